What follows belongs to an exercise in optimizing a design on an open flow for small area, a short achievable clock period and few clock cycles; a production flow would make more cautious choices.
RTL that was checked went through simulation tests only; none was proved equivalent to the original.
The runs stand in the order in which they began. Some may have run side by side, so a run need not build on the results above it, and the first need not be the original design.
Not every run is shown, and edits may drop behaviour that the tests do not exercise.
The RTL of runs 4 to 9, 11 to 14, 17, 18, 26, 27 and 35 was laid out without a check of its function.

==> design/flow/design.v <==
`timescale 1 ns / 1 ps
module freqcalccore_v1_0_S00_AXI #
	(
		parameter integer FHT_B = 7,
		parameter integer FHT_N = 2 ** FHT_B,
		parameter IDLE = 3'b000,
		parameter PRELOAD = 3'b001,
		parameter PREMULT_1 = 3'b010,
		parameter PREMULT_2 = 3'b011,
		parameter ACCUMULATION = 3'b100,
		parameter SQUARING = 3'b101,
		parameter CONVERSION = 3'b110,
		parameter FIND_MAX = 3'b111,
		parameter integer PDM_DIV = 2,
		parameter integer SAMPLE_DIV = 256,
		parameter integer C_S_AXI_DATA_WIDTH	= 32,
		parameter integer C_S_AXI_ADDR_WIDTH	= 4
	)
	(
		input wire pdm_data,
		output wire pdm_clk,
		output wire pdm_lrsel,
		output wire led0,
		output wire led1,
		input wire  S_AXI_ACLK,
		input wire  S_AXI_ARESETN,
		input wire [C_S_AXI_ADDR_WIDTH-1 : 0] S_AXI_AWADDR,
		input wire [2 : 0] S_AXI_AWPROT,
		input wire  S_AXI_AWVALID,
		output wire  S_AXI_AWREADY,
		input wire [C_S_AXI_DATA_WIDTH-1 : 0] S_AXI_WDATA,
		input wire [(C_S_AXI_DATA_WIDTH/8)-1 : 0] S_AXI_WSTRB,
		input wire  S_AXI_WVALID,
		output wire  S_AXI_WREADY,
		output wire [1 : 0] S_AXI_BRESP,
		output wire  S_AXI_BVALID,
		input wire  S_AXI_BREADY,
		input wire [C_S_AXI_ADDR_WIDTH-1 : 0] S_AXI_ARADDR,
		input wire [2 : 0] S_AXI_ARPROT,
		input wire  S_AXI_ARVALID,
		output wire  S_AXI_ARREADY,
		output wire [C_S_AXI_DATA_WIDTH-1 : 0] S_AXI_RDATA,
		output wire [1 : 0] S_AXI_RRESP,
		output wire  S_AXI_RVALID,
		input wire  S_AXI_RREADY
	);
    localparam [767:0] CLS_TBL = 768'hb6db6cb2cb2caebaebaaaaaaa68a279a59659248e28a181f79e79e79d75d75c71c6da69a6596186175d65955144d245040f3cf3cf38e38e34d34c30c2cb28a2492081c61440c2040000000000000000000000000000000000000000000000000;
    localparam [1151:0] THR_TBL = 1152'h31ffcd8ff3a7fcfaff42dfd4fff63ffdcfff7fffe9ffffffffffffffffffffffffffffffffffffffffffffffffffffe9fff7fffdcfff63ffd4fff42dfcfaff3a7fcd8ff31ffcb7bf29dfc96ed21ab0766b198a855e81169835650949024e30528814a10518414600518014600518014600518414a10528824e30949035651169855e8198a8766b21ab096ed29dfcb7bf;
    function ge6;
        input [5:0] a;
        input [5:0] b;
        integer n;
        reg r;
        begin
            r = 1'b1;
            for (n = 0; n < 6; n = n + 1)
                r = (a[n] & ~b[n]) | (~(a[n] ^ b[n]) & r);
            ge6 = r;
        end
    endfunction
    wire clk = S_AXI_ACLK;
    wire rstn = S_AXI_ARESETN;
    reg bvalid, rvalid;
    reg [1:0] raddr;
    reg [5:0] out_k;         
    reg [17:0] out_amp;      
    reg [5:0] cache_k;       
    reg [17:0] cache_amp;
    wire wr_hs = S_AXI_AWVALID & S_AXI_WVALID & ~bvalid;
    wire rd_hs = S_AXI_ARVALID & ~rvalid;
    wire wr_nz = (S_AXI_WSTRB[0] & (|S_AXI_WDATA[7:0])) | (S_AXI_WSTRB[1] & (|S_AXI_WDATA[15:8])) |
                 (S_AXI_WSTRB[2] & (|S_AXI_WDATA[23:16])) | (S_AXI_WSTRB[3] & (|S_AXI_WDATA[31:24]));
    wire start = wr_hs & (S_AXI_AWADDR[3:2] == 2'd3) & wr_nz;
    assign S_AXI_AWREADY = ~bvalid;
    assign S_AXI_WREADY  = ~bvalid;
    assign S_AXI_BVALID  = bvalid;
    assign S_AXI_BRESP   = 2'b00;
    assign S_AXI_ARREADY = ~rvalid;
    assign S_AXI_RVALID  = rvalid;
    assign S_AXI_RRESP   = 2'b00;
    assign S_AXI_RDATA   = (raddr == 2'd1) ? {23'd0, out_k, 3'd0} :
                           (raddr == 2'd2) ? {14'd0, out_amp} : 32'd0;
    always @(posedge clk) begin
        if (!rstn) begin
            bvalid <= 1'b0;
            rvalid <= 1'b0;
            out_k <= 6'd0;
            out_amp <= 18'd0;
        end else begin
            if (wr_hs) bvalid <= 1'b1;
            else if (S_AXI_BREADY) bvalid <= 1'b0;
            if (rd_hs) rvalid <= 1'b1;
            else if (S_AXI_RREADY) rvalid <= 1'b0;
            if (start) begin
                out_k <= cache_k;
                out_amp <= cache_amp;
            end
        end
    end
    always @(posedge clk) if (rd_hs) raddr <= S_AXI_ARADDR[3:2];
    reg [7:0] cnt;           
    reg [6:0] acc;           
    wire bnd = (cnt == 8'd255);
    assign pdm_clk = ~cnt[0];
    assign led0 = ~cnt[0];
    assign led1 = pdm_data;
    assign pdm_lrsel = 1'b0;
    always @(posedge clk) begin
        if (!rstn) cnt <= 8'd0;
        else cnt <= cnt + 8'd1;
        if (cnt[0]) acc <= bnd ? 7'd0 : acc + {6'd0, pdm_data};
    end
    reg [767:0] ring;
    reg [5:0] hold;
    reg pending, clr;
    reg [6:0] ptr;
    wire ins = pending & (ptr[3:0] == 4'd15);
    wire [6:0] ptr1 = ptr + 7'd1;
    wire [2:0] wsel = ins ? ptr1[6:4] : ptr[6:4];
    always @(posedge clk) begin
        if (!rstn) begin
            pending <= 1'b0;
            clr <= 1'b0;
            ptr <= 7'd0;
        end else begin
            clr <= ins;
            if (bnd) pending <= 1'b1;
            else if (ins) pending <= 1'b0;
            if (!clr) ptr <= ptr1;
        end
        if (bnd) hold <= CLS_TBL[6*acc +: 6];
    end
    genvar gq;
    generate
        for (gq = 0; gq < 128; gq = gq + 1) begin : g_ring
            if ((gq % 16) == 0) begin : g_ins
                wire here = (ins | clr) & (wsel == (gq / 16));
                always @(posedge clk)
                    ring[6*gq +: 6] <= here ? (ins ? hold : 6'd0) : ring[6*((gq + 127) % 128) +: 6];
            end else begin : g_sh
                always @(posedge clk)
                    ring[6*gq +: 6] <= ring[6*((gq + 127) % 128) +: 6];
            end
        end
    endgenerate
    reg run_i;
    reg [3:0] ph_i;
    reg [4:0] lk_i;
    wire go = ~run_i & (cnt[7:2] == 6'd5) & (ptr1[1:0] == 2'd0);
    wire last_i = (ph_i == 4'd11) & (lk_i == 5'd16);
    always @(posedge clk) begin
        if (!rstn) begin
            run_i <= 1'b0;
            ph_i <= 4'd0;
            lk_i <= 5'd0;
        end else if (go) begin
            run_i <= 1'b1;
            ph_i <= 4'd1;
            lk_i <= 5'd0;
        end else if (run_i) begin
            if (last_i) run_i <= 1'b0;
            if (ph_i == 4'd11) begin
                ph_i <= 4'd0;
                lk_i <= lk_i + 5'd1;
            end else begin
                ph_i <= ph_i + 4'd1;
            end
        end
    end
    wire [3:0] ph_n = go ? 4'd0 : ph_i;
    wire [6:0] lk7 = go ? 7'd0 : {2'd0, lk_i};
    wire [6:0] xb = (ph_n[3:2] == 2'd0) ? lk7 :
                    (ph_n[0] ? (7'd0 - lk7) : (7'd1 - lk7));
    reg [111:0] m_r;
    reg xodd_r;
    wire [6:0] Jn = ptr1;
    wire [6:0] Mx = Jn * xb;
    genvar gu;
    generate
        for (gu = 0; gu < 16; gu = gu + 1) begin : g_m
            wire [4:0] ux = gu * xb[4:0];
            always @(posedge clk) m_r[7*gu +: 7] <= Mx - {ux, 2'b00};
        end
    endgenerate
    always @(posedge clk) xodd_r <= xb[0];
    reg [95:0] t_r;
    generate
        for (gu = 0; gu < 16; gu = gu + 1) begin : g_t
            wire [6:0] mu = m_r[7*gu +: 7];
            wire [17:0] th = THR_TBL[18*mu[5:0] +: 18];
            wire ng = (mu >= 7'd49) && (mu <= 7'd111);
            wire [5:0] xa = ring[6*(4*gu) +: 6];
            wire [5:0] xc = ring[6*(4*gu+64) +: 6];
            wire [1:0] fa = {1'b0, ge6(xa, th[17:12])} + {1'b0, ge6(xa, th[11:6])} + {1'b0, ge6(xa, th[5:0])};
            wire [1:0] fc = {1'b0, ge6(xc, th[17:12])} + {1'b0, ge6(xc, th[11:6])} + {1'b0, ge6(xc, th[5:0])};
            wire nc = ng ^ xodd_r;
            always @(posedge clk) begin
                t_r[3*gu +: 3]      <= ng ? (3'd0 - {1'b0, fa}) : {1'b0, fa};
                t_r[3*(gu+16) +: 3] <= nc ? (3'd0 - {1'b0, fc}) : {1'b0, fc};
            end
        end
    endgenerate
    reg run_e1, run_e2;
    reg [3:0] ph_e1, ph_e2;
    reg [4:0] lk_e1, lk_e2;
    always @(posedge clk) begin
        if (!rstn) begin
            run_e1 <= 1'b0;
            run_e2 <= 1'b0;
        end else begin
            run_e1 <= run_i | go;
            run_e2 <= run_e1;
        end
        ph_e1 <= ph_n;
        lk_e1 <= lk7[4:0];
        ph_e2 <= ph_e1;
        lk_e2 <= lk_e1;
    end
    integer i;
    reg signed [7:0] vsum;
    always @(*) begin
        vsum = 8'sd0;
        for (i = 0; i < 32; i = i + 1)
            vsum = vsum + {{5{t_r[3*i+2]}}, t_r[3*i +: 3]};
    end
    reg signed [7:0] vb0, vb1, vb2, vb3, vn0, vm1, vn2, vm3;
    reg signed [8:0] c1, c2;      
    wire item_e2 = run_e2 & ~ph_e2[3];
    always @(posedge clk) begin
        if (item_e2) begin
            case (ph_e2[2:0])
                3'd0: vb0 <= vsum;
                3'd1: vb1 <= vsum;
                3'd2: vb2 <= vsum;
                3'd3: vb3 <= vsum;
                3'd4: vn0 <= vsum;
                3'd5: vm1 <= vsum;
                3'd6: vn2 <= vsum;
                default: vm3 <= vsum;
            endcase
        end
        if (run_e2 && ph_e2 == 4'd10) c1 <= vm1 + vm3;
        if (run_e2 && ph_e2 == 4'd11) c2 <= vb1 - vb3;
    end
    wire gap_e2 = run_e2 & ph_e2[3];
    wire [1:0] g = ph_e2[1:0];
    wire signed [8:0] e_hi = g[1] ? (vb0 - vb2) : (vb0 + vb2);
    wire signed [8:0] o_hi = g[1] ? (vm1 - vm3) : (vb1 + vb3);
    wire signed [9:0] bin1 = g[0] ? (e_hi - o_hi) : (e_hi + o_hi);
    wire signed [8:0] e_lo = g[1] ? (vn0 - vn2) : (vn0 + vn2);
    wire signed [8:0] cc = g[1] ? c2 : c1;
    wire signed [9:0] bin2 = (g == 2'd0 || g == 2'd3) ? (e_lo + cc) : (e_lo - cc);
    wire [5:0] lk6 = {1'b0, lk_e2};
    reg [5:0] k_p;
    reg v_p;
    always @(*) begin
        case (g)
            2'd0: begin k_p = lk6 - 6'd1;  v_p = (lk_e2 >= 5'd9); end
            2'd1: begin k_p = 6'd0 - lk6;  v_p = (lk_e2 >= 5'd2); end   
            2'd2: begin k_p = lk6 + 6'd31; v_p = (lk_e2 >= 5'd1); end
            default: begin k_p = 6'd32 - lk6; v_p = (lk_e2 >= 5'd1); end
        endcase
    end
    reg signed [9:0] b1_r, b2_r;
    reg [5:0] k1_r;
    reg v1_r;
    always @(posedge clk) begin
        if (!rstn) v1_r <= 1'b0;
        else v1_r <= gap_e2 & v_p;
        b1_r <= bin1;
        b2_r <= bin2;
        k1_r <= k_p;
    end
    wire [8:0] a1 = b1_r[9] ? (9'd0 - b1_r[8:0]) : b1_r[8:0];
    wire [8:0] a2 = b2_r[9] ? (9'd0 - b2_r[8:0]) : b2_r[8:0];
    reg [16:0] sq1_r, sq2_r;
    reg signed [10:0] s_r;
    reg [5:0] k2_r;
    reg v2_r;
    always @(posedge clk) begin
        if (!rstn) v2_r <= 1'b0;
        else v2_r <= v1_r;
        sq1_r <= a1 * a1;
        sq2_r <= a2 * a2;
        s_r <= b1_r + b2_r;
        k2_r <= k1_r;
    end
    wire [17:0] p0 = sq1_r + sq2_r;
    wire [53:0] pd;
    assign pd[17:0] = p0;
    assign pd[35:18] = p0 + {{6{s_r[10]}}, s_r, 1'b0} + 18'd2;
    assign pd[53:36] = p0 + {{5{s_r[10]}}, s_r, 2'b00} + 18'd8;
    reg [53:0] mx;
    reg [17:0] mk;
    wire clr_cand = go;
    genvar gd;
    generate
        for (gd = 0; gd < 3; gd = gd + 1) begin : g_c
            wire [17:0] pv = pd[18*gd +: 18];
            wire [17:0] mv = mx[18*gd +: 18];
            wire [5:0] kv = mk[6*gd +: 6];
            wire better = (pv > mv) | ((pv == mv) & (k2_r < kv));
            always @(posedge clk) begin
                if (clr_cand) begin
                    mx[18*gd +: 18] <= 18'd0;
                    mk[6*gd +: 6] <= 6'd0;
                end else if (v2_r & better) begin
                    mx[18*gd +: 18] <= pv;
                    mk[6*gd +: 6] <= k2_r;
                end
            end
        end
    endgenerate
    wire [1:0] dsel = (acc >= 7'd91) ? 2'd2 : (acc >= 7'd46) ? 2'd1 : 2'd0;
    always @(posedge clk) begin
        if (bnd) begin
            cache_k <= mk[6*dsel +: 6];
            cache_amp <= mx[18*dsel +: 18];
        end
    end
endmodule
==> design/flow/run.sh <==
#!/bin/bash
# synth_recipe.tcl (not shown) runs the flow's synth.tcl, then flattens the netlist and writes it again
# the make line also repeats each setting of config.mk as NAME=value (left out here)
make -C /OpenROAD-flow-scripts/flow DESIGN_CONFIG=/design/flow/config.mk WORK_HOME=/design/flow/orfs CLKGATE_MAP_FILE= SYNTH_SCRIPT=/design/flow/synth_recipe.tcl finish
==> design/flow/config.mk <==
export PLATFORM = sky130hd
export DESIGN_NAME = freqcalccore_v1_0_S00_AXI
export DESIGN_NICKNAME = freqcalccore_v1_0_S00_AXI
export VERILOG_FILES = /design/flow/design.v
export SDC_FILE = /design/flow/constraint.sdc
export NUM_CORES = 8
export LEC_CHECK = 0
export CAP_MARGIN = 20
export CORE_MARGIN = 2
export CORE_UTILIZATION = 30
export PLACE_DENSITY = 0.45
export SLEW_MARGIN = 20
==> design/flow/constraint.sdc <==
create_clock -name core_clock -period 12.0 [get_ports {S_AXI_ACLK}]
set_input_delay 2.4000 -clock core_clock [delete_from_list [all_inputs] [get_ports {S_AXI_ACLK}]]
set_output_delay 2.4000 -clock core_clock [all_outputs]
set_load 0.01 [all_outputs]
==> results of run 1 <==
state kept, by name, summed over array words and instances, names as in the netlist, 11 cells and up:
name and count:
ring 768, t_r 96, mx 54, m_r 48, cache_amp 18, mk 18
out_amp 18, sq1_r 16, sq2_r 16, s_r 11
synthesized netlist by cell type (52+ instances only):
cell      number
xnor2_1      216
nor2b_1       89
nand3_1       59
nor3_1        52
mux2i_1      224
nor2_1       604
nand2b_1      81
dfxtp_1     1135
a21o_1        97
fa_1         241
a21oi_1      415
and2_1        93
nand2_1      364
xor2_1        95
clkbuf_1     161
inv_1        629
edfxtp_1     121
ha_1         880
o21a_1       162
o21ai_0      420
per-layer routing:
layer,vias to the layer above,share of wire (%),global-route usage [%]
li1,22870,-,-
met1,21920,46,24.53
met2,1001,44,28.94
met3,304,4.6,3.011
met4,0,4.6,8.106
met5,-,0,0
critical path, stage by stage (launching register included):
cell and delay (ns):
dfxtp_1 0.66, ha_1 0.27, nand4_1 0.62, nand2_1 0.38, ha_1 0.24, and2_1 0.14, o21ai_0 0.12, a21oi_2 0.59
nand2_1 0.16, fa_1 0.54, inv_1 0.04, ha_1 0.26, inv_1 0.05, fa_1 0.50, fa_1 0.55, inv_1 0.05
ha_1 0.31, a21oi_1 0.17, xnor2_1 0.17, xnor2_1 0.10, xnor3_1 0.91, xor2_4 0.35, xnor2_1 0.14
worst min-delay path by stage:
stage	from	endpoint	slack [ns]
after floorplan	k1_r[0]	k2_r[0]	0.31
after detailed placement	ring[152]	ring[158]	0.31
after global placement	ring[351]	ring[357]	0.31
after CTS	ring[404]	ring[410]	0.29
final	ring[404]	ring[410]	0.30
after global routing	ring[280]	ring[286]	0.31
kinds of logic after synthesis:
group / Yosys count / synth area share [%]
adder cells (fa/ha/maj): 1125 / 23.92
AND/OR/NAND/NOR: 1464 / 10.07
buffers and inverters: 872 / 5.104
flip-flops: 1256 / 39.72
AO/OA/AOI/OAI: 1410 / 12.92
XOR/XNOR: 313 / 4.180
multiplexers: 265 / 4.075
other: 1 / 0.005651
metrics by stage:
stage / setup slack (ns) / hold WS (ns) / util (%)
floorplan: 5.801 / 0.3096 / -
detailed placement: 4.452 / 0.3121 / 32.01
global route: 3.915 / 0.3052 / 34.29
CTS: 4.381 / 0.2894 / 34.28
global placement: 4.548 / 0.3096 / 32.00
finish: 4.520 / 0.2988 / 34.30
layout make-up:
type	count	area share [%]
Sequential cell	1256	34.98
Clock inverter	59	1.199
Multi-Input combinational cell	4596	48.75
Clock buffer	197	5.435
Inverter	651	3.242
Antenna cell	15	0.04980
Tap cell	2958	4.910
Timing Repair Buffer	121	1.441
==> flow_summary_export.csv, run 1 <==
group,metric,value,unit
logic_synthesis,synthTopCellsByArea,"dfxtp_1, ha_1, fa_1",
clock_tree,cts_tree,"yes",
sta,final_hold_viol_count,0,
setup_path,cp-startpoint,"ptr[0]",
setup_path,worstSetupEndpoint,"m_r[13]",
clock_tree,numCtsBuffers,140,
layout,area.sequential,0.02636,sq mm
sta,fin_setup_tns,0,ns
grt,grt_pass1_vias,46160,
place,place_inst,9582,
place,gp_congestion,0.9514,
die,initial_core_util,30.20,%
setup_path,crit_fanout,16,
routing,vias,46100,
routing,detail_route.vias_per_cell,4.679,
sta,fin_skew,0.04904,ns
sta,max_freq,0.1337,GHz
setup_path,reg2reg_setup_slack,4.52,ns
layout,instances_no_fill,9853,
logic_synthesis,synthArstFlopShare,0,%
grt,grt_pass1_wl,303800,um
clock_tree,cts.sinks,1256,
setup_path,critPathKind,"reg -> reg",
place,dp_hpwl,164800,um
sta,worstMarginPinSlew,1.147,ns
layout,fillers,22180,
layout,multi_input_area,0.03674,sq mm
die,num_io_pins,103,
routing,firstDrtPassIters,5,
clock_tree,clk_latency,0.81,ns
die,rows,172,
layout,nNetsFinal,7945,
setup_path,cp.required,12.66,ns
sta,grt_setup_unrepaired,"false",
place,io_buffers,73,
clock_tree,cts_resized,0,
logic_synthesis,synth_edf_count,121,
die,die_area,0.2250,sq mm
setup_path,critical_path_arrival,8.14,ns
grt,overflow,0,
logic_synthesis,ys_types,81,
logic_synthesis,synth_flop_cell,"dfxtp_1",
logic_synthesis,synth_top_area_share,34.24,%
setup_path,end_kind,"flip-flop",
die,die_w,474.3,um
min_path,hold_class,"reg -> reg",
run_status,status,"failed layout checks",
setup_path,r2r-start,"ptr[0]",
routing,wl,206200,um
setup_path,cp-start-kind,"flip-flop",
setup_path,ff2ff_path_depth,22,
layout,layout-drive-gt1-share,5.669,%
layout,syn2layout_area_growth,13.59,%
run_status,check.faults,"antenna violations",
logic_synthesis,netlist_instances,6706,
clock_tree,path_clk_slew,0.07,ns
run,maxCapViolCount,0,
logic_synthesis,ys_ff_latch,1256,
grt,grt_max_degree,75,
routing,drc,0,
routing,first_iter_violations,2795,
logic_synthesis,syn_area,0.06635,sq mm
clock_tree,cts_setup_buffers,0,
setup_path,timing.rr.end,"m_r[13]",
sta,drv_slew,0,
sta,finalSetupViolCount,0,
grt,antenna_found_initial,11,
logic_synthesis,synth_warnings,1,
logic_synthesis,syn_area_per_cell,9.895,sq um
grt,grt_use_total,18.33,%
clock_tree,root_buffer,"clkbuf_16",
routing,wl_per_cell,20.93,um
logic_synthesis,synth_top_cell_by_area,"dfxtp_1",
die,core_region_area,0.2197,sq mm
clock_tree,ctsHoldBuffers,0,
clock_tree,cts_max_path_buffers,3,
place,placed_cell_area,0.07033,sq mm
sta,period_needed,7.481,ns
layout,final_cell_mix,"dfxtp_1, ha_1, inv_1, nor2_1, o21ai_0",
die,die_h,474.3,um
logic_synthesis,ys_seq_area_share,39.72,%
min_path,hold_depth,0,
routing,ant_nets,1,
sta,max-slew-margin-rel,23.27,%
clock_tree,h-tree-depth,4,
sta,fin_crit_sh,62.34,%
layout,final_area,0.07537,sq mm
layout,mostFrequentLayoutCell,"dfxtp_1",
Testbench counts, summed over its fixed seeds: cycles 180.
Power of run 1 is not shown: the default activity estimate is doubtful for this run.
==> inputs of run 2 (changes only) <==
--- a/design/flow/design.v
+++ b/design/flow/design.v
@@ -46,6 +46,20 @@
 	);
     localparam [767:0] CLS_TBL = 768'hb6db6cb2cb2caebaebaaaaaaa68a279a59659248e28a181f79e79e79d75d75c71c6da69a6596186175d65955144d245040f3cf3cf38e38e34d34c30c2cb28a2492081c61440c2040000000000000000000000000000000000000000000000000;
     localparam [1151:0] THR_TBL = 1152'h31ffcd8ff3a7fcfaff42dfd4fff63ffdcfff7fffe9ffffffffffffffffffffffffffffffffffffffffffffffffffffe9fff7fffdcfff63ffd4fff42dfcfaff3a7fcd8ff31ffcb7bf29dfc96ed21ab0766b198a855e81169835650949024e30528814a10518414600518014600518014600518414a10528824e30949035651169855e8198a8766b21ab096ed29dfcb7bf;
+    function [16:0] sq9;
+        input [8:0] a;
+        begin
+            sq9 = 17'({(a[0] & a[8]), (a[0] & a[7]), (a[0] & a[6]), (a[0] & a[5]), (a[0] & a[4]), (a[0] & a[3]), (a[0] & a[2]), (a[0] & a[1]), 1'b0, a[0]})
+                + 17'({(a[1] & a[8]), (a[1] & a[7]), (a[1] & a[6]), (a[1] & a[5]), (a[1] & a[4]), (a[1] & a[3]), (a[1] & a[2]), 1'b0, a[1], 1'b0, 1'b0})
+                + 17'({(a[2] & a[8]), (a[2] & a[7]), (a[2] & a[6]), (a[2] & a[5]), (a[2] & a[4]), (a[2] & a[3]), 1'b0, a[2], 1'b0, 1'b0, 1'b0, 1'b0})
+                + 17'({(a[3] & a[8]), (a[3] & a[7]), (a[3] & a[6]), (a[3] & a[5]), (a[3] & a[4]), 1'b0, a[3], 1'b0, 1'b0, 1'b0, 1'b0, 1'b0, 1'b0})
+                + 17'({(a[4] & a[8]), (a[4] & a[7]), (a[4] & a[6]), (a[4] & a[5]), 1'b0, a[4], 1'b0, 1'b0, 1'b0, 1'b0, 1'b0, 1'b0, 1'b0, 1'b0})
+                + 17'({(a[5] & a[8]), (a[5] & a[7]), (a[5] & a[6]), 1'b0, a[5], 1'b0, 1'b0, 1'b0, 1'b0, 1'b0, 1'b0, 1'b0, 1'b0, 1'b0, 1'b0})
+                + 17'({(a[6] & a[8]), (a[6] & a[7]), 1'b0, a[6], 1'b0, 1'b0, 1'b0, 1'b0, 1'b0, 1'b0, 1'b0, 1'b0, 1'b0, 1'b0, 1'b0, 1'b0})
+                + 17'({(a[7] & a[8]), 1'b0, a[7], 1'b0, 1'b0, 1'b0, 1'b0, 1'b0, 1'b0, 1'b0, 1'b0, 1'b0, 1'b0, 1'b0, 1'b0, 1'b0, 1'b0})
+                + 17'({a[8], 1'b0, 1'b0, 1'b0, 1'b0, 1'b0, 1'b0, 1'b0, 1'b0, 1'b0, 1'b0, 1'b0, 1'b0, 1'b0, 1'b0, 1'b0, 1'b0});
+        end
+    endfunction
     function ge6;
         input [5:0] a;
         input [5:0] b;
@@ -146,7 +160,8 @@
     reg run_i;
     reg [3:0] ph_i;
     reg [4:0] lk_i;
-    wire go = ~run_i & (cnt[7:2] == 6'd5) & (ptr1[1:0] == 2'd0);
+    wire [6:0] ptr2 = ptr + 7'd2;
+    wire go = ~run_i & (cnt[7:2] == 6'd5) & (ptr2[1:0] == 2'd0);
     wire last_i = (ph_i == 4'd11) & (lk_i == 5'd16);
     always @(posedge clk) begin
         if (!rstn) begin
@@ -171,18 +186,21 @@
     wire [6:0] lk7 = go ? 7'd0 : {2'd0, lk_i};
     wire [6:0] xb = (ph_n[3:2] == 2'd0) ? lk7 :
                     (ph_n[0] ? (7'd0 - lk7) : (7'd1 - lk7));
+    reg [6:0] jx_r, x_r;
+    always @(posedge clk) begin
+        jx_r <= ptr2 * xb;
+        x_r <= xb;
+    end
     reg [111:0] m_r;
     reg xodd_r;
-    wire [6:0] Jn = ptr1;
-    wire [6:0] Mx = Jn * xb;
     genvar gu;
     generate
         for (gu = 0; gu < 16; gu = gu + 1) begin : g_m
-            wire [4:0] ux = gu * xb[4:0];
-            always @(posedge clk) m_r[7*gu +: 7] <= Mx - {ux, 2'b00};
+            wire [4:0] ux = gu * x_r[4:0];
+            always @(posedge clk) m_r[7*gu +: 7] <= jx_r - {ux, 2'b00};
         end
     endgenerate
-    always @(posedge clk) xodd_r <= xb[0];
+    always @(posedge clk) xodd_r <= x_r[0];
     reg [95:0] t_r;
     generate
         for (gu = 0; gu < 16; gu = gu + 1) begin : g_t
@@ -191,8 +209,10 @@
             wire ng = (mu >= 7'd49) && (mu <= 7'd111);
             wire [5:0] xa = ring[6*(4*gu) +: 6];
             wire [5:0] xc = ring[6*(4*gu+64) +: 6];
-            wire [1:0] fa = {1'b0, ge6(xa, th[17:12])} + {1'b0, ge6(xa, th[11:6])} + {1'b0, ge6(xa, th[5:0])};
-            wire [1:0] fc = {1'b0, ge6(xc, th[17:12])} + {1'b0, ge6(xc, th[11:6])} + {1'b0, ge6(xc, th[5:0])};
+            wire a2 = ge6(xa, th[11:6]);
+            wire c2 = ge6(xc, th[11:6]);
+            wire [1:0] fa = {a2, ge6(xa, a2 ? th[5:0] : th[17:12])};
+            wire [1:0] fc = {c2, ge6(xc, c2 ? th[5:0] : th[17:12])};
             wire nc = ng ^ xodd_r;
             always @(posedge clk) begin
                 t_r[3*gu +: 3]      <= ng ? (3'd0 - {1'b0, fa}) : {1'b0, fa};
@@ -200,19 +220,23 @@
             end
         end
     endgenerate
-    reg run_e1, run_e2;
-    reg [3:0] ph_e1, ph_e2;
-    reg [4:0] lk_e1, lk_e2;
+    reg run_s1, run_e1, run_e2;
+    reg [3:0] ph_s1, ph_e1, ph_e2;
+    reg [4:0] lk_s1, lk_e1, lk_e2;
     always @(posedge clk) begin
         if (!rstn) begin
+            run_s1 <= 1'b0;
             run_e1 <= 1'b0;
             run_e2 <= 1'b0;
         end else begin
-            run_e1 <= run_i | go;
+            run_s1 <= run_i | go;
+            run_e1 <= run_s1;
             run_e2 <= run_e1;
         end
-        ph_e1 <= ph_n;
-        lk_e1 <= lk7[4:0];
+        ph_s1 <= ph_n;
+        lk_s1 <= lk7[4:0];
+        ph_e1 <= ph_s1;
+        lk_e1 <= lk_s1;
         ph_e2 <= ph_e1;
         lk_e2 <= lk_e1;
     end
@@ -223,56 +247,67 @@
         for (i = 0; i < 32; i = i + 1)
             vsum = vsum + {{5{t_r[3*i+2]}}, t_r[3*i +: 3]};
     end
+    reg signed [7:0] vsum_r;
+    reg run_e3;
+    reg [3:0] ph_e3;
+    reg [4:0] lk_e3;
+    always @(posedge clk) begin
+        if (!rstn) run_e3 <= 1'b0;
+        else run_e3 <= run_e2;
+        ph_e3 <= ph_e2;
+        lk_e3 <= lk_e2;
+        vsum_r <= vsum;
+    end
     reg signed [7:0] vb0, vb1, vb2, vb3, vn0, vm1, vn2, vm3;
     reg signed [8:0] c1, c2;      
-    wire item_e2 = run_e2 & ~ph_e2[3];
+    wire item_e3 = run_e3 & ~ph_e3[3];
     always @(posedge clk) begin
-        if (item_e2) begin
-            case (ph_e2[2:0])
-                3'd0: vb0 <= vsum;
-                3'd1: vb1 <= vsum;
-                3'd2: vb2 <= vsum;
-                3'd3: vb3 <= vsum;
-                3'd4: vn0 <= vsum;
-                3'd5: vm1 <= vsum;
-                3'd6: vn2 <= vsum;
-                default: vm3 <= vsum;
+        if (item_e3) begin
+            case (ph_e3[2:0])
+                3'd0: vb0 <= vsum_r;
+                3'd1: vb1 <= vsum_r;
+                3'd2: vb2 <= vsum_r;
+                3'd3: vb3 <= vsum_r;
+                3'd4: vn0 <= vsum_r;
+                3'd5: vm1 <= vsum_r;
+                3'd6: vn2 <= vsum_r;
+                default: vm3 <= vsum_r;
             endcase
         end
-        if (run_e2 && ph_e2 == 4'd10) c1 <= vm1 + vm3;
-        if (run_e2 && ph_e2 == 4'd11) c2 <= vb1 - vb3;
+        if (run_e3 && ph_e3 == 4'd10) c1 <= vm1 + vm3;
+        if (run_e3 && ph_e3 == 4'd11) c2 <= vb1 - vb3;
     end
-    wire gap_e2 = run_e2 & ph_e2[3];
-    wire [1:0] g = ph_e2[1:0];
+    wire gap_e3 = run_e3 & ph_e3[3];
+    wire [1:0] g = ph_e3[1:0];
     wire signed [8:0] e_hi = g[1] ? (vb0 - vb2) : (vb0 + vb2);
     wire signed [8:0] o_hi = g[1] ? (vm1 - vm3) : (vb1 + vb3);
     wire signed [9:0] bin1 = g[0] ? (e_hi - o_hi) : (e_hi + o_hi);
     wire signed [8:0] e_lo = g[1] ? (vn0 - vn2) : (vn0 + vn2);
     wire signed [8:0] cc = g[1] ? c2 : c1;
     wire signed [9:0] bin2 = (g == 2'd0 || g == 2'd3) ? (e_lo + cc) : (e_lo - cc);
-    wire [5:0] lk6 = {1'b0, lk_e2};
+    wire [5:0] lk6 = {1'b0, lk_e3};
     reg [5:0] k_p;
     reg v_p;
     always @(*) begin
         case (g)
-            2'd0: begin k_p = lk6 - 6'd1;  v_p = (lk_e2 >= 5'd9); end
-            2'd1: begin k_p = 6'd0 - lk6;  v_p = (lk_e2 >= 5'd2); end   
-            2'd2: begin k_p = lk6 + 6'd31; v_p = (lk_e2 >= 5'd1); end
-            default: begin k_p = 6'd32 - lk6; v_p = (lk_e2 >= 5'd1); end
+            2'd0: begin k_p = lk6 - 6'd1;  v_p = (lk_e3 >= 5'd9); end
+            2'd1: begin k_p = 6'd0 - lk6;  v_p = (lk_e3 >= 5'd2); end   
+            2'd2: begin k_p = lk6 + 6'd31; v_p = (lk_e3 >= 5'd1); end
+            default: begin k_p = 6'd32 - lk6; v_p = (lk_e3 >= 5'd1); end
         endcase
     end
-    reg signed [9:0] b1_r, b2_r;
+    reg [8:0] a1_r, a2_r;
+    reg signed [10:0] s1_r;
     reg [5:0] k1_r;
     reg v1_r;
     always @(posedge clk) begin
         if (!rstn) v1_r <= 1'b0;
-        else v1_r <= gap_e2 & v_p;
-        b1_r <= bin1;
-        b2_r <= bin2;
+        else v1_r <= gap_e3 & v_p;
+        a1_r <= bin1[9] ? (9'd0 - bin1[8:0]) : bin1[8:0];
+        a2_r <= bin2[9] ? (9'd0 - bin2[8:0]) : bin2[8:0];
+        s1_r <= bin1 + bin2;
         k1_r <= k_p;
     end
-    wire [8:0] a1 = b1_r[9] ? (9'd0 - b1_r[8:0]) : b1_r[8:0];
-    wire [8:0] a2 = b2_r[9] ? (9'd0 - b2_r[8:0]) : b2_r[8:0];
     reg [16:0] sq1_r, sq2_r;
     reg signed [10:0] s_r;
     reg [5:0] k2_r;
@@ -280,26 +315,27 @@
     always @(posedge clk) begin
         if (!rstn) v2_r <= 1'b0;
         else v2_r <= v1_r;
-        sq1_r <= a1 * a1;
-        sq2_r <= a2 * a2;
-        s_r <= b1_r + b2_r;
+        sq1_r <= sq9(a1_r);
+        sq2_r <= sq9(a2_r);
+        s_r <= s1_r;
         k2_r <= k1_r;
     end
-    wire [17:0] p0 = sq1_r + sq2_r;
-    wire [53:0] pd;
-    assign pd[17:0] = p0;
-    assign pd[35:18] = p0 + {{6{s_r[10]}}, s_r, 1'b0} + 18'd2;
-    assign pd[53:36] = p0 + {{5{s_r[10]}}, s_r, 2'b00} + 18'd8;
+    wire [17:0] dl0 = 18'd0;
+    wire [17:0] dl1 = {{6{s_r[10]}}, s_r, 1'b0} + 18'd2;
+    wire [17:0] dl2 = {{5{s_r[10]}}, s_r, 2'b00} + 18'd8;
+    wire [53:0] dl = {dl2, dl1, dl0};
     reg [53:0] mx;
     reg [17:0] mk;
     wire clr_cand = go;
     genvar gd;
     generate
         for (gd = 0; gd < 3; gd = gd + 1) begin : g_c
-            wire [17:0] pv = pd[18*gd +: 18];
+            wire [17:0] dv = dl[18*gd +: 18];
             wire [17:0] mv = mx[18*gd +: 18];
             wire [5:0] kv = mk[6*gd +: 6];
-            wire better = (pv > mv) | ((pv == mv) & (k2_r < kv));
+            wire [17:0] pv = sq1_r + sq2_r + dv;
+            wire [18:0] df = {2'b00, sq1_r} + {2'b00, sq2_r} + {dv[17], dv} - {1'b0, mv};
+            wire better = ~df[18] & ((df != 19'd0) | (k2_r < kv));    
             always @(posedge clk) begin
                 if (clr_cand) begin
                     mx[18*gd +: 18] <= 18'd0;
--- a/design/flow/config.mk
+++ b/design/flow/config.mk
@@ -5,8 +5,10 @@
 export SDC_FILE = /design/flow/constraint.sdc
 export NUM_CORES = 8
 export LEC_CHECK = 0
+export ABC_CLOCK_PERIOD_IN_PS = 5000
 export CAP_MARGIN = 20
 export CORE_MARGIN = 2
-export CORE_UTILIZATION = 30
-export PLACE_DENSITY = 0.45
+export CORE_UTILIZATION = 40
+export PLACE_DENSITY = 0.6
+export SETUP_SLACK_MARGIN = 5
 export SLEW_MARGIN = 20
==> run 2 against run 1 <==
Net effect: the run now finishes clean; sequential share of layout area grew 1.3 points; maximum frequency grew 13%; register-to-register slack gained 0.88 ns; hold slack gained 0.0082 ns; synthesized cell count grew 1.6%; non-clock buffer count grew 31; design area is essentially flat; first-iteration DRC count grew 63%; routed wire length shrank 2.8%; sequential cell count grew 49; clock skew shrank 0.014 ns; critical path type unchanged; critical endpoint is now t_r[55]; highest routed layer is now met5.
==> flow_summary_export.csv, run 2 <==
group,metric,value,unit
layout,regMostFlops,"ring",
logic_synthesis,ys_ff_latch,1305,
logic_synthesis,synthArstFlopShare,0,%
setup_path,end_kind,"flip-flop",
grt,grt_use_total,22.68,%
routing,met3WireLength,17690,um
sta,grt_setup_unrepaired,"false",
clock_tree,h-tree-depth,4,
sta,period_needed,6.604,ns
routing,wl_met2,83690,um
run,maxCapViolCount,0,
logic_synthesis,ys_seq_area_share,40.50,%
logic_synthesis,synth_flop_cell,"dfxtp_1",
grt,grt_pass1_wl,293600,um
routing,vias,49750,
routing,wl,200400,um
die,num_io_pins,103,
routing,wl_met1,90070,um
layout,reg_top3,"ring x768, t_r x96, mx x54",
logic_synthesis,syn_area_per_cell,9.905,sq um
clock_tree,cts.sinks,1305,
logic_synthesis,synth_top_area_share,35.12,%
sta,final_hold_viol_count,0,
clock_tree,ctsHoldBuffers,0,
clock_tree,cts_resized,0,
setup_path,critical_path_arrival,7.23,ns
die,die_area,0.1720,sq mm
place,gp_congestion,1.007,
grt,antenna_found_initial,14,
die,rows,150,
sta,fin_skew,0.03511,ns
clock_tree,root_buffer,"clkbuf_16",
routing,firstDrtPassIters,7,
logic_synthesis,synthTopCellsByCount,"dfxtp_1, ha_1, nor2_1",
routing,ant_nets,0,
grt,grt_max_degree,70,
setup_path,cp-start-kind,"flip-flop",
clock_tree,cts_max_path_buffers,3,
logic_synthesis,synth_top_cell_by_area,"dfxtp_1",
logic_synthesis,synth_warnings,1,
clock_tree,path_clk_slew,0.06,ns
die,die_h,414.8,um
place,dp_hpwl,157200,um
clock_tree,cts_tree,"yes",
die,initial_core_util,40.32,%
clock_tree,clk_latency,0.80,ns
routing,detail_route.vias_per_cell,5.414,
logic_synthesis,synth_edf_count,121,
sta,fin_setup_tns,0,ns
logic_synthesis,netlist_instances,6814,
min_path,hold_class,"reg -> reg",
setup_path,critPathKind,"reg -> reg",
sta,fin_crit_sh,55.03,%
sta,drv_slew,0,
routing,wl_per_cell,21.81,um
logic_synthesis,synthTopCellsByArea,"dfxtp_1, ha_1, fa_1",
clock_tree,numCtsBuffers,138,
grt,overflow,0,
setup_path,crit_fanout,69,
sta,worstMarginPinSlew,1.365,ns
layout,syn2layout_area_growth,11.57,%
logic_synthesis,ys_types,102,
die,core_region_area,0.1674,sq mm
die,die_w,414.8,um
layout,layout-drive-gt1-share,6.852,%
routing,top_layer_used,"met5",
setup_path,cp.required,12.62,ns
sta,finalSetupViolCount,0,
run_status,status,"timing/DRC/antenna clean",
layout,largest_reg_flops,768,
sta,max_freq,0.1514,GHz
sta,max-slew-margin-rel,8.325,%
routing,first_iter_violations,4569,
grt,grt_pass1_vias,46870,
logic_synthesis,yosysMostFrequentCell,"dfxtp_1",
clock_tree,cts_setup_buffers,0,
layout,nNetsFinal,7858,
routing,drc,0,
logic_synthesis,syn_area,0.06749,sq mm
layout,final_cell_mix,"dfxtp_1, ha_1, nor2_1, inv_1, nand2_1",
place,io_buffers,73,
layout,mostFrequentLayoutCell,"dfxtp_1",
run 2: cell types whose count changed after synthesis, sizes merged, moves of 32 or more:
cell	previous run	this run
ha	880	726
inv	645	506
o21ai	420	319
nand2	364	454
o21a	162	73
nor2	607	552
nand3	59	112
dfxtp	1135	1184
nor2b	89	130
mux2	41	79
nor3	52	88
or3	16	50
fa	241	209
run 2: worst max-delay path, cell delays in order, from the launching register on:
cell      delay [ns]
dfxtp_2         0.31
buf_4           0.57
inv_1           0.63
ha_1            0.83
o21ai_0         0.17
o21ai_0         0.53
nor2_1          0.08
a21oi_1         0.26
ha_1            0.30
and3_1          0.15
a21oi_1         0.10
o21ai_1         0.08
o41a_1          0.47
mux2_2          0.33
ha_1            0.27
o311a_1         0.16
o211ai_1        0.10
a31o_1          0.25
ha_1            0.28
nor2_1          0.04
a21oi_1         0.46
run 2: metal layers:
metal  GRT usage [%]  up-vias
met5               0        -
met4           9.978       10
met3           5.921      418
met2           33.31     1772
met1           31.20    23740
li1                -    23810
run 2: kinds of logic (layout without fill, tap and decap cells):
logic type | Yosys count | in the layout | share of synthesized area, %
AO/OA/AOI/OAI | 1427 | 1427 | 13.95
other | 1 | 27 | 0.005556
AND/OR/NAND/NOR | 1730 | 1730 | 12.09
adder cells (fa/ha/maj) | 935 | 935 | 19.66
flip-flops | 1305 | 1305 | 40.50
XOR/XNOR | 329 | 329 | 4.269
multiplexers | 320 | 320 | 5.028
buffers and inverters | 767 | 911 | 4.497
run 2: worst paths after layout:
path / slack [ns] / from / endpoint / cells after the start
max: 5.40 / m_r[2] / t_r[55] / 20
min: 0.31 / ring[261] / ring[267] / 0
max reg2reg: 5.40 / m_r[2] / t_r[55] / 20
min reg2reg: 0.31 / ring[261] / ring[267] / 0
run 2: cell type report:
type	count	area, sq um
multi-input cells	4760	37250
flip-flops and latches	1305	27340
repair buffers	152	1329
inverters	508	1907
fillers	15740	92110
clock inverters	68	775.7
diodes	8	20.02
well taps	2204	2758
clock buffers	183	3919
run 2: stage by stage:
stage	hold WS, ns	instance area [sq um]	utilization, %	worst slack (ns)	std cells
final	0.3069	75300	44.98	5.396	9188
after global routing	0.3131	75280	44.97	5.006	9180
after CTS	0.3042	75250	44.95	5.410	9178
after detailed placement	0.3121	70560	42.15	5.472	8927
after global placement	0.3099	70550	42.14	5.501	8927
after floorplan	0.3096	67560	-	6.110	6832
Testbench counts for the RTL of run 2, summed over its fixed seeds: cycles 180.
Power of run 2 is not shown: the default activity estimate is doubtful for this run.
==> inputs of run 3 (changes only) <==
--- a/design/flow/config.mk
+++ b/design/flow/config.mk
@@ -5,10 +5,8 @@
 export SDC_FILE = /design/flow/constraint.sdc
 export NUM_CORES = 8
 export LEC_CHECK = 0
-export ABC_CLOCK_PERIOD_IN_PS = 5000
 export CAP_MARGIN = 20
 export CORE_MARGIN = 2
 export CORE_UTILIZATION = 40
 export PLACE_DENSITY = 0.6
-export SETUP_SLACK_MARGIN = 5
 export SLEW_MARGIN = 20
==> run 3 against run 2 <==
Net effect: non-clock buffer count unchanged; routed wire length unchanged; utilization unchanged; via count unchanged; largest cell class unchanged; highest routed layer unchanged.
==> flow_summary_export.csv, run 3 <==
group,metric,value,unit
run_status,status,"timing/DRC/antenna clean",
logic_synthesis,yosysMostFrequentCell,"dfxtp_1",
sta,max_freq,0.1514,GHz
min_path,hold_class,"reg -> reg",
die,initial_core_util,40.32,%
logic_synthesis,ys_ff_latch,1305,
die,die_h,414.8,um
clock_tree,clk_latency,0.80,ns
routing,wl,200400,um
sta,worstMarginPinSlew,1.365,ns
place,dp_hpwl,157200,um
layout,largest_reg_flops,768,
routing,firstDrtPassIters,7,
clock_tree,cts_resized,0,
clock_tree,h-tree-depth,4,
setup_path,cp-start-kind,"flip-flop",
setup_path,crit_fanout,69,
sta,fin_crit_sh,55.03,%
logic_synthesis,ys_types,102,
logic_synthesis,synthTopCellsByArea,"dfxtp_1, ha_1, fa_1",
grt,antenna_found_initial,14,
die,rows,150,
sta,finalSetupViolCount,0,
layout,mostFrequentLayoutCell,"dfxtp_1",
die,die_w,414.8,um
layout,instances_no_fill,9188,
place,gp_congestion,1.007,
sta,drv_slew,0,
layout,final_cell_mix,"dfxtp_1, ha_1, nor2_1, inv_1, nand2_1",
layout,syn2layout_area_growth,11.57,%
sta,grt_setup_unrepaired,"false",
logic_synthesis,synth_flop_cell,"dfxtp_1",
routing,detail_route.vias_per_cell,5.414,
layout,fillers,15740,
clock_tree,cts_max_path_buffers,3,
setup_path,critPathKind,"reg -> reg",
setup_path,end_kind,"flip-flop",
clock_tree,root_buffer,"clkbuf_16",
sta,fin_setup_tns,0,ns
sta,period_needed,6.604,ns
routing,first_iter_violations,4569,
layout,regMostFlops,"ring",
clock_tree,numCtsBuffers,138,
layout,layout-drive-gt1-share,6.852,%
sta,fin_skew,0.03511,ns
logic_synthesis,syn_area,0.06749,sq mm
clock_tree,ctsHoldBuffers,0,
sta,max-slew-margin-rel,8.325,%
clock_tree,cts_tree,"yes",
grt,grt_pass1_wl,293600,um
routing,drc,0,
min_path,hold_depth,0,
routing,ant_nets,0,
setup_path,cp.required,12.62,ns
run,maxCapViolCount,0,
layout,nNetsFinal,7858,
clock_tree,cts.sinks,1305,
place,place_inst,8927,
logic_synthesis,syn_area_per_cell,9.905,sq um
routing,wl_per_cell,21.81,um
layout,reg_top3,"ring x768, t_r x96, mx x54",
grt,grt_pass1_vias,46870,
setup_path,cpMaxStageDelayCell,"ha_1",
place,io_buffers,73,
grt,grt_max_degree,70,
logic_synthesis,synthTopCellsByCount,"dfxtp_1, ha_1, nor2_1",
setup_path,critical_path_arrival,7.23,ns
logic_synthesis,synthArstFlopShare,0,%
grt,overflow,0,
clock_tree,cts_setup_buffers,0,
setup_path,crit_chain,"buf_4, inv_1, ha_1, o21ai_0, o21ai_0, nor2_1, a21oi_1, ha_1, and3_1, a21oi_1, o21ai_1, o41a_1, mux2_2, ha_1, o311a_1, o211ai_1, a31o_1, ha_1, nor2_1, a21oi_1",
routing,vias,49750,
grt,grt_use_total,22.68,%
die,core_region_area,0.1674,sq mm
die,num_io_pins,103,
die,die_area,0.1720,sq mm
setup_path,cp_common_cell,"ha_1",
logic_synthesis,synth_top_cell_by_area,"dfxtp_1",
logic_synthesis,netlist_instances,6814,
setup_path,cpPeakStageDelay,0.83,ns
logic_synthesis,synth_top_area_share,35.12,%
clock_tree,path_clk_slew,0.06,ns
setup_path,ff2ff_path_depth,20,
logic_synthesis,synth_edf_count,121,
sta,final_hold_viol_count,0,
logic_synthesis,ys_seq_area_share,40.50,%
logic_synthesis,synth_warnings,1,
## run 3: cell counts after synthesis
Identical to the previous run, type by type.
## run 3: path summary, 6_finish.rpt
check                           slack (ns)   endpoint       from
worst max-delay path                  5.40    t_r[55]     m_r[2]
worst min-delay path                  0.31  ring[267]  ring[261]
worst max register to register        5.40    t_r[55]     m_r[2]
worst min register to register        0.31  ring[267]  ring[261]
## run 3: metal layers
metal | GRT usage (%) | part of all wire (%) | vias to the layer above
li1 | - | - | 23810
met1 | 31.20 | 45 | 23740
met2 | 33.31 | 42 | 1772
met3 | 5.921 | 8.8 | 418
met4 | 9.978 | 4.4 | 10
met5 | 0 | 0.030 | -
## run 3: per-stage QoR
| step | hold slack [ns] | area, sq um | worst slack (ns) | utilization (%) |
|---|---|---|---|---|
| after global placement | 0.3099 | 70550 | 5.501 | 42.14 |
| after CTS | 0.3042 | 75250 | 5.410 | 44.95 |
| after global routing | 0.3131 | 75280 | 5.006 | 44.97 |
| final | 0.3069 | 75300 | 5.396 | 44.98 |
| after detailed placement | 0.3121 | 70560 | 5.472 | 42.15 |
| after floorplan | 0.3096 | 67560 | 6.110 | - |
## run 3: worst max-delay path: cells and delay by family, from the launching register on
family | cells | cell delay (ns)
buffers and inverters | 2 | 1.20
AND/OR/NAND/NOR | 3 | 0.27
flip-flops | 1 | 0.31
multiplexers | 1 | 0.33
AO/OA/AOI/OAI | 10 | 2.58
adder cells (fa/ha/maj) | 4 | 1.68
## run 3: final cells by class
class                      count  area, sq um  share of cell area, %
timing repair buffer         152         1329                  1.765
clock inverter                68        775.7                  1.030
multi-input combinational   4760        37250                  49.47
sequential                  1305        27340                  36.31
clock buffer                 183         3919                  5.204
tap                         2204         2758                  3.662
antenna                        8        20.02                0.02659
inverter                     508         1907                  2.532
## run 3: cells by family after synthesis
kind of cell / after synthesis / share of synthesized area [%]
flip-flops: 1305 / 40.50
XOR/XNOR: 329 / 4.269
AND/OR/NAND/NOR: 1730 / 12.09
multiplexers: 320 / 5.028
other: 1 / 0.005556
adder cells (fa/ha/maj): 935 / 19.66
buffers and inverters: 767 / 4.497
AO/OA/AOI/OAI: 1427 / 13.95
Power of run 3 is not shown: the default activity estimate is doubtful for this run.
==> inputs of run 4 (changes only) <==
--- a/design/flow/design.v
+++ b/design/flow/design.v
@@ -157,152 +157,200 @@
             end
         end
     endgenerate
+    localparam [167:0] TPL = 168'hddafd77cd8e97fbcf2d576bcc8805b2cc888c9214f;
+    localparam [23:0] FIRST = 24'h041c35;    
     reg run_i;
-    reg [3:0] ph_i;
-    reg [4:0] lk_i;
+    reg [4:0] s_i;
+    reg [3:0] d_i;
     wire [6:0] ptr2 = ptr + 7'd2;
-    wire go = ~run_i & (cnt[7:2] == 6'd5) & (ptr2[1:0] == 2'd0);
-    wire last_i = (ph_i == 4'd11) & (lk_i == 5'd16);
+    wire go = ~run_i & (cnt[7:3] == 5'd2) & (ptr2[2:0] == 3'd0);
+    wire wrap_i = (s_i == 5'd23);
+    wire last_i = (d_i == 4'd9) & (s_i == 5'd5);
     always @(posedge clk) begin
         if (!rstn) begin
             run_i <= 1'b0;
-            ph_i <= 4'd0;
-            lk_i <= 5'd0;
+            s_i <= 5'd0;
+            d_i <= 4'd0;
         end else if (go) begin
             run_i <= 1'b1;
-            ph_i <= 4'd1;
-            lk_i <= 5'd0;
+            s_i <= 5'd1;
+            d_i <= 4'd0;
         end else if (run_i) begin
             if (last_i) run_i <= 1'b0;
-            if (ph_i == 4'd11) begin
-                ph_i <= 4'd0;
-                lk_i <= lk_i + 5'd1;
-            end else begin
-                ph_i <= ph_i + 4'd1;
-            end
+            s_i <= wrap_i ? 5'd0 : s_i + 5'd1;
+            if (wrap_i) d_i <= d_i + 4'd1;
         end
     end
-    wire [3:0] ph_n = go ? 4'd0 : ph_i;
-    wire [6:0] lk7 = go ? 7'd0 : {2'd0, lk_i};
-    wire [6:0] xb = (ph_n[3:2] == 2'd0) ? lk7 :
-                    (ph_n[0] ? (7'd0 - lk7) : (7'd1 - lk7));
+    wire [4:0] s_n = go ? 5'd0 : s_i;
+    wire [3:0] d_n = go ? 4'd0 : d_i;
+    wire [6:0] tpl = TPL[7*s_n +: 7];
+    wire [2:0] ty_n = tpl[6:4];
+    wire lag_n = tpl[0];
+    wire [6:0] b7 = {3'd0, d_n};
+    reg [6:0] xb;
+    always @(*) begin
+        case (ty_n)
+            3'd0, 3'd2, 3'd4: xb = b7;                   
+            3'd1:    xb = 7'd1 - b7;                      
+            3'd3:    xb = 7'd16 + b7;                     
+            3'd5:    xb = 7'd0 - b7;                      
+            3'd6:    xb = 7'd16 - b7;                     
+            default: xb = 7'd48 + b7;                     
+        endcase
+    end
+    wire item_n = (run_i | go) & (d_n != 4'd9);
     reg [6:0] jx_r, x_r;
+    reg lag_r;
     always @(posedge clk) begin
-        jx_r <= ptr2 * xb;
+        jx_r <= (ptr2 - {6'd0, lag_n}) * xb;
         x_r <= xb;
+        lag_r <= lag_n;
     end
-    reg [111:0] m_r;
-    reg xodd_r;
+    reg [55:0] m_r;
+    reg xodd_r, lag_s;
     genvar gu;
     generate
-        for (gu = 0; gu < 16; gu = gu + 1) begin : g_m
-            wire [4:0] ux = gu * x_r[4:0];
-            always @(posedge clk) m_r[7*gu +: 7] <= jx_r - {ux, 2'b00};
+        for (gu = 0; gu < 8; gu = gu + 1) begin : g_m
+            wire [3:0] ux = gu * x_r[3:0];
+            always @(posedge clk) m_r[7*gu +: 7] <= jx_r - {ux, 3'b000};
         end
     endgenerate
-    always @(posedge clk) xodd_r <= x_r[0];
-    reg [95:0] t_r;
+    always @(posedge clk) begin
+        xodd_r <= x_r[0];
+        lag_s <= lag_r;
+    end
+    reg [47:0] t_r;
     generate
-        for (gu = 0; gu < 16; gu = gu + 1) begin : g_t
+        for (gu = 0; gu < 8; gu = gu + 1) begin : g_t
             wire [6:0] mu = m_r[7*gu +: 7];
             wire [17:0] th = THR_TBL[18*mu[5:0] +: 18];
             wire ng = (mu >= 7'd49) && (mu <= 7'd111);
-            wire [5:0] xa = ring[6*(4*gu) +: 6];
-            wire [5:0] xc = ring[6*(4*gu+64) +: 6];
+            wire [5:0] xa = lag_s ? ring[6*(8*gu+1) +: 6] : ring[6*(8*gu) +: 6];
+            wire [5:0] xc = lag_s ? ring[6*(8*gu+65) +: 6] : ring[6*(8*gu+64) +: 6];
             wire a2 = ge6(xa, th[11:6]);
             wire c2 = ge6(xc, th[11:6]);
             wire [1:0] fa = {a2, ge6(xa, a2 ? th[5:0] : th[17:12])};
             wire [1:0] fc = {c2, ge6(xc, c2 ? th[5:0] : th[17:12])};
             wire nc = ng ^ xodd_r;
             always @(posedge clk) begin
-                t_r[3*gu +: 3]      <= ng ? (3'd0 - {1'b0, fa}) : {1'b0, fa};
-                t_r[3*(gu+16) +: 3] <= nc ? (3'd0 - {1'b0, fc}) : {1'b0, fc};
+                t_r[3*gu +: 3]     <= ng ? (3'd0 - {1'b0, fa}) : {1'b0, fa};
+                t_r[3*(gu+8) +: 3] <= nc ? (3'd0 - {1'b0, fc}) : {1'b0, fc};
             end
         end
     endgenerate
-    reg run_s1, run_e1, run_e2;
-    reg [3:0] ph_s1, ph_e1, ph_e2;
-    reg [4:0] lk_s1, lk_e1, lk_e2;
+    reg it_s1, it_e1, it_e2, it_e3;
+    reg run_s1, run_e1;
+    reg [4:0] s_s1, s_e1, s_e2, s_e3;
+    reg [3:0] d_s1, d_e1;
     always @(posedge clk) begin
         if (!rstn) begin
-            run_s1 <= 1'b0;
-            run_e1 <= 1'b0;
-            run_e2 <= 1'b0;
+            it_s1 <= 1'b0; it_e1 <= 1'b0; it_e2 <= 1'b0; it_e3 <= 1'b0;
+            run_s1 <= 1'b0; run_e1 <= 1'b0;
         end else begin
-            run_s1 <= run_i | go;
-            run_e1 <= run_s1;
-            run_e2 <= run_e1;
-        end
-        ph_s1 <= ph_n;
-        lk_s1 <= lk7[4:0];
-        ph_e1 <= ph_s1;
-        lk_e1 <= lk_s1;
-        ph_e2 <= ph_e1;
-        lk_e2 <= lk_e1;
+            it_s1 <= item_n; it_e1 <= it_s1; it_e2 <= it_e1; it_e3 <= it_e2;
+            run_s1 <= run_i | go; run_e1 <= run_s1;
+        end
+        s_s1 <= s_n; s_e1 <= s_s1; s_e2 <= s_e1; s_e3 <= s_e2;
+        d_s1 <= d_n; d_e1 <= d_s1;
     end
     integer i;
-    reg signed [7:0] vsum;
+    reg signed [6:0] vsum;
     always @(*) begin
-        vsum = 8'sd0;
-        for (i = 0; i < 32; i = i + 1)
-            vsum = vsum + {{5{t_r[3*i+2]}}, t_r[3*i +: 3]};
-    end
-    reg signed [7:0] vsum_r;
-    reg run_e3;
-    reg [3:0] ph_e3;
-    reg [4:0] lk_e3;
-    always @(posedge clk) begin
-        if (!rstn) run_e3 <= 1'b0;
-        else run_e3 <= run_e2;
-        ph_e3 <= ph_e2;
-        lk_e3 <= lk_e2;
-        vsum_r <= vsum;
-    end
-    reg signed [7:0] vb0, vb1, vb2, vb3, vn0, vm1, vn2, vm3;
-    reg signed [8:0] c1, c2;      
-    wire item_e3 = run_e3 & ~ph_e3[3];
-    always @(posedge clk) begin
-        if (item_e3) begin
-            case (ph_e3[2:0])
-                3'd0: vb0 <= vsum_r;
-                3'd1: vb1 <= vsum_r;
-                3'd2: vb2 <= vsum_r;
-                3'd3: vb3 <= vsum_r;
-                3'd4: vn0 <= vsum_r;
-                3'd5: vm1 <= vsum_r;
-                3'd6: vn2 <= vsum_r;
-                default: vm3 <= vsum_r;
-            endcase
-        end
-        if (run_e3 && ph_e3 == 4'd10) c1 <= vm1 + vm3;
-        if (run_e3 && ph_e3 == 4'd11) c2 <= vb1 - vb3;
-    end
-    wire gap_e3 = run_e3 & ph_e3[3];
-    wire [1:0] g = ph_e3[1:0];
-    wire signed [8:0] e_hi = g[1] ? (vb0 - vb2) : (vb0 + vb2);
-    wire signed [8:0] o_hi = g[1] ? (vm1 - vm3) : (vb1 + vb3);
-    wire signed [9:0] bin1 = g[0] ? (e_hi - o_hi) : (e_hi + o_hi);
-    wire signed [8:0] e_lo = g[1] ? (vn0 - vn2) : (vn0 + vn2);
-    wire signed [8:0] cc = g[1] ? c2 : c1;
-    wire signed [9:0] bin2 = (g == 2'd0 || g == 2'd3) ? (e_lo + cc) : (e_lo - cc);
-    wire [5:0] lk6 = {1'b0, lk_e3};
+        vsum = 7'sd0;
+        for (i = 0; i < 16; i = i + 1)
+            vsum = vsum + {{4{t_r[3*i+2]}}, t_r[3*i +: 3]};
+    end
+    reg signed [6:0] vsum_r;
+    always @(posedge clk) vsum_r <= vsum;
+    wire [6:0] tpl3 = TPL[7*s_e3 +: 7];
+    wire [2:0] ty3 = tpl3[6:4];
+    wire [2:0] r3 = tpl3[3:1];
+    wire neg3 = (r3 == 3'd3) | (r3 == 3'd4) | (r3 == 3'd6) | (r3 == 3'd7);
+    wire first3 = FIRST[s_e3];
+    reg [143:0] ac;      
+    wire signed [8:0] vx = {{2{vsum_r[6]}}, vsum_r};
+    genvar ga;
+    generate
+        for (ga = 0; ga < 8; ga = ga + 1) begin : g_acc
+            wire signed [8:0] so = ac[18*ga +: 9];
+            wire signed [8:0] dn = ac[18*ga+9 +: 9];
+            wire signed [8:0] sa = first3 ? 9'sd0 : so;
+            wire signed [8:0] da = first3 ? 9'sd0 : dn;
+            always @(posedge clk) begin
+                if (it_e3 && ty3 == ga) begin
+                    ac[18*ga +: 9] <= sa + vx;
+                    ac[18*ga+9 +: 9] <= neg3 ? (da - vx) : (da + vx);
+                end
+            end
+        end
+    endgenerate
+    wire signed [8:0] uS = ac[0 +: 9],   uD = ac[9 +: 9];
+    wire signed [8:0] wS = ac[18 +: 9],  wD = ac[27 +: 9];
+    wire signed [8:0] tbS = ac[36 +: 9], tbD = ac[45 +: 9];
+    wire signed [8:0] tcS = ac[54 +: 9], tcD = ac[63 +: 9];
+    wire signed [8:0] obS = ac[72 +: 9], obD = ac[81 +: 9];
+    wire signed [8:0] omS = ac[90 +: 9], omD = ac[99 +: 9];
+    wire signed [8:0] ocS = ac[108 +: 9], ocD = ac[117 +: 9];
+    wire signed [8:0] odS = ac[126 +: 9], odD = ac[135 +: 9];
+    reg signed [8:0] c_o1, c_o33, c_t2c, c_o17, c_t2b, c_o113;
+    always @(posedge clk) begin
+        if (run_e1) begin
+            if (s_e1 == 5'd20) c_o1 <= omS;
+            if (s_e1 == 5'd21) begin c_o33 <= obD; c_t2c <= tcD; end
+            if (s_e1 == 5'd2) c_o17 <= ocS;
+            if (s_e1 == 5'd3) begin c_t2b <= tbD; c_o113 <= odD; end
+        end
+    end
+    reg [2:0] pp;      
+    always @(*) begin
+        case (s_e1)
+            5'd12: pp = 3'd1;
+            5'd20: pp = 3'd2;
+            5'd21: pp = 3'd3;
+            5'd0:  pp = 3'd4;
+            5'd1:  pp = 3'd5;
+            5'd2:  pp = 3'd6;
+            5'd3:  pp = 3'd7;
+            default: pp = 3'd0;
+        endcase
+    end
+    wire [3:0] own = pp[2] ? (d_e1 - 4'd1) : d_e1;    
+    wire [5:0] b6 = {2'd0, own};
+    wire bp = pp[2];
+    wire signed [8:0] op_u = bp ? uD : uS;
+    wire signed [8:0] op_t = bp ? tcS : tbS;
+    wire signed [8:0] op_w = bp ? wD : wS;
+    wire signed [8:0] op_t2 = bp ? c_t2b : c_t2c;
+    reg signed [8:0] op_o, op_c;
+    reg ng_t, ng_o, ng_t2, ng_c;
     reg [5:0] k_p;
     reg v_p;
     always @(*) begin
-        case (g)
-            2'd0: begin k_p = lk6 - 6'd1;  v_p = (lk_e3 >= 5'd9); end
-            2'd1: begin k_p = 6'd0 - lk6;  v_p = (lk_e3 >= 5'd2); end   
-            2'd2: begin k_p = lk6 + 6'd31; v_p = (lk_e3 >= 5'd1); end
-            default: begin k_p = 6'd32 - lk6; v_p = (lk_e3 >= 5'd1); end
+        case (pp)
+            3'd1: begin op_o = obS; op_c = c_o1;   ng_t = 1'b0; ng_o = 1'b1; ng_t2 = 1'b0; ng_c = 1'b1; k_p = 6'd0 - b6;  v_p = (own >= 4'd2); end
+            3'd2: begin op_o = omD; op_c = c_o33;  ng_t = 1'b1; ng_o = 1'b0; ng_t2 = 1'b1; ng_c = 1'b1; k_p = b6 + 6'd31; v_p = (own >= 4'd1); end
+            3'd3: begin op_o = omD; op_c = c_o33;  ng_t = 1'b1; ng_o = 1'b1; ng_t2 = 1'b1; ng_c = 1'b0; k_p = 6'd32 - b6; v_p = (own >= 4'd1); end
+            3'd4: begin op_o = odS; op_c = c_o17;  ng_t = 1'b1; ng_o = 1'b0; ng_t2 = 1'b0; ng_c = 1'b1; k_p = b6 + 6'd47; v_p = (own >= 4'd1); end
+            3'd5: begin op_o = odS; op_c = c_o17;  ng_t = 1'b1; ng_o = 1'b1; ng_t2 = 1'b0; ng_c = 1'b0; k_p = 6'd16 - b6; v_p = (own >= 4'd1); end
+            3'd6: begin op_o = ocD; op_c = c_o113; ng_t = 1'b0; ng_o = 1'b0; ng_t2 = 1'b1; ng_c = 1'b0; k_p = b6 + 6'd15; v_p = (own >= 4'd1); end
+            3'd7: begin op_o = ocD; op_c = c_o113; ng_t = 1'b0; ng_o = 1'b1; ng_t2 = 1'b1; ng_c = 1'b1; k_p = 6'd48 - b6; v_p = (own >= 4'd1); end
+            default: begin op_o = obS; op_c = c_o1; ng_t = 1'b0; ng_o = 1'b0; ng_t2 = 1'b0; ng_c = 1'b0; k_p = 6'd0; v_p = 1'b0; end
         endcase
     end
+    wire [9:0] xt = {op_t[8], op_t} ^ {10{ng_t}};
+    wire [9:0] xo = {op_o[8], op_o} ^ {10{ng_o}};
+    wire [9:0] xt2 = {op_t2[8], op_t2} ^ {10{ng_t2}};
+    wire [9:0] xc = {op_c[8], op_c} ^ {10{ng_c}};
+    wire signed [9:0] bin1 = {op_u[8], op_u} + xt + xo + {8'd0, ng_t & ng_o, ng_t ^ ng_o};
+    wire signed [9:0] bin2 = {op_w[8], op_w} + xt2 + xc + {8'd0, ng_t2 & ng_c, ng_t2 ^ ng_c};
+    wire pair_e1 = run_e1 & (pp != 3'd0) & v_p & (own <= 4'd8);
     reg [8:0] a1_r, a2_r;
     reg signed [10:0] s1_r;
     reg [5:0] k1_r;
     reg v1_r;
     always @(posedge clk) begin
         if (!rstn) v1_r <= 1'b0;
-        else v1_r <= gap_e3 & v_p;
+        else v1_r <= pair_e1;
         a1_r <= bin1[9] ? (9'd0 - bin1[8:0]) : bin1[8:0];
         a2_r <= bin2[9] ? (9'd0 - bin2[8:0]) : bin2[8:0];
         s1_r <= bin1 + bin2;
==> run 4 against run 3 <==
Net effect: worst setup slack lost 0.26 ns; design area shrank 2.5%; area after synthesis shrank 3.1%; routed wire length shrank 20%; sequential share of layout area grew 3.6 points; still clean; register-to-register slack lost 0.26 ns; hold slack lost 0.0090 ns; critical path depth grew 4; non-clock buffer count shrank 19; count of clock-buffer cells in the layout grew 14; final cell count shrank 6.1%; sequential cell count grew 39.
==> flow_summary_export.csv, run 4 <==
group,metric,value,unit
run_status,status,"timing/DRC/antenna clean",
routing,vias,44530,
logic_synthesis,synthTopCellsByCount,"dfxtp_1, ha_1, inv_1",
logic_synthesis,yosysMostFrequentCell,"dfxtp_1",
sta,finalSetupViolCount,0,
clock_tree,path_clk_slew,0.08,ns
layout,regMostFlops,"ring",
logic_synthesis,netlist_instances,6281,
sta,drv_slew,0,
min_path,hold_class,"reg -> reg",
layout,final_cell_mix,"dfxtp_1, ha_1, inv_1, a21oi_1, nand2_1",
die,rows,148,
grt,overflow,0,
logic_synthesis,synth_warnings,1,
routing,detail_route.vias_per_cell,5.163,
routing,first_iter_violations,3298,
place,gp_congestion,0.9061,
routing,wl,160900,um
clock_tree,root_buffer,"clkbuf_16",
run,maxCapViolCount,0,
sta,worstMarginPinSlew,1.270,ns
place,io_buffers,73,
sta,grt_setup_unrepaired,"false",
grt,grt_use_met1,27.60,%
clock_tree,cts_resized,0,
layout,nNetsFinal,7175,
clock_tree,ctsHoldBuffers,0,
layout,instances_no_fill,8626,
setup_path,cp-start-kind,"flip-flop",
setup_path,timing.rr.end,"s1_r[10]",
setup_path,critical_path_arrival,7.53,ns
setup_path,crit_fanout,44,
setup_path,critPathKind,"reg -> reg",
logic_synthesis,syn_area_per_cell,10.41,sq um
sta,period_needed,6.868,ns
routing,drc,0,
min_path,worstHoldEndpoint,"ring[180]",
clock_tree,h-tree-depth,4,
logic_synthesis,synthArstFlopShare,0,%
layout,fillers,15250,
layout,area.sequential,0.02928,sq mm
layout,largest_reg_flops,768,
layout,layout-drive-gt1-share,7.258,%
layout,multi_input_area,0.03358,sq mm
place,dp_hpwl,120400,um
layout,mostFrequentLayoutCell,"dfxtp_1",
logic_synthesis,synth_top_cell_by_area,"dfxtp_1",
sta,fin_skew,0.07710,ns
die,core_region_area,0.1626,sq mm
logic_synthesis,syn_area,0.06538,sq mm
grt,antenna_found_initial,2,
die,initial_core_util,40.21,%
die,die_h,408.3,um
setup_path,cp.required,12.67,ns
logic_synthesis,synth_edf_count,237,
grt,grt_pass1_vias,43160,
layout,syn2layout_area_growth,12.24,%
clock_tree,cts_tree,"yes",
clock_tree,cts_setup_buffers,0,
logic_synthesis,ys_types,90,
min_path,hold_start,"ring[174]",
die,num_io_pins,103,
routing,wl_per_cell,18.65,um
logic_synthesis,ys_seq_area_share,44.78,%
grt,met2_usage,29.55,%
die,die_area,0.1667,sq mm
sta,max-slew-margin-rel,14.42,%
sta,final_hold_viol_count,0,
logic_synthesis,synth_flop_cell,"dfxtp_1",
logic_synthesis,ys_ff_latch,1344,
sta,max_freq,0.1456,GHz
setup_path,r2r-start,"s_e1[3]",
routing,firstDrtPassIters,6,
min_path,hold_depth,0,
grt,gr-usage-met3,2.828,%
grt,top_usage_layer,"met2",
clock_tree,cts.sinks,1344,
die,die_w,408.3,um
sta,fin_crit_sh,57.23,%
sta,fin_setup_tns,0,ns
grt,grt_max_degree,68,
logic_synthesis,synthTopCellsByArea,"dfxtp_1, ha_1, edfxtp_1",
layout,reg_top3,"ring x768, ac x144, mx x54",
setup_path,end_kind,"flip-flop",
place,place_inst,8366,
logic_synthesis,synth_top_area_share,33.90,%
grt,grt_pass1_wl,250400,um
routing,ant_nets,0,
clock_tree,clk_latency,0.82,ns
clock_tree,numCtsBuffers,141,
setup_path,ff2ff_path_depth,24,
clock_tree,cts_max_path_buffers,3,
grt,grt_use_total,19.15,%
setup_path,reg2reg_setup_slack,5.13,ns
## run 4: changes by cell type in the layout (fill, tap and decap cells not counted), moves of 39 or more
cell / change
dfxtp_1: -74
nand2_1: -41
nor2_1: -202
and2_1: +106
ha_1: -116
nor2b_1: -54
mux2_2: +41
xnor2_1: +44
edfxtp_1: +116
inv_1: -64
o21bai_1: +39
## run 4: layer usage
layer,vias up,wire length (um),share of wire [%]
met5,-,0,0
met4,0,4378,2.7
met3,230,8334,5.2
met2,1103,70460,44
met1,21310,77700,48
li1,21890,-,-
## run 4: area by class of cell
type	count	area share [%]
Timing Repair Buffer	133	1.603
Clock buffer	197	5.478
Clock inverter	60	1.248
Inverter	448	2.292
Multi-Input combinational cell	4266	45.76
Antenna cell	3	0.01023
Sequential cell	1344	39.91
Tap cell	2175	3.708
## run 4: cell families after synthesis
| logic type | share of synthesized area [%] |
|---|---|
| adders and majority gates | 16.99 |
| xor gates and xnor gates | 5.366 |
| muxes | 5.471 |
| and+or+nand+nor | 10.71 |
| other | 0.005736 |
| buffers and inverters | 4.116 |
| AOI/OAI and AO/OA | 12.56 |
| DFF | 44.78 |
## run 4: worst max-delay path by stage
stage	startpoint	end	depth (start not counted)
2_1_floorplan	s_e1[2]	s1_r[10]	25
3_3_place_gp	s_e1[4]	s1_r[10]	24
3_5_place_dp	s_e1[4]	s1_r[10]	24
4_1_cts	s_e1[3]	s1_r[10]	24
5_1_grt	s_e1[3]	s1_r[10]	24
6_report	s_e1[3]	s1_r[10]	24
## run 4: metrics by stage
step / hold slack (ns) / setup slack (ns) / instance area, sq um / utilization (%)
CTS: 0.2978 / 5.091 / 73370 / 45.13
finish: 0.2979 / 5.132 / 73380 / 45.14
floorplan: 0.3096 / 5.957 / 65450 / -
detailed placement: 0.3118 / 5.101 / 68440 / 42.09
global route: 0.3066 / 4.575 / 73380 / 45.13
global placement: 0.3096 / 5.180 / 68440 / 42.09
## run 4: critical path, cell delays in order, from the launching register on
cell	delay, ns
dfxtp_1	0.39
or3_1	0.13
buf_4	0.46
inv_2	0.27
a21oi_1	0.64
inv_1	0.24
ha_1	0.24
nor2_1	0.23
inv_2	0.18
xnor2_1	0.24
fa_1	0.47
fa_1	0.50
ha_1	0.23
fa_1	0.40
a21o_1	0.19
a21oi_1	0.22
o21bai_1	0.09
a21oi_1	0.23
o21bai_1	0.09
a21oi_1	0.17
xnor2_1	0.37
inv_1	0.11
ha_1	0.37
nor2b_1	0.06
a31o_2	0.21
Power of run 4 is not shown: the default activity estimate is doubtful for this run.
==> inputs of run 5 (changes only) <==
--- a/design/flow/design.v
+++ b/design/flow/design.v
@@ -157,15 +157,16 @@
             end
         end
     endgenerate
-    localparam [167:0] TPL = 168'hddafd77cd8e97fbcf2d576bcc8805b2cc888c9214f;
-    localparam [23:0] FIRST = 24'h041c35;    
+    localparam [167:0] TPL = 168'hddafd77cdcf17fbcf2d576a908805b2c4988d4e14f;
+    localparam [95:0] REG = 96'hdcefdecfb7ab642058139a89;
+    localparam [23:0] FIRSTR = 24'h0f1007;
     reg run_i;
     reg [4:0] s_i;
     reg [3:0] d_i;
     wire [6:0] ptr2 = ptr + 7'd2;
     wire go = ~run_i & (cnt[7:3] == 5'd2) & (ptr2[2:0] == 3'd0);
     wire wrap_i = (s_i == 5'd23);
-    wire last_i = (d_i == 4'd9) & (s_i == 5'd5);
+    wire last_i = (d_i == 4'd9) & (s_i == 5'd8);
     always @(posedge clk) begin
         if (!rstn) begin
             run_i <= 1'b0;
@@ -262,128 +263,156 @@
     end
     reg signed [6:0] vsum_r;
     always @(posedge clk) vsum_r <= vsum;
-    wire [6:0] tpl3 = TPL[7*s_e3 +: 7];
-    wire [2:0] ty3 = tpl3[6:4];
-    wire [2:0] r3 = tpl3[3:1];
-    wire neg3 = (r3 == 3'd3) | (r3 == 3'd4) | (r3 == 3'd6) | (r3 == 3'd7);
-    wire first3 = FIRST[s_e3];
-    reg [143:0] ac;      
-    wire signed [8:0] vx = {{2{vsum_r[6]}}, vsum_r};
-    genvar ga;
-    generate
-        for (ga = 0; ga < 8; ga = ga + 1) begin : g_acc
-            wire signed [8:0] so = ac[18*ga +: 9];
-            wire signed [8:0] dn = ac[18*ga+9 +: 9];
-            wire signed [8:0] sa = first3 ? 9'sd0 : so;
-            wire signed [8:0] da = first3 ? 9'sd0 : dn;
-            always @(posedge clk) begin
-                if (it_e3 && ty3 == ga) begin
-                    ac[18*ga +: 9] <= sa + vx;
-                    ac[18*ga+9 +: 9] <= neg3 ? (da - vx) : (da + vx);
-                end
-            end
+    wire [3:0] rg3 = REG[4*s_e3 +: 4];
+    wire first3 = FIRSTR[s_e3];
+    wire signed [7:0] vx = {vsum_r[6], vsum_r};
+    reg signed [6:0] iu0, iu4, iw0, iw4, itb2, itb6, itc2, itc6;
+    reg signed [7:0] pb, qb, pm, qm, pc, qc, pd, qd;
+    reg signed [7:0] acc_in;
+    always @(*) begin
+        case (rg3[2:0])
+            3'd0: acc_in = pb;
+            3'd1: acc_in = qb;
+            3'd2: acc_in = pm;
+            3'd3: acc_in = qm;
+            3'd4: acc_in = pc;
+            3'd5: acc_in = qc;
+            3'd6: acc_in = pd;
+            default: acc_in = qd;
+        endcase
+    end
+    wire signed [7:0] acc_out = (first3 ? 8'sd0 : acc_in) + vx;
+    always @(posedge clk) begin
+        if (it_e3) begin
+            case (rg3)
+                4'd0: iu0 <= vsum_r;
+                4'd1: iu4 <= vsum_r;
+                4'd2: iw0 <= vsum_r;
+                4'd3: iw4 <= vsum_r;
+                4'd4: itb2 <= vsum_r;
+                4'd5: itb6 <= vsum_r;
+                4'd6: itc2 <= vsum_r;
+                4'd7: itc6 <= vsum_r;
+                4'd8: pb <= acc_out;
+                4'd9: qb <= acc_out;
+                4'd10: pm <= acc_out;
+                4'd11: qm <= acc_out;
+                4'd12: pc <= acc_out;
+                4'd13: qc <= acc_out;
+                4'd14: pd <= acc_out;
+                default: qd <= acc_out;
+            endcase
         end
-    endgenerate
-    wire signed [8:0] uS = ac[0 +: 9],   uD = ac[9 +: 9];
-    wire signed [8:0] wS = ac[18 +: 9],  wD = ac[27 +: 9];
-    wire signed [8:0] tbS = ac[36 +: 9], tbD = ac[45 +: 9];
-    wire signed [8:0] tcS = ac[54 +: 9], tcD = ac[63 +: 9];
-    wire signed [8:0] obS = ac[72 +: 9], obD = ac[81 +: 9];
-    wire signed [8:0] omS = ac[90 +: 9], omD = ac[99 +: 9];
-    wire signed [8:0] ocS = ac[108 +: 9], ocD = ac[117 +: 9];
-    wire signed [8:0] odS = ac[126 +: 9], odD = ac[135 +: 9];
+    end
     reg signed [8:0] c_o1, c_o33, c_t2c, c_o17, c_t2b, c_o113;
     always @(posedge clk) begin
         if (run_e1) begin
-            if (s_e1 == 5'd20) c_o1 <= omS;
-            if (s_e1 == 5'd21) begin c_o33 <= obD; c_t2c <= tcD; end
-            if (s_e1 == 5'd2) c_o17 <= ocS;
-            if (s_e1 == 5'd3) begin c_t2b <= tbD; c_o113 <= odD; end
+            if (s_e1 == 5'd18) c_o1 <= pm + qm;
+            if (s_e1 == 5'd20) c_o33 <= pb - qb;
+            if (s_e1 == 5'd20) c_t2c <= itc2 - itc6;
+            if (s_e1 == 5'd2) c_o17 <= pc + qc;
+            if (s_e1 == 5'd6) c_t2b <= itb2 - itb6;
+            if (s_e1 == 5'd6) c_o113 <= pd - qd;
         end
     end
     reg [2:0] pp;      
     always @(*) begin
         case (s_e1)
-            5'd12: pp = 3'd1;
-            5'd20: pp = 3'd2;
-            5'd21: pp = 3'd3;
-            5'd0:  pp = 3'd4;
-            5'd1:  pp = 3'd5;
-            5'd2:  pp = 3'd6;
-            5'd3:  pp = 3'd7;
+            5'd13: pp = 3'd1;
+            5'd18: pp = 3'd2;
+            5'd20: pp = 3'd3;
+            5'd0: pp = 3'd4;
+            5'd2: pp = 3'd5;
+            5'd4: pp = 3'd6;
+            5'd6: pp = 3'd7;
             default: pp = 3'd0;
         endcase
     end
     wire [3:0] own = pp[2] ? (d_e1 - 4'd1) : d_e1;    
     wire [5:0] b6 = {2'd0, own};
     wire bp = pp[2];
-    wire signed [8:0] op_u = bp ? uD : uS;
-    wire signed [8:0] op_t = bp ? tcS : tbS;
-    wire signed [8:0] op_w = bp ? wD : wS;
-    wire signed [8:0] op_t2 = bp ? c_t2b : c_t2c;
-    reg signed [8:0] op_o, op_c;
-    reg ng_t, ng_o, ng_t2, ng_c;
+    wire [6:0] op_t2 = bp ? itc2 : itb2;
+    wire [6:0] op_t6 = bp ? itc6 : itb6;
+    wire [8:0] op_tt = bp ? c_t2b : c_t2c;
+    reg [7:0] op_p, op_q;
+    reg [8:0] op_c;
+    reg nu, nt, np, nq, nt2, nc;
     reg [5:0] k_p;
     reg v_p;
     always @(*) begin
+        nu = bp;
         case (pp)
-            3'd1: begin op_o = obS; op_c = c_o1;   ng_t = 1'b0; ng_o = 1'b1; ng_t2 = 1'b0; ng_c = 1'b1; k_p = 6'd0 - b6;  v_p = (own >= 4'd2); end
-            3'd2: begin op_o = omD; op_c = c_o33;  ng_t = 1'b1; ng_o = 1'b0; ng_t2 = 1'b1; ng_c = 1'b1; k_p = b6 + 6'd31; v_p = (own >= 4'd1); end
-            3'd3: begin op_o = omD; op_c = c_o33;  ng_t = 1'b1; ng_o = 1'b1; ng_t2 = 1'b1; ng_c = 1'b0; k_p = 6'd32 - b6; v_p = (own >= 4'd1); end
-            3'd4: begin op_o = odS; op_c = c_o17;  ng_t = 1'b1; ng_o = 1'b0; ng_t2 = 1'b0; ng_c = 1'b1; k_p = b6 + 6'd47; v_p = (own >= 4'd1); end
-            3'd5: begin op_o = odS; op_c = c_o17;  ng_t = 1'b1; ng_o = 1'b1; ng_t2 = 1'b0; ng_c = 1'b0; k_p = 6'd16 - b6; v_p = (own >= 4'd1); end
-            3'd6: begin op_o = ocD; op_c = c_o113; ng_t = 1'b0; ng_o = 1'b0; ng_t2 = 1'b1; ng_c = 1'b0; k_p = b6 + 6'd15; v_p = (own >= 4'd1); end
-            3'd7: begin op_o = ocD; op_c = c_o113; ng_t = 1'b0; ng_o = 1'b1; ng_t2 = 1'b1; ng_c = 1'b1; k_p = 6'd48 - b6; v_p = (own >= 4'd1); end
-            default: begin op_o = obS; op_c = c_o1; ng_t = 1'b0; ng_o = 1'b0; ng_t2 = 1'b0; ng_c = 1'b0; k_p = 6'd0; v_p = 1'b0; end
+            3'd1: begin op_p = pb; op_q = qb; op_c = c_o1;   nt = 1'b0; np = 1'b1; nq = 1'b1; nt2 = 1'b0; nc = 1'b1; k_p = 6'd0 - b6;  v_p = (own >= 4'd2); end
+            3'd2: begin op_p = pm; op_q = qm; op_c = c_o33;  nt = 1'b1; np = 1'b0; nq = 1'b1; nt2 = 1'b1; nc = 1'b1; k_p = b6 + 6'd31; v_p = (own >= 4'd1); end
+            3'd3: begin op_p = pm; op_q = qm; op_c = c_o33;  nt = 1'b1; np = 1'b1; nq = 1'b0; nt2 = 1'b1; nc = 1'b0; k_p = 6'd32 - b6; v_p = (own >= 4'd1); end
+            3'd4: begin op_p = pd; op_q = qd; op_c = c_o17;  nt = 1'b1; np = 1'b0; nq = 1'b0; nt2 = 1'b0; nc = 1'b1; k_p = b6 + 6'd47; v_p = (own >= 4'd1); end
+            3'd5: begin op_p = pd; op_q = qd; op_c = c_o17;  nt = 1'b1; np = 1'b1; nq = 1'b1; nt2 = 1'b0; nc = 1'b0; k_p = 6'd16 - b6; v_p = (own >= 4'd1); end
+            3'd6: begin op_p = pc; op_q = qc; op_c = c_o113; nt = 1'b0; np = 1'b0; nq = 1'b1; nt2 = 1'b1; nc = 1'b0; k_p = b6 + 6'd15; v_p = (own >= 4'd1); end
+            3'd7: begin op_p = pc; op_q = qc; op_c = c_o113; nt = 1'b0; np = 1'b1; nq = 1'b0; nt2 = 1'b1; nc = 1'b1; k_p = 6'd48 - b6; v_p = (own >= 4'd1); end
+            default: begin op_p = pb; op_q = qb; op_c = c_o1; nt = 1'b0; np = 1'b0; nq = 1'b0; nt2 = 1'b0; nc = 1'b0; k_p = 6'd0; v_p = 1'b0; end
         endcase
     end
-    wire [9:0] xt = {op_t[8], op_t} ^ {10{ng_t}};
-    wire [9:0] xo = {op_o[8], op_o} ^ {10{ng_o}};
-    wire [9:0] xt2 = {op_t2[8], op_t2} ^ {10{ng_t2}};
-    wire [9:0] xc = {op_c[8], op_c} ^ {10{ng_c}};
-    wire signed [9:0] bin1 = {op_u[8], op_u} + xt + xo + {8'd0, ng_t & ng_o, ng_t ^ ng_o};
-    wire signed [9:0] bin2 = {op_w[8], op_w} + xt2 + xc + {8'd0, ng_t2 & ng_c, ng_t2 ^ ng_c};
+    wire [9:0] e_u0 = {{3{iu0[6]}}, iu0};
+    wire [9:0] e_u4 = {{3{iu4[6]}}, iu4} ^ {10{nu}};
+    wire [9:0] e_t2 = {{3{op_t2[6]}}, op_t2} ^ {10{nt}};
+    wire [9:0] e_t6 = {{3{op_t6[6]}}, op_t6} ^ {10{nt}};
+    wire [9:0] e_p = {{2{op_p[7]}}, op_p} ^ {10{np}};
+    wire [9:0] e_q = {{2{op_q[7]}}, op_q} ^ {10{nq}};
+    wire [9:0] e_w0 = {{3{iw0[6]}}, iw0};
+    wire [9:0] e_w4 = {{3{iw4[6]}}, iw4} ^ {10{nu}};
+    wire [9:0] e_tt = {op_tt[8], op_tt} ^ {10{nt2}};
+    wire [9:0] e_c = {op_c[8], op_c} ^ {10{nc}};
+    wire [2:0] one1 = {2'd0, nu} + {1'b0, nt, 1'b0} + {2'd0, np} + {2'd0, nq};
+    wire [1:0] one2 = {1'b0, nu} + {1'b0, nt2} + {1'b0, nc};
+    wire signed [9:0] bin1 = e_u0 + e_u4 + e_t2 + e_t6 + e_p + e_q + {7'd0, one1};
+    wire signed [9:0] bin2 = e_w0 + e_w4 + e_tt + e_c + {8'd0, one2};
     wire pair_e1 = run_e1 & (pp != 3'd0) & v_p & (own <= 4'd8);
     reg [8:0] a1_r, a2_r;
     reg signed [10:0] s1_r;
     reg [5:0] k1_r;
-    reg v1_r;
+    reg v1_r, va_r;
     always @(posedge clk) begin
-        if (!rstn) v1_r <= 1'b0;
-        else v1_r <= pair_e1;
-        a1_r <= bin1[9] ? (9'd0 - bin1[8:0]) : bin1[8:0];
-        a2_r <= bin2[9] ? (9'd0 - bin2[8:0]) : bin2[8:0];
-        s1_r <= bin1 + bin2;
-        k1_r <= k_p;
+        if (!rstn) begin
+            v1_r <= 1'b0;
+            va_r <= 1'b0;
+        end else begin
+            v1_r <= pair_e1;
+            va_r <= v1_r;
+        end
+        if (pair_e1) begin
+            a1_r <= bin1[9] ? (9'd0 - bin1[8:0]) : bin1[8:0];
+            a2_r <= bin2[9] ? (9'd0 - bin2[8:0]) : bin2[8:0];
+            s1_r <= bin1 + bin2;
+            k1_r <= k_p;
+        end
     end
-    reg [16:0] sq1_r, sq2_r;
+    wire [16:0] sq = sq9(va_r ? a2_r : a1_r);
+    reg [16:0] sqa_r;
+    reg [17:0] p0_r;
     reg signed [10:0] s_r;
     reg [5:0] k2_r;
     reg v2_r;
     always @(posedge clk) begin
         if (!rstn) v2_r <= 1'b0;
-        else v2_r <= v1_r;
-        sq1_r <= sq9(a1_r);
-        sq2_r <= sq9(a2_r);
+        else v2_r <= va_r;
+        if (v1_r) sqa_r <= sq;
+        p0_r <= sqa_r + sq;
         s_r <= s1_r;
         k2_r <= k1_r;
     end
-    wire [17:0] dl0 = 18'd0;
     wire [17:0] dl1 = {{6{s_r[10]}}, s_r, 1'b0} + 18'd2;
     wire [17:0] dl2 = {{5{s_r[10]}}, s_r, 2'b00} + 18'd8;
-    wire [53:0] dl = {dl2, dl1, dl0};
+    wire [53:0] pd3 = {p0_r + dl2, p0_r + dl1, p0_r};
     reg [53:0] mx;
     reg [17:0] mk;
     wire clr_cand = go;
     genvar gd;
     generate
         for (gd = 0; gd < 3; gd = gd + 1) begin : g_c
-            wire [17:0] dv = dl[18*gd +: 18];
+            wire [17:0] pv = pd3[18*gd +: 18];
             wire [17:0] mv = mx[18*gd +: 18];
             wire [5:0] kv = mk[6*gd +: 6];
-            wire [17:0] pv = sq1_r + sq2_r + dv;
-            wire [18:0] df = {2'b00, sq1_r} + {2'b00, sq2_r} + {dv[17], dv} - {1'b0, mv};
-            wire better = ~df[18] & ((df != 19'd0) | (k2_r < kv));    
+            wire better = {pv, ~k2_r} > {mv, ~kv};    
             always @(posedge clk) begin
                 if (clr_cand) begin
                     mx[18*gd +: 18] <= 18'd0;
--- a/design/flow/config.mk
+++ b/design/flow/config.mk
@@ -8,5 +8,6 @@
 export CAP_MARGIN = 20
 export CORE_MARGIN = 2
 export CORE_UTILIZATION = 40
+export CTS_BUF_LIST = sky130_fd_sc_hd__clkbuf_4 sky130_fd_sc_hd__clkbuf_8
 export PLACE_DENSITY = 0.6
 export SLEW_MARGIN = 20
==> run 5 against run 4 <==
Net effect: largest cell class is now sequential cells; highest routed layer is now met5; still clean; critical endpoint is now s1_r[9]; clock skew is 0.019 ns lower; final cell count is 10% lower; non-clock buffer count is 14 lower.
==> flow_summary_export.csv, run 5 <==
group,metric,value,unit
die,die_w,389.1,um
setup_path,cpMaxStageDelayCell,"a21oi_2",
place,io_buffers,73,
layout,layout-drive-gt1-share,10.31,%
die,rows,141,
logic_synthesis,synth_flop_cell,"dfxtp_1",
sta,fin_skew,0.05771,ns
run_status,status,"timing/DRC/antenna clean",
sta,finalWorstSetupSlack,4.117,ns
layout,nNetsFinal,6305,
setup_path,critPathKind,"reg -> reg",
sta,worstMarginPinSlew,1.259,ns
setup_path,crit_fanout,49,
setup_path,crit_family,"adder cells",
clock_tree,numCtsBuffers,201,
logic_synthesis,synth_top_cell_by_area,"dfxtp_1",
logic_synthesis,synthTopCellsByCount,"dfxtp_1, ha_1, inv_1",
grt,overflow,0,
routing,first_iter_violations,2922,
setup_path,cpPeakStageDelay,0.60,ns
routing,detail_route.vias_per_cell,5.085,
setup_path,cp_common_cell,"fa_1",
routing,drc,0,
logic_synthesis,syn_area,0.05931,sq mm
logic_synthesis,ys_types,96,
clock_tree,path_clk_slew,0.06,ns
setup_path,critical_path_arrival,8.56,ns
die,die_area,0.1514,sq mm
grt,grt_pass1_vias,38290,
die,die_h,389.1,um
place,gp_congestion,0.9410,
setup_path,cp.required,12.68,ns
min_path,hold_class,"reg -> reg",
grt,grt_pass1_wl,218000,um
logic_synthesis,netlist_instances,5495,
logic_synthesis,yosysMostFrequentCell,"dfxtp_1",
clock_tree,cts_setup_buffers,0,
sta,final_hold_viol_count,0,
logic_synthesis,synth_top_area_share,35.74,%
logic_synthesis,ys_ff_latch,1321,
grt,antenna_found_initial,5,
clock_tree,cts_max_path_buffers,3,
sta,max_freq,0.1269,GHz
routing,wl_per_cell,18.19,um
sta,grt_setup_unrepaired,"false",
setup_path,worst-path-buf-inv,6,
logic_synthesis,syn_area_per_cell,10.79,sq um
grt,grt_max_degree,73,
layout,reg_top3,"ring x768, mx x54, t_r x48",
clock_tree,h-tree-depth,4,
sta,max-slew-margin-rel,15.15,%
die,initial_core_util,40.21,%
layout,largest_reg_flops,768,
layout,final_cell_mix,"dfxtp_1, ha_1, inv_1, nor2_1, a21oi_1",
clock_tree,cts.sinks,1321,
clock_tree,cts_resized,0,
layout,mostFrequentLayoutCell,"dfxtp_1",
clock_tree,cts_tree,"yes",
logic_synthesis,ys_seq_area_share,49.01,%
sta,drv_slew,0,
clock_tree,ctsHoldBuffers,0,
routing,vias,39280,
logic_synthesis,synth_edf_count,262,
place,dp_hpwl,105800,um
routing,ant_nets,0,
clock_tree,root_buffer,"clkbuf_8",
logic_synthesis,synthTopCellsByArea,"dfxtp_1, edfxtp_1, ha_1",
sta,fin_setup_tns,0,ns
die,core_region_area,0.1475,sq mm
routing,firstDrtPassIters,6,
die,num_io_pins,103,
routing,wl,140500,um
clock_tree,clk_latency,0.93,ns
sta,finalSetupViolCount,0,
grt,grt_use_total,18.44,%
setup_path,cp-start-kind,"flip-flop",
logic_synthesis,synth_warnings,1,
run,maxCapViolCount,0,
place,place_ws,4.114,ns
setup_path,end_kind,"flip-flop",
sta,fin_crit_sh,65.69,%
logic_synthesis,synthArstFlopShare,0,%
layout,syn2layout_area_growth,12.67,%
sta,period_needed,7.883,ns
layout,regMostFlops,"ring",
[run 5: layout make-up]
| cell class | count | area [sq um] |
|---|---|---|
| Sequential cell | 1321 | 29070 |
| Timing Repair Buffer | 119 | 1131 |
| Tap cell | 1930 | 2415 |
| Antenna cell | 4 | 10.01 |
| Clock inverter | 77 | 967.2 |
| Fill cell | 13660 | 80660 |
| Inverter | 434 | 1629 |
| Multi-Input combinational cell | 3541 | 27820 |
| Clock buffer | 298 | 3782 |
[run 5: worst paths after layout]
check / start / slack, ns / end / cells past startpoint
max: s_e1[2] / 4.12 / s1_r[9] / 28
min: ring[505] / 0.30 / ring[511] / 0
max reg2reg: s_e1[2] / 4.12 / s1_r[9] / 28
min reg2reg: ring[505] / 0.30 / ring[511] / 0
[run 5: cells by family after synthesis]
kind of cell    Yosys count  synth area share [%]
xor+xnor                298                 4.413
buf+inv                 651                 4.339
other cells               1              0.006323
mux                     346                 6.217
fa+ha+maj               630                 15.10
compound gates         1032                 11.20
flops                  1321                 49.01
simple gates           1216                 9.719
[run 5: metal layers]
metal | vias up | track usage, % | share of wire, %
met5 | - | 0 | 0.011
met2 | 1000 | 28.25 | 44
met1 | 18740 | 26.14 | 48
met3 | 227 | 3.241 | 5.5
met4 | 2 | 6.448 | 2.8
li1 | 19310 | - | -
[run 5: metrics by stage]
stage                     cells  cell area, sq um  hold WS, ns  utilization (%)
after detailed placement   7342             61990       0.3121            42.03
after floorplan            5513             59380       0.3096                -
after CTS                  7717             66740       0.2851            45.25
final                      7724             66830       0.2950            45.31
after global placement     7342             61990       0.3098            42.03
after global routing       7721             66820       0.2938            45.31
Power of run 5 is not shown: the default activity estimate is doubtful for this run.
==> inputs of run 6 (changes only) <==
--- a/design/flow/design.v
+++ b/design/flow/design.v
@@ -45,7 +45,7 @@
 		input wire  S_AXI_RREADY
 	);
     localparam [767:0] CLS_TBL = 768'hb6db6cb2cb2caebaebaaaaaaa68a279a59659248e28a181f79e79e79d75d75c71c6da69a6596186175d65955144d245040f3cf3cf38e38e34d34c30c2cb28a2492081c61440c2040000000000000000000000000000000000000000000000000;
-    localparam [1151:0] THR_TBL = 1152'h31ffcd8ff3a7fcfaff42dfd4fff63ffdcfff7fffe9ffffffffffffffffffffffffffffffffffffffffffffffffffffe9fff7fffdcfff63ffd4fff42dfcfaff3a7fcd8ff31ffcb7bf29dfc96ed21ab0766b198a855e81169835650949024e30528814a10518414600518014600518014600518414a10528824e30949035651169855e8198a8766b21ab096ed29dfcb7bf;
+    localparam [575:0] THR_TBL = 576'hffffffffffffffffffffffe9fff7fffdcfff63ffd4fff42dfcfaff3a7fcd8ff31ffcb7bf29dfc96ed21ab0766b198a855e81169835650949024e30528814a1051841460051801460;
     function [16:0] sq9;
         input [8:0] a;
         begin
@@ -163,10 +163,10 @@
     reg run_i;
     reg [4:0] s_i;
     reg [3:0] d_i;
-    wire [6:0] ptr2 = ptr + 7'd2;
-    wire go = ~run_i & (cnt[7:3] == 5'd2) & (ptr2[2:0] == 3'd0);
+    wire [6:0] ptr3 = ptr + 7'd3;
+    wire go = ~run_i & ~pending & ~clr & (cnt >= 8'd14) & (cnt <= 8'd40) & (ptr3[2:0] == 3'd0);
     wire wrap_i = (s_i == 5'd23);
-    wire last_i = (d_i == 4'd9) & (s_i == 5'd8);
+    wire last_i = (d_i == 4'd9) & (s_i == 5'd9);
     always @(posedge clk) begin
         if (!rstn) begin
             run_i <= 1'b0;
@@ -186,7 +186,6 @@
     wire [3:0] d_n = go ? 4'd0 : d_i;
     wire [6:0] tpl = TPL[7*s_n +: 7];
     wire [2:0] ty_n = tpl[6:4];
-    wire lag_n = tpl[0];
     wire [6:0] b7 = {3'd0, d_n};
     reg [6:0] xb;
     always @(*) begin
@@ -200,20 +199,31 @@
         endcase
     end
     wire item_n = (run_i | go) & (d_n != 4'd9);
+    reg [6:0] xb_x;
+    reg lag_x;
+    always @(posedge clk) begin
+        xb_x <= xb;
+        lag_x <= tpl[0];
+    end
     reg [6:0] jx_r, x_r;
     reg lag_r;
+    wire [6:0] ptr2 = ptr + 7'd2;
     always @(posedge clk) begin
-        jx_r <= (ptr2 - {6'd0, lag_n}) * xb;
-        x_r <= xb;
-        lag_r <= lag_n;
+        jx_r <= (ptr2 - {6'd0, lag_x}) * xb_x;
+        x_r <= xb_x;
+        lag_r <= lag_x;
     end
-    reg [55:0] m_r;
+    reg [47:0] dg_r;      
     reg xodd_r, lag_s;
     genvar gu;
     generate
         for (gu = 0; gu < 8; gu = gu + 1) begin : g_m
             wire [3:0] ux = gu * x_r[3:0];
-            always @(posedge clk) m_r[7*gu +: 7] <= jx_r - {ux, 3'b000};
+            wire [6:0] mu = jx_r - {ux, 3'b000};
+            wire [5:0] uu = mu[5:0] - 6'd16;
+            wire [4:0] dd = (uu == 6'd32) ? 5'd31 : (uu[5] ? (5'd0 - uu[4:0]) : uu[4:0]);
+            wire ng = (mu >= 7'd49) && (mu <= 7'd111);
+            always @(posedge clk) dg_r[6*gu +: 6] <= {ng, dd};
         end
     endgenerate
     always @(posedge clk) begin
@@ -223,15 +233,15 @@
     reg [47:0] t_r;
     generate
         for (gu = 0; gu < 8; gu = gu + 1) begin : g_t
-            wire [6:0] mu = m_r[7*gu +: 7];
-            wire [17:0] th = THR_TBL[18*mu[5:0] +: 18];
-            wire ng = (mu >= 7'd49) && (mu <= 7'd111);
+            wire [4:0] dd = dg_r[6*gu +: 5];
+            wire ng = dg_r[6*gu+5];
+            wire [17:0] th = THR_TBL[18*dd +: 18];
             wire [5:0] xa = lag_s ? ring[6*(8*gu+1) +: 6] : ring[6*(8*gu) +: 6];
             wire [5:0] xc = lag_s ? ring[6*(8*gu+65) +: 6] : ring[6*(8*gu+64) +: 6];
-            wire a2 = ge6(xa, th[11:6]);
-            wire c2 = ge6(xc, th[11:6]);
-            wire [1:0] fa = {a2, ge6(xa, a2 ? th[5:0] : th[17:12])};
-            wire [1:0] fc = {c2, ge6(xc, c2 ? th[5:0] : th[17:12])};
+            wire a1 = ge6(xa, th[17:12]), a2 = ge6(xa, th[11:6]), a3 = ge6(xa, th[5:0]);
+            wire c1 = ge6(xc, th[17:12]), c2 = ge6(xc, th[11:6]), c3 = ge6(xc, th[5:0]);
+            wire [1:0] fa = {a2, (a1 & ~a2) | a3};
+            wire [1:0] fc = {c2, (c1 & ~c2) | c3};
             wire nc = ng ^ xodd_r;
             always @(posedge clk) begin
                 t_r[3*gu +: 3]     <= ng ? (3'd0 - {1'b0, fa}) : {1'b0, fa};
@@ -239,20 +249,20 @@
             end
         end
     endgenerate
-    reg it_s1, it_e1, it_e2, it_e3;
-    reg run_s1, run_e1;
-    reg [4:0] s_s1, s_e1, s_e2, s_e3;
-    reg [3:0] d_s1, d_e1;
+    reg it_s0, it_s1, it_e1, it_e2, it_e3;
+    reg run_s0, run_s1, run_e1;
+    reg [4:0] s_s0, s_s1, s_e1, s_e2, s_e3;
+    reg [3:0] d_s0, d_s1, d_e1;
     always @(posedge clk) begin
         if (!rstn) begin
-            it_s1 <= 1'b0; it_e1 <= 1'b0; it_e2 <= 1'b0; it_e3 <= 1'b0;
-            run_s1 <= 1'b0; run_e1 <= 1'b0;
+            it_s0 <= 1'b0; it_s1 <= 1'b0; it_e1 <= 1'b0; it_e2 <= 1'b0; it_e3 <= 1'b0;
+            run_s0 <= 1'b0; run_s1 <= 1'b0; run_e1 <= 1'b0;
         end else begin
-            it_s1 <= item_n; it_e1 <= it_s1; it_e2 <= it_e1; it_e3 <= it_e2;
-            run_s1 <= run_i | go; run_e1 <= run_s1;
+            it_s0 <= item_n; it_s1 <= it_s0; it_e1 <= it_s1; it_e2 <= it_e1; it_e3 <= it_e2;
+            run_s0 <= run_i | go; run_s1 <= run_s0; run_e1 <= run_s1;
         end
-        s_s1 <= s_n; s_e1 <= s_s1; s_e2 <= s_e1; s_e3 <= s_e2;
-        d_s1 <= d_n; d_e1 <= d_s1;
+        s_s0 <= s_n; s_s1 <= s_s0; s_e1 <= s_s1; s_e2 <= s_e1; s_e3 <= s_e2;
+        d_s0 <= d_n; d_s1 <= d_s0; d_e1 <= d_s1;
     end
     integer i;
     reg signed [6:0] vsum;
@@ -364,41 +374,45 @@
     wire [9:0] e_c = {op_c[8], op_c} ^ {10{nc}};
     wire [2:0] one1 = {2'd0, nu} + {1'b0, nt, 1'b0} + {2'd0, np} + {2'd0, nq};
     wire [1:0] one2 = {1'b0, nu} + {1'b0, nt2} + {1'b0, nc};
-    wire signed [9:0] bin1 = e_u0 + e_u4 + e_t2 + e_t6 + e_p + e_q + {7'd0, one1};
-    wire signed [9:0] bin2 = e_w0 + e_w4 + e_tt + e_c + {8'd0, one2};
+    wire [2:0] one1a = {2'd0, nu} + {1'b0, nt, 1'b0};
+    wire [1:0] one1b = {1'b0, np} + {1'b0, nq};
+    wire [9:0] x1 = e_u0 + e_u4 + e_t2 + e_t6 + {7'd0, one1a};
+    wire [9:0] x2 = e_p + e_q + {8'd0, one1b};
+    wire [9:0] y2 = e_w0 + e_w4 + e_tt + e_c + {8'd0, one2};
     wire pair_e1 = run_e1 & (pp != 3'd0) & v_p & (own <= 4'd8);
-    reg [8:0] a1_r, a2_r;
-    reg signed [10:0] s1_r;
-    reg [5:0] k1_r;
-    reg v1_r, va_r;
+    reg [9:0] x1_r, x2_r, y2_r, b1_r, b2_r;
+    reg [5:0] k1_r, kb_r;
+    reg v1_r, vb_r;
     always @(posedge clk) begin
         if (!rstn) begin
             v1_r <= 1'b0;
-            va_r <= 1'b0;
+            vb_r <= 1'b0;
         end else begin
             v1_r <= pair_e1;
-            va_r <= v1_r;
+            vb_r <= v1_r;
         end
-        if (pair_e1) begin
-            a1_r <= bin1[9] ? (9'd0 - bin1[8:0]) : bin1[8:0];
-            a2_r <= bin2[9] ? (9'd0 - bin2[8:0]) : bin2[8:0];
-            s1_r <= bin1 + bin2;
-            k1_r <= k_p;
-        end
-    end
-    wire [16:0] sq = sq9(va_r ? a2_r : a1_r);
-    reg [16:0] sqa_r;
+        x1_r <= x1;
+        x2_r <= x2;
+        y2_r <= y2;
+        k1_r <= k_p;
+        b1_r <= x1_r + x2_r;
+        b2_r <= y2_r;
+        kb_r <= k1_r;
+    end
+    wire [8:0] c1m = b1_r[8:0] ^ {9{b1_r[9]}};
+    wire [8:0] c2m = b2_r[8:0] ^ {9{b2_r[9]}};
+    wire [17:0] p0 = sq9(c1m) + sq9(c2m) + (b1_r[9] ? {8'd0, c1m, 1'b1} : 18'd0)
+                                         + (b2_r[9] ? {8'd0, c2m, 1'b1} : 18'd0);
     reg [17:0] p0_r;
     reg signed [10:0] s_r;
     reg [5:0] k2_r;
     reg v2_r;
     always @(posedge clk) begin
         if (!rstn) v2_r <= 1'b0;
-        else v2_r <= va_r;
-        if (v1_r) sqa_r <= sq;
-        p0_r <= sqa_r + sq;
-        s_r <= s1_r;
-        k2_r <= k1_r;
+        else v2_r <= vb_r;
+        p0_r <= p0;
+        s_r <= $signed(b1_r) + $signed(b2_r);
+        k2_r <= kb_r;
     end
     wire [17:0] dl1 = {{6{s_r[10]}}, s_r, 1'b0} + 18'd2;
     wire [17:0] dl2 = {{5{s_r[10]}}, s_r, 2'b00} + 18'd8;
==> run 6 against run 5 <==
Net effect: critical path depth fell by 6; register-to-register slack gained 1.5 ns; critical endpoint is now p0_r[14]; routed wire length shrank 0.42%; sequential share of layout area fell by 2.5 points; non-clock buffer count is 20 lower; design area up 8.2%; utilization decreased by 0.23 points; global-route usage fell by 1.5 points; hold slack improved by 0.0015 ns; die area rose by 8.7%; sequential cell count increased by 53.
==> flow_summary_export.csv, run 6 <==
group,metric,value,unit
run_status,status,"timing/DRC/antenna clean",
setup_path,critPathKind,"reg -> reg",
clock_tree,cts_max_path_buffers,3,
clock_tree,clk_latency,0.96,ns
die,die_h,405.7,um
logic_synthesis,syn_area,0.06455,sq mm
die,die_area,0.1646,sq mm
clock_tree,cts.sinks,1374,
sta,period_needed,6.426,ns
routing,wl,139900,um
clock_tree,root_buffer,"clkbuf_8",
routing,firstDrtPassIters,5,
sta,fin_skew,0.05240,ns
routing,wl_per_cell,16.48,um
grt,antenna_found_initial,8,
clock_tree,numCtsBuffers,215,
layout,largest_reg_flops,768,
setup_path,cp-startpoint,"b1_r[9]",
die,num_io_pins,103,
sta,worstMarginPinSlew,1.165,ns
clock_tree,h-tree-depth,4,
routing,first_iter_violations,2525,
die,core_region_area,0.1604,sq mm
min_path,hold_class,"reg -> reg",
setup_path,cpPeakStageDelay,0.62,ns
grt,overflow,0,
clock_tree,cts_resized,0,
place,dp_hpwl,103100,um
min_path,hold_start,"ring[463]",
grt,grt_max_degree,64,
logic_synthesis,synthTopCellsByArea,"dfxtp_1, ha_1, edfxtp_1",
logic_synthesis,ys_seq_area_share,45.89,%
logic_synthesis,synth_top_cell_by_area,"dfxtp_1",
run,maxCapViolCount,0,
layout,reg_top3,"ring x768, mx x54",
layout,fillers,14980,
sta,max-slew-margin-rel,22.02,%
setup_path,end_kind,"flip-flop",
sta,max_freq,0.1556,GHz
layout,final_cell_mix,"dfxtp_1, ha_1, inv_1, nor2_1, a21oi_1",
layout,mostFrequentLayoutCell,"dfxtp_1",
logic_synthesis,yosysMostFrequentCell,"dfxtp_1",
logic_synthesis,syn_area_per_cell,10.71,sq um
min_path,hold_depth,0,
logic_synthesis,synth_edf_count,211,
die,initial_core_util,40.24,%
logic_synthesis,synth_top_area_share,36.07,%
sta,fin_crit_sh,53.55,%
grt,grt_pass1_vias,41380,
clock_tree,cts_tree,"yes",
routing,ant_nets,0,
sta,final_hold_viol_count,0,
setup_path,crit_chain,"ha_1, or2_2, fa_1, fa_1, inv_1, ha_1, ha_1, a21o_1, a21oi_1, xnor2_1, fa_1, inv_1, fa_1, inv_1, ha_1, and2_1, a31o_2, a31oi_1, a21oi_1, a21o_1, a21oi_1, xnor2_1",
layout,regMostFlops,"ring",
logic_synthesis,synthTopCellsByCount,"dfxtp_1, ha_1, inv_1",
setup_path,cp.required,12.83,ns
clock_tree,path_clk_slew,0.06,ns
logic_synthesis,synth_warnings,1,
logic_synthesis,synthArstFlopShare,0,%
place,io_buffers,73,
die,rows,147,
setup_path,cp-start-kind,"flip-flop",
grt,grt_pass1_wl,222000,um
grt,grt_use_total,16.98,%
layout,layout-drive-gt1-share,10.43,%
layout,nNetsFinal,7094,
sta,grt_setup_unrepaired,"false",
routing,vias,41930,
logic_synthesis,ys_ff_latch,1374,
clock_tree,ctsHoldBuffers,0,
sta,finalSetupViolCount,0,
die,die_w,405.7,um
logic_synthesis,ys_types,99,
routing,drc,0,
routing,detail_route.vias_per_cell,4.938,
setup_path,r2r-start,"b1_r[9]",
setup_path,crit_fanout,11,
setup_path,ff2ff_path_depth,22,
logic_synthesis,netlist_instances,6027,
place,gp_congestion,0.8689,
logic_synthesis,synth_flop_cell,"dfxtp_1",
setup_path,critical_path_arrival,7.26,ns
clock_tree,cts_setup_buffers,0,
setup_path,cpMaxStageDelayCell,"dfxtp_1",
layout,syn2layout_area_growth,12.01,%
sta,drv_slew,0,
sta,fin_setup_tns,0,ns
## run 6: kinds of logic (layout without fill, tap and decap cells)
kind of cell,count (synthesis),count (layout),share of synthesized area (%)
compound gates,1115,1115,11.12
xor+xnor,325,325,4.422
other cells,1,23,0.005810
simple gates,1240,1240,9.091
flops,1374,1374,45.89
fa+ha+maj,897,897,19.25
mux,328,328,5.534
buf+inv,747,1029,4.695
## run 6: stage by stage
stage,hold slack [ns],instance area [sq um],setup slack [ns],cells,util [%]
global placement,0.3099,67200,5.631,8081,41.90
global route,0.3088,72290,5.195,8488,45.07
detailed placement,0.3121,67200,5.560,8081,41.90
CTS,0.2963,72260,5.540,8486,45.06
finish,0.2965,72300,5.574,8491,45.08
floorplan,0.3096,64610,6.136,6045,-
## run 6: final timing paths
path,slack [ns],to
worst min register to register,0.30,ring[469]
worst max-delay path,5.57,p0_r[14]
worst min-delay path,0.30,ring[469]
worst max register to register,5.57,p0_r[14]
## run 6: area by class of cell
type | instances | area, sq um | share of cell area, %
Sequential cell | 1374 | 29620 | 40.97
Inverter | 525 | 1971 | 2.726
Clock buffer | 324 | 4115 | 5.692
Tap cell | 2160 | 2703 | 3.738
Timing Repair Buffer | 99 | 933.4 | 1.291
Antenna cell | 4 | 10.01 | 0.01385
Multi-Input combinational cell | 3924 | 31990 | 44.25
Clock inverter | 81 | 948.4 | 1.312
## run 6: critical path, delay by kind of cell, from the launching register on
| kind | cells | cell delay (ns) |
|---|---|---|
| buf+inv | 3 | 0.14 |
| xor+xnor | 2 | 0.26 |
| flops | 1 | 0.62 |
| simple gates | 2 | 0.56 |
| compound gates | 7 | 1.35 |
| fa+ha+maj | 8 | 3.40 |
## run 6: metal layers
metal / track usage (%) / routed length, um / vias to the layer above
met3: 2.741 / 5715 / 199
met5: 0 / 13 / -
li1: - / - / 20960
met4: 5.491 / 3118 / 2
met1: 23.72 / 68370 / 20010
met2: 26.73 / 62670 / 763
Power of run 6 is not shown: the default activity estimate is doubtful for this run.
==> inputs of run 7 (changes only) <==
==> design/flow/flow/run.sh (new file) <==
#!/bin/bash
# Own layout flow: the standard flow (standard.sh, unchanged synthesis), with repair_timing
# aiming at a tighter setup margin so that the layout's reg-to-reg and port paths come out
# shorter.  The clock period and the constraints are the design's (constraint.sdc).
set -euo pipefail
MARGIN=$(cat flow/margin.txt 2>/dev/null || echo 6)
bash standard.sh SETUP_SLACK_MARGIN=$MARGIN TNS_END_PERCENT=100 finish > standard_make.log 2>&1
==> design/flow/flow/margin.txt (new file) <==
6.5
==> design/flow/standard.sh (new file) <==
#!/bin/bash
# synth_recipe.tcl (not shown) runs the flow's synth.tcl, then flattens the netlist and writes it again
# the make line also repeats each setting of config.mk as NAME=value (left out here)
make -C /OpenROAD-flow-scripts/flow DESIGN_CONFIG=/design/flow/config.mk WORK_HOME=/design/flow/orfs CLKGATE_MAP_FILE= SYNTH_SCRIPT=/design/flow/synth_recipe.tcl "${@:-finish}"
removed: design/flow/run.sh
==> run 7 against run 6 <==
Net effect: die area unchanged; routed wire length increased by 0.70%; still clean; global-route usage increased by 0.13 points; area after synthesis unchanged; highest routed layer is now met4; critical path type unchanged; critical path depth increased by 1; non-clock buffer count increased by 26; design area increased by 0.90%; clock skew increased by 0.00060 ns; maximum frequency increased by 16%; hold slack improved by 0.013 ns; worst setup slack improved by 0.87 ns; via count increased by 0.43%.
==> flow_summary_export.csv, run 7 <==
group,metric,value,unit
sta,max-slew-margin-rel,27.35,%
logic_synthesis,synthTopCellsByArea,"dfxtp_1, ha_1, edfxtp_1",
layout,instances_no_fill,8517,
run,maxCapViolCount,0,
setup_path,critical_path_arrival,6.37,ns
place,dp_hpwl,103400,um
clock_tree,root_buffer,"clkbuf_8",
logic_synthesis,synth_adder_area_share,19.25,%
logic_synthesis,synth_top_family_by_area,"adder cells",
grt,antenna_found_initial,9,
setup_path,critPathKind,"reg -> reg",
setup_path,timing.rr.end,"p0_r[15]",
sta,period_needed,5.554,ns
setup_path,r2r-start,"b1_r[9]",
layout,mostFrequentLayoutCell,"dfxtp_1",
place,gp_congestion,0.8663,
run_status,status,"timing/DRC/antenna clean",
die,die_h,405.7,um
grt,overflow,0,
layout,largest_reg_flops,768,
sta,max_freq,0.1800,GHz
logic_synthesis,synthXorXnorAreaFrac,4.422,%
routing,drc,0,
min_path,hold_class,"reg -> reg",
routing,detail_route.vias_per_cell,4.944,
min_path,hold_start,"ring[275]",
die,initial_core_util,40.24,%
sta,drv_slew,0,
routing,wl_per_cell,16.54,um
logic_synthesis,synth_top_area_share,36.07,%
logic_synthesis,synth_top_cell_by_area,"dfxtp_1",
grt,grt_use_total,17.10,%
logic_synthesis,syn_area,0.06455,sq mm
sta,final_hold_viol_count,0,
logic_synthesis,synth-compound-area-share,11.12,%
sta,worstMarginPinSlew,1.090,ns
layout,final_cell_mix,"dfxtp_1, ha_1, inv_1, nor2_1, a21oi_1",
die,die_area,0.1646,sq mm
routing,ant_nets,0,
place,io_buffers,73,
setup_path,cp_common_cell,"fa_1",
setup_path,end_kind,"flip-flop",
clock_tree,path_clk_slew,0.07,ns
logic_synthesis,ys_types,99,
logic_synthesis,synth_warnings,1,
clock_tree,cts.sinks,1374,
grt,grt_pass1_wl,223700,um
logic_synthesis,synth_flop_cell,"dfxtp_1",
min_path,hold_depth,0,
routing,firstDrtPassIters,6,
die,num_io_pins,103,
setup_path,crit_chain,"buf_12, ha_4, nor2_4, fa_1, inv_2, fa_1, inv_2, fa_1, ha_4, a21oi_4, xnor2_2, fa_1, inv_2, fa_1, inv_2, ha_4, and2_4, o21a_1, a31oi_2, a211o_1, o21bai_1, a21oi_2, xnor2_1",
layout,nNetsFinal,7123,
logic_synthesis,ys_ff_latch,1374,
layout,reg_top3,"ring x768, mx x54",
die,rows,147,
clock_tree,h-tree-depth,4,
routing,wl,140900,um
logic_synthesis,synthTopCellsByCount,"dfxtp_1, ha_1, inv_1",
logic_synthesis,synthMuxAreaShare,5.534,%
clock_tree,cts_max_path_buffers,3,
logic_synthesis,synth_edf_count,211,
layout,syn2layout_area_growth,13.01,%
sta,grt_setup_unrepaired,"true",
sta,finalSetupViolCount,0,
clock_tree,ctsHoldBuffers,0,
logic_synthesis,syn_area_per_cell,10.71,sq um
setup_path,cp-start-kind,"flip-flop",
setup_path,crit_fanout,6,
clock_tree,cts_tree,"yes",
die,core_region_area,0.1604,sq mm
sta,fin_skew,0.05300,ns
sta,fin_setup_tns,0,ns
setup_path,cpMaxStageDelayCell,"fa_1",
clock_tree,numCtsBuffers,218,
logic_synthesis,synthArstFlopShare,0,%
setup_path,reg2reg_setup_slack,6.45,ns
min_path,worstHoldEndpoint,"ring[281]",
place,place_inst,8081,
logic_synthesis,yosysMostFrequentCell,"dfxtp_1",
grt,grt_pass1_vias,41420,
sta,fin_crit_sh,46.28,%
routing,vias,42110,
setup_path,cpPeakStageDelay,0.58,ns
grt,grt_max_degree,64,
layout,layout-drive-gt1-share,11.90,%
clock_tree,clk_latency,0.95,ns
logic_synthesis,synth_simple_gate_area_share,9.091,%
setup_path,cp.required,12.82,ns
logic_synthesis,ys_seq_area_share,45.89,%
layout,regMostFlops,"ring",
setup_path,ff2ff_path_depth,23,
die,die_w,405.7,um
routing,first_iter_violations,2604,
logic_synthesis,netlist_instances,6027,
[run 7: per-stage QoR]
step | setup WS (ns) | cell area [sq um] | utilization, % | hold WS, ns
2_1_floorplan | 6.490 | 64690 | - | 0.3095
3_3_place_gp | 5.986 | 67260 | 41.94 | 0.3105
3_5_place_dp | 6.017 | 67260 | 41.94 | 0.3121
4_1_cts | 6.434 | 72710 | 45.34 | 0.3061
5_1_grt | 6.260 | 72940 | 45.48 | 0.3113
6_report | 6.446 | 72950 | 45.48 | 0.3093
[run 7: critical path: cells and delay by family (launching register included)]
kind	cells	cell delay, ns
compound gates	6	0.97
xor+xnor	2	0.20
buf+inv	5	0.32
fa+ha+maj	8	3.42
simple gates	2	0.19
flops	1	0.37
[run 7: layer usage]
metal  GRT usage, %  part of all wire, %  wire length [um]  vias to the layer above
li1               -                    -                 -                    21040
met1          24.07                   49             68690                    20000
met2          26.62                   44             62480                      853
met3          2.729                  4.4              6175                      220
met4          5.804                  2.5              3529                        0
met5              0                    0                 0                        -
[run 7: timing repair]
item,4_1_cts,5_1_grt
pin swaps,32,28
gates resized for setup,63,33
setup buffers,19,8
endpoints found under the hold margin,0,0
endpoints found under the setup margin,32,46
[run 7: area by class of cell]
type | count | area [sq um]
diodes | 3 | 7.507
clock buffers | 320 | 4035
clock inverters | 86 | 982.2
fillers | 14950 | 87440
inverters | 525 | 1973
multi-input cells | 3924 | 32460
flip-flops and latches | 1374 | 29630
well taps | 2160 | 2703
repair buffers | 125 | 1150
[run 7: cell families after synthesis]
family | after synthesis
flip-flops | 1374
AND/OR/NAND/NOR | 1240
AO/OA/AOI/OAI | 1115
adder cells (fa/ha/maj) | 897
buffers and inverters | 747
multiplexers | 328
XOR/XNOR | 325
other | 1
[run 7: worst max path at each step]
stage / from / to / slack [ns] / depth (start not counted)
2_1_floorplan: b1_r[1] / p0_r[14] / 6.49 / 24
3_3_place_gp: b1_r[9] / p0_r[17] / 5.99 / 23
3_5_place_dp: b1_r[0] / p0_r[17] / 6.02 / 23
4_1_cts: b1_r[9] / p0_r[15] / 6.43 / 23
5_1_grt: b1_r[1] / p0_r[15] / 6.26 / 23
6_report: b1_r[9] / p0_r[15] / 6.45 / 23
Power of run 7 is not shown: the default activity estimate is doubtful for this run.
==> inputs of run 8 (changes only) <==
--- a/design/flow/design.v
+++ b/design/flow/design.v
@@ -380,9 +380,12 @@
     wire [9:0] x2 = e_p + e_q + {8'd0, one1b};
     wire [9:0] y2 = e_w0 + e_w4 + e_tt + e_c + {8'd0, one2};
     wire pair_e1 = run_e1 & (pp != 3'd0) & v_p & (own <= 4'd8);
-    reg [9:0] x1_r, x2_r, y2_r, b1_r, b2_r;
+    reg [9:0] x1_r, x2_r, y2_r;
+    reg [8:0] a1_r, a2_r;
+    reg signed [10:0] s1_r;
     reg [5:0] k1_r, kb_r;
     reg v1_r, vb_r;
+    wire [9:0] b1 = x1_r + x2_r;
     always @(posedge clk) begin
         if (!rstn) begin
             v1_r <= 1'b0;
@@ -395,14 +398,11 @@
         x2_r <= x2;
         y2_r <= y2;
         k1_r <= k_p;
-        b1_r <= x1_r + x2_r;
-        b2_r <= y2_r;
+        a1_r <= b1[9] ? (9'd0 - b1[8:0]) : b1[8:0];
+        a2_r <= y2_r[9] ? (9'd0 - y2_r[8:0]) : y2_r[8:0];
+        s1_r <= $signed({x1_r[9], x1_r}) + $signed({x2_r[9], x2_r}) + $signed({y2_r[9], y2_r});
         kb_r <= k1_r;
     end
-    wire [8:0] c1m = b1_r[8:0] ^ {9{b1_r[9]}};
-    wire [8:0] c2m = b2_r[8:0] ^ {9{b2_r[9]}};
-    wire [17:0] p0 = sq9(c1m) + sq9(c2m) + (b1_r[9] ? {8'd0, c1m, 1'b1} : 18'd0)
-                                         + (b2_r[9] ? {8'd0, c2m, 1'b1} : 18'd0);
     reg [17:0] p0_r;
     reg signed [10:0] s_r;
     reg [5:0] k2_r;
@@ -410,8 +410,8 @@
     always @(posedge clk) begin
         if (!rstn) v2_r <= 1'b0;
         else v2_r <= vb_r;
-        p0_r <= p0;
-        s_r <= $signed(b1_r) + $signed(b2_r);
+        p0_r <= sq9(a1_r) + sq9(a2_r);
+        s_r <= s1_r;
         k2_r <= kb_r;
     end
     wire [17:0] dl1 = {{6{s_r[10]}}, s_r, 1'b0} + 18'd2;
==> design/flow/flow/margin.txt (replaced) <==
6.8
==> run 8 against run 7 <==
Net effect: count of clock-buffer cells in the layout is 14 lower; final cell count up 0.39%; sequential cell count is 9 higher; maximum frequency increased by 8.8%; largest cell class unchanged; clock skew grew 0.011 ns; worst setup slack better by 0.45 ns; critical path depth fell by 21; global-route usage is essentially flat; hold slack worse by 0.021 ns.
==> flow_summary_export.csv, run 8 <==
group,metric,value,unit
run_status,status,"timing/DRC/antenna clean",
die,die_area,0.1643,sq mm
routing,ant_nets,0,
layout,fillers,14830,
setup_path,reg2reg_setup_slack,7.02,ns
logic_synthesis,ys_ff_latch,1383,
routing,wl_met2,64410,um
routing,firstDrtPassIters,7,
routing,top_layer_used,"met4",
grt,grt_pass1_wl,224300,um
routing,wl_per_cell,16.59,um
clock_tree,cts_tree,"yes",
logic_synthesis,synth_edf_count,211,
sta,final_hold_viol_count,0,
routing,met3WireLength,6710,um
layout,syn2layout_area_growth,12.28,%
die,die_h,405.4,um
setup_path,crit_family,"buffers and inverters",
logic_synthesis,synthXorXnorAreaFrac,4.351,%
logic_synthesis,synth-compound-area-share,12.57,%
layout,regMostFlops,"ring",
die,die_w,405.4,um
routing,detail_route.vias_per_cell,4.991,
setup_path,r2r-start,"t_r[11]",
layout,mostFrequentLayoutCell,"dfxtp_1",
min_path,worstHoldEndpoint,"ring[275]",
layout,largest_reg_flops,768,
grt,antenna_found_initial,7,
clock_tree,clk_latency,0.97,ns
routing,drc,0,
routing,wl_met1,67760,um
run,maxCapViolCount,0,
logic_synthesis,yosysMostFrequentCell,"dfxtp_1",
clock_tree,path_clk_slew,0.07,ns
sta,grt_setup_unrepaired,"true",
logic_synthesis,synth_top_cell_by_area,"dfxtp_1",
die,core_region_area,0.1602,sq mm
logic_synthesis,ys_seq_area_share,46.24,%
sta,period_needed,5.103,ns
die,initial_core_util,40.23,%
logic_synthesis,synth_flop_cell,"dfxtp_1",
min_path,hold_start,"ring[269]",
routing,wl,141900,um
sta,max_freq,0.1960,GHz
place,dp_hpwl,105400,um
sta,max-slew-margin-rel,26.70,%
layout,nNetsFinal,7124,
grt,overflow,0,
grt,grt_pass1_vias,41850,
sta,fin_skew,0.06392,ns
setup_path,end_kind,"output port",
logic_synthesis,netlist_instances,6084,
setup_path,critPathKind,"in -> out",
min_path,hold_class,"reg -> reg",
layout,final_cell_mix,"dfxtp_1, ha_1, inv_1, a21oi_1, nor2_1",
sta,fin_setup_tns,0,ns
sta,finalSetupViolCount,0,
setup_path,timing.rr.end,"vsum_r[6]",
clock_tree,h-tree-depth,4,
logic_synthesis,synth_top_area_share,36.41,%
logic_synthesis,synthMuxAreaShare,4.436,%
layout,layout-drive-gt1-share,10.04,%
clock_tree,cts_max_path_buffers,3,
logic_synthesis,syn_area_per_cell,10.59,sq um
logic_synthesis,synth_adder_area_share,18.34,%
setup_path,critical_path_arrival,2.70,ns
layout,reg_top3,"ring x768, mx x54",
setup_path,crit_chain,"dlymetal6s2s_1, clkbuf_2",
logic_synthesis,synthTopCellsByArea,"dfxtp_1, ha_1, edfxtp_1",
setup_path,cpPeakStageDelay,0.16,ns
setup_path,cp.required,9.60,ns
grt,grt_use_total,17.13,%
routing,vias,42680,
clock_tree,cts.sinks,1383,
logic_synthesis,syn_area,0.06445,sq mm
setup_path,crit_fanout,2,
sta,fin_crit_sh,42.52,%
sta,worstMarginPinSlew,1.100,ns
setup_path,cpMaxStageDelayCell,"clkbuf_2",
setup_path,cp-start-kind,"input port",
clock_tree,numCtsBuffers,210,
logic_synthesis,synthTopCellsByCount,"dfxtp_1, ha_1, inv_1",
min_path,hold_depth,0,
logic_synthesis,synthArstFlopShare,0,%
logic_synthesis,synth_simple_gate_area_share,9.839,%
routing,first_iter_violations,2678,
die,num_io_pins,103,
die,rows,147,
clock_tree,root_buffer,"clkbuf_8",
sta,drv_slew,0,
logic_synthesis,synth_top_family_by_area,"adder cells",
setup_path,ff2ff_path_depth,15,
grt,grt_max_degree,80,
place,io_buffers,73,
logic_synthesis,ys_types,90,
logic_synthesis,synth_warnings,1,
place,gp_congestion,0.8897,
setup_path,worst-path-buf-inv,2,
[run 8: worst max-delay path by stage]
stage / from / to / slack, ns / cells after the start
2_1_floorplan: pdm_data / led1 / 7.08 / 1
3_3_place_gp: pdm_data / led1 / 6.11 / 2
3_5_place_dp: pdm_data / led1 / 6.10 / 2
4_1_cts: pdm_data / led1 / 6.37 / 2
5_1_grt: s_e1[4] / x1_r[9] / 6.77 / 17
6_report: pdm_data / led1 / 6.90 / 2
[run 8: what timing repair did]
item / 4_1_cts / 5_1_grt
resized for setup: 8 / 30
pin swaps: 3 / 2
gates cloned: 0 / 1
hold buffers: 0 / 0
buffers inserted: 3 / 6
endpoints found under the setup margin: 73 / 63
[run 8: kinds of logic (layout without fill, tap and decap cells)]
family / after synthesis / in the layout
compound gates: 1271 / 1271
mux: 255 / 255
flops: 1383 / 1383
other cells: 1 / 24
simple gates: 1320 / 1320
buf+inv: 683 / 966
xor+xnor: 318 / 318
fa+ha+maj: 853 / 853
[run 8: metrics by stage]
step	hold WS [ns]	cell area [sq um]	instances	utilization [%]	setup WS (ns)
6_report	0.2882	72360	8550	45.17	6.897
3_3_place_gp	0.3105	67290	8150	42.00	6.108
3_5_place_dp	0.3121	67290	8150	42.00	6.098
5_1_grt	0.2760	72350	8547	45.16	6.766
2_1_floorplan	0.3096	64510	6102	-	7.081
4_1_cts	0.2767	72180	8537	45.06	6.374
[run 8: layout make-up]
type	instances	area, sq um	share of cell area (%)
multi-input combinational	4036	32140	44.42
sequential	1383	29810	41.20
clock buffer	306	3836	5.302
tap	2160	2703	3.735
inverter	465	1749	2.417
timing repair buffer	117	1090	1.506
clock inverter	78	1012	1.399
antenna	5	12.51	0.01729
[run 8: metal layers]
metal | track usage (%) | vias to the layer above
li1 | - | 21420
met1 | 23.44 | 20260
met2 | 27.43 | 785
met3 | 3.100 | 214
met4 | 5.217 | 0
met5 | 0 | -
Power of run 8 is not shown: the default activity estimate is doubtful for this run.
==> inputs of run 9 (changes only) <==
--- a/design/flow/config.mk
+++ b/design/flow/config.mk
@@ -8,6 +8,6 @@
 export CAP_MARGIN = 20
 export CORE_MARGIN = 2
 export CORE_UTILIZATION = 40
-export CTS_BUF_LIST = sky130_fd_sc_hd__clkbuf_4 sky130_fd_sc_hd__clkbuf_8
+export CTS_BUF_LIST = sky130_fd_sc_hd__clkbuf_4
 export PLACE_DENSITY = 0.6
 export SLEW_MARGIN = 20
==> run 9 against run 8 <==
Net effect: die area stayed put; hold slack worse by 0.035 ns; maximum frequency hardly changed; via count is 2.1% higher; utilization is 0.27 points lower; sequential cell count stayed put; non-clock buffer count is 5 higher; first-iteration DRC count is 3.4% higher; routed wire length is 0.85% higher; sequential share of layout area is 0.25 points higher; global-route usage is 0.19 points higher; register-to-register slack worse by 0.04 ns; critical endpoint unchanged; highest routed layer unchanged.
==> flow_summary_export.csv, run 9 <==
group,metric,value,unit
routing,ant_nets,0,
sta,max_freq,0.1960,GHz
routing,firstDrtPassIters,5,
clock_tree,cts.sinks,1383,
setup_path,critPathKind,"in -> out",
setup_path,cpPeakStageDelay,0.16,ns
layout,reg_top3,"ring x768, mx x54",
layout,largest_reg_flops,768,
sta,final_hold_viol_count,0,
routing,vias,43560,
grt,antenna_found_initial,12,
die,core_region_area,0.1602,sq mm
clock_tree,numCtsBuffers,357,
layout,final_cell_mix,"dfxtp_1, ha_1, clkbuf_4, inv_1, a21oi_1",
setup_path,crit_chain,"dlymetal6s2s_1, clkbuf_2",
layout,layout-drive-gt1-share,12.41,%
grt,grt_use_total,17.32,%
run_status,status,"timing/DRC/antenna clean",
sta,worstMarginPinSlew,1.136,ns
place,dp_hpwl,105400,um
die,initial_core_util,40.23,%
setup_path,end_kind,"output port",
logic_synthesis,synth_edf_count,211,
logic_synthesis,synthArstFlopShare,0,%
grt,grt_pass1_wl,227300,um
sta,fin_crit_sh,42.52,%
clock_tree,clk_latency,1.30,ns
layout,syn2layout_area_growth,11.60,%
setup_path,crit_fanout,2,
die,die_w,405.4,um
logic_synthesis,synthTopCellsByArea,"dfxtp_1, ha_1, edfxtp_1",
sta,max-slew-margin-rel,24.30,%
clock_tree,cts_max_path_buffers,4,
logic_synthesis,syn_area_per_cell,10.59,sq um
sta,finalSetupViolCount,0,
setup_path,cpMaxStageDelayCell,"clkbuf_2",
routing,first_iter_violations,2768,
logic_synthesis,synth_flop_cell,"dfxtp_1",
grt,grt_pass1_vias,43210,
clock_tree,cts_tree,"yes",
logic_synthesis,synthTopCellsByCount,"dfxtp_1, ha_1, inv_1",
setup_path,reg2reg_setup_slack,6.98,ns
die,rows,147,
sta,holdWs,0.2531,ns
sta,grt_setup_unrepaired,"false",
clock_tree,path_clk_slew,0.07,ns
sta,fin_setup_tns,0,ns
layout,regMostFlops,"ring",
logic_synthesis,synth_warnings,1,
layout,mostFrequentLayoutCell,"dfxtp_1",
logic_synthesis,ys_types,90,
die,die_area,0.1643,sq mm
die,num_io_pins,103,
min_path,hold_class,"reg -> reg",
sta,fin_skew,0.1030,ns
sta,period_needed,5.103,ns
layout,fillers,15060,
grt,overflow,0,
layout,nNetsFinal,7277,
place,io_buffers,73,
sta,drv_slew,0,
logic_synthesis,synth_top_cell_by_area,"dfxtp_1",
logic_synthesis,ys_seq_area_share,46.24,%
clock_tree,h-tree-depth,5,
logic_synthesis,ys_ff_latch,1383,
setup_path,cp-start-kind,"input port",
logic_synthesis,synth_top_area_share,36.41,%
place,gp_congestion,0.8897,
routing,wl,143100,um
logic_synthesis,netlist_instances,6084,
setup_path,cp.required,9.60,ns
routing,drc,0,
setup_path,critical_path_arrival,2.70,ns
run,maxCapViolCount,0,
routing,wl_per_cell,16.29,um
setup_path,worst-path-buf-inv,2,
grt,grt_max_degree,80,
logic_synthesis,yosysMostFrequentCell,"dfxtp_1",
routing,detail_route.vias_per_cell,4.958,
layout,final_core_util,44.89,%
die,die_h,405.4,um
clock_tree,root_buffer,"clkbuf_4",
logic_synthesis,syn_area,0.06445,sq mm
setup_path,crit_family,"buffers and inverters",
## run 9: what timing repair did
| action | 4_1_cts | 5_1_grt |
|---|---|---|
| setup buffers | 4 | 10 |
| gates cloned | 0 | 2 |
| pin swaps | 3 | 4 |
| hold buffers | 0 | 0 |
| endpoints found under the setup margin | 72 | 73 |
| hold endpoints to repair | 0 | 0 |
| resized for setup | 19 | 37 |
## run 9: cell families after synthesis
family | count (synthesis) | synth area share, %
flops | 1383 | 46.24
compound gates | 1271 | 12.57
simple gates | 1320 | 9.839
xor+xnor | 318 | 4.351
mux | 255 | 4.436
fa+ha+maj | 853 | 18.34
buf+inv | 683 | 4.221
other cells | 1 | 0.005819
## run 9: metrics by stage
stage	worst slack (ns)	area (sq um)	cells
5_1_grt	6.785	71910	8781
3_3_place_gp	6.108	67290	8150
3_5_place_dp	6.098	67290	8150
2_1_floorplan	7.081	64510	6102
4_1_cts	6.374	71670	8761
6_report	6.897	71920	8785
## run 9: layer usage
layer / track usage [%] / part of all wire [%]
met1: 23.21 / 47
met2: 27.58 / 46
met3: 3.891 / 5.2
met4: 5.636 / 2.1
met5: 0 / 0
## run 9: path summary, 6_finish.rpt
kind,from,to,depth (start not counted)
worst max-delay path,pdm_data,led1,2
worst min register to register,ring[280],ring[286],0
worst max register to register,t_r[11],vsum_r[6],15
worst min-delay path,ring[280],ring[286],0
## run 9: layout make-up
cell class                      instances  area [sq um]  area share, %
Clock buffer                          507          3806          5.292
Inverter                              465          1749          2.432
Tap cell                             2160          2703          3.758
Clock inverter                        100         503.0         0.6994
Sequential cell                      1383         29810          41.45
Antenna cell                           11         27.53        0.03827
Multi-Input combinational cell       4037         32170          44.74
Timing Repair Buffer                  122          1144          1.590
Power of run 9 is not shown: the default activity estimate is doubtful for this run.
==> inputs of run 10 (changes only) <==
--- a/design/flow/design.v
+++ b/design/flow/design.v
@@ -45,7 +45,7 @@
 		input wire  S_AXI_RREADY
 	);
     localparam [767:0] CLS_TBL = 768'hb6db6cb2cb2caebaebaaaaaaa68a279a59659248e28a181f79e79e79d75d75c71c6da69a6596186175d65955144d245040f3cf3cf38e38e34d34c30c2cb28a2492081c61440c2040000000000000000000000000000000000000000000000000;
-    localparam [575:0] THR_TBL = 576'hffffffffffffffffffffffe9fff7fffdcfff63ffd4fff42dfcfaff3a7fcd8ff31ffcb7bf29dfc96ed21ab0766b198a855e81169835650949024e30528814a1051841460051801460;
+    localparam [1151:0] THR_TBL = 1152'h31ffcd8ff3a7fcfaff42dfd4fff63ffdcfff7fffe9ffffffffffffffffffffffffffffffffffffffffffffffffffffe9fff7fffdcfff63ffd4fff42dfcfaff3a7fcd8ff31ffcb7bf29dfc96ed21ab0766b198a855e81169835650949024e30528814a10518414600518014600518014600518414a10528824e30949035651169855e8198a8766b21ab096ed29dfcb7bf;
     function [16:0] sq9;
         input [8:0] a;
         begin
@@ -213,17 +213,13 @@
         x_r <= xb_x;
         lag_r <= lag_x;
     end
-    reg [47:0] dg_r;      
+    reg [55:0] m_r;
     reg xodd_r, lag_s;
     genvar gu;
     generate
         for (gu = 0; gu < 8; gu = gu + 1) begin : g_m
             wire [3:0] ux = gu * x_r[3:0];
-            wire [6:0] mu = jx_r - {ux, 3'b000};
-            wire [5:0] uu = mu[5:0] - 6'd16;
-            wire [4:0] dd = (uu == 6'd32) ? 5'd31 : (uu[5] ? (5'd0 - uu[4:0]) : uu[4:0]);
-            wire ng = (mu >= 7'd49) && (mu <= 7'd111);
-            always @(posedge clk) dg_r[6*gu +: 6] <= {ng, dd};
+            always @(posedge clk) m_r[7*gu +: 7] <= jx_r - {ux, 3'b000};
         end
     endgenerate
     always @(posedge clk) begin
@@ -233,9 +229,9 @@
     reg [47:0] t_r;
     generate
         for (gu = 0; gu < 8; gu = gu + 1) begin : g_t
-            wire [4:0] dd = dg_r[6*gu +: 5];
-            wire ng = dg_r[6*gu+5];
-            wire [17:0] th = THR_TBL[18*dd +: 18];
+            wire [6:0] mu = m_r[7*gu +: 7];
+            wire [17:0] th = THR_TBL[18*mu[5:0] +: 18];
+            wire ng = (mu >= 7'd49) && (mu <= 7'd111);
             wire [5:0] xa = lag_s ? ring[6*(8*gu+1) +: 6] : ring[6*(8*gu) +: 6];
             wire [5:0] xc = lag_s ? ring[6*(8*gu+65) +: 6] : ring[6*(8*gu+64) +: 6];
             wire a1 = ge6(xa, th[17:12]), a2 = ge6(xa, th[11:6]), a3 = ge6(xa, th[5:0]);
@@ -374,46 +370,47 @@
     wire [9:0] e_c = {op_c[8], op_c} ^ {10{nc}};
     wire [2:0] one1 = {2'd0, nu} + {1'b0, nt, 1'b0} + {2'd0, np} + {2'd0, nq};
     wire [1:0] one2 = {1'b0, nu} + {1'b0, nt2} + {1'b0, nc};
-    wire [2:0] one1a = {2'd0, nu} + {1'b0, nt, 1'b0};
-    wire [1:0] one1b = {1'b0, np} + {1'b0, nq};
-    wire [9:0] x1 = e_u0 + e_u4 + e_t2 + e_t6 + {7'd0, one1a};
-    wire [9:0] x2 = e_p + e_q + {8'd0, one1b};
-    wire [9:0] y2 = e_w0 + e_w4 + e_tt + e_c + {8'd0, one2};
+    wire [9:0] bin1 = e_u0 + e_u4 + e_t2 + e_t6 + e_p + e_q + {7'd0, one1};
+    wire [9:0] bin2 = e_w0 + e_w4 + e_tt + e_c + {8'd0, one2};
     wire pair_e1 = run_e1 & (pp != 3'd0) & v_p & (own <= 4'd8);
-    reg [9:0] x1_r, x2_r, y2_r;
-    reg [8:0] a1_r, a2_r;
-    reg signed [10:0] s1_r;
-    reg [5:0] k1_r, kb_r;
-    reg v1_r, vb_r;
-    wire [9:0] b1 = x1_r + x2_r;
+    reg [9:0] b1_r, b2_r;
+    reg [5:0] k1_r;
+    reg v1_r;
+    always @(posedge clk) begin
+        if (!rstn) v1_r <= 1'b0;
+        else v1_r <= pair_e1;
+        if (pair_e1) begin
+            b1_r <= bin1;
+            b2_r <= bin2;
+            k1_r <= k_p;
+        end
+    end
+    reg va_r, vq_r;
     always @(posedge clk) begin
         if (!rstn) begin
-            v1_r <= 1'b0;
-            vb_r <= 1'b0;
+            va_r <= 1'b0;
+            vq_r <= 1'b0;
         end else begin
-            v1_r <= pair_e1;
-            vb_r <= v1_r;
+            va_r <= v1_r;
+            vq_r <= va_r;
         end
-        x1_r <= x1;
-        x2_r <= x2;
-        y2_r <= y2;
-        k1_r <= k_p;
-        a1_r <= b1[9] ? (9'd0 - b1[8:0]) : b1[8:0];
-        a2_r <= y2_r[9] ? (9'd0 - y2_r[8:0]) : y2_r[8:0];
-        s1_r <= $signed({x1_r[9], x1_r}) + $signed({x2_r[9], x2_r}) + $signed({y2_r[9], y2_r});
-        kb_r <= k1_r;
     end
-    reg [17:0] p0_r;
+    wire [9:0] bq = va_r ? b2_r : b1_r;
+    wire [8:0] cq = bq[8:0] ^ {9{bq[9]}};
+    wire [16:0] sq = sq9(cq) + (bq[9] ? {7'd0, cq, 1'b1} : 17'd0);
+    reg [16:0] sqa_r, sqb_r;
     reg signed [10:0] s_r;
     reg [5:0] k2_r;
-    reg v2_r;
     always @(posedge clk) begin
-        if (!rstn) v2_r <= 1'b0;
-        else v2_r <= vb_r;
-        p0_r <= sq9(a1_r) + sq9(a2_r);
-        s_r <= s1_r;
-        k2_r <= kb_r;
+        if (v1_r) begin
+            sqa_r <= sq;
+            s_r <= {b1_r[9], b1_r} + {b2_r[9], b2_r};
+            k2_r <= k1_r;
+        end
+        if (va_r) sqb_r <= sq;
     end
+    wire v2_r = vq_r;
+    wire [17:0] p0_r = {1'b0, sqa_r} + {1'b0, sqb_r};
     wire [17:0] dl1 = {{6{s_r[10]}}, s_r, 1'b0} + 18'd2;
     wire [17:0] dl2 = {{5{s_r[10]}}, s_r, 2'b00} + 18'd8;
     wire [53:0] pd3 = {p0_r + dl2, p0_r + dl1, p0_r};
==> run 10 against run 9 <==
Net effect: critical endpoint is now mx[53]; sequential cell count fell by 54; clock skew rose by 0.088 ns; critical path type is now reg -> reg; via count fell by 6.4%; area after synthesis shrank 6.1%; hold slack got worse by 0.012 ns; first-iteration DRC count fell by 10%; utilization is 1.3 points higher.
==> flow_summary_export.csv, run 10 <==
group,metric,value,unit
grt,grt_pass1_vias,40260,
logic_synthesis,synthTopCellsByCount,"dfxtp_1, ha_1, inv_1",
die,die_area,0.1545,sq mm
logic_synthesis,synth_flop_cell,"dfxtp_1",
routing,first_iter_violations,2484,
setup_path,cp.required,13.09,ns
setup_path,critical_path_arrival,6.64,ns
clock_tree,clk_latency,1.34,ns
run,maxCapViolCount,0,
layout,nNetsFinal,6712,
grt,grt_pass1_wl,221400,um
logic_synthesis,ys_ff_latch,1329,
routing,drc,0,
clock_tree,root_buffer,"clkbuf_4",
logic_synthesis,ys_seq_area_share,48.67,%
grt,grt_max_degree,68,
sta,fin_crit_sh,46.31,%
sta,fin_skew,0.1913,ns
sta,finalSetupViolCount,0,
routing,vias,40770,
grt,overflow,0,
logic_synthesis,synth_edf_count,286,
logic_synthesis,synth_top_area_share,34.49,%
layout,instances_no_fill,8171,
layout,layout-drive-gt1-share,16.02,%
clock_tree,cts.sinks,1329,
sta,period_needed,5.557,ns
sta,fin_setup_tns,0,ns
clock_tree,h-tree-depth,5,
place,gp_congestion,0.9355,
layout,reg_top3,"ring x768, mx x54, t_r x48",
die,die_w,393.0,um
sta,drv_slew,0,
routing,detail_route.vias_per_cell,4.990,
place,place_inst,7511,
die,num_io_pins,103,
logic_synthesis,synthTopCellsByArea,"dfxtp_1, edfxtp_1, ha_1",
grt,grt_use_total,18.53,%
setup_path,critPathKind,"reg -> reg",
sta,final_hold_viol_count,0,
logic_synthesis,ys_types,97,
die,core_region_area,0.1501,sq mm
layout,regMostFlops,"ring",
layout,fillers,14040,
clock_tree,cts_max_path_buffers,4,
place,io_buffers,73,
sta,max-slew-margin-rel,23.28,%
die,rows,142,
sta,worstMarginPinSlew,1.147,ns
routing,wl,145000,um
setup_path,cpPeakStageDelay,0.42,ns
routing,ant_nets,0,
setup_path,end_kind,"flip-flop",
logic_synthesis,synth_warnings,1,
setup_path,cp-start-kind,"flip-flop",
place,dp_hpwl,105600,um
clock_tree,numCtsBuffers,342,
logic_synthesis,synthArstFlopShare,0,%
setup_path,cp_common_cell,"buf_4",
layout,mostFrequentLayoutCell,"dfxtp_1",
setup_path,cpMaxStageDelayCell,"edfxtp_1",
clock_tree,cts_tree,"yes",
run_status,status,"timing/DRC/antenna clean",
logic_synthesis,netlist_instances,5574,
layout,largest_reg_flops,768,
layout,syn2layout_area_growth,14.55,%
logic_synthesis,syn_area,0.06054,sq mm
logic_synthesis,syn_area_per_cell,10.86,sq um
sta,max_freq,0.1800,GHz
routing,wl_per_cell,17.75,um
clock_tree,path_clk_slew,0.07,ns
grt,antenna_found_initial,6,
layout,final_cell_mix,"dfxtp_1, ha_1, clkbuf_4, inv_1, nor2_1",
die,die_h,393.0,um
sta,grt_setup_unrepaired,"true",
die,initial_core_util,40.33,%
min_path,hold_class,"reg -> reg",
routing,firstDrtPassIters,7,
logic_synthesis,synth_top_cell_by_area,"dfxtp_1",
setup_path,crit_fanout,8,
logic_synthesis,yosysMostFrequentCell,"dfxtp_1",
-- run 10: area by class of cell --
cell class / instances / area [sq um] / area share (%)
Multi-Input combinational cell: 3595 / 29470 / 42.49
Antenna cell: 5 / 12.51 / 0.01804
Clock inverter: 95 / 515.5 / 0.7433
Timing Repair inverter: 1 / 8.758 / 0.01263
Sequential cell: 1329 / 29490 / 42.52
Inverter: 457 / 1730 / 2.495
Clock buffer: 472 / 3543 / 5.109
Tap cell: 2016 / 2522 / 3.637
Timing Repair Buffer: 201 / 2066 / 2.979
-- run 10: stage by stage --
step | hold slack [ns] | setup WS, ns | area (sq um) | utilization, %
after floorplan | 0.3096 | 6.774 | 60620 | -
after global placement | 0.3096 | 5.318 | 63270 | 42.14
after detailed placement | 0.3118 | 5.505 | 63300 | 42.16
after CTS | 0.2351 | 6.423 | 68520 | 45.64
after global routing | 0.2386 | 6.193 | 69350 | 46.19
final | 0.2410 | 6.443 | 69350 | 46.19
-- run 10: kinds of logic (layout without fill, tap and decap cells) --
group | Yosys count | count (layout) | synth area share [%]
adder cells (fa/ha/maj) | 727 | 727 | 16.83
buffers and inverters | 669 | 1226 | 4.460
flip-flops | 1329 | 1329 | 48.67
XOR/XNOR | 282 | 282 | 4.123
AND/OR/NAND/NOR | 1204 | 1204 | 9.263
AO/OA/AOI/OAI | 1023 | 1024 | 10.74
other | 1 | 24 | 0.006194
multiplexers | 339 | 339 | 5.904
-- run 10: critical path: cells and delay by family, from the launching register on --
family                   cells  cell delay, ns
adder cells (fa/ha/maj)      3            0.76
AND/OR/NAND/NOR              7            0.82
AO/OA/AOI/OAI               11            2.22
XOR/XNOR                     1            0.15
buffers and inverters        6            1.02
flip-flops                   1            0.42
-- run 10: layer usage --
metal | track usage (%) | part of all wire, %
met3 | 4.154 | 6.3
met2 | 29.43 | 45
met4 | 5.441 | 2.0
met5 | 0 | 0
met1 | 25.19 | 47
-- run 10: timing repair --
item	in CTS	in global routing
resized for setup	128	118
pin swaps	40	52
hold buffers	0	0
setup buffers	53	25
setup endpoints to repair	87	68
gates cloned	6	4
-- run 10: final timing paths --
check	startpoint	endpoint	slack, ns	depth (start not counted)
setup / recovery	sqa_r[3]	mx[53]	6.44	28
hold / removal	ring[384]	ring[390]	0.24	0
setup reg to reg	sqa_r[3]	mx[53]	6.44	28
hold reg to reg	ring[384]	ring[390]	0.24	0
Testbench counts for the RTL of run 10, summed over its fixed seeds: cycles 180.
Power of run 10 is not shown: the default activity estimate is doubtful for this run.
==> inputs of run 11 (changes only) <==
--- a/design/flow/design.v
+++ b/design/flow/design.v
@@ -213,35 +213,38 @@
         x_r <= xb_x;
         lag_r <= lag_x;
     end
-    reg [55:0] m_r;
-    reg xodd_r, lag_s;
-    genvar gu;
+    reg [27:0] m_r;
+    reg [1:0] x2_s;
+    reg lag_s;
+    genvar gu, gk;
     generate
-        for (gu = 0; gu < 8; gu = gu + 1) begin : g_m
+        for (gu = 0; gu < 4; gu = gu + 1) begin : g_m
             wire [3:0] ux = gu * x_r[3:0];
             always @(posedge clk) m_r[7*gu +: 7] <= jx_r - {ux, 3'b000};
         end
     endgenerate
     always @(posedge clk) begin
-        xodd_r <= x_r[0];
+        x2_s <= x_r[1:0];
         lag_s <= lag_r;
     end
     reg [47:0] t_r;
     generate
-        for (gu = 0; gu < 8; gu = gu + 1) begin : g_t
-            wire [6:0] mu = m_r[7*gu +: 7];
-            wire [17:0] th = THR_TBL[18*mu[5:0] +: 18];
-            wire ng = (mu >= 7'd49) && (mu <= 7'd111);
-            wire [5:0] xa = lag_s ? ring[6*(8*gu+1) +: 6] : ring[6*(8*gu) +: 6];
-            wire [5:0] xc = lag_s ? ring[6*(8*gu+65) +: 6] : ring[6*(8*gu+64) +: 6];
-            wire a1 = ge6(xa, th[17:12]), a2 = ge6(xa, th[11:6]), a3 = ge6(xa, th[5:0]);
-            wire c1 = ge6(xc, th[17:12]), c2 = ge6(xc, th[11:6]), c3 = ge6(xc, th[5:0]);
-            wire [1:0] fa = {a2, (a1 & ~a2) | a3};
-            wire [1:0] fc = {c2, (c1 & ~c2) | c3};
-            wire nc = ng ^ xodd_r;
-            always @(posedge clk) begin
-                t_r[3*gu +: 3]     <= ng ? (3'd0 - {1'b0, fa}) : {1'b0, fa};
-                t_r[3*(gu+8) +: 3] <= nc ? (3'd0 - {1'b0, fc}) : {1'b0, fc};
+        for (gu = 0; gu < 4; gu = gu + 1) begin : g_t
+            wire [6:0] m0 = m_r[7*gu +: 7];
+            wire [5:0] m32 = m0[5:0] + 6'd32;
+            wire [17:0] th0 = THR_TBL[18*m0[5:0] +: 18];
+            wire [17:0] th1 = THR_TBL[18*m32 +: 18];
+            wire [17:0] tho = x2_s[0] ? th1 : th0;
+            for (gk = 0; gk < 4; gk = gk + 1) begin : g_k
+                wire [1:0] kx = gk * x2_s;
+                wire [6:0] mk = m0 - {kx, 5'b00000};
+                wire ng = (mk >= 7'd49) && (mk <= 7'd111);
+                wire [17:0] th = (gk % 2 == 1) ? tho : th0;
+                wire [5:0] xa = lag_s ? ring[6*(8*gu+32*gk+1) +: 6] : ring[6*(8*gu+32*gk) +: 6];
+                wire a1 = ge6(xa, th[17:12]), a2 = ge6(xa, th[11:6]), a3 = ge6(xa, th[5:0]);
+                wire [1:0] fa = {a2, (a1 & ~a2) | a3};
+                always @(posedge clk)
+                    t_r[3*(gu+4*gk) +: 3] <= ng ? (3'd0 - {1'b0, fa}) : {1'b0, fa};
             end
         end
     endgenerate
--- a/design/flow/config.mk
+++ b/design/flow/config.mk
@@ -8,6 +8,7 @@
 export CAP_MARGIN = 20
 export CORE_MARGIN = 2
 export CORE_UTILIZATION = 40
-export CTS_BUF_LIST = sky130_fd_sc_hd__clkbuf_4
+export CTS_BUF_LIST = sky130_fd_sc_hd__clkbuf_8
+export CTS_CLUSTER_SIZE = 20
 export PLACE_DENSITY = 0.6
 export SLEW_MARGIN = 20
==> run 11 against run 10 <==
Net effect: final cell count decreased by 1.8%; register-to-register slack improved by 0.06 ns; routed wire length rose by 3.7%; count of clock-buffer cells in the layout fell by 231; still clean; sequential cell count down 7; critical endpoint is now mx[36]; synthesized cell count grew 1.1%.
==> flow_summary_export.csv, run 11 <==
group,metric,value,unit
sta,holdWs,0.2833,ns
logic_synthesis,syn_area_per_cell,10.78,sq um
run,maxCapViolCount,0,
routing,ant_nets,0,
min_path,hold_class,"reg -> reg",
sta,finalSetupViolCount,0,
logic_synthesis,synthArstFlopShare,0,%
layout,mostFrequentLayoutCell,"dfxtp_1",
sta,final_hold_viol_count,0,
routing,first_iter_violations,2887,
grt,grt_use_total,19.13,%
sta,fin_skew,0.06922,ns
min_path,hold_start,"jx_r[1]",
clock_tree,cts.sinks,1322,
layout,layout-drive-gt1-share,11.54,%
layout,final_cell_mix,"dfxtp_1, ha_1, inv_1, nor2_1, a21oi_1",
layout,area.sequential,0.02935,sq mm
sta,grt_setup_unrepaired,"true",
routing,vias,40540,
die,die_h,393.7,um
grt,grt_max_degree,80,
layout,nNetsFinal,6601,
die,initial_core_util,40.13,%
logic_synthesis,synth_warnings,1,
clock_tree,path_clk_slew,0.07,ns
logic_synthesis,synth_top_cell_by_area,"dfxtp_1",
layout,syn2layout_area_growth,14.44,%
logic_synthesis,yosysMostFrequentCell,"dfxtp_1",
routing,detail_route.vias_per_cell,5.055,
place,dp_hpwl,110900,um
logic_synthesis,ys_seq_area_share,48.28,%
setup_path,cp.required,12.77,ns
sta,fin_setup_tns,0,ns
setup_path,end_kind,"flip-flop",
setup_path,crit_fanout,7,
grt,overflow,0,
die,core_region_area,0.1514,sq mm
sta,period_needed,5.500,ns
sta,fin_crit_sh,45.83,%
setup_path,r2r-start,"sqa_r[3]",
logic_synthesis,syn_area,0.06075,sq mm
grt,antenna_found_initial,11,
logic_synthesis,synth_top_area_share,34.14,%
layout,fillers,13940,
layout,final_core_util,45.93,%
clock_tree,cts_tree,"yes",
routing,wl_per_cell,18.75,um
die,num_io_pins,103,
clock_tree,h-tree-depth,4,
layout,reg_top3,"ring x768, mx x54, t_r x48",
clock_tree,clk_latency,0.97,ns
logic_synthesis,synth_edf_count,286,
layout,multi_input_area,0.02954,sq mm
sta,worstMarginPinSlew,1.081,ns
routing,drc,0,
logic_synthesis,synth_flop_cell,"dfxtp_1",
run_status,status,"timing/DRC/antenna clean",
clock_tree,ctsHoldBuffers,0,
die,die_w,393.7,um
grt,grt_pass1_wl,229900,um
grt,grt_pass1_vias,39450,
setup_path,cp-start-kind,"flip-flop",
routing,wl,150400,um
setup_path,critical_path_arrival,6.27,ns
logic_synthesis,ys_types,96,
logic_synthesis,ys_ff_latch,1322,
place,gp_congestion,0.9315,
setup_path,critPathKind,"reg -> reg",
die,die_area,0.1550,sq mm
die,rows,143,
sta,max-slew-margin-rel,27.95,%
setup_path,cp-startpoint,"sqa_r[3]",
clock_tree,numCtsBuffers,204,
routing,firstDrtPassIters,8,
layout,largest_reg_flops,768,
layout,regMostFlops,"ring",
logic_synthesis,synthTopCellsByArea,"dfxtp_1, edfxtp_1, ha_1",
sta,max_freq,0.1818,GHz
clock_tree,cts_max_path_buffers,3,
logic_synthesis,synthTopCellsByCount,"dfxtp_1, ha_1, inv_1",
logic_synthesis,netlist_instances,5633,
clock_tree,root_buffer,"clkbuf_8",
place,io_buffers,73,
sta,drv_slew,0,
==> run 11: area by class of cell <==
class	count	area share, %
well taps	2030	3.653
diodes	4	0.01440
inverters	450	2.455
repair buffers	187	2.869
clock inverters	130	1.505
multi-input cells	3654	42.49
flip-flops and latches	1322	42.22
clock buffers	241	4.771
repair inverters	2	0.02520
==> run 11: worst max-delay path: stages (launching register included) <==
cell	delay (ns)
edfxtp_1	0.41
ha_4	0.30
a211oi_4	0.06
o21a_1	0.22
o31a_1	0.31
o21bai_4	0.18
a21oi_4	0.08
buf_4	0.16
xnor2_4	0.27
ha_4	0.27
or2_2	0.30
a21oi_1	0.18
a31oi_1	0.11
a31oi_1	0.22
xnor2_1	0.15
ha_1	0.31
nand4_1	0.13
or3_4	0.43
nor4_4	0.13
buf_4	0.18
o21ai_4	0.06
a221oi_4	0.33
buf_4	0.20
buf_16	0.13
mux2i_1	0.18
nor2_1	0.05
==> run 11: worst paths after layout <==
path	end	slack [ns]	cells after the start
worst max-delay path	mx[36]	6.50	25
worst min-delay path	m_r[1]	0.28	0
worst max register to register	mx[36]	6.50	25
worst min register to register	m_r[1]	0.28	0
==> run 11: timing repair <==
action / CTS / global route
buffers inserted: 37 / 25
gates resized for setup: 105 / 57
cloned: 10 / 3
endpoints found under the setup margin: 92 / 86
pin swaps: 28 / 41
==> run 11: logic make-up after synthesis <==
logic type      Yosys count  synth area share (%)
compound gates         1083                 11.34
xor+xnor                287                 4.185
fa+ha+maj               722                 16.65
buf+inv                 675                 4.389
flops                  1322                 48.28
mux                     324                 5.635
other cells               1              0.006173
simple gates           1219                 9.519
==> run 11: metal layers <==
layer / routed length, um / GRT usage (%) / up-vias
met3: 8318 / 3.055 / 245
met5: 15 / 0 / -
met4: 4120 / 6.288 / 2
met1: 70800 / 26.98 / 19410
li1: - / - / 19890
met2: 67090 / 29.89 / 1007
==> run 11: metrics by stage <==
step	instance area (sq um)	setup WS [ns]	cells
2_1_floorplan	60840	6.810	5651
3_3_place_gp	63500	5.618	7569
3_5_place_dp	63530	5.591	7570
4_1_cts	68940	6.443	7988
5_1_grt	69520	6.189	8017
6_report	69520	6.500	8020
Power of run 11 is not shown: the default activity estimate is doubtful for this run.
==> inputs of run 12 (changes only) <==
--- a/design/flow/design.v
+++ b/design/flow/design.v
@@ -158,8 +158,8 @@
         end
     endgenerate
     localparam [167:0] TPL = 168'hddafd77cdcf17fbcf2d576a908805b2c4988d4e14f;
-    localparam [95:0] REG = 96'hdcefdecfb7ab642058139a89;
-    localparam [23:0] FIRSTR = 24'h0f1007;
+    localparam [95:0] REG2 = 96'hefdecfb7ab642058139a89dc;
+    localparam [23:0] FIRSTR2 = 24'h3c401c;
     reg run_i;
     reg [4:0] s_i;
     reg [3:0] d_i;
@@ -250,18 +250,28 @@
     endgenerate
     reg it_s0, it_s1, it_e1, it_e2, it_e3;
     reg run_s0, run_s1, run_e1;
-    reg [4:0] s_s0, s_s1, s_e1, s_e2, s_e3;
-    reg [3:0] d_s0, d_s1, d_e1;
+    reg go_s0, go_s1;
+    reg [4:0] s_e1;
+    reg [3:0] d_e1;
     always @(posedge clk) begin
         if (!rstn) begin
             it_s0 <= 1'b0; it_s1 <= 1'b0; it_e1 <= 1'b0; it_e2 <= 1'b0; it_e3 <= 1'b0;
             run_s0 <= 1'b0; run_s1 <= 1'b0; run_e1 <= 1'b0;
+            go_s0 <= 1'b0; go_s1 <= 1'b0;
         end else begin
             it_s0 <= item_n; it_s1 <= it_s0; it_e1 <= it_s1; it_e2 <= it_e1; it_e3 <= it_e2;
             run_s0 <= run_i | go; run_s1 <= run_s0; run_e1 <= run_s1;
+            go_s0 <= go; go_s1 <= go_s0;
+        end
+        if (go_s1) begin
+            s_e1 <= 5'd0;
+            d_e1 <= 4'd0;
+        end else if (s_e1 == 5'd23) begin
+            s_e1 <= 5'd0;
+            d_e1 <= d_e1 + 4'd1;
+        end else begin
+            s_e1 <= s_e1 + 5'd1;
         end
-        s_s0 <= s_n; s_s1 <= s_s0; s_e1 <= s_s1; s_e2 <= s_e1; s_e3 <= s_e2;
-        d_s0 <= d_n; d_s1 <= d_s0; d_e1 <= d_s1;
     end
     integer i;
     reg signed [6:0] vsum;
@@ -272,8 +282,8 @@
     end
     reg signed [6:0] vsum_r;
     always @(posedge clk) vsum_r <= vsum;
-    wire [3:0] rg3 = REG[4*s_e3 +: 4];
-    wire first3 = FIRSTR[s_e3];
+    wire [3:0] rg3 = REG2[4*s_e1 +: 4];
+    wire first3 = FIRSTR2[s_e1];
     wire signed [7:0] vx = {vsum_r[6], vsum_r};
     reg signed [6:0] iu0, iu4, iw0, iw4, itb2, itb6, itc2, itc6;
     reg signed [7:0] pb, qb, pm, qm, pc, qc, pd, qd;
@@ -413,10 +423,11 @@
         if (va_r) sqb_r <= sq;
     end
     wire v2_r = vq_r;
-    wire [17:0] p0_r = {1'b0, sqa_r} + {1'b0, sqb_r};
-    wire [17:0] dl1 = {{6{s_r[10]}}, s_r, 1'b0} + 18'd2;
-    wire [17:0] dl2 = {{5{s_r[10]}}, s_r, 2'b00} + 18'd8;
-    wire [53:0] pd3 = {p0_r + dl2, p0_r + dl1, p0_r};
+    wire [17:0] s2 = {{6{s_r[10]}}, s_r, 1'b0};
+    wire [17:0] s4 = {{5{s_r[10]}}, s_r, 2'b00};
+    wire [53:0] pd3 = {{1'b0, sqa_r} + {1'b0, sqb_r} + s4 + 18'd8,
+                       {1'b0, sqa_r} + {1'b0, sqb_r} + s2 + 18'd2,
+                       {1'b0, sqa_r} + {1'b0, sqb_r}};
     reg [53:0] mx;
     reg [17:0] mk;
     wire clr_cand = go;
--- a/design/flow/config.mk
+++ b/design/flow/config.mk
@@ -9,6 +9,5 @@
 export CORE_MARGIN = 2
 export CORE_UTILIZATION = 40
 export CTS_BUF_LIST = sky130_fd_sc_hd__clkbuf_8
-export CTS_CLUSTER_SIZE = 20
 export PLACE_DENSITY = 0.6
 export SLEW_MARGIN = 20
==> run 12 against run 11 <==
Net effect: still clean; area after synthesis decreased by 1.4%; sequential share of layout area decreased by 0.49 points; clock skew decreased by 0.011 ns; worst setup slack improved by 0.11 ns; maximum frequency rose by 2.1%; largest cell class unchanged.
==> flow_summary_export.csv, run 12 <==
group,metric,value,unit
routing,vias,39680,
grt,top_usage_layer,"met2",
layout,layout-drive-gt1-share,13.79,%
die,initial_core_util,40.41,%
clock_tree,root_buffer,"clkbuf_8",
grt,met2_usage,28.81,%
logic_synthesis,synthTopCellsByCount,"dfxtp_1, ha_1, inv_1",
setup_path,critPathKind,"reg -> reg",
grt,grt_pass1_vias,38400,
routing,detail_route.vias_per_cell,5.092,
layout,nNetsFinal,6492,
logic_synthesis,synth_edf_count,286,
grt,grt_use_met1,25.80,%
sta,fin_setup_tns,0,ns
setup_path,cp-start-kind,"flip-flop",
sta,fin_skew,0.05787,ns
setup_path,critical_path_arrival,6.20,ns
clock_tree,numCtsBuffers,203,
logic_synthesis,ys_seq_area_share,48.10,%
sta,max-slew-margin-rel,23.09,%
logic_synthesis,synth_warnings,1,
clock_tree,path_clk_slew,0.06,ns
grt,grt_pass1_wl,218400,um
logic_synthesis,synth_top_cell_by_area,"dfxtp_1",
clock_tree,clk_latency,0.95,ns
place,dp_hpwl,105100,um
clock_tree,cts.sinks,1296,
sta,worstMarginPinSlew,1.150,ns
routing,first_iter_violations,2437,
layout,regMostFlops,"ring",
sta,final_hold_viol_count,0,
layout,mostFrequentLayoutCell,"dfxtp_1",
logic_synthesis,synthArstFlopShare,0,%
setup_path,crit_fanout,4,
grt,overflow,0,
die,rows,141,
place,io_buffers,73,
setup_path,cpPeakStageDelay,0.42,ns
logic_synthesis,yosysMostFrequentCell,"dfxtp_1",
logic_synthesis,ys_ff_latch,1296,
grt,antenna_found_initial,5,
die,core_region_area,0.1482,sq mm
sta,period_needed,5.386,ns
grt,grt_max_degree,73,
min_path,hold_class,"reg -> reg",
place,gp_congestion,0.9252,
setup_path,cp_common_cell,"ha_4",
run,maxCapViolCount,0,
logic_synthesis,synthTopCellsByArea,"dfxtp_1, edfxtp_1, ha_1",
die,die_w,390.9,um
clock_tree,cts_tree,"yes",
sta,fin_crit_sh,44.89,%
logic_synthesis,synth_flop_cell,"dfxtp_1",
die,die_area,0.1528,sq mm
logic_synthesis,syn_area_per_cell,10.92,sq um
routing,drc,0,
logic_synthesis,synth_top_area_share,33.76,%
setup_path,cp.required,12.82,ns
layout,final_core_util,46.63,%
routing,firstDrtPassIters,5,
logic_synthesis,netlist_instances,5484,
sta,drv_slew,0,
clock_tree,h-tree-depth,4,
routing,wl,143600,um
layout,final_cell_mix,"dfxtp_1, ha_1, inv_1, nor2_1, a21oi_1",
layout,reg_top3,"ring x768, mx x54, t_r x48",
clock_tree,cts_max_path_buffers,3,
run_status,status,"timing/DRC/antenna clean",
logic_synthesis,ys_types,90,
grt,grt_use_total,18.44,%
die,num_io_pins,103,
layout,syn2layout_area_growth,15.37,%
layout,fillers,13490,
routing,ant_nets,0,
sta,finalSetupViolCount,0,
grt,gr-usage-met3,3.256,%
sta,grt_setup_unrepaired,"true",
logic_synthesis,syn_area,0.05989,sq mm
setup_path,crit_chain,"ha_4, a211oi_4, o21ai_2, and3_4, o21a_1, nor2_2, xnor2_2, ha_4, ha_4, and3_4, a21boi_4, nand3b_1, a41oi_2, xnor2_1, ha_1, nand4_1, nor3_2, nand4_1, o31a_1, o41ai_4, bufinv_8, and4_1, a311o_1",
die,die_h,390.9,um
setup_path,end_kind,"flip-flop",
layout,largest_reg_flops,768,
sta,max_freq,0.1857,GHz
setup_path,cpMaxStageDelayCell,"edfxtp_1",
routing,wl_per_cell,18.43,um
clock_tree,ctsHoldBuffers,0,
==> run 12: metal layers <==
metal	part of all wire (%)	routed length [um]
met1	48	68260
met3	5.2	7404
met5	0	0
met4	2.6	3798
met2	45	64130
==> run 12: logic make-up after synthesis <==
kind of cell               synth area share [%]
AOI/OAI and AO/OA                         11.13
muxes                                     6.324
xor gates and xnor gates                  3.974
buffers and inverters                     4.324
and+or+nand+nor                           8.877
other                                  0.006261
adders and majority gates                 17.26
DFF                                       48.10
==> run 12: critical path: cells and delay by family, from the launching register on <==
family          cells  cell delay, ns
fa+ha+maj           4            1.08
compound gates      8            1.75
simple gates        8            1.49
flops               1            0.42
buf+inv             1            0.28
xor+xnor            2            0.29
==> run 12: repair_timing <==
| action | 4_1_cts | 5_1_grt |
|---|---|---|
| pin swaps | 44 | 68 |
| resized for setup | 124 | 142 |
| buffers inserted | 30 | 51 |
| gates cloned | 9 | 2 |
| endpoints found under the setup margin | 105 | 82 |
==> run 12: stage by stage <==
stage / instance area [sq um] / setup WS [ns] / std cells / hold slack [ns]
2_1_floorplan: 60010 / 6.772 / 5502 / 0.3096
3_3_place_gp: 62520 / 4.615 / 7325 / 0.3096
3_5_place_dp: 62520 / 4.539 / 7325 / 0.3121
4_1_cts: 67850 / 6.670 / 7736 / 0.2801
5_1_grt: 69100 / 6.422 / 7792 / 0.2923
6_report: 69100 / 6.614 / 7793 / 0.2952
==> run 12: cell type report <==
class | count | area [sq um] | share of cell area [%]
multi-input combinational | 3555 | 29740 | 43.05
sequential | 1296 | 28830 | 41.73
clock buffer | 243 | 3344 | 4.840
tap | 1930 | 2415 | 3.495
timing repair buffer | 201 | 2093 | 3.029
inverter | 436 | 1690 | 2.446
clock inverter | 129 | 955.9 | 1.383
timing repair inverter | 1 | 16.27 | 0.02354
antenna | 2 | 5.005 | 0.007243
==> run 12: final timing paths <==
| check | cells past startpoint | slack [ns] | end | startpoint |
|---|---|---|---|---|
| worst max register to register | 23 | 6.61 | mx[34] | sqa_r[3] |
| worst min register to register | 0 | 0.30 | ring[356] | ring[350] |
| worst min-delay path | 0 | 0.30 | ring[356] | ring[350] |
| worst max-delay path | 23 | 6.61 | mx[34] | sqa_r[3] |
Power of run 12 is not shown: the default activity estimate is doubtful for this run.
==> inputs of run 13 (changes only) <==
==> design/flow/flow/margin.txt (replaced) <==
7.2
==> run 13 against run 12 <==
Net effect: still clean on timing, DRC and antenna; count of clock-buffer cells in the layout decreased by 5; first-iteration DRC count rose by 4.4%; routed wire length increased by 2.0%; via count up 1.2%; design area increased by 1.3%; sequential share of layout area decreased by 0.54 points; maximum frequency is 1.1% lower; worst setup slack got worse by 0.059 ns; die area is the same; critical path type unchanged; critical endpoint unchanged; largest cell class unchanged; highest routed layer unchanged.
==> flow_summary_export.csv, run 13 <==
group,metric,value,unit
grt,grt_max_degree,80,
logic_synthesis,synthTopCellsByCount,"dfxtp_1, ha_1, inv_1",
min_path,worstHoldEndpoint,"ring[319]",
layout,syn2layout_area_growth,16.92,%
grt,overflow,0,
die,initial_core_util,40.41,%
sta,period_needed,5.446,ns
setup_path,timing.rr.end,"mx[34]",
place,placed_cell_area,0.06278,sq mm
min_path,hold_start,"ring[313]",
sta,fin_skew,0.05674,ns
routing,detail_route.vias_per_cell,5.112,
layout,nNetsFinal,6553,
grt,antenna_found_initial,4,
setup_path,cp-startpoint,"sqa_r[3]",
grt,grt_pass1_vias,39740,
logic_synthesis,ys_ff_latch,1296,
setup_path,critical_path_arrival,6.24,ns
logic_synthesis,netlist_instances,5484,
clock_tree,ctsHoldBuffers,0,
setup_path,crit_fanout,5,
place,gp_congestion,0.9557,
sta,fin_crit_sh,45.38,%
setup_path,cp-start-kind,"flip-flop",
min_path,hold_class,"reg -> reg",
clock_tree,cts_max_path_buffers,3,
routing,wl,146500,um
logic_synthesis,synthArstFlopShare,0,%
logic_synthesis,ys_types,90,
place,dp_hpwl,105700,um
clock_tree,numCtsBuffers,203,
sta,drv_slew,0,
setup_path,end_kind,"flip-flop",
logic_synthesis,syn_area,0.05989,sq mm
layout,final_area,0.07003,sq mm
logic_synthesis,ys_seq_area_share,48.10,%
logic_synthesis,synth_edf_count,286,
die,rows,141,
die,die_h,390.9,um
logic_synthesis,synth_top_cell_by_area,"dfxtp_1",
sta,finalSetupViolCount,0,
setup_path,cp.required,12.80,ns
setup_path,r2r-start,"sqa_r[3]",
layout,largest_reg_flops,768,
die,num_io_pins,103,
setup_path,cpMaxStageDelayCell,"edfxtp_1",
clock_tree,cts.sinks,1296,
sta,holdWs,0.2935,ns
layout,final_cell_mix,"dfxtp_1, ha_1, inv_1, nor2_1, a21oi_1",
logic_synthesis,synth_flop_cell,"dfxtp_1",
routing,vias,40140,
setup_path,cpPeakStageDelay,0.42,ns
clock_tree,path_clk_slew,0.07,ns
setup_path,crit_family,"compound AO/OA/AOI/OAI gates",
grt,grt_pass1_wl,225600,um
clock_tree,root_buffer,"clkbuf_8",
layout,regMostFlops,"ring",
setup_path,ff2ff_path_depth,24,
layout,reg_top3,"ring x768, mx x54, t_r x48",
clock_tree,h-tree-depth,4,
die,die_w,390.9,um
layout,final_core_util,47.25,%
setup_path,reg2reg_setup_slack,6.55,ns
routing,first_iter_violations,2545,
logic_synthesis,synth_top_area_share,33.76,%
run_status,status,"timing/DRC/antenna clean",
sta,worstMarginPinSlew,1.039,ns
sta,final_hold_viol_count,0,
clock_tree,clk_latency,0.95,ns
layout,mostFrequentLayoutCell,"dfxtp_1",
place,io_buffers,73,
routing,wl_per_cell,18.65,um
routing,firstDrtPassIters,8,
sta,fin_setup_tns,0,ns
routing,ant_nets,0,
clock_tree,cts_tree,"yes",
sta,max_freq,0.1836,GHz
logic_synthesis,synth_warnings,1,
sta,max-slew-margin-rel,30.70,%
logic_synthesis,synthTopCellsByArea,"dfxtp_1, edfxtp_1, ha_1",
sta,grt_setup_unrepaired,"true",
setup_path,worst-path-buf-inv,2,
layout,layout-drive-gt1-share,16.40,%
setup_path,crit_chain,"ha_4, a211oi_4, o21ai_2, and3_4, o21a_1, nor2_2, xnor2_2, ha_1, ha_4, and3_4, a21boi_4, nand3b_1, a41oi_2, xnor2_1, ha_1, nand4_1, nor3_2, nand4_1, o31a_1, o41ai_4, buf_4, buf_12, nor4_1, a311o_1",
logic_synthesis,syn_area_per_cell,10.92,sq um
run,maxCapViolCount,0,
grt,grt_use_total,19.05,%
min_path,hold_depth,0,
logic_synthesis,yosysMostFrequentCell,"dfxtp_1",
die,die_area,0.1528,sq mm
setup_path,critPathKind,"reg -> reg",
die,core_region_area,0.1482,sq mm
routing,drc,0,
run 13: cell types whose count changed in the layout (fill, tap and decap cells not counted), moves of 14 or more:
cell	delta
ha_4	+14
inv_1	-24
dlygate4sd2_1	+18
ha_1	-18
buf_4	+48
clkdlybuf4s50_1	-18
run 13: worst register-to-register path, cell delays in order, from the launching register on:
cell      delay, ns
edfxtp_1       0.42
ha_4           0.28
a211oi_4       0.26
o21ai_2        0.12
and3_4         0.18
o21a_1         0.17
nor2_2         0.12
xnor2_2        0.11
ha_1           0.34
ha_4           0.29
and3_4         0.20
a21boi_4       0.19
nand3b_1       0.19
a41oi_2        0.15
xnor2_1        0.16
ha_1           0.29
nand4_1        0.17
nor3_2         0.25
nand4_1        0.23
o31a_1         0.39
o41ai_4        0.07
buf_4          0.19
buf_12         0.12
nor4_1         0.05
a311o_1        0.35
run 13: cells by family after synthesis:
| logic type | synth area share [%] |
|---|---|
| flip-flops | 48.10 |
| AND/OR/NAND/NOR | 8.877 |
| AO/OA/AOI/OAI | 11.13 |
| adder cells (fa/ha/maj) | 17.26 |
| buffers and inverters | 4.324 |
| multiplexers | 6.324 |
| XOR/XNOR | 3.974 |
| other | 0.006261 |
run 13: metal layers:
layer / track usage [%] / part of all wire, %
met5: 0 / 0
met4: 7.006 / 3.1
met3: 3.302 / 5.5
met2: 30.01 / 45
met1: 26.17 / 47
run 13: per-stage QoR:
| step | worst slack [ns] | cells |
|---|---|---|
| after global placement | 4.851 | 7329 |
| after floorplan | 7.047 | 5502 |
| after global routing | 6.342 | 7850 |
| after CTS | 6.560 | 7801 |
| final | 6.554 | 7852 |
| after detailed placement | 4.755 | 7329 |
run 13: how the worst max path moves through the flow:
stage                          to  slack [ns]  cells after the start
final                      mx[34]        6.55                     24
after global routing       mx[24]        6.34                     24
after CTS                  mx[34]        6.56                     23
after detailed placement  b1_r[9]        4.75                     23
after global placement    b1_r[9]        4.85                     23
after floorplan           b1_r[8]        7.05                     26
run 13: what timing repair did:
| action | 4_1_cts | 5_1_grt |
|---|---|---|
| endpoints found under the setup margin | 155 | 128 |
| setup buffers | 91 | 45 |
| endpoints found under the hold margin | 0 | 0 |
| cloned | 12 | 2 |
| gates resized for setup | 202 | 175 |
| pin swaps | 92 | 93 |
run 13: layout make-up:
class / count / area (sq um)
Tap cell: 1930 / 2415
Clock buffer: 238 / 3276
Inverter: 436 / 1697
Multi-Input combinational cell: 3557 / 30230
Antenna cell: 3 / 7.507
Sequential cell: 1296 / 28850
Timing Repair inverter: 2 / 22.52
Fill cell: 13500 / 78170
Timing Repair Buffer: 259 / 2537
Clock inverter: 131 / 991.0
Power of run 13 is not shown: the default activity estimate is doubtful for this run.
==> inputs of run 14 (changes only) <==
--- a/design/flow/design.v
+++ b/design/flow/design.v
@@ -425,19 +425,19 @@
     wire v2_r = vq_r;
     wire [17:0] s2 = {{6{s_r[10]}}, s_r, 1'b0};
     wire [17:0] s4 = {{5{s_r[10]}}, s_r, 2'b00};
-    wire [53:0] pd3 = {{1'b0, sqa_r} + {1'b0, sqb_r} + s4 + 18'd8,
-                       {1'b0, sqa_r} + {1'b0, sqb_r} + s2 + 18'd2,
-                       {1'b0, sqa_r} + {1'b0, sqb_r}};
+    wire [53:0] dl = {s4 + 18'd8, s2 + 18'd2, 18'd0};
     reg [53:0] mx;
     reg [17:0] mk;
     wire clr_cand = go;
     genvar gd;
     generate
         for (gd = 0; gd < 3; gd = gd + 1) begin : g_c
-            wire [17:0] pv = pd3[18*gd +: 18];
+            wire [17:0] dv = dl[18*gd +: 18];
             wire [17:0] mv = mx[18*gd +: 18];
             wire [5:0] kv = mk[6*gd +: 6];
-            wire better = {pv, ~k2_r} > {mv, ~kv};    
+            wire [17:0] pv = {1'b0, sqa_r} + {1'b0, sqb_r} + dv;
+            wire [18:0] df = {2'b00, sqa_r} + {2'b00, sqb_r} + {dv[17], dv} - {1'b0, mv};
+            wire better = ~df[18] & ((df != 19'd0) | (k2_r < kv));    
             always @(posedge clk) begin
                 if (clr_cand) begin
                     mx[18*gd +: 18] <= 18'd0;
==> design/flow/flow/margin.txt (replaced) <==
6.8
==> run 14 against run 13 <==
Net effect: clock skew increased by 0.055 ns; worst setup slack improved by 0.021 ns; critical endpoint is now mk[14]; via count increased by 4.5%; count of clock-buffer cells in the layout increased by 2; largest cell class unchanged; utilization decreased by 0.86 points; critical path depth decreased by 2.
==> flow_summary_export.csv, run 14 <==
group,metric,value,unit
run_status,status,"timing/DRC/antenna clean",
sta,grt_setup_unrepaired,"true",
routing,detail_route.vias_per_cell,5.121,
sta,fin_crit_sh,45.21,%
die,rows,144,
sta,final_hold_viol_count,0,
layout,reg_top3,"ring x768, mx x54, t_r x48",
setup_path,cpMaxStageDelayCell,"or4_4",
run,maxCapViolCount,0,
setup_path,critical_path_arrival,6.14,ns
logic_synthesis,synth_warnings,1,
logic_synthesis,synth_flop_cell,"dfxtp_1",
routing,top_layer_used,"met4",
place,dp_hpwl,112000,um
setup_path,end_kind,"flip-flop",
place,placed_cell_area,0.06483,sq mm
die,die_h,397.6,um
routing,first_iter_violations,2920,
setup_path,cp_common_cell,"ha_4",
logic_synthesis,syn_area,0.06198,sq mm
place,gp_congestion,0.9423,
logic_synthesis,ys_seq_area_share,46.48,%
grt,grt_pass1_wl,235600,um
clock_tree,numCtsBuffers,201,
routing,wl_per_cell,18.72,um
logic_synthesis,synthArstFlopShare,0,%
setup_path,cp-start-kind,"flip-flop",
sta,fin_setup_tns,0,ns
logic_synthesis,ys_ff_latch,1296,
layout,final_area,0.07147,sq mm
logic_synthesis,syn_area_per_cell,10.76,sq um
logic_synthesis,yosysMostFrequentCell,"dfxtp_1",
layout,instances_no_fill,8192,
clock_tree,path_clk_slew,0.06,ns
layout,mostFrequentLayoutCell,"dfxtp_1",
routing,wl_met2,69050,um
layout,largest_reg_flops,768,
logic_synthesis,netlist_instances,5759,
logic_synthesis,ys_types,102,
sta,max_freq,0.1843,GHz
die,die_w,397.6,um
sta,fin_skew,0.1118,ns
layout,layout-drive-gt1-share,13.29,%
sta,worstMarginPinSlew,1.026,ns
logic_synthesis,synth_top_area_share,32.62,%
setup_path,critPathKind,"reg -> reg",
layout,nNetsFinal,6792,
clock_tree,clk_latency,0.96,ns
clock_tree,cts.sinks,1296,
logic_synthesis,synth_edf_count,286,
routing,drc,0,
grt,grt_use_total,19.19,%
sta,finalSetupViolCount,0,
grt,antenna_found_initial,4,
clock_tree,cts_max_path_buffers,3,
setup_path,crit_fanout,8,
setup_path,cp.required,12.71,ns
routing,wl,153300,um
die,num_io_pins,103,
sta,drv_slew,0,
grt,grt_pass1_vias,41130,
routing,vias,41950,
routing,met3WireLength,8124,um
die,initial_core_util,40.23,%
layout,fillers,14110,
grt,grt_max_degree,67,
sta,max-slew-margin-rel,31.11,%
place,place_inst,7721,
setup_path,cpPeakStageDelay,0.57,ns
routing,firstDrtPassIters,6,
logic_synthesis,synthTopCellsByArea,"dfxtp_1, edfxtp_1, ha_1",
logic_synthesis,synth_top_cell_by_area,"dfxtp_1",
clock_tree,root_buffer,"clkbuf_8",
routing,wl_met1,71870,um
layout,regMostFlops,"ring",
sta,period_needed,5.425,ns
setup_path,crit_chain,"ha_4, a21o_1, nand2_1, nor4b_4, or3b_4, a31oi_4, a21oi_4, buf_6, xnor2_4, fa_1, ha_4, o21ai_4, nor2_4, o21a_1, or4b_4, mux2i_2, o22ai_1, or4_4, nand3_4, buf_12, mux2i_1, nor2_1",
routing,ant_nets,0,
die,core_region_area,0.1540,sq mm
grt,overflow,0,
sta,holdWs,0.2771,ns
clock_tree,h-tree-depth,4,
logic_synthesis,synthTopCellsByCount,"dfxtp_1, ha_1, inv_1",
layout,final_cell_mix,"dfxtp_1, ha_1, inv_1, nor2_1, a21oi_1",
place,io_buffers,73,
clock_tree,cts_tree,"yes",
layout,syn2layout_area_growth,15.31,%
die,die_area,0.1581,sq mm
min_path,hold_class,"reg -> reg",
## run 14: changes by cell type in the layout (fill, tap and decap cells not counted), sizes merged, moves of 17 or more
cell	change
inv	+43
fa	+36
dlygate4sd2	-17
buf	-46
o21ai	+70
o21a	+19
nand3	+22
a21o	+43
xnor2	+26
nand2b	+25
a211oi	-17
clkdlybuf4s50	+18
## run 14: final timing paths
kind	slack [ns]	from	depth (start not counted)	to
setup / recovery	6.57	sqa_r[5]	22	mk[14]
setup reg to reg	6.57	sqa_r[5]	22	mk[14]
hold / removal	0.28	ring[425]	0	ring[431]
hold reg to reg	0.28	ring[425]	0	ring[431]
## run 14: critical path, delay by kind of cell, from the launching register on
kind	cells	cell delay, ns
AO/OA/AOI/OAI	6	0.91
XOR/XNOR	1	0.23
adder cells (fa/ha/maj)	3	1.11
buffers and inverters	2	0.30
flip-flops	1	0.41
multiplexers	2	0.35
AND/OR/NAND/NOR	8	1.88
## run 14: through the flow
step	utilization [%]	setup WS, ns
2_1_floorplan	-	6.749
3_3_place_gp	42.09	5.633
5_1_grt	46.39	6.406
6_report	46.39	6.575
4_1_cts	45.91	6.498
3_5_place_dp	42.09	5.575
## run 14: logic make-up (layout without fill, tap and decap cells)
group	Yosys count	count (layout)	share of synthesized area [%]
flip-flops	1296	1296	46.48
AO/OA/AOI/OAI	1178	1178	11.94
AND/OR/NAND/NOR	1148	1149	8.925
adder cells (fa/ha/maj)	760	760	17.52
buffers and inverters	710	1078	4.524
multiplexers	355	355	6.172
XOR/XNOR	311	311	4.429
other	1	21	0.006051
## run 14: area by class of cell
class	count	area, sq um	area share [%]
Multi-Input combinational cell	3772	31340	43.85
Sequential cell	1296	28830	40.34
Clock buffer	240	3303	4.622
Tap cell	2044	2557	3.579
Timing Repair Buffer	211	2250	3.148
Inverter	492	1876	2.624
Clock inverter	135	1301	1.821
Antenna cell	2	5.005	0.007003
## run 14: routing by layer
metal  global-route usage (%)  up-vias
li1                         -    20410
met1                    26.74    20200
met2                    30.26     1087
met3                    3.175      257
met4                    6.311        0
met5                        0        -
## run 14: what timing repair did
action                     4_1_cts  5_1_grt
gates resized for setup        128       84
setup endpoints to repair      174      106
pin swaps                       38       52
hold buffers                     0        0
buffers inserted                51       33
gates cloned                     8        1
hold endpoints to repair         0        0
Power of run 14 is not shown: the default activity estimate is doubtful for this run.
==> inputs of run 15 (changes only) <==
--- a/design/flow/design.v
+++ b/design/flow/design.v
@@ -44,8 +44,8 @@
 		output wire  S_AXI_RVALID,
 		input wire  S_AXI_RREADY
 	);
-    localparam [767:0] CLS_TBL = 768'hb6db6cb2cb2caebaebaaaaaaa68a279a59659248e28a181f79e79e79d75d75c71c6da69a6596186175d65955144d245040f3cf3cf38e38e34d34c30c2cb28a2492081c61440c2040000000000000000000000000000000000000000000000000;
-    localparam [1151:0] THR_TBL = 1152'h31ffcd8ff3a7fcfaff42dfd4fff63ffdcfff7fffe9ffffffffffffffffffffffffffffffffffffffffffffffffffffe9fff7fffdcfff63ffd4fff42dfcfaff3a7fcd8ff31ffcb7bf29dfc96ed21ab0766b198a855e81169835650949024e30528814a10518414600518014600518014600518414a10528824e30949035651169855e8198a8766b21ab096ed29dfcb7bf;
+    localparam [767:0] CLS_TBL = 768'hf7df7cf3cf3cefbefbebaebae78e37db5d75d34cf2cb1c2eb6db6db6cb2cb2baebaa9a69a289e79e69a59648e38a181f7de79e79e75d75d71c71b6db69a6596185d7595513491400000000000000000000000000000000000000000000000000;
+    localparam [1151:0] THR_TBL = 1152'h6eefdccff777fdeeff7fdfe3fff9fffebfffbbfff9fffffffffffffffffffffffffffffffffffffffffffffffffffff9fffbbffebfff9fffe3fff7fdfdeeff777fdccff6eefdab7f66cfd8abd5e9f16a3b567e949b84e5d92935463d118b3421c90871420c50830420c10830420c10830420c50871421c918b3463d129354e5d949b8567e96a3b5e9f18abd66cfdab7f;
     function [16:0] sq9;
         input [8:0] a;
         begin
@@ -398,46 +398,48 @@
             k1_r <= k_p;
         end
     end
-    reg va_r, vq_r;
+    reg va_r, vq_r, vp_r;
     always @(posedge clk) begin
         if (!rstn) begin
             va_r <= 1'b0;
             vq_r <= 1'b0;
+            vp_r <= 1'b0;
         end else begin
             va_r <= v1_r;
             vq_r <= va_r;
+            vp_r <= vq_r;
         end
     end
     wire [9:0] bq = va_r ? b2_r : b1_r;
     wire [8:0] cq = bq[8:0] ^ {9{bq[9]}};
     wire [16:0] sq = sq9(cq) + (bq[9] ? {7'd0, cq, 1'b1} : 17'd0);
     reg [16:0] sqa_r, sqb_r;
+    reg [17:0] p0_r;
     reg signed [10:0] s_r;
     reg [5:0] k2_r;
     always @(posedge clk) begin
-        if (v1_r) begin
-            sqa_r <= sq;
+        if (v1_r) sqa_r <= sq;
+        if (va_r) begin
+            sqb_r <= sq;
             s_r <= {b1_r[9], b1_r} + {b2_r[9], b2_r};
             k2_r <= k1_r;
         end
-        if (va_r) sqb_r <= sq;
+        if (vq_r) p0_r <= {1'b0, sqa_r} + {1'b0, sqb_r};
     end
-    wire v2_r = vq_r;
+    wire v2_r = vp_r;
     wire [17:0] s2 = {{6{s_r[10]}}, s_r, 1'b0};
     wire [17:0] s4 = {{5{s_r[10]}}, s_r, 2'b00};
-    wire [53:0] dl = {s4 + 18'd8, s2 + 18'd2, 18'd0};
+    wire [53:0] pd3 = {p0_r + s4 + 18'd8, p0_r + s2 + 18'd2, p0_r};
     reg [53:0] mx;
     reg [17:0] mk;
     wire clr_cand = go;
     genvar gd;
     generate
         for (gd = 0; gd < 3; gd = gd + 1) begin : g_c
-            wire [17:0] dv = dl[18*gd +: 18];
+            wire [17:0] pv = pd3[18*gd +: 18];
             wire [17:0] mv = mx[18*gd +: 18];
             wire [5:0] kv = mk[6*gd +: 6];
-            wire [17:0] pv = {1'b0, sqa_r} + {1'b0, sqb_r} + dv;
-            wire [18:0] df = {2'b00, sqa_r} + {2'b00, sqb_r} + {dv[17], dv} - {1'b0, mv};
-            wire better = ~df[18] & ((df != 19'd0) | (k2_r < kv));    
+            wire better = {pv, ~k2_r} > {mv, ~kv};    
             always @(posedge clk) begin
                 if (clr_cand) begin
                     mx[18*gd +: 18] <= 18'd0;
==> run 15 against run 14 <==
Net effect: final cell count is 6.2% lower; first-iteration DRC count is 11% lower; routed wire length is 4.8% lower; non-clock buffer count is 53 lower; highest routed layer is now met5; still clean; critical path depth is 20 lower; largest cell class is now sequential cells; count of clock-buffer cells in the layout is 7 higher; via count is 6.3% lower; sequential cell count is 19 higher; maximum frequency is 5.7% higher; worst setup slack better by 0.29 ns.
==> flow_summary_export.csv, run 15 <==
group,metric,value,unit
sta,drv_slew,0,
sta,max-slew-margin-rel,29.42,%
sta,max_freq,0.1948,GHz
place,dp_hpwl,107300,um
place,gp_congestion,0.9223,
die,rows,141,
routing,first_iter_violations,2599,
logic_synthesis,synth_warnings,1,
run,maxCapViolCount,0,
clock_tree,cts.sinks,1315,
die,num_io_pins,103,
setup_path,crit_family,"buffers and inverters",
grt,gr-usage-met3,3.518,%
layout,nNetsFinal,6349,
routing,detail_route.vias_per_cell,5.113,
die,die_area,0.1527,sq mm
sta,fin_crit_sh,42.78,%
grt,antenna_found_initial,5,
setup_path,critPathKind,"in -> out",
logic_synthesis,synth_top_cell_by_area,"dfxtp_1",
sta,fin_skew,0.09081,ns
sta,worstMarginPinSlew,1.059,ns
setup_path,crit_fanout,2,
sta,finalSetupViolCount,0,
clock_tree,h-tree-depth,4,
clock_tree,numCtsBuffers,207,
routing,firstDrtPassIters,6,
logic_synthesis,synthArstFlopShare,0,%
setup_path,crit_chain,"clkdlybuf4s15_1, buf_2",
setup_path,worst-path-buf-inv,2,
die,initial_core_util,40.38,%
layout,reg_top3,"ring x768, mx x54, t_r x48",
clock_tree,cts_max_path_buffers,3,
routing,vias,39300,
min_path,hold_class,"reg -> reg",
setup_path,critical_path_arrival,2.73,ns
logic_synthesis,syn_area_per_cell,11.06,sq um
logic_synthesis,netlist_instances,5411,
layout,regMostFlops,"ring",
layout,syn2layout_area_growth,13.63,%
grt,grt_use_total,18.93,%
sta,final_hold_viol_count,0,
grt,grt_use_met1,26.45,%
setup_path,reg2reg_setup_slack,6.90,ns
layout,final_cell_mix,"dfxtp_1, ha_1, inv_1, nor2_1, a21oi_1",
logic_synthesis,synth_top_area_share,33.83,%
logic_synthesis,ys_seq_area_share,49.08,%
grt,top_usage_layer,"met2",
run_status,status,"timing/DRC/antenna clean",
clock_tree,root_buffer,"clkbuf_8",
logic_synthesis,syn_area,0.05983,sq mm
sta,fin_setup_tns,0,ns
logic_synthesis,synth_edf_count,304,
setup_path,end_kind,"output port",
logic_synthesis,synthTopCellsByCount,"dfxtp_1, ha_1, inv_1",
die,die_h,390.8,um
layout,layout-drive-gt1-share,12.32,%
layout,largest_reg_flops,768,
logic_synthesis,yosysMostFrequentCell,"dfxtp_1",
die,die_w,390.8,um
logic_synthesis,ys_ff_latch,1315,
clock_tree,cts_tree,"yes",
setup_path,cp.required,9.60,ns
setup_path,cpMaxStageDelayCell,"clkdlybuf4s15_1",
die,core_region_area,0.1482,sq mm
layout,fillers,13610,
setup_path,cp-start-kind,"input port",
logic_synthesis,synthTopCellsByArea,"dfxtp_1, edfxtp_1, ha_1",
grt,overflow,0,
grt,grt_max_degree,77,
place,io_buffers,73,
logic_synthesis,ys_types,89,
layout,mostFrequentLayoutCell,"dfxtp_1",
grt,grt_pass1_vias,38820,
grt,met2_usage,29.85,%
routing,wl,145900,um
setup_path,cpPeakStageDelay,0.18,ns
routing,drc,0,
grt,grt_pass1_wl,222700,um
sta,period_needed,5.133,ns
sta,grt_setup_unrepaired,"true",
clock_tree,path_clk_slew,0.06,ns
clock_tree,ctsHoldBuffers,0,
routing,ant_nets,0,
clock_tree,clk_latency,0.97,ns
logic_synthesis,synth_flop_cell,"dfxtp_1",
routing,wl_per_cell,18.99,um
-- run 15: changes by cell type after synthesis, moves of 35 or more --
cell	change
a21o_1	-36
nor2_1	-54
nand2b_1	-35
fa_1	-36
inv_1	-74
buf_2	+35
-- run 15: cells by family after synthesis --
kind of cell	count (synthesis)	share of synthesized area, %
AOI/OAI and AO/OA	1067	11.15
xor gates and xnor gates	273	4.009
DFF	1315	49.08
adders and majority gates	710	16.65
buffers and inverters	632	4.222
and+or+nand+nor	1069	8.532
muxes	344	6.340
other	1	0.006267
-- run 15: final cells by class --
| type | count | area, sq um | share of cell area (%) |
|---|---|---|---|
| flip-flops and latches | 1315 | 29390 | 43.23 |
| clock buffers | 247 | 3400 | 5.000 |
| clock inverters | 134 | 1245 | 1.831 |
| inverters | 416 | 1568 | 2.306 |
| well taps | 1930 | 2415 | 3.552 |
| diodes | 2 | 5.005 | 0.007361 |
| multi-input cells | 3483 | 28370 | 41.72 |
| repair buffers | 158 | 1594 | 2.345 |
-- run 15: per-layer routing --
layer / wire (um) / share of wire [%]
met1: 69060 / 47
met2: 65460 / 45
met5: 12 / 0.0082
met4: 3019 / 2.1
met3: 8369 / 5.7
-- run 15: through the flow --
step | std cells | setup slack (ns) | hold WS [ns] | util, % | area (sq um)
finish | 7685 | 6.867 | 0.2621 | 45.88 | 67990
global route | 7684 | 6.692 | 0.2891 | 45.88 | 67980
CTS | 7666 | 6.705 | 0.2658 | 45.56 | 67510
detailed placement | 7264 | 5.744 | 0.3121 | 42.19 | 62520
global placement | 7264 | 5.795 | 0.3095 | 42.19 | 62520
floorplan | 5429 | 6.820 | 0.3096 | - | 59940
-- run 15: what timing repair did --
item                       4_1_cts  5_1_grt
buffers inserted                19       13
gates cloned                     2        4
setup endpoints to repair       74       68
gates resized for setup         41       64
pin swaps                        6       25
-- run 15: worst paths after layout --
kind | start | depth (start not counted) | to
worst min-delay path | ring[742] | 0 | ring[748]
worst min register to register | ring[742] | 0 | ring[748]
worst max-delay path | pdm_data | 2 | led1
worst max register to register | s_e1[1] | 25 | b1_r[8]
Testbench counts for the RTL of run 15, summed over its fixed seeds: cycles 180.
Power of run 15 is not shown: the default activity estimate is doubtful for this run.
==> inputs of run 16 (changes only) <==
--- a/design/flow/config.mk
+++ b/design/flow/config.mk
@@ -7,7 +7,7 @@
 export LEC_CHECK = 0
 export CAP_MARGIN = 20
 export CORE_MARGIN = 2
-export CORE_UTILIZATION = 40
+export CORE_UTILIZATION = 50
 export CTS_BUF_LIST = sky130_fd_sc_hd__clkbuf_8
-export PLACE_DENSITY = 0.6
+export PLACE_DENSITY = 0.75
 export SLEW_MARGIN = 20
==> run 16 against run 15 <==
Net effect: critical path depth stayed put; count of clock-buffer cells in the layout is 12 lower; synthesized cell count stayed put; design area is 1.3% lower; critical endpoint unchanged; sequential cell count stayed put; first-iteration DRC count is 18% higher; via count is 1.1% higher; sequential share of layout area is 0.58 points higher; hold slack worse by 0.024 ns; die area is 20% lower; routed wire length is 3.6% lower.
==> flow_summary_export.csv, run 16 <==
group,metric,value,unit
layout,regMostFlops,"ring",
logic_synthesis,synth_top_area_share,33.83,%
clock_tree,cts_tree,"yes",
setup_path,cpPeakStageDelay,0.19,ns
min_path,hold_depth,0,
die,die_h,349.9,um
routing,first_iter_violations,3079,
layout,multi_input_area,0.02827,sq mm
logic_synthesis,ys_types,89,
logic_synthesis,synth_warnings,1,
setup_path,cpMaxStageDelayCell,"clkdlybuf4s15_1",
die,die_w,349.9,um
setup_path,timing.rr.end,"b1_r[8]",
routing,firstDrtPassIters,6,
die,rows,126,
grt,grt_use_total,22.82,%
logic_synthesis,ys_seq_area_share,49.08,%
logic_synthesis,synthTopCellsByArea,"dfxtp_1, edfxtp_1, ha_1",
clock_tree,h-tree-depth,4,
setup_path,critPathKind,"in -> out",
logic_synthesis,yosysMostFrequentCell,"dfxtp_1",
sta,fin_skew,0.1116,ns
clock_tree,ctsHoldBuffers,0,
clock_tree,cts_max_path_buffers,3,
logic_synthesis,ys_ff_latch,1315,
setup_path,cp.required,9.60,ns
sta,period_needed,5.140,ns
layout,fillers,9639,
clock_tree,clk_latency,0.97,ns
routing,wl_per_cell,19.18,um
die,die_area,0.1225,sq mm
layout,largest_reg_flops,768,
die,num_io_pins,103,
min_path,hold_start,"ring[421]",
logic_synthesis,syn_area,0.05983,sq mm
setup_path,worst-path-buf-inv,2,
logic_synthesis,netlist_instances,5411,
setup_path,crit_family,"buffers and inverters",
run_status,status,"timing/DRC/antenna clean",
sta,max-slew-margin-rel,24.81,%
place,io_buffers,73,
sta,fin_crit_sh,42.83,%
setup_path,ff2ff_path_depth,25,
min_path,hold_class,"reg -> reg",
setup_path,crit_chain,"clkdlybuf4s15_1, buf_2",
sta,final_hold_viol_count,0,
layout,mostFrequentLayoutCell,"dfxtp_1",
grt,grt_pass1_wl,216400,um
routing,ant_nets,0,
sta,holdWs,0.2382,ns
layout,layout-drive-gt1-share,11.22,%
setup_path,critical_path_arrival,2.74,ns
die,initial_core_util,50.54,%
setup_path,reg2reg_setup_slack,6.91,ns
layout,reg_top3,"ring x768, mx x54, t_r x48",
die,core_region_area,0.1184,sq mm
logic_synthesis,syn_area_per_cell,11.06,sq um
layout,syn2layout_area_growth,12.11,%
sta,drv_slew,0,
logic_synthesis,synth_top_cell_by_area,"dfxtp_1",
sta,grt_setup_unrepaired,"true",
setup_path,cp-start-kind,"input port",
routing,vias,39720,
routing,drc,0,
grt,overflow,0,
routing,detail_route.vias_per_cell,5.417,
setup_path,end_kind,"output port",
min_path,worstHoldEndpoint,"ring[427]",
clock_tree,path_clk_slew,0.06,ns
sta,finalSetupViolCount,0,
place,gp_congestion,0.9633,
clock_tree,root_buffer,"clkbuf_8",
logic_synthesis,synthTopCellsByCount,"dfxtp_1, ha_1, inv_1",
grt,grt_max_degree,82,
sta,max_freq,0.1946,GHz
sta,fin_setup_tns,0,ns
routing,wl,140700,um
setup_path,r2r-start,"s_e1[0]",
logic_synthesis,synthArstFlopShare,0,%
setup_path,crit_fanout,2,
place,dp_hpwl,102900,um
grt,grt_pass1_vias,38940,
run,maxCapViolCount,0,
clock_tree,cts.sinks,1315,
layout,area.sequential,0.02939,sq mm
logic_synthesis,synth_edf_count,304,
logic_synthesis,synth_flop_cell,"dfxtp_1",
clock_tree,numCtsBuffers,198,
grt,antenna_found_initial,4,
layout,final_cell_mix,"dfxtp_1, ha_1, inv_1, nor2_1, a21oi_1",
sta,worstMarginPinSlew,1.114,ns
layout,nNetsFinal,6332,
## run 16: changes by cell type in the layout (fill, tap and decap cells not counted), sizes merged, moves of 2 or more
cell / before / now
inv: 463 / 491
clkinv: 67 / 41
diode: 2 / 4
clkbuf: 251 / 237
bufinv: 14 / 10
clkinvlp: 6 / 4
buf: 82 / 76
## run 16: worst max path at each step
stage	endpoint	cells past startpoint	startpoint
2_1_floorplan	b1_r[8]	27	s_e1[1]
3_3_place_gp	b1_r[8]	26	s_e1[1]
3_5_place_dp	b1_r[8]	26	s_e1[1]
4_1_cts	b1_r[8]	24	s_e1[0]
5_1_grt	b1_r[8]	25	s_e1[0]
6_report	led1	2	pdm_data
## run 16: logic make-up after synthesis
logic type                 after synthesis  synth area share, %
muxes                                  344                6.340
DFF                                   1315                49.08
adders and majority gates              710                16.65
buffers and inverters                  632                4.222
AOI/OAI and AO/OA                     1067                11.15
other                                    1             0.006267
and+or+nand+nor                       1069                8.532
xor gates and xnor gates               273                4.009
## run 16: timing repair
action,CTS,global route
pin swaps,16,13
resized for setup,54,36
endpoints found under the setup margin,98,79
setup buffers,17,13
cloned,2,2
## run 16: through the flow
| stage | setup slack [ns] | utilization (%) | instances | area (sq um) |
|---|---|---|---|---|
| after floorplan | 6.820 | - | 5429 | 59940 |
| after global placement | 5.407 | 52.43 | 6930 | 62070 |
| after detailed placement | 5.287 | 52.43 | 6930 | 62070 |
| after CTS | 6.797 | 56.41 | 7314 | 66780 |
| after global routing | 6.723 | 56.65 | 7332 | 67080 |
| final | 6.860 | 56.66 | 7333 | 67080 |
## run 16: cell type report
cell class | count | share of cell area [%]
Timing Repair Buffer | 151 | 2.240
Sequential cell | 1315 | 43.81
Multi-Input combinational cell | 3482 | 42.15
Antenna cell | 4 | 0.01492
Inverter | 416 | 2.339
Tap cell | 1600 | 2.984
Clock buffer | 235 | 4.822
Clock inverter | 130 | 1.640
## run 16: per-layer routing
layer / track usage [%] / vias to the layer above / wire length [um]
met5: 0 / - / 0
met2: 36.06 / 1153 / 63420
li1: - / 19130 / -
met3: 3.779 / 233 / 8537
met4: 7.398 / 0 / 3666
met1: 31.90 / 19210 / 65040
Power of run 16 is not shown: the default activity estimate is doubtful for this run.
==> inputs of run 17 (changes only) <==
--- a/design/flow/design.v
+++ b/design/flow/design.v
@@ -398,35 +398,31 @@
             k1_r <= k_p;
         end
     end
-    reg va_r, vq_r, vp_r;
+    reg va_r, vq_r;
     always @(posedge clk) begin
         if (!rstn) begin
             va_r <= 1'b0;
             vq_r <= 1'b0;
-            vp_r <= 1'b0;
         end else begin
             va_r <= v1_r;
             vq_r <= va_r;
-            vp_r <= vq_r;
         end
     end
     wire [9:0] bq = va_r ? b2_r : b1_r;
     wire [8:0] cq = bq[8:0] ^ {9{bq[9]}};
-    wire [16:0] sq = sq9(cq) + (bq[9] ? {7'd0, cq, 1'b1} : 17'd0);
-    reg [16:0] sqa_r, sqb_r;
     reg [17:0] p0_r;
     reg signed [10:0] s_r;
     reg [5:0] k2_r;
+    wire [17:0] pin = va_r ? p0_r : 18'd0;
     always @(posedge clk) begin
-        if (v1_r) sqa_r <= sq;
+        if (v1_r | va_r)
+            p0_r <= {1'b0, sq9(cq)} + (bq[9] ? {8'd0, cq, 1'b1} : 18'd0) + pin;
         if (va_r) begin
-            sqb_r <= sq;
             s_r <= {b1_r[9], b1_r} + {b2_r[9], b2_r};
             k2_r <= k1_r;
         end
-        if (vq_r) p0_r <= {1'b0, sqa_r} + {1'b0, sqb_r};
     end
-    wire v2_r = vp_r;
+    wire v2_r = vq_r;
     wire [17:0] s2 = {{6{s_r[10]}}, s_r, 1'b0};
     wire [17:0] s4 = {{5{s_r[10]}}, s_r, 2'b00};
     wire [53:0] pd3 = {p0_r + s4 + 18'd8, p0_r + s2 + 18'd2, p0_r};
==> run 17 against run 16 <==
Net effect: sequential cell count decreased by 33; area after synthesis decreased by 0.25%; critical path depth increased by 17; synthesized cell count increased by 1.4%; sequential share of layout area decreased by 1.8 points; non-clock buffer count increased by 49; utilization increased by 0.57 points; maximum frequency decreased by 8.0%; count of clock-buffer cells in the layout decreased by 2; critical endpoint is now p0_r[17]; highest routed layer is now met5.
==> flow_summary_export.csv, run 17 <==
group,metric,value,unit
run_status,status,"timing/DRC/antenna clean",
logic_synthesis,ys_ff_latch,1282,
sta,final_hold_viol_count,0,
min_path,hold_class,"reg -> reg",
grt,grt_pass1_wl,222300,um
sta,max-slew-margin-rel,31.00,%
clock_tree,ctsHoldBuffers,0,
setup_path,cp-start-kind,"flip-flop",
routing,detail_route.vias_per_cell,5.505,
clock_tree,cts.sinks,1282,
grt,grt_use_total,23.39,%
setup_path,critPathKind,"reg -> reg",
grt,overflow,0,
sta,fin_setup_tns,0,ns
grt,grt_max_degree,84,
clock_tree,clk_latency,0.92,ns
setup_path,crit_fanout,7,
sta,drv_slew,0,
grt,grt_pass1_vias,39810,
clock_tree,cts_tree,"yes",
sta,grt_setup_unrepaired,"true",
layout,fillers,9620,
logic_synthesis,synth_top_cell_by_area,"dfxtp_1",
sta,finalSetupViolCount,0,
routing,wl,144500,um
routing,firstDrtPassIters,6,
clock_tree,h-tree-depth,4,
logic_synthesis,ys_types,89,
layout,regMostFlops,"ring",
die,die_h,349.5,um
logic_synthesis,yosysMostFrequentCell,"dfxtp_1",
clock_tree,cts_max_path_buffers,3,
logic_synthesis,synth_top_area_share,33.88,%
sta,period_needed,5.584,ns
clock_tree,root_buffer,"clkbuf_8",
die,die_area,0.1222,sq mm
logic_synthesis,netlist_instances,5486,
sta,fin_skew,0.04803,ns
die,initial_core_util,50.48,%
layout,instances_no_fill,7381,
logic_synthesis,syn_area_per_cell,10.88,sq um
clock_tree,path_clk_slew,0.06,ns
layout,nNetsFinal,6451,
layout,syn2layout_area_growth,13.37,%
logic_synthesis,synth_warnings,1,
place,place_inst,6943,
place,dp_hpwl,105900,um
logic_synthesis,syn_area,0.05969,sq mm
layout,mostFrequentLayoutCell,"dfxtp_1",
setup_path,critical_path_arrival,6.26,ns
layout,reg_top3,"ring x768, mx x54, t_r x48",
routing,first_iter_violations,3175,
logic_synthesis,synthTopCellsByCount,"dfxtp_1, ha_1, inv_1",
setup_path,cp.required,12.67,ns
sta,holdWs,0.2806,ns
logic_synthesis,synthArstFlopShare,0,%
logic_synthesis,synthTopCellsByArea,"dfxtp_1, edfxtp_1, ha_1",
sta,worstMarginPinSlew,1.031,ns
grt,antenna_found_initial,6,
die,core_region_area,0.1182,sq mm
logic_synthesis,synth_flop_cell,"dfxtp_1",
setup_path,end_kind,"flip-flop",
layout,layout-drive-gt1-share,13.08,%
routing,wl_per_cell,19.57,um
routing,drc,0,
sta,fin_crit_sh,46.53,%
layout,final_cell_mix,"dfxtp_1, ha_1, inv_1, nor2_1, nand2_1",
die,num_io_pins,103,
die,die_w,349.5,um
place,gp_congestion,0.9762,
routing,ant_nets,0,
clock_tree,numCtsBuffers,195,
layout,largest_reg_flops,768,
logic_synthesis,synth_edf_count,272,
die,rows,126,
logic_synthesis,ys_seq_area_share,47.56,%
sta,max_freq,0.1791,GHz
run,maxCapViolCount,0,
place,io_buffers,73,
routing,vias,40630,
-- run 17: changes by cell type in the layout (fill, tap and decap cells not counted), sizes merged, moves of 20 or more --
cell	delta
nand2	+48
a21oi	-76
nor2	-25
buf	+49
a22oi	+21
edfxtp	-32
o21a	+20
o22ai	+33
nor3	+30
nand3	-22
-- run 17: logic make-up after synthesis --
kind of cell / share of synthesized area [%]
AO/OA/AOI/OAI: 11.78
XOR/XNOR: 3.874
adder cells (fa/ha/maj): 16.80
buffers and inverters: 4.453
flip-flops: 47.56
multiplexers: 6.440
other: 0.006283
AND/OR/NAND/NOR: 9.087
-- run 17: what timing repair did --
action                                  CTS  global route
endpoints found under the setup margin   91            83
pin swaps                                15            21
buffers inserted                         26            41
hold endpoints to repair                  0             0
gates resized for setup                  80            70
gates cloned                              2             5
-- run 17: metrics by stage --
| step | setup WS (ns) | instance area, sq um | utilization (%) |
|---|---|---|---|
| floorplan | 6.567 | 60150 | - |
| global placement | 5.030 | 62120 | 52.53 |
| detailed placement | 5.695 | 62130 | 52.55 |
| CTS | 6.452 | 66930 | 56.60 |
| global route | 6.206 | 67660 | 57.22 |
| finish | 6.416 | 67660 | 57.23 |
-- run 17: final timing paths --
| path | startpoint | endpoint | slack (ns) | cells past startpoint |
|---|---|---|---|---|
| setup / recovery | va_r | p0_r[17] | 6.42 | 19 |
| hold reg to reg | ring[413] | ring[419] | 0.28 | 0 |
| setup reg to reg | va_r | p0_r[17] | 6.42 | 19 |
| hold / removal | ring[413] | ring[419] | 0.28 | 0 |
-- run 17: layout make-up --
| cell class | instances | area (sq um) | area share (%) |
|---|---|---|---|
| repair buffers | 200 | 1877 | 2.774 |
| well taps | 1536 | 1922 | 2.840 |
| clock buffers | 233 | 3207 | 4.739 |
| diodes | 2 | 5.005 | 0.007397 |
| clock inverters | 127 | 1010 | 1.492 |
| flip-flops and latches | 1282 | 28420 | 42.00 |
| multi-input cells | 3570 | 29580 | 43.72 |
| inverters | 431 | 1645 | 2.432 |
-- run 17: worst max-delay path, stage by stage (launching register included) --
cell,delay [ns]
dfxtp_4,0.44
buf_8,0.17
mux2i_4,0.29
ha_4,0.26
or2_4,0.23
fa_1,0.47
fa_1,0.52
inv_2,0.05
ha_4,0.25
ha_1,0.22
xor2_1,0.19
fa_1,0.44
ha_1,0.26
nor3_1,0.31
o21ai_0,0.25
a41oi_2,0.29
a21oi_2,0.11
a311o_1,0.38
a21oi_2,0.14
xnor2_1,0.08
-- run 17: per-layer routing --
metal	global-route usage, %	vias up	wire (um)
met5	0	-	13
met3	5.071	263	9732
li1	-	19590	-
met4	8.330	2	4313
met2	36.63	1245	64770
met1	31.95	19530	65630
Power of run 17 is not shown: the default activity estimate is doubtful for this run.
==> inputs of run 18 (changes only) <==
--- a/design/flow/config.mk
+++ b/design/flow/config.mk
@@ -5,6 +5,7 @@
 export SDC_FILE = /design/flow/constraint.sdc
 export NUM_CORES = 8
 export LEC_CHECK = 0
+export ABC_AREA = 1
 export CAP_MARGIN = 20
 export CORE_MARGIN = 2
 export CORE_UTILIZATION = 50
==> run 18 against run 17 <==
Net effect: critical path type unchanged; final cell count rose by 11%; synthesized cell count rose by 14%; register-to-register slack improved by 0.08 ns; design area fell by 0.95%; global-route usage rose by 0.10 points; highest routed layer is now met4; worst setup slack improved by 0.076 ns; first-iteration DRC count rose by 2.0%; non-clock buffer count fell by 13; still clean; utilization rose by 0.37 points; clock skew rose by 0.012 ns.
==> flow_summary_export.csv, run 18 <==
group,metric,value,unit
run_status,status,"timing/DRC/antenna clean",
logic_synthesis,netlist_instances,6242,
logic_synthesis,synth_top_area_share,34.39,%
logic_synthesis,syn_area_per_cell,9.420,sq um
setup_path,crit_family,"adder cells",
sta,fin_skew,0.05975,ns
clock_tree,h-tree-depth,4,
logic_synthesis,ys_types,63,
routing,vias,42190,
setup_path,cpPeakStageDelay,0.50,ns
die,num_io_pins,103,
sta,fin_setup_tns,0,ns
logic_synthesis,yosysMostFrequentCell,"nand2_1",
sta,max_freq,0.1816,GHz
routing,first_iter_violations,3240,
run,maxCapViolCount,0,
routing,firstDrtPassIters,6,
layout,largest_reg_flops,768,
logic_synthesis,syn_area,0.05880,sq mm
grt,grt_use_total,23.50,%
setup_path,ff2ff_path_depth,28,
clock_tree,path_clk_slew,0.06,ns
sta,period_needed,5.507,ns
setup_path,cp.required,12.65,ns
logic_synthesis,synthTopCellsByCount,"nand2_1, dfxtp_1, inv_1",
min_path,worstHoldEndpoint,"ring[24]",
logic_synthesis,ys_ff_latch,1282,
routing,wl_per_cell,17.69,um
sta,worstMarginPinSlew,1.105,ns
setup_path,cpMaxStageDelayCell,"fa_1",
layout,final_cell_mix,"nand2_1, dfxtp_1, inv_1, ha_1, o21ai_0",
layout,mostFrequentLayoutCell,"nand2_1",
sta,fin_crit_sh,45.89,%
logic_synthesis,synthArstFlopShare,0,%
setup_path,cp-start-kind,"flip-flop",
setup_path,critPathKind,"reg -> reg",
die,rows,125,
layout,fillers,9660,
grt,antenna_found_initial,5,
place,dp_hpwl,107500,um
sta,holdWs,0.2904,ns
grt,grt_pass1_wl,221300,um
sta,final_hold_viol_count,0,
routing,drc,0,
layout,nNetsFinal,7251,
routing,detail_route.vias_per_cell,5.162,
die,initial_core_util,50.53,%
logic_synthesis,synth_warnings,1,
setup_path,timing.rr.end,"p0_r[16]",
die,core_region_area,0.1164,sq mm
clock_tree,cts.sinks,1282,
layout,regMostFlops,"ring",
setup_path,r2r-start,"va_r",
logic_synthesis,synthTopCellsByArea,"dfxtp_1, edfxtp_1, ha_1",
min_path,hold_depth,0,
clock_tree,numCtsBuffers,197,
grt,grt_max_degree,76,
die,die_w,346.9,um
setup_path,cp_common_cell,"nor2_4",
clock_tree,root_buffer,"clkbuf_8",
logic_synthesis,ys_seq_area_share,48.28,%
layout,syn2layout_area_growth,13.98,%
sta,drv_slew,0,
sta,max-slew-margin-rel,25.55,%
sta,finalSetupViolCount,0,
clock_tree,cts_tree,"yes",
layout,reg_top3,"ring x768, mx x54, t_r x48",
grt,overflow,0,
sta,grt_setup_unrepaired,"true",
routing,ant_nets,0,
clock_tree,clk_latency,0.93,ns
die,die_area,0.1204,sq mm
grt,grt_pass1_vias,40970,
min_path,hold_class,"reg -> reg",
setup_path,crit_fanout,7,
logic_synthesis,synth_edf_count,272,
clock_tree,cts_max_path_buffers,3,
setup_path,critical_path_arrival,6.16,ns
place,io_buffers,73,
setup_path,end_kind,"flip-flop",
routing,wl,144600,um
min_path,hold_start,"ring[18]",
setup_path,worst-path-buf-inv,4,
layout,layout-drive-gt1-share,10.31,%
logic_synthesis,synth_flop_cell,"dfxtp_1",
setup_path,reg2reg_setup_slack,6.49,ns
logic_synthesis,synth_top_cell_by_area,"dfxtp_1",
die,die_h,346.9,um
place,gp_congestion,0.9645,
## run 18: cells by family (layout without fill, tap and decap cells)
group	Yosys count	in the layout	synth area share, %
fa+ha+maj	713	713	17.05
simple gates	1898	1898	13.03
compound gates	946	946	8.744
xor+xnor	251	251	3.841
other cells	1	23	0.006378
buf+inv	1033	1418	6.867
mux	118	118	2.179
flops	1282	1282	48.28
## run 18: worst max-delay path by stage
stage,cells past startpoint,endpoint,from
2_1_floorplan,28,p0_r[17],va_r
3_3_place_gp,30,b1_r[9],s_e1[1]
3_5_place_dp,30,b1_r[9],s_e1[1]
4_1_cts,28,p0_r[16],va_r
5_1_grt,29,p0_r[17],va_r
6_report,28,p0_r[16],va_r
## run 18: repair_timing
item	in CTS	in global routing
pin swaps	40	59
hold buffers	0	0
endpoints found under the setup margin	59	45
gates cloned	3	1
setup buffers	39	49
resized for setup	105	105
## run 18: per-layer routing
metal / global-route usage [%] / up-vias / part of all wire [%]
met4: 7.063 / 0 / 2.2
met1: 32.82 / 19940 / 46
met2: 37.29 / 1284 / 45
met5: 0 / - / 0
li1: - / 20750 / -
met3: 4.098 / 220 / 6.5
## run 18: layout make-up
cell class / instances / area, sq um / share of cell area (%)
timing repair buffer: 187 / 1795 / 2.679
tap: 1524 / 1907 / 2.845
antenna: 4 / 10.01 / 0.01494
multi-input combinational: 3945 / 27410 / 40.90
clock inverter: 129 / 939.7 / 1.402
timing repair inverter: 1 / 7.507 / 0.01120
inverter: 866 / 3304 / 4.931
sequential: 1282 / 28410 / 42.39
clock buffer: 235 / 3234 / 4.826
## run 18: worst register-to-register path: cells and delay by family (launching register included)
kind / cells / cell delay, ns
xor gates and xnor gates: 2 / 0.25
adders and majority gates: 7 / 2.74
buffers and inverters: 4 / 0.38
AOI/OAI and AO/OA: 5 / 0.59
DFF: 1 / 0.39
and+or+nand+nor: 10 / 0.88
## run 18: per-stage QoR
step / instance area (sq um) / instances / worst slack [ns] / utilization (%)
global route: 67010 / 8171 / 6.250 / 57.59
global placement: 61180 / 7713 / 5.595 / 52.58
floorplan: 59180 / 6260 / 6.626 / -
finish: 67020 / 8173 / 6.493 / 57.59
CTS: 66150 / 8119 / 6.563 / 56.85
detailed placement: 61180 / 7713 / 5.527 / 52.58
Power of run 18 is not shown: the default activity estimate is doubtful for this run.
==> inputs of run 19 (changes only) <==
--- a/design/flow/design.v
+++ b/design/flow/design.v
@@ -398,31 +398,35 @@
             k1_r <= k_p;
         end
     end
-    reg va_r, vq_r;
+    reg va_r, vq_r, vp_r;
     always @(posedge clk) begin
         if (!rstn) begin
             va_r <= 1'b0;
             vq_r <= 1'b0;
+            vp_r <= 1'b0;
         end else begin
             va_r <= v1_r;
             vq_r <= va_r;
+            vp_r <= vq_r;
         end
     end
     wire [9:0] bq = va_r ? b2_r : b1_r;
     wire [8:0] cq = bq[8:0] ^ {9{bq[9]}};
+    wire [16:0] sq = sq9(cq) + (bq[9] ? {7'd0, cq, 1'b1} : 17'd0);
+    reg [16:0] sqa_r, sqb_r;
     reg [17:0] p0_r;
     reg signed [10:0] s_r;
     reg [5:0] k2_r;
-    wire [17:0] pin = va_r ? p0_r : 18'd0;
     always @(posedge clk) begin
-        if (v1_r | va_r)
-            p0_r <= {1'b0, sq9(cq)} + (bq[9] ? {8'd0, cq, 1'b1} : 18'd0) + pin;
+        if (v1_r) sqa_r <= sq;
         if (va_r) begin
+            sqb_r <= sq;
             s_r <= {b1_r[9], b1_r} + {b2_r[9], b2_r};
             k2_r <= k1_r;
         end
+        if (vq_r) p0_r <= {1'b0, sqa_r} + {1'b0, sqb_r};
     end
-    wire v2_r = vq_r;
+    wire v2_r = vp_r;
     wire [17:0] s2 = {{6{s_r[10]}}, s_r, 1'b0};
     wire [17:0] s4 = {{5{s_r[10]}}, s_r, 2'b00};
     wire [53:0] pd3 = {p0_r + s4 + 18'd8, p0_r + s2 + 18'd2, p0_r};
==> run 19 against run 18 <==
Net effect: hold slack got worse by 0.0030 ns; critical path depth is 26 lower; non-clock buffer count shrank 56; worst setup slack improved by 0.33 ns; still clean on timing, DRC and antenna; count of clock-buffer cells in the layout is 5 lower.
==> flow_summary_export.csv, run 19 <==
group,metric,value,unit
layout,multi_input_area,0.02666,sq mm
logic_synthesis,synth_edf_count,304,
routing,detail_route.vias_per_cell,5.195,
setup_path,crit_chain,"dlygate4sd2_1, buf_2",
layout,largest_reg_flops,768,
logic_synthesis,synthArstFlopShare,0,%
logic_synthesis,ys_seq_area_share,49.36,%
logic_synthesis,synthTopCellsByCount,"nand2_1, dfxtp_1, inv_1",
logic_synthesis,synthTopCellsByArea,"dfxtp_1, edfxtp_1, ha_1",
grt,grt_max_degree,75,
die,die_w,348.9,um
clock_tree,ctsHoldBuffers,0,
sta,fin_setup_tns,0,ns
clock_tree,numCtsBuffers,198,
logic_synthesis,synth_flop_cell,"dfxtp_1",
setup_path,end_kind,"output port",
run_status,status,"timing/DRC/antenna clean",
sta,final_hold_viol_count,0,
setup_path,critical_path_arrival,2.78,ns
logic_synthesis,syn_area,0.05949,sq mm
layout,fillers,9954,
clock_tree,root_buffer,"clkbuf_8",
routing,vias,41900,
setup_path,critPathKind,"in -> out",
setup_path,worst-path-buf-inv,2,
sta,max_freq,0.1930,GHz
setup_path,crit_family,"buffers and inverters",
die,num_io_pins,103,
grt,grt_pass1_vias,40630,
place,io_buffers,73,
min_path,hold_class,"reg -> reg",
setup_path,cp.required,9.60,ns
sta,finalSetupViolCount,0,
clock_tree,clk_latency,0.95,ns
grt,grt_pass1_wl,224900,um
grt,overflow,0,
sta,fin_skew,0.06744,ns
clock_tree,cts_max_path_buffers,3,
layout,area.sequential,0.02939,sq mm
clock_tree,cts.sinks,1315,
layout,layout-drive-gt1-share,8.397,%
die,initial_core_util,50.38,%
logic_synthesis,ys_ff_latch,1315,
logic_synthesis,netlist_instances,6181,
layout,reg_top3,"ring x768, mx x54, t_r x48",
sta,grt_setup_unrepaired,"true",
layout,final_cell_mix,"nand2_1, dfxtp_1, inv_1, ha_1, o21ai_0",
logic_synthesis,yosysMostFrequentCell,"nand2_1",
setup_path,cp-start-kind,"input port",
place,dp_hpwl,110600,um
layout,regMostFlops,"ring",
clock_tree,h-tree-depth,4,
layout,mostFrequentLayoutCell,"nand2_1",
logic_synthesis,synth_warnings,1,
setup_path,crit_fanout,2,
place,gp_congestion,0.9719,
logic_synthesis,syn_area_per_cell,9.625,sq um
die,rows,126,
run,maxCapViolCount,0,
grt,antenna_found_initial,7,
logic_synthesis,ys_types,70,
die,core_region_area,0.1181,sq mm
setup_path,cpPeakStageDelay,0.24,ns
sta,max-slew-margin-rel,18.28,%
routing,first_iter_violations,3236,
layout,nNetsFinal,7137,
grt,grt_use_total,23.97,%
setup_path,cpMaxStageDelayCell,"dlygate4sd2_1",
routing,wl,147000,um
logic_synthesis,synth_top_area_share,34.02,%
die,die_h,348.9,um
routing,wl_per_cell,18.23,um
sta,fin_crit_sh,43.17,%
sta,period_needed,5.180,ns
routing,ant_nets,0,
routing,drc,0,
clock_tree,path_clk_slew,0.06,ns
sta,drv_slew,0,
sta,worstMarginPinSlew,1.213,ns
clock_tree,cts_tree,"yes",
die,die_area,0.1218,sq mm
routing,firstDrtPassIters,6,
layout,syn2layout_area_growth,12.04,%
logic_synthesis,synth_top_cell_by_area,"dfxtp_1",
==> run 19: changes by cell type in the layout (fill, tap and decap cells not counted), sizes merged, moves of 8 or more <==
cell    before   now
buf        113    59
xor2       189   197
o21bai      12    21
a21oi      300   330
inv        942   898
clkinv      35    57
edfxtp     272   304
o21ai      488   454
nand2     1237  1144
o22ai       26    46
==> run 19: path summary, 6_finish.rpt <==
| check | startpoint | to | slack (ns) | depth (start not counted) |
|---|---|---|---|---|
| worst min register to register | ring[354] | ring[360] | 0.29 | 0 |
| worst min-delay path | ring[354] | ring[360] | 0.29 | 0 |
| worst max register to register | s_e1[1] | b1_r[9] | 6.96 | 28 |
| worst max-delay path | pdm_data | led1 | 6.82 | 2 |
==> run 19: kinds of logic (layout without fill, tap and decap cells) <==
family	Yosys count	count (layout)	synth area share [%]
and+or+nand+nor	1801	1804	12.31
DFF	1315	1315	49.36
AOI/OAI and AO/OA	967	967	8.955
adders and majority gates	710	710	16.75
muxes	119	119	2.170
other	1	22	0.006303
buffers and inverters	1011	1335	6.627
xor gates and xnor gates	257	257	3.821
==> run 19: stage by stage <==
stage | instance area, sq um | hold slack (ns) | worst slack (ns) | std cells | util (%)
6_report | 66650 | 0.2874 | 6.820 | 8065 | 56.45
2_1_floorplan | 59560 | 0.3096 | 6.839 | 6199 | -
3_3_place_gp | 61660 | 0.3095 | 5.154 | 7667 | 52.22
5_1_grt | 66650 | 0.2973 | 6.690 | 8064 | 56.45
3_5_place_dp | 61660 | 0.3121 | 5.085 | 7667 | 52.22
4_1_cts | 66220 | 0.2787 | 6.718 | 8041 | 56.08
==> run 19: layer usage <==
layer / share of wire (%) / global-route usage (%) / vias to the layer above
met4: 2.5 / 7.108 / 2
met1: 45 / 32.82 / 19860
met2: 45 / 38.10 / 1218
li1: - / - / 20560
met3: 6.9 / 5.216 / 256
met5: 0.013 / 0 / -
==> run 19: area by class of cell <==
type	count	share of cell area (%)
inverters	846	4.817
diodes	3	0.01126
flip-flops and latches	1315	44.09
multi-input cells	3876	40.00
clock buffers	230	4.749
repair buffers	131	1.868
clock inverters	127	1.575
repair inverters	1	0.01126
well taps	1536	2.883
==> run 19: what timing repair did <==
| action | in CTS | in global routing |
|---|---|---|
| gates resized for setup | 53 | 59 |
| pin swaps | 8 | 30 |
| gates cloned | 4 | 1 |
| setup buffers | 13 | 19 |
| endpoints found under the setup margin | 51 | 54 |
Testbench counts for the RTL of run 19, summed over its fixed seeds: cycles 180.
Power of run 19 is not shown: the default activity estimate is doubtful for this run.
==> inputs of run 20 (changes only) <==
--- a/design/flow/config.mk
+++ b/design/flow/config.mk
@@ -5,10 +5,9 @@
 export SDC_FILE = /design/flow/constraint.sdc
 export NUM_CORES = 8
 export LEC_CHECK = 0
-export ABC_AREA = 1
 export CAP_MARGIN = 20
 export CORE_MARGIN = 2
-export CORE_UTILIZATION = 50
+export CORE_UTILIZATION = 60
 export CTS_BUF_LIST = sky130_fd_sc_hd__clkbuf_8
-export PLACE_DENSITY = 0.75
+export PLACE_DENSITY = 0.82
 export SLEW_MARGIN = 20
==> run 20 against run 19 <==
Net effect: non-clock buffer count grew 38; first-iteration DRC count rose by 22%; hold slack worse by 0.039 ns; worst setup slack improved by 0.050 ns; synthesized cell count fell by 12%; global-route usage is 3.8 points higher; largest cell class unchanged; via count decreased by 3.0%.
==> flow_summary_export.csv, run 20 <==
group,metric,value,unit
logic_synthesis,ys_types,89,
routing,wl,145000,um
routing,firstDrtPassIters,14,
layout,regMostFlops,"ring",
sta,period_needed,5.130,ns
layout,syn2layout_area_growth,12.04,%
setup_path,critical_path_arrival,2.73,ns
clock_tree,cts_max_path_buffers,3,
setup_path,cpPeakStageDelay,0.18,ns
setup_path,crit_fanout,2,
routing,wl_met2,67060,um
sta,drv_slew,0,
logic_synthesis,yosysMostFrequentCell,"dfxtp_1",
layout,layout-drive-gt1-share,12.16,%
routing,wl_per_cell,20.61,um
logic_synthesis,ys_ff_latch,1315,
sta,fin_crit_sh,42.75,%
die,die_h,319.8,um
grt,grt_max_degree,82,
routing,met3WireLength,11700,um
grt,antenna_found_initial,5,
setup_path,crit_chain,"clkdlybuf4s15_1, buf_2",
clock_tree,cts.sinks,1315,
layout,reg_top3,"ring x768, mx x54, t_r x48",
sta,max-slew-margin-rel,27.06,%
sta,worstMarginPinSlew,1.093,ns
die,rows,115,
logic_synthesis,synth_flop_cell,"dfxtp_1",
logic_synthesis,syn_area,0.05983,sq mm
setup_path,crit_family,"buffers and inverters",
place,gp_congestion,0.9970,
die,num_io_pins,103,
die,core_region_area,0.09856,sq mm
sta,holdWs,0.2488,ns
setup_path,cp-start-kind,"input port",
die,initial_core_util,60.71,%
logic_synthesis,synthTopCellsByArea,"dfxtp_1, edfxtp_1, ha_1",
layout,nNetsFinal,6346,
setup_path,critPathKind,"in -> out",
logic_synthesis,synth_warnings,1,
routing,ant_nets,0,
logic_synthesis,netlist_instances,5411,
routing,first_iter_violations,3937,
logic_synthesis,synthArstFlopShare,0,%
logic_synthesis,synth_top_area_share,33.83,%
setup_path,cpMaxStageDelayCell,"clkdlybuf4s15_1",
min_path,hold_class,"reg -> reg",
sta,fin_setup_tns,0,ns
routing,detail_route.vias_per_cell,5.774,
logic_synthesis,synthTopCellsByCount,"dfxtp_1, ha_1, inv_1",
logic_synthesis,synth_top_cell_by_area,"dfxtp_1",
clock_tree,numCtsBuffers,194,
routing,vias,40640,
clock_tree,root_buffer,"clkbuf_8",
place,io_buffers,73,
clock_tree,h-tree-depth,4,
routing,drc,0,
run,maxCapViolCount,0,
sta,finalSetupViolCount,0,
logic_synthesis,ys_seq_area_share,49.08,%
sta,fin_skew,0.1203,ns
logic_synthesis,synth_edf_count,304,
layout,mostFrequentLayoutCell,"dfxtp_1",
clock_tree,cts_tree,"yes",
clock_tree,clk_latency,0.93,ns
layout,final_core_util,68.01,%
layout,final_cell_mix,"dfxtp_1, ha_1, inv_1, nor2_1, a21oi_1",
grt,grt_pass1_vias,40630,
logic_synthesis,syn_area_per_cell,11.06,sq um
setup_path,end_kind,"output port",
grt,overflow,0,
clock_tree,path_clk_slew,0.07,ns
die,die_area,0.1023,sq mm
sta,finalWorstSetupSlack,6.870,ns
sta,final_hold_viol_count,0,
run_status,status,"timing/DRC/antenna clean",
die,die_w,319.8,um
routing,top_layer_used,"met4",
setup_path,worst-path-buf-inv,2,
place,place_ws,5.640,ns
place,dp_hpwl,101500,um
grt,grt_use_total,27.81,%
grt,grt_pass1_wl,222100,um
sta,max_freq,0.1949,GHz
layout,largest_reg_flops,768,
sta,grt_setup_unrepaired,"true",
routing,wl_met1,60800,um
setup_path,cp.required,9.60,ns
## run 20: cell count changes in the layout (fill, tap and decap cells not counted), sizes merged, moves of 68 or more
cell	delta
and2	+75
nand2	-898
mux2i	+136
nor2b	+98
xnor2	+140
o21ai	-189
inv	-429
a21o	+68
xor2	-124
nand3	-122
mux2	+77
## run 20: metrics by stage
stage                     instances  instance area, sq um
after global placement         6615                 61670
final                          7038                 67040
after CTS                      6994                 66400
after floorplan                5429                 59940
after detailed placement       6615                 61670
after global routing           7038                 67040
## run 20: cell type report
| cell class | count | area (sq um) |
|---|---|---|
| multi-input combinational | 3482 | 28350 |
| tap | 1287 | 1610 |
| fill | 6719 | 31530 |
| clock inverter | 117 | 935.9 |
| timing repair buffer | 169 | 1724 |
| sequential | 1315 | 29390 |
| inverter | 416 | 1579 |
| antenna | 2 | 5.005 |
| clock buffer | 250 | 3441 |
## run 20: logic make-up (layout without fill, tap and decap cells)
group                      count (synthesis)  after routing  share of synthesized area [%]
muxes                                    344            344                          6.340
buffers and inverters                    632            952                          4.222
and+or+nand+nor                         1069           1069                          8.532
adders and majority gates                710            710                          16.65
AOI/OAI and AO/OA                       1067           1067                          11.15
DFF                                     1315           1315                          49.08
xor gates and xnor gates                 273            273                          4.009
other                                      1             21                       0.006267
## run 20: repair_timing
action | CTS | global route
gates resized for setup | 51 | 60
endpoints found under the hold margin | 0 | 0
cloned | 3 | 4
setup buffers | 9 | 38
setup endpoints to repair | 80 | 69
pin swaps | 4 | 29
hold buffers | 0 | 0
## run 20: path summary, 6_finish.rpt
path                            startpoint         to  slack [ns]  cells after the start
worst max-delay path              pdm_data       led1        6.87                      2
worst min-delay path             ring[446]  ring[452]        0.25                      0
worst max register to register     b1_r[9]  sqa_r[16]        6.88                     15
worst min register to register   ring[446]  ring[452]        0.25                      0
## run 20: routing by layer
layer	vias to the layer above	global-route usage (%)
met5	-	0
li1	19150	-
met4	0	11.46
met3	362	5.826
met2	1620	44.85
met1	19500	36.55
Power of run 20 is not shown: the default activity estimate is doubtful for this run.
==> inputs of run 21 (changes only) <==
==> design/flow/flow/run.sh (replaced) <==
#!/bin/bash
# Own layout flow: the standard flow (standard.sh, unchanged synthesis), with repair_timing
# aiming at a tighter setup margin so that the layout's reg-to-reg and port paths come out
# shorter, and clock tree synthesis without dummy balancing loads.  The clock period and the
# constraints are the design's (constraint.sdc).
set -euo pipefail
MARGIN=$(cat flow/margin.txt 2>/dev/null || echo 6)
CTS="-sink_clustering_enable -repair_clock_nets -dont_use_dummy_load -buf_list sky130_fd_sc_hd__clkbuf_8"
bash standard.sh SETUP_SLACK_MARGIN=$MARGIN TNS_END_PERCENT=100 "CTS_ARGS=$CTS" finish > standard_make.log 2>&1
--- a/design/flow/config.mk
+++ b/design/flow/config.mk
@@ -5,9 +5,10 @@
 export SDC_FILE = /design/flow/constraint.sdc
 export NUM_CORES = 8
 export LEC_CHECK = 0
+export ABC_AREA = 1
 export CAP_MARGIN = 20
 export CORE_MARGIN = 2
-export CORE_UTILIZATION = 60
+export CORE_UTILIZATION = 50
 export CTS_BUF_LIST = sky130_fd_sc_hd__clkbuf_8
-export PLACE_DENSITY = 0.82
+export PLACE_DENSITY = 0.75
 export SLEW_MARGIN = 20
==> run 21 against run 20 <==
Net effect: critical path depth is the same; routed wire length grew 0.47%; register-to-register slack gained 0.04 ns; highest routed layer unchanged; final cell count grew 12%; maximum frequency shrank 0.96%; clock skew grew 0.028 ns; first-iteration DRC count shrank 17%.
==> flow_summary_export.csv, run 21 <==
group,metric,value,unit
grt,grt_pass1_wl,223100,um
min_path,worstHoldEndpoint,"ring[95]",
logic_synthesis,synthTopCellsByCount,"nand2_1, dfxtp_1, inv_1",
clock_tree,cts_tree,"yes",
clock_tree,numCtsBuffers,198,
logic_synthesis,synth_edf_count,304,
setup_path,crit_fanout,2,
sta,fin_crit_sh,43.17,%
routing,wl,145700,um
setup_path,reg2reg_setup_slack,6.92,ns
logic_synthesis,synth_top_cell_by_area,"dfxtp_1",
sta,max_freq,0.1930,GHz
routing,vias,41550,
logic_synthesis,netlist_instances,6181,
grt,antenna_found_initial,6,
layout,regMostFlops,"ring",
sta,period_needed,5.180,ns
place,io_buffers,73,
setup_path,crit_chain,"dlygate4sd2_1, buf_2",
logic_synthesis,synthTopCellsByArea,"dfxtp_1, edfxtp_1, ha_1",
routing,firstDrtPassIters,6,
min_path,hold_class,"reg -> reg",
clock_tree,h-tree-depth,4,
sta,final_hold_viol_count,0,
die,core_region_area,0.1181,sq mm
setup_path,r2r-start,"s_e1[1]",
place,gp_congestion,0.9719,
sta,finalSetupViolCount,0,
sta,drv_slew,0,
clock_tree,clk_latency,0.96,ns
setup_path,end_kind,"output port",
die,die_area,0.1218,sq mm
layout,mostFrequentLayoutCell,"nand2_1",
layout,largest_reg_flops,768,
logic_synthesis,synth_top_area_share,34.02,%
layout,instances_no_fill,7904,
logic_synthesis,ys_types,70,
sta,fin_setup_tns,0,ns
place,place_inst,7667,
routing,wl_per_cell,18.43,um
routing,drc,0,
layout,layout-drive-gt1-share,7.056,%
setup_path,cp.required,9.60,ns
sta,worstMarginPinSlew,1.285,ns
logic_synthesis,syn_area_per_cell,9.625,sq um
die,num_io_pins,103,
clock_tree,cts.sinks,1315,
grt,grt_use_total,23.78,%
clock_tree,root_buffer,"clkbuf_8",
die,initial_core_util,50.38,%
die,die_w,348.9,um
setup_path,cp-start-kind,"input port",
min_path,hold_depth,0,
clock_tree,cts_max_path_buffers,3,
setup_path,cpPeakStageDelay,0.24,ns
sta,max-slew-margin-rel,13.40,%
layout,final_area,0.06508,sq mm
grt,grt_max_degree,75,
setup_path,timing.rr.end,"b1_r[9]",
layout,syn2layout_area_growth,9.399,%
logic_synthesis,synth_warnings,1,
run_status,status,"timing/DRC/antenna clean",
clock_tree,path_clk_slew,0.06,ns
routing,first_iter_violations,3257,
place,dp_hpwl,110600,um
place,placed_cell_area,0.06166,sq mm
routing,ant_nets,0,
setup_path,crit_family,"buffers and inverters",
logic_synthesis,ys_ff_latch,1315,
logic_synthesis,syn_area,0.05949,sq mm
logic_synthesis,ys_seq_area_share,49.36,%
min_path,hold_start,"ring[89]",
clock_tree,ctsHoldBuffers,0,
layout,reg_top3,"ring x768, mx x54, t_r x48",
logic_synthesis,synthArstFlopShare,0,%
logic_synthesis,yosysMostFrequentCell,"nand2_1",
setup_path,cpMaxStageDelayCell,"dlygate4sd2_1",
routing,detail_route.vias_per_cell,5.257,
grt,overflow,0,
setup_path,ff2ff_path_depth,28,
layout,nNetsFinal,7133,
die,rows,126,
logic_synthesis,synth_flop_cell,"dfxtp_1",
sta,grt_setup_unrepaired,"true",
run,maxCapViolCount,0,
setup_path,worst-path-buf-inv,2,
setup_path,critical_path_arrival,2.78,ns
setup_path,critPathKind,"in -> out",
sta,fin_skew,0.1488,ns
grt,grt_pass1_vias,40370,
layout,final_cell_mix,"nand2_1, dfxtp_1, inv_1, ha_1, o21ai_0",
die,die_h,348.9,um
run 21: per-stage QoR:
step | util [%] | hold slack (ns) | worst slack, ns
2_1_floorplan | - | 0.3096 | 6.839
3_3_place_gp | 52.22 | 0.3095 | 5.154
3_5_place_dp | 52.22 | 0.3121 | 5.085
4_1_cts | 54.81 | 0.2437 | 6.638
5_1_grt | 55.12 | 0.2587 | 6.680
6_report | 55.12 | 0.2471 | 6.820
run 21: worst max path at each step:
stage | from | end | slack (ns) | cells past startpoint
2_1_floorplan | s_e1[1] | b1_r[9] | 6.84 | 26
3_3_place_gp | s_e1[1] | b1_r[9] | 5.15 | 26
3_5_place_dp | s_e1[1] | b1_r[9] | 5.08 | 26
4_1_cts | s_e1[1] | b1_r[9] | 6.64 | 27
5_1_grt | s_e1[1] | b1_r[9] | 6.68 | 26
6_report | pdm_data | led1 | 6.82 | 2
run 21: area by class of cell:
cell class	count	area (sq um)
repair buffers	128	1207
repair inverters	1	7.507
inverters	846	3206
diodes	5	12.51
multi-input cells	3875	26610
clock buffers	198	2725
well taps	1536	1922
flip-flops and latches	1315	29390
fillers	10150	53000
run 21: cell families (layout without fill, tap and decap cells):
family	Yosys count	count (layout)	share of synthesized area [%]
compound gates	967	967	8.955
xor+xnor	257	257	3.821
fa+ha+maj	710	710	16.75
buf+inv	1011	1173	6.627
flops	1315	1315	49.36
mux	119	119	2.170
other cells	1	24	0.006303
simple gates	1801	1803	12.31
run 21: per-layer routing:
metal	wire [um]	track usage, %
met1	66710	32.68
met2	65310	37.71
met3	9930	5.019
met4	3750	7.187
met5	0	0
run 21: timing repair:
action,4_1_cts,5_1_grt
pin swaps,6,22
gates cloned,3,1
resized for setup,58,49
setup buffers,15,14
endpoints found under the setup margin,50,45
Power of run 21 is not shown: the default activity estimate is doubtful for this run.
==> inputs of run 22 (changes only) <==
--- a/design/flow/flow/run.sh
+++ b/design/flow/flow/run.sh
@@ -5,5 +5,5 @@
 # constraints are the design's (constraint.sdc).
 set -euo pipefail
 MARGIN=$(cat flow/margin.txt 2>/dev/null || echo 6)
-CTS="-sink_clustering_enable -repair_clock_nets -dont_use_dummy_load -buf_list sky130_fd_sc_hd__clkbuf_8"
+CTS="-sink_clustering_enable -repair_clock_nets -dont_use_dummy_load -sink_clustering_size 15 -sink_clustering_max_diameter 80 -buf_list sky130_fd_sc_hd__clkbuf_8"
 bash standard.sh SETUP_SLACK_MARGIN=$MARGIN TNS_END_PERCENT=100 "CTS_ARGS=$CTS" finish > standard_make.log 2>&1
==> run 22 against run 21 <==
Net effect: synthesized cell count unchanged; clock skew decreased by 0.065 ns; design area decreased by 1.9%; critical path depth unchanged; utilization decreased by 1.1 points; sequential share of layout area increased by 0.89 points; maximum frequency unchanged; worst setup slack unchanged; area after synthesis unchanged; non-clock buffer count increased by 4; via count decreased by 1.5%; die area unchanged; critical endpoint unchanged; largest cell class unchanged; highest routed layer unchanged.
==> flow_summary_export.csv, run 22 <==
group,metric,value,unit
run_status,status,"timing/DRC/antenna clean",
clock_tree,cts.sinks,1315,
routing,firstDrtPassIters,7,
die,rows,126,
routing,wl,144000,um
place,dp_hpwl,110600,um
setup_path,timing.rr.end,"b1_r[9]",
sta,fin_setup_tns,0,ns
layout,mostFrequentLayoutCell,"nand2_1",
layout,largest_reg_flops,768,
grt,overflow,0,
layout,regMostFlops,"ring",
die,die_area,0.1218,sq mm
logic_synthesis,synthTopCellsByCount,"nand2_1, dfxtp_1, inv_1",
clock_tree,h-tree-depth,3,
clock_tree,path_clk_slew,0.08,ns
setup_path,critical_path_arrival,2.78,ns
min_path,hold_start,"ring[506]",
routing,drc,0,
setup_path,critPathKind,"in -> out",
die,die_h,348.9,um
logic_synthesis,synth_flop_cell,"dfxtp_1",
sta,finalSetupViolCount,0,
setup_path,reg2reg_setup_slack,6.88,ns
routing,first_iter_violations,3153,
setup_path,ff2ff_path_depth,26,
min_path,hold_class,"reg -> reg",
place,gp_congestion,0.9719,
layout,layout-drive-gt1-share,5.883,%
sta,period_needed,5.180,ns
run,maxCapViolCount,0,
routing,detail_route.vias_per_cell,5.242,
setup_path,cp-start-kind,"input port",
setup_path,crit_family,"buffers and inverters",
logic_synthesis,yosysMostFrequentCell,"nand2_1",
min_path,worstHoldEndpoint,"ring[512]",
setup_path,worst-path-buf-inv,2,
setup_path,r2r-start,"s_e1[1]",
sta,fin_crit_sh,43.17,%
place,io_buffers,73,
logic_synthesis,syn_area_per_cell,9.625,sq um
routing,wl_per_cell,18.43,um
sta,worstMarginPinSlew,1.383,ns
logic_synthesis,synthArstFlopShare,0,%
sta,fin_skew,0.08365,ns
setup_path,crit_fanout,2,
logic_synthesis,ys_types,70,
grt,grt_pass1_wl,219800,um
sta,final_hold_viol_count,0,
sta,grt_setup_unrepaired,"true",
sta,max-slew-margin-rel,6.840,%
layout,reg_top3,"ring x768, mx x54, t_r x48",
clock_tree,clk_latency,0.83,ns
sta,max_freq,0.1930,GHz
logic_synthesis,synth_top_area_share,34.02,%
logic_synthesis,synthTopCellsByArea,"dfxtp_1, edfxtp_1, ha_1",
logic_synthesis,ys_seq_area_share,49.36,%
setup_path,crit_chain,"dlygate4sd2_1, buf_2",
grt,antenna_found_initial,3,
min_path,hold_depth,0,
grt,grt_max_degree,75,
clock_tree,root_buffer,"clkbuf_8",
grt,grt_pass1_vias,39320,
logic_synthesis,ys_ff_latch,1315,
setup_path,cpMaxStageDelayCell,"dlygate4sd2_1",
routing,ant_nets,0,
layout,syn2layout_area_growth,7.294,%
clock_tree,cts_max_path_buffers,3,
layout,final_cell_mix,"nand2_1, dfxtp_1, inv_1, ha_1, o21ai_0",
sta,drv_slew,0,
die,die_w,348.9,um
setup_path,cp.required,9.60,ns
routing,vias,40940,
layout,nNetsFinal,7042,
logic_synthesis,netlist_instances,6181,
clock_tree,numCtsBuffers,102,
setup_path,cpPeakStageDelay,0.24,ns
logic_synthesis,synth_top_cell_by_area,"dfxtp_1",
setup_path,end_kind,"output port",
die,core_region_area,0.1181,sq mm
grt,grt_use_total,23.40,%
logic_synthesis,synth_warnings,1,
clock_tree,cts_tree,"yes",
die,initial_core_util,50.38,%
logic_synthesis,synth_edf_count,304,
logic_synthesis,syn_area,0.05949,sq mm
die,num_io_pins,103,
## run 22: cell counts after synthesis
No cell type changed its count.
## run 22: metrics by stage
| step | util [%] | hold slack, ns | instance area (sq um) | instances | setup WS, ns |
|---|---|---|---|---|---|
| finish | 54.06 | 0.2642 | 63830 | 7810 | 6.820 |
| global route | 54.06 | 0.2685 | 63830 | 7810 | 6.649 |
| CTS | 53.74 | 0.2622 | 63450 | 7791 | 6.692 |
| detailed placement | 52.22 | 0.3121 | 61660 | 7667 | 5.085 |
| global placement | 52.22 | 0.3095 | 61660 | 7667 | 5.154 |
| floorplan | - | 0.3096 | 59560 | 6199 | 6.839 |
## run 22: cell families after synthesis
group / after synthesis / share of synthesized area, %
AO/OA/AOI/OAI: 967 / 8.955
XOR/XNOR: 257 / 3.821
adder cells (fa/ha/maj): 710 / 16.75
buffers and inverters: 1011 / 6.627
flip-flops: 1315 / 49.36
multiplexers: 119 / 2.170
other: 1 / 0.006303
AND/OR/NAND/NOR: 1801 / 12.31
## run 22: worst max path at each step
stage               startpoint  depth (start not counted)      end
detailed placement     s_e1[1]                         26  b1_r[9]
finish                pdm_data                          2     led1
floorplan              s_e1[1]                         26  b1_r[9]
global placement       s_e1[1]                         26  b1_r[9]
global route           s_e1[1]                         27  b1_r[9]
CTS                    s_e1[1]                         26  b1_r[9]
## run 22: cell type report
| cell class | instances | area, sq um |
|---|---|---|
| clock buffers | 102 | 1404 |
| repair buffers | 132 | 1236 |
| inverters | 846 | 3211 |
| diodes | 2 | 5.005 |
| well taps | 1536 | 1922 |
| flip-flops and latches | 1315 | 29390 |
| fillers | 10250 | 54250 |
| repair inverters | 1 | 7.507 |
| multi-input cells | 3876 | 26650 |
## run 22: worst register-to-register path: cells and delay by family (launching register included)
kind	cells	cell delay, ns
AO/OA/AOI/OAI	8	1.04
XOR/XNOR	2	0.40
adder cells (fa/ha/maj)	5	2.03
buffers and inverters	4	0.33
flip-flops	1	0.41
AND/OR/NAND/NOR	7	0.71
## run 22: layer usage
layer	vias up	global-route usage [%]	share of wire [%]
met5	-	0	0
li1	20190	-	-
met4	0	6.615	2.4
met3	229	3.838	6.6
met2	1109	37.30	45
met1	19410	32.87	46
## run 22: repair_timing
action                                  in CTS  in global routing
endpoints found under the setup margin      53                 55
pin swaps                                   10                 30
buffers inserted                            18                 15
hold buffers                                 0                  0
resized for setup                           52                 66
gates cloned                                 4                  1
hold endpoints to repair                     0                  0
Power of run 22 is not shown: the default activity estimate is doubtful for this run.
==> inputs of run 23 (changes only) <==
==> design/flow/flow/run.sh (replaced) <==
#!/bin/bash
# Own layout flow: the standard flow (standard.sh, unchanged synthesis), with repair_timing
# aiming at a tighter setup margin so that the layout's reg-to-reg and port paths come out
# shorter; clock tree synthesis with larger sink clusters and without dummy balancing loads;
# and the port buffers (every port still gets one) made of buf_2 cells.  The clock period and
# the constraints are the design's (constraint.sdc).
set -euo pipefail
MARGIN=$(cat flow/margin.txt 2>/dev/null || echo 6)
CTS="-sink_clustering_enable -repair_clock_nets -dont_use_dummy_load -sink_clustering_size 20 -sink_clustering_max_diameter 65 -buf_list sky130_fd_sc_hd__clkbuf_8"
bash standard.sh SETUP_SLACK_MARGIN=$MARGIN TNS_END_PERCENT=100 "CTS_ARGS=$CTS" "BUFFER_PORTS_ARGS=-buffer_cell sky130_fd_sc_hd__buf_2" finish > standard_make.log 2>&1
==> run 23 against run 22 <==
Net effect: worst setup slack improved by 0.013 ns; maximum frequency increased by 0.26%; via count about the same; critical path depth rose by 25; utilization shrank 0.26 points; die area unchanged; final cell count up 0.10%; clock skew rose by 0.027 ns; non-clock buffer count increased by 8; critical path type is now reg -> reg; highest routed layer unchanged.
==> flow_summary_export.csv, run 23 <==
group,metric,value,unit
run_status,status,"timing/DRC/antenna clean",
place,place_ws,5.096,ns
setup_path,critical_path_arrival,5.67,ns
setup_path,worst-path-stages,27,
logic_synthesis,synthMuxAreaShare,2.170,%
logic_synthesis,yosysMostFrequentCell,"nand2_1",
die,die_w,348.9,um
sta,fin_setup_tns,0,ns
place,gp_congestion,0.9772,
routing,drc,0,
clock_tree,numCtsBuffers,99,
sta,grt_setup_unrepaired,"true",
logic_synthesis,synth_flop_cell,"dfxtp_1",
layout,area.sequential,0.02939,sq mm
grt,grt_pass1_wl,216000,um
routing,wl,141200,um
setup_path,cpPeakStageDelay,0.55,ns
min_path,hold_class,"reg -> reg",
logic_synthesis,synth_top_area_share,34.02,%
sta,max_freq,0.1935,GHz
grt,grt_pass1_vias,39100,
grt,grt_use_met1,31.89,%
grt,top_usage_layer,"met2",
layout,reg_top3,"ring x768, mx x54, t_r x48",
routing,first_iter_violations,3530,
setup_path,reg2reg_setup_slack,6.83,ns
setup_path,end_kind,"flip-flop",
die,initial_core_util,50.38,%
die,rows,126,
setup_path,crit_family,"adder cells",
setup_path,cp.required,12.50,ns
logic_synthesis,syn_area_per_cell,9.625,sq um
sta,worstMarginPinSlew,1.351,ns
die,core_region_area,0.1181,sq mm
logic_synthesis,syn_area,0.05949,sq mm
layout,fillers,10170,
routing,detail_route.vias_per_cell,5.233,
logic_synthesis,netlist_instances,6181,
routing,ant_nets,0,
sta,finalWorstSetupSlack,6.833,ns
clock_tree,h-tree-depth,3,
layout,multi_input_area,0.02665,sq mm
logic_synthesis,synth_warnings,1,
clock_tree,cts_tree,"yes",
logic_synthesis,synth-compound-area-share,8.955,%
clock_tree,clk_latency,0.83,ns
layout,final_cell_mix,"nand2_1, dfxtp_1, inv_1, ha_1, o21ai_0",
setup_path,crit_fanout,7,
layout,layout-drive-gt1-share,7.026,%
place,io_buffers,73,
logic_synthesis,synth_top_family_by_area,"adder cells",
layout,final_core_util,53.80,%
logic_synthesis,synth_edf_count,304,
logic_synthesis,synthTopCellsByCount,"nand2_1, dfxtp_1, inv_1",
place,dp_hpwl,107500,um
sta,fin_skew,0.1105,ns
logic_synthesis,synthTopCellsByArea,"dfxtp_1, edfxtp_1, ha_1",
sta,final_hold_viol_count,0,
routing,wl_per_cell,18.06,um
grt,antenna_found_initial,7,
layout,nNetsFinal,7047,
setup_path,cpMaxStageDelayCell,"fa_1",
clock_tree,path_clk_slew,0.11,ns
die,die_area,0.1218,sq mm
logic_synthesis,ys_seq_area_share,49.36,%
run,maxCapViolCount,0,
logic_synthesis,synth_simple_gate_area_share,12.31,%
routing,firstDrtPassIters,6,
die,num_io_pins,103,
layout,regMostFlops,"ring",
layout,mostFrequentLayoutCell,"nand2_1",
layout,syn2layout_area_growth,6.776,%
sta,fin_crit_sh,43.06,%
clock_tree,root_buffer,"clkbuf_8",
logic_synthesis,synthXorXnorAreaFrac,3.821,%
grt,gr-usage-met3,3.901,%
die,die_h,348.9,um
grt,grt_use_total,22.84,%
grt,grt_max_degree,75,
clock_tree,cts_max_path_buffers,3,
setup_path,cp-start-kind,"flip-flop",
setup_path,critPathKind,"reg -> reg",
grt,overflow,0,
logic_synthesis,synthArstFlopShare,0,%
sta,period_needed,5.167,ns
logic_synthesis,ys_types,70,
sta,max-slew-margin-rel,9.002,%
sta,drv_slew,0,
setup_path,ff2ff_path_depth,27,
logic_synthesis,synth_adder_area_share,16.75,%
grt,met2_usage,36.77,%
layout,largest_reg_flops,768,
logic_synthesis,ys_ff_latch,1315,
clock_tree,cts.sinks,1315,
sta,finalSetupViolCount,0,
setup_path,worst-path-buf-inv,6,
min_path,hold_depth,0,
logic_synthesis,synth_top_cell_by_area,"dfxtp_1",
routing,vias,40910,
## run 23: cell count changes in the layout (fill, tap and decap cells not counted), sizes merged, moves of 3 or more
| cell | previous run | this run |
|---|---|---|
| clkbuf | 102 | 99 |
| clkdlybuf4s50 | 70 | 0 |
| diode | 2 | 5 |
| buf | 60 | 139 |
## run 23: cells by family (layout without fill, tap and decap cells)
logic type | Yosys count | in the layout
multiplexers | 119 | 119
XOR/XNOR | 257 | 257
adder cells (fa/ha/maj) | 710 | 710
flip-flops | 1315 | 1315
other | 1 | 24
AND/OR/NAND/NOR | 1801 | 1804
buffers and inverters | 1011 | 1086
AO/OA/AOI/OAI | 967 | 967
## run 23: worst paths after layout
path             start   endpoint
max            s_e1[1]    b1_r[9]
min          ring[407]  ring[413]
max reg2reg    s_e1[1]    b1_r[9]
min reg2reg  ring[407]  ring[413]
## run 23: timing repair
| item | CTS | global route |
|---|---|---|
| pin swaps | 8 | 32 |
| gates resized for setup | 50 | 58 |
| hold endpoints to repair | 0 | 0 |
| endpoints found under the setup margin | 59 | 54 |
| cloned | 4 | 1 |
| buffers inserted | 19 | 23 |
| hold buffers | 0 | 0 |
## run 23: layout make-up
cell class	instances	share of cell area, %
diodes	5	0.01970
multi-input cells	3876	41.95
flip-flops and latches	1315	46.26
clock buffers	99	2.145
repair buffers	140	1.528
repair inverters	1	0.01182
well taps	1536	3.025
inverters	846	5.060
## run 23: routing by layer
metal / part of all wire (%) / wire length [um] / up-vias
met5: 0 / 0 / -
met2: 45 / 63940 / 1172
met3: 6.7 / 9405 / 206
met1: 46 / 64440 / 19320
li1: - / - / 20220
met4: 2.4 / 3437 / 0
## run 23: metrics by stage
step / instance area [sq um] / std cells / hold slack, ns
2_1_floorplan: 59560 / 6199 / 0.3096
3_3_place_gp: 61280 / 7666 / 0.3095
3_5_place_dp: 61280 / 7666 / 0.3121
4_1_cts: 63040 / 7788 / 0.2205
5_1_grt: 63520 / 7818 / 0.2219
6_report: 63520 / 7818 / 0.2312
Power of run 23 is not shown: the default activity estimate is doubtful for this run.
==> inputs of run 24 (changes only) <==
--- a/design/flow/flow/run.sh
+++ b/design/flow/flow/run.sh
@@ -6,5 +6,5 @@
 # the constraints are the design's (constraint.sdc).
 set -euo pipefail
 MARGIN=$(cat flow/margin.txt 2>/dev/null || echo 6)
-CTS="-sink_clustering_enable -repair_clock_nets -dont_use_dummy_load -sink_clustering_size 20 -sink_clustering_max_diameter 65 -buf_list sky130_fd_sc_hd__clkbuf_8"
+CTS="-sink_clustering_enable -repair_clock_nets -dont_use_dummy_load -sink_clustering_size 18 -sink_clustering_max_diameter 60 -buf_list sky130_fd_sc_hd__clkbuf_8"
 bash standard.sh SETUP_SLACK_MARGIN=$MARGIN TNS_END_PERCENT=100 "CTS_ARGS=$CTS" "BUFFER_PORTS_ARGS=-buffer_cell sky130_fd_sc_hd__buf_2" finish > standard_make.log 2>&1
==> run 24 against run 23 <==
Net effect: still clean; area after synthesis stayed put; count of clock-buffer cells in the layout is 7 higher; non-clock buffer count stayed put; utilization is 0.064 points higher; maximum frequency is 1.3% higher; sequential cell count stayed put; register-to-register slack better by 0.07 ns; die area stayed put; clock skew is 0.023 ns higher; hold slack better by 0.045 ns; design area is 0.12% higher; sequential share of layout area is 0.053 points lower.
==> flow_summary_export.csv, run 24 <==
group,metric,value,unit
logic_synthesis,synthTopCellsByCount,"nand2_1, dfxtp_1, inv_1",
sta,grt_setup_unrepaired,"true",
logic_synthesis,synth_edf_count,304,
layout,syn2layout_area_growth,6.903,%
layout,layout-drive-gt1-share,7.161,%
die,die_w,348.9,um
die,initial_core_util,50.38,%
place,io_buffers,73,
logic_synthesis,synth_top_area_share,34.02,%
logic_synthesis,netlist_instances,6181,
sta,max_freq,0.1961,GHz
die,core_region_area,0.1181,sq mm
layout,regMostFlops,"ring",
grt,grt_pass1_wl,215600,um
layout,reg_top3,"ring x768, mx x54, t_r x48",
min_path,hold_start,"ring[169]",
place,gp_congestion,0.9772,
setup_path,critical_path_arrival,5.62,ns
setup_path,cp-start-kind,"flip-flop",
sta,period_needed,5.098,ns
grt,antenna_found_initial,5,
clock_tree,cts_max_path_buffers,3,
sta,final_hold_viol_count,0,
logic_synthesis,syn_area_per_cell,9.625,sq um
setup_path,cp-startpoint,"s_e1[1]",
logic_synthesis,ys_seq_area_share,49.36,%
logic_synthesis,synth_warnings,1,
grt,grt_use_total,22.81,%
run,maxCapViolCount,0,
place,dp_hpwl,107500,um
routing,detail_route.vias_per_cell,5.239,
grt,grt_max_degree,75,
grt,grt_pass1_vias,39080,
clock_tree,cts.sinks,1315,
die,rows,126,
routing,ant_nets,0,
layout,multi_input_area,0.02662,sq mm
sta,fin_skew,0.1331,ns
routing,wl_per_cell,18.00,um
logic_synthesis,syn_area,0.05949,sq mm
logic_synthesis,synth_flop_cell,"dfxtp_1",
layout,final_core_util,53.86,%
run_status,status,"timing/DRC/antenna clean",
sta,max-slew-margin-rel,12.12,%
logic_synthesis,synth_simple_gate_area_share,12.31,%
layout,fillers,10190,
place,place_inst,7666,
sta,drv_slew,0,
min_path,hold_class,"reg -> reg",
setup_path,crit_fanout,10,
grt,overflow,0,
routing,firstDrtPassIters,6,
logic_synthesis,synthArstFlopShare,0,%
logic_synthesis,synth-compound-area-share,8.955,%
clock_tree,cts_tree,"yes",
die,die_area,0.1218,sq mm
logic_synthesis,yosysMostFrequentCell,"nand2_1",
sta,finalSetupViolCount,0,
die,num_io_pins,103,
grt,grt_use_met1,31.96,%
layout,final_cell_mix,"nand2_1, dfxtp_1, inv_1, ha_1, o21ai_0",
logic_synthesis,synth_top_family_by_area,"adder cells",
clock_tree,numCtsBuffers,106,
die,die_h,348.9,um
grt,top_usage_layer,"met2",
routing,wl,140800,um
setup_path,critPathKind,"reg -> reg",
layout,nNetsFinal,7054,
clock_tree,path_clk_slew,0.10,ns
sta,fin_setup_tns,0,ns
clock_tree,root_buffer,"clkbuf_8",
sta,fin_crit_sh,42.49,%
setup_path,end_kind,"flip-flop",
routing,drc,0,
logic_synthesis,synth_adder_area_share,16.75,%
routing,first_iter_violations,3598,
layout,mostFrequentLayoutCell,"nand2_1",
logic_synthesis,synthXorXnorAreaFrac,3.821,%
layout,area.sequential,0.02939,sq mm
layout,instances_no_fill,7824,
logic_synthesis,ys_ff_latch,1315,
grt,gr-usage-met3,3.513,%
routing,vias,40990,
clock_tree,h-tree-depth,3,
logic_synthesis,ys_types,70,
clock_tree,clk_latency,0.83,ns
layout,largest_reg_flops,768,
logic_synthesis,synth_top_cell_by_area,"dfxtp_1",
setup_path,cp.required,12.52,ns
logic_synthesis,synthTopCellsByArea,"dfxtp_1, edfxtp_1, ha_1",
sta,worstMarginPinSlew,1.304,ns
grt,met2_usage,36.60,%
logic_synthesis,synthMuxAreaShare,2.170,%
setup_path,r2r-start,"s_e1[1]",
## run 24: metal layers
metal,routed length [um],share of wire (%)
met5,0,0
met4,3850,2.7
met3,9717,6.9
met2,63150,45
met1,64080,46
## run 24: worst max-delay path, cell delays in order, from the launching register on
cell and delay (ns):
dfxtp_4 0.37, inv_2 0.11, ha_4 0.19, nand3_4 0.12, nor2_4 0.14, inv_1 0.08, nand2_2 0.11, buf_12 0.16
clkinvlp_4 0.19, buf_4 0.20, o221ai_2 0.20, nor2_1 0.09, xor2_1 0.16, fa_1 0.49, inv_1 0.05, fa_1 0.46
fa_1 0.55, inv_1 0.05, ha_1 0.35, inv_1 0.09, o21bai_2 0.06, nand2_1 0.07, nand2_1 0.06, a21oi_2 0.17
o21ai_1 0.08, a21oi_1 0.19, xor2_1 0.09
## run 24: kinds of logic (layout without fill, tap and decap cells)
group           after synthesis  count (layout)
compound gates              967             967
xor+xnor                    257             257
fa+ha+maj                   710             710
buf+inv                    1011            1093
flops                      1315            1315
mux                         119             119
other cells                   1              23
simple gates               1801            1804
## run 24: path summary, 6_finish.rpt
check,end,slack [ns],cells past startpoint
max,b1_r[9],6.90,26
min,ring[175],0.28,0
max reg2reg,b1_r[9],6.90,26
min reg2reg,ring[175],0.28,0
## run 24: timing repair
action	CTS	global route
hold buffers	0	0
pin swaps	5	35
setup endpoints to repair	58	53
gates resized for setup	49	57
buffers inserted	17	25
gates cloned	4	1
## run 24: final cells by class
class	instances	area share [%]
multi-input cells	3876	41.86
diodes	4	0.01574
well taps	1536	3.022
flip-flops and latches	1315	46.21
inverters	846	5.056
repair inverters	1	0.01180
clock buffers	106	2.294
repair buffers	140	1.535
## run 24: metrics by stage
stage / hold slack (ns) / cell area (sq um) / setup WS, ns
after CTS: 0.2605 / 63140 / 6.717
after detailed placement: 0.3121 / 61280 / 5.096
final: 0.2766 / 63600 / 6.902
after global routing: 0.2740 / 63600 / 6.675
after global placement: 0.3095 / 61280 / 5.276
after floorplan: 0.3096 / 59560 / 6.839
Power of run 24 is not shown: the default activity estimate is doubtful for this run.
==> inputs of run 25 (changes only) <==
==> design/flow/flow/run.sh (replaced) <==
#!/bin/bash
# Own layout flow: the standard flow (standard.sh, unchanged synthesis), with repair_timing
# aiming at a tighter setup margin so that the layout's reg-to-reg and port paths come out
# shorter, and clock tree synthesis without dummy balancing loads.  The clock period and the
# constraints are the design's (constraint.sdc).
set -euo pipefail
MARGIN=$(cat flow/margin.txt 2>/dev/null || echo 6)
CTS="-sink_clustering_enable -repair_clock_nets -dont_use_dummy_load -sink_clustering_size 18 -sink_clustering_max_diameter 60 -buf_list sky130_fd_sc_hd__clkbuf_8"
bash standard.sh SETUP_SLACK_MARGIN=$MARGIN TNS_END_PERCENT=100 "CTS_ARGS=$CTS" finish > standard_make.log 2>&1
==> run 25 against run 24 <==
Net effect: still clean on timing, DRC and antenna; area after synthesis unchanged; sequential cell count is the same; design area up 0.37%; utilization up 0.20 points; count of clock-buffer cells in the layout down 1; critical path depth fell by 24; first-iteration DRC count is 14% lower; sequential share of layout area decreased by 0.16 points; worst setup slack lost 0.082 ns; maximum frequency decreased by 1.6%; register-to-register slack gained 0.02 ns; critical path type is now in -> out; largest cell class unchanged.
==> flow_summary_export.csv, run 25 <==
group,metric,value,unit
logic_synthesis,netlist_instances,6181,
clock_tree,cts.sinks,1315,
die,core_region_area,0.1181,sq mm
grt,grt_pass1_vias,39360,
routing,firstDrtPassIters,6,
clock_tree,path_clk_slew,0.10,ns
clock_tree,root_buffer,"clkbuf_8",
die,initial_core_util,50.38,%
logic_synthesis,syn_area,0.05949,sq mm
setup_path,r2r-start,"s_e1[1]",
setup_path,cp-startpoint,"pdm_data",
clock_tree,cts_max_path_buffers,3,
logic_synthesis,synth_flop_cell,"dfxtp_1",
min_path,hold_class,"reg -> reg",
layout,area.sequential,0.02939,sq mm
routing,ant_nets,0,
logic_synthesis,synthTopCellsByArea,"dfxtp_1, edfxtp_1, ha_1",
layout,mostFrequentLayoutCell,"nand2_1",
logic_synthesis,synth_warnings,1,
logic_synthesis,ys_seq_area_share,49.36,%
setup_path,worst-path-buf-inv,2,
setup_path,reg2reg_setup_slack,6.92,ns
place,dp_hpwl,110600,um
die,rows,126,
layout,fillers,10280,
setup_path,cpMaxStageDelayCell,"dlygate4sd2_1",
setup_path,worst-path-stages,2,
routing,detail_route.vias_per_cell,5.244,
routing,wl,144000,um
die,die_h,348.9,um
setup_path,cpPeakStageDelay,0.24,ns
logic_synthesis,synthArstFlopShare,0,%
setup_path,cp.required,9.60,ns
layout,syn2layout_area_growth,7.296,%
logic_synthesis,synthTopCellsByCount,"nand2_1, dfxtp_1, inv_1",
sta,grt_setup_unrepaired,"true",
routing,wl_per_cell,18.44,um
routing,drc,0,
setup_path,end_kind,"output port",
setup_path,ff2ff_path_depth,25,
layout,reg_top3,"ring x768, mx x54, t_r x48",
die,num_io_pins,103,
place,io_buffers,73,
setup_path,crit_fanout,2,
logic_synthesis,syn_area_per_cell,9.625,sq um
setup_path,crit_family,"buffers and inverters",
layout,nNetsFinal,7040,
sta,finalSetupViolCount,0,
setup_path,cp-start-kind,"input port",
layout,final_cell_mix,"nand2_1, dfxtp_1, inv_1, ha_1, o21ai_0",
sta,final_hold_viol_count,0,
grt,antenna_found_initial,4,
logic_synthesis,synth_top_area_share,34.02,%
run,maxCapViolCount,0,
clock_tree,cts_tree,"yes",
setup_path,timing.rr.end,"b1_r[9]",
layout,layout-drive-gt1-share,5.710,%
setup_path,critPathKind,"in -> out",
sta,worstMarginPinSlew,1.414,ns
sta,drv_slew,0,
sta,fin_skew,0.1124,ns
logic_synthesis,yosysMostFrequentCell,"nand2_1",
setup_path,critical_path_arrival,2.78,ns
grt,grt_use_total,23.43,%
grt,grt_max_degree,75,
setup_path,crit_chain,"dlygate4sd2_1, buf_2",
logic_synthesis,synth_top_cell_by_area,"dfxtp_1",
sta,max_freq,0.1930,GHz
layout,largest_reg_flops,768,
clock_tree,clk_latency,0.86,ns
clock_tree,numCtsBuffers,105,
grt,overflow,0,
sta,fin_setup_tns,0,ns
sta,period_needed,5.180,ns
clock_tree,h-tree-depth,3,
routing,first_iter_violations,3099,
layout,multi_input_area,0.02664,sq mm
grt,grt_pass1_wl,219900,um
die,die_area,0.1218,sq mm
run_status,status,"timing/DRC/antenna clean",
place,gp_congestion,0.9719,
clock_tree,ctsHoldBuffers,0,
setup_path,worstSetupEndpoint,"led1",
logic_synthesis,ys_types,70,
die,die_w,348.9,um
layout,regMostFlops,"ring",
logic_synthesis,ys_ff_latch,1315,
routing,vias,40950,
logic_synthesis,synth_edf_count,304,
sta,fin_crit_sh,43.17,%
sta,max-slew-margin-rel,4.716,%
[run 25: cell types whose count changed in the layout (fill, tap and decap cells not counted), moves of 4 or more]
cell | before | now
o21ai_0 | 426 | 431
xor2_1 | 192 | 188
inv_2 | 14 | 10
xor2_2 | 5 | 9
buf_2 | 73 | 2
o21ai_1 | 23 | 16
inv_1 | 813 | 817
clkdlybuf4s50_1 | 0 | 70
buf_4 | 60 | 49
[run 25: worst min-delay path by stage]
| stage | from | endpoint | slack, ns | cells past startpoint |
|---|---|---|---|---|
| 2_1_floorplan | lag_r | lag_s | 0.31 | 0 |
| 3_3_place_gp | ring[750] | ring[756] | 0.31 | 0 |
| 3_5_place_dp | ring[112] | ring[118] | 0.31 | 0 |
| 4_1_cts | ring[506] | ring[512] | 0.25 | 0 |
| 5_1_grt | ring[413] | ring[419] | 0.26 | 0 |
| 6_report | ring[373] | ring[379] | 0.25 | 0 |
[run 25: logic make-up after synthesis]
family          Yosys count  synth area share [%]
simple gates           1801                 12.31
flops                  1315                 49.36
buf+inv                1011                 6.627
compound gates          967                 8.955
fa+ha+maj               710                 16.75
xor+xnor                257                 3.821
mux                     119                 2.170
other cells               1              0.006303
[run 25: through the flow]
| step | setup slack (ns) | instances | instance area (sq um) | utilization (%) | hold slack, ns |
|---|---|---|---|---|---|
| global placement | 5.154 | 7667 | 61660 | 52.22 | 0.3095 |
| floorplan | 6.839 | 6199 | 59560 | - | 0.3096 |
| detailed placement | 5.085 | 7667 | 61660 | 52.22 | 0.3121 |
| global route | 6.672 | 7808 | 63830 | 54.06 | 0.2605 |
| finish | 6.820 | 7809 | 63830 | 54.06 | 0.2513 |
| CTS | 6.708 | 7794 | 63490 | 53.76 | 0.2521 |
[run 25: final cells by class]
| cell class | count | area share (%) |
|---|---|---|
| Timing Repair inverter | 1 | 0.01176 |
| Multi-Input combinational cell | 3875 | 41.73 |
| Inverter | 846 | 5.026 |
| Sequential cell | 1315 | 46.05 |
| Clock buffer | 105 | 2.264 |
| Antenna cell | 3 | 0.01176 |
| Timing Repair Buffer | 128 | 1.903 |
| Tap cell | 1536 | 3.011 |
[run 25: repair_timing]
action                     in CTS  in global routing
gates resized for setup        52                 50
buffers inserted               18                 11
setup endpoints to repair      50                 50
cloned                          4                  0
pin swaps                      10                 21
[run 25: layer usage]
layer	wire (um)	GRT usage [%]	vias up
met5	8	0	-
met4	3622	6.844	2
met3	9582	3.912	240
met2	64600	37.48	1124
met1	66170	32.68	19370
li1	-	-	20210
Power of run 25 is not shown: the default activity estimate is doubtful for this run.
==> inputs of run 26 (changes only) <==
--- a/design/flow/design.v
+++ b/design/flow/design.v
@@ -244,7 +244,7 @@
                 wire a1 = ge6(xa, th[17:12]), a2 = ge6(xa, th[11:6]), a3 = ge6(xa, th[5:0]);
                 wire [1:0] fa = {a2, (a1 & ~a2) | a3};
                 always @(posedge clk)
-                    t_r[3*(gu+4*gk) +: 3] <= ng ? (3'd0 - {1'b0, fa}) : {1'b0, fa};
+                    t_r[3*(gu+4*gk) +: 3] <= {1'b0, fa} ^ {3{ng}};    
             end
         end
     endgenerate
@@ -278,7 +278,7 @@
     always @(*) begin
         vsum = 7'sd0;
         for (i = 0; i < 16; i = i + 1)
-            vsum = vsum + {{4{t_r[3*i+2]}}, t_r[3*i +: 3]};
+            vsum = vsum + {{4{t_r[3*i+2]}}, t_r[3*i +: 3]} + {6'd0, t_r[3*i+2]};
     end
     reg signed [6:0] vsum_r;
     always @(posedge clk) vsum_r <= vsum;
@@ -334,21 +334,48 @@
             if (s_e1 == 5'd6) c_o113 <= pd - qd;
         end
     end
-    reg [2:0] pp;      
+    reg [2:0] pp_n;
     always @(*) begin
         case (s_e1)
-            5'd13: pp = 3'd1;
-            5'd18: pp = 3'd2;
-            5'd20: pp = 3'd3;
-            5'd0: pp = 3'd4;
-            5'd2: pp = 3'd5;
-            5'd4: pp = 3'd6;
-            5'd6: pp = 3'd7;
-            default: pp = 3'd0;
+            5'd12: pp_n = 3'd1;
+            5'd17: pp_n = 3'd2;
+            5'd19: pp_n = 3'd3;
+            5'd23: pp_n = 3'd4;
+            5'd1: pp_n = 3'd5;
+            5'd3: pp_n = 3'd6;
+            5'd5: pp_n = 3'd7;
+            default: pp_n = 3'd0;
         endcase
     end
-    wire [3:0] own = pp[2] ? (d_e1 - 4'd1) : d_e1;    
+    wire [3:0] d_nx = (s_e1 == 5'd23) ? d_e1 + 4'd1 : d_e1;
+    wire [3:0] own = pp_n[2] ? (d_nx - 4'd1) : d_nx;    
     wire [5:0] b6 = {2'd0, own};
+    reg [5:0] k_n;
+    always @(*) begin
+        case (pp_n)
+            3'd1: k_n = 6'd0 - b6;
+            3'd2: k_n = b6 + 6'd31;
+            3'd3: k_n = 6'd32 - b6;
+            3'd4: k_n = b6 + 6'd47;
+            3'd5: k_n = 6'd16 - b6;
+            3'd6: k_n = b6 + 6'd15;
+            default: k_n = 6'd48 - b6;
+        endcase
+    end
+    wire v_n = run_s1 & ~go_s1 & (pp_n != 3'd0) & (own >= ((pp_n == 3'd1) ? 4'd2 : 4'd1)) & (own <= 4'd8);
+    reg [2:0] pp;
+    reg pair_e1;
+    reg [5:0] k_p;
+    always @(posedge clk) begin
+        if (!rstn) begin
+            pp <= 3'd0;
+            pair_e1 <= 1'b0;
+        end else begin
+            pp <= pp_n;
+            pair_e1 <= v_n;
+        end
+        k_p <= k_n;
+    end
     wire bp = pp[2];
     wire [6:0] op_t2 = bp ? itc2 : itb2;
     wire [6:0] op_t6 = bp ? itc6 : itb6;
@@ -356,19 +383,17 @@
     reg [7:0] op_p, op_q;
     reg [8:0] op_c;
     reg nu, nt, np, nq, nt2, nc;
-    reg [5:0] k_p;
-    reg v_p;
     always @(*) begin
         nu = bp;
         case (pp)
-            3'd1: begin op_p = pb; op_q = qb; op_c = c_o1;   nt = 1'b0; np = 1'b1; nq = 1'b1; nt2 = 1'b0; nc = 1'b1; k_p = 6'd0 - b6;  v_p = (own >= 4'd2); end
-            3'd2: begin op_p = pm; op_q = qm; op_c = c_o33;  nt = 1'b1; np = 1'b0; nq = 1'b1; nt2 = 1'b1; nc = 1'b1; k_p = b6 + 6'd31; v_p = (own >= 4'd1); end
-            3'd3: begin op_p = pm; op_q = qm; op_c = c_o33;  nt = 1'b1; np = 1'b1; nq = 1'b0; nt2 = 1'b1; nc = 1'b0; k_p = 6'd32 - b6; v_p = (own >= 4'd1); end
-            3'd4: begin op_p = pd; op_q = qd; op_c = c_o17;  nt = 1'b1; np = 1'b0; nq = 1'b0; nt2 = 1'b0; nc = 1'b1; k_p = b6 + 6'd47; v_p = (own >= 4'd1); end
-            3'd5: begin op_p = pd; op_q = qd; op_c = c_o17;  nt = 1'b1; np = 1'b1; nq = 1'b1; nt2 = 1'b0; nc = 1'b0; k_p = 6'd16 - b6; v_p = (own >= 4'd1); end
-            3'd6: begin op_p = pc; op_q = qc; op_c = c_o113; nt = 1'b0; np = 1'b0; nq = 1'b1; nt2 = 1'b1; nc = 1'b0; k_p = b6 + 6'd15; v_p = (own >= 4'd1); end
-            3'd7: begin op_p = pc; op_q = qc; op_c = c_o113; nt = 1'b0; np = 1'b1; nq = 1'b0; nt2 = 1'b1; nc = 1'b1; k_p = 6'd48 - b6; v_p = (own >= 4'd1); end
-            default: begin op_p = pb; op_q = qb; op_c = c_o1; nt = 1'b0; np = 1'b0; nq = 1'b0; nt2 = 1'b0; nc = 1'b0; k_p = 6'd0; v_p = 1'b0; end
+            3'd1: begin op_p = pb; op_q = qb; op_c = c_o1;   nt = 1'b0; np = 1'b1; nq = 1'b1; nt2 = 1'b0; nc = 1'b1; end
+            3'd2: begin op_p = pm; op_q = qm; op_c = c_o33;  nt = 1'b1; np = 1'b0; nq = 1'b1; nt2 = 1'b1; nc = 1'b1; end
+            3'd3: begin op_p = pm; op_q = qm; op_c = c_o33;  nt = 1'b1; np = 1'b1; nq = 1'b0; nt2 = 1'b1; nc = 1'b0; end
+            3'd4: begin op_p = pd; op_q = qd; op_c = c_o17;  nt = 1'b1; np = 1'b0; nq = 1'b0; nt2 = 1'b0; nc = 1'b1; end
+            3'd5: begin op_p = pd; op_q = qd; op_c = c_o17;  nt = 1'b1; np = 1'b1; nq = 1'b1; nt2 = 1'b0; nc = 1'b0; end
+            3'd6: begin op_p = pc; op_q = qc; op_c = c_o113; nt = 1'b0; np = 1'b0; nq = 1'b1; nt2 = 1'b1; nc = 1'b0; end
+            3'd7: begin op_p = pc; op_q = qc; op_c = c_o113; nt = 1'b0; np = 1'b1; nq = 1'b0; nt2 = 1'b1; nc = 1'b1; end
+            default: begin op_p = pb; op_q = qb; op_c = c_o1; nt = 1'b0; np = 1'b0; nq = 1'b0; nt2 = 1'b0; nc = 1'b0; end
         endcase
     end
     wire [9:0] e_u0 = {{3{iu0[6]}}, iu0};
@@ -385,7 +410,6 @@
     wire [1:0] one2 = {1'b0, nu} + {1'b0, nt2} + {1'b0, nc};
     wire [9:0] bin1 = e_u0 + e_u4 + e_t2 + e_t6 + e_p + e_q + {7'd0, one1};
     wire [9:0] bin2 = e_w0 + e_w4 + e_tt + e_c + {8'd0, one2};
-    wire pair_e1 = run_e1 & (pp != 3'd0) & v_p & (own <= 4'd8);
     reg [9:0] b1_r, b2_r;
     reg [5:0] k1_r;
     reg v1_r;
==> design/flow/flow/run.sh (replaced) <==
#!/bin/bash
# Own layout flow: the standard flow (standard.sh, unchanged synthesis), with repair_timing
# aiming at a tighter setup margin so that the layout's reg-to-reg and port paths come out
# shorter; clock tree synthesis with larger sink clusters and without dummy balancing loads;
# and the port buffers (every port still gets one) made of buf_2 cells.  The clock period and
# the constraints are the design's (constraint.sdc).
set -euo pipefail
MARGIN=$(cat flow/margin.txt 2>/dev/null || echo 6)
CTS="-sink_clustering_enable -repair_clock_nets -dont_use_dummy_load -sink_clustering_size 18 -sink_clustering_max_diameter 60 -buf_list sky130_fd_sc_hd__clkbuf_8"
bash standard.sh SETUP_SLACK_MARGIN=$MARGIN TNS_END_PERCENT=100 "CTS_ARGS=$CTS" "BUFFER_PORTS_ARGS=-buffer_cell sky130_fd_sc_hd__buf_2" finish > standard_make.log 2>&1
==> run 26 against run 25 <==
Net effect: still clean on timing, DRC and antenna; utilization is 0.15 points lower; critical path depth stayed put; final cell count is 1.3% higher; first-iteration DRC count is 16% higher; design area hardly changed; maximum frequency is 2.6% higher; register-to-register slack better by 0.05 ns; non-clock buffer count stayed put; global-route usage is 1.0 points lower; routed wire length is 4.2% lower.
==> flow_summary_export.csv, run 26 <==
group,metric,value,unit
run_status,status,"timing/DRC/antenna clean",
sta,period_needed,5.048,ns
clock_tree,cts_tree,"yes",
die,num_io_pins,103,
routing,vias,40680,
logic_synthesis,ys_types,68,
logic_synthesis,synth_top_family_by_area,"adder cells",
layout,reg_top3,"ring x768, mx x54, t_r x48",
grt,grt_max_degree,75,
place,dp_hpwl,106600,um
clock_tree,path_clk_slew,0.10,ns
place,gp_congestion,0.9754,
layout,largest_reg_flops,768,
clock_tree,clk_latency,0.81,ns
clock_tree,h-tree-depth,3,
logic_synthesis,synthXorXnorAreaFrac,4.201,%
logic_synthesis,synth_adder_area_share,16.70,%
layout,area.sequential,0.02959,sq mm
grt,grt_pass1_wl,214300,um
layout,nNetsFinal,7068,
setup_path,end_kind,"output port",
sta,finalSetupViolCount,0,
die,initial_core_util,50.56,%
grt,antenna_found_initial,3,
setup_path,crit_chain,"buf_2, buf_2",
sta,max_freq,0.1981,GHz
layout,syn2layout_area_growth,6.621,%
clock_tree,ctsHoldBuffers,0,
logic_synthesis,syn_area_per_cell,9.640,sq um
logic_synthesis,synthTopCellsByCount,"nand2_1, dfxtp_1, inv_1",
grt,grt_use_total,22.41,%
logic_synthesis,yosysMostFrequentCell,"nand2_1",
logic_synthesis,synth_edf_count,304,
setup_path,crit_family,"buffers and inverters",
sta,holdWs,0.2633,ns
logic_synthesis,synth_top_area_share,34.14,%
clock_tree,numCtsBuffers,100,
layout,multi_input_area,0.02642,sq mm
sta,fin_crit_sh,42.07,%
routing,firstDrtPassIters,7,
die,die_area,0.1225,sq mm
clock_tree,cts.sinks,1325,
clock_tree,root_buffer,"clkbuf_8",
die,rows,126,
run,maxCapViolCount,0,
sta,drv_slew,0,
routing,ant_nets,0,
logic_synthesis,synthMuxAreaShare,1.877,%
die,core_region_area,0.1184,sq mm
routing,wl_per_cell,17.45,um
sta,grt_setup_unrepaired,"true",
sta,fin_setup_tns,0,ns
logic_synthesis,synth_flop_cell,"dfxtp_1",
grt,grt_pass1_vias,39290,
setup_path,cpPeakStageDelay,0.14,ns
place,io_buffers,73,
logic_synthesis,synth_top_cell_by_area,"dfxtp_1",
logic_synthesis,ys_seq_area_share,49.39,%
logic_synthesis,synth_simple_gate_area_share,11.92,%
routing,detail_route.vias_per_cell,5.145,
layout,final_cell_mix,"nand2_1, dfxtp_1, inv_1, ha_1, o21ai_0",
die,die_w,350.0,um
min_path,hold_class,"reg -> reg",
sta,final_hold_viol_count,0,
grt,overflow,0,
layout,layout-drive-gt1-share,6.648,%
logic_synthesis,syn_area,0.05986,sq mm
routing,wl,138000,um
logic_synthesis,netlist_instances,6210,
setup_path,cp-start-kind,"input port",
logic_synthesis,synth_warnings,1,
setup_path,cpMaxStageDelayCell,"buf_2",
layout,fillers,10390,
sta,worstMarginPinSlew,1.233,ns
logic_synthesis,synthArstFlopShare,0,%
layout,final_area,0.06383,sq mm
layout,mostFrequentLayoutCell,"nand2_1",
routing,drc,0,
setup_path,critPathKind,"in -> out",
clock_tree,cts_max_path_buffers,3,
logic_synthesis,synth-compound-area-share,8.904,%
setup_path,cp_common_cell,"buf_2",
sta,max-slew-margin-rel,17.80,%
routing,first_iter_violations,3603,
sta,fin_skew,0.09499,ns
setup_path,worst-path-buf-inv,2,
logic_synthesis,ys_ff_latch,1325,
die,die_h,350.0,um
logic_synthesis,synthTopCellsByArea,"dfxtp_1, edfxtp_1, ha_1",
setup_path,cp.required,9.60,ns
setup_path,crit_fanout,2,
setup_path,critical_path_arrival,2.65,ns
place,placed_cell_area,0.06187,sq mm
layout,regMostFlops,"ring",
==> run 26: changes by cell type after synthesis, moves of 11 or more <==
cell	before	now
inv_1	826	898
nor2_1	369	302
a21oi_1	329	277
nand2_1	1135	1175
xnor2_1	60	86
mux2i_1	39	20
ha_1	566	548
fa_1	144	157
a31oi_1	6	17
==> run 26: cell type report <==
type	instances	area share, %
Inverter	922	5.471
Antenna cell	5	0.01960
Timing Repair Buffer	128	1.457
Multi-Input combinational cell	3827	41.40
Sequential cell	1325	46.36
Timing Repair inverter	1	0.007841
Tap cell	1600	3.137
Clock buffer	100	2.156
==> run 26: per-stage QoR <==
| stage | utilization, % | cells | setup slack (ns) |
|---|---|---|---|
| 2_1_floorplan | - | 6228 | 6.928 |
| 3_3_place_gp | 52.26 | 7781 | 5.908 |
| 5_1_grt | 53.90 | 7905 | 6.778 |
| 4_1_cts | 53.62 | 7892 | 6.743 |
| 3_5_place_dp | 52.26 | 7781 | 5.834 |
| 6_report | 53.91 | 7908 | 6.952 |
==> run 26: path summary, 6_finish.rpt <==
path | slack, ns | cells past startpoint | end | startpoint
worst max register to register | 6.97 | 25 | b1_r[9] | pp[2]
worst min-delay path | 0.26 | 0 | ring[599] | ring[593]
worst max-delay path | 6.95 | 2 | led1 | pdm_data
worst min register to register | 0.26 | 0 | ring[599] | ring[593]
==> run 26: metal layers <==
layer | vias to the layer above | global-route usage, % | share of wire, %
met5 | - | 0 | 0
met4 | 0 | 7.336 | 3.0
met3 | 219 | 3.139 | 6.0
met2 | 1156 | 36.06 | 45
met1 | 19110 | 31.15 | 46
li1 | 20200 | - | -
==> run 26: cells by family after synthesis <==
family / after synthesis
AOI/OAI and AO/OA: 954
xor gates and xnor gates: 282
adders and majority gates: 705
buffers and inverters: 1077
DFF: 1325
muxes: 101
other: 1
and+or+nand+nor: 1765
==> run 26: repair_timing <==
action / 4_1_cts / 5_1_grt
gates cloned: 3 / 4
resized for setup: 23 / 52
setup buffers: 8 / 7
pin swaps: 1 / 10
endpoints found under the setup margin: 45 / 23
Power of run 26 is not shown: the default activity estimate is doubtful for this run.
==> inputs of run 27 (changes only) <==
==> design/flow/flow/margin.txt (replaced) <==
6.95
==> run 27 against run 26 <==
Net effect: still clean; synthesized cell count is the same; design area grew 0.59%; critical path depth is the same; area after synthesis is the same; first-iteration DRC count shrank 8.1%; clock skew grew 0.0086 ns; routed wire length grew 1.3%; critical endpoint unchanged.
==> flow_summary_export.csv, run 27 <==
group,metric,value,unit
sta,finalSetupViolCount,0,
die,initial_core_util,50.56,%
routing,drc,0,
place,place_ws,5.710,ns
logic_synthesis,syn_area,0.05986,sq mm
logic_synthesis,synthTopCellsByCount,"nand2_1, dfxtp_1, inv_1",
clock_tree,root_buffer,"clkbuf_8",
layout,regMostFlops,"ring",
grt,overflow,0,
min_path,hold_depth,0,
clock_tree,path_clk_slew,0.10,ns
grt,grt_pass1_wl,215100,um
grt,grt_pass1_vias,39510,
layout,final_cell_mix,"nand2_1, dfxtp_1, inv_1, ha_1, o21ai_0",
clock_tree,ctsHoldBuffers,0,
sta,grt_setup_unrepaired,"true",
layout,syn2layout_area_growth,7.253,%
layout,nNetsFinal,7097,
setup_path,cp_common_cell,"buf_2",
layout,layout-drive-gt1-share,7.359,%
setup_path,r2r-start,"t_r[11]",
clock_tree,cts.sinks,1325,
layout,instances_no_fill,7933,
setup_path,crit_fanout,2,
min_path,hold_class,"reg -> reg",
sta,fin_skew,0.1036,ns
die,num_io_pins,103,
routing,wl,139700,um
sta,period_needed,5.037,ns
logic_synthesis,synth_warnings,1,
die,die_area,0.1225,sq mm
layout,largest_reg_flops,768,
setup_path,cp.required,9.60,ns
logic_synthesis,synthTopCellsByArea,"dfxtp_1, edfxtp_1, ha_1",
clock_tree,cts_max_path_buffers,3,
logic_synthesis,ys_types,68,
logic_synthesis,ys_seq_area_share,49.39,%
layout,fillers,10270,
die,die_h,350.0,um
routing,detail_route.vias_per_cell,5.135,
setup_path,crit_family,"buffers and inverters",
setup_path,timing.rr.end,"vsum_r[5]",
routing,wl_per_cell,17.61,um
routing,vias,40740,
setup_path,crit_chain,"buf_2, buf_2",
grt,antenna_found_initial,3,
clock_tree,h-tree-depth,3,
sta,max_freq,0.1985,GHz
setup_path,critical_path_arrival,2.64,ns
logic_synthesis,synth_flop_cell,"dfxtp_1",
setup_path,worst-path-buf-inv,2,
logic_synthesis,netlist_instances,6210,
place,placed_cell_area,0.06189,sq mm
sta,fin_crit_sh,41.98,%
logic_synthesis,synthArstFlopShare,0,%
place,gp_congestion,0.9908,
setup_path,end_kind,"output port",
clock_tree,numCtsBuffers,103,
logic_synthesis,synth_edf_count,304,
sta,finalWorstSetupSlack,6.963,ns
min_path,worstHoldEndpoint,"ring[43]",
routing,first_iter_violations,3312,
sta,max-slew-margin-rel,27.33,%
grt,grt_use_total,22.60,%
setup_path,cpMaxStageDelayCell,"buf_2",
setup_path,cp-start-kind,"input port",
layout,final_area,0.06420,sq mm
logic_synthesis,yosysMostFrequentCell,"nand2_1",
clock_tree,clk_latency,0.83,ns
place,place_inst,7782,
logic_synthesis,synth_top_cell_by_area,"dfxtp_1",
die,die_w,350.0,um
layout,mostFrequentLayoutCell,"nand2_1",
die,core_region_area,0.1184,sq mm
logic_synthesis,synth_top_area_share,34.14,%
run_status,status,"timing/DRC/antenna clean",
place,io_buffers,73,
sta,final_hold_viol_count,0,
setup_path,critPathKind,"in -> out",
logic_synthesis,syn_area_per_cell,9.640,sq um
sta,drv_slew,0,
setup_path,ff2ff_path_depth,16,
run,maxCapViolCount,0,
routing,ant_nets,0,
sta,worstMarginPinSlew,1.090,ns
setup_path,reg2reg_setup_slack,7.13,ns
clock_tree,cts_tree,"yes",
grt,grt_max_degree,75,
logic_synthesis,ys_ff_latch,1325,
die,rows,126,
min_path,hold_start,"ring[37]",
place,dp_hpwl,106900,um
sta,fin_setup_tns,0,ns
setup_path,cpPeakStageDelay,0.13,ns
routing,firstDrtPassIters,6,
layout,reg_top3,"ring x768, mx x54, t_r x48",
-- run 27: changes by cell type in the layout (fill, tap and decap cells not counted), moves of 3 or more --
| cell | delta |
|---|---|
| buf_4 | +25 |
| a21oi_1 | -5 |
| ha_4 | +5 |
| a21oi_2 | +4 |
| diode_2 | -4 |
| ha_1 | -4 |
| buf_6 | +3 |
| clkbuf_8 | +3 |
-- run 27: timing repair --
| action | CTS | global route |
|---|---|---|
| gates cloned | 3 | 1 |
| resized for setup | 31 | 70 |
| pin swaps | 3 | 21 |
| setup buffers | 6 | 37 |
| setup endpoints to repair | 25 | 77 |
-- run 27: worst max path at each step --
stage | from | endpoint | slack [ns] | depth (start not counted)
after floorplan | va_r | sqa_r[16] | 7.08 | 22
after global placement | pp[2] | b1_r[8] | 5.81 | 26
after CTS | pp[2] | b1_r[8] | 6.94 | 24
after global routing | va_r | sqa_r[15] | 6.89 | 23
final | pdm_data | led1 | 6.96 | 2
after detailed placement | pp[2] | b1_r[8] | 5.71 | 26
-- run 27: kinds of logic after synthesis --
kind of cell	synth area share, %
DFF	49.39
adders and majority gates	16.70
xor gates and xnor gates	4.201
and+or+nand+nor	11.92
muxes	1.877
buffers and inverters	6.996
AOI/OAI and AO/OA	8.904
other	0.006264
-- run 27: layer usage --
| layer | vias up | wire, um | GRT usage [%] | share of wire [%] |
|---|---|---|---|---|
| met5 | - | 0 | 0 | 0 |
| met4 | 0 | 5250 | 8.603 | 3.8 |
| met3 | 235 | 9237 | 4.003 | 6.6 |
| met2 | 1115 | 61950 | 35.74 | 44 |
| met1 | 19130 | 63280 | 30.96 | 45 |
| li1 | 20260 | - | - | - |
-- run 27: stage by stage --
step | utilization (%) | hold WS [ns]
2_1_floorplan | - | 0.3096
3_3_place_gp | 52.27 | 0.3095
3_5_place_dp | 52.27 | 0.3121
4_1_cts | 53.67 | 0.2566
5_1_grt | 54.23 | 0.2549
6_report | 54.23 | 0.2595
-- run 27: final cells by class --
cell class / instances / area (sq um) / share of cell area [%]
clock buffer: 103 / 1418 / 2.208
multi-input combinational: 3826 / 26550 / 41.35
timing repair buffer: 156 / 1146 / 1.785
inverter: 922 / 3497 / 5.447
tap: 1600 / 2002 / 3.118
antenna: 1 / 2.502 / 0.003898
sequential: 1325 / 29590 / 46.08
Power of run 27 is not shown: the default activity estimate is doubtful for this run.
==> inputs of run 28 (changes only) <==
--- a/design/flow/design.v
+++ b/design/flow/design.v
@@ -158,8 +158,8 @@
         end
     endgenerate
     localparam [167:0] TPL = 168'hddafd77cdcf17fbcf2d576a908805b2c4988d4e14f;
-    localparam [95:0] REG2 = 96'hefdecfb7ab642058139a89dc;
-    localparam [23:0] FIRSTR2 = 24'h3c401c;
+    localparam [95:0] REG3 = 96'hecfb7ab642058139a89dcefd;
+    localparam [23:0] FIRSTR3 = 24'he200e1;
     reg run_i;
     reg [4:0] s_i;
     reg [3:0] d_i;
@@ -250,27 +250,13 @@
     endgenerate
     reg it_s0, it_s1, it_e1, it_e2, it_e3;
     reg run_s0, run_s1, run_e1;
-    reg go_s0, go_s1;
-    reg [4:0] s_e1;
-    reg [3:0] d_e1;
     always @(posedge clk) begin
         if (!rstn) begin
             it_s0 <= 1'b0; it_s1 <= 1'b0; it_e1 <= 1'b0; it_e2 <= 1'b0; it_e3 <= 1'b0;
             run_s0 <= 1'b0; run_s1 <= 1'b0; run_e1 <= 1'b0;
-            go_s0 <= 1'b0; go_s1 <= 1'b0;
         end else begin
             it_s0 <= item_n; it_s1 <= it_s0; it_e1 <= it_s1; it_e2 <= it_e1; it_e3 <= it_e2;
             run_s0 <= run_i | go; run_s1 <= run_s0; run_e1 <= run_s1;
-            go_s0 <= go; go_s1 <= go_s0;
-        end
-        if (go_s1) begin
-            s_e1 <= 5'd0;
-            d_e1 <= 4'd0;
-        end else if (s_e1 == 5'd23) begin
-            s_e1 <= 5'd0;
-            d_e1 <= d_e1 + 4'd1;
-        end else begin
-            s_e1 <= s_e1 + 5'd1;
         end
     end
     integer i;
@@ -282,8 +268,8 @@
     end
     reg signed [6:0] vsum_r;
     always @(posedge clk) vsum_r <= vsum;
-    wire [3:0] rg3 = REG2[4*s_e1 +: 4];
-    wire first3 = FIRSTR2[s_e1];
+    wire [3:0] rg3 = REG3[4*s_i +: 4];
+    wire first3 = FIRSTR3[s_i];
     wire signed [7:0] vx = {vsum_r[6], vsum_r};
     reg signed [6:0] iu0, iu4, iw0, iw4, itb2, itb6, itc2, itc6;
     reg signed [7:0] pb, qb, pm, qm, pc, qc, pd, qd;
@@ -326,29 +312,28 @@
     reg signed [8:0] c_o1, c_o33, c_t2c, c_o17, c_t2b, c_o113;
     always @(posedge clk) begin
         if (run_e1) begin
-            if (s_e1 == 5'd18) c_o1 <= pm + qm;
-            if (s_e1 == 5'd20) c_o33 <= pb - qb;
-            if (s_e1 == 5'd20) c_t2c <= itc2 - itc6;
-            if (s_e1 == 5'd2) c_o17 <= pc + qc;
-            if (s_e1 == 5'd6) c_t2b <= itb2 - itb6;
-            if (s_e1 == 5'd6) c_o113 <= pd - qd;
+            if (s_i == 5'd21) c_o1 <= pm + qm;
+            if (s_i == 5'd23) c_o33 <= pb - qb;
+            if (s_i == 5'd23) c_t2c <= itc2 - itc6;
+            if (s_i == 5'd5) c_o17 <= pc + qc;
+            if (s_i == 5'd9) c_t2b <= itb2 - itb6;
+            if (s_i == 5'd9) c_o113 <= pd - qd;
         end
     end
     reg [2:0] pp_n;
     always @(*) begin
-        case (s_e1)
-            5'd12: pp_n = 3'd1;
-            5'd17: pp_n = 3'd2;
-            5'd19: pp_n = 3'd3;
-            5'd23: pp_n = 3'd4;
-            5'd1: pp_n = 3'd5;
-            5'd3: pp_n = 3'd6;
-            5'd5: pp_n = 3'd7;
+        case (s_i)
+            5'd15: pp_n = 3'd1;
+            5'd20: pp_n = 3'd2;
+            5'd22: pp_n = 3'd3;
+            5'd2: pp_n = 3'd4;
+            5'd4: pp_n = 3'd5;
+            5'd6: pp_n = 3'd6;
+            5'd8: pp_n = 3'd7;
             default: pp_n = 3'd0;
         endcase
     end
-    wire [3:0] d_nx = (s_e1 == 5'd23) ? d_e1 + 4'd1 : d_e1;
-    wire [3:0] own = pp_n[2] ? (d_nx - 4'd1) : d_nx;    
+    wire [3:0] own = pp_n[2] ? (d_i - 4'd1) : d_i;    
     wire [5:0] b6 = {2'd0, own};
     reg [5:0] k_n;
     always @(*) begin
@@ -362,7 +347,7 @@
             default: k_n = 6'd48 - b6;
         endcase
     end
-    wire v_n = run_s1 & ~go_s1 & (pp_n != 3'd0) & (own >= ((pp_n == 3'd1) ? 4'd2 : 4'd1)) & (own <= 4'd8);
+    wire v_n = run_s1 & (pp_n != 3'd0) & (own >= ((pp_n == 3'd1) ? 4'd2 : 4'd1)) & (own <= 4'd8);
     reg [2:0] pp;
     reg pair_e1;
     reg [5:0] k_p;
==> design/flow/flow/margin.txt (replaced) <==
6.8
==> run 28 against run 27 <==
Net effect: design area down 1.4%; die area fell by 0.44%; critical endpoint unchanged; largest cell class unchanged; critical path depth is the same; critical path type unchanged; first-iteration DRC count decreased by 14%; clock skew is 0.026 ns higher.
==> flow_summary_export.csv, run 28 <==
group,metric,value,unit
routing,ant_nets,0,
place,gp_congestion,0.9559,
clock_tree,ctsHoldBuffers,0,
grt,overflow,0,
setup_path,critPathKind,"in -> out",
layout,reg_top3,"ring x768, mx x54, t_r x48",
logic_synthesis,ys_seq_area_share,49.24,%
die,core_region_area,0.1181,sq mm
die,die_area,0.1220,sq mm
setup_path,cpPeakStageDelay,0.18,ns
sta,worstMarginPinSlew,1.126,ns
logic_synthesis,synth_top_cell_by_area,"dfxtp_1",
die,num_io_pins,103,
setup_path,critical_path_arrival,2.75,ns
grt,grt_pass1_wl,215600,um
sta,max_freq,0.1943,GHz
routing,firstDrtPassIters,6,
die,die_w,349.2,um
sta,fin_crit_sh,42.88,%
layout,layout-drive-gt1-share,6.772,%
logic_synthesis,ys_types,76,
run,maxCapViolCount,0,
logic_synthesis,syn_area_per_cell,9.647,sq um
grt,grt_use_total,22.71,%
sta,holdWs,0.2295,ns
sta,grt_setup_unrepaired,"false",
sta,period_needed,5.146,ns
logic_synthesis,synth_top_area_share,33.93,%
logic_synthesis,synthArstFlopShare,0,%
layout,nNetsFinal,7021,
logic_synthesis,synth_flop_cell,"dfxtp_1",
grt,antenna_found_initial,6,
routing,wl,139700,um
layout,largest_reg_flops,768,
setup_path,cp.required,9.60,ns
grt,grt_max_degree,65,
grt,grt_pass1_vias,39990,
setup_path,crit_fanout,2,
run_status,status,"timing/DRC/antenna clean",
routing,detail_route.vias_per_cell,5.191,
die,die_h,349.2,um
clock_tree,root_buffer,"clkbuf_8",
sta,final_hold_viol_count,0,
clock_tree,h-tree-depth,3,
die,initial_core_util,50.47,%
logic_synthesis,synth_edf_count,304,
sta,fin_setup_tns,0,ns
sta,drv_slew,0,
setup_path,worst-path-buf-inv,2,
clock_tree,path_clk_slew,0.10,ns
setup_path,crit_family,"buffers and inverters",
min_path,hold_class,"reg -> reg",
clock_tree,cts_max_path_buffers,3,
sta,max-slew-margin-rel,24.16,%
grt,top_usage_layer,"met2",
place,dp_hpwl,107300,um
logic_synthesis,synthTopCellsByCount,"nand2_1, dfxtp_1, inv_1",
logic_synthesis,yosysMostFrequentCell,"nand2_1",
grt,grt_use_met1,28.98,%
clock_tree,clk_latency,0.81,ns
layout,mostFrequentLayoutCell,"nand2_1",
setup_path,cp-start-kind,"input port",
setup_path,crit_chain,"buf_2, buf_2",
routing,wl_per_cell,17.90,um
clock_tree,cts_tree,"yes",
logic_synthesis,syn_area,0.05960,sq mm
place,io_buffers,73,
grt,met2_usage,39.74,%
logic_synthesis,synth_warnings,1,
layout,regMostFlops,"ring",
grt,gr-usage-met3,2.693,%
sta,fin_skew,0.1298,ns
logic_synthesis,ys_ff_latch,1314,
routing,vias,40500,
die,rows,126,
logic_synthesis,netlist_instances,6178,
logic_synthesis,synthTopCellsByArea,"dfxtp_1, edfxtp_1, ha_1",
routing,drc,0,
clock_tree,numCtsBuffers,102,
clock_tree,cts.sinks,1314,
layout,syn2layout_area_growth,6.250,%
layout,final_cell_mix,"nand2_1, dfxtp_1, inv_1, ha_1, o21ai_0",
setup_path,cp_common_cell,"buf_2",
setup_path,end_kind,"output port",
routing,first_iter_violations,2857,
sta,finalSetupViolCount,0,
setup_path,cpMaxStageDelayCell,"buf_2",
[run 28: worst paths after layout]
check / to / slack, ns / cells after the start / from
setup reg to reg: b1_r[9] / 7.03 / 20 / pp[1]
setup / recovery: led1 / 6.85 / 2 / pdm_data
hold reg to reg: ring[88] / 0.23 / 0 / ring[82]
hold / removal: ring[88] / 0.23 / 0 / ring[82]
[run 28: stage by stage]
| stage | std cells | util, % | area, sq um | setup slack (ns) |
|---|---|---|---|---|
| floorplan | 6196 | - | 59670 | 6.926 |
| global placement | 7676 | 52.07 | 61490 | 5.916 |
| detailed placement | 7676 | 52.07 | 61490 | 5.865 |
| CTS | 7784 | 53.35 | 62990 | 6.781 |
| global route | 7798 | 53.62 | 63310 | 6.724 |
| finish | 7801 | 53.63 | 63320 | 6.854 |
[run 28: area by class of cell]
| class | count | area, sq um |
|---|---|---|
| Antenna cell | 4 | 10.01 |
| Multi-Input combinational cell | 3810 | 26370 |
| Clock buffer | 102 | 1404 |
| Sequential cell | 1314 | 29370 |
| Inverter | 907 | 3422 |
| Timing Repair Buffer | 128 | 830.8 |
| Fill cell | 10250 | 54760 |
| Tap cell | 1536 | 1922 |
[run 28: what timing repair did]
item,in CTS,in global routing
gates cloned,0,3
pin swaps,0,11
endpoints found under the hold margin,0,0
endpoints found under the setup margin,43,70
setup buffers,6,10
resized for setup,15,48
[run 28: kinds of logic (layout without fill, tap and decap cells)]
kind of cell	after synthesis	in the layout	share of synthesized area, %
flip-flops	1314	1314	49.24
multiplexers	110	110	2.036
other	1	23	0.006292
adder cells (fa/ha/maj)	700	700	16.67
buffers and inverters	1072	1137	6.993
XOR/XNOR	278	278	4.205
AND/OR/NAND/NOR	1768	1768	12.08
AO/OA/AOI/OAI	935	935	8.765
[run 28: routing by layer]
| metal | wire length [um] | vias to the layer above | share of wire, % |
|---|---|---|---|
| met2 | 68140 | 1034 | 49 |
| met5 | 0 | - | 0 |
| li1 | - | 20100 | - |
| met3 | 7198 | 243 | 5.2 |
| met1 | 59420 | 19120 | 43 |
| met4 | 4900 | 0 | 3.5 |
Testbench counts for the RTL of run 28, summed over its fixed seeds: cycles 180.
Power of run 28 is not shown: the default activity estimate is doubtful for this run.
==> inputs of run 29 (changes only) <==
--- a/design/flow/flow/run.sh
+++ b/design/flow/flow/run.sh
@@ -6,5 +6,5 @@
 # the constraints are the design's (constraint.sdc).
 set -euo pipefail
 MARGIN=$(cat flow/margin.txt 2>/dev/null || echo 6)
-CTS="-sink_clustering_enable -repair_clock_nets -dont_use_dummy_load -sink_clustering_size 18 -sink_clustering_max_diameter 60 -buf_list sky130_fd_sc_hd__clkbuf_8"
+CTS="-sink_clustering_enable -repair_clock_nets -dont_use_dummy_load -sink_clustering_size 30 -sink_clustering_max_diameter 80 -sink_clustering_buffer sky130_fd_sc_hd__clkbuf_16 -buf_list sky130_fd_sc_hd__clkbuf_8"
 bash standard.sh SETUP_SLACK_MARGIN=$MARGIN TNS_END_PERCENT=100 "CTS_ARGS=$CTS" "BUFFER_PORTS_ARGS=-buffer_cell sky130_fd_sc_hd__buf_2" finish > standard_make.log 2>&1
==> design/flow/flow/margin.txt (replaced) <==
6.95
==> run 29 against run 28 <==
Net effect: routed wire length up 1.5%; worst setup slack better by 0.11 ns; synthesized cell count unchanged; area after synthesis unchanged.
==> flow_summary_export.csv, run 29 <==
group,metric,value,unit
die,die_area,0.1220,sq mm
sta,fin_crit_sh,42.00,%
clock_tree,cts_max_path_buffers,3,
layout,nNetsFinal,7004,
setup_path,cp-startpoint,"pdm_data",
setup_path,end_kind,"output port",
logic_synthesis,ys_seq_area_share,49.24,%
die,num_io_pins,103,
grt,grt_max_degree,65,
place,io_buffers,73,
grt,grt_use_total,23.00,%
die,initial_core_util,50.47,%
setup_path,worst-path-buf-inv,2,
layout,regMostFlops,"ring",
sta,max_freq,0.1984,GHz
clock_tree,clk_latency,0.89,ns
logic_synthesis,ys_types,76,
grt,antenna_found_initial,3,
routing,vias,40790,
logic_synthesis,synthTopCellsByCount,"nand2_1, dfxtp_1, inv_1",
setup_path,cp_common_cell,"buf_6",
setup_path,ff2ff_path_depth,24,
sta,fin_setup_tns,0,ns
logic_synthesis,synth_top_cell_by_area,"dfxtp_1",
die,core_region_area,0.1181,sq mm
clock_tree,cts.sinks,1314,
grt,grt_pass1_wl,218200,um
setup_path,crit_family,"buffers and inverters",
sta,worstMarginPinSlew,1.111,ns
min_path,hold_start,"ring[447]",
routing,ant_nets,0,
layout,mostFrequentLayoutCell,"nand2_1",
logic_synthesis,synth_flop_cell,"dfxtp_1",
routing,drc,0,
routing,wl,141700,um
layout,layout-drive-gt1-share,7.207,%
clock_tree,ctsHoldBuffers,0,
setup_path,r2r-start,"pp[2]",
logic_synthesis,synth_edf_count,304,
min_path,hold_class,"reg -> reg",
logic_synthesis,synthArstFlopShare,0,%
layout,syn2layout_area_growth,7.012,%
logic_synthesis,synth_warnings,1,
setup_path,critPathKind,"in -> out",
setup_path,worst-path-stages,2,
logic_synthesis,yosysMostFrequentCell,"nand2_1",
layout,final_cell_mix,"nand2_1, dfxtp_1, inv_1, ha_1, o21ai_0",
routing,wl_per_cell,18.21,um
sta,final_hold_viol_count,0,
die,die_h,349.2,um
clock_tree,root_buffer,"clkbuf_8",
logic_synthesis,netlist_instances,6178,
setup_path,critical_path_arrival,2.64,ns
clock_tree,path_clk_slew,0.11,ns
clock_tree,numCtsBuffers,60,
setup_path,cp-start-kind,"input port",
min_path,hold_depth,0,
clock_tree,cts_tree,"yes",
sta,period_needed,5.040,ns
routing,detail_route.vias_per_cell,5.241,
grt,overflow,0,
sta,grt_setup_unrepaired,"false",
sta,drv_slew,0,
logic_synthesis,ys_ff_latch,1314,
die,rows,126,
layout,reg_top3,"ring x768, mx x54, t_r x48",
sta,finalSetupViolCount,0,
die,die_w,349.2,um
routing,firstDrtPassIters,7,
clock_tree,h-tree-depth,2,
place,dp_hpwl,106800,um
setup_path,cp.required,9.60,ns
logic_synthesis,synth_top_area_share,33.93,%
run,maxCapViolCount,0,
layout,largest_reg_flops,768,
logic_synthesis,syn_area,0.05960,sq mm
place,gp_congestion,0.9703,
sta,max-slew-margin-rel,25.14,%
logic_synthesis,syn_area_per_cell,9.647,sq um
routing,first_iter_violations,3125,
grt,grt_pass1_vias,39780,
logic_synthesis,synthTopCellsByArea,"dfxtp_1, edfxtp_1, ha_1",
setup_path,crit_chain,"buf_6, buf_6",
setup_path,crit_fanout,2,
run_status,status,"timing/DRC/antenna clean",
setup_path,cpMaxStageDelayCell,"buf_6",
sta,fin_skew,0.1066,ns
setup_path,cpPeakStageDelay,0.12,ns
[run 29: kinds of logic (layout without fill, tap and decap cells)]
group | after synthesis | in the layout | share of synthesized area, %
adders and majority gates | 700 | 700 | 16.67
other | 1 | 22 | 0.006292
muxes | 110 | 110 | 2.036
buffers and inverters | 1072 | 1120 | 6.993
AOI/OAI and AO/OA | 935 | 935 | 8.765
DFF | 1314 | 1314 | 49.24
and+or+nand+nor | 1768 | 1768 | 12.08
xor gates and xnor gates | 278 | 278 | 4.205
[run 29: worst paths after layout]
check / to / slack [ns]
worst min-delay path: ring[453] / 0.22
worst max-delay path: led1 / 6.96
worst max register to register: b1_r[9] / 7.03
worst min register to register: ring[453] / 0.22
[run 29: per-layer routing]
metal | wire length, um | vias up | global-route usage (%)
met5 | 15 | - | 0
met4 | 4903 | 2 | 7.987
met3 | 7440 | 249 | 2.629
met2 | 68630 | 1032 | 39.79
met1 | 60750 | 19450 | 29.77
li1 | - | 20060 | -
[run 29: repair_timing]
action / in CTS / in global routing
cloned: 2 / 2
setup endpoints to repair: 44 / 61
buffers inserted: 7 / 29
hold endpoints to repair: 0 / 0
pin swaps: 9 / 58
resized for setup: 39 / 82
[run 29: cell type report]
type	instances	area, sq um
repair buffers	153	1129
diodes	3	7.507
flip-flops and latches	1314	29390
clock buffers	60	1445
multi-input cells	3810	26470
inverters	907	3416
fillers	10210	54300
well taps	1536	1922
[run 29: stage by stage]
stage	hold WS, ns	instance area [sq um]	utilization, %	std cells	worst slack (ns)
after floorplan	0.3096	59670	-	6196	7.033
after global placement	0.3098	61520	52.10	7680	6.451
after detailed placement	0.3121	61520	52.10	7680	6.356
after CTS	0.2208	63200	53.52	7749	6.954
after global routing	0.2181	63770	54.01	7781	6.852
final	0.2229	63780	54.01	7783	6.960
Power of run 29 is not shown: the default activity estimate is doubtful for this run.
==> inputs of run 30 (changes only) <==
--- a/design/flow/flow/run.sh
+++ b/design/flow/flow/run.sh
@@ -6,5 +6,5 @@
 # the constraints are the design's (constraint.sdc).
 set -euo pipefail
 MARGIN=$(cat flow/margin.txt 2>/dev/null || echo 6)
-CTS="-sink_clustering_enable -repair_clock_nets -dont_use_dummy_load -sink_clustering_size 30 -sink_clustering_max_diameter 80 -sink_clustering_buffer sky130_fd_sc_hd__clkbuf_16 -buf_list sky130_fd_sc_hd__clkbuf_8"
+CTS="-sink_clustering_enable -repair_clock_nets -dont_use_dummy_load -sink_clustering_size 18 -sink_clustering_max_diameter 60 -buf_list sky130_fd_sc_hd__clkbuf_8"
 bash standard.sh SETUP_SLACK_MARGIN=$MARGIN TNS_END_PERCENT=100 "CTS_ARGS=$CTS" "BUFFER_PORTS_ARGS=-buffer_cell sky130_fd_sc_hd__buf_2" finish > standard_make.log 2>&1
==> run 30 against run 29 <==
Net effect: still clean on timing, DRC and antenna; register-to-register slack improved by 0.02 ns; worst setup slack improved by 0.0022 ns; final cell count grew 0.44%; count of clock-buffer cells in the layout is 47 higher; clock skew is 0.059 ns higher; hold slack improved by 0.0042 ns; first-iteration DRC count rose by 3.0%; utilization decreased by 0.058 points; area after synthesis did not move; critical endpoint unchanged; highest routed layer is now met4.
==> flow_summary_export.csv, run 30 <==
group,metric,value,unit
sta,fin_crit_sh,41.98,%
routing,first_iter_violations,3218,
run_status,status,"timing/DRC/antenna clean",
clock_tree,h-tree-depth,3,
clock_tree,root_buffer,"clkbuf_8",
layout,mostFrequentLayoutCell,"nand2_1",
layout,final_area,0.06371,sq mm
die,die_h,349.2,um
setup_path,worst-path-buf-inv,2,
clock_tree,cts_max_path_buffers,3,
sta,finalWorstSetupSlack,6.963,ns
clock_tree,path_clk_slew,0.10,ns
routing,detail_route.vias_per_cell,5.230,
grt,grt_pass1_vias,40190,
logic_synthesis,synthTopCellsByArea,"dfxtp_1, edfxtp_1, ha_1",
die,initial_core_util,50.47,%
place,dp_hpwl,106800,um
die,num_io_pins,103,
logic_synthesis,synthXorXnorAreaFrac,4.205,%
die,rows,126,
sta,fin_skew,0.1660,ns
setup_path,timing.rr.end,"b1_r[9]",
logic_synthesis,synth_top_family_by_area,"adder cells",
setup_path,cpMaxStageDelayCell,"buf_6",
sta,fin_setup_tns,0,ns
die,die_w,349.2,um
logic_synthesis,synth_top_area_share,33.93,%
sta,finalSetupViolCount,0,
place,gp_congestion,0.9703,
routing,firstDrtPassIters,6,
setup_path,r2r-start,"pp[1]",
setup_path,cpPeakStageDelay,0.12,ns
setup_path,reg2reg_setup_slack,7.05,ns
die,core_region_area,0.1181,sq mm
setup_path,ff2ff_path_depth,23,
setup_path,critPathKind,"in -> out",
place,place_ws,6.356,ns
min_path,hold_start,"ring[653]",
routing,met3WireLength,7542,um
logic_synthesis,synthArstFlopShare,0,%
setup_path,crit_family,"buffers and inverters",
layout,multi_input_area,0.02651,sq mm
logic_synthesis,ys_ff_latch,1314,
clock_tree,numCtsBuffers,107,
logic_synthesis,yosysMostFrequentCell,"nand2_1",
logic_synthesis,netlist_instances,6178,
logic_synthesis,synth_flop_cell,"dfxtp_1",
layout,layout-drive-gt1-share,7.662,%
clock_tree,clk_latency,0.83,ns
routing,ant_nets,0,
die,die_area,0.1220,sq mm
logic_synthesis,synthTopCellsByCount,"nand2_1, dfxtp_1, inv_1",
setup_path,end_kind,"output port",
sta,period_needed,5.037,ns
logic_synthesis,synth_top_cell_by_area,"dfxtp_1",
grt,grt_pass1_wl,218500,um
grt,overflow,0,
layout,area.sequential,0.02938,sq mm
setup_path,cp.required,9.60,ns
run,maxCapViolCount,0,
layout,syn2layout_area_growth,6.897,%
logic_synthesis,synthMuxAreaShare,2.036,%
sta,final_hold_viol_count,0,
logic_synthesis,synth_adder_area_share,16.67,%
logic_synthesis,synth_warnings,1,
logic_synthesis,ys_seq_area_share,49.24,%
sta,max_freq,0.1985,GHz
logic_synthesis,synth-compound-area-share,8.765,%
routing,top_layer_used,"met4",
grt,grt_use_total,23.03,%
layout,regMostFlops,"ring",
logic_synthesis,synth_simple_gate_area_share,12.08,%
routing,drc,0,
clock_tree,cts.sinks,1314,
place,io_buffers,73,
setup_path,crit_chain,"buf_6, buf_6",
min_path,hold_depth,0,
routing,wl_met1,60660,um
logic_synthesis,syn_area,0.05960,sq mm
layout,largest_reg_flops,768,
layout,nNetsFinal,7038,
setup_path,critical_path_arrival,2.64,ns
logic_synthesis,syn_area_per_cell,9.647,sq um
setup_path,cp_common_cell,"buf_6",
routing,wl_per_cell,18.13,um
setup_path,cp-start-kind,"input port",
place,placed_cell_area,0.06152,sq mm
min_path,hold_class,"reg -> reg",
sta,worstMarginPinSlew,1.124,ns
routing,wl_met2,68420,um
clock_tree,cts_tree,"yes",
logic_synthesis,ys_types,76,
routing,wl,141700,um
grt,grt_max_degree,65,
layout,final_cell_mix,"nand2_1, dfxtp_1, inv_1, ha_1, o21ai_0",
setup_path,crit_fanout,2,
sta,drv_slew,0,
sta,grt_setup_unrepaired,"false",
sta,max-slew-margin-rel,24.27,%
layout,fillers,10220,
routing,vias,40880,
grt,antenna_found_initial,2,
logic_synthesis,synth_edf_count,304,
min_path,worstHoldEndpoint,"ring[659]",
layout,reg_top3,"ring x768, mx x54, t_r x48",
## run 30: repair_timing
item                                    in CTS  in global routing
gates cloned                                 1                  3
endpoints found under the setup margin      46                 61
hold buffers                                 0                  0
resized for setup                           37                 81
pin swaps                                    9                 37
buffers inserted                             8                 15
## run 30: cell families (layout without fill, tap and decap cells)
group | count (synthesis) | count (layout)
and+or+nand+nor | 1768 | 1768
DFF | 1314 | 1314
buffers and inverters | 1072 | 1154
AOI/OAI and AO/OA | 935 | 935
adders and majority gates | 700 | 700
xor gates and xnor gates | 278 | 278
muxes | 110 | 110
other | 1 | 22
## run 30: cell type report
type	instances	area share (%)
Antenna cell	3	0.01178
Clock buffer	107	2.312
Inverter	907	5.362
Multi-Input combinational cell	3810	41.61
Sequential cell	1314	46.11
Tap cell	1536	3.017
Timing Repair Buffer	140	1.575
## run 30: how the worst max path moves through the flow
stage             start        end  slack [ns]  cells after the start
5_1_grt         t_r[38]  vsum_r[5]        6.90                     18
2_1_floorplan      va_r  sqa_r[15]        7.03                     22
6_report       pdm_data       led1        6.96                      2
3_3_place_gp      pp[1]    b1_r[9]        6.45                     25
4_1_cts          s_i[0]      qc[7]        6.95                     23
3_5_place_dp     s_r[1]     mx[47]        6.36                     23
## run 30: per-stage QoR
step	utilization [%]	cells	hold slack [ns]
after floorplan	-	6196	0.3096
after global placement	52.10	7680	0.3098
after detailed placement	52.10	7680	0.3121
after CTS	53.53	7796	0.2250
after global routing	53.95	7815	0.2081
final	53.95	7817	0.2270
## run 30: per-layer routing
layer  up-vias  GRT usage (%)
met5         -              0
met4         0          8.242
met3       287          3.119
met2      1113          39.65
met1     19390          29.57
li1      20100              -
Power of run 30 is not shown: the default activity estimate is doubtful for this run.
==> inputs of run 31 (changes only) <==
==> design/flow/flow/run.sh (replaced) <==
#!/bin/bash
# Own layout flow: the standard flow (standard.sh, unchanged synthesis), with repair_timing
# aiming at a tighter setup margin so that the layout's reg-to-reg and port paths come out
# shorter; clock tree synthesis with larger sink clusters and without dummy balancing loads;
# and the port buffers (every port still gets one) made of buf_4 cells.  The clock period and
# the constraints are the design's (constraint.sdc).
set -euo pipefail
MARGIN=$(cat flow/margin.txt 2>/dev/null || echo 6)
CTS="-sink_clustering_enable -repair_clock_nets -dont_use_dummy_load -sink_clustering_size 18 -sink_clustering_max_diameter 60 -buf_list sky130_fd_sc_hd__clkbuf_8"
bash standard.sh SETUP_SLACK_MARGIN=$MARGIN TNS_END_PERCENT=100 "CTS_ARGS=$CTS" "BUFFER_PORTS_ARGS=-buffer_cell sky130_fd_sc_hd__buf_4" finish > standard_make.log 2>&1
==> design/flow/flow/margin.txt (replaced) <==
7.05
==> run 31 against run 30 <==
Net effect: critical endpoint unchanged; critical path type unchanged; first-iteration DRC count increased by 7.8%; routed wire length increased by 2.4%; global-route usage increased by 0.50 points; non-clock buffer count increased by 23; design area increased by 0.80%; count of clock-buffer cells in the layout increased by 4; synthesized cell count unchanged; worst setup slack improved by 0.028 ns; maximum frequency increased by 0.55%.
==> flow_summary_export.csv, run 31 <==
group,metric,value,unit
run_status,status,"timing/DRC/antenna clean",
die,num_io_pins,103,
setup_path,critical_path_arrival,2.61,ns
clock_tree,root_buffer,"clkbuf_8",
setup_path,cpMaxStageDelayCell,"buf_6",
setup_path,r2r-start,"pp[1]",
setup_path,crit_family,"buffers and inverters",
setup_path,end_kind,"output port",
min_path,hold_depth,0,
routing,detail_route.vias_per_cell,5.248,
grt,overflow,0,
logic_synthesis,netlist_instances,6178,
clock_tree,path_clk_slew,0.10,ns
die,die_w,349.2,um
logic_synthesis,ys_seq_area_share,49.24,%
grt,grt_max_degree,64,
routing,firstDrtPassIters,6,
min_path,worstHoldEndpoint,"ring[172]",
die,core_region_area,0.1181,sq mm
place,dp_hpwl,108700,um
layout,mostFrequentLayoutCell,"nand2_1",
layout,reg_top3,"ring x768, mx x54, t_r x48",
routing,first_iter_violations,3470,
logic_synthesis,synthArstFlopShare,0,%
setup_path,worst-path-buf-inv,2,
die,die_h,349.2,um
clock_tree,cts_tree,"yes",
die,die_area,0.1220,sq mm
sta,worstMarginPinSlew,1.203,ns
die,initial_core_util,50.47,%
logic_synthesis,synthTopCellsByArea,"dfxtp_1, edfxtp_1, ha_1",
clock_tree,cts.sinks,1314,
routing,drc,0,
setup_path,crit_fanout,2,
logic_synthesis,syn_area,0.05960,sq mm
layout,layout-drive-gt1-share,8.358,%
layout,nNetsFinal,7065,
setup_path,timing.rr.end,"b1_r[9]",
sta,drv_slew,0,
logic_synthesis,ys_types,76,
layout,largest_reg_flops,768,
place,gp_congestion,0.9468,
grt,top_usage_layer,"met2",
sta,period_needed,5.010,ns
setup_path,cp-start-kind,"input port",
logic_synthesis,syn_area_per_cell,9.647,sq um
sta,grt_setup_unrepaired,"true",
routing,vias,41180,
routing,wl_per_cell,18.49,um
grt,grt_pass1_wl,222200,um
grt,met2_usage,39.78,%
sta,fin_crit_sh,41.75,%
grt,grt_use_met1,31.50,%
place,io_buffers,73,
sta,max-slew-margin-rel,18.98,%
setup_path,reg2reg_setup_slack,7.05,ns
layout,syn2layout_area_growth,7.751,%
logic_synthesis,synth_edf_count,304,
logic_synthesis,ys_ff_latch,1314,
sta,final_hold_viol_count,0,
routing,ant_nets,0,
grt,grt_use_total,23.53,%
layout,regMostFlops,"ring",
grt,antenna_found_initial,5,
routing,wl,145100,um
clock_tree,h-tree-depth,3,
sta,max_freq,0.1996,GHz
run,maxCapViolCount,0,
clock_tree,cts_max_path_buffers,3,
logic_synthesis,synth_warnings,1,
layout,final_cell_mix,"nand2_1, dfxtp_1, inv_1, ha_1, o21ai_0",
logic_synthesis,synth_flop_cell,"dfxtp_1",
logic_synthesis,synth_top_cell_by_area,"dfxtp_1",
setup_path,crit_chain,"buf_12, buf_6",
min_path,hold_start,"ring[166]",
logic_synthesis,synthTopCellsByCount,"nand2_1, dfxtp_1, inv_1",
grt,gr-usage-met3,3.130,%
setup_path,cp.required,9.60,ns
sta,finalSetupViolCount,0,
setup_path,critPathKind,"in -> out",
die,rows,126,
setup_path,cpPeakStageDelay,0.11,ns
clock_tree,clk_latency,0.83,ns
setup_path,ff2ff_path_depth,25,
layout,fillers,10190,
logic_synthesis,synth_top_area_share,33.93,%
sta,fin_setup_tns,0,ns
logic_synthesis,yosysMostFrequentCell,"nand2_1",
clock_tree,numCtsBuffers,111,
sta,fin_skew,0.1060,ns
min_path,hold_class,"reg -> reg",
grt,grt_pass1_vias,40330,
[run 31: cell types whose count changed in the layout (fill, tap and decap cells not counted), moves of 4 or more]
cell / change
buf_2: -71
buf_4: +88
clkbuf_8: +4
dfxtp_1: -7
dfxtp_2: +7
nor2_1: -4
[run 31: kinds of logic after synthesis]
logic type	after synthesis	synth area share (%)
AOI/OAI and AO/OA	935	8.765
xor gates and xnor gates	278	4.205
adders and majority gates	700	16.67
muxes	110	2.036
buffers and inverters	1072	6.993
and+or+nand+nor	1768	12.08
DFF	1314	49.24
other	1	0.006292
[run 31: worst max-delay path by stage]
| stage | from | to | slack, ns | cells past startpoint |
|---|---|---|---|---|
| after global placement | va_r | sqa_r[15] | 6.45 | 20 |
| after CTS | pdm_data | led1 | 7.00 | 2 |
| after floorplan | pdm_data | led1 | 7.08 | 1 |
| after global routing | pp[1] | b1_r[9] | 6.86 | 25 |
| after detailed placement | va_r | sqa_r[15] | 6.37 | 20 |
| final | pdm_data | led1 | 6.99 | 2 |
[run 31: metrics by stage]
| step | instance area, sq um | utilization (%) | std cells | worst slack [ns] | hold WS, ns |
|---|---|---|---|---|---|
| 4_1_cts | 63530 | 53.81 | 7804 | 6.996 | 0.1958 |
| 5_1_grt | 64210 | 54.38 | 7844 | 6.864 | 0.2043 |
| 2_1_floorplan | 59670 | - | 6196 | 7.081 | 0.3096 |
| 3_3_place_gp | 61690 | 52.24 | 7678 | 6.451 | 0.3098 |
| 6_report | 64220 | 54.38 | 7847 | 6.990 | 0.2118 |
| 3_5_place_dp | 61690 | 52.25 | 7678 | 6.368 | 0.3121 |
[run 31: per-layer routing]
layer | vias to the layer above | share of wire, %
li1 | 20150 | -
met1 | 19610 | 44
met2 | 1174 | 47
met3 | 248 | 5.8
met4 | 0 | 3.1
met5 | - | 0
[run 31: cell type report]
class                      count  area (sq um)  share of cell area, %
tap                         1536          1922                  2.993
clock buffer                 111          1528                  2.379
antenna                        6         15.01                0.02338
multi-input combinational   3810         26540                  41.33
timing repair buffer         163          1405                  2.188
inverter                     907          3418                  5.323
sequential                  1314         29390                  45.76
[run 31: what timing repair did]
| item | in CTS | in global routing |
|---|---|---|
| cloned | 2 | 2 |
| pin swaps | 9 | 50 |
| setup buffers | 13 | 35 |
| hold buffers | 0 | 0 |
| resized for setup | 43 | 95 |
| endpoints found under the setup margin | 31 | 82 |
Power of run 31 is not shown: the default activity estimate is doubtful for this run.
==> inputs of run 32 (changes only) <==
--- a/design/flow/design.v
+++ b/design/flow/design.v
@@ -310,14 +310,27 @@
         end
     end
     reg signed [8:0] c_o1, c_o33, c_t2c, c_o17, c_t2b, c_o113;
+    reg signed [7:0] ca, cb;
+    reg csub;
+    always @(*) begin
+        case (s_i)
+            5'd21:  begin ca = pm; cb = qm; csub = 1'b0; end
+            5'd3: begin ca = pb; cb = qb; csub = 1'b1; end
+            5'd23: begin ca = {itc2[6], itc2}; cb = {itc6[6], itc6}; csub = 1'b1; end
+            5'd5: begin ca = pc; cb = qc; csub = 1'b0; end
+            5'd9: begin ca = {itb2[6], itb2}; cb = {itb6[6], itb6}; csub = 1'b1; end
+            default:   begin ca = pd; cb = qd; csub = 1'b1; end
+        endcase
+    end
+    wire [8:0] cv = {ca[7], ca} + ({cb[7], cb} ^ {9{csub}}) + {8'd0, csub};
     always @(posedge clk) begin
         if (run_e1) begin
-            if (s_i == 5'd21) c_o1 <= pm + qm;
-            if (s_i == 5'd23) c_o33 <= pb - qb;
-            if (s_i == 5'd23) c_t2c <= itc2 - itc6;
-            if (s_i == 5'd5) c_o17 <= pc + qc;
-            if (s_i == 5'd9) c_t2b <= itb2 - itb6;
-            if (s_i == 5'd9) c_o113 <= pd - qd;
+            if (s_i == 5'd21) c_o1 <= cv;
+            if (s_i == 5'd3) c_o33 <= cv;
+            if (s_i == 5'd23) c_t2c <= cv;
+            if (s_i == 5'd5) c_o17 <= cv;
+            if (s_i == 5'd9) c_t2b <= cv;
+            if (s_i == 5'd10) c_o113 <= cv;
         end
     end
     reg [2:0] pp_n;
==> design/flow/flow/run.sh (replaced) <==
#!/bin/bash
# Own layout flow: the standard flow (standard.sh, unchanged synthesis), with repair_timing
# aiming at a tighter setup margin so that the layout's reg-to-reg and port paths come out
# shorter; clock tree synthesis with larger sink clusters and without dummy balancing loads;
# and the port buffers (every port still gets one) made of buf_2 cells.  The clock period and
# the constraints are the design's (constraint.sdc).
set -euo pipefail
MARGIN=$(cat flow/margin.txt 2>/dev/null || echo 6)
CTS="-sink_clustering_enable -repair_clock_nets -dont_use_dummy_load -sink_clustering_size 18 -sink_clustering_max_diameter 60 -buf_list sky130_fd_sc_hd__clkbuf_8"
bash standard.sh SETUP_SLACK_MARGIN=$MARGIN TNS_END_PERCENT=100 "CTS_ARGS=$CTS" "BUFFER_PORTS_ARGS=-buffer_cell sky130_fd_sc_hd__buf_2" finish > standard_make.log 2>&1
==> design/flow/flow/margin.txt (replaced) <==
6.95
==> run 32 against run 31 <==
Net effect: still clean; final cell count decreased by 1.7%; die area fell by 1.2%; critical path depth is the same; design area is 2.3% lower; critical path type unchanged; critical endpoint unchanged; highest routed layer unchanged.
==> flow_summary_export.csv, run 32 <==
group,metric,value,unit
setup_path,worst-path-stages,2,
setup_path,cpMaxStageDelayCell,"buf_6",
clock_tree,cts_max_path_buffers,3,
routing,wl_per_cell,18.34,um
grt,grt_pass1_vias,39420,
die,die_h,347.2,um
routing,vias,40460,
die,die_w,347.2,um
clock_tree,root_buffer,"clkbuf_8",
logic_synthesis,netlist_instances,6108,
sta,finalSetupViolCount,0,
layout,syn2layout_area_growth,6.527,%
grt,grt_pass1_wl,218000,um
grt,overflow,0,
layout,mostFrequentLayoutCell,"nand2_1",
routing,drc,0,
min_path,hold_depth,0,
routing,wl_met2,62890,um
setup_path,crit_family,"buffers and inverters",
setup_path,reg2reg_setup_slack,7.10,ns
routing,top_layer_used,"met4",
grt,grt_max_degree,72,
sta,worstMarginPinSlew,1.113,ns
min_path,hold_start,"ring[499]",
logic_synthesis,synthArstFlopShare,0,%
clock_tree,ctsHoldBuffers,0,
layout,reg_top3,"ring x768, mx x54, t_r x48",
clock_tree,numCtsBuffers,100,
logic_synthesis,yosysMostFrequentCell,"nand2_1",
setup_path,r2r-start,"t_r[16]",
place,gp_congestion,0.9884,
layout,fillers,10210,
logic_synthesis,synthTopCellsByArea,"dfxtp_1, edfxtp_1, ha_1",
setup_path,cpPeakStageDelay,0.11,ns
die,rows,125,
logic_synthesis,synth_top_cell_by_area,"dfxtp_1",
sta,drv_slew,0,
logic_synthesis,synthTopCellsByCount,"nand2_1, dfxtp_1, inv_1",
clock_tree,cts_tree,"yes",
setup_path,worst-path-buf-inv,2,
min_path,hold_class,"reg -> reg",
routing,first_iter_violations,3432,
logic_synthesis,synth_top_area_share,34.33,%
run_status,status,"timing/DRC/antenna clean",
die,die_area,0.1205,sq mm
place,io_buffers,73,
routing,wl_met1,64900,um
setup_path,critPathKind,"in -> out",
logic_synthesis,syn_area_per_cell,9.641,sq um
sta,grt_setup_unrepaired,"false",
layout,largest_reg_flops,768,
routing,firstDrtPassIters,6,
clock_tree,path_clk_slew,0.11,ns
clock_tree,cts.sinks,1316,
setup_path,timing.rr.end,"vsum_r[5]",
logic_synthesis,synth_flop_cell,"dfxtp_1",
layout,multi_input_area,0.02583,sq mm
logic_synthesis,ys_ff_latch,1316,
setup_path,cp_common_cell,"buf_6",
min_path,worstHoldEndpoint,"ring[505]",
setup_path,end_kind,"output port",
clock_tree,h-tree-depth,3,
setup_path,crit_fanout,2,
sta,fin_crit_sh,41.82,%
setup_path,cp-start-kind,"input port",
logic_synthesis,synth_warnings,1,
setup_path,cp.required,9.60,ns
logic_synthesis,synth_edf_count,306,
setup_path,critical_path_arrival,2.62,ns
logic_synthesis,syn_area,0.05889,sq mm
layout,final_cell_mix,"nand2_1, dfxtp_1, inv_1, ha_1, o21ai_0",
routing,wl,141500,um
routing,detail_route.vias_per_cell,5.245,
routing,met3WireLength,7965,um
routing,ant_nets,0,
logic_synthesis,ys_seq_area_share,49.94,%
layout,area.sequential,0.02944,sq mm
sta,fin_skew,0.1383,ns
setup_path,ff2ff_path_depth,18,
grt,antenna_found_initial,4,
sta,period_needed,5.019,ns
grt,grt_use_total,23.20,%
sta,final_hold_viol_count,0,
layout,regMostFlops,"ring",
logic_synthesis,ys_types,72,
die,num_io_pins,103,
sta,fin_setup_tns,0,ns
place,dp_hpwl,107400,um
setup_path,crit_chain,"buf_6, buf_6",
sta,max-slew-margin-rel,25.52,%
die,core_region_area,0.1165,sq mm
layout,nNetsFinal,6903,
sta,max_freq,0.1992,GHz
die,initial_core_util,50.54,%
clock_tree,clk_latency,0.89,ns
layout,layout-drive-gt1-share,7.292,%
setup_path,cp-startpoint,"pdm_data",
run,maxCapViolCount,0,
run 32: area by class of cell:
cell class / count / share of cell area [%]
well taps: 1524 / 3.040
clock buffers: 100 / 2.194
multi-input cells: 3774 / 41.17
inverters: 866 / 5.217
repair buffers: 128 / 1.420
flip-flops and latches: 1316 / 46.93
repair inverters: 1 / 0.007978
diodes: 5 / 0.01994
run 32: how the worst max path moves through the flow:
| stage | end | slack (ns) |
|---|---|---|
| 4_1_cts | b1_r[9] | 6.89 |
| 5_1_grt | vsum_r[6] | 6.94 |
| 3_3_place_gp | b1_r[9] | 5.12 |
| 3_5_place_dp | b1_r[9] | 5.11 |
| 2_1_floorplan | sqa_r[15] | 7.05 |
| 6_report | led1 | 6.98 |
run 32: repair_timing:
item	4_1_cts	5_1_grt
resized for setup	31	82
cloned	3	2
setup buffers	6	14
endpoints found under the setup margin	75	88
pin swaps	5	35
run 32: layer usage:
layer  up-vias  track usage, %
li1      19910               -
met1     19130           32.24
met2      1141           36.89
met3       279           2.968
met4         0           9.033
met5         -               0
run 32: per-stage QoR:
stage / instance area [sq um] / hold WS, ns / setup slack [ns] / utilization (%) / instances
final: 62730 / 0.2640 / 6.981 / 53.84 / 7714
after global routing: 62730 / 0.2655 / 6.942 / 53.83 / 7711
after CTS: 62300 / 0.2674 / 6.889 / 53.47 / 7693
after detailed placement: 60720 / 0.3121 / 5.109 / 52.11 / 7584
after global placement: 60710 / 0.3098 / 5.125 / 52.11 / 7584
after floorplan: 58960 / 0.3096 / 7.052 / - / 6126
run 32: cells by family after synthesis:
family | after synthesis | share of synthesized area, %
flip-flops | 1316 | 49.94
multiplexers | 101 | 1.887
XOR/XNOR | 259 | 3.916
buffers and inverters | 1037 | 6.848
other | 1 | 0.006368
AO/OA/AOI/OAI | 950 | 9.157
adder cells (fa/ha/maj) | 658 | 15.93
AND/OR/NAND/NOR | 1786 | 12.32
Testbench counts for the RTL of run 32, summed over its fixed seeds: cycles 180.
Power of run 32 is not shown: the default activity estimate is doubtful for this run.
==> inputs of run 33 (changes only) <==
--- a/design/flow/config.mk
+++ b/design/flow/config.mk
@@ -10,5 +10,6 @@
 export CORE_MARGIN = 2
 export CORE_UTILIZATION = 50
 export CTS_BUF_LIST = sky130_fd_sc_hd__clkbuf_8
+export GPL_TIMING_DRIVEN = 0
 export PLACE_DENSITY = 0.75
 export SLEW_MARGIN = 20
==> run 33 against run 32 <==
Net effect: hold slack improved by 0.014 ns; critical path depth rose by 1; utilization increased by 0.48 points; count of clock-buffer cells in the layout did not move; worst setup slack lost 0.092 ns; clock skew increased by 0.0069 ns; final cell count rose by 1.8%; global-route usage increased by 1.6 points; maximum frequency is 1.8% lower; sequential share of layout area shrank 0.44 points; register-to-register slack is essentially flat; synthesized cell count unchanged.
==> flow_summary_export.csv, run 33 <==
group,metric,value,unit
run,maxCapViolCount,0,
sta,final_hold_viol_count,0,
min_path,hold_class,"reg -> reg",
logic_synthesis,synthTopCellsByCount,"nand2_1, dfxtp_1, inv_1",
logic_synthesis,syn_area,0.05889,sq mm
routing,first_iter_violations,3655,
clock_tree,path_clk_slew,0.10,ns
logic_synthesis,ys_seq_area_share,49.94,%
routing,wl_per_cell,19.35,um
sta,fin_crit_sh,42.59,%
grt,grt_pass1_vias,40040,
logic_synthesis,syn_area_per_cell,9.641,sq um
layout,layout-drive-gt1-share,7.527,%
routing,drc,0,
logic_synthesis,yosysMostFrequentCell,"nand2_1",
setup_path,crit_fanout,2,
die,num_io_pins,103,
clock_tree,h-tree-depth,3,
run_status,status,"timing/DRC/antenna clean",
logic_synthesis,synth_warnings,1,
routing,detail_route.vias_per_cell,5.255,
clock_tree,root_buffer,"clkbuf_8",
routing,top_layer_used,"met4",
clock_tree,cts_tree,"yes",
die,die_h,347.2,um
layout,reg_top3,"ring x768, mx x54, t_r x48",
routing,wl_met2,71500,um
grt,overflow,0,
die,die_w,347.2,um
sta,grt_setup_unrepaired,"true",
clock_tree,cts_max_path_buffers,3,
setup_path,timing.rr.end,"b1_r[8]",
routing,wl,151900,um
routing,ant_nets,0,
layout,syn2layout_area_growth,7.477,%
setup_path,end_kind,"output port",
clock_tree,clk_latency,0.81,ns
logic_synthesis,synth_flop_cell,"dfxtp_1",
setup_path,ff2ff_path_depth,24,
grt,grt_max_degree,28,
layout,instances_no_fill,7853,
die,initial_core_util,50.54,%
layout,fillers,10200,
setup_path,reg2reg_setup_slack,7.09,ns
grt,antenna_found_initial,9,
logic_synthesis,netlist_instances,6108,
sta,fin_setup_tns,0,ns
logic_synthesis,synth_edf_count,306,
layout,final_cell_mix,"nand2_1, dfxtp_1, inv_1, ha_1, o21ai_0",
routing,vias,41270,
routing,firstDrtPassIters,7,
sta,fin_skew,0.1452,ns
routing,wl_met1,65200,um
routing,met3WireLength,8272,um
clock_tree,cts.sinks,1316,
setup_path,cp.required,9.60,ns
grt,grt_use_total,24.79,%
logic_synthesis,synth_top_area_share,34.33,%
setup_path,cp-start-kind,"input port",
clock_tree,numCtsBuffers,100,
logic_synthesis,synthTopCellsByArea,"dfxtp_1, edfxtp_1, ha_1",
grt,grt_pass1_wl,229000,um
layout,regMostFlops,"ring",
setup_path,r2r-start,"pp[2]",
setup_path,critPathKind,"in -> out",
min_path,hold_start,"ring[336]",
sta,max-slew-margin-rel,14.41,%
sta,period_needed,5.111,ns
die,die_area,0.1205,sq mm
place,gp_congestion,0.9669,
place,dp_hpwl,120500,um
layout,nNetsFinal,7042,
place,place_inst,7726,
sta,drv_slew,0,
place,io_buffers,73,
setup_path,critical_path_arrival,2.71,ns
die,rows,125,
min_path,worstHoldEndpoint,"ring[342]",
logic_synthesis,ys_types,72,
die,core_region_area,0.1165,sq mm
sta,worstMarginPinSlew,1.270,ns
min_path,hold_depth,0,
logic_synthesis,synthArstFlopShare,0,%
sta,finalSetupViolCount,0,
layout,largest_reg_flops,768,
logic_synthesis,ys_ff_latch,1316,
sta,max_freq,0.1957,GHz
layout,mostFrequentLayoutCell,"nand2_1",
logic_synthesis,synth_top_cell_by_area,"dfxtp_1",
-- run 33: cell counts after synthesis --
No cell type changed its count.
-- run 33: cell type report --
class / count / area [sq um] / share of cell area [%]
plain buffers: 171 / 853.3 / 1.348
diodes: 5 / 12.51 / 0.01977
multi-input cells: 3773 / 25830 / 40.81
inverters: 866 / 3269 / 5.165
clock buffers: 100 / 1376 / 2.175
well taps: 1524 / 1907 / 3.013
flip-flops and latches: 1316 / 29430 / 46.50
repair buffers: 98 / 614.3 / 0.9706
-- run 33: cells by family after synthesis --
kind of cell	count (synthesis)	synth area share, %
AND/OR/NAND/NOR	1786	12.32
flip-flops	1316	49.94
buffers and inverters	1037	6.848
AO/OA/AOI/OAI	950	9.157
adder cells (fa/ha/maj)	658	15.93
XOR/XNOR	259	3.916
multiplexers	101	1.887
other	1	0.006368
-- run 33: repair_timing --
action	CTS	global route
buffers inserted	5	16
hold endpoints to repair	0	0
hold buffers	0	0
pin swaps	1	31
cloned	0	0
setup endpoints to repair	52	86
gates resized for setup	41	93
-- run 33: metrics by stage --
stage / area [sq um] / setup WS (ns) / hold slack (ns) / util (%)
floorplan: 58960 / 7.052 / 0.3096 / -
global placement: 61230 / 5.700 / 0.3096 / 52.55
detailed placement: 61280 / 5.603 / 0.3121 / 52.59
CTS: 62800 / 6.892 / 0.2736 / 53.90
global route: 63290 / 6.877 / 0.2717 / 54.31
finish: 63290 / 6.889 / 0.2784 / 54.32
-- run 33: worst max-delay path: stages --
cell,delay [ns]
buf_12,0.10
buf_6,0.10
buf_6,0.11
-- run 33: worst max path at each step --
stage | end | from | slack [ns]
after floorplan | sqa_r[15] | va_r | 7.05
after global placement | b1_r[9] | pp[2] | 5.70
after detailed placement | b1_r[9] | pp[2] | 5.60
after CTS | b1_r[9] | pp[2] | 6.89
after global routing | b1_r[8] | pp[2] | 6.88
final | led1 | pdm_data | 6.89
-- run 33: layer usage --
metal,vias up,global-route usage [%]
met5,-,0
met4,0,10.74
met3,299,2.588
met2,1261,41.86
met1,19500,32.31
li1,20210,-
Power of run 33 is not shown: the default activity estimate is doubtful for this run.
==> inputs of run 34 (changes only) <==
--- a/design/flow/flow/run.sh
+++ b/design/flow/flow/run.sh
@@ -6,5 +6,5 @@
 # the constraints are the design's (constraint.sdc).
 set -euo pipefail
 MARGIN=$(cat flow/margin.txt 2>/dev/null || echo 6)
-CTS="-sink_clustering_enable -repair_clock_nets -dont_use_dummy_load -sink_clustering_size 18 -sink_clustering_max_diameter 60 -buf_list sky130_fd_sc_hd__clkbuf_8"
+CTS="-sink_clustering_enable -repair_clock_nets -dont_use_dummy_load -sink_clustering_size 22 -sink_clustering_max_diameter 50 -buf_list sky130_fd_sc_hd__clkbuf_8"
 bash standard.sh SETUP_SLACK_MARGIN=$MARGIN TNS_END_PERCENT=100 "CTS_ARGS=$CTS" "BUFFER_PORTS_ARGS=-buffer_cell sky130_fd_sc_hd__buf_2" finish > standard_make.log 2>&1
--- a/design/flow/config.mk
+++ b/design/flow/config.mk
@@ -10,6 +10,5 @@
 export CORE_MARGIN = 2
 export CORE_UTILIZATION = 50
 export CTS_BUF_LIST = sky130_fd_sc_hd__clkbuf_8
-export GPL_TIMING_DRIVEN = 0
 export PLACE_DENSITY = 0.75
 export SLEW_MARGIN = 20
==> run 34 against run 33 <==
Net effect: still clean; design area down 0.80%; first-iteration DRC count up 0.38%; register-to-register slack about the same; critical path type unchanged; highest routed layer unchanged.
==> flow_summary_export.csv, run 34 <==
group,metric,value,unit
grt,grt_use_total,23.22,%
logic_synthesis,synth_top_area_share,34.33,%
layout,syn2layout_area_growth,6.614,%
setup_path,worst-path-buf-inv,2,
logic_synthesis,ys_types,72,
sta,fin_skew,0.1562,ns
setup_path,end_kind,"output port",
min_path,hold_start,"ring[29]",
routing,detail_route.vias_per_cell,5.259,
clock_tree,numCtsBuffers,105,
setup_path,cp-start-kind,"input port",
logic_synthesis,netlist_instances,6108,
routing,wl_per_cell,18.36,um
routing,wl,141600,um
die,die_w,347.2,um
sta,drv_slew,0,
run_status,status,"timing/DRC/antenna clean",
sta,fin_crit_sh,41.82,%
sta,max_freq,0.1993,GHz
die,initial_core_util,50.54,%
die,die_h,347.2,um
sta,period_needed,5.018,ns
die,core_region_area,0.1165,sq mm
logic_synthesis,ys_seq_area_share,49.94,%
clock_tree,clk_latency,0.87,ns
logic_synthesis,synth_flop_cell,"dfxtp_1",
logic_synthesis,ys_ff_latch,1316,
clock_tree,cts_max_path_buffers,3,
die,die_area,0.1205,sq mm
grt,antenna_found_initial,5,
clock_tree,root_buffer,"clkbuf_8",
layout,mostFrequentLayoutCell,"nand2_1",
layout,fillers,10220,
logic_synthesis,syn_area_per_cell,9.641,sq um
clock_tree,cts_tree,"yes",
setup_path,reg2reg_setup_slack,7.09,ns
layout,largest_reg_flops,768,
layout,reg_top3,"ring x768, mx x54, t_r x48",
logic_synthesis,synthTopCellsByArea,"dfxtp_1, edfxtp_1, ha_1",
logic_synthesis,syn_area,0.05889,sq mm
min_path,hold_class,"reg -> reg",
layout,final_cell_mix,"nand2_1, dfxtp_1, inv_1, ha_1, o21ai_0",
routing,firstDrtPassIters,6,
setup_path,critical_path_arrival,2.62,ns
setup_path,ff2ff_path_depth,18,
grt,grt_pass1_vias,39520,
clock_tree,ctsHoldBuffers,0,
clock_tree,path_clk_slew,0.12,ns
routing,drc,0,
setup_path,cpPeakStageDelay,0.11,ns
setup_path,cp.required,9.60,ns
sta,finalSetupViolCount,0,
place,gp_congestion,0.9884,
clock_tree,cts.sinks,1316,
min_path,worstHoldEndpoint,"ring[35]",
logic_synthesis,synthArstFlopShare,0,%
routing,vias,40570,
sta,max-slew-margin-rel,19.42,%
grt,grt_max_degree,72,
logic_synthesis,yosysMostFrequentCell,"nand2_1",
setup_path,r2r-start,"t_r[16]",
setup_path,cp_common_cell,"buf_6",
sta,fin_setup_tns,0,ns
sta,final_hold_viol_count,0,
setup_path,critPathKind,"in -> out",
sta,grt_setup_unrepaired,"true",
grt,overflow,0,
setup_path,crit_fanout,2,
logic_synthesis,synth_top_cell_by_area,"dfxtp_1",
routing,ant_nets,0,
sta,worstMarginPinSlew,1.204,ns
logic_synthesis,synth_edf_count,306,
layout,regMostFlops,"ring",
layout,final_area,0.06279,sq mm
layout,nNetsFinal,6906,
setup_path,cpMaxStageDelayCell,"buf_6",
grt,grt_pass1_wl,218500,um
place,dp_hpwl,107400,um
setup_path,crit_family,"buffers and inverters",
die,num_io_pins,103,
routing,first_iter_violations,3669,
layout,layout-drive-gt1-share,7.256,%
logic_synthesis,synth_warnings,1,
place,io_buffers,73,
clock_tree,h-tree-depth,3,
min_path,hold_depth,0,
setup_path,crit_chain,"buf_6, buf_6",
logic_synthesis,synthTopCellsByCount,"nand2_1, dfxtp_1, inv_1",
setup_path,timing.rr.end,"vsum_r[5]",
die,rows,125,
place,placed_cell_area,0.06072,sq mm
run,maxCapViolCount,0,
## run 34: cell count changes in the layout (fill, tap and decap cells not counted), sizes merged
cell	change
buf	-37
bufbuf	+1
clkbuf	-102
clkinv	-1
clkinvlp	+2
diode	-2
nor2	+1
## run 34: cell type report
| class | count | area, sq um | area share [%] |
|---|---|---|---|
| Sequential cell | 1316 | 29440 | 46.89 |
| Timing Repair Buffer | 126 | 875.8 | 1.395 |
| Inverter | 866 | 3273 | 5.213 |
| Multi-Input combinational cell | 3774 | 25830 | 41.15 |
| Antenna cell | 3 | 7.507 | 0.01196 |
| Tap cell | 1524 | 1907 | 3.037 |
| Timing Repair inverter | 1 | 5.005 | 0.007971 |
| Clock buffer | 105 | 1445 | 2.302 |
## run 34: per-layer routing
layer | track usage, % | share of wire [%]
met5 | 0 | 0
met4 | 8.953 | 4.0
met3 | 2.963 | 5.7
met2 | 36.98 | 45
met1 | 32.27 | 46
## run 34: per-stage QoR
stage | instances | util (%) | hold WS [ns] | worst slack (ns)
global route | 7714 | 53.88 | 0.2113 | 6.842
floorplan | 6126 | - | 0.3096 | 7.052
global placement | 7584 | 52.11 | 0.3098 | 5.125
CTS | 7699 | 53.54 | 0.2058 | 6.881
finish | 7715 | 53.88 | 0.2012 | 6.982
detailed placement | 7584 | 52.11 | 0.3121 | 5.109
## run 34: worst reg2reg max path, cell delays in order (launching register included)
cell and delay, ns:
dfxtp_2 0.34, inv_2 0.04, fa_1 0.54, inv_2 0.04, fa_1 0.56, fa_1 0.45, fa_1 0.54, fa_1 0.51
inv_1 0.05, fa_2 0.54, inv_1 0.05, ha_1 0.26, nand2_1 0.07, nor2_1 0.05, a211oi_2 0.24, nor2_1 0.08
o21ai_1 0.14, nand2_1 0.07, xor2_1 0.14
## run 34: cell families after synthesis
kind of cell,count (synthesis),synth area share (%)
AOI/OAI and AO/OA,950,9.157
xor gates and xnor gates,259,3.916
adders and majority gates,658,15.93
buffers and inverters,1037,6.848
DFF,1316,49.94
muxes,101,1.887
other,1,0.006368
and+or+nand+nor,1786,12.32
## run 34: worst max-delay path by stage
stage                endpoint  slack, ns      from  cells past startpoint
floorplan           sqa_r[15]       7.05      va_r                     22
CTS                   b1_r[9]       6.88     pp[2]                     23
detailed placement    b1_r[9]       5.11     pp[2]                     25
global route          b1_r[9]       6.84     pp[2]                     25
finish                   led1       6.98  pdm_data                      2
global placement      b1_r[9]       5.12     pp[2]                     25
## run 34: what timing repair did
item,in CTS,in global routing
buffers inserted,7,11
endpoints found under the hold margin,0,0
gates cloned,3,2
resized for setup,31,75
pin swaps,6,32
endpoints found under the setup margin,65,86
Power of run 34 is not shown: the default activity estimate is doubtful for this run.
==> inputs of run 35 (changes only) <==
--- a/design/flow/design.v
+++ b/design/flow/design.v
@@ -166,7 +166,7 @@
     wire [6:0] ptr3 = ptr + 7'd3;
     wire go = ~run_i & ~pending & ~clr & (cnt >= 8'd14) & (cnt <= 8'd40) & (ptr3[2:0] == 3'd0);
     wire wrap_i = (s_i == 5'd23);
-    wire last_i = (d_i == 4'd9) & (s_i == 5'd9);
+    wire last_i = (d_i == 4'd9) & (s_i == 5'd13);
     always @(posedge clk) begin
         if (!rstn) begin
             run_i <= 1'b0;
@@ -347,23 +347,9 @@
         endcase
     end
     wire [3:0] own = pp_n[2] ? (d_i - 4'd1) : d_i;    
-    wire [5:0] b6 = {2'd0, own};
-    reg [5:0] k_n;
-    always @(*) begin
-        case (pp_n)
-            3'd1: k_n = 6'd0 - b6;
-            3'd2: k_n = b6 + 6'd31;
-            3'd3: k_n = 6'd32 - b6;
-            3'd4: k_n = b6 + 6'd47;
-            3'd5: k_n = 6'd16 - b6;
-            3'd6: k_n = b6 + 6'd15;
-            default: k_n = 6'd48 - b6;
-        endcase
-    end
     wire v_n = run_s1 & (pp_n != 3'd0) & (own >= ((pp_n == 3'd1) ? 4'd2 : 4'd1)) & (own <= 4'd8);
     reg [2:0] pp;
     reg pair_e1;
-    reg [5:0] k_p;
     always @(posedge clk) begin
         if (!rstn) begin
             pp <= 3'd0;
@@ -372,7 +358,6 @@
             pp <= pp_n;
             pair_e1 <= v_n;
         end
-        k_p <= k_n;
     end
     wire bp = pp[2];
     wire [6:0] op_t2 = bp ? itc2 : itb2;
@@ -409,7 +394,6 @@
     wire [9:0] bin1 = e_u0 + e_u4 + e_t2 + e_t6 + e_p + e_q + {7'd0, one1};
     wire [9:0] bin2 = e_w0 + e_w4 + e_tt + e_c + {8'd0, one2};
     reg [9:0] b1_r, b2_r;
-    reg [5:0] k1_r;
     reg v1_r;
     always @(posedge clk) begin
         if (!rstn) v1_r <= 1'b0;
@@ -417,7 +401,6 @@
         if (pair_e1) begin
             b1_r <= bin1;
             b2_r <= bin2;
-            k1_r <= k_p;
         end
     end
     reg va_r, vq_r, vp_r;
@@ -438,17 +421,41 @@
     reg [16:0] sqa_r, sqb_r;
     reg [17:0] p0_r;
     reg signed [10:0] s_r;
-    reg [5:0] k2_r;
     always @(posedge clk) begin
         if (v1_r) sqa_r <= sq;
         if (va_r) begin
             sqb_r <= sq;
             s_r <= {b1_r[9], b1_r} + {b2_r[9], b2_r};
-            k2_r <= k1_r;
         end
         if (vq_r) p0_r <= {1'b0, sqa_r} + {1'b0, sqb_r};
     end
     wire v2_r = vp_r;
+    reg [2:0] pp3;
+    reg wr3;
+    always @(*) begin
+        case (s_i)
+            5'd20: begin pp3 = 3'd1; wr3 = 1'b0; end
+            5'd1: begin pp3 = 3'd2; wr3 = 1'b1; end
+            5'd3: begin pp3 = 3'd3; wr3 = 1'b1; end
+            5'd7: begin pp3 = 3'd4; wr3 = 1'b0; end
+            5'd9: begin pp3 = 3'd5; wr3 = 1'b0; end
+            5'd11: begin pp3 = 3'd6; wr3 = 1'b0; end
+            default:   begin pp3 = 3'd7; wr3 = 1'b0; end
+        endcase
+    end
+    wire [5:0] b6 = {2'd0, d_i - {3'd0, wr3} - {3'd0, pp3[2]}};    
+    reg [5:0] k2_r;
+    always @(*) begin
+        case (pp3)
+            3'd1: k2_r = 6'd0 - b6;
+            3'd2: k2_r = b6 + 6'd31;
+            3'd3: k2_r = 6'd32 - b6;
+            3'd4: k2_r = b6 + 6'd47;
+            3'd5: k2_r = 6'd16 - b6;
+            3'd6: k2_r = b6 + 6'd15;
+            default: k2_r = 6'd48 - b6;
+        endcase
+    end
     wire [17:0] s2 = {{6{s_r[10]}}, s_r, 1'b0};
     wire [17:0] s4 = {{5{s_r[10]}}, s_r, 2'b00};
     wire [53:0] pd3 = {p0_r + s4 + 18'd8, p0_r + s2 + 18'd2, p0_r};
--- a/design/flow/flow/run.sh
+++ b/design/flow/flow/run.sh
@@ -6,5 +6,5 @@
 # the constraints are the design's (constraint.sdc).
 set -euo pipefail
 MARGIN=$(cat flow/margin.txt 2>/dev/null || echo 6)
-CTS="-sink_clustering_enable -repair_clock_nets -dont_use_dummy_load -sink_clustering_size 22 -sink_clustering_max_diameter 50 -buf_list sky130_fd_sc_hd__clkbuf_8"
+CTS="-sink_clustering_enable -repair_clock_nets -dont_use_dummy_load -sink_clustering_size 18 -sink_clustering_max_diameter 60 -buf_list sky130_fd_sc_hd__clkbuf_8"
 bash standard.sh SETUP_SLACK_MARGIN=$MARGIN TNS_END_PERCENT=100 "CTS_ARGS=$CTS" "BUFFER_PORTS_ARGS=-buffer_cell sky130_fd_sc_hd__buf_2" finish > standard_make.log 2>&1
==> run 35 against run 34 <==
Net effect: worst setup slack lost 0.048 ns; utilization up 0.34 points; register-to-register slack got worse by 0.16 ns; critical endpoint is now b1_r[8]; largest cell class unchanged; highest routed layer unchanged.
==> flow_summary_export.csv, run 35 <==
group,metric,value,unit
run_status,status,"timing/DRC/antenna clean",
setup_path,cp-start-kind,"flip-flop",
clock_tree,numCtsBuffers,101,
clock_tree,clk_latency,0.88,ns
routing,vias,40990,
routing,ant_nets,0,
grt,grt_pass1_wl,216400,um
sta,fin_crit_sh,42.22,%
layout,mostFrequentLayoutCell,"nand2_1",
sta,period_needed,5.066,ns
layout,final_cell_mix,"nand2_1, dfxtp_1, inv_1, ha_1, o21ai_0",
logic_synthesis,synthTopCellsByCount,"nand2_1, dfxtp_1, inv_1",
logic_synthesis,synth_top_area_share,34.20,%
layout,nNetsFinal,6985,
logic_synthesis,syn_area_per_cell,9.541,sq um
place,dp_hpwl,104900,um
layout,layout-drive-gt1-share,8.235,%
grt,grt_max_degree,59,
clock_tree,cts_max_path_buffers,3,
place,gp_congestion,0.9661,
sta,final_hold_viol_count,0,
sta,fin_setup_tns,0,ns
logic_synthesis,synthTopCellsByArea,"dfxtp_1, edfxtp_1, ha_1",
layout,final_core_util,54.22,%
layout,final_area,0.06309,sq mm
setup_path,end_kind,"flip-flop",
grt,antenna_found_initial,3,
layout,instances_no_fill,7795,
logic_synthesis,ys_ff_latch,1298,
layout,regMostFlops,"ring",
die,die_w,346.9,um
logic_synthesis,ys_seq_area_share,49.22,%
clock_tree,path_clk_slew,0.10,ns
logic_synthesis,yosysMostFrequentCell,"nand2_1",
sta,fin_skew,0.09941,ns
clock_tree,cts.sinks,1298,
sta,max-slew-margin-rel,32.13,%
die,die_area,0.1203,sq mm
setup_path,critical_path_arrival,5.61,ns
logic_synthesis,synth_flop_cell,"dfxtp_1",
sta,max_freq,0.1974,GHz
grt,grt_use_total,22.93,%
sta,worstMarginPinSlew,1.014,ns
sta,finalSetupViolCount,0,
logic_synthesis,synth_edf_count,294,
grt,overflow,0,
setup_path,crit_fanout,3,
clock_tree,h-tree-depth,3,
place,placed_cell_area,0.06046,sq mm
routing,firstDrtPassIters,6,
routing,wl_per_cell,18.05,um
die,rows,125,
sta,grt_setup_unrepaired,"true",
clock_tree,root_buffer,"clkbuf_8",
layout,syn2layout_area_growth,7.353,%
place,place_inst,7626,
clock_tree,ctsHoldBuffers,0,
die,die_h,346.9,um
die,num_io_pins,103,
sta,drv_slew,0,
logic_synthesis,ys_types,76,
routing,wl,140700,um
clock_tree,cts_tree,"yes",
logic_synthesis,netlist_instances,6160,
routing,first_iter_violations,3554,
min_path,hold_class,"reg -> reg",
die,core_region_area,0.1164,sq mm
logic_synthesis,syn_area,0.05877,sq mm
layout,largest_reg_flops,768,
run,maxCapViolCount,0,
routing,drc,0,
setup_path,critPathKind,"reg -> reg",
logic_synthesis,synth_top_cell_by_area,"dfxtp_1",
die,initial_core_util,50.51,%
logic_synthesis,synth_warnings,1,
logic_synthesis,synthArstFlopShare,0,%
layout,reg_top3,"ring x768, mx x54, t_r x48",
layout,fillers,10210,
grt,grt_pass1_vias,39490,
place,io_buffers,73,
routing,detail_route.vias_per_cell,5.259,
setup_path,cp.required,12.54,ns
-- run 35: metrics by stage --
step | hold slack (ns) | setup slack, ns
floorplan | 0.3096 | 7.006
global placement | 0.3093 | 5.631
detailed placement | 0.3121 | 5.562
CTS | 0.2591 | 6.866
global route | 0.2576 | 6.770
finish | 0.2635 | 6.934
-- run 35: critical path: stages (launching register included) --
cell and delay, ns:
dfxtp_4 0.37, buf_12 0.12, clkinvlp_4 0.10, buf_12 0.14, nor2_4 0.21, clkinv_4 0.12, o22ai_2 0.10, a21oi_1 0.06
nand2_1 0.11, xor2_1 0.15, inv_1 0.07, fa_1 0.50, inv_2 0.04, fa_1 0.49, inv_2 0.04, fa_1 0.52
fa_2 0.40, fa_2 0.39, nand3_2 0.09, nand2_2 0.07, a21oi_2 0.14, o21ai_2 0.08, and2_4 0.14, o21ai_2 0.10
nand2_1 0.07, xor2_1 0.14
-- run 35: timing repair --
item / in CTS / in global routing
gates cloned: 5 / 5
pin swaps: 12 / 36
setup endpoints to repair: 108 / 95
buffers inserted: 22 / 31
resized for setup: 54 / 131
-- run 35: per-layer routing --
layer / vias to the layer above / GRT usage [%] / part of all wire, %
li1: 20050 / - / -
met1: 19310 / 31.12 / 44
met2: 1321 / 36.47 / 45
met3: 307 / 3.273 / 6.3
met4: 0 / 10.23 / 4.6
met5: - / 0 / 0
-- run 35: cell type report --
class                           count  area, sq um  area share (%)
Antenna cell                        5        12.51         0.01983
Clock buffer                      101         1390           2.203
Inverter                          895         3398           5.386
Multi-Input combinational cell   3817        26260           41.62
Sequential cell                  1298        28960           45.91
Tap cell                         1524         1907           3.022
Timing Repair Buffer              152         1139           1.805
Timing Repair inverter              3        22.52         0.03570
-- run 35: worst paths after layout --
path / slack, ns / start / cells after the start / endpoint
setup / recovery: 6.93 / pp[2] / 25 / b1_r[8]
hold / removal: 0.26 / ring[268] / 0 / ring[274]
setup reg to reg: 6.93 / pp[2] / 25 / b1_r[8]
hold reg to reg: 0.26 / ring[268] / 0 / ring[274]
-- run 35: cell families (layout without fill, tap and decap cells) --
group | Yosys count | count (layout) | share of synthesized area [%]
xor gates and xnor gates | 260 | 260 | 3.958
and+or+nand+nor | 1848 | 1850 | 12.75
DFF | 1298 | 1298 | 49.22
AOI/OAI and AO/OA | 931 | 931 | 9.110
other | 1 | 24 | 0.006381
adders and majority gates | 659 | 659 | 16.02
muxes | 98 | 98 | 1.822
buffers and inverters | 1065 | 1151 | 7.117
Power of run 35 is not shown: the default activity estimate is doubtful for this run.
==> inputs of run 36 (changes only) <==
==> design/flow/design.v: back to that of run 32 <==
--- a/design/flow/config.mk
+++ b/design/flow/config.mk
@@ -8,7 +8,7 @@
 export ABC_AREA = 1
 export CAP_MARGIN = 20
 export CORE_MARGIN = 2
-export CORE_UTILIZATION = 50
+export CORE_UTILIZATION = 45
 export CTS_BUF_LIST = sky130_fd_sc_hd__clkbuf_8
-export PLACE_DENSITY = 0.75
+export PLACE_DENSITY = 0.7
 export SLEW_MARGIN = 20
==> run 36 against run 35 <==
Net effect: design area is 0.36% higher; area after synthesis is 0.20% higher; non-clock buffer count is 4 lower; routed wire length is 1.3% higher; maximum frequency is 0.52% higher; critical endpoint is now led1; final cell count is 1.9% higher; die area is 11% higher; critical path depth is 23 lower.
==> flow_summary_export.csv, run 36 <==
group,metric,value,unit
die,die_w,365.8,um
logic_synthesis,synth_warnings,1,
grt,grt_use_met1,29.26,%
layout,largest_reg_flops,768,
min_path,worstHoldEndpoint,"ring[312]",
place,dp_hpwl,106800,um
sta,fin_skew,0.1688,ns
grt,met2_usage,33.18,%
grt,gr-usage-met3,2.931,%
die,core_region_area,0.1296,sq mm
clock_tree,h-tree-depth,3,
setup_path,reg2reg_setup_slack,7.12,ns
logic_synthesis,synth_top_area_share,34.33,%
setup_path,worst-path-buf-inv,2,
grt,top_usage_layer,"met2",
setup_path,critPathKind,"in -> out",
routing,detail_route.vias_per_cell,5.100,
grt,grt_use_total,20.89,%
setup_path,ff2ff_path_depth,27,
clock_tree,root_buffer,"clkbuf_8",
routing,wl,142600,um
clock_tree,cts.sinks,1316,
setup_path,crit_family,"buffers and inverters",
sta,fin_setup_tns,0,ns
grt,grt_pass1_vias,38760,
logic_synthesis,yosysMostFrequentCell,"nand2_1",
logic_synthesis,synth-compound-area-share,9.157,%
routing,vias,40530,
grt,overflow,0,
sta,grt_setup_unrepaired,"true",
logic_synthesis,syn_area_per_cell,9.641,sq um
logic_synthesis,ys_ff_latch,1316,
setup_path,timing.rr.end,"b1_r[9]",
logic_synthesis,synth_edf_count,306,
setup_path,cp.required,9.60,ns
sta,drv_slew,0,
routing,firstDrtPassIters,6,
routing,ant_nets,0,
layout,syn2layout_area_growth,7.523,%
grt,grt_pass1_wl,219100,um
min_path,hold_class,"reg -> reg",
logic_synthesis,synthMuxAreaShare,1.887,%
logic_synthesis,ys_seq_area_share,49.94,%
logic_synthesis,synthTopCellsByCount,"nand2_1, dfxtp_1, inv_1",
sta,period_needed,5.040,ns
sta,max_freq,0.1984,GHz
die,num_io_pins,103,
setup_path,crit_chain,"buf_4, buf_6",
setup_path,worst-path-stages,2,
sta,fin_crit_sh,42.00,%
die,die_area,0.1338,sq mm
layout,mostFrequentLayoutCell,"nand2_1",
logic_synthesis,synth_adder_area_share,15.93,%
die,die_h,365.8,um
logic_synthesis,synthArstFlopShare,0,%
setup_path,critical_path_arrival,2.64,ns
clock_tree,cts_tree,"yes",
layout,regMostFlops,"ring",
setup_path,cpMaxStageDelayCell,"buf_4",
routing,wl_per_cell,17.94,um
min_path,hold_start,"ring[306]",
die,initial_core_util,45.42,%
place,io_buffers,73,
clock_tree,clk_latency,0.87,ns
logic_synthesis,syn_area,0.05889,sq mm
setup_path,cp-start-kind,"input port",
logic_synthesis,synth_top_family_by_area,"adder cells",
layout,final_cell_mix,"nand2_1, dfxtp_1, inv_1, ha_1, o21ai_0",
clock_tree,numCtsBuffers,100,
setup_path,r2r-start,"pp[2]",
run_status,status,"timing/DRC/antenna clean",
logic_synthesis,synthXorXnorAreaFrac,3.916,%
min_path,hold_depth,0,
setup_path,crit_fanout,2,
grt,grt_max_degree,66,
layout,layout-drive-gt1-share,7.899,%
clock_tree,ctsHoldBuffers,0,
sta,max-slew-margin-rel,22.14,%
sta,final_hold_viol_count,0,
logic_synthesis,synthTopCellsByArea,"dfxtp_1, edfxtp_1, ha_1",
layout,reg_top3,"ring x768, mx x54, t_r x48",
logic_synthesis,synth_simple_gate_area_share,12.32,%
clock_tree,path_clk_slew,0.10,ns
place,gp_congestion,0.9601,
logic_synthesis,netlist_instances,6108,
logic_synthesis,synth_top_cell_by_area,"dfxtp_1",
die,rows,132,
setup_path,end_kind,"output port",
logic_synthesis,synth_flop_cell,"dfxtp_1",
clock_tree,cts_max_path_buffers,3,
sta,finalSetupViolCount,0,
run,maxCapViolCount,0,
logic_synthesis,ys_types,72,
grt,antenna_found_initial,5,
routing,first_iter_violations,3497,
setup_path,cpPeakStageDelay,0.13,ns
routing,drc,0,
sta,worstMarginPinSlew,1.164,ns
layout,nNetsFinal,6921,
-- run 36: layout make-up --
| type | instances | area (sq um) |
|---|---|---|
| Sequential cell | 1316 | 29450 |
| Fill cell | 11820 | 66330 |
| Timing Repair Buffer | 148 | 1072 |
| Inverter | 866 | 3279 |
| Multi-Input combinational cell | 3773 | 25960 |
| Tap cell | 1742 | 2180 |
| Clock buffer | 100 | 1376 |
| Antenna cell | 2 | 5.005 |
-- run 36: how the worst max path moves through the flow --
stage,startpoint,endpoint,slack (ns)
CTS,pp[2],b1_r[9],6.91
floorplan,va_r,sqa_r[15],7.05
global placement,pp[2],b1_r[9],6.00
global route,pp[2],b1_r[9],6.88
detailed placement,pp[2],b1_r[9],5.99
finish,pdm_data,led1,6.96
-- run 36: layer usage --
metal	wire length, um	up-vias
met5	13	-
met4	4559	2
met3	8786	237
met2	64080	1157
met1	65160	19190
li1	-	19940
-- run 36: cells by family after synthesis --
kind of cell,after synthesis
buffers and inverters,1037
XOR/XNOR,259
AND/OR/NAND/NOR,1786
other,1
multiplexers,101
AO/OA/AOI/OAI,950
flip-flops,1316
adder cells (fa/ha/maj),658
-- run 36: timing repair --
item	in CTS	in global routing
gates resized for setup	36	107
pin swaps	7	59
buffers inserted	6	30
cloned	2	3
endpoints found under the setup margin	71	77
-- run 36: per-stage QoR --
step	setup WS, ns	util (%)	instances	cell area, sq um	hold WS [ns]
after floorplan	7.052	-	6126	58960	0.3096
after global placement	5.995	47.05	7804	61000	0.3096
after detailed placement	5.991	47.05	7804	61000	0.3121
after CTS	6.908	48.29	7912	62610	0.2559
after global routing	6.885	48.84	7947	63320	0.2567
final	6.960	48.84	7947	63320	0.2643
Testbench counts for the RTL of run 36, summed over its fixed seeds: cycles 180.
Power of run 36 is not shown: the default activity estimate is doubtful for this run.
==> inputs of run 37 (changes only) <==
--- a/design/flow/config.mk
+++ b/design/flow/config.mk
@@ -8,7 +8,7 @@
 export ABC_AREA = 1
 export CAP_MARGIN = 20
 export CORE_MARGIN = 2
-export CORE_UTILIZATION = 45
+export CORE_UTILIZATION = 55
 export CTS_BUF_LIST = sky130_fd_sc_hd__clkbuf_8
-export PLACE_DENSITY = 0.7
+export PLACE_DENSITY = 0.8
 export SLEW_MARGIN = 20
==> run 37 against run 36 <==
Net effect: largest cell class unchanged; maximum frequency about the same; critical path type unchanged; design area is 1.4% lower; utilization is 9.7 points higher.
==> flow_summary_export.csv, run 37 <==
group,metric,value,unit
run_status,status,"timing/DRC/antenna clean",
die,die_area,0.1097,sq mm
clock_tree,clk_latency,0.83,ns
clock_tree,path_clk_slew,0.10,ns
die,die_h,331.2,um
grt,grt_max_degree,66,
logic_synthesis,netlist_instances,6108,
logic_synthesis,syn_area,0.05889,sq mm
grt,gr-usage-met3,3.759,%
grt,met2_usage,42.45,%
logic_synthesis,ys_types,72,
routing,firstDrtPassIters,6,
setup_path,end_kind,"output port",
clock_tree,cts.sinks,1316,
logic_synthesis,synthMuxAreaShare,1.887,%
die,initial_core_util,55.24,%
layout,mostFrequentLayoutCell,"nand2_1",
grt,overflow,0,
routing,ant_nets,0,
min_path,hold_depth,0,
sta,max_freq,0.1983,GHz
grt,grt_use_total,25.05,%
logic_synthesis,synth_flop_cell,"dfxtp_1",
setup_path,critical_path_arrival,2.64,ns
grt,grt_pass1_wl,215200,um
logic_synthesis,synth_top_area_share,34.33,%
setup_path,worst-path-buf-inv,2,
sta,final_hold_viol_count,0,
sta,grt_setup_unrepaired,"true",
layout,layout-drive-gt1-share,6.929,%
clock_tree,cts_max_path_buffers,3,
run,maxCapViolCount,0,
layout,largest_reg_flops,768,
logic_synthesis,synthTopCellsByArea,"dfxtp_1, edfxtp_1, ha_1",
setup_path,critPathKind,"in -> out",
routing,wl_per_cell,18.54,um
setup_path,crit_fanout,2,
logic_synthesis,ys_ff_latch,1316,
logic_synthesis,synth_top_cell_by_area,"dfxtp_1",
setup_path,worst-path-stages,2,
die,rows,120,
sta,worstMarginPinSlew,1.142,ns
sta,finalSetupViolCount,0,
layout,reg_top3,"ring x768, mx x54, t_r x48",
layout,syn2layout_area_growth,5.989,%
layout,regMostFlops,"ring",
place,dp_hpwl,106500,um
place,io_buffers,73,
clock_tree,cts_tree,"yes",
clock_tree,root_buffer,"clkbuf_8",
place,gp_congestion,0.9662,
layout,nNetsFinal,6895,
logic_synthesis,synthArstFlopShare,0,%
setup_path,cp.required,9.60,ns
sta,fin_setup_tns,0,ns
setup_path,cpPeakStageDelay,0.12,ns
routing,vias,40900,
sta,max-slew-margin-rel,23.56,%
grt,antenna_found_initial,6,
logic_synthesis,synth_adder_area_share,15.93,%
logic_synthesis,synthTopCellsByCount,"nand2_1, dfxtp_1, inv_1",
clock_tree,ctsHoldBuffers,0,
logic_synthesis,synth_top_family_by_area,"adder cells",
clock_tree,h-tree-depth,3,
clock_tree,numCtsBuffers,95,
setup_path,ff2ff_path_depth,22,
grt,top_usage_layer,"met2",
setup_path,crit_family,"buffers and inverters",
logic_synthesis,synth_warnings,1,
setup_path,cp_common_cell,"buf_6",
logic_synthesis,synthXorXnorAreaFrac,3.916,%
logic_synthesis,synth_edf_count,306,
routing,first_iter_violations,3294,
logic_synthesis,synth-compound-area-share,9.157,%
setup_path,crit_chain,"buf_6, buf_6",
setup_path,cpMaxStageDelayCell,"buf_6",
setup_path,cp-start-kind,"input port",
routing,wl,140600,um
grt,grt_use_met1,32.33,%
die,die_w,331.2,um
routing,drc,0,
logic_synthesis,synth_simple_gate_area_share,12.32,%
sta,fin_skew,0.1063,ns
sta,fin_crit_sh,42.03,%
grt,grt_pass1_vias,39810,
logic_synthesis,ys_seq_area_share,49.94,%
sta,drv_slew,0,
logic_synthesis,yosysMostFrequentCell,"nand2_1",
routing,detail_route.vias_per_cell,5.394,
sta,period_needed,5.044,ns
logic_synthesis,syn_area_per_cell,9.641,sq um
die,num_io_pins,103,
layout,final_cell_mix,"nand2_1, dfxtp_1, inv_1, ha_1, o21ai_0",
die,core_region_area,0.1066,sq mm
min_path,hold_class,"reg -> reg",
-- run 37: cell counts after synthesis --
Identical to the previous run, type by type.
-- run 37: area by class of cell --
| cell class | count | area [sq um] |
|---|---|---|
| antenna | 2 | 5.005 |
| clock buffer | 95 | 1308 |
| timing repair buffer | 127 | 883.3 |
| fill | 8962 | 44180 |
| multi-input combinational | 3773 | 25760 |
| inverter | 866 | 3269 |
| sequential | 1316 | 29440 |
| tap | 1403 | 1755 |
-- run 37: final timing paths --
kind,from,to,slack [ns]
setup / recovery,pdm_data,led1,6.96
hold / removal,jx_r[1],m_r[1],0.27
setup reg to reg,pp[1],b1_r[9],7.06
hold reg to reg,jx_r[1],m_r[1],0.27
-- run 37: cells by family after synthesis --
logic type	count (synthesis)
AO/OA/AOI/OAI	950
AND/OR/NAND/NOR	1786
adder cells (fa/ha/maj)	658
buffers and inverters	1037
other	1
XOR/XNOR	259
flip-flops	1316
multiplexers	101
-- run 37: through the flow --
| step | setup WS [ns] | instances | util (%) | cell area [sq um] | hold slack [ns] |
|---|---|---|---|---|---|
| final | 6.956 | 7582 | 58.55 | 62420 | 0.2660 |
| after global placement | 5.847 | 7456 | 56.76 | 60500 | 0.3096 |
| after floorplan | 7.052 | 6126 | - | 58960 | 0.3096 |
| after global routing | 6.868 | 7581 | 58.55 | 62410 | 0.2430 |
| after CTS | 6.838 | 7556 | 58.13 | 61970 | 0.2554 |
| after detailed placement | 5.727 | 7456 | 56.76 | 60500 | 0.3121 |
-- run 37: routing by layer --
layer / share of wire [%] / vias to the layer above
li1: - / 19900
met1: 42 / 19340
met2: 47 / 1352
met3: 6.6 / 301
met4: 3.8 / 0
met5: 0 / -
-- run 37: what timing repair did --
| action | 4_1_cts | 5_1_grt |
|---|---|---|
| buffers inserted | 4 | 21 |
| pin swaps | 4 | 14 |
| resized for setup | 31 | 64 |
| setup endpoints to repair | 82 | 84 |
| gates cloned | 1 | 2 |
Power of run 37 is not shown: the default activity estimate is doubtful for this run.
==> inputs of run 38 (changes only) <==
--- a/design/flow/flow/run.sh
+++ b/design/flow/flow/run.sh
@@ -6,5 +6,5 @@
 # the constraints are the design's (constraint.sdc).
 set -euo pipefail
 MARGIN=$(cat flow/margin.txt 2>/dev/null || echo 6)
-CTS="-sink_clustering_enable -repair_clock_nets -dont_use_dummy_load -sink_clustering_size 18 -sink_clustering_max_diameter 60 -buf_list sky130_fd_sc_hd__clkbuf_8"
+CTS="-sink_clustering_enable -repair_clock_nets -dont_use_dummy_load -sink_clustering_size 10 -sink_clustering_max_diameter 45 -sink_clustering_buffer sky130_fd_sc_hd__clkbuf_4 -buf_list sky130_fd_sc_hd__clkbuf_4 sky130_fd_sc_hd__clkbuf_8"
 bash standard.sh SETUP_SLACK_MARGIN=$MARGIN TNS_END_PERCENT=100 "CTS_ARGS=$CTS" "BUFFER_PORTS_ARGS=-buffer_cell sky130_fd_sc_hd__buf_2" finish > standard_make.log 2>&1
--- a/design/flow/config.mk
+++ b/design/flow/config.mk
@@ -8,7 +8,7 @@
 export ABC_AREA = 1
 export CAP_MARGIN = 20
 export CORE_MARGIN = 2
-export CORE_UTILIZATION = 55
+export CORE_UTILIZATION = 50
 export CTS_BUF_LIST = sky130_fd_sc_hd__clkbuf_8
-export PLACE_DENSITY = 0.8
+export PLACE_DENSITY = 0.75
 export SLEW_MARGIN = 20
==> run 38 against run 37 <==
Net effect: the flow now stops in 4_1_cts; area after synthesis unchanged; synthesized cell count unchanged.
==> flow_summary_export.csv, run 38 <==
group,metric,value,unit
run_status,status,"did not finish",
run_status,stop_stage,"4_1_cts",
run_status,error,"[ERROR STA-0564] clock_tree_synthesis positional arguments not supported.",
place,dp_hpwl,107400,um
die,die_w,347.2,um
logic_synthesis,synth_top_area_share,34.33,%
logic_synthesis,synth_warnings,1,
logic_synthesis,ys_seq_area_share,49.94,%
die,die_h,347.2,um
logic_synthesis,synth_top_cell_by_area,"dfxtp_1",
logic_synthesis,synthTopCellsByArea,"dfxtp_1, edfxtp_1, ha_1",
logic_synthesis,synth_edf_count,306,
place,io_buffers,73,
die,rows,125,
logic_synthesis,yosysMostFrequentCell,"nand2_1",
logic_synthesis,ys_ff_latch,1316,
die,num_io_pins,103,
logic_synthesis,synth_flop_cell,"dfxtp_1",
logic_synthesis,syn_area,0.05889,sq mm
logic_synthesis,ys_types,72,
logic_synthesis,synthArstFlopShare,0,%
logic_synthesis,syn_area_per_cell,9.641,sq um
place,gp_congestion,0.9884,
logic_synthesis,netlist_instances,6108,
die,initial_core_util,50.54,%
logic_synthesis,synthTopCellsByCount,"nand2_1, dfxtp_1, inv_1",
[run 38: cell counts after synthesis]
No cell type changed its count.
[run 38: logic make-up after synthesis]
group,Yosys count,synth area share [%]
other,1,0.006368
adders and majority gates,658,15.93
buffers and inverters,1037,6.848
AOI/OAI and AO/OA,950,9.157
and+or+nand+nor,1786,12.32
muxes,101,1.887
DFF,1316,49.94
xor gates and xnor gates,259,3.916
[run 38: stage by stage]
stage / hold slack [ns] / cell area, sq um / instances / utilization [%] / worst slack (ns)
after detailed placement: 0.3121 / 60720 / 7584 / 52.11 / 5.109
after global placement: 0.3098 / 60710 / 7584 / 52.11 / 5.125
after floorplan: 0.3096 / 58960 / 6126 / - / 7.052
[run 38: worst min path at each step]
stage | cells past startpoint | slack, ns | start | to
detailed placement | 0 | 0.31 | ring[109] | ring[115]
global placement | 0 | 0.31 | ring[60] | ring[66]
floorplan | 0 | 0.31 | lag_r | lag_s
==> inputs of run 39 (changes only) <==
--- a/design/flow/flow/run.sh
+++ b/design/flow/flow/run.sh
@@ -6,5 +6,5 @@
 # the constraints are the design's (constraint.sdc).
 set -euo pipefail
 MARGIN=$(cat flow/margin.txt 2>/dev/null || echo 6)
-CTS="-sink_clustering_enable -repair_clock_nets -dont_use_dummy_load -sink_clustering_size 10 -sink_clustering_max_diameter 45 -sink_clustering_buffer sky130_fd_sc_hd__clkbuf_4 -buf_list sky130_fd_sc_hd__clkbuf_4 sky130_fd_sc_hd__clkbuf_8"
+CTS="-sink_clustering_enable -repair_clock_nets -dont_use_dummy_load -sink_clustering_size 12 -sink_clustering_max_diameter 40 -sink_clustering_buffer sky130_fd_sc_hd__clkbuf_4 -buf_list sky130_fd_sc_hd__clkbuf_4 sky130_fd_sc_hd__clkbuf_8"
 bash standard.sh SETUP_SLACK_MARGIN=$MARGIN TNS_END_PERCENT=100 "CTS_ARGS=$CTS" "BUFFER_PORTS_ARGS=-buffer_cell sky130_fd_sc_hd__buf_2" finish > standard_make.log 2>&1
==> run 39 against run 38 <==
Net effect: the run again fails in 4_1_cts; area after synthesis unchanged; synthesized cell count unchanged.
==> flow_summary_export.csv, run 39 <==
group,metric,value,unit
run_status,status,"did not finish",
run_status,stop_stage,"4_1_cts",
run_status,error,"[ERROR STA-0564] clock_tree_synthesis positional arguments not supported.",
logic_synthesis,ys_ff_latch,1316,
die,die_w,347.2,um
logic_synthesis,synth_flop_cell,"dfxtp_1",
logic_synthesis,synth_top_area_share,34.33,%
logic_synthesis,syn_area_per_cell,9.641,sq um
die,num_io_pins,103,
place,gp_congestion,0.9884,
logic_synthesis,ys_types,72,
logic_synthesis,synthArstFlopShare,0,%
place,io_buffers,73,
logic_synthesis,syn_area,0.05889,sq mm
logic_synthesis,ys_seq_area_share,49.94,%
logic_synthesis,synth_warnings,1,
logic_synthesis,synthTopCellsByCount,"nand2_1, dfxtp_1, inv_1",
place,dp_hpwl,107400,um
place,place_inst,7584,
die,rows,125,
logic_synthesis,yosysMostFrequentCell,"nand2_1",
logic_synthesis,netlist_instances,6108,
logic_synthesis,synth_edf_count,306,
logic_synthesis,synth_top_cell_by_area,"dfxtp_1",
logic_synthesis,synthTopCellsByArea,"dfxtp_1, edfxtp_1, ha_1",
die,initial_core_util,50.54,%
die,die_h,347.2,um
==> run 39: cell counts after synthesis <==
No cell type changed its count.
==> run 39: worst max path at each step <==
stage	from	to	slack, ns	depth (start not counted)
3_3_place_gp	pp[2]	b1_r[9]	5.12	25
2_1_floorplan	va_r	sqa_r[15]	7.05	22
3_5_place_dp	pp[2]	b1_r[9]	5.11	25
==> run 39: cells by family after synthesis <==
| group | after synthesis | synth area share [%] |
|---|---|---|
| XOR/XNOR | 259 | 3.916 |
| adder cells (fa/ha/maj) | 658 | 15.93 |
| other | 1 | 0.006368 |
| AO/OA/AOI/OAI | 950 | 9.157 |
| AND/OR/NAND/NOR | 1786 | 12.32 |
| flip-flops | 1316 | 49.94 |
| multiplexers | 101 | 1.887 |
| buffers and inverters | 1037 | 6.848 |
==> run 39: metrics by stage <==
| stage | setup WS (ns) | instance area, sq um | hold slack [ns] |
|---|---|---|---|
| 2_1_floorplan | 7.052 | 58960 | 0.3096 |
| 3_3_place_gp | 5.125 | 60710 | 0.3098 |
| 3_5_place_dp | 5.109 | 60720 | 0.3121 |
==> inputs of run 40 (changes only) <==
--- a/design/flow/flow/run.sh
+++ b/design/flow/flow/run.sh
@@ -6,5 +6,5 @@
 # the constraints are the design's (constraint.sdc).
 set -euo pipefail
 MARGIN=$(cat flow/margin.txt 2>/dev/null || echo 6)
-CTS="-sink_clustering_enable -repair_clock_nets -dont_use_dummy_load -sink_clustering_size 12 -sink_clustering_max_diameter 40 -sink_clustering_buffer sky130_fd_sc_hd__clkbuf_4 -buf_list sky130_fd_sc_hd__clkbuf_4 sky130_fd_sc_hd__clkbuf_8"
+CTS="-sink_clustering_enable -repair_clock_nets -dont_use_dummy_load -sink_clustering_size 10 -sink_clustering_max_diameter 45 -sink_clustering_buffer sky130_fd_sc_hd__clkbuf_4 -buf_list {sky130_fd_sc_hd__clkbuf_4 sky130_fd_sc_hd__clkbuf_8}"
 bash standard.sh SETUP_SLACK_MARGIN=$MARGIN TNS_END_PERCENT=100 "CTS_ARGS=$CTS" "BUFFER_PORTS_ARGS=-buffer_cell sky130_fd_sc_hd__buf_2" finish > standard_make.log 2>&1
==> run 40 against run 39 <==
Net effect: the run now finishes clean; synthesized cell count unchanged; area after synthesis unchanged.
==> flow_summary_export.csv, run 40 <==
group,metric,value,unit
run_status,status,"timing/DRC/antenna clean",
layout,largest_reg_flops,768,
die,rows,125,
logic_synthesis,ys_types,72,
logic_synthesis,synth_flop_cell,"dfxtp_1",
setup_path,timing.rr.end,"c_t2b[8]",
logic_synthesis,synth_edf_count,306,
sta,drv_slew,0,
clock_tree,path_clk_slew,0.09,ns
clock_tree,root_buffer,"clkbuf_8",
layout,regMostFlops,"ring",
sta,grt_setup_unrepaired,"false",
setup_path,reg2reg_setup_slack,7.14,ns
logic_synthesis,synthArstFlopShare,0,%
setup_path,cp-start-kind,"input port",
layout,final_cell_mix,"nand2_1, dfxtp_1, inv_1, ha_1, o21ai_0",
setup_path,crit_fanout,2,
layout,instances_no_fill,7785,
clock_tree,numCtsBuffers,168,
logic_synthesis,synth_top_area_share,34.33,%
logic_synthesis,ys_ff_latch,1316,
logic_synthesis,netlist_instances,6108,
die,core_region_area,0.1165,sq mm
routing,ant_nets,0,
layout,layout-drive-gt1-share,8.104,%
routing,drc,0,
grt,overflow,0,
die,die_area,0.1205,sq mm
clock_tree,cts_max_path_buffers,3,
sta,fin_skew,0.1166,ns
setup_path,critPathKind,"in -> out",
setup_path,cp_common_cell,"buf_6",
place,place_inst,7584,
setup_path,end_kind,"output port",
layout,mostFrequentLayoutCell,"nand2_1",
clock_tree,cts_tree,"yes",
die,num_io_pins,103,
die,die_w,347.2,um
run,maxCapViolCount,0,
sta,max_freq,0.1993,GHz
die,initial_core_util,50.54,%
logic_synthesis,ys_seq_area_share,49.94,%
setup_path,crit_family,"buffers and inverters",
die,die_h,347.2,um
setup_path,cpPeakStageDelay,0.11,ns
grt,grt_max_degree,72,
sta,worstMarginPinSlew,1.129,ns
logic_synthesis,syn_area_per_cell,9.641,sq um
sta,finalSetupViolCount,0,
logic_synthesis,synthTopCellsByCount,"nand2_1, dfxtp_1, inv_1",
sta,final_hold_viol_count,0,
setup_path,critical_path_arrival,2.62,ns
place,io_buffers,73,
logic_synthesis,syn_area,0.05889,sq mm
logic_synthesis,synthTopCellsByArea,"dfxtp_1, edfxtp_1, ha_1",
grt,grt_pass1_wl,219600,um
routing,detail_route.vias_per_cell,5.258,
layout,multi_input_area,0.02581,sq mm
place,gp_congestion,0.9884,
setup_path,r2r-start,"s_i[2]",
min_path,hold_class,"reg -> reg",
sta,period_needed,5.019,ns
grt,grt_use_total,23.46,%
setup_path,worst-path-buf-inv,2,
routing,wl_per_cell,18.27,um
setup_path,crit_chain,"buf_6, buf_6",
sta,fin_setup_tns,0,ns
layout,reg_top3,"ring x768, mx x54, t_r x48",
clock_tree,clk_latency,0.92,ns
clock_tree,h-tree-depth,4,
setup_path,cpMaxStageDelayCell,"buf_6",
logic_synthesis,synth_warnings,1,
sta,max-slew-margin-rel,24.44,%
routing,wl,142300,um
min_path,worstHoldEndpoint,"ring[413]",
layout,nNetsFinal,6974,
layout,fillers,10240,
setup_path,ff2ff_path_depth,14,
min_path,hold_depth,0,
routing,vias,40930,
grt,grt_pass1_vias,40070,
setup_path,cp.required,9.60,ns
grt,antenna_found_initial,6,
sta,fin_crit_sh,41.82,%
routing,first_iter_violations,3509,
clock_tree,cts.sinks,1316,
layout,syn2layout_area_growth,6.533,%
logic_synthesis,yosysMostFrequentCell,"nand2_1",
min_path,hold_start,"ring[407]",
routing,firstDrtPassIters,7,
logic_synthesis,synth_top_cell_by_area,"dfxtp_1",
layout,area.sequential,0.02943,sq mm
place,dp_hpwl,107400,um
[run 40: timing repair]
item,in CTS,in global routing
resized for setup,29,67
hold buffers,0,0
cloned,3,2
pin swaps,2,19
setup buffers,6,17
setup endpoints to repair,66,85
[run 40: logic make-up (layout without fill, tap and decap cells)]
| group | count (synthesis) | after routing | synth area share [%] |
|---|---|---|---|
| adder cells (fa/ha/maj) | 658 | 658 | 15.93 |
| other | 1 | 24 | 0.006368 |
| AO/OA/AOI/OAI | 950 | 950 | 9.157 |
| buffers and inverters | 1037 | 1166 | 6.848 |
| AND/OR/NAND/NOR | 1786 | 1787 | 12.32 |
| multiplexers | 101 | 101 | 1.887 |
| flip-flops | 1316 | 1316 | 49.94 |
| XOR/XNOR | 259 | 259 | 3.916 |
[run 40: area by class of cell]
type / instances / area share, %
clock buffers: 168 / 2.180
repair buffers: 131 / 1.482
inverters: 866 / 5.217
repair inverters: 1 / 0.007977
well taps: 1524 / 3.039
diodes: 5 / 0.01994
flip-flops and latches: 1316 / 46.91
multi-input cells: 3774 / 41.14
[run 40: how the worst max path moves through the flow]
stage	endpoint	startpoint	depth (start not counted)	slack, ns
after floorplan	sqa_r[15]	va_r	22	7.05
after global placement	b1_r[9]	pp[2]	25	5.12
after detailed placement	b1_r[9]	pp[2]	25	5.11
after CTS	b1_r[9]	pp[2]	23	6.88
after global routing	sqa_r[15]	va_r	22	6.94
final	led1	pdm_data	2	6.98
[run 40: through the flow]
stage	cell area [sq um]	setup WS [ns]	hold slack, ns	util (%)
floorplan	58960	7.052	0.3096	-
finish	62740	6.981	0.2804	53.84
global route	62740	6.936	0.2826	53.84
CTS	62300	6.880	0.2727	53.47
detailed placement	60720	5.109	0.3121	52.11
global placement	60710	5.125	0.3098	52.11
[run 40: per-layer routing]
metal  up-vias  share of wire (%)  wire length [um]  global-route usage [%]
met5         -                  0                 0                       0
met3       305                6.1              8679                   3.830
met1     19250                 45             64520                   32.05
met4         0                3.7              5328                   9.272
li1      20130                  -                 -                       -
met2      1244                 45             63730                   37.26
Power of run 40 is not shown: the default activity estimate is doubtful for this run.

## afterwards: timing with drivers on the ports
How much do the figures lean on ideal ports? The routed layouts below were timed once more, with nothing changed but the port constraints. Step 1 sets driving cells, clkbuf_16 on the clock port and buf_2 on the other inputs (assumed; they add their load-dependent delay and slew). Step 2 adds t to the input delays and takes it off the output delays; t is the mean of the earliest and latest rising clock arrival at the registers after step 1. Input paths then give back, and output paths get back, about the clock's delay inside the block. Slacks: ideal ports / drivers / drivers and shift; pairs: ideal ports / drivers.
| run | shift t [ns] | setup slack, ns | worst hold slack (ns) | worst register clock-pin slew, ns |
|---|---|---|---|---|
| run 1 | 0.869 | 4.519 / 4.519 / 4.519 | 0.299 / 0.299 / 0.299 | 0.07 / 0.07 |
| run 2 | 0.871 | 5.396 / 5.396 / 5.396 | 0.307 / 0.307 / 0.307 | 0.07 / 0.07 |
| run 3 | 0.871 | 5.396 / 5.396 / 5.396 | 0.307 / 0.307 / 0.307 | 0.07 / 0.07 |
| run 4 | 0.848 | 5.132 / 5.132 / 5.132 | 0.298 / 0.298 / 0.298 | 0.08 / 0.08 |
| run 5 | 0.968 | 4.117 / 4.117 / 4.117 | 0.295 / 0.295 / 0.295 | 0.07 / 0.07 |
| run 6 | 0.996 | 5.574 / 5.574 / 5.574 | 0.297 / 0.297 / 0.297 | 0.07 / 0.07 |
| run 7 | 1.000 | 6.446 / 6.446 / 6.446 | 0.309 / 0.309 / 0.309 | 0.07 / 0.07 |
| run 8 | 1.010 | 6.897 / 6.867 / 6.867 | 0.288 / 0.288 / 0.288 | 0.08 / 0.08 |
| run 9 | 1.315 | 6.897 / 6.866 / 6.866 | 0.253 / 0.253 / 0.253 | 0.08 / 0.08 |
| run 10 | 1.301 | 6.443 / 6.443 / 6.443 | 0.241 / 0.241 / 0.241 | 0.09 / 0.09 |
| run 11 | 1.002 | 6.500 / 6.500 / 6.500 | 0.283 / 0.283 / 0.283 | 0.08 / 0.08 |
| run 12 | 0.979 | 6.614 / 6.614 / 6.614 | 0.295 / 0.295 / 0.295 | 0.07 / 0.07 |
| run 13 | 0.994 | 6.554 / 6.554 / 6.554 | 0.294 / 0.294 / 0.294 | 0.09 / 0.09 |
| run 14 | 0.981 | 6.575 / 6.575 / 6.575 | 0.277 / 0.277 / 0.277 | 0.07 / 0.07 |
| run 15 | 0.991 | 6.867 / 6.842 / 6.842 | 0.262 / 0.262 / 0.262 | 0.07 / 0.07 |
| run 16 | 0.992 | 6.860 / 6.831 / 6.831 | 0.238 / 0.238 / 0.238 | 0.08 / 0.08 |
| run 17 | 0.972 | 6.416 / 6.416 / 6.416 | 0.281 / 0.281 / 0.281 | 0.08 / 0.08 |
| run 18 | 0.963 | 6.493 / 6.493 / 6.493 | 0.290 / 0.290 / 0.290 | 0.07 / 0.07 |
| run 19 | 0.988 | 6.820 / 6.795 / 6.795 | 0.287 / 0.287 / 0.287 | 0.08 / 0.08 |
| run 20 | 0.931 | 6.870 / 6.840 / 6.840 | 0.249 / 0.249 / 0.249 | 0.07 / 0.07 |
| run 21 | 0.947 | 6.820 / 6.795 / 6.795 | 0.247 / 0.247 / 0.247 | 0.07 / 0.07 |
| run 22 | 0.851 | 6.820 / 6.795 / 6.795 | 0.264 / 0.264 / 0.264 | 0.11 / 0.11 |
| run 23 | 0.832 | 6.833 / 6.833 / 6.833 | 0.231 / 0.231 / 0.231 | 0.12 / 0.12 |
| run 24 | 0.832 | 6.902 / 6.902 / 6.902 | 0.277 / 0.277 / 0.277 | 0.11 / 0.11 |
| run 25 | 0.867 | 6.820 / 6.795 / 6.795 | 0.251 / 0.251 / 0.251 | 0.11 / 0.11 |
| run 26 | 0.832 | 6.952 / 6.929 / 6.929 | 0.263 / 0.263 / 0.263 | 0.11 / 0.11 |
| run 27 | 0.838 | 6.963 / 6.937 / 6.937 | 0.259 / 0.259 / 0.259 | 0.11 / 0.11 |
| run 28 | 0.820 | 6.854 / 6.829 / 6.829 | 0.229 / 0.229 / 0.229 | 0.11 / 0.11 |
| run 29 | 0.909 | 6.960 / 6.929 / 6.929 | 0.223 / 0.223 / 0.223 | 0.12 / 0.12 |
| run 30 | 0.815 | 6.963 / 6.931 / 6.931 | 0.227 / 0.227 / 0.227 | 0.11 / 0.11 |
| run 31 | 0.851 | 6.990 / 6.937 / 6.937 | 0.212 / 0.212 / 0.212 | 0.11 / 0.11 |
| run 32 | 0.885 | 6.981 / 6.948 / 6.948 | 0.264 / 0.264 / 0.264 | 0.12 / 0.12 |
| run 33 | 0.807 | 6.889 / 6.838 / 6.838 | 0.278 / 0.278 / 0.278 | 0.11 / 0.11 |
| run 34 | 0.863 | 6.982 / 6.948 / 6.948 | 0.201 / 0.201 / 0.201 | 0.12 / 0.12 |
| run 35 | 0.884 | 6.934 / 6.934 / 6.934 | 0.264 / 0.264 / 0.264 | 0.11 / 0.11 |
| run 36 | 0.863 | 6.960 / 6.934 / 6.934 | 0.264 / 0.264 / 0.264 | 0.12 / 0.12 |
| run 37 | 0.832 | 6.956 / 6.919 / 6.919 | 0.266 / 0.266 / 0.266 | 0.11 / 0.11 |
| run 40 | 0.929 | 6.981 / 6.948 / 6.948 | 0.280 / 0.280 / 0.280 | 0.11 / 0.11 |
For run 31, which loses most, drivers alone change the setup slack by -0.053 ns; drivers and shift together by -0.053 ns.
